Background: an optimization exercise with open tools, aiming at small area and a short achievable clock period. Do not read the settings as production practice. At most, simulation tests tie the RTL to the original design; equivalence was not proved. Runs are listed by start time; runs that overlapped did not see each other's results, and the first one shown may already differ from the original design. Not every run is shown, and edits may drop behaviour that the tests do not exercise. For runs 1 to 9, 11, 13, 21, 23, 24, 27 to 29, 36 and 39, only the layout was checked, not whether the RTL still works. The clock cells of runs 19 to 40 come from the design's own scripts or RTL, not from TritonCTS. No driver is modelled on the clock port, so clock power and skew are understated where the tree is cut down; a real chip needs a root buffer or a tree.

===== design/flow/config.mk =====
export PLATFORM = sky130hd
export DESIGN_NAME = mult_top
export DESIGN_NICKNAME = mult_top
export VERILOG_FILES = /design/flow/design.v
export SDC_FILE = /design/flow/constraint.sdc
export NUM_CORES = 4
export LEC_CHECK = 0
export CAP_MARGIN = 20
export CORE_MARGIN = 2
export CORE_UTILIZATION = 40
export SLEW_MARGIN = 20

===== design/flow/constraint.sdc =====
create_clock -name core_clock -period 28.0 [get_ports {clk}]
set_input_delay 5.6000 -clock core_clock [delete_from_list [all_inputs] [get_ports {clk}]]
set_output_delay 5.6000 -clock core_clock [all_outputs]
set_load 0.01 [all_outputs]

===== design/flow/design.v =====
module mult_top (
    input             clk,
    input      [31:0] mplier,
    input      [31:0] mcand,
    output     [63:0] product
);
    reg  [31:0] mplier_q;
    reg  [31:0] mcand_q;
    reg  [63:0] product_q;
    wire [63:0] product_d;
    signed_array_mplier #(.N(32)) u_mult (
        .mplier (mplier_q),
        .mcand  (mcand_q),
        .product(product_d)
    );
    always @(posedge clk) begin
        mplier_q  <= mplier;
        mcand_q   <= mcand;
        product_q <= product_d;
    end
    assign product = product_q;
endmodule

module full_adder (
    input  a, b, c,
    output sum, cout
);
    assign sum = a ^ b ^ c;
    assign cout = (a & b) | (b & c) | (c & a);
endmodule
module signed_array_mplier #(
    parameter N = 32
) (
    input  [N-1:0]   mplier,
    input  [N-1:0]   mcand,
    output [2*N-1:0] product
);
    wire [N-1:0] pp [0:N-1];
    genvar i, j;
    generate
        for (i=0; i<N; i=i+1) begin : pp_gen
            for (j=0; j<N; j=j+1) begin : and_gen
                if(j == N-1 ^ i == N-1)                          
                    assign pp[i][j] = !(mcand[i] & mplier[j]);
                else
                    assign pp[i][j] = mcand[i] & mplier[j];
            end
        end
    endgenerate
    wire [N-1:0] sum [0:N-1];
    wire [N-1:0] carry [0:N-1];
    generate
        for (i = 0; i < N; i = i + 1) begin : rows_gen
            for (j = 0; j < N; j = j + 1) begin : cols_gen
                if (i == 0) begin                                
                    full_adder fa (
                        .a(pp[i][j]),
                        .b(1'b0),                                
                        .c(1'b0),                              
                        .sum(sum[i][j]),
                        .cout(carry[i][j])
                    );
                end
                else if (i > 0 && j == N-1) begin                
                    full_adder fa (
                        .a(pp[i][j]),
                        .b(carry[i-1][j]),
                        .c(1'b0),
                        .sum(sum[i][j]),
                        .cout(carry[i][j])
                    );
                end
                else begin                                       
                    full_adder fa (
                        .a(pp[i][j]),
                        .b(sum[i-1][j+1]),
                        .c(carry[i-1][j]),
                        .sum(sum[i][j]),
                        .cout(carry[i][j])
                    );
                end
            end
        end
    endgenerate
    wire [N-1:0] cin;
    assign cin[0] = 1'b1;
    assign product[0] = sum[0][0];
    generate
        for (j = 0; j < N ; j = j + 1) begin : Connect_lower_bits_of_product
            assign product[j] = sum[j][0];
        end
        for (i = 0; i < N-1; i = i + 1) begin : Connect_upper_bits_of_product
             full_adder fa (
                        .a(sum[N-1][i+1]),
                        .b(carry[N-1][i]),
                        .c(cin[i]),
            			.sum(product[N+i]),              
            			.cout(cin[i+1])
                     );
        end
    endgenerate
    assign product[2*N-1] = cin[N-1] + 1;
endmodule

===== design/flow/run.sh =====
#!/bin/bash
# synth_recipe.tcl (not shown) runs the flow's synth.tcl, then flattens the netlist and writes it again
# the make line also repeats each setting of config.mk as NAME=value (left out here)
make -C /OpenROAD-flow-scripts/flow DESIGN_CONFIG=/design/flow/config.mk WORK_HOME=/design/flow/orfs CLKGATE_MAP_FILE= SYNTH_SCRIPT=/design/flow/synth_recipe.tcl finish

==> impl_metrics.json, run 1 <==
{
  "slew_headroom_pct": 32.4,
  "drc": 0,
  "cpLargestDelayFamily": "adder cells",
  "period_share_pct": 97.7,
  "firstDrtPassIters": 4,
  "endpoint_kind": "flop",
  "n_fill_cell": 7039,
  "drv_cap": 0,
  "worstMarginPinSlew_ns": 1.01,
  "io_pins": 129,
  "hp-class": "reg2reg",
  "core_region_area_um2": 74700,
  "syn_area_per_cell_um2": 11.7,
  "insertion_delay_ns": 0.49,
  "htreeDepth": 4,
  "vias": 16800,
  "dpl.hpwl_um": 43200,
  "seq_area_frac_synth_pct": 8.45,
  "antenna_found_initial": 0,
  "antenna_cells": 0,
  "grt_pass1_vias": 19500,
  "pre_cts_ws_ns": -0.393,
  "cts-root-buf": "clkbuf_16",
  "worst-path-buf-inv": 5,
  "drt_iter0_drc": 327,
  "dieArea_um2": 78000,
  "synth_cells": 2595,
  "vias_per_cell": 4.70,
  "start_util_pct": 40.6,
  "slowest_stage": "fa_2",
  "drive_gt1_share_pct": 4.65,
  "yosysWarnings": 2,
  "crit_arrival_ns": 27.74,
  "cp.required_ns": 28.39,
  "cp-start-kind": "flop",
  "fmax_mhz": 36.6,
  "synthToLayoutAreaGrowth_pct": 8.61,
  "period_minus_slack_ns": 27.35,
  "worst_slack_ns": 0.646,
  "die_h_um": 279,
  "portBuffers": 128,
  "cts.sinks": 128,
  "final_cell_mix": "927 x and2_1, 919 x fa_1, 259 x inv_1",
  "status": "finished clean",
  "layout_commonest_cell": "and2_1",
  "instances_no_fill": 3571,
  "worstSetupPathType": "reg2reg",
  "globalRouteOverflowTotal": 0,
  "drt_wl_total_um": 48100,
  "ant_nets": 0,
  "finalWeightedCongestion": 0.743,
  "post_cts_buffers": 0,
  "slew_violations": 0,
  "netlist_area_um2": 30300,
  "die_x_um": 279,
  "fin_skew_ns": 0.0170,
  "post_dp_cell_area_um2": 32200,
  "final_cell_area_um2": 32900,
  "clockBufferDepth": 2,
  "setup_viol": 0,
  "cts_buffers": 17,
  "num_rows": 100,
  "cp_common_cell": "fa_1",
  "grt_max_degree": 33,
  "worstPathMaxFanout": 14,
  "cts_hold_buf": 0,
  "clk_pin_slew_ns": 0.07,
  "finalNetCount": 3646,
  "netlist-cell-type-count": 10,
  "wl_per_cell_um": 13.5,
  "hold_viol": 0,
  "tns_ns": 0,
  "cts_tree": "yes",
  "dp_cells": 3539,
  "grt.total_usage_pct": 13.6,
  "slowest_delay_ns": 0.58,
  "ys_ff_latch": 128,
  "grt_pass1_wl_um": 89200
}
==> worst min-delay path: cells and delay by family (launching register included) <==
kind / cells / cell delay (ns)
buf+inv: 1 / 0.17
flops: 1 / 0.35
simple gates: 1 / 0.14
==> worst paths after layout <==
path              depth (start not counted)  slack (ns)       endpoint          from
setup / recovery                         68        0.65  product_q[62]  mplier_q[29]
hold reg to reg                           2        0.74   product_q[0]    mcand_q[0]
setup reg to reg                         68        0.65  product_q[62]  mplier_q[29]
hold / removal                            2        0.74   product_q[0]    mcand_q[0]
==> state kept, by name, indices dropped and copies added, names as in the netlist <==
register	flops
mcand_q	32
mplier_q	32
product_q	64
==> cells in the mapped netlist <==
library cell	n	share of area [%]
buf_4	1	0.025
and2_2	8	0.20
nand2_1	89	1.1
and2_1	927	19
fa_1	960	63
dfxtp_1	128	8.5
clkbuf_2	116	1.9
ha_1	32	1.3
inv_1	259	3.2
buf_2	75	1.2
==> timing repair <==
| action | CTS | global route |
|---|---|---|
| hold endpoints to repair | 0 | 0 |
| resized for setup | 18 | 26 |
| pin swaps | 46 | 29 |
| endpoints found under the setup margin | 3 | 3 |
==> through the flow <==
step / hold slack, ns / util, %
after global routing: 0.781 / 44.1
after detailed placement: 0.774 / 43.1
after CTS: 0.743 / 44.0
final: 0.741 / 44.1
after floorplan: 0.607 / -
after global placement: 0.758 / 43.1
==> logic make-up (layout without fill, tap and decap cells) <==
| logic type | count (synthesis) | after routing | synth area share (%) |
|---|---|---|---|
| adders and majority gates | 992 | 992 | 64.7 |
| DFF | 128 | 128 | 8.45 |
| buffers and inverters | 451 | 458 | 6.39 |
| and+or+nand+nor | 1024 | 1024 | 20.4 |
==> per-layer routing <==
layer | vias to the layer above | wire, µm | global-route usage [%]
met5 | - | 0 | 0
met4 | 0 | 454 | 2.44
met3 | 31 | 1060 | 2.38
met2 | 118 | 26300 | 24.7
met1 | 9251 | 20300 | 17.0
li1 | 7399 | - | -
==> area by class of cell <==
class,count,area [µm²],share of cell area [%]
sequential,128,2560,7.79
tap,969,1210,3.68
clock buffer,19,443,1.35
multi-input combinational,2016,25900,78.7
timing repair buffer,167,1620,4.93
inverter,259,972,2.95
clock inverter,13,188,0.570
Power of run 1 is left out: the tool's default activity adds up to more than one toggle a clock period on the data nets, which glitch-free logic cannot reach.
==> run 2: too many edits to list; what changed since run 1 <==
design/flow/design.v: 103 -> 3910 lines; modules unchanged: 2
  signed_array_mplier: edited, 73 -> 3880 lines, shown in part
==> module signed_array_mplier as of run 2, first 61 of 3880 lines <==
module signed_array_mplier #(
    parameter N = 32
) (
    input  [N-1:0]   mplier,
    input  [N-1:0]   mcand,
    output [2*N-1:0] product
);
    wire one0;
    wire two0;
    wire pp0_0;
    wire pp0_1;
    wire pp0_2;
    wire pp0_3;
    wire pp0_4;
    wire pp0_5;
    wire pp0_6;
    wire pp0_7;
    wire pp0_8;
    wire pp0_9;
    wire pp0_10;
    wire pp0_11;
    wire pp0_12;
    wire pp0_13;
    wire pp0_14;
    wire pp0_15;
    wire pp0_16;
    wire pp0_17;
    wire pp0_18;
    wire pp0_19;
    wire pp0_20;
    wire pp0_21;
    wire pp0_22;
    wire pp0_23;
    wire pp0_24;
    wire pp0_25;
    wire pp0_26;
    wire pp0_27;
    wire pp0_28;
    wire pp0_29;
    wire pp0_30;
    wire pp0_31;
    wire pp0_32;
    wire ns0;
    wire one1;
    wire two1;
    wire pp1_0;
    wire pp1_1;
    wire pp1_2;
    wire pp1_3;
    wire pp1_4;
    wire pp1_5;
    wire pp1_6;
    wire pp1_7;
    wire pp1_8;
    wire pp1_9;
    wire pp1_10;
    wire pp1_11;
    wire pp1_12;
    wire pp1_13;
    wire pp1_14;
    wire pp1_15;
--- a/design/flow/config.mk
+++ b/design/flow/config.mk
@@ -5,6 +5,7 @@
 export SDC_FILE = /design/flow/constraint.sdc
 export NUM_CORES = 4
 export LEC_CHECK = 0
+export ABC_AREA = 1
 export CAP_MARGIN = 20
 export CORE_MARGIN = 2
 export CORE_UTILIZATION = 40
==> impl_metrics.json, run 2 <==
{
  "multi_input_area_um2": 20700,
  "synth-xor-area-share_pct": 17.5,
  "grt_pass1_vias": 23400,
  "ys_ff_latch": 128,
  "layout_commonest_cell": "inv_1",
  "htreeDepth": 4,
  "top_register": "product_q",
  "io_pins": 129,
  "cts_buffers": 17,
  "route.met3.wl_um": 10100,
  "portBuffers": 128,
  "ant_nets": 0,
  "grt_pass1_wl_um": 139000,
  "cts_tree": "yes",
  "pre_cts_ws_ns": 20.28,
  "synthTopCellsByCount": "608 x inv_1, 526 x xor2_1, 495 x o22ai_1, 427 x fa_1, 325 x nand2_1",
  "start_util_pct": 40.5,
  "fin_skew_ns": 0.0204,
  "synthArstFlopShare_pct": 0,
  "grt_max_degree": 39,
  "slew_violations": 0,
  "insertion_delay_ns": 0.51,
  "reg2regPathDepth": 26,
  "vias_per_cell": 5.61,
  "firstDrtPassIters": 7,
  "crit_arrival_ns": 8.13,
  "clk_pin_slew_ns": 0.08,
  "antenna_cells": 0,
  "tns_ns": 0,
  "hp-class": "reg2reg",
  "cp.required_ns": 28.39,
  "seq_area_frac_synth_pct": 9.60,
  "dpl.hpwl_um": 60800,
  "synth_cells": 3198,
  "grt.total_usage_pct": 26.3,
  "vias": 22800,
  "post_cts_buffers": 0,
  "wl_met2_um": 40700,
  "core_region_area_um2": 65900,
  "hold_viol": 0,
  "wl_per_cell_um": 22.2,
  "period_share_pct": 27.7,
  "post-synth-top-count-cell": "inv_1",
  "synth_top_area_share_pct": 32.0,
  "finalWeightedCongestion": 0.926,
  "seqCellArea_um2": 2560,
  "num_rows": 94,
  "worst_slack_ns": 20.26,
  "slew_headroom_pct": 35.3,
  "clockBufferDepth": 2,
  "cts.sinks": 128,
  "drt_wl_total_um": 90100,
  "rsz0062_at_grt": "false",
  "globalRouteOverflowTotal": 0,
  "synth_area_leaders": "fa_1 32%, xor2_1 17%, o22ai_1 12%, dfxtp_1 9.6%, inv_1 8.5%",
  "setup_viol": 0,
  "yosysTopAreaCell": "fa_1",
  "synth_top_family_by_area": "adder cells",
  "yosysWarnings": 1,
  "synth_edf_count": 0,
  "netlist-cell-type-count": 39,
  "met1_length_um": 35500,
  "syn_area_per_cell_um2": 8.35,
  "die_h_um": 262,
  "endpoint_kind": "flop",
  "dieArea_um2": 68800,
  "top_layer_used": "met5",
  "synth-adder-area-share_pct": 37.7,
  "cp-start-kind": "flop",
  "cts_hold_buf": 0,
  "drv_cap": 0,
  "final_cell_mix": "600 x inv_1, 526 x xor2_1, 495 x o22ai_1",
  "synth_compound_area_share_pct": 14.3,
  "n_fill_cell": 6529,
  "drive_gt1_share_pct": 6.05,
  "drt_iter0_drc": 2382,
  "synthToLayoutAreaGrowth_pct": 9.48,
  "worstMarginPinSlew_ns": 0.970,
  "largest_reg_flops": 64,
  "finalNetCount": 3792,
  "synth_mux_area_share_pct": 0,
  "yosys.area_share.simple_pct": 7.79,
  "fmax_mhz": 129,
  "drc": 0,
  "netlist_area_um2": 26700,
  "worstSetupPathType": "reg2reg",
  "die_x_um": 262,
  "status": "finished clean",
  "worstPathMaxFanout": 31,
  "cts-root-buf": "clkbuf_16",
  "period_minus_slack_ns": 7.74,
  "post_cts_resized": 0,
  "antenna_found_initial": 1,
  "reg.largest.list": "product_q x64, mcand_q x32, mplier_q x32",
  "hold_depth": 3,
  "synth_ff_type": "dfxtp_1"
}
==> run 2: cells by family (layout without fill, tap and decap cells) <==
group / count (synthesis) / after routing
compound gates: 608 / 608
xor+xnor: 532 / 532
fa+ha+maj: 548 / 548
buf+inv: 880 / 874
flops: 128 / 128
simple gates: 502 / 502
==> run 2: layout make-up <==
class / count / area share (%)
clock buffer: 17 / 1.46
clock inverter: 15 / 0.368
inverter: 619 / 7.95
multi-input combinational: 2190 / 70.9
sequential: 128 / 8.77
tap: 864 / 3.70
timing repair buffer: 223 / 6.82
==> run 2: stage by stage <==
stage	cells	hold WS, ns	utilization [%]	area (µm²)
after CTS	4056	0.632	44.4	29200
after global placement	4024	0.610	43.6	28700
after floorplan	3198	0.544	-	26700
after global routing	4056	0.676	44.4	29200
after detailed placement	4024	0.622	43.6	28700
final	4056	0.619	44.4	29200
==> run 2: metal layers <==
layer	vias up	GRT usage, %
li1	10100	-
met2	1382	41.1
met5	-	0
met1	11100	33.9
met4	2	11.9
met3	257	7.44
==> run 2: worst max-delay path: stages (launching register included) <==
cell,delay (ns)
dfxtp_1,0.96
inv_1,0.17
o21ai_2,0.72
buf_4,0.36
o22ai_1,0.11
xor2_1,0.19
fa_1,0.43
inv_1,0.11
fa_1,0.45
fa_1,0.43
fa_1,0.38
inv_1,0.08
fa_1,0.42
fa_1,0.49
inv_1,0.04
ha_1,0.27
ha_1,0.32
nand2_1,0.08
nand2_1,0.04
inv_1,0.06
nor2_1,0.04
nor2_1,0.08
nand2_1,0.06
a21oi_1,0.14
nand2_2,0.42
fa_1,0.58
xor2_1,0.14
==> run 2: worst paths after layout <==
check | from | endpoint | slack, ns
max | mplier_q[11] | product_q[33] | 20.26
max reg2reg | mplier_q[11] | product_q[33] | 20.26
min reg2reg | mcand_q[0] | product_q[0] | 0.62
min | mcand_q[0] | product_q[0] | 0.62
Power of run 2 is left out for the same reason.
==> run 3, diff against run 2 <==
--- a/design/flow/design.v
+++ b/design/flow/design.v
@@ -28,6 +28,13 @@
     assign sum = a ^ b ^ c;
     assign cout = (a & b) | (b & c) | (c & a);
 endmodule
+module half_adder (
+    input  a, b,
+    output sum, cout
+);
+    assign sum  = a ^ b;
+    assign cout = a & b;
+endmodule
 module signed_array_mplier #(
     parameter N = 32
 ) (
@@ -2734,76 +2741,62 @@
     assign pp15_31 = ((one15 & mcand[31]) | (two15 & mcand[30])) ^ neg15;
     assign pp15_32 = ((one15 & mcand[31]) | (two15 & mcand[31])) ^ neg15;
     assign ns15 = ~pp15_32;
-    assign s1 = neg1 ^ pp0_2;
-    assign c2 = neg1 & pp0_2;
-    assign s3 = pp0_3 ^ pp1_1;
-    assign c4 = pp0_3 & pp1_1;
+    half_adder ha1 (.a(neg1), .b(pp0_2), .sum(s1), .cout(c2));
+    half_adder ha2 (.a(pp0_3), .b(pp1_1), .sum(s3), .cout(c4));
     full_adder fa1 (.a(neg2), .b(pp0_4), .c(pp1_2), .sum(s5), .cout(c6));
-    assign s7 = pp2_0 ^ c4;
-    assign c8 = pp2_0 & c4;
+    half_adder ha3 (.a(pp2_0), .b(c4), .sum(s7), .cout(c8));
     full_adder fa2 (.a(pp0_5), .b(pp1_3), .c(pp2_1), .sum(s9), .cout(c10));
-    assign s11 = c6 ^ c8;
-    assign c12 = c6 & c8;
+    half_adder ha4 (.a(c6), .b(c8), .sum(s11), .cout(c12));
     full_adder fa3 (.a(neg3), .b(pp0_6), .c(pp1_4), .sum(s13), .cout(c14));
     full_adder fa4 (.a(pp2_2), .b(pp3_0), .c(c10), .sum(s15), .cout(c16));
-    assign s17 = s13 ^ c12;
-    assign c18 = s13 & c12;
+    half_adder ha5 (.a(s13), .b(c12), .sum(s17), .cout(c18));
     full_adder fa5 (.a(pp0_7), .b(pp1_5), .c(pp2_3), .sum(s19), .cout(c20));
     full_adder fa6 (.a(pp3_1), .b(c14), .c(s19), .sum(s21), .cout(c22));
-    assign s23 = c16 ^ c18;
-    assign c24 = c16 & c18;
+    half_adder ha6 (.a(c16), .b(c18), .sum(s23), .cout(c24));
     full_adder fa7 (.a(neg4), .b(pp0_8), .c(pp1_6), .sum(s25), .cout(c26));
     full_adder fa8 (.a(pp2_4), .b(pp3_2), .c(pp4_0), .sum(s27), .cout(c28));
     full_adder fa9 (.a(c20), .b(s25), .c(s27), .sum(s29), .cout(c30));
-    assign s31 = c22 ^ s29;
-    assign c32 = c22 & s29;
+    half_adder ha7 (.a(c22), .b(s29), .sum(s31), .cout(c32));
     full_adder fa10 (.a(pp0_9), .b(pp1_7), .c(pp2_5), .sum(s33), .cout(c34));
     full_adder fa11 (.a(pp3_3), .b(pp4_1), .c(c26), .sum(s35), .cout(c36));
     full_adder fa12 (.a(c28), .b(s33), .c(s35), .sum(s37), .cout(c38));
-    assign s39 = c30 ^ c32;
-    assign c40 = c30 & c32;
+    half_adder ha8 (.a(c30), .b(c32), .sum(s39), .cout(c40));
     full_adder fa13 (.a(neg5), .b(pp0_10), .c(pp1_8), .sum(s41), .cout(c42));
     full_adder fa14 (.a(pp2_6), .b(pp3_4), .c(pp4_2), .sum(s43), .cout(c44));
     full_adder fa15 (.a(pp5_0), .b(c34), .c(s41), .sum(s45), .cout(c46));
     full_adder fa16 (.a(s43), .b(c36), .c(s45), .sum(s47), .cout(c48));
-    assign s49 = c38 ^ c40;
-    assign c50 = c38 & c40;
+    half_adder ha9 (.a(c38), .b(c40), .sum(s49), .cout(c50));
     full_adder fa17 (.a(pp0_11), .b(pp1_9), .c(pp2_7), .sum(s51), .cout(c52));
     full_adder fa18 (.a(pp3_5), .b(pp4_3), .c(pp5_1), .sum(s53), .cout(c54));
     full_adder fa19 (.a(c42), .b(c44), .c(s51), .sum(s55), .cout(c56));
     full_adder fa20 (.a(s53), .b(c46), .c(s55), .sum(s57), .cout(c58));
-    assign s59 = c48 ^ s57;
-    assign c60 = c48 & s57;
+    half_adder ha10 (.a(c48), .b(s57), .sum(s59), .cout(c60));
     full_adder fa21 (.a(neg6), .b(pp0_12), .c(pp1_10), .sum(s61), .cout(c62));
     full_adder fa22 (.a(pp2_8), .b(pp3_6), .c(pp4_4), .sum(s63), .cout(c64));
     full_adder fa23 (.a(pp5_2), .b(pp6_0), .c(c52), .sum(s65), .cout(c66));
     full_adder fa24 (.a(c54), .b(s61), .c(s63), .sum(s67), .cout(c68));
     full_adder fa25 (.a(s65), .b(c56), .c(s67), .sum(s69), .cout(c70));
-    assign s71 = c58 ^ s69;
-    assign c72 = c58 & s69;
+    half_adder ha11 (.a(c58), .b(s69), .sum(s71), .cout(c72));
     full_adder fa26 (.a(pp0_13), .b(pp1_11), .c(pp2_9), .sum(s73), .cout(c74));
     full_adder fa27 (.a(pp3_7), .b(pp4_5), .c(pp5_3), .sum(s75), .cout(c76));
     full_adder fa28 (.a(pp6_1), .b(c62), .c(c64), .sum(s77), .cout(c78));
     full_adder fa29 (.a(s73), .b(s75), .c(c66), .sum(s79), .cout(c80));
     full_adder fa30 (.a(s77), .b(c68), .c(s79), .sum(s81), .cout(c82));
-    assign s83 = c70 ^ c72;
-    assign c84 = c70 & c72;
+    half_adder ha12 (.a(c70), .b(c72), .sum(s83), .cout(c84));
     full_adder fa31 (.a(neg7), .b(pp0_14), .c(pp1_12), .sum(s85), .cout(c86));
     full_adder fa32 (.a(pp2_10), .b(pp3_8), .c(pp4_6), .sum(s87), .cout(c88));
     full_adder fa33 (.a(pp5_4), .b(pp6_2), .c(pp7_0), .sum(s89), .cout(c90));
     full_adder fa34 (.a(c74), .b(c76), .c(s85), .sum(s91), .cout(c92));
     full_adder fa35 (.a(s87), .b(s89), .c(c78), .sum(s93), .cout(c94));
     full_adder fa36 (.a(s91), .b(c80), .c(s93), .sum(s95), .cout(c96));
-    assign s97 = c82 ^ s95;
-    assign c98 = c82 & s95;
+    half_adder ha13 (.a(c82), .b(s95), .sum(s97), .cout(c98));
     full_adder fa37 (.a(pp0_15), .b(pp1_13), .c(pp2_11), .sum(s99), .cout(c100));
     full_adder fa38 (.a(pp3_9), .b(pp4_7), .c(pp5_5), .sum(s101), .cout(c102));
     full_adder fa39 (.a(pp6_3), .b(pp7_1), .c(c86), .sum(s103), .cout(c104));
     full_adder fa40 (.a(c88), .b(c90), .c(s99), .sum(s105), .cout(c106));
     full_adder fa41 (.a(s101), .b(s103), .c(c92), .sum(s107), .cout(c108));
     full_adder fa42 (.a(s105), .b(c94), .c(s107), .sum(s109), .cout(c110));
-    assign s111 = c96 ^ s109;
-    assign c112 = c96 & s109;
+    half_adder ha14 (.a(c96), .b(s109), .sum(s111), .cout(c112));
     full_adder fa43 (.a(neg8), .b(pp0_16), .c(pp1_14), .sum(s113), .cout(c114));
     full_adder fa44 (.a(pp2_12), .b(pp3_10), .c(pp4_8), .sum(s115), .cout(c116));
     full_adder fa45 (.a(pp5_6), .b(pp6_4), .c(pp7_2), .sum(s117), .cout(c118));
@@ -2811,8 +2804,7 @@
     full_adder fa47 (.a(s113), .b(s115), .c(s117), .sum(s121), .cout(c122));
     full_adder fa48 (.a(c104), .b(s119), .c(c106), .sum(s123), .cout(c124));
     full_adder fa49 (.a(s121), .b(c108), .c(s123), .sum(s125), .cout(c126));
-    assign s127 = c110 ^ s125;
-    assign c128 = c110 & s125;
+    half_adder ha15 (.a(c110), .b(s125), .sum(s127), .cout(c128));
     full_adder fa50 (.a(pp0_17), .b(pp1_15), .c(pp2_13), .sum(s129), .cout(c130));
     full_adder fa51 (.a(pp3_11), .b(pp4_9), .c(pp5_7), .sum(s131), .cout(c132));
     full_adder fa52 (.a(pp6_5), .b(pp7_3), .c(pp8_1), .sum(s133), .cout(c134));
@@ -2820,8 +2812,7 @@
     full_adder fa54 (.a(s129), .b(s131), .c(s133), .sum(s137), .cout(c138));
     full_adder fa55 (.a(c120), .b(s135), .c(c122), .sum(s139), .cout(c140));
     full_adder fa56 (.a(s137), .b(c124), .c(s139), .sum(s141), .cout(c142));
-    assign s143 = c126 ^ s141;
-    assign c144 = c126 & s141;
+    half_adder ha16 (.a(c126), .b(s141), .sum(s143), .cout(c144));
     full_adder fa57 (.a(neg9), .b(pp0_18), .c(pp1_16), .sum(s145), .cout(c146));
     full_adder fa58 (.a(pp2_14), .b(pp3_12), .c(pp4_10), .sum(s147), .cout(c148));
     full_adder fa59 (.a(pp5_8), .b(pp6_6), .c(pp7_4), .sum(s149), .cout(c150));
@@ -2830,8 +2821,7 @@
     full_adder fa62 (.a(s147), .b(s149), .c(c136), .sum(s155), .cout(c156));
     full_adder fa63 (.a(s151), .b(c138), .c(s153), .sum(s157), .cout(c158));
     full_adder fa64 (.a(c140), .b(s155), .c(s157), .sum(s159), .cout(c160));
-    assign s161 = c142 ^ s159;
-    assign c162 = c142 & s159;
+    half_adder ha17 (.a(c142), .b(s159), .sum(s161), .cout(c162));
     full_adder fa65 (.a(pp0_19), .b(pp1_17), .c(pp2_15), .sum(s163), .cout(c164));
     full_adder fa66 (.a(pp3_13), .b(pp4_11), .c(pp5_9), .sum(s165), .cout(c166));
     full_adder fa67 (.a(pp6_7), .b(pp7_5), .c(pp8_3), .sum(s167), .cout(c168));
@@ -2840,8 +2830,7 @@
     full_adder fa70 (.a(s167), .b(c152), .c(s169), .sum(s173), .cout(c174));
     full_adder fa71 (.a(c154), .b(s171), .c(c156), .sum(s175), .cout(c176));
     full_adder fa72 (.a(c158), .b(s173), .c(s175), .sum(s177), .cout(c178));
-    assign s179 = c160 ^ c162;
-    assign c180 = c160 & c162;
+    half_adder ha18 (.a(c160), .b(c162), .sum(s179), .cout(c180));
     full_adder fa73 (.a(neg10), .b(pp0_20), .c(pp1_18), .sum(s181), .cout(c182));
     full_adder fa74 (.a(pp2_16), .b(pp3_14), .c(pp4_12), .sum(s183), .cout(c184));
     full_adder fa75 (.a(pp5_10), .b(pp6_8), .c(pp7_6), .sum(s185), .cout(c186));
@@ -2851,8 +2840,7 @@
     full_adder fa79 (.a(s187), .b(c170), .c(s189), .sum(s193), .cout(c194));
     full_adder fa80 (.a(c172), .b(s191), .c(c174), .sum(s195), .cout(c196));
     full_adder fa81 (.a(s193), .b(c176), .c(s195), .sum(s197), .cout(c198));
-    assign s199 = c178 ^ s197;
-    assign c200 = c178 & s197;
+    half_adder ha19 (.a(c178), .b(s197), .sum(s199), .cout(c200));
     full_adder fa82 (.a(pp0_21), .b(pp1_19), .c(pp2_17), .sum(s201), .cout(c202));
     full_adder fa83 (.a(pp3_15), .b(pp4_13), .c(pp5_11), .sum(s203), .cout(c204));
     full_adder fa84 (.a(pp6_9), .b(pp7_7), .c(pp8_5), .sum(s205), .cout(c206));
@@ -2862,8 +2850,7 @@
     full_adder fa88 (.a(c190), .b(s207), .c(s209), .sum(s213), .cout(c214));
     full_adder fa89 (.a(c192), .b(s211), .c(c194), .sum(s215), .cout(c216));
     full_adder fa90 (.a(s213), .b(c196), .c(s215), .sum(s217), .cout(c218));
-    assign s219 = c198 ^ s217;
-    assign c220 = c198 & s217;
+    half_adder ha20 (.a(c198), .b(s217), .sum(s219), .cout(c220));
     full_adder fa91 (.a(neg11), .b(pp0_22), .c(pp1_20), .sum(s221), .cout(c222));
     full_adder fa92 (.a(pp2_18), .b(pp3_16), .c(pp4_14), .sum(s223), .cout(c224));
     full_adder fa93 (.a(pp5_12), .b(pp6_10), .c(pp7_8), .sum(s225), .cout(c226));
@@ -2874,8 +2861,7 @@
     full_adder fa98 (.a(c210), .b(s229), .c(c212), .sum(s235), .cout(c236));
     full_adder fa99 (.a(s231), .b(c214), .c(s233), .sum(s237), .cout(c238));
     full_adder fa100 (.a(s235), .b(c216), .c(s237), .sum(s239), .cout(c240));
-    assign s241 = c218 ^ s239;
-    assign c242 = c218 & s239;
+    half_adder ha21 (.a(c218), .b(s239), .sum(s241), .cout(c242));
     full_adder fa101 (.a(pp0_23), .b(pp1_21), .c(pp2_19), .sum(s243), .cout(c244));
     full_adder fa102 (.a(pp3_17), .b(pp4_15), .c(pp5_13), .sum(s245), .cout(c246));
     full_adder fa103 (.a(pp6_11), .b(pp7_9), .c(pp8_7), .sum(s247), .cout(c248));
@@ -2886,8 +2872,7 @@
     full_adder fa108 (.a(s251), .b(c232), .c(s253), .sum(s257), .cout(c258));
     full_adder fa109 (.a(c234), .b(c236), .c(s255), .sum(s259), .cout(c260));
     full_adder fa110 (.a(s257), .b(c238), .c(s259), .sum(s261), .cout(c262));
-    assign s263 = c240 ^ s261;
-    assign c264 = c240 & s261;
+    half_adder ha22 (.a(c240), .b(s261), .sum(s263), .cout(c264));
     full_adder fa111 (.a(neg12), .b(pp0_24), .c(pp1_22), .sum(s265), .cout(c266));
     full_adder fa112 (.a(pp2_20), .b(pp3_18), .c(pp4_16), .sum(s267), .cout(c268));
     full_adder fa113 (.a(pp5_14), .b(pp6_12), .c(pp7_10), .sum(s269), .cout(c270));
@@ -2899,8 +2884,7 @@
     full_adder fa119 (.a(s275), .b(c254), .c(s277), .sum(s281), .cout(c282));
     full_adder fa120 (.a(c256), .b(c258), .c(s279), .sum(s283), .cout(c284));
     full_adder fa121 (.a(s281), .b(c260), .c(s283), .sum(s285), .cout(c286));
-    assign s287 = c262 ^ s285;
-    assign c288 = c262 & s285;
+    half_adder ha23 (.a(c262), .b(s285), .sum(s287), .cout(c288));
     full_adder fa122 (.a(pp0_25), .b(pp1_23), .c(pp2_21), .sum(s289), .cout(c290));
     full_adder fa123 (.a(pp3_19), .b(pp4_17), .c(pp5_15), .sum(s291), .cout(c292));
     full_adder fa124 (.a(pp6_13), .b(pp7_11), .c(pp8_9), .sum(s293), .cout(c294));
@@ -2912,8 +2896,7 @@
     full_adder fa130 (.a(c278), .b(s299), .c(s301), .sum(s305), .cout(c306));
     full_adder fa131 (.a(c280), .b(c282), .c(s303), .sum(s307), .cout(c308));
     full_adder fa132 (.a(s305), .b(c284), .c(s307), .sum(s309), .cout(c310));
-    assign s311 = c286 ^ s309;
-    assign c312 = c286 & s309;
+    half_adder ha24 (.a(c286), .b(s309), .sum(s311), .cout(c312));
     full_adder fa133 (.a(neg13), .b(pp0_26), .c(pp1_24), .sum(s313), .cout(c314));
     full_adder fa134 (.a(pp2_22), .b(pp3_20), .c(pp4_18), .sum(s315), .cout(c316));
     full_adder fa135 (.a(pp5_16), .b(pp6_14), .c(pp7_12), .sum(s317), .cout(c318));
@@ -2926,8 +2909,7 @@
     full_adder fa142 (.a(c302), .b(s325), .c(s327), .sum(s331), .cout(c332));
     full_adder fa143 (.a(c304), .b(c306), .c(s329), .sum(s333), .cout(c334));
     full_adder fa144 (.a(s331), .b(c308), .c(s333), .sum(s335), .cout(c336));
-    assign s337 = c310 ^ s335;
-    assign c338 = c310 & s335;
+    half_adder ha25 (.a(c310), .b(s335), .sum(s337), .cout(c338));
     full_adder fa145 (.a(pp0_27), .b(pp1_25), .c(pp2_23), .sum(s339), .cout(c340));
     full_adder fa146 (.a(pp3_21), .b(pp4_19), .c(pp5_17), .sum(s341), .cout(c342));
     full_adder fa147 (.a(pp6_15), .b(pp7_13), .c(pp8_11), .sum(s343), .cout(c344));
@@ -2940,8 +2922,7 @@
     full_adder fa154 (.a(c328), .b(s351), .c(c330), .sum(s357), .cout(c358));
     full_adder fa155 (.a(s353), .b(c332), .c(s355), .sum(s359), .cout(c360));
     full_adder fa156 (.a(c334), .b(s357), .c(s359), .sum(s361), .cout(c362));
-    assign s363 = c336 ^ s361;
-    assign c364 = c336 & s361;
+    half_adder ha26 (.a(c336), .b(s361), .sum(s363), .cout(c364));
     full_adder fa157 (.a(neg14), .b(pp0_28), .c(pp1_26), .sum(s365), .cout(c366));
     full_adder fa158 (.a(pp2_24), .b(pp3_22), .c(pp4_20), .sum(s367), .cout(c368));
     full_adder fa159 (.a(pp5_18), .b(pp6_16), .c(pp7_14), .sum(s369), .cout(c370));
@@ -2955,8 +2936,7 @@
     full_adder fa167 (.a(s379), .b(c354), .c(c356), .sum(s385), .cout(c386));
     full_adder fa168 (.a(s381), .b(s383), .c(c358), .sum(s387), .cout(c388));
     full_adder fa169 (.a(c360), .b(s385), .c(s387), .sum(s389), .cout(c390));
-    assign s391 = c362 ^ c364;
-    assign c392 = c362 & c364;
+    half_adder ha27 (.a(c362), .b(c364), .sum(s391), .cout(c392));
     full_adder fa170 (.a(pp0_29), .b(pp1_27), .c(pp2_25), .sum(s393), .cout(c394));
     full_adder fa171 (.a(pp3_23), .b(pp4_21), .c(pp5_19), .sum(s395), .cout(c396));
     full_adder fa172 (.a(pp6_17), .b(pp7_15), .c(pp8_13), .sum(s397), .cout(c398));
@@ -2970,8 +2950,7 @@
     full_adder fa180 (.a(s407), .b(c382), .c(c384), .sum(s413), .cout(c414));
     full_adder fa181 (.a(s409), .b(s411), .c(c386), .sum(s415), .cout(c416));
     full_adder fa182 (.a(s413), .b(c388), .c(s415), .sum(s417), .cout(c418));
-    assign s419 = c390 ^ s417;
-    assign c420 = c390 & s417;
+    half_adder ha28 (.a(c390), .b(s417), .sum(s419), .cout(c420));
     full_adder fa183 (.a(neg15), .b(pp0_30), .c(pp1_28), .sum(s421), .cout(c422));
     full_adder fa184 (.a(pp2_26), .b(pp3_24), .c(pp4_22), .sum(s423), .cout(c424));
     full_adder fa185 (.a(pp5_20), .b(pp6_18), .c(pp7_16), .sum(s425), .cout(c426));
@@ -2986,8 +2965,7 @@
     full_adder fa194 (.a(s437), .b(c410), .c(c412), .sum(s443), .cout(c444));
     full_adder fa195 (.a(s439), .b(s441), .c(c414), .sum(s445), .cout(c446));
     full_adder fa196 (.a(s443), .b(c416), .c(s445), .sum(s447), .cout(c448));
-    assign s449 = c418 ^ s447;
-    assign c450 = c418 & s447;
+    half_adder ha29 (.a(c418), .b(s447), .sum(s449), .cout(c450));
     full_adder fa197 (.a(pp0_31), .b(pp1_29), .c(pp2_27), .sum(s451), .cout(c452));
     full_adder fa198 (.a(pp3_25), .b(pp4_23), .c(pp5_21), .sum(s453), .cout(c454));
     full_adder fa199 (.a(pp6_19), .b(pp7_17), .c(pp8_15), .sum(s455), .cout(c456));
@@ -3002,8 +2980,7 @@
     full_adder fa208 (.a(c440), .b(s467), .c(c442), .sum(s473), .cout(c474));
     full_adder fa209 (.a(s469), .b(s471), .c(c444), .sum(s475), .cout(c476));
     full_adder fa210 (.a(s473), .b(c446), .c(s475), .sum(s477), .cout(c478));
-    assign s479 = c448 ^ s477;
-    assign c480 = c448 & s477;
+    half_adder ha30 (.a(c448), .b(s477), .sum(s479), .cout(c480));
     full_adder fa211 (.a(pp0_32), .b(pp1_30), .c(pp2_28), .sum(s481), .cout(c482));
     full_adder fa212 (.a(pp3_26), .b(pp4_24), .c(pp5_22), .sum(s483), .cout(c484));
     full_adder fa213 (.a(pp6_20), .b(pp7_18), .c(pp8_16), .sum(s485), .cout(c486));
@@ -3018,8 +2995,7 @@
     full_adder fa222 (.a(c470), .b(s497), .c(c472), .sum(s503), .cout(c504));
     full_adder fa223 (.a(s499), .b(s501), .c(c474), .sum(s505), .cout(c506));
     full_adder fa224 (.a(s503), .b(c476), .c(s505), .sum(s507), .cout(c508));
-    assign s509 = c478 ^ s507;
-    assign c510 = c478 & s507;
+    half_adder ha31 (.a(c478), .b(s507), .sum(s509), .cout(c510));
     full_adder fa225 (.a(pp0_32), .b(pp1_31), .c(pp2_29), .sum(s511), .cout(c512));
     full_adder fa226 (.a(pp3_27), .b(pp4_25), .c(pp5_23), .sum(s513), .cout(c514));
     full_adder fa227 (.a(pp6_21), .b(pp7_19), .c(pp8_17), .sum(s515), .cout(c516));
@@ -3034,8 +3010,7 @@
     full_adder fa236 (.a(c500), .b(s527), .c(s529), .sum(s533), .cout(c534));
     full_adder fa237 (.a(c502), .b(s531), .c(c504), .sum(s535), .cout(c536));
     full_adder fa238 (.a(s533), .b(c506), .c(s535), .sum(s537), .cout(c538));
-    assign s539 = c508 ^ s537;
-    assign c540 = c508 & s537;
+    half_adder ha32 (.a(c508), .b(s537), .sum(s539), .cout(c540));
     full_adder fa239 (.a(ns0), .b(ns1), .c(pp2_30), .sum(s541), .cout(c542));
     full_adder fa240 (.a(pp3_28), .b(pp4_26), .c(pp5_24), .sum(s543), .cout(c544));
     full_adder fa241 (.a(pp6_22), .b(pp7_20), .c(pp8_18), .sum(s545), .cout(c546));
@@ -3050,8 +3025,7 @@
     full_adder fa250 (.a(c530), .b(s557), .c(s559), .sum(s563), .cout(c564));
     full_adder fa251 (.a(c532), .b(s561), .c(c534), .sum(s565), .cout(c566));
     full_adder fa252 (.a(s563), .b(c536), .c(s565), .sum(s567), .cout(c568));
-    assign s569 = c538 ^ s567;
-    assign c570 = c538 & s567;
+    half_adder ha33 (.a(c538), .b(s567), .sum(s569), .cout(c570));
     assign s571 = ~(pp2_31 ^ pp3_29);
     assign c572 = pp2_31 | pp3_29;
     full_adder fa253 (.a(pp4_27), .b(pp5_25), .c(pp6_23), .sum(s573), .cout(c574));
@@ -3093,8 +3067,7 @@
     full_adder fa287 (.a(s637), .b(c614), .c(s639), .sum(s643), .cout(c644));
     full_adder fa288 (.a(c616), .b(s641), .c(c618), .sum(s645), .cout(c646));
     full_adder fa289 (.a(s643), .b(c620), .c(s645), .sum(s647), .cout(c648));
-    assign s649 = c622 ^ s647;
-    assign c650 = c622 & s647;
+    half_adder ha34 (.a(c622), .b(s647), .sum(s649), .cout(c650));
     full_adder fa290 (.a(ns3), .b(pp4_30), .c(pp5_28), .sum(s651), .cout(c652));
     full_adder fa291 (.a(pp6_26), .b(pp7_24), .c(pp8_22), .sum(s653), .cout(c654));
     full_adder fa292 (.a(pp9_20), .b(pp10_18), .c(pp11_16), .sum(s655), .cout(c656));
@@ -3119,8 +3092,7 @@
     full_adder fa309 (.a(c662), .b(c664), .c(s687), .sum(s691), .cout(c692));
     full_adder fa310 (.a(c666), .b(c668), .c(s689), .sum(s693), .cout(c694));
     full_adder fa311 (.a(s691), .b(c670), .c(s693), .sum(s695), .cout(c696));
-    assign s697 = c672 ^ s695;
-    assign c698 = c672 & s695;
+    half_adder ha35 (.a(c672), .b(s695), .sum(s697), .cout(c698));
     full_adder fa312 (.a(ns4), .b(pp5_30), .c(pp6_28), .sum(s699), .cout(c700));
     full_adder fa313 (.a(pp7_26), .b(pp8_24), .c(pp9_22), .sum(s701), .cout(c702));
     full_adder fa314 (.a(pp10_20), .b(pp11_18), .c(pp12_16), .sum(s703), .cout(c704));
@@ -3143,8 +3115,7 @@
     full_adder fa329 (.a(s729), .b(c710), .c(s731), .sum(s735), .cout(c736));
     full_adder fa330 (.a(c712), .b(c714), .c(s733), .sum(s737), .cout(c738));
     full_adder fa331 (.a(s735), .b(c716), .c(s737), .sum(s739), .cout(c740));
-    assign s741 = c718 ^ s739;
-    assign c742 = c718 & s739;
+    half_adder ha36 (.a(c718), .b(s739), .sum(s741), .cout(c742));
     full_adder fa332 (.a(ns5), .b(pp6_30), .c(pp7_28), .sum(s743), .cout(c744));
     full_adder fa333 (.a(pp8_26), .b(pp9_24), .c(pp10_22), .sum(s745), .cout(c746));
     full_adder fa334 (.a(pp11_20), .b(pp12_18), .c(pp13_16), .sum(s747), .cout(c748));
@@ -3165,8 +3136,7 @@
     full_adder fa347 (.a(s769), .b(c752), .c(s771), .sum(s775), .cout(c776));
     full_adder fa348 (.a(c754), .b(s773), .c(c756), .sum(s777), .cout(c778));
     full_adder fa349 (.a(s775), .b(c758), .c(s777), .sum(s779), .cout(c780));
-    assign s781 = c760 ^ s779;
-    assign c782 = c760 & s779;
+    half_adder ha37 (.a(c760), .b(s779), .sum(s781), .cout(c782));
     full_adder fa350 (.a(ns6), .b(pp7_30), .c(pp8_28), .sum(s783), .cout(c784));
     full_adder fa351 (.a(pp9_26), .b(pp10_24), .c(pp11_22), .sum(s785), .cout(c786));
     full_adder fa352 (.a(pp12_20), .b(pp13_18), .c(pp14_16), .sum(s787), .cout(c788));
@@ -3185,8 +3155,7 @@
     full_adder fa363 (.a(s805), .b(c790), .c(s807), .sum(s811), .cout(c812));
     full_adder fa364 (.a(c792), .b(s809), .c(c794), .sum(s813), .cout(c814));
     full_adder fa365 (.a(s811), .b(c796), .c(s813), .sum(s815), .cout(c816));
-    assign s817 = c798 ^ s815;
-    assign c818 = c798 & s815;
+    half_adder ha38 (.a(c798), .b(s815), .sum(s817), .cout(c818));
     full_adder fa366 (.a(ns7), .b(pp8_30), .c(pp9_28), .sum(s819), .cout(c820));
     full_adder fa367 (.a(pp10_26), .b(pp11_24), .c(pp12_22), .sum(s821), .cout(c822));
     full_adder fa368 (.a(pp13_20), .b(pp14_18), .c(pp15_16), .sum(s823), .cout(c824));
@@ -3203,8 +3172,7 @@
     full_adder fa377 (.a(c824), .b(s837), .c(s839), .sum(s843), .cout(c844));
     full_adder fa378 (.a(c826), .b(s841), .c(c828), .sum(s845), .cout(c846));
     full_adder fa379 (.a(s843), .b(c830), .c(s845), .sum(s847), .cout(c848));
-    assign s849 = c832 ^ s847;
-    assign c850 = c832 & s847;
+    half_adder ha39 (.a(c832), .b(s847), .sum(s849), .cout(c850));
     full_adder fa380 (.a(ns8), .b(pp9_30), .c(pp10_28), .sum(s851), .cout(c852));
     full_adder fa381 (.a(pp11_26), .b(pp12_24), .c(pp13_22), .sum(s853), .cout(c854));
     full_adder fa382 (.a(pp14_20), .b(pp15_18), .c(c836), .sum(s855), .cout(c856));
@@ -3219,8 +3187,7 @@
     full_adder fa389 (.a(c852), .b(c854), .c(s867), .sum(s871), .cout(c872));
     full_adder fa390 (.a(c856), .b(s869), .c(c858), .sum(s873), .cout(c874));
     full_adder fa391 (.a(s871), .b(c860), .c(s873), .sum(s875), .cout(c876));
-    assign s877 = c862 ^ s875;
-    assign c878 = c862 & s875;
+    half_adder ha40 (.a(c862), .b(s875), .sum(s877), .cout(c878));
     full_adder fa392 (.a(ns9), .b(pp10_30), .c(pp11_28), .sum(s879), .cout(c880));
     full_adder fa393 (.a(pp12_26), .b(pp13_24), .c(pp14_22), .sum(s881), .cout(c882));
     full_adder fa394 (.a(pp15_20), .b(c866), .c(c868), .sum(s883), .cout(c884));
@@ -3233,8 +3200,7 @@
     full_adder fa399 (.a(pp15_21), .b(s891), .c(c880), .sum(s895), .cout(c896));
     full_adder fa400 (.a(c882), .b(s893), .c(c884), .sum(s897), .cout(c898));
     full_adder fa401 (.a(s895), .b(c886), .c(s897), .sum(s899), .cout(c900));
-    assign s901 = c888 ^ s899;
-    assign c902 = c888 & s899;
+    half_adder ha41 (.a(c888), .b(s899), .sum(s901), .cout(c902));
     full_adder fa402 (.a(ns10), .b(pp11_30), .c(pp12_28), .sum(s903), .cout(c904));
     full_adder fa403 (.a(pp13_26), .b(pp14_24), .c(pp15_22), .sum(s905), .cout(c906));
     full_adder fa404 (.a(c892), .b(c894), .c(s903), .sum(s907), .cout(c908));
@@ -3245,8 +3211,7 @@
     full_adder fa407 (.a(pp13_27), .b(pp14_25), .c(pp15_23), .sum(s915), .cout(c916));
     full_adder fa408 (.a(s913), .b(c904), .c(c906), .sum(s917), .cout(c918));
     full_adder fa409 (.a(s915), .b(s917), .c(c908), .sum(s919), .cout(c920));
-    assign s921 = c910 ^ s919;
-    assign c922 = c910 & s919;
+    half_adder ha42 (.a(c910), .b(s919), .sum(s921), .cout(c922));
     full_adder fa410 (.a(ns11), .b(pp12_30), .c(pp13_28), .sum(s923), .cout(c924));
     full_adder fa411 (.a(pp14_26), .b(pp15_24), .c(c914), .sum(s925), .cout(c926));
     full_adder fa412 (.a(c916), .b(s923), .c(s925), .sum(s927), .cout(c928));
@@ -3255,22 +3220,19 @@
     assign c932 = pp12_31 | pp13_29;
     full_adder fa414 (.a(pp14_27), .b(pp15_25), .c(s931), .sum(s933), .cout(c934));
     full_adder fa415 (.a(c924), .b(c926), .c(s933), .sum(s935), .cout(c936));
-    assign s937 = c928 ^ s935;
-    assign c938 = c928 & s935;
+    half_adder ha43 (.a(c928), .b(s935), .sum(s937), .cout(c938));
     full_adder fa416 (.a(ns12), .b(pp13_30), .c(pp14_28), .sum(s939), .cout(c940));
     full_adder fa417 (.a(pp15_26), .b(c932), .c(s939), .sum(s941), .cout(c942));
     full_adder fa418 (.a(c934), .b(s941), .c(c936), .sum(s943), .cout(c944));
     assign s945 = ~(pp13_31 ^ pp14_29);
     assign c946 = pp13_31 | pp14_29;
     full_adder fa419 (.a(pp15_27), .b(s945), .c(c940), .sum(s947), .cout(c948));
-    assign s949 = s947 ^ c942;
-    assign c950 = s947 & c942;
+    half_adder ha44 (.a(s947), .b(c942), .sum(s949), .cout(c950));
     full_adder fa420 (.a(ns13), .b(pp14_30), .c(pp15_28), .sum(s951), .cout(c952));
     full_adder fa421 (.a(c946), .b(s951), .c(c948), .sum(s953), .cout(c954));
     assign s955 = ~(pp14_31 ^ pp15_29);
     assign c956 = pp14_31 | pp15_29;
-    assign s957 = s955 ^ c952;
-    assign c958 = s955 & c952;
+    half_adder ha45 (.a(s955), .b(c952), .sum(s957), .cout(c958));
     full_adder fa422 (.a(ns14), .b(pp15_30), .c(c956), .sum(s959), .cout(c960));
     assign s961 = ~(pp15_31 ^ c960);
     assign c962 = pp15_31 | c960;
--- a/design/flow/config.mk
+++ b/design/flow/config.mk
@@ -10,3 +10,5 @@
 export CORE_MARGIN = 2
 export CORE_UTILIZATION = 40
 export SLEW_MARGIN = 20
+export SYNTH_HIERARCHICAL = 1
+export SYNTH_MINIMUM_KEEP_SIZE = 0
==> impl_metrics.json, run 3 <==
{
  "htreeDepth": 4,
  "cp_common_cell": "fa_1",
  "start_util_pct": 40.4,
  "rsz0062_at_grt": "false",
  "final_cell_mix": "527 x xor2_1, 495 x o22ai_1, 427 x fa_1",
  "post_cts_resized": 0,
  "endpoint_kind": "flop",
  "post-synth-top-count-cell": "xor2_1",
  "instances_no_fill": 3590,
  "path_cells": "buf_4 -> inv_1 -> o21ai_2 -> buf_4 -> o22ai_1 -> xor2_1 -> fa_1 -> fa_1 -> fa_1 -> fa_1 -> fa_1 -> fa_1 -> ha_1 -> ha_1 -> nand2_1 -> nor2_1 -> nand2_1 -> nor2_1 -> nand2_1 -> nand2_2 -> fa_1",
  "crit_arrival_ns": 7.77,
  "tns_ns": 0,
  "top_register": "product_q",
  "synth_cells": 2833,
  "io_pins": 129,
  "busiest_layer": "met2",
  "antenna_cells": 0,
  "core_region_area_um2": 63000,
  "clk_pin_slew_ns": 0.08,
  "seq_area_frac_synth_pct": 10.1,
  "use_met2_pct": 42.5,
  "cp-start-kind": "flop",
  "slowest_stage": "buf_4",
  "cts_tree": "yes",
  "firstDrtPassIters": 5,
  "finalWeightedCongestion": 0.899,
  "finalNetCount": 3344,
  "grt_max_degree": 47,
  "layout_commonest_cell": "xor2_1",
  "globalRouteOverflowTotal": 0,
  "num_rows": 92,
  "syn_area_per_cell_um2": 8.98,
  "cp.required_ns": 28.36,
  "vias_per_cell": 5.94,
  "slowest_delay_ns": 0.58,
  "grt_util_met3_pct": 4.47,
  "worstSetupPathType": "reg2reg",
  "worstPathMaxFanout": 36,
  "n_fill_cell": 6032,
  "yosysWarnings": 7,
  "drive_gt1_share_pct": 6.38,
  "synth_area_leaders": "fa_1 34%, xor2_1 18%, o22ai_1 12%, dfxtp_1 10%, ha_1 6.0%",
  "yosysTopAreaCell": "fa_1",
  "drv_cap": 0,
  "antenna_found_initial": 0,
  "hp-class": "reg2reg",
  "synth_top_area_share_pct": 33.6,
  "grt_pass1_wl_um": 130000,
  "hold_viol": 0,
  "grt.total_usage_pct": 25.5,
  "worstMarginPinSlew_ns": 0.861,
  "slew_headroom_pct": 42.5,
  "vias": 21300,
  "reg.largest.list": "product_q x64, mcand_q x32, mplier_q x32",
  "status": "finished clean",
  "slew_violations": 0,
  "synth_edf_count": 0,
  "dieArea_um2": 65600,
  "grt_pass1_vias": 22500,
  "synth_mux_area_share_pct": 0,
  "synthArstFlopShare_pct": 0,
  "cts.sinks": 128,
  "fmax_mhz": 135,
  "ys_ff_latch": 128,
  "synth-xor-area-share_pct": 18.3,
  "use_met1_pct": 30.4,
  "dp_cells": 3558,
  "cts_buffers": 17,
  "drc": 0,
  "post_cts_buffers": 0,
  "drt_iter0_drc": 2247,
  "fin_skew_ns": 0.0205,
  "cts-root-buf": "clkbuf_16",
  "largest_reg_flops": 64,
  "synthToLayoutAreaGrowth_pct": 7.94,
  "wl_per_cell_um": 23.2,
  "netlist-cell-type-count": 36,
  "die_h_um": 256,
  "netlist_area_um2": 25400,
  "drt_wl_total_um": 83100,
  "ant_nets": 0,
  "synth_top_family_by_area": "adder cells",
  "synthTopCellsByCount": "527 x xor2_1, 495 x o22ai_1, 427 x fa_1, 312 x nand2_1, 202 x inv_1",
  "synth_ff_type": "dfxtp_1",
  "multi_input_area_um2": 20600,
  "setup_viol": 0,
  "clockBufferDepth": 2,
  "insertion_delay_ns": 0.50,
  "dpl.hpwl_um": 57600,
  "cts_hold_buf": 0,
  "synth_compound_area_share_pct": 14.9,
  "yosys.area_share.simple_pct": 7.64,
  "period_share_pct": 26.5,
  "period_minus_slack_ns": 7.41,
  "die_x_um": 256,
  "seqCellArea_um2": 2580,
  "portBuffers": 128,
  "synth-adder-area-share_pct": 39.5
}
run 3: cell count changes after synthesis, sizes merged, moves of 4 or more:
cell,previous run,this run
nand2,342,322
nor2,98,90
a21oi,68,75
buf,165,231
o21ai,21,16
inv,618,208
nor3,5,13
a211oi,11,15
nand3,53,49
run 3: routing by layer:
metal / share of wire [%] / up-vias
met1: 37 / 10600
met5: 0 / -
met4: 6.3 / 0
met2: 48 / 1289
li1: - / 9159
met3: 8.1 / 299
run 3: final timing paths:
path / start / to / slack, ns / cells past startpoint
setup reg to reg: mplier_q[23] / product_q[32] / 20.59 / 21
hold reg to reg: mplier_q[0] / product_q[0] / 0.73 / 3
hold / removal: mplier_q[0] / product_q[0] / 0.73 / 3
setup / recovery: mplier_q[23] / product_q[32] / 20.59 / 21
run 3: area by class of cell:
cell class                 count  share of cell area [%]
clock buffer                  17                    1.55
clock inverter                15                   0.715
inverter                     208                    2.84
multi-input combinational   2170                    74.8
sequential                   128                    9.40
tap                          846                    3.85
timing repair buffer         206                    6.80
run 3: critical path, delay by kind of cell (launching register included):
| family | cells | cell delay [ns] |
|---|---|---|
| flops | 1 | 0.32 |
| fa+ha+maj | 9 | 3.90 |
| compound gates | 2 | 0.51 |
| xor+xnor | 1 | 0.19 |
| simple gates | 6 | 1.07 |
| buf+inv | 3 | 1.21 |
run 3: through the flow:
stage          setup slack [ns]  hold slack, ns  instance area [µm²]  utilization [%]
2_1_floorplan             22.07           0.661                25400                -
3_3_place_gp              20.81           0.727                26800             42.6
3_5_place_dp              20.71           0.729                26800             42.6
4_1_cts                   20.68           0.740                27500             43.6
5_1_grt                   20.26           0.747                27500             43.6
6_report                  20.59           0.735                27500             43.6
run 3: kinds of logic (layout without fill, tap and decap cells):
kind of cell / Yosys count / count (layout)
AOI/OAI and AO/OA: 613 / 613
xor gates and xnor gates: 532 / 532
adders and majority gates: 548 / 548
buffers and inverters: 535 / 446
DFF: 128 / 128
and+or+nand+nor: 477 / 477
run 3: per-module statistics from Yosys (local to each module, per instance), excerpt:
module	flops+latches	copies in the design
full_adder	0	422
half_adder	0	45
mult_top	128	1
Power of run 3 is left out for the same reason.
==> run 4, diff against run 3 <==
==> design/flow/flow/run.sh (new file) <==
#!/bin/bash
# Own layout flow: the standard flow (standard.sh), with the standard
# synthesis unchanged, then the layout steps with
#  - plain buffers (buf_2) on the ports instead of the resizer's default pick,
#  - repair_timing aiming at a slack margin below the fixed clock period, so
#    that it sizes and buffers the multiplier's critical paths.
# Each step's full output is in this folder (make_*.log) and in orfs/logs/.
set -euo pipefail
MARGIN=${MARGIN:-21}
bash standard.sh synth > make_synth.log 2>&1
bash standard.sh \
  SETUP_SLACK_MARGIN=$MARGIN \
  "BUFFER_PORTS_ARGS=-buffer_cell sky130_fd_sc_hd__buf_2" \
  finish > make_finish.log 2>&1
==> design/flow/standard.sh (new file) <==
#!/bin/bash
# synth_recipe.tcl (not shown) runs the flow's synth.tcl, then flattens the netlist and writes it again
# the make line also repeats each setting of config.mk as NAME=value (left out here)
make -C /OpenROAD-flow-scripts/flow DESIGN_CONFIG=/design/flow/config.mk WORK_HOME=/design/flow/orfs CLKGATE_MAP_FILE= SYNTH_SCRIPT=/design/flow/synth_recipe.tcl "${@:-finish}"
removed: design/flow/run.sh
==> impl_metrics.json, run 4 <==
{
  "path_cells": "clkbuf_8 -> inv_1 -> o21ai_2 -> buf_6 -> o22ai_1 -> xor2_1 -> fa_1 -> fa_1 -> fa_1 -> fa_1 -> fa_1 -> fa_1 -> fa_1 -> ha_1 -> a21oi_1 -> nand2_2 -> nand2_2 -> nand2_2 -> nand2_2 -> nand2_4 -> a21oi_1 -> nand2_1 -> nand2_1 -> nand2_1",
  "top_register": "product_q",
  "layout_commonest_cell": "xor2_1",
  "worstSetupPathType": "reg2reg",
  "drive_gt1_share_pct": 11.4,
  "wl_per_cell_um": 23.7,
  "cp.required_ns": 28.39,
  "synth_area_leaders": "fa_1 34%, xor2_1 18%, o22ai_1 12%, dfxtp_1 10%, ha_1 6.0%",
  "drt_iter0_drc": 1906,
  "clockBufferDepth": 2,
  "slowest_delay_ns": 0.51,
  "cp-start-kind": "flop",
  "die_h_um": 256,
  "grt_max_degree": 47,
  "final_cell_mix": "527 x xor2_1, 495 x o22ai_1, 427 x fa_1",
  "period_share_pct": 24.0,
  "vias": 21700,
  "insertion_delay_ns": 0.50,
  "dp_cells": 3558,
  "ys_ff_latch": 128,
  "setup_viol": 0,
  "syn_area_per_cell_um2": 8.98,
  "yosysTopAreaCell": "fa_1",
  "slowest_stage": "fa_1",
  "finalNetCount": 3353,
  "cts_tree": "yes",
  "grt_pass1_wl_um": 132000,
  "worstMarginPinSlew_ns": 0.888,
  "status": "finished clean",
  "reg.largest.list": "product_q x64, mcand_q x32, mplier_q x32",
  "cts-root-buf": "clkbuf_16",
  "cts_buffers": 17,
  "synthTopCellsByCount": "527 x xor2_1, 495 x o22ai_1, 427 x fa_1, 312 x nand2_1, 202 x inv_1",
  "fmax_mhz": 149,
  "die_x_um": 256,
  "portBuffers": 128,
  "ant_nets": 0,
  "synth_top_area_share_pct": 33.6,
  "antenna_found_initial": 0,
  "drv_cap": 0,
  "instances_no_fill": 3599,
  "synth_cells": 2833,
  "htreeDepth": 4,
  "tns_ns": 0,
  "firstDrtPassIters": 6,
  "timing.hold.ws_ns": 0.730,
  "worst-path-buf-inv": 3,
  "num_rows": 92,
  "hold_viol": 0,
  "synthToLayoutAreaGrowth_pct": 6.69,
  "cp_common_cell": "fa_1",
  "dieArea_um2": 65600,
  "drt_wl_total_um": 85200,
  "synthArstFlopShare_pct": 0,
  "worstPathMaxFanout": 36,
  "yosysWarnings": 7,
  "finalWeightedCongestion": 0.881,
  "crit_arrival_ns": 7.10,
  "cpLargestDelayFamily": "adder cells",
  "post-synth-top-count-cell": "xor2_1",
  "fin_skew_ns": 0.0236,
  "core_region_area_um2": 63000,
  "hp-class": "reg2reg",
  "netlist-cell-type-count": 36,
  "grt_pass1_vias": 23000,
  "dpl.hpwl_um": 57000,
  "synth_edf_count": 0,
  "netlist_area_um2": 25400,
  "synth_ff_type": "dfxtp_1",
  "vias_per_cell": 6.04,
  "start_util_pct": 40.4,
  "slew_headroom_pct": 40.7,
  "cts_hold_buf": 0,
  "io_pins": 129,
  "fin_util_pct": 43.1,
  "rsz0062_at_grt": "false",
  "clk_pin_slew_ns": 0.06,
  "endpoint_kind": "flop",
  "period_minus_slack_ns": 6.71,
  "cts.sinks": 128,
  "slew_violations": 0,
  "drc": 0,
  "largest_reg_flops": 64,
  "globalRouteOverflowTotal": 0,
  "grt.total_usage_pct": 25.9,
  "antenna_cells": 0,
  "seq_area_frac_synth_pct": 10.1
}
==> run 4: cell counts after synthesis <==
Identical to the previous run, type by type.
==> run 4: cell families (layout without fill, tap and decap cells) <==
family / count (synthesis) / after routing / synth area share [%]
compound gates: 613 / 613 / 14.9
xor+xnor: 532 / 532 / 18.3
fa+ha+maj: 548 / 548 / 39.5
buf+inv: 535 / 455 / 9.53
flops: 128 / 128 / 10.1
simple gates: 477 / 477 / 7.64
==> run 4: layer usage <==
metal	wire [µm]	vias up	track usage, %	part of all wire, %
li1	-	9174	-	-
met1	32000	10800	31.6	38
met2	40500	1394	42.7	48
met3	7930	343	5.28	9.3
met4	4790	0	14.7	5.6
met5	0	-	0	0
==> run 4: worst register-to-register path, delay by kind of cell (launching register included) <==
| family | cells | cell delay, ns |
|---|---|---|
| adder cells (fa/ha/maj) | 8 | 3.44 |
| buffers and inverters | 3 | 0.97 |
| AO/OA/AOI/OAI | 4 | 0.87 |
| AND/OR/NAND/NOR | 8 | 0.82 |
| flip-flops | 1 | 0.32 |
| XOR/XNOR | 1 | 0.19 |
==> run 4: layout make-up <==
type | count | area [µm²]
fillers | 6076 | 35800
multi-input cells | 2170 | 20600
flip-flops and latches | 128 | 2590
repair buffers | 215 | 1500
well taps | 846 | 1060
inverters | 208 | 781
clock buffers | 22 | 464
clock inverters | 10 | 150
==> run 4: final timing paths <==
path	start	slack, ns	cells past startpoint	to
worst max register to register	mplier_q[27]	21.29	24	product_q[58]
worst min-delay path	mplier_q[0]	0.73	3	product_q[0]
worst min register to register	mplier_q[0]	0.73	3	product_q[0]
worst max-delay path	mplier_q[27]	21.29	24	product_q[58]
==> run 4: repair_timing <==
action	4_1_cts	5_1_grt
setup endpoints to repair	32	32
setup buffers	0	9
pin swaps	0	1
resized for setup	10	65
==> run 4: modules after synthesis (local to each module, per instance), a selection <==
| module | area [µm²] | times used | cells inside | flip-flops and latches |
|---|---|---|---|---|
| half_adder | 12.5 | 45 | 1 | 0 |
| mult_top | 2560 | 1 | 128 | 128 |
| full_adder | 20.0 | 422 | 1 | 0 |
==> run 4: through the flow <==
| stage | setup WS, ns | area (µm²) |
|---|---|---|
| after floorplan | 22.07 | 25400 |
| after global placement | 20.70 | 26200 |
| after detailed placement | 20.59 | 26200 |
| after CTS | 20.98 | 26900 |
| after global routing | 21.01 | 27100 |
| final | 21.29 | 27100 |
Power of run 4 is left out for the same reason.
==> run 5: too many edits to list; what changed since run 4 <==
design/flow/design.v: 3872 -> 3616 lines; modules unchanged: 3
  signed_array_mplier: edited, 3835 -> 3579 lines, shown in part
==> module signed_array_mplier, changes in run 5, first 57 of 2504 lines <==
@@ -1543,22 +1543,22 @@
     wire c960;
     wire s961;
     wire c962;
-    wire g963;
-    wire p964;
-    wire g965;
-    wire p966;
-    wire g967;
-    wire p968;
-    wire g969;
-    wire p970;
-    wire g971;
-    wire p972;
-    wire g973;
-    wire p974;
-    wire g975;
-    wire p976;
-    wire g977;
-    wire p978;
+    wire s963;
+    wire c964;
+    wire s965;
+    wire c966;
+    wire s967;
+    wire c968;
+    wire s969;
+    wire c970;
+    wire s971;
+    wire c972;
+    wire s973;
+    wire c974;
+    wire s975;
+    wire c976;
+    wire s977;
+    wire c978;
     wire g979;
     wire p980;
     wire g981;
@@ -1621,50 +1621,50 @@
     wire p1038;
     wire g1039;
     wire p1040;
-    wire g1041;
-    wire p1042;
-    wire g1043;
-    wire p1044;
-    wire g1045;
-    wire p1046;
-    wire g1047;
-    wire p1048;
-    wire g1049;
-    wire p1050;
-    wire g1051;
-    wire p1052;
-    wire g1053;
-    wire p1054;
--- a/design/flow/flow/run.sh
+++ b/design/flow/flow/run.sh
@@ -6,7 +6,7 @@
 #    that it sizes and buffers the multiplier's critical paths.
 # Each step's full output is in this folder (make_*.log) and in orfs/logs/.
 set -euo pipefail
-MARGIN=${MARGIN:-21}
+MARGIN=${MARGIN:-21.45}
 bash standard.sh synth > make_synth.log 2>&1
 bash standard.sh \
   SETUP_SLACK_MARGIN=$MARGIN \
==> impl_metrics.json, run 5 <==
{
  "status": "finished clean",
  "synth_ff_type": "dfxtp_1",
  "endpoint_kind": "output pin",
  "period_minus_slack_ns": 6.58,
  "period_share_pct": 23.5,
  "synth_top_area_share_pct": 36.8,
  "netlist-cell-type-count": 36,
  "fmax_mhz": 152,
  "drv_cap": 0,
  "worst-path-buf-inv": 1,
  "core_region_area_um2": 61400,
  "rsz0062_at_grt": "true",
  "slew_violations": 0,
  "vias_per_cell": 6.27,
  "n_fill_cell": 5534,
  "synthArstFlopShare_pct": 0,
  "cpLargestDelayFamily": "flip-flops",
  "reg2regPathDepth": 25,
  "die_h_um": 252,
  "worstSetupPathType": "reg2out",
  "synth_area_leaders": "fa_1 37%, xor2_1 17%, o22ai_1 12%, dfxtp_1 10%, nand2_1 4.0%",
  "seqCellArea_um2": 2650,
  "firstDrtPassIters": 6,
  "grt.total_usage_pct": 28.7,
  "finalNetCount": 3317,
  "drt_iter0_drc": 2754,
  "slowest_stage": "dfxtp_4",
  "worstMarginPinSlew_ns": 0.772,
  "drive_gt1_share_pct": 21.3,
  "finalWeightedCongestion": 0.925,
  "tns_ns": 0,
  "drc": 0,
  "reg.largest.list": "product_q x64, mcand_q x32, mplier_q x32",
  "die_x_um": 252,
  "dieArea_um2": 63700,
  "cp-start-kind": "flop",
  "ys_ff_latch": 128,
  "instances_no_fill": 3532,
  "hold_depth": 3,
  "path_cells": "buf_6",
  "start_util_pct": 40.2,
  "vias": 22200,
  "globalRouteOverflowTotal": 0,
  "setup_viol": 0,
  "dp_cells": 3366,
  "worstPathMaxFanout": 1,
  "cts.sinks": 128,
  "htreeDepth": 4,
  "post-synth-top-count-cell": "xor2_1",
  "reg2reg_from": "mplier_q[13]",
  "hp-class": "reg2reg",
  "fin_skew_ns": 0.0329,
  "seq_area_frac_synth_pct": 10.4,
  "synthTopCellsByCount": "489 x xor2_1, 466 x o22ai_1, 454 x fa_1, 262 x nand2_1, 176 x inv_1",
  "min_to": "product_q[1]",
  "r2r_end": "product_q[41]",
  "r2r_slack_ns": 21.56,
  "drt_wl_total_um": 95700,
  "largest_reg_flops": 64,
  "syn_area_per_cell_um2": 9.12,
  "multi_input_area_um2": 20700,
  "final_cell_mix": "484 x xor2_1, 454 x o22ai_1, 412 x fa_1",
  "yosysWarnings": 7,
  "layout_commonest_cell": "xor2_1",
  "slew_headroom_pct": 48.4,
  "slowest_delay_ns": 0.37,
  "io_pins": 129,
  "cts_tree": "yes",
  "hold_viol": 0,
  "cts_buffers": 17,
  "clockBufferDepth": 2,
  "synth_cells": 2706,
  "grt_pass1_vias": 22700,
  "synthToLayoutAreaGrowth_pct": 17.1,
  "antenna_found_initial": 3,
  "top_register": "product_q",
  "insertion_delay_ns": 0.51,
  "synth_edf_count": 0,
  "cp.required_ns": 22.40,
  "dpl.hpwl_um": 58100,
  "num_rows": 91,
  "portBuffers": 128,
  "grt_pass1_wl_um": 137000,
  "clk_pin_slew_ns": 0.07,
  "cts-root-buf": "clkbuf_16",
  "wl_per_cell_um": 27.1,
  "crit_arrival_ns": 0.98,
  "ant_nets": 0,
  "yosysTopAreaCell": "fa_1",
  "netlist_area_um2": 24700,
  "worstHoldStart": "mcand_q[1]",
  "grt_max_degree": 64
}
-- run 5: cell types whose count changed in the layout (fill, tap and decap cells not counted), moves of 38 or more --
cell,delta
o22ai_1,-41
xor2_1,-43
ha_1,-67
fa_2,+42
buf_4,+76
dfxtp_1,-38
inv_1,-39
nand2_1,-66
-- run 5: cell families (layout without fill, tap and decap cells) --
logic type                 after synthesis  in the layout  share of synthesized area [%]
AOI/OAI and AO/OA                      615            619                           15.1
xor gates and xnor gates               493            493                           17.5
adders and majority gates              526            526                           40.5
buffers and inverters                  504            531                           9.23
DFF                                    128            128                           10.4
other                                    0              3                              0
and+or+nand+nor                        440            442                           7.24
-- run 5: how the worst max path moves through the flow --
| stage | depth (start not counted) | slack [ns] | end | start |
|---|---|---|---|---|
| after floorplan | 25 | 21.90 | product_q[41] | mplier_q[3] |
| after global placement | 23 | 20.22 | product_q[41] | mplier_q[9] |
| after detailed placement | 22 | 20.22 | product_q[41] | mplier_q[9] |
| after CTS | 1 | 21.36 | product[63] | product_q[63] |
| after global routing | 1 | 21.38 | product[63] | product_q[63] |
| final | 1 | 21.42 | product[63] | product_q[63] |
-- run 5: timing repair --
action	in CTS	in global routing
hold buffers	0	0
resized for setup	142	199
setup endpoints to repair	107	92
cloned	14	13
pin swaps	11	60
buffers inserted	44	60
-- run 5: area by class of cell --
type                    count  share of cell area (%)
inverters                 179                    2.60
flip-flops and latches    128                    9.18
repair buffers            318                    10.9
multi-input cells        2080                    71.7
diodes                      3                  0.0260
repair inverters            2                  0.0520
clock buffers              18                    1.52
clock inverters            14                   0.554
well taps                 790                    3.42
-- run 5: metal layers --
layer	GRT usage, %	vias to the layer above	routed length (µm)
li1	-	8979	-
met1	34.3	10900	34100
met2	45.2	1788	43000
met3	9.32	453	12200
met4	17.2	2	6330
met5	0	-	77
-- run 5: modules after synthesis (local to each module, per instance), a selection --
module	cell area, µm²	flops+latches	cells inside	copies in the design
full_adder	20.0	0	1	452
mult_top	2560	128	128	1
half_adder	12.5	0	1	23
-- run 5: metrics by stage --
stage	util [%]	area [µm²]	setup WS, ns	hold WS [ns]
floorplan	-	24700	21.90	0.669
global placement	41.3	25300	20.22	0.709
detailed placement	41.3	25300	20.22	0.698
CTS	44.4	27200	21.36	0.717
global route	47.1	28900	21.38	0.799
finish	47.1	28900	21.42	0.711
Power of run 5 is left out for the same reason.
==> run 6, diff against run 5 <==
--- a/design/flow/design.v
+++ b/design/flow/design.v
@@ -1864,167 +1864,61 @@
     wire P1244;
     wire G1245;
     wire P1246;
-    wire G1247;
-    wire P1248;
-    wire G1249;
-    wire P1250;
-    wire G1251;
-    wire P1252;
-    wire G1253;
-    wire P1254;
-    wire G1255;
-    wire P1256;
-    wire G1257;
-    wire P1258;
-    wire G1259;
-    wire P1260;
-    wire G1261;
-    wire P1262;
-    wire G1263;
-    wire P1264;
-    wire G1265;
-    wire P1266;
-    wire G1267;
-    wire P1268;
-    wire G1269;
-    wire P1270;
-    wire G1271;
-    wire P1272;
-    wire G1273;
-    wire P1274;
-    wire G1275;
-    wire P1276;
-    wire G1277;
-    wire P1278;
-    wire G1279;
-    wire P1280;
-    wire G1281;
-    wire P1282;
-    wire G1283;
-    wire P1284;
-    wire G1285;
-    wire P1286;
-    wire G1287;
-    wire P1288;
-    wire G1289;
-    wire P1290;
-    wire G1291;
-    wire P1292;
-    wire G1293;
-    wire P1294;
-    wire G1295;
-    wire P1296;
-    wire G1297;
-    wire P1298;
-    wire G1299;
-    wire P1300;
-    wire G1301;
-    wire P1302;
-    wire G1303;
-    wire P1304;
-    wire G1305;
-    wire P1306;
-    wire G1307;
-    wire P1308;
-    wire G1309;
-    wire P1310;
-    wire G1311;
-    wire P1312;
-    wire G1313;
-    wire P1314;
-    wire G1315;
-    wire P1316;
-    wire G1317;
-    wire P1318;
-    wire G1319;
-    wire P1320;
-    wire G1321;
-    wire P1322;
-    wire G1323;
-    wire P1324;
-    wire G1325;
-    wire P1326;
-    wire G1327;
-    wire P1328;
-    wire G1329;
-    wire P1330;
-    wire G1331;
-    wire P1332;
-    wire G1333;
-    wire P1334;
-    wire G1335;
-    wire P1336;
-    wire G1337;
-    wire P1338;
-    wire G1339;
-    wire P1340;
-    wire G1341;
-    wire P1342;
-    wire G1343;
-    wire P1344;
-    wire G1345;
-    wire P1346;
-    wire G1347;
-    wire P1348;
-    wire G1349;
-    wire P1350;
-    wire G1351;
-    wire P1352;
-    wire o1353;
-    wire o1354;
-    wire o1355;
-    wire o1356;
-    wire o1357;
-    wire o1358;
-    wire o1359;
-    wire o1360;
-    wire o1361;
-    wire o1362;
-    wire o1363;
-    wire o1364;
-    wire o1365;
-    wire o1366;
-    wire o1367;
-    wire o1368;
-    wire o1369;
-    wire o1370;
-    wire o1371;
-    wire o1372;
-    wire o1373;
-    wire o1374;
-    wire o1375;
-    wire o1376;
-    wire o1377;
-    wire o1378;
-    wire o1379;
-    wire o1380;
-    wire o1381;
-    wire o1382;
-    wire o1383;
-    wire o1384;
-    wire o1385;
-    wire o1386;
-    wire o1387;
-    wire o1388;
-    wire o1389;
-    wire o1390;
-    wire o1391;
-    wire o1392;
-    wire o1393;
-    wire o1394;
-    wire o1395;
-    wire o1396;
-    wire o1397;
-    wire o1398;
-    wire o1399;
-    wire o1400;
-    wire o1401;
-    wire o1402;
-    wire o1403;
-    wire o1404;
-    wire o1405;
-    wire o1406;
-    wire o1407;
+    wire o1247;
+    wire o1248;
+    wire o1249;
+    wire o1250;
+    wire o1251;
+    wire o1252;
+    wire o1253;
+    wire o1254;
+    wire o1255;
+    wire o1256;
+    wire o1257;
+    wire o1258;
+    wire o1259;
+    wire o1260;
+    wire o1261;
+    wire o1262;
+    wire o1263;
+    wire o1264;
+    wire o1265;
+    wire o1266;
+    wire o1267;
+    wire o1268;
+    wire o1269;
+    wire o1270;
+    wire o1271;
+    wire o1272;
+    wire o1273;
+    wire o1274;
+    wire o1275;
+    wire o1276;
+    wire o1277;
+    wire o1278;
+    wire o1279;
+    wire o1280;
+    wire o1281;
+    wire o1282;
+    wire o1283;
+    wire o1284;
+    wire o1285;
+    wire o1286;
+    wire o1287;
+    wire o1288;
+    wire o1289;
+    wire o1290;
+    wire o1291;
+    wire o1292;
+    wire o1293;
+    wire o1294;
+    wire o1295;
+    wire o1296;
+    wire o1297;
+    wire o1298;
+    wire o1299;
+    wire o1300;
+    wire o1301;
     assign one0 = mplier[0];
     assign two0 = mplier[1] & ~mplier[0];
     wire neg0 = mplier[1];
@@ -3238,317 +3132,211 @@
     assign P1094 = s977 & p1038;
     assign G1095 = 1'b0 | (1'b1 & g1039);
     assign P1096 = 1'b1 & p1040;
-    assign G1097 = g981 | (p982 & G1041);
-    assign P1098 = p982 & P1042;
-    assign G1099 = G1043 | (P1044 & G1041);
-    assign P1100 = P1044 & P1042;
-    assign G1101 = g983 | (p984 & G1045);
-    assign P1102 = p984 & P1046;
-    assign G1103 = G1047 | (P1048 & G1045);
-    assign P1104 = P1048 & P1046;
-    assign G1105 = g985 | (p986 & G1049);
-    assign P1106 = p986 & P1050;
-    assign G1107 = G1051 | (P1052 & G1049);
-    assign P1108 = P1052 & P1050;
-    assign G1109 = 1'b0 | (s257 & G1053);
-    assign P1110 = s257 & P1054;
-    assign G1111 = G1055 | (P1056 & G1053);
-    assign P1112 = P1056 & P1054;
-    assign G1113 = 1'b0 | (s353 & G1057);
-    assign P1114 = s353 & P1058;
-    assign G1115 = G1059 | (P1060 & G1057);
-    assign P1116 = P1060 & P1058;
-    assign G1117 = g997 | (p998 & G1061);
-    assign P1118 = p998 & P1062;
-    assign G1119 = G1063 | (P1064 & G1061);
-    assign P1120 = P1064 & P1062;
-    assign G1121 = g1005 | (p1006 & G1065);
-    assign P1122 = p1006 & P1066;
-    assign G1123 = G1067 | (P1068 & G1065);
-    assign P1124 = P1068 & P1066;
-    assign G1125 = g1013 | (p1014 & G1069);
-    assign P1126 = p1014 & P1070;
-    assign G1127 = G1071 | (P1072 & G1069);
-    assign P1128 = P1072 & P1070;
-    assign G1129 = g1019 | (p1020 & G1073);
-    assign P1130 = p1020 & P1074;
-    assign G1131 = G1075 | (P1076 & G1073);
-    assign P1132 = P1076 & P1074;
-    assign G1133 = g1023 | (p1024 & G1077);
-    assign P1134 = p1024 & P1078;
-    assign G1135 = G1079 | (P1080 & G1077);
-    assign P1136 = P1080 & P1078;
-    assign G1137 = g1027 | (p1028 & G1081);
-    assign P1138 = p1028 & P1082;
-    assign G1139 = G1083 | (P1084 & G1081);
-    assign P1140 = P1084 & P1082;
-    assign G1141 = g1031 | (p1032 & G1085);
-    assign P1142 = p1032 & P1086;
-    assign G1143 = G1087 | (P1088 & G1085);
-    assign P1144 = P1088 & P1086;
-    assign G1145 = g1035 | (p1036 & G1089);
-    assign P1146 = p1036 & P1090;
-    assign G1147 = G1091 | (P1092 & G1089);
-    assign P1148 = P1092 & P1090;
-    assign G1149 = g1039 | (p1040 & G1093);
-    assign P1150 = p1040 & P1094;
-    assign G1151 = G1095 | (P1096 & G1093);
-    assign P1152 = P1096 & P1094;
-    assign G1153 = 1'b0 | (s87 & G1099);
-    assign P1154 = s87 & P1100;
-    assign G1155 = G1045 | (P1046 & G1099);
-    assign P1156 = P1046 & P1100;
-    assign G1157 = G1101 | (P1102 & G1099);
-    assign P1158 = P1102 & P1100;
-    assign G1159 = G1103 | (P1104 & G1099);
-    assign P1160 = P1104 & P1100;
-    assign G1161 = 1'b0 | (s215 & G1107);
-    assign P1162 = s215 & P1108;
-    assign G1163 = G1053 | (P1054 & G1107);
-    assign P1164 = P1054 & P1108;
-    assign G1165 = G1109 | (P1110 & G1107);
-    assign P1166 = P1110 & P1108;
-    assign G1167 = G1111 | (P1112 & G1107);
-    assign P1168 = P1112 & P1108;
-    assign G1169 = 1'b0 | (s407 & G1115);
-    assign P1170 = s407 & P1116;
-    assign G1171 = G1061 | (P1062 & G1115);
-    assign P1172 = P1062 & P1116;
-    assign G1173 = G1117 | (P1118 & G1115);
-    assign P1174 = P1118 & P1116;
-    assign G1175 = G1119 | (P1120 & G1115);
-    assign P1176 = P1120 & P1116;
-    assign G1177 = g1009 | (p1010 & G1123);
-    assign P1178 = p1010 & P1124;
-    assign G1179 = G1069 | (P1070 & G1123);
-    assign P1180 = P1070 & P1124;
-    assign G1181 = G1125 | (P1126 & G1123);
-    assign P1182 = P1126 & P1124;
-    assign G1183 = G1127 | (P1128 & G1123);
-    assign P1184 = P1128 & P1124;
-    assign G1185 = g1021 | (p1022 & G1131);
-    assign P1186 = p1022 & P1132;
-    assign G1187 = G1077 | (P1078 & G1131);
-    assign P1188 = P1078 & P1132;
-    assign G1189 = G1133 | (P1134 & G1131);
-    assign P1190 = P1134 & P1132;
-    assign G1191 = G1135 | (P1136 & G1131);
-    assign P1192 = P1136 & P1132;
-    assign G1193 = g1029 | (p1030 & G1139);
-    assign P1194 = p1030 & P1140;
-    assign G1195 = G1085 | (P1086 & G1139);
-    assign P1196 = P1086 & P1140;
-    assign G1197 = G1141 | (P1142 & G1139);
-    assign P1198 = P1142 & P1140;
-    assign G1199 = G1143 | (P1144 & G1139);
-    assign P1200 = P1144 & P1140;
-    assign G1201 = g1037 | (p1038 & G1147);
-    assign P1202 = p1038 & P1148;
-    assign G1203 = G1093 | (P1094 & G1147);
-    assign P1204 = P1094 & P1148;
-    assign G1205 = G1149 | (P1150 & G1147);
-    assign P1206 = P1150 & P1148;
-    assign G1207 = G1151 | (P1152 & G1147);
-    assign P1208 = P1152 & P1148;
-    assign G1209 = 1'b0 | (s143 & G1159);
-    assign P1210 = s143 & P1160;
-    assign G1211 = G1049 | (P1050 & G1159);
-    assign P1212 = P1050 & P1160;
-    assign G1213 = G1105 | (P1106 & G1159);
-    assign P1214 = P1106 & P1160;
-    assign G1215 = G1107 | (P1108 & G1159);
-    assign P1216 = P1108 & P1160;
-    assign G1217 = G1161 | (P1162 & G1159);
-    assign P1218 = P1162 & P1160;
-    assign G1219 = G1163 | (P1164 & G1159);
-    assign P1220 = P1164 & P1160;
-    assign G1221 = G1165 | (P1166 & G1159);
-    assign P1222 = P1166 & P1160;
-    assign G1223 = G1167 | (P1168 & G1159);
-    assign P1224 = P1168 & P1160;
-    assign G1225 = g1001 | (p1002 & G1175);
-    assign P1226 = p1002 & P1176;
-    assign G1227 = G1065 | (P1066 & G1175);
-    assign P1228 = P1066 & P1176;
-    assign G1229 = G1121 | (P1122 & G1175);
-    assign P1230 = P1122 & P1176;
-    assign G1231 = G1123 | (P1124 & G1175);
-    assign P1232 = P1124 & P1176;
-    assign G1233 = G1177 | (P1178 & G1175);
-    assign P1234 = P1178 & P1176;
-    assign G1235 = G1179 | (P1180 & G1175);
-    assign P1236 = P1180 & P1176;
-    assign G1237 = G1181 | (P1182 & G1175);
-    assign P1238 = P1182 & P1176;
-    assign G1239 = G1183 | (P1184 & G1175);
-    assign P1240 = P1184 & P1176;
-    assign G1241 = g1025 | (p1026 & G1191);
-    assign P1242 = p1026 & P1192;
-    assign G1243 = G1081 | (P1082 & G1191);
-    assign P1244 = P1082 & P1192;
-    assign G1245 = G1137 | (P1138 & G1191);
-    assign P1246 = P1138 & P1192;
-    assign G1247 = G1139 | (P1140 & G1191);
-    assign P1248 = P1140 & P1192;
-    assign G1249 = G1193 | (P1194 & G1191);
-    assign P1250 = P1194 & P1192;
-    assign G1251 = G1195 | (P1196 & G1191);
-    assign P1252 = P1196 & P1192;
-    assign G1253 = G1197 | (P1198 & G1191);
-    assign P1254 = P1198 & P1192;
-    assign G1255 = G1199 | (P1200 & G1191);
-    assign P1256 = P1200 & P1192;
-    assign G1257 = 1'b0 | (s303 & G1223);
-    assign P1258 = s303 & P1224;
-    assign G1259 = G1057 | (P1058 & G1223);
-    assign P1260 = P1058 & P1224;
-    assign G1261 = G1113 | (P1114 & G1223);
-    assign P1262 = P1114 & P1224;
-    assign G1263 = G1115 | (P1116 & G1223);
-    assign P1264 = P1116 & P1224;
-    assign G1265 = G1169 | (P1170 & G1223);
-    assign P1266 = P1170 & P1224;
-    assign G1267 = G1171 | (P1172 & G1223);
-    assign P1268 = P1172 & P1224;
-    assign G1269 = G1173 | (P1174 & G1223);
-    assign P1270 = P1174 & P1224;
-    assign G1271 = G1175 | (P1176 & G1223);
-    assign P1272 = P1176 & P1224;
-    assign G1273 = G1225 | (P1226 & G1223);
-    assign P1274 = P1226 & P1224;
-    assign G1275 = G1227 | (P1228 & G1223);
-    assign P1276 = P1228 & P1224;
-    assign G1277 = G1229 | (P1230 & G1223);
-    assign P1278 = P1230 & P1224;
-    assign G1279 = G1231 | (P1232 & G1223);
-    assign P1280 = P1232 & P1224;
-    assign G1281 = G1233 | (P1234 & G1223);
-    assign P1282 = P1234 & P1224;
-    assign G1283 = G1235 | (P1236 & G1223);
-    assign P1284 = P1236 & P1224;
-    assign G1285 = G1237 | (P1238 & G1223);
-    assign P1286 = P1238 & P1224;
-    assign G1287 = G1239 | (P1240 & G1223);
-    assign P1288 = P1240 & P1224;
-    assign G1289 = g1033 | (p1034 & G1255);
-    assign P1290 = p1034 & P1256;
-    assign G1291 = G1089 | (P1090 & G1255);
-    assign P1292 = P1090 & P1256;
-    assign G1293 = G1145 | (P1146 & G1255);
-    assign P1294 = P1146 & P1256;
-    assign G1295 = G1147 | (P1148 & G1255);
-    assign P1296 = P1148 & P1256;
-    assign G1297 = G1201 | (P1202 & G1255);
-    assign P1298 = P1202 & P1256;
-    assign G1299 = G1203 | (P1204 & G1255);
-    assign P1300 = P1204 & P1256;
-    assign G1301 = G1205 | (P1206 & G1255);
-    assign P1302 = P1206 & P1256;
-    assign G1303 = G1207 | (P1208 & G1255);
-    assign P1304 = P1208 & P1256;
-    assign G1305 = g1017 | (p1018 & G1287);
-    assign P1306 = p1018 & P1288;
-    assign G1307 = G1073 | (P1074 & G1287);
-    assign P1308 = P1074 & P1288;
-    assign G1309 = G1129 | (P1130 & G1287);
-    assign P1310 = P1130 & P1288;
-    assign G1311 = G1131 | (P1132 & G1287);
-    assign P1312 = P1132 & P1288;
-    assign G1313 = G1185 | (P1186 & G1287);
-    assign P1314 = P1186 & P1288;
-    assign G1315 = G1187 | (P1188 & G1287);
-    assign P1316 = P1188 & P1288;
-    assign G1317 = G1189 | (P1190 & G1287);
-    assign P1318 = P1190 & P1288;
-    assign G1319 = G1191 | (P1192 & G1287);
-    assign P1320 = P1192 & P1288;
-    assign G1321 = G1241 | (P1242 & G1287);
-    assign P1322 = P1242 & P1288;
-    assign G1323 = G1243 | (P1244 & G1287);
-    assign P1324 = P1244 & P1288;
-    assign G1325 = G1245 | (P1246 & G1287);
-    assign P1326 = P1246 & P1288;
-    assign G1327 = G1247 | (P1248 & G1287);
-    assign P1328 = P1248 & P1288;
-    assign G1329 = G1249 | (P1250 & G1287);
-    assign P1330 = P1250 & P1288;
-    assign G1331 = G1251 | (P1252 & G1287);
-    assign P1332 = P1252 & P1288;
-    assign G1333 = G1253 | (P1254 & G1287);
-    assign P1334 = P1254 & P1288;
-    assign G1335 = G1255 | (P1256 & G1287);
-    assign P1336 = P1256 & P1288;
-    assign G1337 = G1289 | (P1290 & G1287);
-    assign P1338 = P1290 & P1288;
-    assign G1339 = G1291 | (P1292 & G1287);
-    assign P1340 = P1292 & P1288;
-    assign G1341 = G1293 | (P1294 & G1287);
-    assign P1342 = P1294 & P1288;
-    assign G1343 = G1295 | (P1296 & G1287);
-    assign P1344 = P1296 & P1288;
-    assign G1345 = G1297 | (P1298 & G1287);
-    assign P1346 = P1298 & P1288;
-    assign G1347 = G1299 | (P1300 & G1287);
-    assign P1348 = P1300 & P1288;
-    assign G1349 = G1301 | (P1302 & G1287);
-    assign P1350 = P1302 & P1288;
-    assign G1351 = G1303 | (P1304 & G1287);
-    assign P1352 = P1304 & P1288;
-    assign o1353 = s55 ^ g979;
-    assign o1354 = p982 ^ G1041;
-    assign o1355 = s75 ^ G1097;
-    assign o1356 = s87 ^ G1099;
-    assign o1357 = s99 ^ G1153;
-    assign o1358 = p984 ^ G1155;
-    assign o1359 = s127 ^ G1157;
-    assign o1360 = s143 ^ G1159;
-    assign o1361 = s159 ^ G1209;
-    assign o1362 = p986 ^ G1211;
-    assign o1363 = s195 ^ G1213;
-    assign o1364 = s215 ^ G1215;
-    assign o1365 = p988 ^ G1217;
-    assign o1366 = s257 ^ G1219;
-    assign o1367 = p990 ^ G1221;
-    assign o1368 = s303 ^ G1223;
-    assign o1369 = p992 ^ G1257;
-    assign o1370 = s353 ^ G1259;
-    assign o1371 = p994 ^ G1261;
-    assign o1372 = s407 ^ G1263;
-    assign o1373 = p996 ^ G1265;
-    assign o1374 = p998 ^ G1267;
-    assign o1375 = p1000 ^ G1269;
-    assign o1376 = p1002 ^ G1271;
-    assign o1377 = p1004 ^ G1273;
-    assign o1378 = p1006 ^ G1275;
-    assign o1379 = p1008 ^ G1277;
-    assign o1380 = p1010 ^ G1279;
-    assign o1381 = p1012 ^ G1281;
-    assign o1382 = p1014 ^ G1283;
-    assign o1383 = p1016 ^ G1285;
-    assign o1384 = p1018 ^ G1287;
-    assign o1385 = s757 ^ G1305;
-    assign o1386 = p1020 ^ G1307;
-    assign o1387 = s797 ^ G1309;
-    assign o1388 = p1022 ^ G1311;
-    assign o1389 = s833 ^ G1313;
-    assign o1390 = p1024 ^ G1315;
-    assign o1391 = s865 ^ G1317;
-    assign o1392 = p1026 ^ G1319;
-    assign o1393 = s893 ^ G1321;
-    assign o1394 = p1028 ^ G1323;
-    assign o1395 = s917 ^ G1325;
-    assign o1396 = p1030 ^ G1327;
-    assign o1397 = s937 ^ G1329;
-    assign o1398 = p1032 ^ G1331;
-    assign o1399 = s953 ^ G1333;
-    assign o1400 = p1034 ^ G1335;
-    assign o1401 = s965 ^ G1337;
-    assign o1402 = p1036 ^ G1339;
-    assign o1403 = s973 ^ G1341;
-    assign o1404 = p1038 ^ G1343;
-    assign o1405 = s977 ^ G1345;
-    assign o1406 = p1040 ^ G1347;
-    assign o1407 = 1'b1 ^ G1349;
+    assign G1097 = G1043 | (P1044 & G1041);
+    assign P1098 = P1044 & P1042;
+    assign G1099 = G1047 | (P1048 & G1045);
+    assign P1100 = P1048 & P1046;
+    assign G1101 = G1051 | (P1052 & G1049);
+    assign P1102 = P1052 & P1050;
+    assign G1103 = G1055 | (P1056 & G1053);
+    assign P1104 = P1056 & P1054;
+    assign G1105 = G1059 | (P1060 & G1057);
+    assign P1106 = P1060 & P1058;
+    assign G1107 = G1063 | (P1064 & G1061);
+    assign P1108 = P1064 & P1062;
+    assign G1109 = G1067 | (P1068 & G1065);
+    assign P1110 = P1068 & P1066;
+    assign G1111 = G1071 | (P1072 & G1069);
+    assign P1112 = P1072 & P1070;
+    assign G1113 = G1075 | (P1076 & G1073);
+    assign P1114 = P1076 & P1074;
+    assign G1115 = G1079 | (P1080 & G1077);
+    assign P1116 = P1080 & P1078;
+    assign G1117 = G1083 | (P1084 & G1081);
+    assign P1118 = P1084 & P1082;
+    assign G1119 = G1087 | (P1088 & G1085);
+    assign P1120 = P1088 & P1086;
+    assign G1121 = G1091 | (P1092 & G1089);
+    assign P1122 = P1092 & P1090;
+    assign G1123 = G1095 | (P1096 & G1093);
+    assign P1124 = P1096 & P1094;
+    assign G1125 = G1099 | (P1100 & G1097);
+    assign P1126 = P1100 & P1098;
+    assign G1127 = G1103 | (P1104 & G1101);
+    assign P1128 = P1104 & P1102;
+    assign G1129 = G1107 | (P1108 & G1105);
+    assign P1130 = P1108 & P1106;
+    assign G1131 = G1111 | (P1112 & G1109);
+    assign P1132 = P1112 & P1110;
+    assign G1133 = G1115 | (P1116 & G1113);
+    assign P1134 = P1116 & P1114;
+    assign G1135 = G1119 | (P1120 & G1117);
+    assign P1136 = P1120 & P1118;
+    assign G1137 = G1123 | (P1124 & G1121);
+    assign P1138 = P1124 & P1122;
+    assign G1139 = G1127 | (P1128 & G1125);
+    assign P1140 = P1128 & P1126;
+    assign G1141 = G1131 | (P1132 & G1129);
+    assign P1142 = P1132 & P1130;
+    assign G1143 = G1135 | (P1136 & G1133);
+    assign P1144 = P1136 & P1134;
+    assign G1145 = G1141 | (P1142 & G1139);
+    assign P1146 = P1142 & P1140;
+    assign G1147 = G1143 | (P1144 & G1145);
+    assign P1148 = P1144 & P1146;
+    assign G1149 = G1129 | (P1130 & G1139);
+    assign P1150 = P1130 & P1140;
+    assign G1151 = G1133 | (P1134 & G1145);
+    assign P1152 = P1134 & P1146;
+    assign G1153 = G1137 | (P1138 & G1147);
+    assign P1154 = P1138 & P1148;
+    assign G1155 = G1101 | (P1102 & G1125);
+    assign P1156 = P1102 & P1126;
+    assign G1157 = G1105 | (P1106 & G1139);
+    assign P1158 = P1106 & P1140;
+    assign G1159 = G1109 | (P1110 & G1149);
+    assign P1160 = P1110 & P1150;
+    assign G1161 = G1113 | (P1114 & G1145);
+    assign P1162 = P1114 & P1146;
+    assign G1163 = G1117 | (P1118 & G1151);
+    assign P1164 = P1118 & P1152;
+    assign G1165 = G1121 | (P1122 & G1147);
+    assign P1166 = P1122 & P1148;
+    assign G1167 = G1045 | (P1046 & G1097);
+    assign P1168 = P1046 & P1098;
+    assign G1169 = G1049 | (P1050 & G1125);
+    assign P1170 = P1050 & P1126;
+    assign G1171 = G1053 | (P1054 & G1155);
+    assign P1172 = P1054 & P1156;
+    assign G1173 = G1057 | (P1058 & G1139);
+    assign P1174 = P1058 & P1140;
+    assign G1175 = G1061 | (P1062 & G1157);
+    assign P1176 = P1062 & P1158;
+    assign G1177 = G1065 | (P1066 & G1149);
+    assign P1178 = P1066 & P1150;
+    assign G1179 = G1069 | (P1070 & G1159);
+    assign P1180 = P1070 & P1160;
+    assign G1181 = G1073 | (P1074 & G1145);
+    assign P1182 = P1074 & P1146;
+    assign G1183 = G1077 | (P1078 & G1161);
+    assign P1184 = P1078 & P1162;
+    assign G1185 = G1081 | (P1082 & G1151);
+    assign P1186 = P1082 & P1152;
+    assign G1187 = G1085 | (P1086 & G1163);
+    assign P1188 = P1086 & P1164;
+    assign G1189 = G1089 | (P1090 & G1147);
+    assign P1190 = P1090 & P1148;
+    assign G1191 = G1093 | (P1094 & G1165);
+    assign P1192 = P1094 & P1166;
+    assign G1193 = g981 | (p982 & G1041);
+    assign P1194 = p982 & P1042;
+    assign G1195 = 1'b0 | (s87 & G1097);
+    assign P1196 = s87 & P1098;
+    assign G1197 = g983 | (p984 & G1167);
+    assign P1198 = p984 & P1168;
+    assign G1199 = 1'b0 | (s143 & G1125);
+    assign P1200 = s143 & P1126;
+    assign G1201 = g985 | (p986 & G1169);
+    assign P1202 = p986 & P1170;
+    assign G1203 = 1'b0 | (s215 & G1155);
+    assign P1204 = s215 & P1156;
+    assign G1205 = 1'b0 | (s257 & G1171);
+    assign P1206 = s257 & P1172;
+    assign G1207 = 1'b0 | (s303 & G1139);
+    assign P1208 = s303 & P1140;
+    assign G1209 = 1'b0 | (s353 & G1173);
+    assign P1210 = s353 & P1174;
+    assign G1211 = 1'b0 | (s407 & G1157);
+    assign P1212 = s407 & P1158;
+    assign G1213 = g997 | (p998 & G1175);
+    assign P1214 = p998 & P1176;
+    assign G1215 = g1001 | (p1002 & G1149);
+    assign P1216 = p1002 & P1150;
+    assign G1217 = g1005 | (p1006 & G1177);
+    assign P1218 = p1006 & P1178;
+    assign G1219 = g1009 | (p1010 & G1159);
+    assign P1220 = p1010 & P1160;
+    assign G1221 = g1013 | (p1014 & G1179);
+    assign P1222 = p1014 & P1180;
+    assign G1223 = g1017 | (p1018 & G1145);
+    assign P1224 = p1018 & P1146;
+    assign G1225 = g1019 | (p1020 & G1181);
+    assign P1226 = p1020 & P1182;
+    assign G1227 = g1021 | (p1022 & G1161);
+    assign P1228 = p1022 & P1162;
+    assign G1229 = g1023 | (p1024 & G1183);
+    assign P1230 = p1024 & P1184;
+    assign G1231 = g1025 | (p1026 & G1151);
+    assign P1232 = p1026 & P1152;
+    assign G1233 = g1027 | (p1028 & G1185);
+    assign P1234 = p1028 & P1186;
+    assign G1235 = g1029 | (p1030 & G1163);
+    assign P1236 = p1030 & P1164;
+    assign G1237 = g1031 | (p1032 & G1187);
+    assign P1238 = p1032 & P1188;
+    assign G1239 = g1033 | (p1034 & G1147);
+    assign P1240 = p1034 & P1148;
+    assign G1241 = g1035 | (p1036 & G1189);
+    assign P1242 = p1036 & P1190;
+    assign G1243 = g1037 | (p1038 & G1165);
+    assign P1244 = p1038 & P1166;
+    assign G1245 = g1039 | (p1040 & G1191);
+    assign P1246 = p1040 & P1192;
+    assign o1247 = s55 ^ g979;
+    assign o1248 = p982 ^ G1041;
+    assign o1249 = s75 ^ G1193;
+    assign o1250 = s87 ^ G1097;
+    assign o1251 = s99 ^ G1195;
+    assign o1252 = p984 ^ G1167;
+    assign o1253 = s127 ^ G1197;
+    assign o1254 = s143 ^ G1125;
+    assign o1255 = s159 ^ G1199;
+    assign o1256 = p986 ^ G1169;
+    assign o1257 = s195 ^ G1201;
+    assign o1258 = s215 ^ G1155;
+    assign o1259 = p988 ^ G1203;
+    assign o1260 = s257 ^ G1171;
+    assign o1261 = p990 ^ G1205;
+    assign o1262 = s303 ^ G1139;
+    assign o1263 = p992 ^ G1207;
+    assign o1264 = s353 ^ G1173;
+    assign o1265 = p994 ^ G1209;
+    assign o1266 = s407 ^ G1157;
+    assign o1267 = p996 ^ G1211;
+    assign o1268 = p998 ^ G1175;
+    assign o1269 = p1000 ^ G1213;
+    assign o1270 = p1002 ^ G1149;
+    assign o1271 = p1004 ^ G1215;
+    assign o1272 = p1006 ^ G1177;
+    assign o1273 = p1008 ^ G1217;
+    assign o1274 = p1010 ^ G1159;
+    assign o1275 = p1012 ^ G1219;
+    assign o1276 = p1014 ^ G1179;
+    assign o1277 = p1016 ^ G1221;
+    assign o1278 = p1018 ^ G1145;
+    assign o1279 = s757 ^ G1223;
+    assign o1280 = p1020 ^ G1181;
+    assign o1281 = s797 ^ G1225;
+    assign o1282 = p1022 ^ G1161;
+    assign o1283 = s833 ^ G1227;
+    assign o1284 = p1024 ^ G1183;
+    assign o1285 = s865 ^ G1229;
+    assign o1286 = p1026 ^ G1151;
+    assign o1287 = s893 ^ G1231;
+    assign o1288 = p1028 ^ G1185;
+    assign o1289 = s917 ^ G1233;
+    assign o1290 = p1030 ^ G1163;
+    assign o1291 = s937 ^ G1235;
+    assign o1292 = p1032 ^ G1187;
+    assign o1293 = s953 ^ G1237;
+    assign o1294 = p1034 ^ G1147;
+    assign o1295 = s965 ^ G1239;
+    assign o1296 = p1036 ^ G1189;
+    assign o1297 = s973 ^ G1241;
+    assign o1298 = p1038 ^ G1165;
+    assign o1299 = s977 ^ G1243;
+    assign o1300 = p1040 ^ G1191;
+    assign o1301 = 1'b1 ^ G1245;
     assign product[0] = s1;
     assign product[1] = s3;
     assign product[2] = s7;
@@ -3558,59 +3346,59 @@
     assign product[6] = s31;
     assign product[7] = s39;
     assign product[8] = p980;
-    assign product[9] = o1353;
-    assign product[10] = o1354;
-    assign product[11] = o1355;
-    assign product[12] = o1356;
-    assign product[13] = o1357;
-    assign product[14] = o1358;
-    assign product[15] = o1359;
-    assign product[16] = o1360;
-    assign product[17] = o1361;
-    assign product[18] = o1362;
-    assign product[19] = o1363;
-    assign product[20] = o1364;
-    assign product[21] = o1365;
-    assign product[22] = o1366;
-    assign product[23] = o1367;
-    assign product[24] = o1368;
-    assign product[25] = o1369;
-    assign product[26] = o1370;
-    assign product[27] = o1371;
-    assign product[28] = o1372;
-    assign product[29] = o1373;
-    assign product[30] = o1374;
-    assign product[31] = o1375;
-    assign product[32] = o1376;
-    assign product[33] = o1377;
-    assign product[34] = o1378;
-    assign product[35] = o1379;
-    assign product[36] = o1380;
-    assign product[37] = o1381;
-    assign product[38] = o1382;
-    assign product[39] = o1383;
-    assign product[40] = o1384;
-    assign product[41] = o1385;
-    assign product[42] = o1386;
-    assign product[43] = o1387;
-    assign product[44] = o1388;
-    assign product[45] = o1389;
-    assign product[46] = o1390;
-    assign product[47] = o1391;
-    assign product[48] = o1392;
-    assign product[49] = o1393;
-    assign product[50] = o1394;
-    assign product[51] = o1395;
-    assign product[52] = o1396;
-    assign product[53] = o1397;
-    assign product[54] = o1398;
-    assign product[55] = o1399;
-    assign product[56] = o1400;
-    assign product[57] = o1401;
-    assign product[58] = o1402;
-    assign product[59] = o1403;
-    assign product[60] = o1404;
-    assign product[61] = o1405;
-    assign product[62] = o1406;
-    assign product[63] = o1407;
+    assign product[9] = o1247;
+    assign product[10] = o1248;
+    assign product[11] = o1249;
+    assign product[12] = o1250;
+    assign product[13] = o1251;
+    assign product[14] = o1252;
+    assign product[15] = o1253;
+    assign product[16] = o1254;
+    assign product[17] = o1255;
+    assign product[18] = o1256;
+    assign product[19] = o1257;
+    assign product[20] = o1258;
+    assign product[21] = o1259;
+    assign product[22] = o1260;
+    assign product[23] = o1261;
+    assign product[24] = o1262;
+    assign product[25] = o1263;
+    assign product[26] = o1264;
+    assign product[27] = o1265;
+    assign product[28] = o1266;
+    assign product[29] = o1267;
+    assign product[30] = o1268;
+    assign product[31] = o1269;
+    assign product[32] = o1270;
+    assign product[33] = o1271;
+    assign product[34] = o1272;
+    assign product[35] = o1273;
+    assign product[36] = o1274;
+    assign product[37] = o1275;
+    assign product[38] = o1276;
+    assign product[39] = o1277;
+    assign product[40] = o1278;
+    assign product[41] = o1279;
+    assign product[42] = o1280;
+    assign product[43] = o1281;
+    assign product[44] = o1282;
+    assign product[45] = o1283;
+    assign product[46] = o1284;
+    assign product[47] = o1285;
+    assign product[48] = o1286;
+    assign product[49] = o1287;
+    assign product[50] = o1288;
+    assign product[51] = o1289;
+    assign product[52] = o1290;
+    assign product[53] = o1291;
+    assign product[54] = o1292;
+    assign product[55] = o1293;
+    assign product[56] = o1294;
+    assign product[57] = o1295;
+    assign product[58] = o1296;
+    assign product[59] = o1297;
+    assign product[60] = o1298;
+    assign product[61] = o1299;
+    assign product[62] = o1300;
+    assign product[63] = o1301;
 endmodule
==> impl_metrics.json, run 6 <==
{
  "dpl.hpwl_um": 52700,
  "fmax_mhz": 153,
  "start_util_pct": 40.2,
  "syn_area_per_cell_um2": 9.97,
  "die_h_um": 250,
  "grt_pass1_vias": 22300,
  "cts_tree": "yes",
  "worst-path-buf-inv": 5,
  "wl_per_cell_um": 28.0,
  "worstPathMaxFanout": 6,
  "synth_top_area_share_pct": 39.2,
  "period_share_pct": 23.4,
  "yosysTopAreaCell": "fa_1",
  "top_register": "product_q",
  "io_pins": 129,
  "endpoint_kind": "flop",
  "clockBufferDepth": 2,
  "dieArea_um2": 62300,
  "synth_cells": 2420,
  "drt_iter0_drc": 3112,
  "synthArstFlopShare_pct": 0,
  "clk_pin_slew_ns": 0.07,
  "finalNetCount": 3121,
  "portBuffers": 128,
  "fin_skew_ns": 0.0143,
  "worstSetupPathType": "reg2reg",
  "setup_viol": 0,
  "grt_max_degree": 33,
  "cp.required_ns": 28.36,
  "layout_commonest_cell": "xor2_1",
  "antenna_found_initial": 2,
  "period_minus_slack_ns": 6.55,
  "slew_headroom_pct": 55.5,
  "netlist_area_um2": 24100,
  "slowest_delay_ns": 0.58,
  "seq_area_frac_synth_pct": 10.6,
  "synth_ff_type": "dfxtp_1",
  "reg.largest.list": "product_q x64, mcand_q x32, mplier_q x32",
  "post-synth-top-count-cell": "xor2_1",
  "final_cell_mix": "522 x xor2_1, 461 x o22ai_1, 334 x fa_1",
  "cts_hold_buf": 0,
  "drc": 0,
  "synthTopCellsByCount": "531 x xor2_1, 495 x o22ai_1, 472 x fa_1, 128 x dfxtp_1, 126 x buf_2",
  "globalRouteOverflowTotal": 0,
  "hold_depth": 2,
  "ant_nets": 0,
  "cpLargestDelayFamily": "adder cells",
  "cts-root-buf": "clkbuf_16",
  "tns_ns": 0,
  "synth_edf_count": 0,
  "cp-start-kind": "flop",
  "die_x_um": 250,
  "slowest_stage": "fa_1",
  "drive_gt1_share_pct": 32.2,
  "synthToLayoutAreaGrowth_pct": 24.5,
  "netlist-cell-type-count": 36,
  "crit_cells": 30,
  "core_region_area_um2": 60000,
  "largest_reg_flops": 64,
  "firstDrtPassIters": 9,
  "rsz0062_at_grt": "true",
  "worstMarginPinSlew_ns": 0.667,
  "synth_area_leaders": "fa_1 39%, xor2_1 19%, o22ai_1 13%, dfxtp_1 11%, ha_1 3.9%",
  "reg2regPathDepth": 30,
  "hold_viol": 0,
  "finalWeightedCongestion": 0.942,
  "slew_violations": 0,
  "hp-class": "reg2reg",
  "drv_cap": 0,
  "cts_buffers": 17,
  "drt_wl_total_um": 92600,
  "insertion_delay_ns": 0.49,
  "crit_arrival_ns": 6.91,
  "yosysWarnings": 7,
  "vias": 21400,
  "grt.total_usage_pct": 28.9,
  "grt_pass1_wl_um": 135000,
  "cts.sinks": 128,
  "ys_ff_latch": 128,
  "vias_per_cell": 6.46,
  "num_rows": 90,
  "htreeDepth": 4,
  "status": "finished clean"
}
## run 6: cell count changes after synthesis, moves of 15 or more
cell | before | now
o21ai_0 | 35 | 6
buf_2 | 103 | 126
xor2_1 | 489 | 531
inv_1 | 176 | 119
o22ai_1 | 466 | 495
a21oi_1 | 70 | 19
nand3_1 | 33 | 13
inv_2 | 1 | 16
nand2_1 | 262 | 105
clkbuf_1 | 134 | 109
nor2_1 | 118 | 47
fa_1 | 454 | 472
## run 6: area by class of cell
class                   instances  area (µm²)
well taps                     782         978
flip-flops and latches        128        2650
repair buffers                380        4200
fillers                      5256       30000
clock buffers                  17         425
clock inverters                14         158
diodes                          1        2.50
inverters                     136         552
multi-input cells            1845       21100
repair inverters                1        7.51
## run 6: per-stage QoR
stage	setup WS (ns)	cells	hold slack, ns	instance area, µm²	utilization, %
after floorplan	21.72	2420	0.540	24100	-
after global placement	20.20	3080	0.826	24800	41.4
after detailed placement	20.13	3080	0.856	24800	41.4
after CTS	21.41	3252	0.914	28700	47.8
after global routing	21.32	3304	0.938	30000	50.0
final	21.45	3304	0.896	30000	50.0
## run 6: worst paths after layout
| kind | from | to | slack (ns) |
|---|---|---|---|
| worst max register to register | mplier_q[11] | product_q[55] | 21.45 |
| worst min-delay path | mcand_q[31] | product_q[63] | 0.90 |
| worst max-delay path | mplier_q[11] | product_q[55] | 21.45 |
| worst min register to register | mcand_q[31] | product_q[63] | 0.90 |
## run 6: tightest hold or removal path, stage by stage, from the launching register on
cell     delay (ns)
dfxtp_2        0.37
o21ai_0        0.29
fa_1           0.19
## run 6: kinds of logic (layout without fill, tap and decap cells)
kind of cell | after synthesis | after routing | synth area share (%)
AO/OA/AOI/OAI | 560 | 565 | 14.5
other | 0 | 1 | 0
AND/OR/NAND/NOR | 192 | 196 | 3.59
buffers and inverters | 456 | 548 | 8.76
flip-flops | 128 | 128 | 10.6
XOR/XNOR | 537 | 537 | 19.5
adder cells (fa/ha/maj) | 547 | 547 | 43.1
## run 6: modules after synthesis, one instance, submodules excluded, excerpt
module	flip-flops and latches	times used	cells
full_adder	0	452	1
mult_top	128	1	128
half_adder	0	23	1
## run 6: layer usage
metal  routed length (µm)  global-route usage [%]
met4                 7520                    20.3
met3                12700                    9.12
met1                31400                    34.5
met2                41000                    44.4
met5                   11                       0
## run 6: what timing repair did
item	CTS	global route
resized for setup	346	206
buffers inserted	106	47
setup endpoints to repair	115	72
pin swaps	102	112
cloned	35	4
Power of run 6 is left out for the same reason.
--- run 7: outline of the changes from run 6 ---
design/flow/design.v: 3404 -> 3592 lines; modules unchanged: 3
  signed_array_mplier: edited, 3367 -> 3555 lines, shown in part
==> module signed_array_mplier, changes in run 7, first 42 of 2055 lines <==
@@ -1609,18 +1609,18 @@
     wire p1026;
     wire g1027;
     wire p1028;
-    wire g1029;
-    wire p1030;
-    wire g1031;
-    wire p1032;
-    wire g1033;
-    wire p1034;
-    wire g1035;
-    wire p1036;
-    wire g1037;
-    wire p1038;
-    wire g1039;
-    wire p1040;
+    wire G1029;
+    wire P1030;
+    wire G1031;
+    wire P1032;
+    wire G1033;
+    wire P1034;
+    wire G1035;
+    wire P1036;
+    wire G1037;
+    wire P1038;
+    wire G1039;
+    wire P1040;
     wire G1041;
     wire P1042;
     wire G1043;
@@ -1827,64 +1827,158 @@
     wire P1244;
     wire G1245;
     wire P1246;
-    wire o1247;
-    wire o1248;
-    wire o1249;
-    wire o1250;
-    wire o1251;
-    wire o1252;
-    wire o1253;
==> design/flow/flow/run.sh (replaced) <==
#!/bin/bash
# Own layout flow: the standard flow (standard.sh) with the standard
# synthesis unchanged, then the layout steps with
#  - the buffers ABC inserted removed at floorplan (the resizer rebuffers),
#  - plain buffers (buf_2) on the ports,
#  - repair_timing aiming at a slack margin below the fixed clock period, so
#    that it sizes and buffers the multiplier's critical paths.
# The output of each make run is in make_*.log here; each step's log is in
# orfs/logs/.
set -euo pipefail
bash standard.sh synth > make_synth.log 2>&1
bash standard.sh \
  SETUP_SLACK_MARGIN=21.2 \
  REMOVE_ABC_BUFFERS=1 \
  "BUFFER_PORTS_ARGS=-buffer_cell sky130_fd_sc_hd__buf_2" \
  finish > make_finish.log 2>&1
==> impl_metrics.json, run 7 <==
{
  "die_h_um": 252,
  "cts-root-buf": "clkbuf_16",
  "grt_max_degree": 64,
  "hp-class": "reg2reg",
  "worstSetupPathType": "reg2reg",
  "vias_per_cell": 6.30,
  "cts_hold_buf": 0,
  "syn_area_per_cell_um2": 9.19,
  "endpoint_kind": "flop",
  "cp-start-kind": "flop",
  "synthArstFlopShare_pct": 0,
  "yosysTopAreaCell": "fa_1",
  "grt_pass1_vias": 22800,
  "cts_buffers": 17,
  "slew_violations": 0,
  "reg.largest.list": "product_q x64, mcand_q x32, mplier_q x32",
  "synth_cells": 2671,
  "netlist-cell-type-count": 32,
  "finalWeightedCongestion": 0.922,
  "rsz0062_at_grt": "true",
  "start_util_pct": 40.6,
  "setup_viol": 0,
  "insertion_delay_ns": 0.50,
  "ant_nets": 0,
  "firstDrtPassIters": 6,
  "drt_iter0_drc": 2828,
  "io_pins": 129,
  "ys_ff_latch": 128,
  "synth_top_area_share_pct": 37.5,
  "period_share_pct": 23.9,
  "globalRouteOverflowTotal": 0,
  "cp.required_ns": 28.39,
  "die_x_um": 252,
  "dpl.hpwl_um": 56100,
  "worstPathMaxFanout": 10,
  "drt_wl_total_um": 90600,
  "yosysWarnings": 7,
  "clk_pin_slew_ns": 0.07,
  "tns_ns": 0,
  "drc": 0,
  "finalNetCount": 3222,
  "synthTopCellsByCount": "494 x xor2_1, 466 x o22ai_1, 460 x fa_1, 222 x nand2_1, 159 x inv_1",
  "top_register": "product_q",
  "grt_pass1_wl_um": 136000,
  "cts_tree": "yes",
  "seq_area_frac_synth_pct": 10.4,
  "synth_area_leaders": "fa_1 38%, xor2_1 18%, o22ai_1 12%, dfxtp_1 10%, nand2_1 3.4%",
  "worstMarginPinSlew_ns": 0.953,
  "clockBufferDepth": 2,
  "period_minus_slack_ns": 6.68,
  "largest_reg_flops": 64,
  "fin_skew_ns": 0.0215,
  "layout_commonest_cell": "xor2_1",
  "synthToLayoutAreaGrowth_pct": 12.6,
  "htreeDepth": 4,
  "post-synth-top-count-cell": "xor2_1",
  "num_rows": 90,
  "status": "finished clean",
  "grt.total_usage_pct": 28.4,
  "slew_headroom_pct": 36.4,
  "fmax_mhz": 150,
  "dieArea_um2": 63400,
  "portBuffers": 128,
  "crit_arrival_ns": 7.07,
  "netlist_area_um2": 24500,
  "drive_gt1_share_pct": 17.3,
  "core_region_area_um2": 60500,
  "vias": 21600,
  "antenna_found_initial": 1,
  "synth_edf_count": 0,
  "synth_ff_type": "dfxtp_1",
  "hold_viol": 0,
  "drv_cap": 0,
  "cts.sinks": 128,
  "wl_per_cell_um": 26.4,
  "final_cell_mix": "492 x xor2_1, 461 x o22ai_1, 422 x fa_1"
}
-- run 7: changes by cell type after synthesis, sizes merged, moves of 15 or more --
cell	before	now
a21oi	21	77
nand3	14	42
ha	75	60
xor2	531	494
buf	211	193
nor2	54	125
clkbuf	109	133
nand2	120	232
o22ai	495	466
inv	135	163
o21ai	22	53
-- run 7: worst max-delay path, stage by stage, from the launching register on --
cell        delay (ns)
dfxtp_4           0.38
buf_12            0.17
nand2_1           0.11
inv_1             0.08
nor2_4            0.17
clkinvlp_4        0.20
buf_6             0.18
o22ai_1           0.18
xor2_1            0.27
fa_2              0.51
fa_2              0.44
fa_1              0.41
fa_1              0.41
fa_1              0.47
fa_1              0.38
ha_1              0.22
fa_2              0.36
ha_4              0.29
nand2_1           0.12
nor2_4            0.15
nand2_2           0.10
a21oi_4           0.15
nor2_4            0.06
buf_12            0.12
nand2_8           0.06
inv_1             0.05
fa_1              0.37
xnor2_1           0.14
-- run 7: cells by family after synthesis --
logic type	Yosys count	synth area share (%)
AOI/OAI and AO/OA	628	15.5
xor gates and xnor gates	496	17.7
adders and majority gates	520	40.6
buffers and inverters	491	9.08
DFF	128	10.4
and+or+nand+nor	408	6.71
-- run 7: metal layers --
| layer | wire (µm) | share of wire, % | global-route usage, % | vias to the layer above |
|---|---|---|---|---|
| met2 | 41800 | 46 | 45.4 | 1690 |
| met4 | 5430 | 6.0 | 16.5 | 0 |
| li1 | - | - | - | 8775 |
| met5 | 0 | 0 | 0 | - |
| met1 | 32800 | 36 | 34.4 | 10700 |
| met3 | 10600 | 12 | 7.85 | 425 |
-- run 7: repair_timing --
action / 4_1_cts / 5_1_grt
endpoints found under the hold margin: 0 / 0
setup buffers: 30 / 22
endpoints found under the setup margin: 42 / 28
resized for setup: 115 / 103
cloned: 15 / 3
pin swaps: 11 / 38
-- run 7: per-stage QoR --
step	util [%]	cells	hold slack, ns	worst slack [ns]	cell area, µm²
2_1_floorplan	-	2345	0.659	19.90	22900
3_3_place_gp	41.8	3330	0.688	20.24	25300
3_5_place_dp	41.8	3330	0.704	20.10	25300
4_1_cts	44.6	3407	0.719	21.20	27000
5_1_grt	45.7	3432	0.760	21.14	27600
6_report	45.7	3433	0.725	21.32	27600
-- run 7: path summary, 6_finish.rpt --
path / cells past startpoint / from / endpoint / slack, ns
setup reg to reg: 27 / mplier_q[3] / product_q[41] / 21.32
hold / removal: 3 / mcand_q[1] / product_q[1] / 0.72
hold reg to reg: 3 / mcand_q[1] / product_q[1] / 0.72
setup / recovery: 27 / mplier_q[3] / product_q[41] / 21.32
-- run 7: final cells by class --
class / count / area, µm²
antenna: 1 / 2.50
clock buffer: 17 / 425
clock inverter: 15 / 151
fill: 5629 / 32800
inverter: 165 / 646
multi-input combinational: 2054 / 20400
sequential: 128 / 2600
tap: 782 / 978
timing repair buffer: 269 / 2450
timing repair inverter: 2 / 15.0
-- run 7: modules after synthesis (local to each module, per instance), a selection --
module	flops+latches	area [µm²]	times used
full_adder	0	20.0	458
half_adder	0	12.5	17
mult_top	128	2560	1
Power of run 7 is left out for the same reason.
==> run 8, diff against run 7 <==
--- a/design/flow/design.v
+++ b/design/flow/design.v
@@ -1852,167 +1852,61 @@
     wire P1232;
     wire G1233;
     wire P1234;
-    wire G1235;
-    wire P1236;
-    wire G1237;
-    wire P1238;
-    wire G1239;
-    wire P1240;
-    wire G1241;
-    wire P1242;
-    wire G1243;
-    wire P1244;
-    wire G1245;
-    wire P1246;
-    wire G1247;
-    wire P1248;
-    wire G1249;
-    wire P1250;
-    wire G1251;
-    wire P1252;
-    wire G1253;
-    wire P1254;
-    wire G1255;
-    wire P1256;
-    wire G1257;
-    wire P1258;
-    wire G1259;
-    wire P1260;
-    wire G1261;
-    wire P1262;
-    wire G1263;
-    wire P1264;
-    wire G1265;
-    wire P1266;
-    wire G1267;
-    wire P1268;
-    wire G1269;
-    wire P1270;
-    wire G1271;
-    wire P1272;
-    wire G1273;
-    wire P1274;
-    wire G1275;
-    wire P1276;
-    wire G1277;
-    wire P1278;
-    wire G1279;
-    wire P1280;
-    wire G1281;
-    wire P1282;
-    wire G1283;
-    wire P1284;
-    wire G1285;
-    wire P1286;
-    wire G1287;
-    wire P1288;
-    wire G1289;
-    wire P1290;
-    wire G1291;
-    wire P1292;
-    wire G1293;
-    wire P1294;
-    wire G1295;
-    wire P1296;
-    wire G1297;
-    wire P1298;
-    wire G1299;
-    wire P1300;
-    wire G1301;
-    wire P1302;
-    wire G1303;
-    wire P1304;
-    wire G1305;
-    wire P1306;
-    wire G1307;
-    wire P1308;
-    wire G1309;
-    wire P1310;
-    wire G1311;
-    wire P1312;
-    wire G1313;
-    wire P1314;
-    wire G1315;
-    wire P1316;
-    wire G1317;
-    wire P1318;
-    wire G1319;
-    wire P1320;
-    wire G1321;
-    wire P1322;
-    wire G1323;
-    wire P1324;
-    wire G1325;
-    wire P1326;
-    wire G1327;
-    wire P1328;
-    wire G1329;
-    wire P1330;
-    wire G1331;
-    wire P1332;
-    wire G1333;
-    wire P1334;
-    wire G1335;
-    wire P1336;
-    wire G1337;
-    wire P1338;
-    wire G1339;
-    wire P1340;
-    wire o1341;
-    wire o1342;
-    wire o1343;
-    wire o1344;
-    wire o1345;
-    wire o1346;
-    wire o1347;
-    wire o1348;
-    wire o1349;
-    wire o1350;
-    wire o1351;
-    wire o1352;
-    wire o1353;
-    wire o1354;
-    wire o1355;
-    wire o1356;
-    wire o1357;
-    wire o1358;
-    wire o1359;
-    wire o1360;
-    wire o1361;
-    wire o1362;
-    wire o1363;
-    wire o1364;
-    wire o1365;
-    wire o1366;
-    wire o1367;
-    wire o1368;
-    wire o1369;
-    wire o1370;
-    wire o1371;
-    wire o1372;
-    wire o1373;
-    wire o1374;
-    wire o1375;
-    wire o1376;
-    wire o1377;
-    wire o1378;
-    wire o1379;
-    wire o1380;
-    wire o1381;
-    wire o1382;
-    wire o1383;
-    wire o1384;
-    wire o1385;
-    wire o1386;
-    wire o1387;
-    wire o1388;
-    wire o1389;
-    wire o1390;
-    wire o1391;
-    wire o1392;
-    wire o1393;
-    wire o1394;
-    wire o1395;
+    wire o1235;
+    wire o1236;
+    wire o1237;
+    wire o1238;
+    wire o1239;
+    wire o1240;
+    wire o1241;
+    wire o1242;
+    wire o1243;
+    wire o1244;
+    wire o1245;
+    wire o1246;
+    wire o1247;
+    wire o1248;
+    wire o1249;
+    wire o1250;
+    wire o1251;
+    wire o1252;
+    wire o1253;
+    wire o1254;
+    wire o1255;
+    wire o1256;
+    wire o1257;
+    wire o1258;
+    wire o1259;
+    wire o1260;
+    wire o1261;
+    wire o1262;
+    wire o1263;
+    wire o1264;
+    wire o1265;
+    wire o1266;
+    wire o1267;
+    wire o1268;
+    wire o1269;
+    wire o1270;
+    wire o1271;
+    wire o1272;
+    wire o1273;
+    wire o1274;
+    wire o1275;
+    wire o1276;
+    wire o1277;
+    wire o1278;
+    wire o1279;
+    wire o1280;
+    wire o1281;
+    wire o1282;
+    wire o1283;
+    wire o1284;
+    wire o1285;
+    wire o1286;
+    wire o1287;
+    wire o1288;
+    wire o1289;
     wire neg0 = mplier[1];
     assign one0 = mplier[0];
     assign two0 = mplier[1] & ~mplier[0];
@@ -3214,317 +3108,211 @@
     assign P1082 = s977 & p1026;
     assign G1083 = 1'b0 | (1'b1 & g1027);
     assign P1084 = 1'b1 & p1028;
-    assign G1085 = g981 | (p982 & G1029);
-    assign P1086 = p982 & P1030;
-    assign G1087 = G1031 | (P1032 & G1029);
-    assign P1088 = P1032 & P1030;
-    assign G1089 = 1'b0 | (s113 & G1033);
-    assign P1090 = s113 & P1034;
-    assign G1091 = G1035 | (P1036 & G1033);
-    assign P1092 = P1036 & P1034;
-    assign G1093 = 1'b0 | (s177 & G1037);
-    assign P1094 = s177 & P1038;
-    assign G1095 = G1039 | (P1040 & G1037);
-    assign P1096 = P1040 & P1038;
-    assign G1097 = g987 | (p988 & G1041);
-    assign P1098 = p988 & P1042;
-    assign G1099 = G1043 | (P1044 & G1041);
-    assign P1100 = P1044 & P1042;
-    assign G1101 = 1'b0 | (s353 & G1045);
-    assign P1102 = s353 & P1046;
-    assign G1103 = G1047 | (P1048 & G1045);
-    assign P1104 = P1048 & P1046;
-    assign G1105 = g993 | (p994 & G1049);
-    assign P1106 = p994 & P1050;
-    assign G1107 = G1051 | (P1052 & G1049);
-    assign P1108 = P1052 & P1050;
-    assign G1109 = g997 | (p998 & G1053);
-    assign P1110 = p998 & P1054;
-    assign G1111 = G1055 | (P1056 & G1053);
-    assign P1112 = P1056 & P1054;
-    assign G1113 = g1003 | (p1004 & G1057);
-    assign P1114 = p1004 & P1058;
-    assign G1115 = G1059 | (P1060 & G1057);
-    assign P1116 = P1060 & P1058;
-    assign G1117 = g1007 | (p1008 & G1061);
-    assign P1118 = p1008 & P1062;
-    assign G1119 = G1063 | (P1064 & G1061);
-    assign P1120 = P1064 & P1062;
-    assign G1121 = g1011 | (p1012 & G1065);
-    assign P1122 = p1012 & P1066;
-    assign G1123 = G1067 | (P1068 & G1065);
-    assign P1124 = P1068 & P1066;
-    assign G1125 = g1015 | (p1016 & G1069);
-    assign P1126 = p1016 & P1070;
-    assign G1127 = G1071 | (P1072 & G1069);
-    assign P1128 = P1072 & P1070;
-    assign G1129 = g1019 | (p1020 & G1073);
-    assign P1130 = p1020 & P1074;
-    assign G1131 = G1075 | (P1076 & G1073);
-    assign P1132 = P1076 & P1074;
-    assign G1133 = g1023 | (p1024 & G1077);
-    assign P1134 = p1024 & P1078;
-    assign G1135 = G1079 | (P1080 & G1077);
-    assign P1136 = P1080 & P1078;
-    assign G1137 = g1027 | (p1028 & G1081);
-    assign P1138 = p1028 & P1082;
-    assign G1139 = G1083 | (P1084 & G1081);
-    assign P1140 = P1084 & P1082;
-    assign G1141 = 1'b0 | (s87 & G1087);
-    assign P1142 = s87 & P1088;
-    assign G1143 = G1033 | (P1034 & G1087);
-    assign P1144 = P1034 & P1088;
-    assign G1145 = G1089 | (P1090 & G1087);
-    assign P1146 = P1090 & P1088;
-    assign G1147 = G1091 | (P1092 & G1087);
-    assign P1148 = P1092 & P1088;
-    assign G1149 = 1'b0 | (s215 & G1095);
-    assign P1150 = s215 & P1096;
-    assign G1151 = G1041 | (P1042 & G1095);
-    assign P1152 = P1042 & P1096;
-    assign G1153 = G1097 | (P1098 & G1095);
-    assign P1154 = P1098 & P1096;
-    assign G1155 = G1099 | (P1100 & G1095);
-    assign P1156 = P1100 & P1096;
-    assign G1157 = g991 | (p992 & G1103);
-    assign P1158 = p992 & P1104;
-    assign G1159 = G1049 | (P1050 & G1103);
-    assign P1160 = P1050 & P1104;
-    assign G1161 = G1105 | (P1106 & G1103);
-    assign P1162 = P1106 & P1104;
-    assign G1163 = G1107 | (P1108 & G1103);
-    assign P1164 = P1108 & P1104;
-    assign G1165 = g1001 | (p1002 & G1111);
-    assign P1166 = p1002 & P1112;
-    assign G1167 = G1057 | (P1058 & G1111);
-    assign P1168 = P1058 & P1112;
-    assign G1169 = G1113 | (P1114 & G1111);
-    assign P1170 = P1114 & P1112;
-    assign G1171 = G1115 | (P1116 & G1111);
-    assign P1172 = P1116 & P1112;
-    assign G1173 = g1009 | (p1010 & G1119);
-    assign P1174 = p1010 & P1120;
-    assign G1175 = G1065 | (P1066 & G1119);
-    assign P1176 = P1066 & P1120;
-    assign G1177 = G1121 | (P1122 & G1119);
-    assign P1178 = P1122 & P1120;
-    assign G1179 = G1123 | (P1124 & G1119);
-    assign P1180 = P1124 & P1120;
-    assign G1181 = g1017 | (p1018 & G1127);
-    assign P1182 = p1018 & P1128;
-    assign G1183 = G1073 | (P1074 & G1127);
-    assign P1184 = P1074 & P1128;
-    assign G1185 = G1129 | (P1130 & G1127);
-    assign P1186 = P1130 & P1128;
-    assign G1187 = G1131 | (P1132 & G1127);
-    assign P1188 = P1132 & P1128;
-    assign G1189 = g1025 | (p1026 & G1135);
-    assign P1190 = p1026 & P1136;
-    assign G1191 = G1081 | (P1082 & G1135);
-    assign P1192 = P1082 & P1136;
-    assign G1193 = G1137 | (P1138 & G1135);
-    assign P1194 = P1138 & P1136;
-    assign G1195 = G1139 | (P1140 & G1135);
-    assign P1196 = P1140 & P1136;
-    assign G1197 = 1'b0 | (s143 & G1147);
-    assign P1198 = s143 & P1148;
-    assign G1199 = G1037 | (P1038 & G1147);
-    assign P1200 = P1038 & P1148;
-    assign G1201 = G1093 | (P1094 & G1147);
-    assign P1202 = P1094 & P1148;
-    assign G1203 = G1095 | (P1096 & G1147);
-    assign P1204 = P1096 & P1148;
-    assign G1205 = G1149 | (P1150 & G1147);
-    assign P1206 = P1150 & P1148;
-    assign G1207 = G1151 | (P1152 & G1147);
-    assign P1208 = P1152 & P1148;
-    assign G1209 = G1153 | (P1154 & G1147);
-    assign P1210 = P1154 & P1148;
-    assign G1211 = G1155 | (P1156 & G1147);
-    assign P1212 = P1156 & P1148;
-    assign G1213 = g995 | (p996 & G1163);
-    assign P1214 = p996 & P1164;
-    assign G1215 = G1053 | (P1054 & G1163);
-    assign P1216 = P1054 & P1164;
-    assign G1217 = G1109 | (P1110 & G1163);
-    assign P1218 = P1110 & P1164;
-    assign G1219 = G1111 | (P1112 & G1163);
-    assign P1220 = P1112 & P1164;
-    assign G1221 = G1165 | (P1166 & G1163);
-    assign P1222 = P1166 & P1164;
-    assign G1223 = G1167 | (P1168 & G1163);
-    assign P1224 = P1168 & P1164;
-    assign G1225 = G1169 | (P1170 & G1163);
-    assign P1226 = P1170 & P1164;
-    assign G1227 = G1171 | (P1172 & G1163);
-    assign P1228 = P1172 & P1164;
-    assign G1229 = g1013 | (p1014 & G1179);
-    assign P1230 = p1014 & P1180;
-    assign G1231 = G1069 | (P1070 & G1179);
-    assign P1232 = P1070 & P1180;
-    assign G1233 = G1125 | (P1126 & G1179);
-    assign P1234 = P1126 & P1180;
-    assign G1235 = G1127 | (P1128 & G1179);
-    assign P1236 = P1128 & P1180;
-    assign G1237 = G1181 | (P1182 & G1179);
-    assign P1238 = P1182 & P1180;
-    assign G1239 = G1183 | (P1184 & G1179);
-    assign P1240 = P1184 & P1180;
-    assign G1241 = G1185 | (P1186 & G1179);
-    assign P1242 = P1186 & P1180;
-    assign G1243 = G1187 | (P1188 & G1179);
-    assign P1244 = P1188 & P1180;
-    assign G1245 = 1'b0 | (s303 & G1211);
-    assign P1246 = s303 & P1212;
-    assign G1247 = G1045 | (P1046 & G1211);
-    assign P1248 = P1046 & P1212;
-    assign G1249 = G1101 | (P1102 & G1211);
-    assign P1250 = P1102 & P1212;
-    assign G1251 = G1103 | (P1104 & G1211);
-    assign P1252 = P1104 & P1212;
-    assign G1253 = G1157 | (P1158 & G1211);
-    assign P1254 = P1158 & P1212;
-    assign G1255 = G1159 | (P1160 & G1211);
-    assign P1256 = P1160 & P1212;
-    assign G1257 = G1161 | (P1162 & G1211);
-    assign P1258 = P1162 & P1212;
-    assign G1259 = G1163 | (P1164 & G1211);
-    assign P1260 = P1164 & P1212;
-    assign G1261 = G1213 | (P1214 & G1211);
-    assign P1262 = P1214 & P1212;
-    assign G1263 = G1215 | (P1216 & G1211);
-    assign P1264 = P1216 & P1212;
-    assign G1265 = G1217 | (P1218 & G1211);
-    assign P1266 = P1218 & P1212;
-    assign G1267 = G1219 | (P1220 & G1211);
-    assign P1268 = P1220 & P1212;
-    assign G1269 = G1221 | (P1222 & G1211);
-    assign P1270 = P1222 & P1212;
-    assign G1271 = G1223 | (P1224 & G1211);
-    assign P1272 = P1224 & P1212;
-    assign G1273 = G1225 | (P1226 & G1211);
-    assign P1274 = P1226 & P1212;
-    assign G1275 = G1227 | (P1228 & G1211);
-    assign P1276 = P1228 & P1212;
-    assign G1277 = g1021 | (p1022 & G1243);
-    assign P1278 = p1022 & P1244;
-    assign G1279 = G1077 | (P1078 & G1243);
-    assign P1280 = P1078 & P1244;
-    assign G1281 = G1133 | (P1134 & G1243);
-    assign P1282 = P1134 & P1244;
-    assign G1283 = G1135 | (P1136 & G1243);
-    assign P1284 = P1136 & P1244;
-    assign G1285 = G1189 | (P1190 & G1243);
-    assign P1286 = P1190 & P1244;
-    assign G1287 = G1191 | (P1192 & G1243);
-    assign P1288 = P1192 & P1244;
-    assign G1289 = G1193 | (P1194 & G1243);
-    assign P1290 = P1194 & P1244;
-    assign G1291 = G1195 | (P1196 & G1243);
-    assign P1292 = P1196 & P1244;
-    assign G1293 = g1005 | (p1006 & G1275);
-    assign P1294 = p1006 & P1276;
-    assign G1295 = G1061 | (P1062 & G1275);
-    assign P1296 = P1062 & P1276;
-    assign G1297 = G1117 | (P1118 & G1275);
-    assign P1298 = P1118 & P1276;
-    assign G1299 = G1119 | (P1120 & G1275);
-    assign P1300 = P1120 & P1276;
-    assign G1301 = G1173 | (P1174 & G1275);
-    assign P1302 = P1174 & P1276;
-    assign G1303 = G1175 | (P1176 & G1275);
-    assign P1304 = P1176 & P1276;
-    assign G1305 = G1177 | (P1178 & G1275);
-    assign P1306 = P1178 & P1276;
-    assign G1307 = G1179 | (P1180 & G1275);
-    assign P1308 = P1180 & P1276;
-    assign G1309 = G1229 | (P1230 & G1275);
-    assign P1310 = P1230 & P1276;
-    assign G1311 = G1231 | (P1232 & G1275);
-    assign P1312 = P1232 & P1276;
-    assign G1313 = G1233 | (P1234 & G1275);
-    assign P1314 = P1234 & P1276;
-    assign G1315 = G1235 | (P1236 & G1275);
-    assign P1316 = P1236 & P1276;
-    assign G1317 = G1237 | (P1238 & G1275);
-    assign P1318 = P1238 & P1276;
-    assign G1319 = G1239 | (P1240 & G1275);
-    assign P1320 = P1240 & P1276;
-    assign G1321 = G1241 | (P1242 & G1275);
-    assign P1322 = P1242 & P1276;
-    assign G1323 = G1243 | (P1244 & G1275);
-    assign P1324 = P1244 & P1276;
-    assign G1325 = G1277 | (P1278 & G1275);
-    assign P1326 = P1278 & P1276;
-    assign G1327 = G1279 | (P1280 & G1275);
-    assign P1328 = P1280 & P1276;
-    assign G1329 = G1281 | (P1282 & G1275);
-    assign P1330 = P1282 & P1276;
-    assign G1331 = G1283 | (P1284 & G1275);
-    assign P1332 = P1284 & P1276;
-    assign G1333 = G1285 | (P1286 & G1275);
-    assign P1334 = P1286 & P1276;
-    assign G1335 = G1287 | (P1288 & G1275);
-    assign P1336 = P1288 & P1276;
-    assign G1337 = G1289 | (P1290 & G1275);
-    assign P1338 = P1290 & P1276;
-    assign G1339 = G1291 | (P1292 & G1275);
-    assign P1340 = P1292 & P1276;
-    assign o1341 = s55 ^ g979;
-    assign o1342 = p982 ^ G1029;
-    assign o1343 = s75 ^ G1085;
-    assign o1344 = s87 ^ G1087;
-    assign o1345 = s99 ^ G1141;
-    assign o1346 = s113 ^ G1143;
-    assign o1347 = p984 ^ G1145;
-    assign o1348 = s143 ^ G1147;
-    assign o1349 = s159 ^ G1197;
-    assign o1350 = s177 ^ G1199;
-    assign o1351 = p986 ^ G1201;
-    assign o1352 = s215 ^ G1203;
-    assign o1353 = s235 ^ G1205;
-    assign o1354 = p988 ^ G1207;
-    assign o1355 = s279 ^ G1209;
-    assign o1356 = s303 ^ G1211;
-    assign o1357 = p990 ^ G1245;
-    assign o1358 = s353 ^ G1247;
-    assign o1359 = s379 ^ G1249;
-    assign o1360 = p992 ^ G1251;
-    assign o1361 = s435 ^ G1253;
-    assign o1362 = p994 ^ G1255;
-    assign o1363 = s495 ^ G1257;
-    assign o1364 = p996 ^ G1259;
-    assign o1365 = s555 ^ G1261;
-    assign o1366 = p998 ^ G1263;
-    assign o1367 = p1000 ^ G1265;
-    assign o1368 = p1002 ^ G1267;
-    assign o1369 = s665 ^ G1269;
-    assign o1370 = p1004 ^ G1271;
-    assign o1371 = s713 ^ G1273;
-    assign o1372 = p1006 ^ G1275;
-    assign o1373 = s757 ^ G1293;
-    assign o1374 = p1008 ^ G1295;
-    assign o1375 = s797 ^ G1297;
-    assign o1376 = p1010 ^ G1299;
-    assign o1377 = s833 ^ G1301;
-    assign o1378 = p1012 ^ G1303;
-    assign o1379 = s865 ^ G1305;
-    assign o1380 = p1014 ^ G1307;
-    assign o1381 = s893 ^ G1309;
-    assign o1382 = p1016 ^ G1311;
-    assign o1383 = s917 ^ G1313;
-    assign o1384 = p1018 ^ G1315;
-    assign o1385 = s937 ^ G1317;
-    assign o1386 = p1020 ^ G1319;
-    assign o1387 = s953 ^ G1321;
-    assign o1388 = p1022 ^ G1323;
-    assign o1389 = s965 ^ G1325;
-    assign o1390 = p1024 ^ G1327;
-    assign o1391 = s973 ^ G1329;
-    assign o1392 = p1026 ^ G1331;
-    assign o1393 = s977 ^ G1333;
-    assign o1394 = p1028 ^ G1335;
-    assign o1395 = 1'b1 ^ G1337;
+    assign G1085 = G1031 | (P1032 & G1029);
+    assign P1086 = P1032 & P1030;
+    assign G1087 = G1035 | (P1036 & G1033);
+    assign P1088 = P1036 & P1034;
+    assign G1089 = G1039 | (P1040 & G1037);
+    assign P1090 = P1040 & P1038;
+    assign G1091 = G1043 | (P1044 & G1041);
+    assign P1092 = P1044 & P1042;
+    assign G1093 = G1047 | (P1048 & G1045);
+    assign P1094 = P1048 & P1046;
+    assign G1095 = G1051 | (P1052 & G1049);
+    assign P1096 = P1052 & P1050;
+    assign G1097 = G1055 | (P1056 & G1053);
+    assign P1098 = P1056 & P1054;
+    assign G1099 = G1059 | (P1060 & G1057);
+    assign P1100 = P1060 & P1058;
+    assign G1101 = G1063 | (P1064 & G1061);
+    assign P1102 = P1064 & P1062;
+    assign G1103 = G1067 | (P1068 & G1065);
+    assign P1104 = P1068 & P1066;
+    assign G1105 = G1071 | (P1072 & G1069);
+    assign P1106 = P1072 & P1070;
+    assign G1107 = G1075 | (P1076 & G1073);
+    assign P1108 = P1076 & P1074;
+    assign G1109 = G1079 | (P1080 & G1077);
+    assign P1110 = P1080 & P1078;
+    assign G1111 = G1083 | (P1084 & G1081);
+    assign P1112 = P1084 & P1082;
+    assign G1113 = G1087 | (P1088 & G1085);
+    assign P1114 = P1088 & P1086;
+    assign G1115 = G1091 | (P1092 & G1089);
+    assign P1116 = P1092 & P1090;
+    assign G1117 = G1095 | (P1096 & G1093);
+    assign P1118 = P1096 & P1094;
+    assign G1119 = G1099 | (P1100 & G1097);
+    assign P1120 = P1100 & P1098;
+    assign G1121 = G1103 | (P1104 & G1101);
+    assign P1122 = P1104 & P1102;
+    assign G1123 = G1107 | (P1108 & G1105);
+    assign P1124 = P1108 & P1106;
+    assign G1125 = G1111 | (P1112 & G1109);
+    assign P1126 = P1112 & P1110;
+    assign G1127 = G1115 | (P1116 & G1113);
+    assign P1128 = P1116 & P1114;
+    assign G1129 = G1119 | (P1120 & G1117);
+    assign P1130 = P1120 & P1118;
+    assign G1131 = G1123 | (P1124 & G1121);
+    assign P1132 = P1124 & P1122;
+    assign G1133 = G1129 | (P1130 & G1127);
+    assign P1134 = P1130 & P1128;
+    assign G1135 = G1131 | (P1132 & G1133);
+    assign P1136 = P1132 & P1134;
+    assign G1137 = G1117 | (P1118 & G1127);
+    assign P1138 = P1118 & P1128;
+    assign G1139 = G1121 | (P1122 & G1133);
+    assign P1140 = P1122 & P1134;
+    assign G1141 = G1125 | (P1126 & G1135);
+    assign P1142 = P1126 & P1136;
+    assign G1143 = G1089 | (P1090 & G1113);
+    assign P1144 = P1090 & P1114;
+    assign G1145 = G1093 | (P1094 & G1127);
+    assign P1146 = P1094 & P1128;
+    assign G1147 = G1097 | (P1098 & G1137);
+    assign P1148 = P1098 & P1138;
+    assign G1149 = G1101 | (P1102 & G1133);
+    assign P1150 = P1102 & P1134;
+    assign G1151 = G1105 | (P1106 & G1139);
+    assign P1152 = P1106 & P1140;
+    assign G1153 = G1109 | (P1110 & G1135);
+    assign P1154 = P1110 & P1136;
+    assign G1155 = G1033 | (P1034 & G1085);
+    assign P1156 = P1034 & P1086;
+    assign G1157 = G1037 | (P1038 & G1113);
+    assign P1158 = P1038 & P1114;
+    assign G1159 = G1041 | (P1042 & G1143);
+    assign P1160 = P1042 & P1144;
+    assign G1161 = G1045 | (P1046 & G1127);
+    assign P1162 = P1046 & P1128;
+    assign G1163 = G1049 | (P1050 & G1145);
+    assign P1164 = P1050 & P1146;
+    assign G1165 = G1053 | (P1054 & G1137);
+    assign P1166 = P1054 & P1138;
+    assign G1167 = G1057 | (P1058 & G1147);
+    assign P1168 = P1058 & P1148;
+    assign G1169 = G1061 | (P1062 & G1133);
+    assign P1170 = P1062 & P1134;
+    assign G1171 = G1065 | (P1066 & G1149);
+    assign P1172 = P1066 & P1150;
+    assign G1173 = G1069 | (P1070 & G1139);
+    assign P1174 = P1070 & P1140;
+    assign G1175 = G1073 | (P1074 & G1151);
+    assign P1176 = P1074 & P1152;
+    assign G1177 = G1077 | (P1078 & G1135);
+    assign P1178 = P1078 & P1136;
+    assign G1179 = G1081 | (P1082 & G1153);
+    assign P1180 = P1082 & P1154;
+    assign G1181 = g981 | (p982 & G1029);
+    assign P1182 = p982 & P1030;
+    assign G1183 = 1'b0 | (s87 & G1085);
+    assign P1184 = s87 & P1086;
+    assign G1185 = 1'b0 | (s113 & G1155);
+    assign P1186 = s113 & P1156;
+    assign G1187 = 1'b0 | (s143 & G1113);
+    assign P1188 = s143 & P1114;
+    assign G1189 = 1'b0 | (s177 & G1157);
+    assign P1190 = s177 & P1158;
+    assign G1191 = 1'b0 | (s215 & G1143);
+    assign P1192 = s215 & P1144;
+    assign G1193 = g987 | (p988 & G1159);
+    assign P1194 = p988 & P1160;
+    assign G1195 = 1'b0 | (s303 & G1127);
+    assign P1196 = s303 & P1128;
+    assign G1197 = 1'b0 | (s353 & G1161);
+    assign P1198 = s353 & P1162;
+    assign G1199 = g991 | (p992 & G1145);
+    assign P1200 = p992 & P1146;
+    assign G1201 = g993 | (p994 & G1163);
+    assign P1202 = p994 & P1164;
+    assign G1203 = g995 | (p996 & G1137);
+    assign P1204 = p996 & P1138;
+    assign G1205 = g997 | (p998 & G1165);
+    assign P1206 = p998 & P1166;
+    assign G1207 = g1001 | (p1002 & G1147);
+    assign P1208 = p1002 & P1148;
+    assign G1209 = g1003 | (p1004 & G1167);
+    assign P1210 = p1004 & P1168;
+    assign G1211 = g1005 | (p1006 & G1133);
+    assign P1212 = p1006 & P1134;
+    assign G1213 = g1007 | (p1008 & G1169);
+    assign P1214 = p1008 & P1170;
+    assign G1215 = g1009 | (p1010 & G1149);
+    assign P1216 = p1010 & P1150;
+    assign G1217 = g1011 | (p1012 & G1171);
+    assign P1218 = p1012 & P1172;
+    assign G1219 = g1013 | (p1014 & G1139);
+    assign P1220 = p1014 & P1140;
+    assign G1221 = g1015 | (p1016 & G1173);
+    assign P1222 = p1016 & P1174;
+    assign G1223 = g1017 | (p1018 & G1151);
+    assign P1224 = p1018 & P1152;
+    assign G1225 = g1019 | (p1020 & G1175);
+    assign P1226 = p1020 & P1176;
+    assign G1227 = g1021 | (p1022 & G1135);
+    assign P1228 = p1022 & P1136;
+    assign G1229 = g1023 | (p1024 & G1177);
+    assign P1230 = p1024 & P1178;
+    assign G1231 = g1025 | (p1026 & G1153);
+    assign P1232 = p1026 & P1154;
+    assign G1233 = g1027 | (p1028 & G1179);
+    assign P1234 = p1028 & P1180;
+    assign o1235 = s55 ^ g979;
+    assign o1236 = p982 ^ G1029;
+    assign o1237 = s75 ^ G1181;
+    assign o1238 = s87 ^ G1085;
+    assign o1239 = s99 ^ G1183;
+    assign o1240 = s113 ^ G1155;
+    assign o1241 = p984 ^ G1185;
+    assign o1242 = s143 ^ G1113;
+    assign o1243 = s159 ^ G1187;
+    assign o1244 = s177 ^ G1157;
+    assign o1245 = p986 ^ G1189;
+    assign o1246 = s215 ^ G1143;
+    assign o1247 = s235 ^ G1191;
+    assign o1248 = p988 ^ G1159;
+    assign o1249 = s279 ^ G1193;
+    assign o1250 = s303 ^ G1127;
+    assign o1251 = p990 ^ G1195;
+    assign o1252 = s353 ^ G1161;
+    assign o1253 = s379 ^ G1197;
+    assign o1254 = p992 ^ G1145;
+    assign o1255 = s435 ^ G1199;
+    assign o1256 = p994 ^ G1163;
+    assign o1257 = s495 ^ G1201;
+    assign o1258 = p996 ^ G1137;
+    assign o1259 = s555 ^ G1203;
+    assign o1260 = p998 ^ G1165;
+    assign o1261 = p1000 ^ G1205;
+    assign o1262 = p1002 ^ G1147;
+    assign o1263 = s665 ^ G1207;
+    assign o1264 = p1004 ^ G1167;
+    assign o1265 = s713 ^ G1209;
+    assign o1266 = p1006 ^ G1133;
+    assign o1267 = s757 ^ G1211;
+    assign o1268 = p1008 ^ G1169;
+    assign o1269 = s797 ^ G1213;
+    assign o1270 = p1010 ^ G1149;
+    assign o1271 = s833 ^ G1215;
+    assign o1272 = p1012 ^ G1171;
+    assign o1273 = s865 ^ G1217;
+    assign o1274 = p1014 ^ G1139;
+    assign o1275 = s893 ^ G1219;
+    assign o1276 = p1016 ^ G1173;
+    assign o1277 = s917 ^ G1221;
+    assign o1278 = p1018 ^ G1151;
+    assign o1279 = s937 ^ G1223;
+    assign o1280 = p1020 ^ G1175;
+    assign o1281 = s953 ^ G1225;
+    assign o1282 = p1022 ^ G1135;
+    assign o1283 = s965 ^ G1227;
+    assign o1284 = p1024 ^ G1177;
+    assign o1285 = s973 ^ G1229;
+    assign o1286 = p1026 ^ G1153;
+    assign o1287 = s977 ^ G1231;
+    assign o1288 = p1028 ^ G1179;
+    assign o1289 = 1'b1 ^ G1233;
     assign product[0] = s1;
     assign product[1] = s3;
     assign product[2] = s7;
@@ -3534,59 +3322,59 @@
     assign product[6] = s31;
     assign product[7] = s39;
     assign product[8] = p980;
-    assign product[9] = o1341;
-    assign product[10] = o1342;
-    assign product[11] = o1343;
-    assign product[12] = o1344;
-    assign product[13] = o1345;
-    assign product[14] = o1346;
-    assign product[15] = o1347;
-    assign product[16] = o1348;
-    assign product[17] = o1349;
-    assign product[18] = o1350;
-    assign product[19] = o1351;
-    assign product[20] = o1352;
-    assign product[21] = o1353;
-    assign product[22] = o1354;
-    assign product[23] = o1355;
-    assign product[24] = o1356;
-    assign product[25] = o1357;
-    assign product[26] = o1358;
-    assign product[27] = o1359;
-    assign product[28] = o1360;
-    assign product[29] = o1361;
-    assign product[30] = o1362;
-    assign product[31] = o1363;
-    assign product[32] = o1364;
-    assign product[33] = o1365;
-    assign product[34] = o1366;
-    assign product[35] = o1367;
-    assign product[36] = o1368;
-    assign product[37] = o1369;
-    assign product[38] = o1370;
-    assign product[39] = o1371;
-    assign product[40] = o1372;
-    assign product[41] = o1373;
-    assign product[42] = o1374;
-    assign product[43] = o1375;
-    assign product[44] = o1376;
-    assign product[45] = o1377;
-    assign product[46] = o1378;
-    assign product[47] = o1379;
-    assign product[48] = o1380;
-    assign product[49] = o1381;
-    assign product[50] = o1382;
-    assign product[51] = o1383;
-    assign product[52] = o1384;
-    assign product[53] = o1385;
-    assign product[54] = o1386;
-    assign product[55] = o1387;
-    assign product[56] = o1388;
-    assign product[57] = o1389;
-    assign product[58] = o1390;
-    assign product[59] = o1391;
-    assign product[60] = o1392;
-    assign product[61] = o1393;
-    assign product[62] = o1394;
-    assign product[63] = o1395;
+    assign product[9] = o1235;
+    assign product[10] = o1236;
+    assign product[11] = o1237;
+    assign product[12] = o1238;
+    assign product[13] = o1239;
+    assign product[14] = o1240;
+    assign product[15] = o1241;
+    assign product[16] = o1242;
+    assign product[17] = o1243;
+    assign product[18] = o1244;
+    assign product[19] = o1245;
+    assign product[20] = o1246;
+    assign product[21] = o1247;
+    assign product[22] = o1248;
+    assign product[23] = o1249;
+    assign product[24] = o1250;
+    assign product[25] = o1251;
+    assign product[26] = o1252;
+    assign product[27] = o1253;
+    assign product[28] = o1254;
+    assign product[29] = o1255;
+    assign product[30] = o1256;
+    assign product[31] = o1257;
+    assign product[32] = o1258;
+    assign product[33] = o1259;
+    assign product[34] = o1260;
+    assign product[35] = o1261;
+    assign product[36] = o1262;
+    assign product[37] = o1263;
+    assign product[38] = o1264;
+    assign product[39] = o1265;
+    assign product[40] = o1266;
+    assign product[41] = o1267;
+    assign product[42] = o1268;
+    assign product[43] = o1269;
+    assign product[44] = o1270;
+    assign product[45] = o1271;
+    assign product[46] = o1272;
+    assign product[47] = o1273;
+    assign product[48] = o1274;
+    assign product[49] = o1275;
+    assign product[50] = o1276;
+    assign product[51] = o1277;
+    assign product[52] = o1278;
+    assign product[53] = o1279;
+    assign product[54] = o1280;
+    assign product[55] = o1281;
+    assign product[56] = o1282;
+    assign product[57] = o1283;
+    assign product[58] = o1284;
+    assign product[59] = o1285;
+    assign product[60] = o1286;
+    assign product[61] = o1287;
+    assign product[62] = o1288;
+    assign product[63] = o1289;
 endmodule
==> impl_metrics.json, run 8 <==
{
  "status": "finished clean",
  "endpoint_kind": "flop",
  "firstDrtPassIters": 22,
  "insertion_delay_ns": 0.51,
  "synth_area_leaders": "fa_1 40%, xor2_1 20%, o22ai_1 13%, dfxtp_1 11%, ha_1 3.3%",
  "crit_arrival_ns": 7.26,
  "grt.total_usage_pct": 32.2,
  "yosysTopAreaCell": "fa_1",
  "cp-start-kind": "flop",
  "netlist_area_um2": 24000,
  "ant_nets": 0,
  "dp_cells": 3051,
  "drive_gt1_share_pct": 27.7,
  "cts_tree": "yes",
  "num_rows": 89,
  "cts.sinks": 128,
  "seq_area_frac_synth_pct": 10.7,
  "clk_pin_slew_ns": 0.08,
  "synth_cells": 2395,
  "cts_buffers": 17,
  "finalNetCount": 3087,
  "wl_per_cell_um": 31.6,
  "syn_area_per_cell_um2": 10.0,
  "layout_commonest_cell": "xor2_1",
  "drt_wl_total_um": 103000,
  "n_fill_cell": 5060,
  "top_register": "product_q",
  "slew_violations": 0,
  "portBuffers": 128,
  "drc": 0,
  "hold_viol": 0,
  "final_cell_mix": "525 x xor2_1, 478 x o22ai_1, 384 x fa_1",
  "synth_top_area_share_pct": 39.9,
  "synth_mux_area_share_pct": 0,
  "reg2reg_from": "mplier_q[4]",
  "period_minus_slack_ns": 6.86,
  "reg2regPathDepth": 29,
  "cpLargestDelayFamily": "adder cells",
  "core_region_area_um2": 59100,
  "worstMarginPinSlew_ns": 0.675,
  "io_pins": 129,
  "slowest_delay_ns": 0.53,
  "hp-class": "reg2reg",
  "worst-path-buf-inv": 3,
  "die_h_um": 249,
  "period_share_pct": 24.5,
  "endpoint": "product_q[62]",
  "fin_util_pct": 49.9,
  "worstSetupPathType": "reg2reg",
  "finalWeightedCongestion": 0.956,
  "die_x_um": 249,
  "r2r_end": "product_q[62]",
  "netlist-cell-type-count": 29,
  "synth_top_family_by_area": "adder cells",
  "yosys.area_share.simple_pct": 3.50,
  "synth_edf_count": 0,
  "cts-root-buf": "clkbuf_16",
  "synth-adder-area-share_pct": 43.2,
  "yosysWarnings": 7,
  "startpoint": "mplier_q[4]",
  "drv_cap": 0,
  "antenna_found_initial": 4,
  "cp.required_ns": 28.40,
  "reg.largest.list": "product_q x64, mcand_q x32, mplier_q x32",
  "slew_headroom_pct": 55.0,
  "r2r_slack_ns": 21.14,
  "vias": 22200,
  "grt_pass1_vias": 22700,
  "post-synth-top-count-cell": "xor2_1",
  "instances_no_fill": 3271,
  "worstPathMaxFanout": 8,
  "synth-xor-area-share_pct": 19.6,
  "dieArea_um2": 61900,
  "synthToLayoutAreaGrowth_pct": 23.1,
  "drt_iter0_drc": 4057,
  "clockBufferDepth": 2,
  "fmax_mhz": 146,
  "slowest_stage": "fa_1",
  "grt_pass1_wl_um": 147000,
  "synthArstFlopShare_pct": 0,
  "fin_skew_ns": 0.0199,
  "synthTopCellsByCount": "535 x xor2_1, 495 x o22ai_1, 478 x fa_1, 128 x dfxtp_1, 126 x buf_2",
  "crit_cells": 29,
  "ys_ff_latch": 128,
  "synth_compound_area_share_pct": 14.5,
  "htreeDepth": 4,
  "vias_per_cell": 6.78,
  "globalRouteOverflowTotal": 0,
  "tns_ns": 0,
  "setup_viol": 0,
  "grt_max_degree": 46,
  "rsz0062_at_grt": "true",
  "start_util_pct": 40.6,
  "dpl.hpwl_um": 54200,
  "largest_reg_flops": 64,
  "synth_ff_type": "dfxtp_1"
}
[run 8: cell count changes in the layout (fill, tap and decap cells not counted), moves of 31 or more]
cell / previous run / this run
fa_1: 422 / 384
a21oi_1: 75 / 19
inv_1: 151 / 97
buf_12: 28 / 66
nand3_1: 41 / 10
o21ai_0: 37 / 5
nand2_1: 212 / 63
nor2_1: 97 / 29
xor2_1: 492 / 525
buf_4: 85 / 135
fa_2: 38 / 94
[run 8: final cells by class]
| type | instances | area [µm²] | area share [%] |
|---|---|---|---|
| Clock buffer | 21 | 450 | 1.53 |
| Inverter | 119 | 517 | 1.75 |
| Sequential cell | 128 | 2620 | 8.89 |
| Clock inverter | 11 | 83.8 | 0.284 |
| Multi-Input combinational cell | 1832 | 20500 | 69.6 |
| Antenna cell | 4 | 10.0 | 0.0339 |
| Tap cell | 773 | 967 | 3.28 |
| Timing Repair Buffer | 383 | 4330 | 14.7 |
[run 8: repair_timing]
action                                  4_1_cts  5_1_grt
gates cloned                                 35        6
hold buffers                                  0        0
pin swaps                                    46      130
endpoints found under the setup margin       47       35
setup buffers                                71       72
resized for setup                           241      195
[run 8: worst min path at each step]
stage / from / slack [ns] / end / cells past startpoint
6_report: mplier_q[0] / 0.76 / product_q[0] / 3
5_1_grt: mplier_q[0] / 0.83 / product_q[0] / 3
4_1_cts: mplier_q[0] / 0.75 / product_q[0] / 3
3_5_place_dp: mplier_q[0] / 0.78 / product_q[0] / 3
3_3_place_gp: mplier_q[0] / 0.78 / product_q[0] / 3
2_1_floorplan: mcand_q[0] / 0.65 / product_q[0] / 3
[run 8: kinds of logic (layout without fill, tap and decap cells)]
family                     Yosys count  count (layout)
xor gates and xnor gates           537             537
AOI/OAI and AO/OA                  559             563
DFF                                128             128
buffers and inverters              439             534
other                                0               4
and+or+nand+nor                    191             191
adders and majority gates          541             541
[run 8: per-layer routing]
metal	GRT usage (%)	share of wire, %	up-vias
met4	23.6	10	12
met2	45.9	41	2400
met3	16.8	17	942
met1	36.3	32	10600
met5	4.17	0.26	-
li1	-	-	8187
[run 8: tightest hold or removal path: cells and delay by family, from the launching register on]
family,cells,cell delay (ns)
and+or+nand+nor,1,0.08
DFF,1,0.39
xor gates and xnor gates,1,0.15
adders and majority gates,1,0.13
[run 8: stage by stage]
step	area (µm²)	hold slack (ns)	worst slack (ns)
2_1_floorplan	22400	0.654	19.78
3_3_place_gp	24700	0.782	19.94
3_5_place_dp	24700	0.782	19.92
4_1_cts	27900	0.748	21.19
5_1_grt	29500	0.830	21.00
6_report	29500	0.758	21.14
[run 8: Yosys stat by module (local to each module, per instance), a selection]
module	flip-flops and latches	times used	cell area [µm²]	cells inside
full_adder	0	458	20.0	1
half_adder	0	17	12.5	1
mult_top	128	1	2560	128
Power of run 8 is left out for the same reason.
==> run 9: too many edits to list; what changed since run 8 <==
design/flow/design.v: 3380 -> 4648 lines; modules unchanged: 3
  signed_array_mplier: edited, 3343 -> 4611 lines, shown in part
==> module signed_array_mplier, changes in run 9, first 52 of 5709 lines <==
@@ -5,8 +5,42 @@
     input  [N-1:0]   mcand,
     output [2*N-1:0] product
 );
-    wire one0;
-    wire two0;
+    wire one_n0;
+    wire two_n0;
+    wire neg0;
+    wire tn0_0;
+    wire tn0_1;
+    wire tn0_2;
+    wire tn0_3;
+    wire tn0_4;
+    wire tn0_5;
+    wire tn0_6;
+    wire tn0_7;
+    wire tn0_8;
+    wire tn0_9;
+    wire tn0_10;
+    wire tn0_11;
+    wire tn0_12;
+    wire tn0_13;
+    wire tn0_14;
+    wire tn0_15;
+    wire tn0_16;
+    wire tn0_17;
+    wire tn0_18;
+    wire tn0_19;
+    wire tn0_20;
+    wire tn0_21;
+    wire tn0_22;
+    wire tn0_23;
+    wire tn0_24;
+    wire tn0_25;
+    wire tn0_26;
+    wire tn0_27;
+    wire tn0_28;
+    wire tn0_29;
+    wire tn0_30;
+    wire tn0_31;
+    wire tn0_32;
     wire pp0_0;
     wire pp0_1;
     wire pp0_2;
@@ -41,8 +75,42 @@
     wire pp0_31;
     wire pp0_32;
     wire ns0;
-    wire one1;
-    wire two1;
+    wire one_n1;
--- a/design/flow/flow/run.sh
+++ b/design/flow/flow/run.sh
@@ -10,7 +10,7 @@
 set -euo pipefail
 bash standard.sh synth > make_synth.log 2>&1
 bash standard.sh \
-  SETUP_SLACK_MARGIN=21.2 \
+  SETUP_SLACK_MARGIN=21.0 \
   REMOVE_ABC_BUFFERS=1 \
   "BUFFER_PORTS_ARGS=-buffer_cell sky130_fd_sc_hd__buf_2" \
   finish > make_finish.log 2>&1
==> impl_metrics.json, run 9 <==
{
  "io_pins": 129,
  "reg2reg_from": "mplier_q[3]",
  "start_util_pct": 40.4,
  "slowest_delay_ns": 0.61,
  "fin_skew_ns": 0.0206,
  "grt_max_degree": 37,
  "cp.required_ns": 28.37,
  "endpoint_kind": "flop",
  "ys_ff_latch": 128,
  "antenna_found_initial": 0,
  "endpoint": "product_q[62]",
  "drc": 0,
  "syn_area_per_cell_um2": 10.1,
  "dieArea_um2": 62800,
  "worstPathMaxFanout": 34,
  "crit_cells": 27,
  "yosys.area_share.simple_pct": 3.88,
  "drt_iter0_drc": 2123,
  "grt_pass1_wl_um": 120000,
  "slew_headroom_pct": 36.5,
  "hp-class": "reg2reg",
  "cts_buffers": 17,
  "wl_per_cell_um": 24.6,
  "synth_area_leaders": "fa_1 38%, xnor2_1 16%, o22ai_1 12%, dfxtp_1 11%, ha_1 6.4%",
  "fmax_mhz": 148,
  "netlist-cell-type-count": 35,
  "firstDrtPassIters": 7,
  "setup_viol": 0,
  "synth_ff_type": "dfxtp_1",
  "synth_cells": 2400,
  "rsz0062_at_grt": "false",
  "hold_viol": 0,
  "post-synth-top-count-cell": "o22ai_1",
  "r2r_slack_ns": 21.24,
  "seq_area_frac_synth_pct": 10.5,
  "synth-adder-area-share_pct": 44.1,
  "worstMarginPinSlew_ns": 0.950,
  "final_cell_mix": "479 x o22ai_1, 458 x fa_1, 451 x xnor2_1",
  "cts.sinks": 128,
  "reg.largest.list": "product_q x64, mcand_q x32, mplier_q x32",
  "top_register": "product_q",
  "ant_nets": 0,
  "synth_top_area_share_pct": 37.7,
  "layout_commonest_cell": "o22ai_1",
  "cpLargestDelayFamily": "adder cells",
  "antenna_cells": 0,
  "clk_pin_slew_ns": 0.07,
  "drive_gt1_share_pct": 12.5,
  "synthTopCellsByCount": "479 x o22ai_1, 458 x fa_1, 451 x xnor2_1, 128 x dfxtp_1, 125 x ha_1",
  "synthToLayoutAreaGrowth_pct": 6.36,
  "synth_edf_count": 0,
  "period_share_pct": 24.1,
  "grt.total_usage_pct": 25.1,
  "num_rows": 90,
  "n_fill_cell": 5747,
  "worstSetupPathType": "reg2reg",
  "period_minus_slack_ns": 6.76,
  "largest_reg_flops": 64,
  "crit_arrival_ns": 7.14,
  "status": "finished clean",
  "dpl.hpwl_um": 59000,
  "die_h_um": 251,
  "synth_compound_area_share_pct": 14.2,
  "portBuffers": 128,
  "vias_per_cell": 6.02,
  "finalWeightedCongestion": 0.924,
  "yosysTopAreaCell": "fa_1",
  "startpoint": "mplier_q[3]",
  "cts_hold_buf": 0,
  "synth_top_family_by_area": "adder cells",
  "worst-path-buf-inv": 1,
  "grt_pass1_vias": 20400,
  "reg2regPathDepth": 27,
  "slowest_stage": "fa_1",
  "synth-xor-area-share_pct": 20.0,
  "yosysWarnings": 7,
  "cts-root-buf": "clkbuf_16",
  "cp-start-kind": "flop",
  "htreeDepth": 4,
  "tns_ns": 0,
  "cp_common_cell": "fa_1",
  "synthArstFlopShare_pct": 0,
  "drv_cap": 0,
  "die_x_um": 251,
  "core_region_area_um2": 60200,
  "vias": 18900,
  "netlist_area_um2": 24300,
  "insertion_delay_ns": 0.51,
  "globalRouteOverflowTotal": 0,
  "finalNetCount": 3002,
  "cts_tree": "yes",
  "clockBufferDepth": 2,
  "r2r_end": "product_q[62]",
  "drt_wl_total_um": 77500,
  "synth_mux_area_share_pct": 0,
  "slew_violations": 0
}
## run 9: cell count changes in the layout (fill, tap and decap cells not counted), moves of 20 or more
| cell | change |
|---|---|
| buf_12 | -65 |
| buf_4 | -64 |
| bufbuf_16 | -25 |
| fa_1 | +74 |
| fa_2 | -94 |
| ha_1 | +73 |
| nand2_1 | +20 |
| nand2_4 | -20 |
| nor2_1 | +37 |
| xnor2_1 | +449 |
| xor2_1 | -419 |
## run 9: how the worst min path moves through the flow
stage	slack [ns]	depth (start not counted)	to	start
after floorplan	0.63	2	product_q[1]	mcand_q[0]
after global placement	0.74	2	product_q[1]	mcand_q[0]
after detailed placement	0.74	2	product_q[1]	mcand_q[0]
after CTS	0.75	2	product_q[1]	mcand_q[0]
after global routing	0.76	2	product_q[1]	mcand_q[0]
final	0.76	2	product_q[1]	mcand_q[0]
## run 9: per-layer routing
| layer | routed length, µm | GRT usage (%) | part of all wire [%] | vias up |
|---|---|---|---|---|
| li1 | - | - | - | 8079 |
| met1 | 29800 | 30.9 | 38 | 9537 |
| met2 | 37200 | 41.7 | 48 | 1105 |
| met3 | 6540 | 5.57 | 8.4 | 222 |
| met4 | 3970 | 12.5 | 5.1 | 0 |
| met5 | 0 | 0 | 0 | - |
## run 9: Yosys stat by module, one instance, submodules excluded, excerpt
| module | flops+latches | cells | cell area (µm²) |
|---|---|---|---|
| half_adder | 0 | 1 | 12.5 |
| mult_top | 128 | 128 | 2560 |
| full_adder | 0 | 1 | 20.0 |
## run 9: worst reg2reg max path: stages (launching register included)
cell and delay [ns]:
dfxtp_1 0.38, ha_1 0.26, nor2_4 0.10, buf_4 0.48
xnor2_1 0.25, o22ai_1 0.15, fa_1 0.61, fa_1 0.44
fa_1 0.46, fa_1 0.39, fa_1 0.51, fa_1 0.45
ha_1 0.35, nand2_1 0.10, nor2_1 0.13, and2_1 0.19
and3_1 0.19, nand2_2 0.08, nand2_4 0.13, nand2_4 0.07
nand2_4 0.16, nand2_4 0.08, nand2_4 0.08, nand2_2 0.05
nand2_2 0.08, nand2_2 0.05, nand2_2 0.06, fa_1 0.38
## run 9: kinds of logic after synthesis
family                     after synthesis
buffers and inverters                  374
DFF                                    128
and+or+nand+nor                        207
adders and majority gates              583
xor gates and xnor gates               557
AOI/OAI and AO/OA                      551
## run 9: what timing repair did
item / 4_1_cts / 5_1_grt
cloned: 1 / 1
pin swaps: 0 / 0
hold endpoints to repair: 0 / 0
resized for setup: 5 / 12
buffers inserted: 3 / 0
endpoints found under the setup margin: 45 / 19
## run 9: per-stage QoR
stage / util (%) / cells / setup WS (ns) / hold WS [ns] / area [µm²]
4_1_cts: 42.9 / 3148 / 21.07 / 0.751 / 25800
3_3_place_gp: 41.8 / 3112 / 19.93 / 0.744 / 25200
5_1_grt: 43.0 / 3149 / 21.01 / 0.760 / 25900
2_1_floorplan: - / 2132 / 19.69 / 0.630 / 23000
6_report: 43.0 / 3149 / 21.24 / 0.757 / 25900
3_5_place_dp: 41.8 / 3112 / 19.73 / 0.736 / 25200
## run 9: cell type report
type / instances / area, µm² / share of cell area (%)
Clock buffer: 17 / 425 / 1.64
Clock inverter: 15 / 141 / 0.546
Inverter: 106 / 405 / 1.57
Multi-Input combinational cell: 1898 / 20100 / 77.8
Sequential cell: 128 / 2570 / 9.92
Tap cell: 782 / 978 / 3.78
Timing Repair Buffer: 202 / 1230 / 4.76
Timing Repair inverter: 1 / 5.00 / 0.0193
Power of run 9 is left out for the same reason.
## Run 10: large edit since run 9, in outline
design/flow/design.v: 4648 -> 4936 lines; modules unchanged: 3
  signed_array_mplier: edited, 4611 -> 4899 lines, shown in part
==> module signed_array_mplier, changes in run 10, first 54 of 1031 lines <==
@@ -2445,69 +2445,213 @@
     wire P1318;
     wire G1319;
     wire P1320;
-    wire o1321;
-    wire o1322;
-    wire o1323;
-    wire o1324;
-    wire o1325;
-    wire o1326;
-    wire o1327;
-    wire o1328;
-    wire o1329;
-    wire o1330;
-    wire o1331;
-    wire o1332;
-    wire o1333;
-    wire o1334;
-    wire o1335;
-    wire o1336;
-    wire o1337;
-    wire o1338;
-    wire o1339;
-    wire o1340;
-    wire o1341;
-    wire o1342;
-    wire o1343;
-    wire o1344;
-    wire o1345;
-    wire o1346;
-    wire o1347;
-    wire o1348;
-    wire o1349;
-    wire o1350;
-    wire o1351;
-    wire o1352;
-    wire o1353;
-    wire o1354;
-    wire o1355;
-    wire o1356;
-    wire o1357;
-    wire o1358;
-    wire o1359;
-    wire o1360;
-    wire o1361;
-    wire o1362;
-    wire o1363;
-    wire o1364;
-    wire o1365;
-    wire o1366;
-    wire o1367;
-    wire o1368;
-    wire o1369;
-    wire o1370;
--- a/design/flow/flow/run.sh
+++ b/design/flow/flow/run.sh
@@ -10,7 +10,7 @@
 set -euo pipefail
 bash standard.sh synth > make_synth.log 2>&1
 bash standard.sh \
-  SETUP_SLACK_MARGIN=21.0 \
+  SETUP_SLACK_MARGIN=21.3 \
   REMOVE_ABC_BUFFERS=1 \
   "BUFFER_PORTS_ARGS=-buffer_cell sky130_fd_sc_hd__buf_2" \
   finish > make_finish.log 2>&1
==> impl_metrics.json, run 10 <==
{
  "status": "finished clean",
  "worstSetupPathType": "reg2out",
  "reg2reg_from": "mplier_q[1]",
  "cts.sinks": 128,
  "grt_pass1_vias": 22400,
  "cts_buffers": 17,
  "drive_gt1_share_pct": 11.4,
  "antenna_cells": 0,
  "die_h_um": 257,
  "r2r_end": "product_q[32]",
  "period_share_pct": 23.5,
  "clk_pin_slew_ns": 0.07,
  "num_rows": 92,
  "synth_area_leaders": "fa_1 34%, xnor2_1 16%, o22ai_1 12%, dfxtp_1 10%, ha_1 6.2%",
  "grt_max_degree": 36,
  "vias_per_cell": 5.86,
  "hp-class": "reg2reg",
  "start_util_pct": 40.5,
  "fmax_mhz": 152,
  "vias": 21100,
  "hold_viol": 0,
  "layout_commonest_cell": "o22ai_1",
  "worstPathMaxFanout": 1,
  "slew_violations": 0,
  "top_register": "product_q",
  "slowest_stage": "dfxtp_1",
  "cp.required_ns": 22.40,
  "tns_ns": 0,
  "synth_mux_area_share_pct": 0,
  "cts-root-buf": "clkbuf_16",
  "clockBufferDepth": 2,
  "path_cells": "buf_2",
  "ant_nets": 0,
  "synth_top_area_share_pct": 33.9,
  "synth_edf_count": 0,
  "insertion_delay_ns": 0.50,
  "synthArstFlopShare_pct": 0,
  "cpLargestDelayFamily": "flip-flops",
  "synth_ff_type": "dfxtp_1",
  "yosys.area_share.simple_pct": 8.33,
  "cts_tree": "yes",
  "startpoint": "product_q[47]",
  "crit_cells": 1,
  "firstDrtPassIters": 7,
  "drc": 0,
  "grt_pass1_wl_um": 128000,
  "drv_cap": 0,
  "r2r_slack_ns": 21.58,
  "antenna_found_initial": 1,
  "drt_wl_total_um": 82100,
  "synth-xor-area-share_pct": 18.7,
  "globalRouteOverflowTotal": 0,
  "reg2regPathDepth": 20,
  "slew_headroom_pct": 42.0,
  "die_x_um": 257,
  "dieArea_um2": 65900,
  "drt_iter0_drc": 2152,
  "synth_compound_area_share_pct": 14.4,
  "io_pins": 129,
  "slowest_delay_ns": 0.34,
  "fin_skew_ns": 0.0167,
  "crit_arrival_ns": 0.97,
  "final_cell_mix": "479 x o22ai_1, 455 x xnor2_1, 432 x fa_1",
  "yosysWarnings": 7,
  "htreeDepth": 4,
  "seq_area_frac_synth_pct": 10.0,
  "syn_area_per_cell_um2": 9.18,
  "synth_top_family_by_area": "adder cells",
  "ys_ff_latch": 128,
  "synthToLayoutAreaGrowth_pct": 6.25,
  "synthTopCellsByCount": "479 x o22ai_1, 455 x xnor2_1, 432 x fa_1, 280 x nand2_1, 193 x inv_1",
  "post-synth-top-count-cell": "o22ai_1",
  "setup_viol": 0,
  "cp-start-kind": "flop",
  "yosysTopAreaCell": "fa_1",
  "worstMarginPinSlew_ns": 0.870,
  "largest_reg_flops": 64,
  "endpoint_kind": "output pin",
  "wl_per_cell_um": 22.8,
  "core_region_area_um2": 63100,
  "finalNetCount": 3357,
  "netlist_area_um2": 25500,
  "portBuffers": 128,
  "grt.total_usage_pct": 25.2,
  "synth_cells": 2781,
  "reg.largest.list": "product_q x64, mcand_q x32, mplier_q x32",
  "rsz0062_at_grt": "false",
  "netlist-cell-type-count": 42,
  "synth-adder-area-share_pct": 40.0,
  "period_minus_slack_ns": 6.57,
  "worst-path-buf-inv": 1,
  "finalWeightedCongestion": 0.911,
  "endpoint": "product[47]",
  "dpl.hpwl_um": 61800
}
run 10: cell types whose count changed after synthesis, moves of 16 or more:
cell     delta
a21oi_1    +32
xor2_1     -16
nand2_1   +196
nor2_1     +31
nand3_1    +33
fa_1       -26
inv_1      +93
run 10: kinds of logic (layout without fill, tap and decap cells):
| kind of cell | count (synthesis) | count (layout) |
|---|---|---|
| and+or+nand+nor | 491 | 491 |
| AOI/OAI and AO/OA | 585 | 585 |
| adders and majority gates | 558 | 558 |
| DFF | 128 | 128 |
| xor gates and xnor gates | 545 | 545 |
| buffers and inverters | 474 | 440 |
run 10: final cells by class:
class	count	area (µm²)
fillers	6252	36000
multi-input cells	2179	20900
flip-flops and latches	128	2560
repair buffers	207	1250
well taps	846	1060
inverters	200	767
clock buffers	17	425
clock inverters	15	168
repair inverters	1	5.00
run 10: per-stage QoR:
stage | cells | util, % | hold slack (ns) | area (µm²) | setup WS [ns]
6_report | 3593 | 43.0 | 0.738 | 27100 | 21.43
5_1_grt | 3593 | 43.0 | 0.770 | 27100 | 21.28
4_1_cts | 3587 | 42.9 | 0.738 | 27100 | 21.37
3_5_place_dp | 3555 | 41.9 | 0.721 | 26500 | 20.94
3_3_place_gp | 3555 | 41.9 | 0.697 | 26500 | 21.04
2_1_floorplan | 2507 | - | 0.630 | 24100 | 20.44
run 10: how the worst min path moves through the flow:
stage / depth (start not counted) / from / to / slack, ns
after floorplan: 2 / mcand_q[0] / product_q[1] / 0.63
after global placement: 2 / mcand_q[0] / product_q[1] / 0.70
after detailed placement: 2 / mcand_q[0] / product_q[1] / 0.72
after CTS: 2 / mcand_q[0] / product_q[1] / 0.74
after global routing: 2 / mcand_q[0] / product_q[1] / 0.77
final: 2 / mcand_q[0] / product_q[1] / 0.74
run 10: layer usage:
metal,global-route usage (%),share of wire (%),up-vias
met5,0,0,-
li1,-,-,9174
met3,5.77,8.9,281
met4,13.6,5.5,0
met2,42.6,49,1184
met1,29.7,37,10400
run 10: per-module statistics from Yosys, one instance, submodules excluded, excerpt:
module,area (µm²),flip-flops and latches
half_adder,12.5,0
full_adder,20.0,0
mult_top,2560,128
run 10: worst register-to-register path, stage by stage (launching register included):
cell,delay (ns)
dfxtp_2,0.34
buf_4,0.51
nand2_1,0.11
buf_4,0.27
o22ai_1,0.37
fa_1,0.47
fa_1,0.52
fa_1,0.44
fa_1,0.40
fa_1,0.56
fa_1,0.44
ha_1,0.35
nand2_1,0.18
nor2_1,0.07
nor2_1,0.11
nand2_1,0.07
a21oi_1,0.22
nand2_4,0.27
inv_1,0.18
fa_1,0.41
inv_1,0.06
run 10: repair_timing:
item / CTS / global route
resized for setup: 2 / 10
hold buffers: 0 / 0
setup endpoints to repair: 32 / 32
cloned: 0 / 1
buffers inserted: 0 / 5
Power of run 10 is left out for the same reason.
--- run 11: outline of the changes from run 10 ---
design/flow/design.v: 4936 -> 4792 lines; modules unchanged: 3
  signed_array_mplier: edited, 4899 -> 4755 lines, shown in part
==> module signed_array_mplier, changes in run 11, first 74 of 2291 lines <==
@@ -2517,177 +2517,105 @@
     wire P1390;
     wire G1391;
     wire P1392;
-    wire G1393;
-    wire P1394;
-    wire G1395;
-    wire P1396;
-    wire G1397;
-    wire P1398;
-    wire G1399;
-    wire P1400;
-    wire G1401;
-    wire P1402;
-    wire G1403;
-    wire P1404;
-    wire G1405;
-    wire P1406;
-    wire G1407;
-    wire P1408;
-    wire G1409;
-    wire P1410;
-    wire G1411;
-    wire P1412;
-    wire G1413;
-    wire P1414;
-    wire G1415;
-    wire P1416;
-    wire G1417;
-    wire P1418;
-    wire G1419;
-    wire P1420;
-    wire G1421;
-    wire P1422;
-    wire G1423;
-    wire P1424;
-    wire G1425;
-    wire P1426;
-    wire G1427;
-    wire P1428;
-    wire G1429;
-    wire P1430;
-    wire G1431;
-    wire P1432;
-    wire G1433;
-    wire P1434;
-    wire G1435;
-    wire P1436;
-    wire G1437;
-    wire P1438;
-    wire G1439;
-    wire P1440;
-    wire G1441;
-    wire P1442;
-    wire G1443;
-    wire P1444;
-    wire G1445;
-    wire P1446;
-    wire G1447;
-    wire P1448;
-    wire G1449;
-    wire P1450;
-    wire G1451;
-    wire P1452;
-    wire G1453;
-    wire P1454;
-    wire G1455;
-    wire P1456;
-    wire G1457;
-    wire P1458;
-    wire G1459;
-    wire P1460;
-    wire G1461;
-    wire P1462;
==> impl_metrics.json, run 11 <==
{
  "insertion_delay_ns": 0.50,
  "crit_arrival_ns": 0.99,
  "worst-path-buf-inv": 1,
  "worstMarginPinSlew_ns": 0.958,
  "netlist_area_um2": 24800,
  "cts_buffers": 17,
  "antenna_cells": 0,
  "reg.largest.list": "product_q x64, mcand_q x32, mplier_q x32",
  "worstSetupPathType": "reg2out",
  "dpl.hpwl_um": 58800,
  "synth_cells": 2572,
  "cts_tree": "yes",
  "wl_per_cell_um": 24.3,
  "synthTopCellsByCount": "522 x xnor2_1, 493 x o22ai_1, 440 x fa_1, 178 x nand2_1, 151 x inv_1",
  "top_register": "product_q",
  "endpoint_kind": "output pin",
  "vias": 19800,
  "io_pins": 129,
  "reg2reg_from": "mplier_q[7]",
  "grt_pass1_wl_um": 125000,
  "synth_ff_type": "dfxtp_1",
  "slowest_stage": "dfxtp_1",
  "n_fill_cell": 5894,
  "hold_viol": 0,
  "start_util_pct": 40.3,
  "grt_max_degree": 37,
  "synthArstFlopShare_pct": 0,
  "hp-class": "reg2reg",
  "path_cells": "buf_2",
  "yosysTopAreaCell": "fa_1",
  "slew_violations": 0,
  "layout_commonest_cell": "xnor2_1",
  "cts-root-buf": "clkbuf_16",
  "synth_top_area_share_pct": 35.5,
  "ys_ff_latch": 128,
  "netlist-cell-type-count": 38,
  "grt_pass1_vias": 21500,
  "endpoint": "product[2]",
  "portBuffers": 128,
  "final_cell_area_um2": 26500,
  "drt_wl_total_um": 80700,
  "period_share_pct": 23.5,
  "worstPathMaxFanout": 1,
  "fin_skew_ns": 0.0201,
  "cpLargestDelayFamily": "flip-flops",
  "clockBufferDepth": 2,
  "antenna_found_initial": 2,
  "r2r_slack_ns": 21.55,
  "cp-start-kind": "flop",
  "reg2regPathDepth": 28,
  "synthToLayoutAreaGrowth_pct": 6.89,
  "cts.sinks": 128,
  "globalRouteOverflowTotal": 0,
  "seq_area_frac_synth_pct": 10.3,
  "finalNetCount": 3144,
  "post-synth-top-count-cell": "xnor2_1",
  "vias_per_cell": 5.97,
  "num_rows": 91,
  "dieArea_um2": 64000,
  "finalWeightedCongestion": 0.909,
  "r2r_end": "product_q[47]",
  "drive_gt1_share_pct": 12.4,
  "clk_pin_slew_ns": 0.06,
  "htreeDepth": 4,
  "ant_nets": 0,
  "final_cell_mix": "522 x xnor2_1, 489 x o22ai_1, 440 x fa_1",
  "grt.total_usage_pct": 25.9,
  "hold_depth": 2,
  "firstDrtPassIters": 5,
  "tns_ns": 0,
  "largest_reg_flops": 64,
  "slowest_delay_ns": 0.36,
  "startpoint": "product_q[2]",
  "syn_area_per_cell_um2": 9.64,
  "timing.hold.ws_ns": 0.905,
  "drv_cap": 0,
  "cp.required_ns": 22.40,
  "crit_cells": 1,
  "drt_iter0_drc": 1832,
  "die_h_um": 253,
  "period_minus_slack_ns": 6.59,
  "fmax_mhz": 152,
  "slew_headroom_pct": 36.1,
  "setup_viol": 0,
  "die_x_um": 253,
  "synth_area_leaders": "fa_1 36%, xnor2_1 18%, o22ai_1 12%, dfxtp_1 10%, ha_1 6.3%",
  "cts_hold_buf": 0,
  "status": "finished clean",
  "core_region_area_um2": 61500,
  "post_dp_cell_area_um2": 25400,
  "drc": 0,
  "rsz0062_at_grt": "false",
  "synth_edf_count": 0,
  "yosysWarnings": 7
}
## run 11: per-layer routing
layer | global-route usage (%) | share of wire, % | routed length (µm) | vias to the layer above
met1 | 31.1 | 38 | 30700 | 9943
met4 | 12.5 | 4.8 | 3870 | 2
met3 | 7.08 | 9.7 | 7830 | 236
li1 | - | - | - | 8535
met5 | 0 | 0.016 | 13 | -
met2 | 42.8 | 47 | 38300 | 1091
## run 11: cell type report
type                            count  area (µm²)  area share, %
Timing Repair inverter              5        37.5          0.142
Timing Repair Buffer              208        1420           5.36
Clock inverter                     12         135          0.510
Sequential cell                   128        2590           9.79
Inverter                          152         593           2.24
Clock buffer                       20         437           1.65
Multi-Input combinational cell   2002       20300           76.6
Tap cell                          790         988           3.73
## run 11: kinds of logic (layout without fill, tap and decap cells)
kind of cell / count (synthesis) / count (layout) / share of synthesized area, %
AOI/OAI and AO/OA: 585 / 585 / 14.9
adders and majority gates: 565 / 565 / 41.8
xor gates and xnor gates: 555 / 555 / 19.6
buffers and inverters: 442 / 397 / 8.39
and+or+nand+nor: 297 / 297 / 4.99
DFF: 128 / 128 / 10.3
## run 11: how the worst min path moves through the flow
stage,slack (ns),end,from
3_3_place_gp,0.91,product_q[63],mplier_q[30]
2_1_floorplan,0.83,product_q[63],mplier_q[30]
5_1_grt,0.93,product_q[0],mplier_q[1]
6_report,0.91,product_q[0],mplier_q[1]
3_5_place_dp,0.91,product_q[63],mplier_q[30]
4_1_cts,0.93,product_q[63],mplier_q[30]
## run 11: worst min-delay path, cell delays in order, from the launching register on
cell	delay (ns)
dfxtp_2	0.34
buf_12	0.26
ha_1	0.25
## run 11: through the flow
step / setup slack [ns] / std cells / util, %
6_report: 21.41 / 3317 / 43.1
5_1_grt: 21.28 / 3317 / 43.1
4_1_cts: 21.30 / 3312 / 42.7
3_5_place_dp: 19.53 / 3264 / 41.4
3_3_place_gp: 19.63 / 3264 / 41.4
2_1_floorplan: 20.44 / 2282 / -
## run 11: timing repair
action / 4_1_cts / 5_1_grt
buffers inserted: 11 / 4
pin swaps: 0 / 1
cloned: 5 / 1
gates resized for setup: 39 / 50
endpoints found under the setup margin: 51 / 22
## run 11: modules after synthesis, one instance, submodules excluded, a selection
module / cells inside / cell area [µm²] / flip-flops and latches
mult_top: 128 / 2560 / 128
full_adder: 1 / 20.0 / 0
half_adder: 1 / 12.5 / 0
Power of run 11 is left out for the same reason.
==> run 12, diff against run 11 <==
--- a/design/flow/design.v
+++ b/design/flow/design.v
@@ -35,6 +35,12 @@
     assign sum  = a ^ b;
     assign cout = a & b;
 endmodule
+module inverter (
+    input  a,
+    output y
+);
+    assign y = ~a;
+endmodule
 module signed_array_mplier #(
     parameter N = 32
 ) (
--- a/design/flow/config.mk
+++ b/design/flow/config.mk
@@ -8,7 +8,7 @@
 export ABC_AREA = 1
 export CAP_MARGIN = 20
 export CORE_MARGIN = 2
-export CORE_UTILIZATION = 40
+export CORE_UTILIZATION = 60
 export SLEW_MARGIN = 20
 export SYNTH_HIERARCHICAL = 1
 export SYNTH_MINIMUM_KEEP_SIZE = 0
==> impl_metrics.json, run 12 <==
{
  "endpoint_kind": "output pin",
  "insertion_delay_ns": 0.51,
  "drt_wl_total_um": 77000,
  "drive_gt1_share_pct": 12.1,
  "finalNetCount": 3142,
  "fmax_mhz": 151,
  "largest_reg_flops": 64,
  "top_register": "product_q",
  "yosysWarnings": 7,
  "wl_per_cell_um": 25.2,
  "synth_cells": 2572,
  "setup_viol": 0,
  "cts_tree": "yes",
  "die_h_um": 207,
  "synthArstFlopShare_pct": 0,
  "layout_commonest_cell": "xnor2_1",
  "netlist_area_um2": 24800,
  "syn_area_per_cell_um2": 9.64,
  "slowest_delay_ns": 0.37,
  "worstSetupPathType": "reg2out",
  "fin_skew_ns": 0.0205,
  "hp-class": "reg2reg",
  "tns_ns": 0,
  "vias": 19700,
  "worstPathMaxFanout": 1,
  "period_minus_slack_ns": 6.63,
  "synthTopCellsByCount": "522 x xnor2_1, 493 x o22ai_1, 440 x fa_1, 178 x nand2_1, 151 x inv_1",
  "yosysTopAreaCell": "fa_1",
  "dpl.hpwl_um": 57700,
  "post-synth-top-count-cell": "xnor2_1",
  "htreeDepth": 4,
  "cp.required_ns": 22.40,
  "synthToLayoutAreaGrowth_pct": 5.58,
  "seq_area_frac_synth_pct": 10.3,
  "n_fill_cell": 3425,
  "synth_area_leaders": "fa_1 36%, xnor2_1 18%, o22ai_1 12%, dfxtp_1 10%, ha_1 6.3%",
  "io_pins": 129,
  "slew_violations": 0,
  "worst-path-buf-inv": 1,
  "grt_pass1_wl_um": 120000,
  "vias_per_cell": 6.45,
  "finalWeightedCongestion": 0.924,
  "firstDrtPassIters": 6,
  "ys_ff_latch": 128,
  "crit_arrival_ns": 1.03,
  "hold_viol": 0,
  "synth_ff_type": "dfxtp_1",
  "drv_cap": 0,
  "num_rows": 74,
  "netlist-cell-type-count": 38,
  "worstMarginPinSlew_ns": 0.901,
  "drc": 0,
  "synth_edf_count": 0,
  "cts-root-buf": "clkbuf_16",
  "clockBufferDepth": 2,
  "ant_nets": 0,
  "grt.total_usage_pct": 36.6,
  "status": "finished clean",
  "final_cell_mix": "521 x xnor2_1, 492 x o22ai_1, 440 x fa_1",
  "cts.sinks": 128,
  "antenna_found_initial": 1,
  "cp-start-kind": "flop",
  "clk_pin_slew_ns": 0.09,
  "dieArea_um2": 43000,
  "path_cells": "buf_2",
  "cpLargestDelayFamily": "flip-flops",
  "reg.largest.list": "product_q x64, mcand_q x32, mplier_q x32",
  "core_region_area_um2": 40800,
  "slew_headroom_pct": 40.0,
  "die_x_um": 207,
  "slowest_stage": "dfxtp_1",
  "cts_hold_buf": 0,
  "globalRouteOverflowTotal": 0,
  "start_util_pct": 60.7,
  "period_share_pct": 23.7,
  "synth_top_area_share_pct": 35.5,
  "portBuffers": 128,
  "grt_max_degree": 37,
  "drt_iter0_drc": 1854,
  "cts_buffers": 17,
  "rsz0062_at_grt": "true",
  "grt_pass1_vias": 20900
}
-- run 12: cell count changes in the layout (fill, tap and decap cells not counted), sizes merged --
| cell | previous run | this run |
|---|---|---|
| diode | 0 | 1 |
| buf | 202 | 205 |
| clkinvlp | 14 | 11 |
| clkbuf | 26 | 19 |
| clkinv | 5 | 7 |
| inv | 148 | 153 |
| bufinv | 2 | 0 |
-- run 12: per-layer routing --
layer | track usage, % | vias to the layer above | part of all wire [%]
met1 | 46.5 | 9768 | 39
met3 | 9.64 | 255 | 9.8
met4 | 18.6 | 2 | 5.2
li1 | - | 8555 | -
met5 | 0 | - | 0.014
met2 | 57.9 | 1152 | 46
-- run 12: modules after synthesis (local to each module, per instance), excerpt --
module | cells inside | flops+latches
mult_top | 128 | 128
half_adder | 1 | 0
full_adder | 1 | 0
-- run 12: cell type report --
type                    count  area (µm²)  share of cell area, %
multi-input cells        2002       20300                   77.3
well taps                 532         666                   2.54
repair inverters            4        30.0                  0.115
repair buffers            207        1440                   5.49
clock buffers              17         425                   1.62
diodes                      1        2.50                0.00956
flip-flops and latches    128        2600                   9.92
inverters                 152         593                   2.26
clock inverters            15         185                  0.707
-- run 12: tightest hold or removal path, delay by kind of cell (launching register included) --
| family | cells | cell delay, ns |
|---|---|---|
| flip-flops | 1 | 0.34 |
| buffers and inverters | 1 | 0.25 |
| adder cells (fa/ha/maj) | 1 | 0.19 |
-- run 12: worst paths after layout --
path                      from            end  slack, ns  cells after the start
setup reg to reg  mplier_q[13]  product_q[47]      21.49                     25
hold reg to reg    mplier_q[1]   product_q[0]       0.81                      2
hold / removal     mplier_q[1]   product_q[0]       0.81                      2
setup / recovery  product_q[7]     product[7]      21.37                      1
-- run 12: stage by stage --
stage / hold WS [ns] / cell area (µm²) / std cells / worst slack, ns / utilization, %
global route: 0.846 / 26200 / 3057 / 21.30 / 64.1
finish: 0.813 / 26200 / 3058 / 21.37 / 64.1
CTS: 0.890 / 26000 / 3054 / 21.30 / 63.7
global placement: 0.911 / 25100 / 3008 / 19.84 / 61.5
floorplan: 0.827 / 23300 / 2282 / 20.44 / -
detailed placement: 0.926 / 25100 / 3008 / 19.66 / 61.5
-- run 12: kinds of logic after synthesis --
group	Yosys count	share of synthesized area, %
flip-flops	128	10.3
buffers and inverters	442	8.39
AND/OR/NAND/NOR	297	4.99
adder cells (fa/ha/maj)	565	41.8
XOR/XNOR	555	19.6
AO/OA/AOI/OAI	585	14.9
-- run 12: repair_timing --
item                       in CTS  in global routing
resized for setup              37                 37
setup buffers                  10                  2
setup endpoints to repair      47                 11
cloned                          4                  1
Power of run 12 is left out for the same reason.
--- run 13: outline of the changes from run 12 ---
design/flow/design.v: 4798 -> 4894 lines; modules unchanged: 4
  signed_array_mplier: edited, 4755 -> 4851 lines, shown in part
==> module signed_array_mplier, changes in run 13, first 59 of 1382 lines <==
@@ -5,9 +5,42 @@
     input  [N-1:0]   mcand,
     output [2*N-1:0] product
 );
+    wire xn0;
+    wire xn1;
+    wire xn2;
+    wire xn3;
+    wire xn4;
+    wire xn5;
+    wire xn6;
+    wire xn7;
+    wire xn8;
+    wire xn9;
+    wire xn10;
+    wire xn11;
+    wire xn12;
+    wire xn13;
+    wire xn14;
+    wire xn15;
+    wire xn16;
+    wire xn17;
+    wire xn18;
+    wire xn19;
+    wire xn20;
+    wire xn21;
+    wire xn22;
+    wire xn23;
+    wire xn24;
+    wire xn25;
+    wire xn26;
+    wire xn27;
+    wire xn28;
+    wire xn29;
+    wire xn30;
+    wire xn31;
     wire one_n0;
     wire two_n0;
     wire neg0;
+    wire b2n0;
     wire tn0_0;
     wire tn0_1;
     wire tn0_2;
@@ -78,6 +111,7 @@
     wire one_n1;
     wire two_n1;
     wire neg1;
+    wire b2n1;
     wire tn1_0;
     wire tn1_1;
     wire tn1_2;
@@ -148,6 +182,7 @@
     wire one_n2;
     wire two_n2;
     wire neg2;
+    wire b2n2;
     wire tn2_0;
     wire tn2_1;
     wire tn2_2;
--- a/design/flow/config.mk
+++ b/design/flow/config.mk
@@ -8,7 +8,7 @@
 export ABC_AREA = 1
 export CAP_MARGIN = 20
 export CORE_MARGIN = 2
-export CORE_UTILIZATION = 60
+export CORE_UTILIZATION = 40
 export SLEW_MARGIN = 20
 export SYNTH_HIERARCHICAL = 1
 export SYNTH_MINIMUM_KEEP_SIZE = 0
==> impl_metrics.json, run 13 <==
{
  "final_cell_mix": "944 x o22ai_1, 440 x fa_1, 166 x nor2_1, 166 x nand2_1, 164 x inv_1",
  "synth_area_leaders": "fa_1 36%, o22ai_1 24%, dfxtp_1 11%, ha_1 6.5%, clkbuf_1 5.2%",
  "synthArstFlopShare_pct": 0,
  "layout_commonest_cell": "o22ai_1",
  "synthTopCellsByCount": "947 x o22ai_1, 440 x fa_1, 335 x clkbuf_1, 207 x inv_1",
  "status": "finished clean",
  "die_x_um": 250,
  "vias": 24800,
  "antenna_found_initial": 0,
  "synth_ff_type": "dfxtp_1",
  "use_met1_pct": 38.1,
  "cpLargestDelayFamily": "flip-flops",
  "yosysTopAreaCell": "fa_1",
  "grt_util_met3_pct": 11.6,
  "slowest_delay_ns": 0.36,
  "synth_top_area_share_pct": 36.4,
  "drv_cap": 0,
  "synthToLayoutAreaGrowth_pct": 9.63,
  "dpl.hpwl_um": 70700,
  "min_to": "product_q[0]",
  "clockBufferDepth": 2,
  "seq_area_frac_synth_pct": 10.6,
  "tns_ns": 0,
  "synth_cells": 2810,
  "fin_util_pct": 44.2,
  "ant_nets": 0,
  "synth_edf_count": 0,
  "drt_wl_total_um": 102000,
  "dieArea_um2": 62400,
  "cts_buffers": 17,
  "dp_cells": 3376,
  "endpoint_kind": "output pin",
  "die_h_um": 250,
  "rsz0062_at_grt": "false",
  "reg2regPathDepth": 20,
  "num_rows": 90,
  "fin_skew_ns": 0.0267,
  "top_register": "product_q",
  "io_pins": 129,
  "cp.required_ns": 22.40,
  "wl_per_cell_um": 29.2,
  "vias_per_cell": 7.07,
  "yosysWarnings": 7,
  "reg.largest.list": "product_q x64, mcand_q x32, mplier_q x32",
  "drt_iter0_drc": 3649,
  "slew_violations": 0,
  "period_share_pct": 23.6,
  "cp-start-kind": "flop",
  "grt_max_degree": 39,
  "antenna_cells": 0,
  "period_minus_slack_ns": 6.61,
  "drc": 0,
  "finalWeightedCongestion": 0.986,
  "use_met2_pct": 50.0,
  "ys_ff_latch": 128,
  "grt_pass1_vias": 25200,
  "firstDrtPassIters": 10,
  "netlist-cell-type-count": 38,
  "syn_area_per_cell_um2": 8.61,
  "hold_depth": 2,
  "r2r_end": "product_q[47]",
  "grt_pass1_wl_um": 153000,
  "largest_reg_flops": 64,
  "drive_gt1_share_pct": 15.5,
  "cts.sinks": 128,
  "setup_viol": 0,
  "globalRouteOverflowTotal": 0,
  "slew_headroom_pct": 25.8,
  "slowest_stage": "dfxtp_1",
  "worst-path-buf-inv": 1,
  "clk_pin_slew_ns": 0.08,
  "finalNetCount": 3339,
  "reg2reg_from": "mplier_q[13]",
  "n_fill_cell": 5769,
  "fmax_mhz": 151,
  "worstSetupPathType": "reg2out",
  "insertion_delay_ns": 0.51,
  "portBuffers": 128,
  "worstHoldStart": "mplier_q[1]",
  "multi_input_area_um2": 19100,
  "instances_no_fill": 3504,
  "worstPathMaxFanout": 1,
  "hp-class": "reg2reg",
  "busiest_layer": "met2",
  "hold_viol": 0,
  "r2r_slack_ns": 21.44,
  "worstMarginPinSlew_ns": 1.11,
  "cts-root-buf": "clkbuf_16",
  "seqCellArea_um2": 2590,
  "netlist_area_um2": 24200,
  "htreeDepth": 4,
  "path_cells": "buf_2",
  "grt.total_usage_pct": 32.2,
  "start_util_pct": 40.3,
  "crit_arrival_ns": 1.01,
  "post-synth-top-count-cell": "o22ai_1",
  "cts_tree": "yes",
  "core_region_area_um2": 60000
}
==> run 13: cell count changes after synthesis, sizes merged, moves of 7 or more <==
cell and delta:
o22a -8, o32ai +29, clkbuf +243, xor2 -9, xnor2 -503, nor2 +110
nand2 -11, o22ai +454, inv +56, buf -115, o21bai -7
==> run 13: area by class of cell <==
type / instances / area share (%)
clock inverters: 14 / 0.741
well taps: 782 / 3.69
multi-input cells: 2057 / 72.1
inverters: 207 / 3.49
clock buffers: 18 / 1.62
repair buffers: 289 / 8.34
flip-flops and latches: 128 / 9.77
repair inverters: 9 / 0.227
==> run 13: metrics by stage <==
stage                     hold WS [ns]  cell area (µm²)  worst slack [ns]
final                            0.856            26500             21.39
after global routing             0.842            26500             21.28
after CTS                        0.901            25500             21.30
after detailed placement         0.830            24500             20.14
after global placement           0.819            24500             20.38
after floorplan                  0.650            22400             20.95
==> run 13: kinds of logic after synthesis <==
kind of cell	synth area share, %
compound gates	27.5
xor+xnor	1.56
fa+ha+maj	42.9
buf+inv	10.8
flops	10.6
simple gates	6.67
==> run 13: per-layer routing <==
metal | wire (µm) | part of all wire [%] | vias to the layer above
met3 | 13700 | 13 | 564
met2 | 44800 | 44 | 2254
met1 | 36100 | 35 | 12000
met5 | 0 | 0 | -
li1 | - | - | 9953
met4 | 7910 | 7.7 | 0
==> run 13: how the worst max path moves through the flow <==
| stage | start | endpoint | slack, ns | cells past startpoint |
|---|---|---|---|---|
| 3_3_place_gp | mplier_q[1] | product_q[47] | 20.38 | 22 |
| 4_1_cts | mplier_q[3] | product_q[48] | 21.30 | 22 |
| 2_1_floorplan | mplier_q[1] | product_q[48] | 20.95 | 22 |
| 5_1_grt | mplier_q[3] | product_q[47] | 21.28 | 26 |
| 3_5_place_dp | mplier_q[1] | product_q[48] | 20.14 | 22 |
| 6_report | product_q[52] | product[52] | 21.39 | 1 |
==> run 13: Yosys stat by module (local to each module, per instance), a selection <==
module      area, µm²  times used
full_adder       20.0         427
half_adder       12.5          40
mult_top         2560           1
inverter         3.75          48
==> run 13: repair_timing <==
item,in CTS,in global routing
hold buffers,0,0
pin swaps,0,2
buffers inserted,20,62
gates resized for setup,42,72
endpoints found under the hold margin,0,0
gates cloned,7,5
setup endpoints to repair,39,21
Power of run 13 is left out for the same reason.
==> run 14, diff against run 13 <==
==> design/flow/design.v: back to that of run 12 <==
--- a/design/flow/flow/run.sh
+++ b/design/flow/flow/run.sh
@@ -12,5 +12,5 @@
 bash standard.sh \
   SETUP_SLACK_MARGIN=21.3 \
   REMOVE_ABC_BUFFERS=1 \
-  "BUFFER_PORTS_ARGS=-buffer_cell sky130_fd_sc_hd__buf_2" \
+  "BUFFER_PORTS_ARGS=-buffer_cell sky130_fd_sc_hd__buf_2" TNS_END_PERCENT=0 \
   finish > make_finish.log 2>&1
==> impl_metrics.json, run 14 <==
{
  "endpoint": "product[2]",
  "firstDrtPassIters": 5,
  "period_minus_slack_ns": 6.59,
  "status": "finished clean",
  "top_register": "product_q",
  "grt_pass1_vias": 21500,
  "clockBufferDepth": 2,
  "endpoint_kind": "output pin",
  "r2r_end": "product_q[47]",
  "drv_cap": 0,
  "period_share_pct": 23.5,
  "cpLargestDelayFamily": "flip-flops",
  "synth_cells": 2572,
  "cp.required_ns": 22.40,
  "crit_arrival_ns": 0.99,
  "insertion_delay_ns": 0.50,
  "worstPathMaxFanout": 1,
  "die_x_um": 253,
  "portBuffers": 128,
  "synthArstFlopShare_pct": 0,
  "clk_pin_slew_ns": 0.06,
  "num_rows": 91,
  "cts-root-buf": "clkbuf_16",
  "worstMarginPinSlew_ns": 0.958,
  "yosysTopAreaCell": "fa_1",
  "final_cell_mix": "522 x xnor2_1, 489 x o22ai_1, 440 x fa_1",
  "slew_violations": 0,
  "synth_area_leaders": "fa_1 36%, xnor2_1 18%, o22ai_1 12%, dfxtp_1 10%, ha_1 6.3%",
  "htreeDepth": 4,
  "antenna_found_initial": 2,
  "slowest_stage": "dfxtp_1",
  "path_cells": "buf_2",
  "seq_area_frac_synth_pct": 10.3,
  "core_region_area_um2": 61500,
  "io_pins": 129,
  "hp-class": "reg2reg",
  "antenna_cells": 0,
  "rsz0062_at_grt": "false",
  "setup_viol": 0,
  "reg2reg_from": "mplier_q[7]",
  "cts_buffers": 17,
  "vias_per_cell": 5.97,
  "vias": 19800,
  "grt_pass1_wl_um": 125000,
  "synthTopCellsByCount": "522 x xnor2_1, 493 x o22ai_1, 440 x fa_1, 178 x nand2_1, 151 x inv_1",
  "finalWeightedCongestion": 0.909,
  "dieArea_um2": 64000,
  "ant_nets": 0,
  "drt_wl_total_um": 80700,
  "slowest_delay_ns": 0.36,
  "cp-start-kind": "flop",
  "fin_skew_ns": 0.0201,
  "cts_tree": "yes",
  "syn_area_per_cell_um2": 9.64,
  "hold_viol": 0,
  "drc": 0,
  "netlist-cell-type-count": 38,
  "reg.largest.list": "product_q x64, mcand_q x32, mplier_q x32",
  "slew_headroom_pct": 36.1,
  "globalRouteOverflowTotal": 0,
  "cts.sinks": 128,
  "finalNetCount": 3144,
  "start_util_pct": 40.3,
  "worstSetupPathType": "reg2out",
  "dpl.hpwl_um": 58800,
  "synthToLayoutAreaGrowth_pct": 6.89,
  "netlist_area_um2": 24800,
  "synth_top_area_share_pct": 35.5,
  "r2r_slack_ns": 21.55,
  "cts_hold_buf": 0,
  "synth_edf_count": 0,
  "largest_reg_flops": 64,
  "synth_ff_type": "dfxtp_1",
  "post-synth-top-count-cell": "xnor2_1",
  "startpoint": "product_q[2]",
  "grt.total_usage_pct": 25.9,
  "worst-path-buf-inv": 1,
  "reg2regPathDepth": 28,
  "crit_cells": 1,
  "worstHoldStart": "mplier_q[1]",
  "tns_ns": 0,
  "fmax_mhz": 152,
  "layout_commonest_cell": "xnor2_1",
  "wl_per_cell_um": 24.3,
  "drt_iter0_drc": 1832,
  "grt_max_degree": 37,
  "drive_gt1_share_pct": 12.4,
  "ys_ff_latch": 128,
  "die_h_um": 253,
  "yosysWarnings": 7
}
## run 14: changes by cell type in the layout (fill, tap and decap cells not counted), moves of 5 or more
| cell | previous run | this run |
|---|---|---|
| xnor2_1 | 17 | 522 |
| o22ai_1 | 944 | 489 |
| nor2_1 | 166 | 56 |
| buf_4 | 128 | 55 |
| clkinvlp_4 | 45 | 14 |
| o32ai_1 | 28 | 0 |
| inv_1 | 164 | 144 |
| buf_12 | 19 | 5 |
| dfxtp_2 | 10 | 23 |
| dfxtp_1 | 114 | 104 |
| xor2_1 | 24 | 33 |
| o22a_1 | 8 | 16 |
| o21bai_1 | 4 | 11 |
| nand2_1 | 166 | 171 |
## run 14: logic make-up (layout without fill, tap and decap cells)
logic type / count (synthesis) / in the layout / synth area share (%)
AO/OA/AOI/OAI: 585 / 585 / 14.9
adder cells (fa/ha/maj): 565 / 565 / 41.8
XOR/XNOR: 555 / 555 / 19.6
buffers and inverters: 442 / 397 / 8.39
AND/OR/NAND/NOR: 297 / 297 / 4.99
flip-flops: 128 / 128 / 10.3
## run 14: how the worst min path moves through the flow
stage / slack, ns / cells past startpoint / end
after floorplan: 0.83 / 7 / product_q[63]
after global placement: 0.91 / 7 / product_q[63]
after detailed placement: 0.91 / 7 / product_q[63]
after CTS: 0.93 / 7 / product_q[63]
after global routing: 0.93 / 2 / product_q[0]
final: 0.91 / 2 / product_q[0]
## run 14: final cells by class
class / instances / area, µm²
clock buffers: 20 / 437
inverters: 152 / 593
repair inverters: 5 / 37.5
repair buffers: 208 / 1420
fillers: 5894 / 35000
multi-input cells: 2002 / 20300
well taps: 790 / 988
flip-flops and latches: 128 / 2590
clock inverters: 12 / 135
## run 14: Yosys stat by module, one instance, submodules excluded, excerpt
module / flip-flops and latches / cells inside / cell area (µm²)
full_adder: 0 / 1 / 20.0
half_adder: 0 / 1 / 12.5
mult_top: 128 / 128 / 2560
## run 14: stage by stage
stage / setup WS, ns / utilization [%] / hold slack, ns / instance area, µm² / cells
4_1_cts: 21.30 / 42.7 / 0.934 / 26300 / 3312
6_report: 21.41 / 43.1 / 0.905 / 26500 / 3317
2_1_floorplan: 20.44 / - / 0.827 / 23300 / 2282
5_1_grt: 21.28 / 43.1 / 0.926 / 26500 / 3317
3_5_place_dp: 19.53 / 41.4 / 0.912 / 25400 / 3264
3_3_place_gp: 19.63 / 41.4 / 0.914 / 25400 / 3264
## run 14: what timing repair did
action,4_1_cts,5_1_grt
endpoints found under the setup margin,51,22
gates cloned,5,1
resized for setup,39,50
pin swaps,0,1
setup buffers,11,4
## run 14: routing by layer
| layer | global-route usage, % | up-vias | part of all wire, % |
|---|---|---|---|
| met2 | 42.8 | 1091 | 47 |
| met4 | 12.5 | 2 | 4.8 |
| li1 | - | 8535 | - |
| met3 | 7.08 | 236 | 9.7 |
| met1 | 31.1 | 9943 | 38 |
| met5 | 0 | - | 0.016 |
Power of run 14 is left out for the same reason.
==> run 15, diff against run 14 <==
--- a/design/flow/flow/run.sh
+++ b/design/flow/flow/run.sh
@@ -11,6 +11,6 @@
 bash standard.sh synth > make_synth.log 2>&1
 bash standard.sh \
   SETUP_SLACK_MARGIN=21.3 \
-  REMOVE_ABC_BUFFERS=1 \
-  "BUFFER_PORTS_ARGS=-buffer_cell sky130_fd_sc_hd__buf_2" TNS_END_PERCENT=0 \
+  REMOVE_ABC_BUFFERS=0 \
+  "BUFFER_PORTS_ARGS=-buffer_cell sky130_fd_sc_hd__buf_2"  \
   finish > make_finish.log 2>&1
==> impl_metrics.json, run 15 <==
{
  "synthArstFlopShare_pct": 0,
  "num_rows": 91,
  "reg.largest.list": "product_q x64, mcand_q x32, mplier_q x32",
  "crit_arrival_ns": 0.95,
  "yosysTopAreaCell": "fa_1",
  "largest_reg_flops": 64,
  "cts_hold_buf": 0,
  "drive_gt1_share_pct": 12.1,
  "ant_nets": 0,
  "reg2reg_from": "mplier_q[15]",
  "drc": 0,
  "worstHoldStart": "mplier_q[30]",
  "vias_per_cell": 5.96,
  "slowest_stage": "dfxtp_1",
  "cp.required_ns": 22.40,
  "fin_skew_ns": 0.0103,
  "drv_cap": 0,
  "finalNetCount": 3144,
  "netlist-cell-type-count": 38,
  "synthTopCellsByCount": "522 x xnor2_1, 493 x o22ai_1, 440 x fa_1, 178 x nand2_1, 151 x inv_1",
  "io_pins": 129,
  "endpoint_kind": "output pin",
  "period_share_pct": 23.4,
  "synthToLayoutAreaGrowth_pct": 7.02,
  "layout_commonest_cell": "xnor2_1",
  "grt.total_usage_pct": 25.4,
  "vias": 19800,
  "post-synth-top-count-cell": "xnor2_1",
  "top_register": "product_q",
  "cp-start-kind": "flop",
  "firstDrtPassIters": 6,
  "worstPathMaxFanout": 1,
  "netlist_area_um2": 24800,
  "hold_viol": 0,
  "synth_top_area_share_pct": 35.5,
  "grt_pass1_wl_um": 123000,
  "syn_area_per_cell_um2": 9.64,
  "htreeDepth": 4,
  "wl_per_cell_um": 23.9,
  "rsz0062_at_grt": "false",
  "tns_ns": 0,
  "yosysWarnings": 7,
  "synth_edf_count": 0,
  "die_x_um": 253,
  "setup_viol": 0,
  "status": "finished clean",
  "fmax_mhz": 153,
  "core_region_area_um2": 61500,
  "worst-path-buf-inv": 1,
  "drt_iter0_drc": 1577,
  "die_h_um": 253,
  "antenna_cells": 0,
  "portBuffers": 128,
  "cts-root-buf": "clkbuf_16",
  "dieArea_um2": 64000,
  "cts_buffers": 17,
  "ys_ff_latch": 128,
  "seq_area_frac_synth_pct": 10.3,
  "finalWeightedCongestion": 0.933,
  "period_minus_slack_ns": 6.55,
  "start_util_pct": 40.3,
  "antenna_found_initial": 0,
  "grt_max_degree": 36,
  "worstSetupPathType": "reg2out",
  "dpl.hpwl_um": 60100,
  "worstMarginPinSlew_ns": 0.641,
  "cts_tree": "yes",
  "hp-class": "reg2reg",
  "slew_violations": 0,
  "synth_area_leaders": "fa_1 36%, xnor2_1 18%, o22ai_1 12%, dfxtp_1 10%, ha_1 6.3%",
  "final_cell_mix": "521 x xnor2_1, 492 x o22ai_1, 440 x fa_1",
  "insertion_delay_ns": 0.49,
  "clockBufferDepth": 2,
  "slowest_delay_ns": 0.33,
  "path_cells": "buf_2",
  "startpoint": "product_q[52]",
  "slew_headroom_pct": 57.0,
  "drt_wl_total_um": 79100,
  "synth_cells": 2572,
  "grt_pass1_vias": 21600,
  "cpLargestDelayFamily": "flip-flops",
  "clk_pin_slew_ns": 0.06,
  "cts.sinks": 128,
  "globalRouteOverflowTotal": 0,
  "synth_ff_type": "dfxtp_1"
}
[run 15: routing by layer]
| metal | vias up | routed length, µm | GRT usage, % |
|---|---|---|---|
| li1 | 8558 | - | - |
| met2 | 961 | 39300 | 43.6 |
| met3 | 233 | 5830 | 4.76 |
| met1 | 10000 | 30500 | 31.0 |
| met4 | 0 | 3510 | 11.2 |
| met5 | - | 0 | 0 |
[run 15: final cells by class]
type	instances	area, µm²
Clock inverter	14	156
Clock buffer	18	429
Timing Repair Buffer	209	1470
Inverter	152	598
Sequential cell	128	2580
Tap cell	790	988
Multi-Input combinational cell	2002	20300
Timing Repair inverter	4	25.0
Fill cell	5976	34900
[run 15: timing repair]
action,CTS,global route
buffers inserted,5,3
gates cloned,3,3
endpoints found under the setup margin,50,7
hold endpoints to repair,0,0
pin swaps,0,1
gates resized for setup,45,39
[run 15: per-stage QoR]
step	instances	setup WS [ns]	cell area, µm²	util, %	hold slack, ns
after floorplan	2572	22.07	24800	-	0.572
after global placement	3271	19.56	25500	41.4	0.897
after detailed placement	3271	19.49	25500	41.4	0.911
after CTS	3311	21.31	26300	42.8	0.930
after global routing	3317	21.30	26500	43.2	0.985
final	3317	21.45	26500	43.2	0.922
[run 15: cell families (layout without fill, tap and decap cells)]
| logic type | count (synthesis) | count (layout) | share of synthesized area, % |
|---|---|---|---|
| buf+inv | 442 | 397 | 8.39 |
| fa+ha+maj | 565 | 565 | 41.8 |
| xor+xnor | 555 | 555 | 19.6 |
| flops | 128 | 128 | 10.3 |
| simple gates | 297 | 297 | 4.99 |
| compound gates | 585 | 585 | 14.9 |
[run 15: final timing paths]
kind	to	cells past startpoint	slack (ns)
max reg2reg	product_q[47]	24	21.59
max	product[52]	1	21.45
min reg2reg	product_q[63]	7	0.92
min	product_q[63]	7	0.92
[run 15: Yosys stat by module, one instance, submodules excluded, excerpt]
| module | cell area (µm²) | cells inside | copies in the design | flip-flops and latches |
|---|---|---|---|---|
| mult_top | 2560 | 128 | 1 | 128 |
| full_adder | 20.0 | 1 | 427 | 0 |
| half_adder | 12.5 | 1 | 40 | 0 |
Power of run 15 is left out for the same reason.
==> run 16, diff against run 15 <==
--- a/design/flow/flow/run.sh
+++ b/design/flow/flow/run.sh
@@ -12,5 +12,5 @@
 bash standard.sh \
   SETUP_SLACK_MARGIN=21.3 \
   REMOVE_ABC_BUFFERS=0 \
-  "BUFFER_PORTS_ARGS=-buffer_cell sky130_fd_sc_hd__buf_2"  \
+  "BUFFER_PORTS_ARGS=-buffer_cell sky130_fd_sc_hd__buf_2" CTS_CLUSTER_SIZE=32 CTS_CLUSTER_DIAMETER=200 \
   finish > make_finish.log 2>&1
==> impl_metrics.json, run 16 <==
{
  "status": "finished clean",
  "largest_reg_flops": 64,
  "netlist-cell-type-count": 38,
  "dpl.hpwl_um": 60100,
  "synthToLayoutAreaGrowth_pct": 7.02,
  "ant_nets": 0,
  "reg2reg_from": "mplier_q[15]",
  "met1_length_um": 30500,
  "synth-adder-area-share_pct": 41.8,
  "drv_cap": 0,
  "finalNetCount": 3144,
  "synth_mux_area_share_pct": 0,
  "drt_iter0_drc": 1577,
  "portBuffers": 128,
  "cts.sinks": 128,
  "cts_hold_buf": 0,
  "cp-start-kind": "flop",
  "setup_viol": 0,
  "period_share_pct": 23.4,
  "num_rows": 91,
  "netlist_area_um2": 24800,
  "multi_input_area_um2": 20300,
  "clk_pin_slew_ns": 0.06,
  "hold_depth": 7,
  "synth_ff_type": "dfxtp_1",
  "reg2regPathDepth": 24,
  "reg.largest.list": "product_q x64, mcand_q x32, mplier_q x32",
  "synth_area_leaders": "fa_1 36%, xnor2_1 18%, o22ai_1 12%, dfxtp_1 10%, ha_1 6.3%",
  "startpoint": "product_q[52]",
  "synth_compound_area_share_pct": 14.9,
  "dp_cells": 3271,
  "slew_headroom_pct": 57.0,
  "dieArea_um2": 64000,
  "globalRouteOverflowTotal": 0,
  "endpoint_kind": "output pin",
  "final_cell_area_um2": 26500,
  "vias": 19800,
  "worstHoldStart": "mplier_q[30]",
  "rsz0062_at_grt": "false",
  "seqCellArea_um2": 2580,
  "seq_area_frac_synth_pct": 10.3,
  "cts_buffers": 17,
  "min_to": "product_q[63]",
  "period_minus_slack_ns": 6.55,
  "ys_ff_latch": 128,
  "final_cell_mix": "521 x xnor2_1, 492 x o22ai_1, 440 x fa_1",
  "firstDrtPassIters": 6,
  "worst-path-buf-inv": 1,
  "die_x_um": 253,
  "wl_met2_um": 39300,
  "hp-class": "reg2reg",
  "grt.total_usage_pct": 25.4,
  "syn_area_per_cell_um2": 9.64,
  "synthArstFlopShare_pct": 0,
  "synth_cells": 2572,
  "io_pins": 129,
  "start_util_pct": 40.3,
  "htreeDepth": 4,
  "synth-xor-area-share_pct": 19.6,
  "fin_skew_ns": 0.0103,
  "worstPathMaxFanout": 1,
  "yosysWarnings": 7,
  "finalWeightedCongestion": 0.933,
  "r2r_end": "product_q[47]",
  "post-synth-top-count-cell": "xnor2_1",
  "clockBufferDepth": 2,
  "route.met3.wl_um": 5830,
  "layout_commonest_cell": "xnor2_1",
  "synth_top_family_by_area": "adder cells",
  "slowest_stage": "dfxtp_1",
  "n_fill_cell": 5976,
  "synth_top_area_share_pct": 35.5,
  "fmax_mhz": 153,
  "die_h_um": 253,
  "tns_ns": 0,
  "yosys.area_share.simple_pct": 4.99,
  "drive_gt1_share_pct": 12.1,
  "r2r_slack_ns": 21.59,
  "antenna_cells": 0,
  "grt_pass1_vias": 21600,
  "crit_arrival_ns": 0.95,
  "hold_viol": 0,
  "wl_per_cell_um": 23.9,
  "worstMarginPinSlew_ns": 0.641,
  "core_region_area_um2": 61500,
  "drc": 0,
  "cpLargestDelayFamily": "flip-flops",
  "synth_edf_count": 0,
  "slowest_delay_ns": 0.33,
  "vias_per_cell": 5.96,
  "post_dp_cell_area_um2": 25500,
  "cts_tree": "yes",
  "top_register": "product_q",
  "instances_no_fill": 3317,
  "grt_max_degree": 36,
  "slew_violations": 0,
  "cts-root-buf": "clkbuf_16",
  "grt_pass1_wl_um": 123000,
  "drt_wl_total_um": 79100,
  "path_cells": "buf_2",
  "yosysTopAreaCell": "fa_1",
  "synthTopCellsByCount": "522 x xnor2_1, 493 x o22ai_1, 440 x fa_1, 178 x nand2_1, 151 x inv_1",
  "insertion_delay_ns": 0.49,
  "worstSetupPathType": "reg2out",
  "cp.required_ns": 22.40,
  "top_layer_used": "met4",
  "antenna_found_initial": 0
}
-- run 16: modules after synthesis (local to each module, per instance), excerpt --
module | cells inside | area, µm²
full_adder | 1 | 20.0
half_adder | 1 | 12.5
mult_top | 128 | 2560
-- run 16: worst max-delay path by stage --
stage / to / slack [ns] / cells after the start
floorplan: product[0] / 22.07 / 0
global placement: product_q[47] / 19.56 / 20
detailed placement: product_q[48] / 19.49 / 20
CTS: product_q[47] / 21.31 / 22
global route: product_q[47] / 21.30 / 29
finish: product[52] / 21.45 / 1
-- run 16: final cells by class --
type                            instances  share of cell area, %
Multi-Input combinational cell       2002                   76.5
Sequential cell                       128                   9.74
Timing Repair Buffer                  209                   5.53
Tap cell                              790                   3.72
Inverter                              152                   2.25
Clock buffer                           18                   1.62
Clock inverter                         14                  0.589
Timing Repair inverter                  4                 0.0943
-- run 16: worst min-delay path: cells and delay by family, from the launching register on --
family | cells | cell delay [ns]
AOI/OAI and AO/OA | 2 | 0.08
xor gates and xnor gates | 1 | 0.14
adders and majority gates | 1 | 0.14
DFF | 1 | 0.34
and+or+nand+nor | 3 | 0.17
-- run 16: kinds of logic after synthesis --
group / count (synthesis)
compound gates: 585
fa+ha+maj: 565
xor+xnor: 555
simple gates: 297
flops: 128
buf+inv: 442
-- run 16: metrics by stage --
step	hold slack, ns	utilization [%]	worst slack, ns
3_3_place_gp	0.897	41.4	19.56
6_report	0.922	43.2	21.45
3_5_place_dp	0.911	41.4	19.49
5_1_grt	0.985	43.2	21.30
4_1_cts	0.930	42.8	21.31
2_1_floorplan	0.572	-	22.07
-- run 16: per-layer routing --
metal / vias up / track usage (%)
li1: 8558 / -
met1: 10000 / 31.0
met2: 961 / 43.6
met3: 233 / 4.76
met4: 0 / 11.2
met5: - / 0
-- run 16: repair_timing --
action,CTS,global route
resized for setup,45,39
hold endpoints to repair,0,0
endpoints found under the setup margin,50,7
pin swaps,0,1
cloned,3,3
buffers inserted,5,3
Power of run 16 is left out for the same reason.
==> run 17, diff against run 16 <==
--- a/design/flow/flow/run.sh
+++ b/design/flow/flow/run.sh
@@ -12,5 +12,5 @@
 bash standard.sh \
   SETUP_SLACK_MARGIN=21.3 \
   REMOVE_ABC_BUFFERS=0 \
-  "BUFFER_PORTS_ARGS=-buffer_cell sky130_fd_sc_hd__buf_2" CTS_CLUSTER_SIZE=32 CTS_CLUSTER_DIAMETER=200 \
+  "BUFFER_PORTS_ARGS=-buffer_cell sky130_fd_sc_hd__buf_2" CTS_BUF_LIST=sky130_fd_sc_hd__clkbuf_8 \
   finish > make_finish.log 2>&1
==> impl_metrics.json, run 17 <==
{
  "status": "finished clean",
  "drt_wl_total_um": 78900,
  "synthArstFlopShare_pct": 0,
  "synth_ff_type": "dfxtp_1",
  "synthToLayoutAreaGrowth_pct": 6.32,
  "worst-path-buf-inv": 1,
  "min_to": "product_q[63]",
  "n_fill_cell": 5995,
  "drv_cap": 0,
  "yosys.area_share.simple_pct": 4.99,
  "ant_nets": 0,
  "worstSetupPathType": "reg2out",
  "tns_ns": 0,
  "fmax_mhz": 151,
  "grt_pass1_wl_um": 123000,
  "syn_area_per_cell_um2": 9.64,
  "timing.hold.ws_ns": 0.928,
  "seq_area_frac_synth_pct": 10.3,
  "rsz0062_at_grt": "false",
  "grt_pass1_vias": 21600,
  "worstPathMaxFanout": 1,
  "firstDrtPassIters": 5,
  "yosysTopAreaCell": "fa_1",
  "hp-class": "reg2reg",
  "grt.total_usage_pct": 25.4,
  "period_share_pct": 23.7,
  "reg2reg_from": "mplier_q[23]",
  "globalRouteOverflowTotal": 0,
  "worstHoldStart": "mplier_q[30]",
  "largest_reg_flops": 64,
  "slowest_stage": "dfxtp_1",
  "netlist-cell-type-count": 38,
  "wl_per_cell_um": 23.8,
  "grt_max_degree": 36,
  "cts_hold_buf": 0,
  "yosysWarnings": 7,
  "insertion_delay_ns": 0.56,
  "netlist_area_um2": 24800,
  "cts_buffers": 17,
  "drive_gt1_share_pct": 12.0,
  "synth-adder-area-share_pct": 41.8,
  "worstMarginPinSlew_ns": 0.625,
  "synth_top_family_by_area": "adder cells",
  "synth_area_leaders": "fa_1 36%, xnor2_1 18%, o22ai_1 12%, dfxtp_1 10%, ha_1 6.3%",
  "reg2regPathDepth": 22,
  "portBuffers": 128,
  "crit_arrival_ns": 1.03,
  "die_h_um": 253,
  "synth_compound_area_share_pct": 14.9,
  "slew_violations": 0,
  "antenna_found_initial": 1,
  "synthTopCellsByCount": "522 x xnor2_1, 493 x o22ai_1, 440 x fa_1, 178 x nand2_1, 151 x inv_1",
  "cp.required_ns": 22.40,
  "cpLargestDelayFamily": "flip-flops",
  "vias": 19700,
  "ys_ff_latch": 128,
  "num_rows": 91,
  "io_pins": 129,
  "slew_headroom_pct": 58.1,
  "clockBufferDepth": 2,
  "r2r_slack_ns": 21.57,
  "hold_depth": 7,
  "setup_viol": 0,
  "fin_util_pct": 42.9,
  "finalNetCount": 3144,
  "start_util_pct": 40.3,
  "synth-xor-area-share_pct": 19.6,
  "top_register": "product_q",
  "cp-start-kind": "flop",
  "slowest_delay_ns": 0.34,
  "dpl.hpwl_um": 60100,
  "layout_commonest_cell": "xnor2_1",
  "cts_tree": "yes",
  "die_x_um": 253,
  "startpoint": "product_q[52]",
  "vias_per_cell": 5.95,
  "reg.largest.list": "product_q x64, mcand_q x32, mplier_q x32",
  "period_minus_slack_ns": 6.63,
  "path_cells": "buf_2",
  "synth_mux_area_share_pct": 0,
  "fin_skew_ns": 0.0141,
  "drc": 0,
  "synth_top_area_share_pct": 35.5,
  "synth_cells": 2572,
  "cts.sinks": 128,
  "core_region_area_um2": 61500,
  "r2r_end": "product_q[47]",
  "clk_pin_slew_ns": 0.08,
  "synth_edf_count": 0,
  "hold_viol": 0,
  "cts-root-buf": "clkbuf_8",
  "endpoint_kind": "output pin",
  "drt_iter0_drc": 1690,
  "final_cell_mix": "521 x xnor2_1, 492 x o22ai_1, 440 x fa_1",
  "htreeDepth": 4,
  "dieArea_um2": 64000,
  "post-synth-top-count-cell": "xnor2_1",
  "finalWeightedCongestion": 0.933
}
## run 17: cell counts after synthesis
No cell type changed its count.
## run 17: how the worst max path moves through the flow
stage	end	slack (ns)	cells after the start
floorplan	product[0]	22.07	0
global placement	product_q[47]	19.56	20
detailed placement	product_q[48]	19.49	20
CTS	product[52]	21.30	1
global route	product[43]	21.30	1
finish	product[52]	21.37	1
## run 17: routing by layer
metal | global-route usage (%) | vias to the layer above | part of all wire (%)
li1 | - | 8558 | -
met1 | 30.9 | 10100 | 39
met2 | 43.6 | 908 | 50
met3 | 5.00 | 215 | 7.3
met4 | 10.9 | 0 | 4.3
met5 | 0 | - | 0
## run 17: cell type report
type | count | area (µm²) | share of cell area [%]
multi-input cells | 2002 | 20300 | 76.9
repair inverters | 4 | 25.0 | 0.0949
flip-flops and latches | 128 | 2580 | 9.80
clock buffers | 17 | 234 | 0.887
inverters | 152 | 601 | 2.28
clock inverters | 15 | 160 | 0.607
well taps | 790 | 988 | 3.75
diodes | 2 | 5.00 | 0.0190
repair buffers | 209 | 1490 | 5.65
## run 17: per-stage QoR
step | instances | area (µm²) | setup WS [ns]
2_1_floorplan | 2572 | 24800 | 22.07
3_3_place_gp | 3271 | 25500 | 19.56
3_5_place_dp | 3271 | 25500 | 19.49
4_1_cts | 3311 | 26100 | 21.30
5_1_grt | 3319 | 26400 | 21.30
6_report | 3319 | 26400 | 21.37
## run 17: per-module statistics from Yosys, one instance, submodules excluded, excerpt
module / cell area (µm²) / flops+latches / cells
mult_top: 2560 / 128 / 128
full_adder: 20.0 / 0 / 1
half_adder: 12.5 / 0 / 1
## run 17: cell families after synthesis
group,after synthesis
XOR/XNOR,555
adder cells (fa/ha/maj),565
buffers and inverters,442
AO/OA/AOI/OAI,585
flip-flops,128
AND/OR/NAND/NOR,297
## run 17: timing repair
action,in CTS,in global routing
pin swaps,0,1
endpoints found under the setup margin,50,9
buffers inserted,5,3
resized for setup,46,43
cloned,3,3
Power of run 17 is left out for the same reason.
==> run 18, diff against run 17 <==
--- a/design/flow/flow/run.sh
+++ b/design/flow/flow/run.sh
@@ -12,5 +12,5 @@
 bash standard.sh \
   SETUP_SLACK_MARGIN=21.3 \
   REMOVE_ABC_BUFFERS=0 \
-  "BUFFER_PORTS_ARGS=-buffer_cell sky130_fd_sc_hd__buf_2" CTS_BUF_LIST=sky130_fd_sc_hd__clkbuf_8 \
+  "BUFFER_PORTS_ARGS=-buffer_cell sky130_fd_sc_hd__buf_2" SLEW_MARGIN=50 CAP_MARGIN=50 \
   finish > make_finish.log 2>&1
==> impl_metrics.json, run 18 <==
{
  "hp-class": "reg2reg",
  "n_fill_cell": 5960,
  "drv_cap": 0,
  "netlist_area_um2": 24800,
  "synthTopCellsByCount": "522 x xnor2_1, 493 x o22ai_1, 440 x fa_1, 178 x nand2_1, 151 x inv_1",
  "cts.sinks": 128,
  "synth_edf_count": 0,
  "slowest_stage": "dfxtp_1",
  "fin_skew_ns": 0.00836,
  "antenna_cells": 0,
  "worstMarginPinSlew_ns": 0.621,
  "status": "finished clean",
  "top_register": "product_q",
  "num_rows": 91,
  "met1_length_um": 30600,
  "synth_area_leaders": "fa_1 36%, xnor2_1 18%, o22ai_1 12%, dfxtp_1 10%, ha_1 6.3%",
  "period_share_pct": 23.4,
  "cpLargestDelayFamily": "flip-flops",
  "worstPathMaxFanout": 1,
  "seqCellArea_um2": 2590,
  "layout_commonest_cell": "xnor2_1",
  "crit_arrival_ns": 0.95,
  "die_x_um": 253,
  "synth_cells": 2572,
  "grt_pass1_vias": 21600,
  "synth_top_family_by_area": "adder cells",
  "multi_input_area_um2": 20300,
  "finalWeightedCongestion": 0.933,
  "core_region_area_um2": 61500,
  "post-synth-top-count-cell": "xnor2_1",
  "drt_wl_total_um": 79200,
  "fmax_mhz": 153,
  "slew_violations": 0,
  "dpl.hpwl_um": 60100,
  "synthArstFlopShare_pct": 0,
  "hold_viol": 0,
  "timing.hold.ws_ns": 0.917,
  "rsz0062_at_grt": "false",
  "endpoint_kind": "output pin",
  "insertion_delay_ns": 0.50,
  "top_layer_used": "met4",
  "globalRouteOverflowTotal": 0,
  "synth-adder-area-share_pct": 41.8,
  "drive_gt1_share_pct": 12.0,
  "grt.total_usage_pct": 25.3,
  "vias": 19600,
  "fin_util_pct": 43.2,
  "reg.largest.list": "product_q x64, mcand_q x32, mplier_q x32",
  "synth_ff_type": "dfxtp_1",
  "slew_headroom_pct": 58.5,
  "syn_area_per_cell_um2": 9.64,
  "synthToLayoutAreaGrowth_pct": 6.98,
  "ant_nets": 0,
  "die_h_um": 253,
  "cp.required_ns": 22.40,
  "firstDrtPassIters": 8,
  "largest_reg_flops": 64,
  "portBuffers": 128,
  "antenna_found_initial": 0,
  "grt_max_degree": 36,
  "wl_met2_um": 39100,
  "final_cell_mix": "521 x xnor2_1, 489 x o22ai_1, 440 x fa_1",
  "route.met3.wl_um": 6130,
  "dieArea_um2": 64000,
  "start_util_pct": 40.3,
  "drt_iter0_drc": 1801,
  "io_pins": 129,
  "path_cells": "buf_2",
  "slowest_delay_ns": 0.33,
  "synth-xor-area-share_pct": 19.6,
  "worstSetupPathType": "reg2out",
  "clockBufferDepth": 2,
  "cts_buffers": 17,
  "worst-path-buf-inv": 1,
  "ys_ff_latch": 128,
  "cp-start-kind": "flop",
  "period_minus_slack_ns": 6.55,
  "cts_tree": "yes",
  "clk_pin_slew_ns": 0.07,
  "tns_ns": 0,
  "yosysTopAreaCell": "fa_1",
  "htreeDepth": 4,
  "yosysWarnings": 7,
  "netlist-cell-type-count": 38,
  "grt_pass1_wl_um": 123000,
  "synth_top_area_share_pct": 35.5,
  "cts-root-buf": "clkbuf_16",
  "wl_per_cell_um": 23.9,
  "drc": 0,
  "vias_per_cell": 5.92,
  "synth_mux_area_share_pct": 0,
  "setup_viol": 0,
  "yosys.area_share.simple_pct": 4.99,
  "finalNetCount": 3139,
  "seq_area_frac_synth_pct": 10.3,
  "synth_compound_area_share_pct": 14.9
}
## run 18: cell types whose count changed in the layout (fill, tap and decap cells not counted), moves of 3 or more
cell | before | now
clkbuf_8 | 21 | 3
clkbuf_16 | 2 | 19
clkinvlp_4 | 11 | 5
buf_12 | 10 | 7
buf_8 | 3 | 6
o22ai_1 | 492 | 489
o22ai_2 | 1 | 4
## run 18: cell families (layout without fill, tap and decap cells)
kind of cell    Yosys count  in the layout
compound gates          585            585
xor+xnor                555            555
fa+ha+maj               565            565
buf+inv                 442            391
flops                   128            128
simple gates            297            298
## run 18: worst register-to-register path: stages (launching register included)
cell     delay, ns
dfxtp_2       0.40
buf_12        0.25
ha_1          0.33
inv_1         0.10
buf_8         0.27
nand2_2       0.21
buf_6         0.24
o22ai_1       0.22
fa_1          0.48
fa_1          0.52
fa_1          0.45
fa_1          0.51
fa_1          0.45
ha_1          0.36
nand2_1       0.11
nor3_1        0.24
nand2_2       0.10
nand2_4       0.17
nand2_2       0.14
nand2_8       0.17
inv_1         0.10
fa_1          0.37
xnor2_1       0.13
## run 18: per-module statistics from Yosys (local to each module, per instance), a selection
module      times used  cells inside  area, µm²  flip-flops and latches
mult_top             1           128       2560                     128
full_adder         427             1       20.0                       0
half_adder          40             1       12.5                       0
## run 18: worst paths after layout
check,slack [ns],depth (start not counted),from,to
setup / recovery,21.45,1,product_q[43],product[43]
hold / removal,0.92,7,mplier_q[30],product_q[63]
setup reg to reg,21.56,22,mplier_q[23],product_q[48]
hold reg to reg,0.92,7,mplier_q[30],product_q[63]
## run 18: layout make-up
type,instances,share of cell area [%]
multi-input cells,2003,76.5
flip-flops and latches,128,9.75
repair buffers,207,5.49
well taps,790,3.73
inverters,152,2.28
clock buffers,18,1.62
clock inverters,14,0.589
## run 18: routing by layer
metal	GRT usage, %	vias to the layer above
met5	0	-
met4	11.5	0
met3	5.63	220
met2	43.3	941
met1	30.3	9886
li1	-	8565
## run 18: stage by stage
stage | std cells | instance area, µm² | setup WS (ns)
detailed placement | 3271 | 25500 | 20.50
CTS | 3304 | 26200 | 21.30
global placement | 3271 | 25500 | 19.56
global route | 3312 | 26500 | 21.29
floorplan | 2572 | 24800 | 22.07
finish | 3312 | 26500 | 21.45
## run 18: what timing repair did
action	4_1_cts	5_1_grt
endpoints found under the hold margin	0	0
hold buffers	0	0
buffers inserted	1	5
pin swaps	0	3
gates cloned	0	3
endpoints found under the setup margin	33	16
resized for setup	35	58
Power of run 18 is left out for the same reason.
==> run 19, diff against run 18 <==
==> design/flow/flow/run.sh (replaced) <==
#!/bin/bash
# Own layout flow: the standard flow (standard.sh) with the standard
# synthesis unchanged, then the layout steps with
#  - plain buffers (buf_2) on the ports,
#  - a two-level balanced clock tree (flow/cts_own.tcl) in place of ORFS's CTS,
#  - repair_timing aiming at a slack margin below the fixed clock period, so
#    that it sizes and buffers the multiplier's critical paths.
# The output of each make run is in make_*.log here; each step's log is in
# orfs/logs/.
set -euo pipefail
export OWN_FLOW_DIR=$(pwd)/flow
bash standard.sh synth > make_synth.log 2>&1
bash standard.sh \
  SETUP_SLACK_MARGIN=21.6 \
  "BUFFER_PORTS_ARGS=-buffer_cell sky130_fd_sc_hd__buf_2" \
  PRE_CTS_TCL=$OWN_FLOW_DIR/cts_own.tcl \
  finish > make_finish.log 2>&1
==> design/flow/flow/cts_own.tcl (new file) <==
set own_l1 sky130_fd_sc_hd__clkbuf_8
set own_l2 sky130_fd_sc_hd__clkbuf_16
set db [ord::get_db]
set block [ord::get_db_block]
set clk_net [$block findNet clk]
set sinks {}
foreach it [$clk_net getITerms] {
  set inst [$it getInst]
  set bb [$inst getBBox]
  set x [expr {([$bb xMin] + [$bb xMax]) / 2}]
  set y [expr {([$bb yMin] + [$bb yMax]) / 2}]
  lappend sinks [list $it $x $y]
}
puts "own cts: [llength $sinks] clock sinks"

# split items (lists whose elements 1, 2 are x, y) into two halves of equal
# size along the longer side of their bounding box
proc own_halves {items} {
  set xs {}; set ys {}
  foreach s $items { lappend xs [lindex $s 1]; lappend ys [lindex $s 2] }
  set xs [lsort -integer $xs]; set ys [lsort -integer $ys]
  set idx [expr {([lindex $xs end] - [lindex $xs 0]) >= ([lindex $ys end] - [lindex $ys 0]) ? 1 : 2}]
  set sorted [lsort -integer -index $idx $items]
  set h [expr {[llength $sorted] / 2}]
  return [list [lrange $sorted 0 [expr {$h - 1}]] [lrange $sorted $h end]]
}
proc own_centroid {items} {
  set sx 0; set sy 0
  foreach s $items { incr sx [lindex $s 1]; incr sy [lindex $s 2] }
  return [list [expr {$sx / [llength $items]}] [expr {$sy / [llength $items]}]]
}
proc own_buffer {name master in_net cx cy} {
  set block [ord::get_db_block]
  set inst [odb::dbInst_create $block $master $name]
  set net [odb::dbNet_create $block "${name}_net"]
  $net setSigType CLOCK
  [$inst findITerm A] connect $in_net
  [$inst findITerm X] connect $net
  set m [$inst getMaster]
  $inst setLocation [expr {$cx - [$m getWidth] / 2}] [expr {$cy - [$m getHeight] / 2}]
  $inst setPlacementStatus PLACED
  return $net
}

set m1 [$db findMaster $own_l1]
set m2 [$db findMaster $own_l2]
set quarters {}
foreach h [own_halves $sinks] { foreach q [own_halves $h] { lappend quarters $q } }
set qi 0
foreach q $quarters {
  set eighths [own_halves $q]
  set leaves {}
  foreach e $eighths { lappend leaves [concat [own_centroid $e]] }
  # first-level buffer midway between its two second-level buffers
  set c1 [own_centroid [list [concat x [lindex $leaves 0]] [concat x [lindex $leaves 1]]]]
  set n1 [own_buffer "clkbuf_own_l1_$qi" $m1 $clk_net [lindex $c1 0] [lindex $c1 1]]
  set ei 0
  foreach e $eighths {
    set c2 [own_centroid $e]
    set n2 [own_buffer "clkbuf_own_l2_${qi}_$ei" $m2 $n1 [lindex $c2 0] [lindex $c2 1]]
    foreach s $e {
      set it [lindex $s 0]
      $it disconnect
      $it connect $n2
    }
    puts "own cts: clkbuf_own_l2_${qi}_$ei drives [llength $e] registers"
    incr ei
  }
  incr qi
}
set_propagated_clock [all_clocks]
rename clock_tree_synthesis own_unused_clock_tree_synthesis
proc clock_tree_synthesis {args} {
  puts "own cts: ORFS clock_tree_synthesis skipped, two-level tree built by flow/cts_own.tcl"
}
==> impl_metrics.json, run 19 <==
{
  "status": "finished clean",
  "worst-path-buf-inv": 1,
  "post_dp_cell_area_um2": 25500,
  "antenna_found_initial": 1,
  "netlist-cell-type-count": 38,
  "dpl.hpwl_um": 60100,
  "n_fill_cell": 5920,
  "cp.required_ns": 22.40,
  "grt_pass1_vias": 21500,
  "synthToLayoutAreaGrowth_pct": 9.46,
  "drt_wl_total_um": 82200,
  "synth_ff_type": "dfxtp_1",
  "yosysWarnings": 7,
  "clk_pin_slew_ns": 0.09,
  "yosysTopAreaCell": "fa_1",
  "cp-start-kind": "flop",
  "endpoint_kind": "output pin",
  "die_h_um": 253,
  "io_pins": 129,
  "synthArstFlopShare_pct": 0,
  "antenna_cells": 0,
  "reg.largest.list": "product_q x64, mcand_q x32, mplier_q x32",
  "drc": 0,
  "dieArea_um2": 64000,
  "num_rows": 91,
  "drt_iter0_drc": 1763,
  "globalRouteOverflowTotal": 0,
  "synth_compound_area_share_pct": 14.9,
  "hp-class": "reg2reg",
  "rsz0062_at_grt": "true",
  "grt.total_usage_pct": 24.9,
  "slew_violations": 0,
  "crit_arrival_ns": 0.77,
  "met1_length_um": 31600,
  "slew_headroom_pct": 56.8,
  "synth_mux_area_share_pct": 0,
  "synth_cells": 2572,
  "worstSetupPathType": "reg2out",
  "syn_area_per_cell_um2": 9.64,
  "setup_viol": 0,
  "hold_viol": 0,
  "route.met3.wl_um": 6330,
  "core_region_area_um2": 61500,
  "path_cells": "buf_6",
  "netlist_area_um2": 24800,
  "synth-xor-area-share_pct": 19.6,
  "finalNetCount": 3180,
  "final_cell_area_um2": 27200,
  "ant_nets": 0,
  "vias": 20000,
  "vias_per_cell": 5.99,
  "synth_top_family_by_area": "adder cells",
  "yosys.area_share.simple_pct": 4.99,
  "ys_ff_latch": 128,
  "slowest_delay_ns": 0.33,
  "insertion_delay_ns": 0.33,
  "fmax_mhz": 157,
  "drv_cap": 0,
  "synth-adder-area-share_pct": 41.8,
  "synth_top_area_share_pct": 35.5,
  "final_cell_mix": "521 x xnor2_1, 477 x o22ai_1, 429 x fa_1",
  "grt_pass1_wl_um": 124000,
  "die_x_um": 253,
  "post-synth-top-count-cell": "xnor2_1",
  "finalWeightedCongestion": 0.933,
  "synthTopCellsByCount": "522 x xnor2_1, 493 x o22ai_1, 440 x fa_1, 178 x nand2_1, 151 x inv_1",
  "largest_reg_flops": 64,
  "period_share_pct": 22.7,
  "synth_area_leaders": "fa_1 36%, xnor2_1 18%, o22ai_1 12%, dfxtp_1 10%, ha_1 6.3%",
  "synth_edf_count": 0,
  "layout_commonest_cell": "xnor2_1",
  "top_layer_used": "met5",
  "top_register": "product_q",
  "start_util_pct": 40.3,
  "tns_ns": 0,
  "worstMarginPinSlew_ns": 0.645,
  "period_minus_slack_ns": 6.37,
  "cpLargestDelayFamily": "flip-flops",
  "wl_met2_um": 40800,
  "grt_max_degree": 36,
  "wl_per_cell_um": 24.6,
  "slowest_stage": "dfxtp_2",
  "worstPathMaxFanout": 1,
  "fin_skew_ns": 0.0476,
  "portBuffers": 128,
  "seq_area_frac_synth_pct": 10.3,
  "drive_gt1_share_pct": 14.8,
  "firstDrtPassIters": 5
}
run 19: final timing paths:
check / from / to / slack (ns) / depth (start not counted)
max: product_q[19] / product[19] / 21.63 / 1
min: mplier_q[30] / product_q[63] / 0.93 / 7
max reg2reg: mplier_q[2] / product_q[48] / 21.74 / 20
min reg2reg: mplier_q[30] / product_q[63] / 0.93 / 7
run 19: metal layers:
layer  global-route usage [%]  vias up
met5                        0        -
met4                     9.99        2
met3                     3.48      205
met2                     43.3      998
met1                     31.1    10200
li1                         -     8630
run 19: Yosys stat by module (local to each module, per instance), excerpt:
module,flip-flops and latches,times used
full_adder,0,427
half_adder,0,40
mult_top,128,1
run 19: stage by stage:
stage | setup slack [ns] | util, % | hold WS, ns | instances
global placement | 19.56 | 41.4 | 0.897 | 3271
global route | 21.57 | 44.2 | 0.966 | 3338
detailed placement | 19.49 | 41.4 | 0.911 | 3271
finish | 21.63 | 44.2 | 0.929 | 3338
CTS | 21.60 | 42.6 | 0.928 | 3297
floorplan | 22.07 | - | 0.572 | 2572
run 19: final cells by class:
type | instances | area, µm² | share of cell area [%]
Multi-Input combinational cell | 2003 | 20600 | 75.9
Sequential cell | 128 | 2600 | 9.57
Timing Repair Buffer | 248 | 2060 | 7.57
Tap cell | 790 | 988 | 3.64
Inverter | 152 | 611 | 2.25
Buffer | 12 | 255 | 0.940
Timing Repair inverter | 5 | 36.3 | 0.134
run 19: repair_timing:
item,4_1_cts,5_1_grt
buffers inserted,8,31
resized for setup,80,111
pin swaps,0,10
hold buffers,0,0
cloned,6,10
setup endpoints to repair,56,24
run 19: cells by family (layout without fill, tap and decap cells):
group	count (synthesis)	after routing
DFF	128	128
and+or+nand+nor	297	298
AOI/OAI and AO/OA	585	585
buffers and inverters	442	417
adders and majority gates	565	565
xor gates and xnor gates	555	555
Power of run 19 is left out for the same reason.
==> run 20, diff against run 19 <==
--- a/design/flow/flow/run.sh
+++ b/design/flow/flow/run.sh
@@ -11,7 +11,7 @@
 export OWN_FLOW_DIR=$(pwd)/flow
 bash standard.sh synth > make_synth.log 2>&1
 bash standard.sh \
-  SETUP_SLACK_MARGIN=21.6 \
+  SETUP_SLACK_MARGIN=21.75 \
   "BUFFER_PORTS_ARGS=-buffer_cell sky130_fd_sc_hd__buf_2" \
   PRE_CTS_TCL=$OWN_FLOW_DIR/cts_own.tcl \
   finish > make_finish.log 2>&1
==> impl_metrics.json, run 20 <==
{
  "status": "finished clean",
  "slowest_stage": "dfxtp_2",
  "largest_reg_flops": 64,
  "worst-path-buf-inv": 1,
  "cp.required_ns": 22.40,
  "core_region_area_um2": 61500,
  "slowest_delay_ns": 0.33,
  "synth-adder-area-share_pct": 41.8,
  "period_share_pct": 22.7,
  "synthToLayoutAreaGrowth_pct": 11.7,
  "top_register": "product_q",
  "worstMarginPinSlew_ns": 0.632,
  "setup_viol": 0,
  "dieArea_um2": 64000,
  "slew_headroom_pct": 57.6,
  "synth_compound_area_share_pct": 14.9,
  "drv_cap": 0,
  "synth_top_family_by_area": "adder cells",
  "synth_top_area_share_pct": 35.5,
  "antenna_cells": 0,
  "yosysWarnings": 7,
  "portBuffers": 128,
  "globalRouteOverflowTotal": 0,
  "finalNetCount": 3186,
  "cpLargestDelayFamily": "flip-flops",
  "firstDrtPassIters": 5,
  "hp-class": "reg2reg",
  "wl_per_cell_um": 24.8,
  "die_x_um": 253,
  "grt_pass1_wl_um": 126000,
  "num_rows": 91,
  "synth_ff_type": "dfxtp_1",
  "netlist_area_um2": 24800,
  "layout_commonest_cell": "xnor2_1",
  "final_cell_mix": "520 x xnor2_1, 466 x o22ai_1, 432 x fa_1",
  "netlist-cell-type-count": 38,
  "period_minus_slack_ns": 6.37,
  "antenna_found_initial": 1,
  "fmax_mhz": 157,
  "drc": 0,
  "synthArstFlopShare_pct": 0,
  "synth_mux_area_share_pct": 0,
  "grt_pass1_vias": 21700,
  "dpl.hpwl_um": 60100,
  "rsz0062_at_grt": "true",
  "synth_area_leaders": "fa_1 36%, xnor2_1 18%, o22ai_1 12%, dfxtp_1 10%, ha_1 6.3%",
  "vias_per_cell": 6.01,
  "ys_ff_latch": 128,
  "drt_wl_total_um": 83000,
  "synth-xor-area-share_pct": 19.6,
  "path_cells": "buf_6",
  "syn_area_per_cell_um2": 9.64,
  "drive_gt1_share_pct": 16.8,
  "cp-start-kind": "flop",
  "ant_nets": 0,
  "synth_edf_count": 0,
  "slew_violations": 0,
  "post-synth-top-count-cell": "xnor2_1",
  "cts_hold_buf": 0,
  "worstSetupPathType": "reg2out",
  "tns_ns": 0,
  "worstPathMaxFanout": 1,
  "grt.total_usage_pct": 25.4,
  "synth_cells": 2572,
  "synthTopCellsByCount": "522 x xnor2_1, 493 x o22ai_1, 440 x fa_1, 178 x nand2_1, 151 x inv_1",
  "reg.largest.list": "product_q x64, mcand_q x32, mplier_q x32",
  "finalWeightedCongestion": 0.933,
  "clk_pin_slew_ns": 0.10,
  "fin_skew_ns": 0.0516,
  "grt_max_degree": 36,
  "crit_arrival_ns": 0.77,
  "fin_util_pct": 45.1,
  "drt_iter0_drc": 1775,
  "hold_viol": 0,
  "yosys.area_share.simple_pct": 4.99,
  "io_pins": 129,
  "endpoint_kind": "output pin",
  "die_h_um": 253,
  "vias": 20100,
  "seq_area_frac_synth_pct": 10.3,
  "start_util_pct": 40.3,
  "yosysTopAreaCell": "fa_1",
  "insertion_delay_ns": 0.33
}
run 20: final cells by class:
cell class                 count  area, µm²
fill                        5877      33800
multi-input combinational   2005      20800
inverter                     152        613
sequential                   128       2630
timing repair buffer         252       2410
tap                          790        988
timing repair inverter         5       35.0
buffer                        12        255
run 20: logic make-up after synthesis:
family	count (synthesis)
AO/OA/AOI/OAI	585
XOR/XNOR	555
adder cells (fa/ha/maj)	565
buffers and inverters	442
flip-flops	128
AND/OR/NAND/NOR	297
run 20: path summary, 6_finish.rpt:
kind / startpoint / endpoint / slack, ns / cells past startpoint
setup / recovery: product_q[19] / product[19] / 21.63 / 1
hold / removal: mplier_q[1] / product_q[0] / 0.89 / 2
setup reg to reg: mplier_q[9] / product_q[47] / 21.87 / 22
hold reg to reg: mplier_q[1] / product_q[0] / 0.89 / 2
run 20: Yosys stat by module (local to each module, per instance), excerpt:
| module | cell area [µm²] | cells | copies in the design |
|---|---|---|---|
| mult_top | 2560 | 128 | 1 |
| full_adder | 20.0 | 1 | 427 |
| half_adder | 12.5 | 1 | 40 |
run 20: per-layer routing:
metal	routed length [µm]	global-route usage (%)
met5	13	0
met4	3820	10.0
met3	6560	3.61
met2	40900	44.2
met1	31700	31.6
run 20: repair_timing:
| item | 4_1_cts | 5_1_grt |
|---|---|---|
| setup endpoints to repair | 120 | 82 |
| cloned | 11 | 8 |
| resized for setup | 145 | 139 |
| buffers inserted | 14 | 28 |
| pin swaps | 1 | 8 |
run 20: per-stage QoR:
stage	hold WS, ns	std cells	cell area, µm²	setup slack (ns)
floorplan	0.572	2572	24800	22.07
global placement	0.897	3271	25500	19.56
detailed placement	0.911	3271	25500	19.49
CTS	0.928	3308	26700	21.61
global route	0.926	3344	27700	21.60
finish	0.887	3344	27700	21.63
Power of run 20 is left out for the same reason.
==> run 21, diff against run 20 <==
--- a/design/flow/design.v
+++ b/design/flow/design.v
@@ -4232,130 +4232,68 @@
     full_adder fa426 (.a(pp15_29), .b(s837), .c(c836), .sum(s952), .cout(c953));
     full_adder fa427 (.a(ns14), .b(pp15_30), .c(pp14_31), .sum(s954), .cout(c955));
     assign s956 = ~pp15_31;
-    assign g957 = neg0 & pp0_0;
-    assign p958 = neg0 ^ pp0_0;
-    assign g959 = pp1_0 & s838;
-    assign p960 = pp1_0 ^ s838;
-    assign g961 = c839 & s840;
-    assign p962 = c839 ^ s840;
-    assign g963 = c841 & s842;
-    assign p964 = c841 ^ s842;
-    assign g965 = c843 & s844;
-    assign p966 = c843 ^ s844;
-    assign g967 = c845 & s846;
-    assign p968 = c845 ^ s846;
-    assign g969 = c847 & s848;
-    assign p970 = c847 ^ s848;
-    assign g971 = c849 & s850;
-    assign p972 = c849 ^ s850;
-    assign g973 = c851 & s852;
-    assign p974 = c851 ^ s852;
-    assign g975 = c853 & s854;
-    assign p976 = c853 ^ s854;
-    assign g977 = c855 & s856;
-    assign p978 = c855 ^ s856;
-    assign g979 = c857 & s858;
-    assign p980 = c857 ^ s858;
-    assign g981 = c859 & s860;
-    assign p982 = c859 ^ s860;
-    assign g983 = c861 & s862;
-    assign p984 = c861 ^ s862;
-    assign g985 = c863 & s864;
-    assign p986 = c863 ^ s864;
-    assign g987 = c865 & s866;
-    assign p988 = c865 ^ s866;
-    assign g989 = c867 & s868;
-    assign p990 = c867 ^ s868;
-    assign g991 = c869 & s870;
-    assign p992 = c869 ^ s870;
-    assign g993 = c871 & s872;
-    assign p994 = c871 ^ s872;
-    assign g995 = c873 & s874;
-    assign p996 = c873 ^ s874;
-    assign g997 = c875 & s876;
-    assign p998 = c875 ^ s876;
-    assign g999 = c877 & s878;
-    assign p1000 = c877 ^ s878;
-    assign g1001 = c879 & s880;
-    assign p1002 = c879 ^ s880;
-    assign g1003 = c881 & s882;
-    assign p1004 = c881 ^ s882;
-    assign g1005 = c883 & s884;
-    assign p1006 = c883 ^ s884;
-    assign g1007 = c885 & s886;
-    assign p1008 = c885 ^ s886;
-    assign g1009 = c887 & s888;
-    assign p1010 = c887 ^ s888;
-    assign g1011 = c889 & s890;
-    assign p1012 = c889 ^ s890;
-    assign g1013 = c891 & s892;
-    assign p1014 = c891 ^ s892;
-    assign g1015 = c893 & s894;
-    assign p1016 = c893 ^ s894;
-    assign g1017 = c895 & s896;
-    assign p1018 = c895 ^ s896;
-    assign g1019 = c897 & s898;
-    assign p1020 = c897 ^ s898;
-    assign g1021 = c899 & s900;
-    assign p1022 = c899 ^ s900;
-    assign g1023 = c901 & s902;
-    assign p1024 = c901 ^ s902;
-    assign g1025 = c903 & s904;
-    assign p1026 = c903 ^ s904;
-    assign g1027 = c905 & s906;
-    assign p1028 = c905 ^ s906;
-    assign g1029 = c907 & s908;
-    assign p1030 = c907 ^ s908;
-    assign g1031 = c909 & s910;
-    assign p1032 = c909 ^ s910;
-    assign g1033 = c911 & s912;
-    assign p1034 = c911 ^ s912;
-    assign g1035 = c913 & s914;
-    assign p1036 = c913 ^ s914;
-    assign g1037 = s916 & c915;
-    assign p1038 = s916 ^ c915;
-    assign g1039 = s918 & c917;
-    assign p1040 = s918 ^ c917;
-    assign g1041 = c919 & s920;
-    assign p1042 = c919 ^ s920;
-    assign g1043 = c921 & s922;
-    assign p1044 = c921 ^ s922;
-    assign g1045 = c923 & s924;
-    assign p1046 = c923 ^ s924;
-    assign g1047 = c925 & s926;
-    assign p1048 = c925 ^ s926;
-    assign g1049 = c927 & s928;
-    assign p1050 = c927 ^ s928;
-    assign g1051 = c929 & s930;
-    assign p1052 = c929 ^ s930;
-    assign g1053 = c931 & s932;
-    assign p1054 = c931 ^ s932;
-    assign g1055 = s934 & c933;
-    assign p1056 = s934 ^ c933;
-    assign g1057 = c935 & s936;
-    assign p1058 = c935 ^ s936;
-    assign g1059 = c937 & s938;
-    assign p1060 = c937 ^ s938;
-    assign g1061 = c939 & s940;
-    assign p1062 = c939 ^ s940;
-    assign g1063 = c941 & s942;
-    assign p1064 = c941 ^ s942;
-    assign g1065 = s944 & c943;
-    assign p1066 = s944 ^ c943;
-    assign g1067 = c945 & s946;
-    assign p1068 = c945 ^ s946;
-    assign g1069 = s948 & c947;
-    assign p1070 = s948 ^ c947;
-    assign g1071 = s950 & c949;
-    assign p1072 = s950 ^ c949;
-    assign g1073 = c951 & s952;
-    assign p1074 = c951 ^ s952;
-    assign g1075 = s954 & c953;
-    assign p1076 = s954 ^ c953;
-    assign g1077 = s956 & c955;
-    assign p1078 = s956 ^ c955;
-    assign g1079 = ns15 & pp15_31;
-    assign p1080 = ns15 ^ pp15_31;
+    half_adder pg0 (.a(neg0), .b(pp0_0), .sum(p958), .cout(g957));
+    half_adder pg2 (.a(pp1_0), .b(s838), .sum(p960), .cout(g959));
+    half_adder pg3 (.a(c839), .b(s840), .sum(p962), .cout(g961));
+    half_adder pg4 (.a(c841), .b(s842), .sum(p964), .cout(g963));
+    half_adder pg5 (.a(c843), .b(s844), .sum(p966), .cout(g965));
+    half_adder pg6 (.a(c845), .b(s846), .sum(p968), .cout(g967));
+    half_adder pg7 (.a(c847), .b(s848), .sum(p970), .cout(g969));
+    half_adder pg8 (.a(c849), .b(s850), .sum(p972), .cout(g971));
+    half_adder pg9 (.a(c851), .b(s852), .sum(p974), .cout(g973));
+    half_adder pg10 (.a(c853), .b(s854), .sum(p976), .cout(g975));
+    half_adder pg11 (.a(c855), .b(s856), .sum(p978), .cout(g977));
+    half_adder pg12 (.a(c857), .b(s858), .sum(p980), .cout(g979));
+    half_adder pg13 (.a(c859), .b(s860), .sum(p982), .cout(g981));
+    half_adder pg14 (.a(c861), .b(s862), .sum(p984), .cout(g983));
+    half_adder pg15 (.a(c863), .b(s864), .sum(p986), .cout(g985));
+    half_adder pg16 (.a(c865), .b(s866), .sum(p988), .cout(g987));
+    half_adder pg17 (.a(c867), .b(s868), .sum(p990), .cout(g989));
+    half_adder pg18 (.a(c869), .b(s870), .sum(p992), .cout(g991));
+    half_adder pg19 (.a(c871), .b(s872), .sum(p994), .cout(g993));
+    half_adder pg20 (.a(c873), .b(s874), .sum(p996), .cout(g995));
+    half_adder pg21 (.a(c875), .b(s876), .sum(p998), .cout(g997));
+    half_adder pg22 (.a(c877), .b(s878), .sum(p1000), .cout(g999));
+    half_adder pg23 (.a(c879), .b(s880), .sum(p1002), .cout(g1001));
+    half_adder pg24 (.a(c881), .b(s882), .sum(p1004), .cout(g1003));
+    half_adder pg25 (.a(c883), .b(s884), .sum(p1006), .cout(g1005));
+    half_adder pg26 (.a(c885), .b(s886), .sum(p1008), .cout(g1007));
+    half_adder pg27 (.a(c887), .b(s888), .sum(p1010), .cout(g1009));
+    half_adder pg28 (.a(c889), .b(s890), .sum(p1012), .cout(g1011));
+    half_adder pg29 (.a(c891), .b(s892), .sum(p1014), .cout(g1013));
+    half_adder pg30 (.a(c893), .b(s894), .sum(p1016), .cout(g1015));
+    half_adder pg31 (.a(c895), .b(s896), .sum(p1018), .cout(g1017));
+    half_adder pg32 (.a(c897), .b(s898), .sum(p1020), .cout(g1019));
+    half_adder pg33 (.a(c899), .b(s900), .sum(p1022), .cout(g1021));
+    half_adder pg34 (.a(c901), .b(s902), .sum(p1024), .cout(g1023));
+    half_adder pg35 (.a(c903), .b(s904), .sum(p1026), .cout(g1025));
+    half_adder pg36 (.a(c905), .b(s906), .sum(p1028), .cout(g1027));
+    half_adder pg37 (.a(c907), .b(s908), .sum(p1030), .cout(g1029));
+    half_adder pg38 (.a(c909), .b(s910), .sum(p1032), .cout(g1031));
+    half_adder pg39 (.a(c911), .b(s912), .sum(p1034), .cout(g1033));
+    half_adder pg40 (.a(c913), .b(s914), .sum(p1036), .cout(g1035));
+    half_adder pg41 (.a(s916), .b(c915), .sum(p1038), .cout(g1037));
+    half_adder pg42 (.a(s918), .b(c917), .sum(p1040), .cout(g1039));
+    half_adder pg43 (.a(c919), .b(s920), .sum(p1042), .cout(g1041));
+    half_adder pg44 (.a(c921), .b(s922), .sum(p1044), .cout(g1043));
+    half_adder pg45 (.a(c923), .b(s924), .sum(p1046), .cout(g1045));
+    half_adder pg46 (.a(c925), .b(s926), .sum(p1048), .cout(g1047));
+    half_adder pg47 (.a(c927), .b(s928), .sum(p1050), .cout(g1049));
+    half_adder pg48 (.a(c929), .b(s930), .sum(p1052), .cout(g1051));
+    half_adder pg49 (.a(c931), .b(s932), .sum(p1054), .cout(g1053));
+    half_adder pg50 (.a(s934), .b(c933), .sum(p1056), .cout(g1055));
+    half_adder pg51 (.a(c935), .b(s936), .sum(p1058), .cout(g1057));
+    half_adder pg52 (.a(c937), .b(s938), .sum(p1060), .cout(g1059));
+    half_adder pg53 (.a(c939), .b(s940), .sum(p1062), .cout(g1061));
+    half_adder pg54 (.a(c941), .b(s942), .sum(p1064), .cout(g1063));
+    half_adder pg55 (.a(s944), .b(c943), .sum(p1066), .cout(g1065));
+    half_adder pg56 (.a(c945), .b(s946), .sum(p1068), .cout(g1067));
+    half_adder pg57 (.a(s948), .b(c947), .sum(p1070), .cout(g1069));
+    half_adder pg58 (.a(s950), .b(c949), .sum(p1072), .cout(g1071));
+    half_adder pg59 (.a(c951), .b(s952), .sum(p1074), .cout(g1073));
+    half_adder pg60 (.a(s954), .b(c953), .sum(p1076), .cout(g1075));
+    half_adder pg61 (.a(s956), .b(c955), .sum(p1078), .cout(g1077));
+    half_adder pg62 (.a(ns15), .b(pp15_31), .sum(p1080), .cout(g1079));
     assign G1081 = 1'b0 | (pp0_1 & g957);
     assign P1082 = pp0_1 & p958;
     assign G1083 = g961 | (p962 & g959);
--- a/design/flow/flow/run.sh
+++ b/design/flow/flow/run.sh
@@ -11,7 +11,7 @@
 export OWN_FLOW_DIR=$(pwd)/flow
 bash standard.sh synth > make_synth.log 2>&1
 bash standard.sh \
-  SETUP_SLACK_MARGIN=21.75 \
+  SETUP_SLACK_MARGIN=21.3 \
   "BUFFER_PORTS_ARGS=-buffer_cell sky130_fd_sc_hd__buf_2" \
   PRE_CTS_TCL=$OWN_FLOW_DIR/cts_own.tcl \
   finish > make_finish.log 2>&1
==> impl_metrics.json, run 21 <==
{
  "antenna_cells": 0,
  "synth_top_area_share_pct": 34.4,
  "vias": 19900,
  "cp.required_ns": 28.25,
  "top_register": "product_q",
  "slowest_stage": "fa_1",
  "netlist-cell-type-count": 39,
  "largest_reg_flops": 64,
  "reg.largest.list": "product_q x64, mcand_q x32, mplier_q x32",
  "hold_depth": 6,
  "seq_area_frac_synth_pct": 10.3,
  "ant_nets": 0,
  "final_cell_mix": "531 x xnor2_1, 492 x o22ai_1, 427 x fa_1",
  "grt_max_degree": 37,
  "synth_edf_count": 0,
  "min_to": "product_q[63]",
  "grt_pass1_vias": 21500,
  "synth_ff_type": "dfxtp_1",
  "worstSetupPathType": "reg2reg",
  "ys_ff_latch": 128,
  "grt_util_met3_pct": 3.46,
  "core_region_area_um2": 61600,
  "portBuffers": 128,
  "drt_iter0_drc": 1840,
  "antenna_found_initial": 1,
  "fin_skew_ns": 0.0534,
  "tns_ns": 0,
  "worstHoldStart": "mplier_q[30]",
  "reg2regPathDepth": 22,
  "reg2reg_from": "mplier_q[5]",
  "grt_pass1_wl_um": 122000,
  "num_rows": 91,
  "path_cells": "clkbuf_8 -> ha_1 -> nor2_4 -> clkinvlp_4 -> buf_4 -> o22ai_1 -> ha_1 -> fa_1 -> fa_1 -> fa_1 -> fa_1 -> fa_1 -> ha_1 -> nand2_1 -> nor2_1 -> a21oi_4 -> nand2_4 -> nand2_4 -> nand2_4 -> ha_1 -> nor2_1 -> xnor2_1",
  "finalNetCount": 3158,
  "cts_hold_buf": 0,
  "io_pins": 129,
  "die_h_um": 253,
  "cp_common_cell": "fa_1",
  "worstPathMaxFanout": 35,
  "slew_headroom_pct": 52.1,
  "slew_violations": 0,
  "crit_arrival_ns": 6.73,
  "use_met1_pct": 30.1,
  "yosysTopAreaCell": "fa_1",
  "dieArea_um2": 64100,
  "worstMarginPinSlew_ns": 0.714,
  "cpLargestDelayFamily": "adder cells",
  "firstDrtPassIters": 7,
  "layout_commonest_cell": "xnor2_1",
  "hp-class": "reg2reg",
  "rsz0062_at_grt": "false",
  "busiest_layer": "met2",
  "synthArstFlopShare_pct": 0,
  "synthToLayoutAreaGrowth_pct": 5.32,
  "globalRouteOverflowTotal": 0,
  "dpl.hpwl_um": 59500,
  "synth_cells": 2586,
  "r2r_slack_ns": 21.51,
  "clk_pin_slew_ns": 0.08,
  "insertion_delay_ns": 0.33,
  "timing.hold.ws_ns": 0.925,
  "fmax_mhz": 154,
  "vias_per_cell": 5.92,
  "synth_area_leaders": "fa_1 34%, xnor2_1 19%, o22ai_1 12%, dfxtp_1 10%, ha_1 7.0%",
  "drv_cap": 0,
  "start_util_pct": 40.3,
  "period_minus_slack_ns": 6.49,
  "r2r_end": "product_q[48]",
  "period_share_pct": 23.2,
  "drt_wl_total_um": 78500,
  "syn_area_per_cell_um2": 9.61,
  "setup_viol": 0,
  "die_x_um": 253,
  "post-synth-top-count-cell": "xnor2_1",
  "status": "finished clean",
  "synthTopCellsByCount": "531 x xnor2_1, 494 x o22ai_1, 427 x fa_1, 173 x nand2_1, 145 x inv_1",
  "netlist_area_um2": 24800,
  "drive_gt1_share_pct": 11.9,
  "endpoint_kind": "flop",
  "worst-path-buf-inv": 3,
  "grt.total_usage_pct": 24.5,
  "slowest_delay_ns": 0.56,
  "wl_per_cell_um": 23.3,
  "drc": 0,
  "yosysWarnings": 7,
  "finalWeightedCongestion": 0.941,
  "cp-start-kind": "flop",
  "use_met2_pct": 42.9,
  "hold_viol": 0
}
## run 21: changes by cell type after synthesis, moves of 9 or more
| cell | previous run | this run |
|---|---|---|
| xnor2_1 | 522 | 531 |
| xor2_1 | 33 | 21 |
| nor2_1 | 58 | 76 |
| ha_1 | 125 | 139 |
| fa_1 | 440 | 427 |
| buf_2 | 115 | 127 |
## run 21: layout make-up
cell class                 instances  area [µm²]
buffer                            12         255
fill                            5989       35400
inverter                         147         586
multi-input combinational       2021       20300
sequential                       128        2580
tap                              837        1050
timing repair buffer             210        1360
timing repair inverter             7        45.0
## run 21: worst min-delay path: cells and delay by family, from the launching register on
family,cells,cell delay (ns)
xor gates and xnor gates,1,0.14
adders and majority gates,1,0.15
AOI/OAI and AO/OA,3,0.20
DFF,1,0.35
and+or+nand+nor,1,0.05
## run 21: repair_timing
| action | CTS | global route |
|---|---|---|
| endpoints found under the setup margin | 45 | 34 |
| buffers inserted | 5 | 5 |
| gates cloned | 4 | 3 |
| resized for setup | 17 | 32 |
| pin swaps | 0 | 0 |
## run 21: kinds of logic (layout without fill, tap and decap cells)
kind of cell	Yosys count	after routing	synth area share, %
DFF	128	128	10.3
adders and majority gates	566	566	41.4
AOI/OAI and AO/OA	589	589	15.0
buffers and inverters	437	376	8.30
xor gates and xnor gates	552	552	19.5
and+or+nand+nor	314	314	5.51
## run 21: stage by stage
step           worst slack (ns)  std cells  instance area [µm²]  utilization (%)
2_1_floorplan             22.07       2586                24800                -
3_3_place_gp              20.04       3331                25600             41.5
3_5_place_dp              20.16       3333                25600             41.6
4_1_cts                   21.32       3354                26000             42.2
5_1_grt                   21.31       3362                26200             42.5
6_report                  21.51       3362                26200             42.5
## run 21: layer usage
layer / up-vias / share of wire (%) / routed length [µm]
met5: - / 0.017 / 13
met4: 2 / 5.0 / 3920
met3: 261 / 8.3 / 6510
met2: 1106 / 49 / 38500
met1: 9946 / 38 / 29500
li1: 8573 / - / -
## run 21: how the worst max path moves through the flow
stage / startpoint / to / slack [ns] / cells after the start
finish: mplier_q[5] / product_q[48] / 21.51 / 22
detailed placement: mplier_q[1] / product_q[48] / 20.16 / 23
global route: mplier_q[15] / product_q[48] / 21.31 / 24
floorplan: product_q[0] / product[0] / 22.07 / 0
global placement: mplier_q[9] / product_q[48] / 20.04 / 23
CTS: mplier_q[11] / product_q[48] / 21.32 / 24
## run 21: modules after synthesis, one instance, submodules excluded, a selection
module / copies in the design / flip-flops and latches / cell area (µm²) / cells inside
mult_top: 1 / 128 / 2560 / 128
full_adder: 427 / 0 / 20.0 / 1
half_adder: 102 / 0 / 12.5 / 1
Power of run 21 is left out for the same reason.
==> run 22, diff against run 21 <==
==> design/flow/design.v: back to that of run 12 <==
==> impl_metrics.json, run 22 <==
{
  "dpl.hpwl_um": 60100,
  "period_minus_slack_ns": 6.44,
  "antenna_found_initial": 1,
  "worstMarginPinSlew_ns": 0.662,
  "post-synth-top-count-cell": "xnor2_1",
  "cp_common_cell": "fa_1",
  "synth_ff_type": "dfxtp_1",
  "path_cells": "clkbuf_8 -> ha_1 -> nor2_1 -> inv_2 -> buf_6 -> o22ai_1 -> fa_1 -> fa_1 -> fa_1 -> fa_1 -> fa_1 -> fa_1 -> ha_1 -> nand2_1 -> inv_1 -> nand2_1 -> nand2_1 -> nand2_1 -> nand2_2 -> a21oi_2 -> nand2_8 -> inv_1 -> fa_1 -> inv_1",
  "seq_area_frac_synth_pct": 10.3,
  "hp-class": "reg2reg",
  "netlist-cell-type-count": 38,
  "clk_pin_slew_ns": 0.07,
  "dp_cells": 3271,
  "pre_cts_ws_ns": 19.49,
  "endpoint": "product_q[47]",
  "insertion_delay_ns": 0.33,
  "drc": 0,
  "tns_ns": 0,
  "seqCellArea_um2": 2580,
  "synthTopCellsByCount": "522 x xnor2_1, 493 x o22ai_1, 440 x fa_1, 178 x nand2_1, 151 x inv_1",
  "finalWeightedCongestion": 0.933,
  "slowest_delay_ns": 0.58,
  "synth_cells": 2572,
  "synth_edf_count": 0,
  "drv_cap": 0,
  "drt_iter0_drc": 1636,
  "endpoint_kind": "flop",
  "grt.total_usage_pct": 24.7,
  "die_h_um": 253,
  "rsz0062_at_grt": "false",
  "grt_pass1_wl_um": 123000,
  "fmax_mhz": 155,
  "fin_skew_ns": 0.0532,
  "synthToLayoutAreaGrowth_pct": 5.79,
  "use_met2_pct": 43.3,
  "ys_ff_latch": 128,
  "worstPathMaxFanout": 35,
  "io_pins": 129,
  "r2r_end": "product_q[47]",
  "period_share_pct": 23.0,
  "slew_violations": 0,
  "ant_nets": 0,
  "busiest_layer": "met2",
  "slowest_stage": "fa_1",
  "vias_per_cell": 5.94,
  "n_fill_cell": 6005,
  "grt_util_met3_pct": 3.33,
  "synthArstFlopShare_pct": 0,
  "slew_headroom_pct": 55.6,
  "syn_area_per_cell_um2": 9.64,
  "cp-start-kind": "flop",
  "core_region_area_um2": 61500,
  "final_cell_mix": "521 x xnor2_1, 492 x o22ai_1, 440 x fa_1",
  "globalRouteOverflowTotal": 0,
  "reg.largest.list": "product_q x64, mcand_q x32, mplier_q x32",
  "cts_hold_buf": 0,
  "die_x_um": 253,
  "largest_reg_flops": 64,
  "reg2reg_from": "mplier_q[15]",
  "dieArea_um2": 64000,
  "startpoint": "mplier_q[15]",
  "netlist_area_um2": 24800,
  "start_util_pct": 40.3,
  "use_met1_pct": 31.0,
  "status": "finished clean",
  "num_rows": 91,
  "drive_gt1_share_pct": 11.5,
  "worst_slack_ns": 21.56,
  "finalNetCount": 3140,
  "vias": 19600,
  "grt_pass1_vias": 21400,
  "crit_arrival_ns": 6.67,
  "fin_util_pct": 42.7,
  "synth_area_leaders": "fa_1 36%, xnor2_1 18%, o22ai_1 12%, dfxtp_1 10%, ha_1 6.3%",
  "yosysWarnings": 7,
  "r2r_slack_ns": 21.56,
  "yosysTopAreaCell": "fa_1",
  "grt_max_degree": 36,
  "cp.required_ns": 28.23,
  "portBuffers": 128,
  "multi_input_area_um2": 20300,
  "reg2regPathDepth": 24,
  "wl_per_cell_um": 23.9,
  "layout_commonest_cell": "xnor2_1",
  "worstSetupPathType": "reg2reg",
  "hold_viol": 0,
  "setup_viol": 0,
  "synth_top_area_share_pct": 35.5,
  "firstDrtPassIters": 7,
  "drt_wl_total_um": 78700,
  "top_register": "product_q",
  "instances_no_fill": 3299
}
-- run 22: cell types whose count changed after synthesis, moves of 6 or more --
cell     change
nor2_1      -18
xnor2_1      -9
inv_1        +6
nand2_4      -8
buf_4        +7
ha_1        -14
buf_2       -12
buf_1        +6
xor2_1      +12
fa_1        +13
-- run 22: worst min path at each step --
stage / slack (ns) / start / cells past startpoint / to
after floorplan: 0.57 / mplier_q[1] / 2 / product_q[0]
after global placement: 0.90 / mplier_q[30] / 7 / product_q[63]
after detailed placement: 0.91 / mplier_q[30] / 7 / product_q[63]
after CTS: 0.93 / mplier_q[30] / 7 / product_q[63]
after global routing: 0.99 / mplier_q[30] / 7 / product_q[63]
final: 0.92 / mplier_q[30] / 7 / product_q[63]
-- run 22: timing repair --
action | 4_1_cts | 5_1_grt
resized for setup | 46 | 44
cloned | 3 | 3
pin swaps | 0 | 1
setup endpoints to repair | 51 | 7
setup buffers | 5 | 4
-- run 22: logic make-up (layout without fill, tap and decap cells) --
group                    Yosys count  count (layout)  share of synthesized area (%)
AO/OA/AOI/OAI                    585             585                           14.9
adder cells (fa/ha/maj)          565             565                           41.8
XOR/XNOR                         555             555                           19.6
buffers and inverters            442             378                           8.39
AND/OR/NAND/NOR                  297             297                           4.99
flip-flops                       128             128                           10.3
other                              0               1                              0
-- run 22: metal layers --
metal	vias to the layer above	share of wire, %
li1	8543	-
met1	9915	39
met2	888	49
met3	240	7.1
met4	2	4.6
met5	-	0.017
-- run 22: stage by stage --
stage	cell area [µm²]	hold WS [ns]
after global placement	25500	0.897
final	26200	0.920
after CTS	26000	0.928
after global routing	26200	0.989
after detailed placement	25500	0.911
after floorplan	24800	0.572
-- run 22: cell type report --
type | instances | share of cell area [%]
sequential | 128 | 9.85
timing repair buffer | 210 | 5.67
tap | 790 | 3.77
inverter | 152 | 2.29
multi-input combinational | 2002 | 77.3
buffer | 12 | 0.973
timing repair inverter | 4 | 0.0954
antenna | 1 | 0.00954
-- run 22: Yosys stat by module, one instance, submodules excluded, a selection --
module / flip-flops and latches / cells inside / copies in the design
full_adder: 0 / 1 / 427
mult_top: 128 / 128 / 1
half_adder: 0 / 1 / 40
-- run 22: critical path: cells and delay by family (launching register included) --
| family | cells | cell delay (ns) |
|---|---|---|
| buffers and inverters | 6 | 1.03 |
| DFF | 1 | 0.32 |
| adders and majority gates | 9 | 3.91 |
| and+or+nand+nor | 7 | 0.68 |
| AOI/OAI and AO/OA | 2 | 0.39 |
Power of run 22 is left out for the same reason.
==> run 23, diff against run 22 <==
==> design/flow/design.v: back to that of run 21 <==
--- a/design/flow/flow/run.sh
+++ b/design/flow/flow/run.sh
@@ -11,7 +11,7 @@
 export OWN_FLOW_DIR=$(pwd)/flow
 bash standard.sh synth > make_synth.log 2>&1
 bash standard.sh \
-  SETUP_SLACK_MARGIN=21.3 \
+  SETUP_SLACK_MARGIN=21.45 \
   "BUFFER_PORTS_ARGS=-buffer_cell sky130_fd_sc_hd__buf_2" \
   PRE_CTS_TCL=$OWN_FLOW_DIR/cts_own.tcl \
   finish > make_finish.log 2>&1
==> impl_metrics.json, run 23 <==
{
  "ys_ff_latch": 128,
  "synth-xor-area-share_pct": 19.5,
  "final_cell_mix": "531 x xnor2_1, 489 x o22ai_1, 427 x fa_1",
  "synth_top_area_share_pct": 34.4,
  "synthToLayoutAreaGrowth_pct": 5.82,
  "synth_mux_area_share_pct": 0,
  "drt_iter0_drc": 1813,
  "netlist-cell-type-count": 39,
  "antenna_cells": 0,
  "dieArea_um2": 64100,
  "start_util_pct": 40.3,
  "synth_compound_area_share_pct": 15.0,
  "antenna_found_initial": 2,
  "largest_reg_flops": 64,
  "die_h_um": 253,
  "slew_headroom_pct": 54.6,
  "synth_cells": 2586,
  "portBuffers": 128,
  "grt_pass1_vias": 21600,
  "slowest_stage": "dfxtp_1",
  "globalRouteOverflowTotal": 0,
  "hold_viol": 0,
  "use_met2_pct": 43.0,
  "io_pins": 129,
  "firstDrtPassIters": 7,
  "ant_nets": 0,
  "status": "finished clean",
  "reg.largest.list": "product_q x64, mcand_q x32, mplier_q x32",
  "top_register": "product_q",
  "drc": 0,
  "yosys.area_share.simple_pct": 5.51,
  "synthArstFlopShare_pct": 0,
  "worstPathMaxFanout": 1,
  "slowest_delay_ns": 0.36,
  "finalNetCount": 3164,
  "core_region_area_um2": 61600,
  "netlist_area_um2": 24800,
  "cp.required_ns": 22.40,
  "wl_per_cell_um": 23.3,
  "seq_area_frac_synth_pct": 10.3,
  "slew_violations": 0,
  "grt_max_degree": 37,
  "insertion_delay_ns": 0.33,
  "synth_edf_count": 0,
  "endpoint_kind": "output pin",
  "path_cells": "buf_2",
  "drt_wl_total_um": 78300,
  "finalWeightedCongestion": 0.941,
  "rsz0062_at_grt": "false",
  "synthTopCellsByCount": "531 x xnor2_1, 494 x o22ai_1, 427 x fa_1, 173 x nand2_1, 145 x inv_1",
  "syn_area_per_cell_um2": 9.61,
  "vias_per_cell": 5.89,
  "grt_util_met3_pct": 3.71,
  "worstSetupPathType": "reg2out",
  "synth_area_leaders": "fa_1 34%, xnor2_1 19%, o22ai_1 12%, dfxtp_1 10%, ha_1 7.0%",
  "setup_viol": 0,
  "busiest_layer": "met2",
  "period_minus_slack_ns": 6.39,
  "dpl.hpwl_um": 59500,
  "grt.total_usage_pct": 24.5,
  "vias": 19800,
  "cpLargestDelayFamily": "flip-flops",
  "fin_skew_ns": 0.0570,
  "worst-path-buf-inv": 1,
  "yosysTopAreaCell": "fa_1",
  "tns_ns": 0,
  "instances_no_fill": 3368,
  "worstMarginPinSlew_ns": 0.677,
  "cts_hold_buf": 0,
  "period_share_pct": 22.8,
  "clk_pin_slew_ns": 0.07,
  "fmax_mhz": 156,
  "die_x_um": 253,
  "layout_commonest_cell": "xnor2_1",
  "use_met1_pct": 30.0,
  "drive_gt1_share_pct": 12.3,
  "dp_cells": 3333,
  "drv_cap": 0,
  "post-synth-top-count-cell": "xnor2_1",
  "synth-adder-area-share_pct": 41.4,
  "hp-class": "reg2reg",
  "cp-start-kind": "flop",
  "yosysWarnings": 7,
  "num_rows": 91,
  "synth_ff_type": "dfxtp_1",
  "grt_pass1_wl_um": 122000,
  "crit_arrival_ns": 0.79,
  "synth_top_family_by_area": "adder cells"
}
[run 23: area by class of cell]
class | instances | area [µm²]
tap | 837 | 1050
multi-input combinational | 2021 | 20300
fill | 5977 | 35300
timing repair buffer | 216 | 1440
timing repair inverter | 7 | 47.5
sequential | 128 | 2580
inverter | 147 | 588
buffer | 12 | 255
[run 23: worst paths after layout]
check,slack [ns],from,cells past startpoint,end
worst max-delay path,21.61,product_q[46],1,product[46]
worst min-delay path,0.92,mplier_q[30],6,product_q[63]
worst max register to register,21.63,mplier_q[9],24,product_q[48]
worst min register to register,0.92,mplier_q[30],6,product_q[63]
[run 23: logic make-up (layout without fill, tap and decap cells)]
logic type	Yosys count	count (layout)
compound gates	589	589
fa+ha+maj	566	566
xor+xnor	552	552
buf+inv	437	382
simple gates	314	314
flops	128	128
[run 23: per-module statistics from Yosys (local to each module, per instance), excerpt]
| module | times used | flops+latches |
|---|---|---|
| mult_top | 1 | 128 |
| full_adder | 427 | 0 |
| half_adder | 102 | 0 |
[run 23: per-layer routing]
metal	up-vias	share of wire, %
met5	-	0.034
met4	4	5.1
met2	1035	49
li1	8584	-
met1	9931	38
met3	267	7.8
[run 23: timing repair]
action                     CTS  global route
setup endpoints to repair   47            30
gates resized for setup     29            41
buffers inserted             5            11
cloned                       5             2
[run 23: per-stage QoR]
| stage | cell area [µm²] | util (%) | worst slack (ns) | hold slack [ns] |
|---|---|---|---|---|
| after floorplan | 24800 | - | 22.07 | 0.572 |
| after global placement | 25600 | 41.5 | 20.04 | 0.917 |
| after detailed placement | 25600 | 41.6 | 20.16 | 0.928 |
| after CTS | 26000 | 42.3 | 21.46 | 0.921 |
| after global routing | 26300 | 42.7 | 21.44 | 0.949 |
| final | 26300 | 42.7 | 21.61 | 0.923 |
Power of run 23 is left out for the same reason.
==> run 24, diff against run 23 <==
==> design/flow/design.v: back to that of run 13 <==
==> impl_metrics.json, run 24 <==
{
  "rsz0062_at_grt": "false",
  "slew_violations": 0,
  "ys_ff_latch": 128,
  "die_h_um": 250,
  "wl_per_cell_um": 27.1,
  "firstDrtPassIters": 9,
  "synth_edf_count": 0,
  "antenna_found_initial": 1,
  "status": "finished clean",
  "synth_cells": 2810,
  "vias": 24100,
  "clk_pin_slew_ns": 0.08,
  "synth_area_leaders": "fa_1 36%, o22ai_1 24%, dfxtp_1 11%, ha_1 6.5%, clkbuf_1 5.2%",
  "drive_gt1_share_pct": 14.8,
  "slew_headroom_pct": 32.8,
  "drc": 0,
  "post-synth-top-count-cell": "o22ai_1",
  "ant_nets": 0,
  "layout_commonest_cell": "o22ai_1",
  "final_cell_mix": "941 x o22ai_1, 438 x fa_1, 167 x inv_1",
  "synth_ff_type": "dfxtp_1",
  "num_rows": 90,
  "dieArea_um2": 62400,
  "use_met1_pct": 36.9,
  "grt_max_degree": 39,
  "syn_area_per_cell_um2": 8.61,
  "die_x_um": 250,
  "fin_skew_ns": 0.0558,
  "synthToLayoutAreaGrowth_pct": 7.36,
  "start_util_pct": 40.3,
  "busiest_layer": "met2",
  "cp-start-kind": "flop",
  "finalNetCount": 3329,
  "yosysTopAreaCell": "fa_1",
  "grt_pass1_wl_um": 145000,
  "endpoint_kind": "flop",
  "hp-class": "reg2reg",
  "largest_reg_flops": 64,
  "grt_pass1_vias": 24500,
  "top_register": "product_q",
  "seq_area_frac_synth_pct": 10.6,
  "yosysWarnings": 7,
  "portBuffers": 128,
  "io_pins": 129,
  "synthTopCellsByCount": "947 x o22ai_1, 440 x fa_1, 335 x clkbuf_1, 207 x inv_1",
  "drt_iter0_drc": 3050,
  "drt_wl_total_um": 94300,
  "crit_arrival_ns": 6.60,
  "reg.largest.list": "product_q x64, mcand_q x32, mplier_q x32",
  "drv_cap": 0,
  "globalRouteOverflowTotal": 0,
  "worstSetupPathType": "reg2reg",
  "period_share_pct": 22.8,
  "core_region_area_um2": 60000,
  "cts_hold_buf": 0,
  "synth_top_area_share_pct": 36.4,
  "setup_viol": 0,
  "period_minus_slack_ns": 6.39,
  "netlist-cell-type-count": 38,
  "synthArstFlopShare_pct": 0,
  "grt.total_usage_pct": 29.4,
  "hold_viol": 0,
  "insertion_delay_ns": 0.33,
  "finalWeightedCongestion": 1.02,
  "cp.required_ns": 28.21,
  "worstMarginPinSlew_ns": 1.01,
  "worstPathMaxFanout": 32,
  "tns_ns": 0,
  "fmax_mhz": 156,
  "netlist_area_um2": 24200,
  "vias_per_cell": 6.91,
  "grt_util_met3_pct": 6.78,
  "use_met2_pct": 47.6,
  "dpl.hpwl_um": 69000
}
run 24: repair_timing:
| action | in CTS | in global routing |
|---|---|---|
| cloned | 5 | 4 |
| endpoints found under the hold margin | 0 | 0 |
| pin swaps | 0 | 3 |
| endpoints found under the setup margin | 33 | 23 |
| resized for setup | 35 | 75 |
| setup buffers | 4 | 72 |
run 24: kinds of logic (layout without fill, tap and decap cells):
family,after synthesis,count (layout),share of synthesized area [%]
xor+xnor,43,43,1.56
buf+inv,625,511,10.8
other cells,0,1,0
flops,128,128,10.6
fa+ha+maj,565,565,42.9
compound gates,1052,1052,27.5
simple gates,397,398,6.67
run 24: final timing paths:
| kind | from | end | slack, ns | cells past startpoint |
|---|---|---|---|---|
| hold reg to reg | mplier_q[1] | product_q[0] | 0.85 | 2 |
| hold / removal | mplier_q[1] | product_q[0] | 0.85 | 2 |
| setup reg to reg | mplier_q[1] | product_q[48] | 21.61 | 23 |
| setup / recovery | mplier_q[1] | product_q[48] | 21.61 | 23 |
run 24: critical path, stage by stage, from the launching register on:
cell,delay [ns]
dfxtp_2,0.40
buf_12,0.19
ha_1,0.27
inv_1,0.10
buf_12,0.20
nand2_2,0.14
buf_8,0.20
o22ai_2,0.15
fa_1,0.50
fa_1,0.53
fa_1,0.44
fa_1,0.40
fa_1,0.52
fa_1,0.43
ha_1,0.35
nand2_1,0.11
nor3_2,0.22
nand2_2,0.10
nand2_4,0.15
nand2_2,0.11
nand2_8,0.15
inv_1,0.07
fa_1,0.37
xnor2_1,0.14
run 24: metal layers:
layer | vias to the layer above | wire length (µm) | part of all wire (%)
met5 | - | 13 | 0.014
met4 | 2 | 5640 | 6.0
met3 | 439 | 10500 | 11
met2 | 1897 | 43100 | 46
met1 | 11800 | 35100 | 37
li1 | 9921 | - | -
run 24: cell type report:
class                      instances  area, µm²
antenna                            1       2.50
buffer                            12        255
fill                            6010      34100
inverter                         207        911
multi-input combinational       2058      19200
sequential                       128       2580
tap                              782        978
timing repair buffer             286       2050
timing repair inverter             6       37.5
run 24: Yosys stat by module, one instance, submodules excluded, a selection:
module	cells inside	flip-flops and latches	area, µm²	copies in the design
full_adder	1	0	20.0	427
half_adder	1	0	12.5	40
inverter	1	0	3.75	48
mult_top	128	128	2560	1
run 24: stage by stage:
| stage | utilization (%) | instances | worst slack [ns] | hold WS (ns) | instance area [µm²] |
|---|---|---|---|---|---|
| floorplan | - | 2810 | 22.07 | 0.594 | 24200 |
| global placement | 40.9 | 3382 | 20.90 | 0.771 | 24600 |
| detailed placement | 40.9 | 3382 | 20.81 | 0.805 | 24600 |
| CTS | 41.7 | 3403 | 21.45 | 0.862 | 25000 |
| global route | 43.3 | 3480 | 21.42 | 0.854 | 26000 |
| finish | 43.3 | 3480 | 21.61 | 0.846 | 26000 |
Power of run 24 is left out for the same reason.
==> run 25, diff against run 24 <==
==> design/flow/design.v: back to that of run 12 <==
==> impl_metrics.json, run 25 <==
{
  "seqCellArea_um2": 2590,
  "start_util_pct": 40.3,
  "dieArea_um2": 64000,
  "synth_cells": 2572,
  "ys_ff_latch": 128,
  "cp.required_ns": 22.40,
  "portBuffers": 128,
  "synthTopCellsByCount": "522 x xnor2_1, 493 x o22ai_1, 440 x fa_1, 178 x nand2_1, 151 x inv_1",
  "netlist_area_um2": 24800,
  "cpLargestDelayFamily": "flip-flops",
  "core_region_area_um2": 61500,
  "path_cells": "buf_2",
  "grt_pass1_wl_um": 124000,
  "cts_hold_buf": 0,
  "die_h_um": 253,
  "vias": 19700,
  "top_register": "product_q",
  "fmax_mhz": 157,
  "period_share_pct": 22.8,
  "wl_per_cell_um": 24.1,
  "die_x_um": 253,
  "grt_max_degree": 36,
  "multi_input_area_um2": 20400,
  "timing.hold.ws_ns": 0.919,
  "drive_gt1_share_pct": 12.4,
  "drt_iter0_drc": 1752,
  "synthToLayoutAreaGrowth_pct": 6.94,
  "layout_commonest_cell": "xnor2_1",
  "firstDrtPassIters": 5,
  "slowest_delay_ns": 0.33,
  "slowest_stage": "dfxtp_1",
  "globalRouteOverflowTotal": 0,
  "rsz0062_at_grt": "false",
  "drc": 0,
  "endpoint_kind": "output pin",
  "hp-class": "reg2reg",
  "grt_pass1_vias": 21500,
  "reg.largest.list": "product_q x64, mcand_q x32, mplier_q x32",
  "synth_ff_type": "dfxtp_1",
  "syn_area_per_cell_um2": 9.64,
  "worstSetupPathType": "reg2out",
  "worstMarginPinSlew_ns": 0.624,
  "insertion_delay_ns": 0.33,
  "yosysWarnings": 7,
  "vias_per_cell": 5.95,
  "n_fill_cell": 5977,
  "drt_wl_total_um": 79700,
  "io_pins": 129,
  "drv_cap": 0,
  "num_rows": 91,
  "netlist-cell-type-count": 38,
  "fin_skew_ns": 0.0493,
  "slew_violations": 0,
  "ant_nets": 0,
  "antenna_found_initial": 1,
  "antenna_cells": 0,
  "synth_edf_count": 0,
  "grt.total_usage_pct": 24.9,
  "yosysTopAreaCell": "fa_1",
  "synth_top_area_share_pct": 35.5,
  "worst-path-buf-inv": 1,
  "largest_reg_flops": 64,
  "post-synth-top-count-cell": "xnor2_1",
  "finalNetCount": 3152,
  "dpl.hpwl_um": 60100,
  "worstPathMaxFanout": 1,
  "synth_area_leaders": "fa_1 36%, xnor2_1 18%, o22ai_1 12%, dfxtp_1 10%, ha_1 6.3%",
  "setup_viol": 0,
  "cp-start-kind": "flop",
  "slew_headroom_pct": 58.2,
  "period_minus_slack_ns": 6.37,
  "hold_viol": 0,
  "status": "finished clean",
  "clk_pin_slew_ns": 0.09,
  "synthArstFlopShare_pct": 0,
  "tns_ns": 0,
  "final_cell_mix": "520 x xnor2_1, 489 x o22ai_1, 440 x fa_1",
  "finalWeightedCongestion": 0.933,
  "crit_arrival_ns": 0.77,
  "seq_area_frac_synth_pct": 10.3
}
-- run 25: layout make-up --
| cell class | instances | area share [%] |
|---|---|---|
| buffer | 12 | 0.962 |
| inverter | 152 | 2.29 |
| multi-input combinational | 2002 | 76.8 |
| sequential | 128 | 9.75 |
| tap | 790 | 3.73 |
| timing repair buffer | 222 | 6.32 |
| timing repair inverter | 4 | 0.104 |
-- run 25: timing repair --
action | 4_1_cts | 5_1_grt
gates cloned | 5 | 3
endpoints found under the setup margin | 52 | 13
gates resized for setup | 57 | 72
buffers inserted | 8 | 11
hold endpoints to repair | 0 | 0
pin swaps | 0 | 2
-- run 25: logic make-up after synthesis --
family | after synthesis | share of synthesized area (%)
buf+inv | 442 | 8.39
compound gates | 585 | 14.9
simple gates | 297 | 4.99
flops | 128 | 10.3
xor+xnor | 555 | 19.6
fa+ha+maj | 565 | 41.8
-- run 25: modules after synthesis, one instance, submodules excluded, excerpt --
module,cells inside,copies in the design,flip-flops and latches,cell area (µm²)
mult_top,128,1,128,2560
half_adder,1,40,0,12.5
full_adder,1,427,0,20.0
-- run 25: routing by layer --
metal | vias up | global-route usage (%) | part of all wire, %
met5 | - | 0 | 0.016
met4 | 2 | 9.64 | 4.3
met3 | 208 | 3.48 | 7.1
met2 | 910 | 43.5 | 50
met1 | 9982 | 31.1 | 39
li1 | 8579 | - | -
-- run 25: path summary, 6_finish.rpt --
check	startpoint	end	slack, ns	cells past startpoint
worst max-delay path	product_q[30]	product[30]	21.63	1
worst min-delay path	mplier_q[30]	product_q[63]	0.92	7
worst max register to register	mplier_q[21]	product_q[48]	21.72	21
worst min register to register	mplier_q[30]	product_q[63]	0.92	7
-- run 25: stage by stage --
stage | worst slack [ns] | utilization, % | cells | cell area [µm²]
6_report | 21.63 | 43.1 | 3310 | 26500
5_1_grt | 21.45 | 43.1 | 3310 | 26500
4_1_cts | 21.48 | 42.4 | 3296 | 26100
3_5_place_dp | 19.49 | 41.4 | 3271 | 25500
3_3_place_gp | 19.56 | 41.4 | 3271 | 25500
2_1_floorplan | 22.07 | - | 2572 | 24800
Power of run 25 is left out for the same reason.
==> run 26, diff against run 25 <==
--- a/design/flow/flow/run.sh
+++ b/design/flow/flow/run.sh
@@ -11,7 +11,7 @@
 export OWN_FLOW_DIR=$(pwd)/flow
 bash standard.sh synth > make_synth.log 2>&1
 bash standard.sh \
-  SETUP_SLACK_MARGIN=21.45 \
+  SETUP_SLACK_MARGIN=21.5 \
   "BUFFER_PORTS_ARGS=-buffer_cell sky130_fd_sc_hd__buf_2" \
   PRE_CTS_TCL=$OWN_FLOW_DIR/cts_own.tcl \
   finish > make_finish.log 2>&1
==> impl_metrics.json, run 26 <==
{
  "post-synth-top-count-cell": "xnor2_1",
  "slew_headroom_pct": 57.3,
  "fin_skew_ns": 0.0482,
  "yosysWarnings": 7,
  "portBuffers": 128,
  "vias": 19800,
  "firstDrtPassIters": 7,
  "netlist-cell-type-count": 38,
  "drive_gt1_share_pct": 12.7,
  "globalRouteOverflowTotal": 0,
  "fmax_mhz": 157,
  "grt_pass1_wl_um": 124000,
  "drv_cap": 0,
  "finalWeightedCongestion": 0.933,
  "worstMarginPinSlew_ns": 0.637,
  "drc": 0,
  "slowest_delay_ns": 0.33,
  "insertion_delay_ns": 0.33,
  "instances_no_fill": 3314,
  "seq_area_frac_synth_pct": 10.3,
  "yosysTopAreaCell": "fa_1",
  "endpoint_kind": "output pin",
  "worstSetupPathType": "reg2out",
  "num_rows": 91,
  "drt_iter0_drc": 1811,
  "synth_edf_count": 0,
  "rsz0062_at_grt": "false",
  "netlist_area_um2": 24800,
  "vias_per_cell": 5.98,
  "clk_pin_slew_ns": 0.09,
  "status": "finished clean",
  "hold_viol": 0,
  "synth_ff_type": "dfxtp_1",
  "path_cells": "buf_2",
  "dieArea_um2": 64000,
  "worstPathMaxFanout": 1,
  "hp-class": "reg2reg",
  "synth_area_leaders": "fa_1 36%, xnor2_1 18%, o22ai_1 12%, dfxtp_1 10%, ha_1 6.3%",
  "antenna_cells": 0,
  "slowest_stage": "dfxtp_1",
  "reg.largest.list": "product_q x64, mcand_q x32, mplier_q x32",
  "syn_area_per_cell_um2": 9.64,
  "dp_cells": 3271,
  "ant_nets": 0,
  "io_pins": 129,
  "antenna_found_initial": 1,
  "grt_max_degree": 36,
  "die_h_um": 253,
  "ys_ff_latch": 128,
  "die_x_um": 253,
  "crit_arrival_ns": 0.77,
  "core_region_area_um2": 61500,
  "start_util_pct": 40.3,
  "period_share_pct": 22.8,
  "final_cell_mix": "520 x xnor2_1, 489 x o22ai_1, 440 x fa_1",
  "wl_per_cell_um": 24.1,
  "synth_cells": 2572,
  "grt_pass1_vias": 21500,
  "period_minus_slack_ns": 6.37,
  "worst-path-buf-inv": 1,
  "largest_reg_flops": 64,
  "drt_wl_total_um": 79900,
  "top_register": "product_q",
  "cp.required_ns": 22.40,
  "cpLargestDelayFamily": "flip-flops",
  "grt.total_usage_pct": 24.9,
  "setup_viol": 0,
  "cp-start-kind": "flop",
  "slew_violations": 0,
  "tns_ns": 0,
  "cts_hold_buf": 0,
  "synth_top_area_share_pct": 35.5,
  "dpl.hpwl_um": 60100,
  "synthArstFlopShare_pct": 0,
  "synthToLayoutAreaGrowth_pct": 7.29,
  "layout_commonest_cell": "xnor2_1",
  "synthTopCellsByCount": "522 x xnor2_1, 493 x o22ai_1, 440 x fa_1, 178 x nand2_1, 151 x inv_1",
  "finalNetCount": 3156
}
[run 26: cell counts after synthesis]
No cell type changed its count.
[run 26: path summary, 6_finish.rpt]
| path | startpoint | to | slack, ns | depth (start not counted) |
|---|---|---|---|---|
| worst max-delay path | product_q[30] | product[30] | 21.63 | 1 |
| worst min-delay path | mplier_q[30] | product_q[63] | 0.92 | 7 |
| worst max register to register | mplier_q[25] | product_q[48] | 21.74 | 21 |
| worst min register to register | mplier_q[30] | product_q[63] | 0.92 | 7 |
[run 26: layout make-up]
type / count / area (µm²)
Tap cell: 790 / 988
Sequential cell: 128 / 2590
Inverter: 152 / 608
Fill cell: 5969 / 34900
Timing Repair Buffer: 226 / 1740
Buffer: 12 / 255
Multi-Input combinational cell: 2002 / 20400
Timing Repair inverter: 4 / 27.5
[run 26: cells by family after synthesis]
| family | Yosys count | synth area share, % |
|---|---|---|
| adder cells (fa/ha/maj) | 565 | 41.8 |
| XOR/XNOR | 555 | 19.6 |
| AND/OR/NAND/NOR | 297 | 4.99 |
| AO/OA/AOI/OAI | 585 | 14.9 |
| buffers and inverters | 442 | 8.39 |
| flip-flops | 128 | 10.3 |
[run 26: stage by stage]
step	cell area [µm²]	hold WS, ns	util, %	setup WS (ns)
detailed placement	25500	0.911	41.4	19.49
global route	26600	0.989	43.3	21.47
finish	26600	0.919	43.3	21.63
floorplan	24800	0.572	-	22.07
CTS	26100	0.928	42.5	21.50
global placement	25500	0.897	41.4	19.56
[run 26: Yosys stat by module (local to each module, per instance), excerpt]
module      area [µm²]  copies in the design  cells inside
full_adder        20.0                   427             1
mult_top          2560                     1           128
half_adder        12.5                    40             1
[run 26: per-layer routing]
| layer | vias up | wire length [µm] | global-route usage (%) |
|---|---|---|---|
| met1 | 10100 | 30900 | 31.1 |
| met5 | - | 13 | 0 |
| met2 | 959 | 39300 | 43.5 |
| met3 | 235 | 5920 | 3.39 |
| li1 | 8568 | - | - |
| met4 | 2 | 3690 | 9.54 |
[run 26: what timing repair did]
action	4_1_cts	5_1_grt
pin swaps	0	3
resized for setup	60	77
cloned	5	4
endpoints found under the setup margin	52	18
buffers inserted	8	14
Power of run 26 is left out for the same reason.
==> run 27, diff against run 26 <==
--- a/design/flow/design.v
+++ b/design/flow/design.v
@@ -2695,7 +2695,7 @@
     assign ns0 = ~pp0_32;
     assign one_n1 = ~(mplier[2] ^ mplier[1]);
     assign two_n1 = ~((mplier[3] ^ mplier[2]) & one_n1);
-    assign neg1 = mplier[3] & ~(mplier[2] & mplier[1]);
+    assign neg1 = mplier[3] & ~(one_n1 & two_n1);
     assign tn1_0 = ~mplier[3];
     assign tn1_1 = ~(mcand[0] ^ mplier[3]);
     assign tn1_2 = ~(mcand[1] ^ mplier[3]);
@@ -2765,7 +2765,7 @@
     assign ns1 = ~pp1_32;
     assign one_n2 = ~(mplier[4] ^ mplier[3]);
     assign two_n2 = ~((mplier[5] ^ mplier[4]) & one_n2);
-    assign neg2 = mplier[5] & ~(mplier[4] & mplier[3]);
+    assign neg2 = mplier[5] & ~(one_n2 & two_n2);
     assign tn2_0 = ~mplier[5];
     assign tn2_1 = ~(mcand[0] ^ mplier[5]);
     assign tn2_2 = ~(mcand[1] ^ mplier[5]);
@@ -2835,7 +2835,7 @@
     assign ns2 = ~pp2_32;
     assign one_n3 = ~(mplier[6] ^ mplier[5]);
     assign two_n3 = ~((mplier[7] ^ mplier[6]) & one_n3);
-    assign neg3 = mplier[7] & ~(mplier[6] & mplier[5]);
+    assign neg3 = mplier[7] & ~(one_n3 & two_n3);
     assign tn3_0 = ~mplier[7];
     assign tn3_1 = ~(mcand[0] ^ mplier[7]);
     assign tn3_2 = ~(mcand[1] ^ mplier[7]);
@@ -2905,7 +2905,7 @@
     assign ns3 = ~pp3_32;
     assign one_n4 = ~(mplier[8] ^ mplier[7]);
     assign two_n4 = ~((mplier[9] ^ mplier[8]) & one_n4);
-    assign neg4 = mplier[9] & ~(mplier[8] & mplier[7]);
+    assign neg4 = mplier[9] & ~(one_n4 & two_n4);
     assign tn4_0 = ~mplier[9];
     assign tn4_1 = ~(mcand[0] ^ mplier[9]);
     assign tn4_2 = ~(mcand[1] ^ mplier[9]);
@@ -2975,7 +2975,7 @@
     assign ns4 = ~pp4_32;
     assign one_n5 = ~(mplier[10] ^ mplier[9]);
     assign two_n5 = ~((mplier[11] ^ mplier[10]) & one_n5);
-    assign neg5 = mplier[11] & ~(mplier[10] & mplier[9]);
+    assign neg5 = mplier[11] & ~(one_n5 & two_n5);
     assign tn5_0 = ~mplier[11];
     assign tn5_1 = ~(mcand[0] ^ mplier[11]);
     assign tn5_2 = ~(mcand[1] ^ mplier[11]);
@@ -3045,7 +3045,7 @@
     assign ns5 = ~pp5_32;
     assign one_n6 = ~(mplier[12] ^ mplier[11]);
     assign two_n6 = ~((mplier[13] ^ mplier[12]) & one_n6);
-    assign neg6 = mplier[13] & ~(mplier[12] & mplier[11]);
+    assign neg6 = mplier[13] & ~(one_n6 & two_n6);
     assign tn6_0 = ~mplier[13];
     assign tn6_1 = ~(mcand[0] ^ mplier[13]);
     assign tn6_2 = ~(mcand[1] ^ mplier[13]);
@@ -3115,7 +3115,7 @@
     assign ns6 = ~pp6_32;
     assign one_n7 = ~(mplier[14] ^ mplier[13]);
     assign two_n7 = ~((mplier[15] ^ mplier[14]) & one_n7);
-    assign neg7 = mplier[15] & ~(mplier[14] & mplier[13]);
+    assign neg7 = mplier[15] & ~(one_n7 & two_n7);
     assign tn7_0 = ~mplier[15];
     assign tn7_1 = ~(mcand[0] ^ mplier[15]);
     assign tn7_2 = ~(mcand[1] ^ mplier[15]);
@@ -3185,7 +3185,7 @@
     assign ns7 = ~pp7_32;
     assign one_n8 = ~(mplier[16] ^ mplier[15]);
     assign two_n8 = ~((mplier[17] ^ mplier[16]) & one_n8);
-    assign neg8 = mplier[17] & ~(mplier[16] & mplier[15]);
+    assign neg8 = mplier[17] & ~(one_n8 & two_n8);
     assign tn8_0 = ~mplier[17];
     assign tn8_1 = ~(mcand[0] ^ mplier[17]);
     assign tn8_2 = ~(mcand[1] ^ mplier[17]);
@@ -3255,7 +3255,7 @@
     assign ns8 = ~pp8_32;
     assign one_n9 = ~(mplier[18] ^ mplier[17]);
     assign two_n9 = ~((mplier[19] ^ mplier[18]) & one_n9);
-    assign neg9 = mplier[19] & ~(mplier[18] & mplier[17]);
+    assign neg9 = mplier[19] & ~(one_n9 & two_n9);
     assign tn9_0 = ~mplier[19];
     assign tn9_1 = ~(mcand[0] ^ mplier[19]);
     assign tn9_2 = ~(mcand[1] ^ mplier[19]);
@@ -3325,7 +3325,7 @@
     assign ns9 = ~pp9_32;
     assign one_n10 = ~(mplier[20] ^ mplier[19]);
     assign two_n10 = ~((mplier[21] ^ mplier[20]) & one_n10);
-    assign neg10 = mplier[21] & ~(mplier[20] & mplier[19]);
+    assign neg10 = mplier[21] & ~(one_n10 & two_n10);
     assign tn10_0 = ~mplier[21];
     assign tn10_1 = ~(mcand[0] ^ mplier[21]);
     assign tn10_2 = ~(mcand[1] ^ mplier[21]);
@@ -3395,7 +3395,7 @@
     assign ns10 = ~pp10_32;
     assign one_n11 = ~(mplier[22] ^ mplier[21]);
     assign two_n11 = ~((mplier[23] ^ mplier[22]) & one_n11);
-    assign neg11 = mplier[23] & ~(mplier[22] & mplier[21]);
+    assign neg11 = mplier[23] & ~(one_n11 & two_n11);
     assign tn11_0 = ~mplier[23];
     assign tn11_1 = ~(mcand[0] ^ mplier[23]);
     assign tn11_2 = ~(mcand[1] ^ mplier[23]);
@@ -3465,7 +3465,7 @@
     assign ns11 = ~pp11_32;
     assign one_n12 = ~(mplier[24] ^ mplier[23]);
     assign two_n12 = ~((mplier[25] ^ mplier[24]) & one_n12);
-    assign neg12 = mplier[25] & ~(mplier[24] & mplier[23]);
+    assign neg12 = mplier[25] & ~(one_n12 & two_n12);
     assign tn12_0 = ~mplier[25];
     assign tn12_1 = ~(mcand[0] ^ mplier[25]);
     assign tn12_2 = ~(mcand[1] ^ mplier[25]);
@@ -3535,7 +3535,7 @@
     assign ns12 = ~pp12_32;
     assign one_n13 = ~(mplier[26] ^ mplier[25]);
     assign two_n13 = ~((mplier[27] ^ mplier[26]) & one_n13);
-    assign neg13 = mplier[27] & ~(mplier[26] & mplier[25]);
+    assign neg13 = mplier[27] & ~(one_n13 & two_n13);
     assign tn13_0 = ~mplier[27];
     assign tn13_1 = ~(mcand[0] ^ mplier[27]);
     assign tn13_2 = ~(mcand[1] ^ mplier[27]);
@@ -3605,7 +3605,7 @@
     assign ns13 = ~pp13_32;
     assign one_n14 = ~(mplier[28] ^ mplier[27]);
     assign two_n14 = ~((mplier[29] ^ mplier[28]) & one_n14);
-    assign neg14 = mplier[29] & ~(mplier[28] & mplier[27]);
+    assign neg14 = mplier[29] & ~(one_n14 & two_n14);
     assign tn14_0 = ~mplier[29];
     assign tn14_1 = ~(mcand[0] ^ mplier[29]);
     assign tn14_2 = ~(mcand[1] ^ mplier[29]);
@@ -3675,7 +3675,7 @@
     assign ns14 = ~pp14_32;
     assign one_n15 = ~(mplier[30] ^ mplier[29]);
     assign two_n15 = ~((mplier[31] ^ mplier[30]) & one_n15);
-    assign neg15 = mplier[31] & ~(mplier[30] & mplier[29]);
+    assign neg15 = mplier[31] & ~(one_n15 & two_n15);
     assign tn15_0 = ~mplier[31];
     assign tn15_1 = ~(mcand[0] ^ mplier[31]);
     assign tn15_2 = ~(mcand[1] ^ mplier[31]);
@@ -4232,130 +4232,68 @@
     full_adder fa426 (.a(pp15_29), .b(s837), .c(c836), .sum(s952), .cout(c953));
     full_adder fa427 (.a(ns14), .b(pp15_30), .c(pp14_31), .sum(s954), .cout(c955));
     assign s956 = ~pp15_31;
-    assign g957 = neg0 & pp0_0;
-    assign p958 = neg0 ^ pp0_0;
-    assign g959 = pp1_0 & s838;
-    assign p960 = pp1_0 ^ s838;
-    assign g961 = c839 & s840;
-    assign p962 = c839 ^ s840;
-    assign g963 = c841 & s842;
-    assign p964 = c841 ^ s842;
-    assign g965 = c843 & s844;
-    assign p966 = c843 ^ s844;
-    assign g967 = c845 & s846;
-    assign p968 = c845 ^ s846;
-    assign g969 = c847 & s848;
-    assign p970 = c847 ^ s848;
-    assign g971 = c849 & s850;
-    assign p972 = c849 ^ s850;
-    assign g973 = c851 & s852;
-    assign p974 = c851 ^ s852;
-    assign g975 = c853 & s854;
-    assign p976 = c853 ^ s854;
-    assign g977 = c855 & s856;
-    assign p978 = c855 ^ s856;
-    assign g979 = c857 & s858;
-    assign p980 = c857 ^ s858;
-    assign g981 = c859 & s860;
-    assign p982 = c859 ^ s860;
-    assign g983 = c861 & s862;
-    assign p984 = c861 ^ s862;
-    assign g985 = c863 & s864;
-    assign p986 = c863 ^ s864;
-    assign g987 = c865 & s866;
-    assign p988 = c865 ^ s866;
-    assign g989 = c867 & s868;
-    assign p990 = c867 ^ s868;
-    assign g991 = c869 & s870;
-    assign p992 = c869 ^ s870;
-    assign g993 = c871 & s872;
-    assign p994 = c871 ^ s872;
-    assign g995 = c873 & s874;
-    assign p996 = c873 ^ s874;
-    assign g997 = c875 & s876;
-    assign p998 = c875 ^ s876;
-    assign g999 = c877 & s878;
-    assign p1000 = c877 ^ s878;
-    assign g1001 = c879 & s880;
-    assign p1002 = c879 ^ s880;
-    assign g1003 = c881 & s882;
-    assign p1004 = c881 ^ s882;
-    assign g1005 = c883 & s884;
-    assign p1006 = c883 ^ s884;
-    assign g1007 = c885 & s886;
-    assign p1008 = c885 ^ s886;
-    assign g1009 = c887 & s888;
-    assign p1010 = c887 ^ s888;
-    assign g1011 = c889 & s890;
-    assign p1012 = c889 ^ s890;
-    assign g1013 = c891 & s892;
-    assign p1014 = c891 ^ s892;
-    assign g1015 = c893 & s894;
-    assign p1016 = c893 ^ s894;
-    assign g1017 = c895 & s896;
-    assign p1018 = c895 ^ s896;
-    assign g1019 = c897 & s898;
-    assign p1020 = c897 ^ s898;
-    assign g1021 = c899 & s900;
-    assign p1022 = c899 ^ s900;
-    assign g1023 = c901 & s902;
-    assign p1024 = c901 ^ s902;
-    assign g1025 = c903 & s904;
-    assign p1026 = c903 ^ s904;
-    assign g1027 = c905 & s906;
-    assign p1028 = c905 ^ s906;
-    assign g1029 = c907 & s908;
-    assign p1030 = c907 ^ s908;
-    assign g1031 = c909 & s910;
-    assign p1032 = c909 ^ s910;
-    assign g1033 = c911 & s912;
-    assign p1034 = c911 ^ s912;
-    assign g1035 = c913 & s914;
-    assign p1036 = c913 ^ s914;
-    assign g1037 = s916 & c915;
-    assign p1038 = s916 ^ c915;
-    assign g1039 = s918 & c917;
-    assign p1040 = s918 ^ c917;
-    assign g1041 = c919 & s920;
-    assign p1042 = c919 ^ s920;
-    assign g1043 = c921 & s922;
-    assign p1044 = c921 ^ s922;
-    assign g1045 = c923 & s924;
-    assign p1046 = c923 ^ s924;
-    assign g1047 = c925 & s926;
-    assign p1048 = c925 ^ s926;
-    assign g1049 = c927 & s928;
-    assign p1050 = c927 ^ s928;
-    assign g1051 = c929 & s930;
-    assign p1052 = c929 ^ s930;
-    assign g1053 = c931 & s932;
-    assign p1054 = c931 ^ s932;
-    assign g1055 = s934 & c933;
-    assign p1056 = s934 ^ c933;
-    assign g1057 = c935 & s936;
-    assign p1058 = c935 ^ s936;
-    assign g1059 = c937 & s938;
-    assign p1060 = c937 ^ s938;
-    assign g1061 = c939 & s940;
-    assign p1062 = c939 ^ s940;
-    assign g1063 = c941 & s942;
-    assign p1064 = c941 ^ s942;
-    assign g1065 = s944 & c943;
-    assign p1066 = s944 ^ c943;
-    assign g1067 = c945 & s946;
-    assign p1068 = c945 ^ s946;
-    assign g1069 = s948 & c947;
-    assign p1070 = s948 ^ c947;
-    assign g1071 = s950 & c949;
-    assign p1072 = s950 ^ c949;
-    assign g1073 = c951 & s952;
-    assign p1074 = c951 ^ s952;
-    assign g1075 = s954 & c953;
-    assign p1076 = s954 ^ c953;
-    assign g1077 = s956 & c955;
-    assign p1078 = s956 ^ c955;
-    assign g1079 = ns15 & pp15_31;
-    assign p1080 = ns15 ^ pp15_31;
+    half_adder pg0 (.a(neg0), .b(pp0_0), .sum(p958), .cout(g957));
+    half_adder pg2 (.a(pp1_0), .b(s838), .sum(p960), .cout(g959));
+    half_adder pg3 (.a(c839), .b(s840), .sum(p962), .cout(g961));
+    half_adder pg4 (.a(c841), .b(s842), .sum(p964), .cout(g963));
+    half_adder pg5 (.a(c843), .b(s844), .sum(p966), .cout(g965));
+    half_adder pg6 (.a(c845), .b(s846), .sum(p968), .cout(g967));
+    half_adder pg7 (.a(c847), .b(s848), .sum(p970), .cout(g969));
+    half_adder pg8 (.a(c849), .b(s850), .sum(p972), .cout(g971));
+    half_adder pg9 (.a(c851), .b(s852), .sum(p974), .cout(g973));
+    half_adder pg10 (.a(c853), .b(s854), .sum(p976), .cout(g975));
+    half_adder pg11 (.a(c855), .b(s856), .sum(p978), .cout(g977));
+    half_adder pg12 (.a(c857), .b(s858), .sum(p980), .cout(g979));
+    half_adder pg13 (.a(c859), .b(s860), .sum(p982), .cout(g981));
+    half_adder pg14 (.a(c861), .b(s862), .sum(p984), .cout(g983));
+    half_adder pg15 (.a(c863), .b(s864), .sum(p986), .cout(g985));
+    half_adder pg16 (.a(c865), .b(s866), .sum(p988), .cout(g987));
+    half_adder pg17 (.a(c867), .b(s868), .sum(p990), .cout(g989));
+    half_adder pg18 (.a(c869), .b(s870), .sum(p992), .cout(g991));
+    half_adder pg19 (.a(c871), .b(s872), .sum(p994), .cout(g993));
+    half_adder pg20 (.a(c873), .b(s874), .sum(p996), .cout(g995));
+    half_adder pg21 (.a(c875), .b(s876), .sum(p998), .cout(g997));
+    half_adder pg22 (.a(c877), .b(s878), .sum(p1000), .cout(g999));
+    half_adder pg23 (.a(c879), .b(s880), .sum(p1002), .cout(g1001));
+    half_adder pg24 (.a(c881), .b(s882), .sum(p1004), .cout(g1003));
+    half_adder pg25 (.a(c883), .b(s884), .sum(p1006), .cout(g1005));
+    half_adder pg26 (.a(c885), .b(s886), .sum(p1008), .cout(g1007));
+    half_adder pg27 (.a(c887), .b(s888), .sum(p1010), .cout(g1009));
+    half_adder pg28 (.a(c889), .b(s890), .sum(p1012), .cout(g1011));
+    half_adder pg29 (.a(c891), .b(s892), .sum(p1014), .cout(g1013));
+    half_adder pg30 (.a(c893), .b(s894), .sum(p1016), .cout(g1015));
+    half_adder pg31 (.a(c895), .b(s896), .sum(p1018), .cout(g1017));
+    half_adder pg32 (.a(c897), .b(s898), .sum(p1020), .cout(g1019));
+    half_adder pg33 (.a(c899), .b(s900), .sum(p1022), .cout(g1021));
+    half_adder pg34 (.a(c901), .b(s902), .sum(p1024), .cout(g1023));
+    half_adder pg35 (.a(c903), .b(s904), .sum(p1026), .cout(g1025));
+    half_adder pg36 (.a(c905), .b(s906), .sum(p1028), .cout(g1027));
+    half_adder pg37 (.a(c907), .b(s908), .sum(p1030), .cout(g1029));
+    half_adder pg38 (.a(c909), .b(s910), .sum(p1032), .cout(g1031));
+    half_adder pg39 (.a(c911), .b(s912), .sum(p1034), .cout(g1033));
+    half_adder pg40 (.a(c913), .b(s914), .sum(p1036), .cout(g1035));
+    half_adder pg41 (.a(s916), .b(c915), .sum(p1038), .cout(g1037));
+    half_adder pg42 (.a(s918), .b(c917), .sum(p1040), .cout(g1039));
+    half_adder pg43 (.a(c919), .b(s920), .sum(p1042), .cout(g1041));
+    half_adder pg44 (.a(c921), .b(s922), .sum(p1044), .cout(g1043));
+    half_adder pg45 (.a(c923), .b(s924), .sum(p1046), .cout(g1045));
+    half_adder pg46 (.a(c925), .b(s926), .sum(p1048), .cout(g1047));
+    half_adder pg47 (.a(c927), .b(s928), .sum(p1050), .cout(g1049));
+    half_adder pg48 (.a(c929), .b(s930), .sum(p1052), .cout(g1051));
+    half_adder pg49 (.a(c931), .b(s932), .sum(p1054), .cout(g1053));
+    half_adder pg50 (.a(s934), .b(c933), .sum(p1056), .cout(g1055));
+    half_adder pg51 (.a(c935), .b(s936), .sum(p1058), .cout(g1057));
+    half_adder pg52 (.a(c937), .b(s938), .sum(p1060), .cout(g1059));
+    half_adder pg53 (.a(c939), .b(s940), .sum(p1062), .cout(g1061));
+    half_adder pg54 (.a(c941), .b(s942), .sum(p1064), .cout(g1063));
+    half_adder pg55 (.a(s944), .b(c943), .sum(p1066), .cout(g1065));
+    half_adder pg56 (.a(c945), .b(s946), .sum(p1068), .cout(g1067));
+    half_adder pg57 (.a(s948), .b(c947), .sum(p1070), .cout(g1069));
+    half_adder pg58 (.a(s950), .b(c949), .sum(p1072), .cout(g1071));
+    half_adder pg59 (.a(c951), .b(s952), .sum(p1074), .cout(g1073));
+    half_adder pg60 (.a(s954), .b(c953), .sum(p1076), .cout(g1075));
+    half_adder pg61 (.a(s956), .b(c955), .sum(p1078), .cout(g1077));
+    half_adder pg62 (.a(ns15), .b(pp15_31), .sum(p1080), .cout(g1079));
     assign G1081 = 1'b0 | (pp0_1 & g957);
     assign P1082 = pp0_1 & p958;
     assign G1083 = g961 | (p962 & g959);
--- a/design/flow/flow/run.sh
+++ b/design/flow/flow/run.sh
@@ -11,7 +11,7 @@
 export OWN_FLOW_DIR=$(pwd)/flow
 bash standard.sh synth > make_synth.log 2>&1
 bash standard.sh \
-  SETUP_SLACK_MARGIN=21.5 \
+  SETUP_SLACK_MARGIN=21.45 \
   "BUFFER_PORTS_ARGS=-buffer_cell sky130_fd_sc_hd__buf_2" \
   PRE_CTS_TCL=$OWN_FLOW_DIR/cts_own.tcl \
   finish > make_finish.log 2>&1
==> impl_metrics.json, run 27 <==
{
  "worstSetupPathType": "reg2out",
  "antenna_cells": 0,
  "netlist-cell-type-count": 40,
  "cp-start-kind": "flop",
  "die_h_um": 254,
  "synth_top_area_share_pct": 34.1,
  "synthArstFlopShare_pct": 0,
  "endpoint_kind": "output pin",
  "period_minus_slack_ns": 6.40,
  "start_util_pct": 40.5,
  "tns_ns": 0,
  "die_x_um": 254,
  "dieArea_um2": 64600,
  "worst-path-buf-inv": 1,
  "ys_ff_latch": 128,
  "finalWeightedCongestion": 0.925,
  "ant_nets": 0,
  "synthToLayoutAreaGrowth_pct": 5.46,
  "vias_per_cell": 5.85,
  "clk_pin_slew_ns": 0.09,
  "final_cell_area_um2": 26400,
  "num_rows": 91,
  "drive_gt1_share_pct": 11.8,
  "netlist_area_um2": 25000,
  "wl_per_cell_um": 23.4,
  "core_region_area_um2": 61800,
  "synth_ff_type": "dfxtp_1",
  "status": "finished clean",
  "finalNetCount": 3199,
  "cpLargestDelayFamily": "flip-flops",
  "instances_no_fill": 3418,
  "grt_pass1_wl_um": 125000,
  "hp-class": "reg2reg",
  "worstMarginPinSlew_ns": 0.732,
  "crit_arrival_ns": 0.80,
  "worst_slack_ns": 21.60,
  "slowest_stage": "dfxtp_1",
  "dp_cells": 3388,
  "grt_pass1_vias": 21600,
  "rsz0062_at_grt": "false",
  "largest_reg_flops": 64,
  "portBuffers": 128,
  "firstDrtPassIters": 5,
  "path_cells": "buf_2",
  "post-synth-top-count-cell": "xnor2_1",
  "slowest_delay_ns": 0.35,
  "insertion_delay_ns": 0.33,
  "synth_cells": 2652,
  "drt_iter0_drc": 1681,
  "slew_violations": 0,
  "syn_area_per_cell_um2": 9.44,
  "final_cell_mix": "517 x xnor2_1, 499 x o22ai_1, 427 x fa_1",
  "period_share_pct": 22.9,
  "synth_area_leaders": "fa_1 34%, xnor2_1 18%, o22ai_1 13%, dfxtp_1 10%, ha_1 6.2%",
  "hold_viol": 0,
  "globalRouteOverflowTotal": 0,
  "fmax_mhz": 156,
  "synth_edf_count": 0,
  "drt_wl_total_um": 80000,
  "fin_skew_ns": 0.0448,
  "vias": 20000,
  "grt_max_degree": 38,
  "pre_cts_ws_ns": 20.35,
  "grt.total_usage_pct": 24.8,
  "multi_input_area_um2": 20300,
  "drc": 0,
  "post_dp_cell_area_um2": 25700,
  "synthTopCellsByCount": "517 x xnor2_1, 505 x o22ai_1, 427 x fa_1, 202 x nand2_1, 183 x buf_2",
  "drv_cap": 0,
  "top_register": "product_q",
  "setup_viol": 0,
  "yosysTopAreaCell": "fa_1",
  "r2r_slack_ns": 21.66,
  "cp.required_ns": 22.40,
  "seq_area_frac_synth_pct": 10.2,
  "slew_headroom_pct": 51.2,
  "antenna_found_initial": 2,
  "yosysWarnings": 7,
  "layout_commonest_cell": "xnor2_1",
  "reg.largest.list": "product_q x64, mcand_q x32, mplier_q x32",
  "seqCellArea_um2": 2590,
  "dpl.hpwl_um": 59600,
  "io_pins": 129,
  "n_fill_cell": 5988,
  "worstPathMaxFanout": 1
}
-- run 27: metrics by stage --
step                hold slack, ns  utilization, %
global route                 0.831            42.7
floorplan                    0.540               -
global placement             0.946            41.5
detailed placement           0.943            41.5
CTS                          0.881            42.2
finish                       0.795            42.7
-- run 27: logic make-up (layout without fill, tap and decap cells) --
kind of cell	after synthesis	count (layout)	synth area share (%)
AOI/OAI and AO/OA	586	586	14.7
and+or+nand+nor	367	368	6.43
adders and majority gates	551	551	40.3
DFF	128	128	10.2
buffers and inverters	468	396	9.02
xor gates and xnor gates	552	552	19.3
-- run 27: cell type report --
type | count | area share, %
multi-input cells | 2057 | 76.9
flip-flops and latches | 128 | 9.83
repair buffers | 217 | 5.90
well taps | 837 | 3.97
inverters | 166 | 2.37
plain buffers | 12 | 0.967
repair inverters | 1 | 0.0284
-- run 27: per-module statistics from Yosys, one instance, submodules excluded, a selection --
| module | times used | area [µm²] | cells | flip-flops and latches |
|---|---|---|---|---|
| full_adder | 427 | 20.0 | 1 | 0 |
| half_adder | 102 | 12.5 | 1 | 0 |
| mult_top | 1 | 2560 | 128 | 128 |
-- run 27: routing by layer --
metal	up-vias	wire length (µm)	global-route usage [%]
met1	10100	31200	31.3
met2	999	38600	42.5
li1	8717	-	-
met3	216	6630	4.31
met4	2	3480	9.04
met5	-	10	0
-- run 27: tightest hold or removal path: stages, from the launching register on --
cell     delay (ns)
dfxtp_2        0.35
buf_12         0.25
ha_1           0.17
-- run 27: timing repair --
item / CTS / global route
endpoints found under the setup margin: 47 / 31
cloned: 1 / 3
pin swaps: 0 / 3
setup buffers: 3 / 11
gates resized for setup: 27 / 45
hold buffers: 0 / 0
-- run 27: final timing paths --
| path | startpoint | to | cells past startpoint |
|---|---|---|---|
| worst max-delay path | product_q[48] | product[48] | 1 |
| worst min-delay path | mplier_q[1] | product_q[0] | 2 |
| worst max register to register | mplier_q[19] | product_q[48] | 26 |
| worst min register to register | mplier_q[1] | product_q[0] | 2 |
Power of run 27 is left out for the same reason.
## Run 28: large edit since run 27, in outline
design/flow/design.v: 4736 -> 4842 lines; modules unchanged: 4
  signed_array_mplier: edited, 4693 -> 4799 lines, shown in part
==> module signed_array_mplier, changes in run 28, first 75 of 2514 lines <==
@@ -5,9 +5,42 @@
     input  [N-1:0]   mcand,
     output [2*N-1:0] product
 );
+    wire xn0;
+    wire xn1;
+    wire xn2;
+    wire xn3;
+    wire xn4;
+    wire xn5;
+    wire xn6;
+    wire xn7;
+    wire xn8;
+    wire xn9;
+    wire xn10;
+    wire xn11;
+    wire xn12;
+    wire xn13;
+    wire xn14;
+    wire xn15;
+    wire xn16;
+    wire xn17;
+    wire xn18;
+    wire xn19;
+    wire xn20;
+    wire xn21;
+    wire xn22;
+    wire xn23;
+    wire xn24;
+    wire xn25;
+    wire xn26;
+    wire xn27;
+    wire xn28;
+    wire xn29;
+    wire xn30;
+    wire xn31;
     wire one_n0;
     wire two_n0;
     wire neg0;
+    wire b2n0;
     wire tn0_0;
     wire tn0_1;
     wire tn0_2;
@@ -78,6 +111,7 @@
     wire one_n1;
     wire two_n1;
     wire neg1;
+    wire b2n1;
     wire tn1_0;
     wire tn1_1;
     wire tn1_2;
@@ -148,6 +182,7 @@
     wire one_n2;
     wire two_n2;
     wire neg2;
+    wire b2n2;
     wire tn2_0;
     wire tn2_1;
     wire tn2_2;
@@ -218,6 +253,7 @@
     wire one_n3;
     wire two_n3;
     wire neg3;
+    wire b2n3;
     wire tn3_0;
     wire tn3_1;
     wire tn3_2;
@@ -288,6 +324,7 @@
     wire one_n4;
     wire two_n4;
     wire neg4;
+    wire b2n4;
     wire tn4_0;
     wire tn4_1;
     wire tn4_2;
==> impl_metrics.json, run 28 <==
{
  "status": "finished clean",
  "cts_hold_buf": 0,
  "hold_viol": 0,
  "final_cell_mix": "914 x o22ai_1, 437 x fa_1, 161 x nor2_1",
  "drt_iter0_drc": 3306,
  "slew_violations": 0,
  "wl_per_cell_um": 28.4,
  "post-synth-top-count-cell": "o22ai_1",
  "reg2reg_from": "mcand_q[27]",
  "start_util_pct": 40.7,
  "drc": 0,
  "firstDrtPassIters": 8,
  "layout_commonest_cell": "o22ai_1",
  "endpoint_kind": "flop",
  "io_pins": 129,
  "portBuffers": 128,
  "clk_pin_slew_ns": 0.08,
  "cp-start-kind": "flop",
  "antenna_cells": 0,
  "hp-class": "reg2reg",
  "min_to": "product_q[0]",
  "vias_per_cell": 7.02,
  "dpl.hpwl_um": 69100,
  "setup_viol": 0,
  "synth_ff_type": "dfxtp_1",
  "yosysWarnings": 7,
  "fin_util_pct": 45.5,
  "top_register": "product_q",
  "grt.total_usage_pct": 30.0,
  "r2r_end": "product_q[56]",
  "hold_depth": 3,
  "fin_skew_ns": 0.0725,
  "core_region_area_um2": 59200,
  "reg2regPathDepth": 21,
  "num_rows": 89,
  "synth_top_area_share_pct": 36.9,
  "synth_edf_count": 0,
  "slew_headroom_pct": 45.2,
  "grt_max_degree": 39,
  "syn_area_per_cell_um2": 8.80,
  "reg.largest.list": "product_q x64, mcand_q x32, mplier_q x32",
  "die_x_um": 249,
  "ant_nets": 0,
  "worstPathMaxFanout": 17,
  "yosysTopAreaCell": "fa_1",
  "finalWeightedCongestion": 0.998,
  "worst_slack_ns": 21.59,
  "worstSetupPathType": "reg2reg",
  "die_h_um": 249,
  "synthTopCellsByCount": "946 x o22ai_1, 444 x fa_1, 284 x clkbuf_1, 189 x inv_1, 164 x nor2_1",
  "synth_area_leaders": "fa_1 37%, o22ai_1 25%, dfxtp_1 11%, ha_1 6.5%, clkbuf_1 4.4%",
  "synth_cells": 2738,
  "worstHoldStart": "mplier_q[1]",
  "antenna_found_initial": 1,
  "seq_area_frac_synth_pct": 10.6,
  "largest_reg_flops": 64,
  "globalRouteOverflowTotal": 0,
  "synthToLayoutAreaGrowth_pct": 11.9,
  "drive_gt1_share_pct": 19.1,
  "worstMarginPinSlew_ns": 0.819,
  "netlist-cell-type-count": 39,
  "r2r_slack_ns": 21.59,
  "period_share_pct": 22.9,
  "fmax_mhz": 156,
  "finalNetCount": 3313,
  "cp.required_ns": 28.20,
  "drv_cap": 0,
  "drt_wl_total_um": 97900,
  "grt_pass1_vias": 24800,
  "tns_ns": 0,
  "netlist_area_um2": 24100,
  "pre_cts_ws_ns": 20.04,
  "vias": 24200,
  "synthArstFlopShare_pct": 0,
  "dieArea_um2": 62200,
  "rsz0062_at_grt": "false",
  "ys_ff_latch": 128,
  "crit_arrival_ns": 6.61,
  "grt_pass1_wl_um": 147000,
  "period_minus_slack_ns": 6.41,
  "insertion_delay_ns": 0.35
}
## run 28: kinds of logic after synthesis
family,Yosys count,share of synthesized area (%)
simple gates,346,5.97
xor+xnor,48,1.74
fa+ha+maj,569,43.4
flops,128,10.6
buf+inv,606,10.8
compound gates,1041,27.5
## run 28: worst max-delay path: stages (launching register included)
cell and delay, ns:
dfxtp_1 0.30, buf_4 0.21, inv_1 0.53, nor2_1 0.13, o32ai_1 0.69, fa_1 0.40
fa_1 0.49, fa_1 0.48, fa_1 0.41, fa_1 0.52, fa_1 0.42, ha_1 0.34
nand2_2 0.10, inv_1 0.05, a21oi_2 0.19, nand2_4 0.13, nand2_8 0.11, nand2_8 0.09
nand2_4 0.11, nand2_8 0.07, fa_2 0.34, xor2_1 0.16
## run 28: per-stage QoR
stage | instance area (µm²) | hold slack (ns) | cells
final | 27000 | 0.884 | 3450
after CTS | 25800 | 0.782 | 3394
after global placement | 24500 | 0.897 | 3312
after detailed placement | 24500 | 0.896 | 3312
after global routing | 27000 | 0.885 | 3450
after floorplan | 24100 | 0.594 | 2738
## run 28: routing by layer
layer | vias to the layer above | part of all wire (%) | global-route usage, %
li1 | 9783 | - | -
met1 | 11800 | 36 | 37.8
met2 | 2106 | 45 | 48.3
met3 | 500 | 13 | 7.49
met4 | 4 | 6.6 | 13.9
met5 | - | 0.047 | 1.00
## run 28: layout make-up
type | count | area [µm²]
inverter | 189 | 842
multi-input combinational | 2005 | 19400
buffer | 12 | 255
fill | 5708 | 32300
timing repair inverter | 6 | 42.5
timing repair buffer | 337 | 2810
sequential | 128 | 2610
tap | 773 | 967
## run 28: what timing repair did
item	4_1_cts	5_1_grt
setup endpoints to repair	40	13
cloned	7	10
buffers inserted	63	45
pin swaps	2	21
resized for setup	113	124
## run 28: worst max-delay path by stage
stage / startpoint / endpoint / slack (ns) / cells after the start
floorplan: mplier_q[1] / product_q[56] / 21.99 / 28
global placement: mplier_q[1] / product_q[56] / 20.14 / 29
detailed placement: mplier_q[1] / product_q[56] / 20.04 / 29
CTS: mplier_q[5] / product_q[56] / 21.45 / 27
global route: mplier_q[1] / product_q[56] / 21.40 / 28
finish: mcand_q[27] / product_q[56] / 21.59 / 21
## run 28: per-module statistics from Yosys (local to each module, per instance), a selection
| module | copies in the design | area (µm²) |
|---|---|---|
| mult_top | 1 | 2560 |
| full_adder | 427 | 20.0 |
| half_adder | 40 | 12.5 |
| inverter | 48 | 3.75 |
Power of run 28 is left out for the same reason.
--- run 29: outline of the changes from run 28 ---
design/flow/design.v: 4842 -> 5038 lines; modules unchanged: 4
  signed_array_mplier: edited, 4799 -> 4995 lines, shown in part
==> module signed_array_mplier, changes in run 29, first 74 of 1111 lines <==
@@ -2539,69 +2539,167 @@
     wire P1364;
     wire G1365;
     wire P1366;
-    wire o1367;
-    wire o1368;
-    wire o1369;
-    wire o1370;
-    wire o1371;
-    wire o1372;
-    wire o1373;
-    wire o1374;
-    wire o1375;
-    wire o1376;
-    wire o1377;
-    wire o1378;
-    wire o1379;
-    wire o1380;
-    wire o1381;
-    wire o1382;
-    wire o1383;
-    wire o1384;
-    wire o1385;
-    wire o1386;
-    wire o1387;
-    wire o1388;
-    wire o1389;
-    wire o1390;
-    wire o1391;
-    wire o1392;
-    wire o1393;
-    wire o1394;
-    wire o1395;
-    wire o1396;
-    wire o1397;
-    wire o1398;
-    wire o1399;
-    wire o1400;
-    wire o1401;
-    wire o1402;
-    wire o1403;
-    wire o1404;
-    wire o1405;
-    wire o1406;
-    wire o1407;
-    wire o1408;
-    wire o1409;
-    wire o1410;
-    wire o1411;
-    wire o1412;
-    wire o1413;
-    wire o1414;
-    wire o1415;
-    wire o1416;
-    wire o1417;
-    wire o1418;
-    wire o1419;
-    wire o1420;
-    wire o1421;
-    wire o1422;
-    wire o1423;
-    wire o1424;
-    wire o1425;
-    wire o1426;
-    wire o1427;
-    wire o1428;
-    wire o1429;
+    wire G1367;
+    wire P1368;
+    wire G1369;
+    wire P1370;
+    wire G1371;
+    wire P1372;
+    wire G1373;
==> impl_metrics.json, run 29 <==
{
  "status": "finished clean",
  "synthToLayoutAreaGrowth_pct": 6.02,
  "top_register": "product_q",
  "synthTopCellsByCount": "948 x o22ai_1, 432 x fa_1, 335 x clkbuf_1, 265 x nand2_1, 239 x inv_1",
  "die_x_um": 253,
  "grt_pass1_vias": 26100,
  "synth_cells": 2990,
  "crit_arrival_ns": 0.80,
  "n_fill_cell": 6104,
  "antenna_cells": 0,
  "drive_gt1_share_pct": 13.2,
  "dpl.hpwl_um": 74500,
  "synth_edf_count": 0,
  "finalNetCount": 3475,
  "post-synth-top-count-cell": "o22ai_1",
  "tns_ns": 0,
  "synthArstFlopShare_pct": 0,
  "hp-class": "reg2reg",
  "start_util_pct": 40.3,
  "netlist_area_um2": 24800,
  "worstSetupPathType": "reg2out",
  "clk_pin_slew_ns": 0.08,
  "dieArea_um2": 64100,
  "drc": 0,
  "portBuffers": 128,
  "slowest_delay_ns": 0.35,
  "slew_violations": 0,
  "synth_ff_type": "dfxtp_1",
  "synth_area_leaders": "fa_1 35%, o22ai_1 24%, dfxtp_1 10%, ha_1 6.3%, clkbuf_1 5.1%",
  "drt_wl_total_um": 102000,
  "antenna_found_initial": 1,
  "grt_max_degree": 38,
  "cp.required_ns": 22.40,
  "drt_iter0_drc": 3114,
  "drv_cap": 0,
  "insertion_delay_ns": 0.34,
  "worst-path-buf-inv": 1,
  "setup_viol": 0,
  "syn_area_per_cell_um2": 8.31,
  "worstMarginPinSlew_ns": 1.06,
  "die_h_um": 253,
  "rsz0062_at_grt": "true",
  "grt_pass1_wl_um": 155000,
  "netlist-cell-type-count": 38,
  "io_pins": 129,
  "reg.largest.list": "product_q x64, mcand_q x32, mplier_q x32",
  "yosysWarnings": 7,
  "period_share_pct": 22.9,
  "num_rows": 91,
  "cp-start-kind": "flop",
  "fmax_mhz": 156,
  "cpLargestDelayFamily": "flip-flops",
  "yosysTopAreaCell": "fa_1",
  "period_minus_slack_ns": 6.40,
  "vias": 25300,
  "globalRouteOverflowTotal": 0,
  "post_dp_cell_area_um2": 25400,
  "vias_per_cell": 6.85,
  "finalWeightedCongestion": 0.999,
  "ant_nets": 0,
  "grt.total_usage_pct": 31.5,
  "largest_reg_flops": 64,
  "core_region_area_um2": 61600,
  "hold_viol": 0,
  "fin_skew_ns": 0.0628,
  "final_cell_area_um2": 26300,
  "synth_top_area_share_pct": 34.8,
  "final_cell_mix": "945 x o22ai_1, 432 x fa_1, 263 x nand2_1",
  "layout_commonest_cell": "o22ai_1",
  "seq_area_frac_synth_pct": 10.3,
  "ys_ff_latch": 128,
  "slowest_stage": "dfxtp_1",
  "worstPathMaxFanout": 1,
  "slew_headroom_pct": 29.1,
  "endpoint_kind": "output pin",
  "wl_per_cell_um": 27.7,
  "path_cells": "buf_2",
  "firstDrtPassIters": 12
}
## run 29: layout make-up
class	instances	area (µm²)	area share (%)
Inverter	243	998	3.79
Tap cell	837	1050	3.98
Timing Repair inverter	3	17.5	0.0665
Buffer	12	255	0.969
Multi-Input combinational cell	2198	19600	74.5
Timing Repair Buffer	266	1830	6.96
Sequential cell	128	2570	9.78
## run 29: worst paths after layout
path	cells past startpoint	from	endpoint	slack, ns
max reg2reg	19	mcand_q[11]	product_q[33]	21.61
max	1	product_q[63]	product[63]	21.60
min reg2reg	5	mplier_q[30]	product_q[62]	1.0
min	5	mplier_q[30]	product_q[62]	1.0
## run 29: cell families after synthesis
logic type               after synthesis  share of synthesized area [%]
AND/OR/NAND/NOR                      538                           8.99
buffers and inverters                665                           11.2
XOR/XNOR                              33                           1.16
flip-flops                           128                           10.3
adder cells (fa/ha/maj)              558                           41.2
AO/OA/AOI/OAI                       1068                           27.2
## run 29: layer usage
metal  GRT usage [%]  vias to the layer above  wire length (µm)  part of all wire, %
met5               0                        -                46                0.045
met4            16.0                        2              7040                  6.9
met3            9.99                      578             13000                   13
met2            51.0                     2024             46000                   45
met1            37.6                    12300             36200                   35
li1                -                    10400                 -                    -
## run 29: through the flow
| stage | setup slack, ns | utilization, % | hold slack, ns | std cells |
|---|---|---|---|---|
| floorplan | 22.07 | - | 0.594 | 2990 |
| global placement | 20.49 | 41.2 | 1.01 | 3629 |
| detailed placement | 20.33 | 41.2 | 1.02 | 3629 |
| CTS | 21.48 | 41.9 | 1.04 | 3653 |
| global route | 21.44 | 42.7 | 1.10 | 3687 |
| finish | 21.60 | 42.7 | 0.996 | 3687 |
## run 29: per-module statistics from Yosys, one instance, submodules excluded, excerpt
module / cell area, µm² / flops+latches / copies in the design / cells
mult_top: 2560 / 128 / 1 / 128
full_adder: 20.0 / 0 / 427 / 1
inverter: 3.75 / 0 / 48 / 1
half_adder: 12.5 / 0 / 40 / 1
## run 29: repair_timing
action | CTS | global route
cloned | 2 | 2
endpoints found under the setup margin | 32 | 32
hold buffers | 0 | 0
resized for setup | 33 | 56
pin swaps | 1 | 0
buffers inserted | 10 | 32
Power of run 29 is left out for the same reason.
==> run 30: too many edits to list; what changed since run 29 <==
design/flow/design.v: 5038 -> 4832 lines; modules unchanged: 4
  signed_array_mplier: edited, 4995 -> 4789 lines, shown in part
==> module signed_array_mplier, changes in run 30, first 74 of 1320 lines <==
@@ -2565,141 +2565,69 @@
     wire P1390;
     wire G1391;
     wire P1392;
-    wire G1393;
-    wire P1394;
-    wire G1395;
-    wire P1396;
-    wire G1397;
-    wire P1398;
-    wire G1399;
-    wire P1400;
-    wire G1401;
-    wire P1402;
-    wire G1403;
-    wire P1404;
-    wire G1405;
-    wire P1406;
-    wire G1407;
-    wire P1408;
-    wire G1409;
-    wire P1410;
-    wire G1411;
-    wire P1412;
-    wire G1413;
-    wire P1414;
-    wire G1415;
-    wire P1416;
-    wire G1417;
-    wire P1418;
-    wire G1419;
-    wire P1420;
-    wire G1421;
-    wire P1422;
-    wire G1423;
-    wire P1424;
-    wire G1425;
-    wire P1426;
-    wire G1427;
-    wire P1428;
-    wire G1429;
-    wire P1430;
-    wire G1431;
-    wire P1432;
-    wire G1433;
-    wire P1434;
-    wire G1435;
-    wire P1436;
-    wire G1437;
-    wire P1438;
-    wire G1439;
-    wire P1440;
-    wire G1441;
-    wire P1442;
-    wire G1443;
-    wire P1444;
-    wire G1445;
-    wire P1446;
-    wire G1447;
-    wire P1448;
-    wire G1449;
-    wire P1450;
-    wire G1451;
-    wire P1452;
-    wire G1453;
-    wire P1454;
-    wire G1455;
-    wire P1456;
-    wire G1457;
-    wire P1458;
-    wire G1459;
-    wire P1460;
-    wire G1461;
-    wire P1462;
==> impl_metrics.json, run 30 <==
{
  "ant_nets": 0,
  "worstSetupPathType": "reg2reg",
  "firstDrtPassIters": 8,
  "worstHoldStart": "mplier_q[1]",
  "grt_pass1_vias": 24700,
  "synth_ff_type": "dfxtp_1",
  "hp-class": "reg2reg",
  "fin_skew_ns": 0.0750,
  "cts_hold_buf": 0,
  "die_x_um": 250,
  "drv_cap": 0,
  "synth_area_leaders": "fa_1 35%, o22ai_1 24%, dfxtp_1 11%, ha_1 7.2%, clkbuf_1 5.1%",
  "period_share_pct": 22.9,
  "drc": 0,
  "worstPathMaxFanout": 17,
  "path_cells": "inv_1 -> o22ai_1 -> o22ai_1 -> fa_1 -> fa_1 -> fa_1 -> fa_1 -> fa_1 -> fa_1 -> ha_1 -> nand2_1 -> inv_2 -> nand2_1 -> nand2_1 -> nand2_1 -> nand2_4 -> a21oi_4 -> buf_4 -> nand2_4 -> buf_4 -> nand2_1 -> nand2_1 -> nand2_1 -> nand2_1",
  "netlist-cell-type-count": 42,
  "vias": 24200,
  "portBuffers": 128,
  "fin_util_pct": 42.6,
  "period_minus_slack_ns": 6.43,
  "clk_pin_slew_ns": 0.08,
  "min_to": "product_q[0]",
  "reg.largest.list": "product_q x64, mcand_q x32, mplier_q x32",
  "setup_viol": 0,
  "die_h_um": 250,
  "dp_cells": 3385,
  "grt_pass1_wl_um": 144000,
  "num_rows": 90,
  "yosysWarnings": 7,
  "synth_edf_count": 0,
  "antenna_found_initial": 0,
  "drive_gt1_share_pct": 13.5,
  "hold_depth": 2,
  "start_util_pct": 40.3,
  "cp.required_ns": 28.21,
  "synth_top_area_share_pct": 35.4,
  "r2r_end": "product_q[52]",
  "fmax_mhz": 156,
  "drt_iter0_drc": 3302,
  "dpl.hpwl_um": 68900,
  "worstMarginPinSlew_ns": 1.16,
  "dieArea_um2": 62400,
  "finalNetCount": 3306,
  "core_region_area_um2": 60000,
  "yosysTopAreaCell": "fa_1",
  "insertion_delay_ns": 0.35,
  "tns_ns": 0,
  "slew_headroom_pct": 22.2,
  "netlist_area_um2": 24200,
  "endpoint_kind": "flop",
  "synthTopCellsByCount": "945 x o22ai_1, 427 x fa_1, 327 x clkbuf_1, 196 x inv_1, 172 x nand2_1",
  "slowest_stage": "dfxtp_2",
  "top_register": "product_q",
  "post-synth-top-count-cell": "o22ai_1",
  "startpoint": "mcand_q[25]",
  "grt.total_usage_pct": 29.2,
  "seq_area_frac_synth_pct": 10.6,
  "crit_arrival_ns": 6.64,
  "layout_commonest_cell": "o22ai_1",
  "synth_cells": 2815,
  "largest_reg_flops": 64,
  "timing.hold.ws_ns": 0.790,
  "reg2regPathDepth": 24,
  "reg2reg_from": "mcand_q[25]",
  "hold_viol": 0,
  "finalWeightedCongestion": 1.02,
  "rsz0062_at_grt": "true",
  "r2r_slack_ns": 21.57,
  "cp_common_cell": "nand2_1",
  "slowest_delay_ns": 0.67,
  "antenna_cells": 0,
  "slew_violations": 0,
  "grt_max_degree": 39,
  "drt_wl_total_um": 94100,
  "synthToLayoutAreaGrowth_pct": 5.65,
  "syn_area_per_cell_um2": 8.59,
  "status": "finished clean",
  "final_cell_mix": "937 x o22ai_1, 427 x fa_1, 171 x nand2_1",
  "cp-start-kind": "flop",
  "io_pins": 129,
  "vias_per_cell": 6.99,
  "wl_per_cell_um": 27.2,
  "ys_ff_latch": 128,
  "globalRouteOverflowTotal": 0,
  "synthArstFlopShare_pct": 0,
  "instances_no_fill": 3455
}
-- run 30: cell families (layout without fill, tap and decap cells) --
family / Yosys count / after routing / synth area share [%]
adders and majority gates: 566 / 566 / 42.6
xor gates and xnor gates: 40 / 40 / 1.45
buffers and inverters: 617 / 474 / 10.7
AOI/OAI and AO/OA: 1059 / 1059 / 27.7
DFF: 128 / 128 / 10.6
and+or+nand+nor: 405 / 406 / 6.96
-- run 30: worst max path at each step --
| stage | slack [ns] | end | depth (start not counted) |
|---|---|---|---|
| 3_3_place_gp | 21.05 | product_q[48] | 21 |
| 4_1_cts | 21.48 | product_q[48] | 25 |
| 6_report | 21.57 | product_q[52] | 24 |
| 2_1_floorplan | 22.07 | product[0] | 0 |
| 3_5_place_dp | 20.93 | product_q[48] | 21 |
| 5_1_grt | 21.38 | product_q[48] | 22 |
-- run 30: per-stage QoR --
stage                     setup slack, ns  instance area, µm²
after CTS                           21.48               24900
after floorplan                     22.07               24200
after global placement              21.05               24500
after detailed placement            20.93               24500
after global routing                21.38               25500
final                               21.57               25500
-- run 30: layout make-up --
type | instances | area (µm²)
repair buffers | 255 | 1720
inverters | 200 | 841
well taps | 782 | 978
plain buffers | 12 | 255
multi-input cells | 2071 | 19100
fillers | 6015 | 34500
flip-flops and latches | 128 | 2580
repair inverters | 7 | 37.5
-- run 30: per-layer routing --
metal	vias up	track usage [%]	share of wire, %	routed length, µm
met1	11800	35.8	36	34300
met3	495	7.34	12	10800
met5	-	0	0	0
met2	1921	47.4	45	42600
li1	9897	-	-	-
met4	0	15.7	6.8	6420
-- run 30: Yosys stat by module (local to each module, per instance), a selection --
module | cells | flip-flops and latches
inverter | 1 | 0
half_adder | 1 | 0
full_adder | 1 | 0
mult_top | 128 | 128
-- run 30: critical path, delay by kind of cell, from the launching register on --
family                   cells  cell delay (ns)
buffers and inverters        4             0.83
adder cells (fa/ha/maj)      7             3.17
AND/OR/NAND/NOR             10             0.82
AO/OA/AOI/OAI                3             0.79
flip-flops                   1             0.67
-- run 30: what timing repair did --
| item | CTS | global route |
|---|---|---|
| resized for setup | 21 | 58 |
| pin swaps | 0 | 2 |
| buffers inserted | 1 | 47 |
| setup endpoints to repair | 33 | 33 |
| cloned | 7 | 2 |
Power of run 30 is left out for the same reason.
==> run 31, diff against run 30 <==
--- a/design/flow/flow/run.sh
+++ b/design/flow/flow/run.sh
@@ -11,7 +11,7 @@
 export OWN_FLOW_DIR=$(pwd)/flow
 bash standard.sh synth > make_synth.log 2>&1
 bash standard.sh \
-  SETUP_SLACK_MARGIN=21.45 \
+  SETUP_SLACK_MARGIN=21.35 \
   "BUFFER_PORTS_ARGS=-buffer_cell sky130_fd_sc_hd__buf_2" \
   PRE_CTS_TCL=$OWN_FLOW_DIR/cts_own.tcl \
   finish > make_finish.log 2>&1
==> impl_metrics.json, run 31 <==
{
  "status": "finished clean",
  "drv_cap": 0,
  "finalNetCount": 3276,
  "dpl.hpwl_um": 68900,
  "pre_cts_ws_ns": 20.93,
  "dieArea_um2": 62400,
  "start_util_pct": 40.3,
  "worstPathMaxFanout": 17,
  "layout_commonest_cell": "o22ai_1",
  "netlist-cell-type-count": 42,
  "cp.required_ns": 28.21,
  "synthTopCellsByCount": "945 x o22ai_1, 427 x fa_1, 327 x clkbuf_1, 196 x inv_1, 172 x nand2_1",
  "period_share_pct": 23.1,
  "synth_edf_count": 0,
  "grt_pass1_vias": 24700,
  "tns_ns": 0,
  "core_region_area_um2": 60000,
  "die_h_um": 250,
  "synthArstFlopShare_pct": 0,
  "portBuffers": 128,
  "drt_wl_total_um": 93300,
  "yosysTopAreaCell": "fa_1",
  "cp-start-kind": "flop",
  "slowest_stage": "inv_1",
  "largest_reg_flops": 64,
  "wl_per_cell_um": 27.2,
  "cpLargestDelayFamily": "adder cells",
  "slew_violations": 0,
  "crit_arrival_ns": 6.69,
  "hp-class": "reg2reg",
  "startpoint": "mcand_q[28]",
  "worst_slack_ns": 21.52,
  "antenna_found_initial": 0,
  "fmax_mhz": 154,
  "setup_viol": 0,
  "ant_nets": 0,
  "hold_viol": 0,
  "synthToLayoutAreaGrowth_pct": 4.09,
  "slew_headroom_pct": 28.0,
  "drc": 0,
  "clk_pin_slew_ns": 0.08,
  "path_cells": "buf_4 -> inv_1 -> nor2_1 -> o32ai_1 -> fa_1 -> fa_1 -> fa_1 -> fa_1 -> fa_1 -> fa_1 -> ha_1 -> nand2_1 -> inv_1 -> nand2_1 -> nand2_1 -> a21oi_2 -> nand2_4 -> nand2_2 -> nand2_4 -> buf_4 -> nand2_1 -> nand2_1 -> nand2_1 -> nand2_1",
  "top_register": "product_q",
  "finalWeightedCongestion": 1.02,
  "ys_ff_latch": 128,
  "insertion_delay_ns": 0.35,
  "final_cell_mix": "939 x o22ai_1, 427 x fa_1, 181 x inv_1",
  "worstMarginPinSlew_ns": 1.08,
  "synth_ff_type": "dfxtp_1",
  "drive_gt1_share_pct": 12.0,
  "num_rows": 90,
  "drt_iter0_drc": 3082,
  "reg2reg_from": "mcand_q[28]",
  "synth_top_area_share_pct": 35.4,
  "slowest_delay_ns": 0.56,
  "grt.total_usage_pct": 29.1,
  "io_pins": 129,
  "grt_max_degree": 39,
  "yosysWarnings": 7,
  "post-synth-top-count-cell": "o22ai_1",
  "antenna_cells": 0,
  "firstDrtPassIters": 8,
  "die_x_um": 250,
  "period_minus_slack_ns": 6.48,
  "fin_skew_ns": 0.0734,
  "worstHoldStart": "mplier_q[1]",
  "grt_pass1_wl_um": 143000,
  "syn_area_per_cell_um2": 8.59,
  "synth_area_leaders": "fa_1 35%, o22ai_1 24%, dfxtp_1 11%, ha_1 7.2%, clkbuf_1 5.1%",
  "cp_common_cell": "nand2_1",
  "netlist_area_um2": 24200,
  "vias": 23800,
  "final_cell_area_um2": 25200,
  "vias_per_cell": 6.96,
  "seq_area_frac_synth_pct": 10.6,
  "endpoint_kind": "flop",
  "reg.largest.list": "product_q x64, mcand_q x32, mplier_q x32",
  "globalRouteOverflowTotal": 0,
  "rsz0062_at_grt": "false",
  "worst-path-buf-inv": 4,
  "synth_cells": 2815,
  "post_dp_cell_area_um2": 24500,
  "worstSetupPathType": "reg2reg"
}
==> run 31: cell types whose count changed in the layout (fill, tap and decap cells not counted), moves of 2 or more <==
cell        previous run  this run
o22ai_2                8         6
buf_6                  6         3
clkinvlp_4            25        11
buf_4                113        91
inv_1                169       181
o22ai_1              937       939
nand2_2               11        13
buf_12                 5         3
nand2_4                9         7
==> run 31: cells by family after synthesis <==
family | after synthesis | synth area share (%)
flops | 128 | 10.6
xor+xnor | 40 | 1.45
compound gates | 1059 | 27.7
fa+ha+maj | 566 | 42.6
simple gates | 405 | 6.96
buf+inv | 617 | 10.7
==> run 31: modules after synthesis (local to each module, per instance), a selection <==
module      times used  cell area [µm²]  flip-flops and latches
half_adder         102             12.5                       0
inverter            48             3.75                       0
full_adder         427             20.0                       0
mult_top             1             2560                     128
==> run 31: per-layer routing <==
| metal | vias up | global-route usage [%] | part of all wire [%] |
|---|---|---|---|
| met5 | - | 0 | 0 |
| met4 | 0 | 15.9 | 6.8 |
| met3 | 489 | 7.19 | 12 |
| met2 | 1889 | 47.2 | 45 |
| met1 | 11600 | 35.5 | 36 |
| li1 | 9829 | - | - |
==> run 31: worst register-to-register path, stage by stage, from the launching register on <==
cell and delay (ns):
dfxtp_1 0.31, buf_4 0.21, inv_1 0.56, nor2_1 0.17, o32ai_1 0.56, fa_1 0.55, fa_1 0.52, fa_1 0.45
fa_1 0.41, fa_1 0.51, fa_1 0.43, ha_1 0.34, nand2_1 0.14, inv_1 0.05, nand2_1 0.07, nand2_1 0.06
a21oi_2 0.15, nand2_4 0.15, nand2_2 0.13, nand2_4 0.15, buf_4 0.22, nand2_1 0.08, nand2_1 0.06, nand2_1 0.05
nand2_1 0.05
==> run 31: stage by stage <==
stage	std cells	hold WS (ns)	utilization [%]
floorplan	2815	0.594	-
global placement	3385	0.901	40.9
detailed placement	3385	0.890	40.9
CTS	3400	0.844	41.4
global route	3425	0.811	41.9
finish	3425	0.784	41.9
==> run 31: cell type report <==
| type | count | area (µm²) |
|---|---|---|
| fill | 6035 | 34900 |
| multi-input combinational | 2070 | 19100 |
| sequential | 128 | 2580 |
| timing repair buffer | 227 | 1460 |
| tap | 782 | 978 |
| inverter | 200 | 792 |
| buffer | 12 | 255 |
| timing repair inverter | 6 | 30.0 |
==> run 31: final timing paths <==
path / endpoint / slack (ns) / cells past startpoint
max: product_q[52] / 21.52 / 24
min: product_q[0] / 0.78 / 2
max reg2reg: product_q[52] / 21.52 / 24
min reg2reg: product_q[0] / 0.78 / 2
==> run 31: repair_timing <==
item                       4_1_cts  5_1_grt
gates resized for setup         13       37
hold buffers                     0        0
pin swaps                        0        1
gates cloned                     2        4
buffers inserted                 1       20
setup endpoints to repair       31       33
Power of run 31 is left out for the same reason.
==> run 32, diff against run 31 <==
--- a/design/flow/flow/run.sh
+++ b/design/flow/flow/run.sh
@@ -11,7 +11,7 @@
 export OWN_FLOW_DIR=$(pwd)/flow
 bash standard.sh synth > make_synth.log 2>&1
 bash standard.sh \
-  SETUP_SLACK_MARGIN=21.35 \
+  SETUP_SLACK_MARGIN=21.55 \
   "BUFFER_PORTS_ARGS=-buffer_cell sky130_fd_sc_hd__buf_2" \
   PRE_CTS_TCL=$OWN_FLOW_DIR/cts_own.tcl \
   finish > make_finish.log 2>&1
==> impl_metrics.json, run 32 <==
{
  "period_share_pct": 22.9,
  "drt_iter0_drc": 3210,
  "tns_ns": 0,
  "portBuffers": 128,
  "seqCellArea_um2": 2580,
  "yosysTopAreaCell": "fa_1",
  "drt_wl_total_um": 93700,
  "grt.total_usage_pct": 29.2,
  "worstMarginPinSlew_ns": 1.02,
  "die_x_um": 250,
  "io_pins": 129,
  "ant_nets": 0,
  "status": "finished clean",
  "synthTopCellsByCount": "945 x o22ai_1, 427 x fa_1, 327 x clkbuf_1, 196 x inv_1, 172 x nand2_1",
  "synthToLayoutAreaGrowth_pct": 5.48,
  "dpl.hpwl_um": 68900,
  "post-synth-top-count-cell": "o22ai_1",
  "yosysWarnings": 7,
  "synth_cells": 2815,
  "antenna_found_initial": 0,
  "endpoint_kind": "output pin",
  "synth_edf_count": 0,
  "cp-start-kind": "flop",
  "drive_gt1_share_pct": 13.3,
  "cp.required_ns": 22.40,
  "synth_area_leaders": "fa_1 35%, o22ai_1 24%, dfxtp_1 11%, ha_1 7.2%, clkbuf_1 5.1%",
  "antenna_cells": 0,
  "hold_depth": 2,
  "globalRouteOverflowTotal": 0,
  "synth_ff_type": "dfxtp_1",
  "cts_hold_buf": 0,
  "grt_pass1_vias": 24800,
  "hp-class": "reg2reg",
  "largest_reg_flops": 64,
  "crit_arrival_ns": 0.80,
  "worstSetupPathType": "reg2out",
  "synthArstFlopShare_pct": 0,
  "grt_max_degree": 39,
  "startpoint": "product_q[29]",
  "rsz0062_at_grt": "true",
  "r2r_slack_ns": 21.70,
  "synth_top_area_share_pct": 35.4,
  "grt_pass1_wl_um": 144000,
  "n_fill_cell": 6014,
  "slew_violations": 0,
  "reg2regPathDepth": 24,
  "fin_skew_ns": 0.0757,
  "dieArea_um2": 62400,
  "cpLargestDelayFamily": "flip-flops",
  "worstHoldStart": "mplier_q[1]",
  "firstDrtPassIters": 6,
  "hold_viol": 0,
  "finalNetCount": 3296,
  "final_cell_mix": "938 x o22ai_1, 427 x fa_1, 171 x nand2_1",
  "die_h_um": 250,
  "ys_ff_latch": 128,
  "setup_viol": 0,
  "slew_headroom_pct": 32.1,
  "reg2reg_from": "mcand_q[12]",
  "vias_per_cell": 7.01,
  "netlist-cell-type-count": 42,
  "finalWeightedCongestion": 1.02,
  "top_register": "product_q",
  "core_region_area_um2": 60000,
  "wl_per_cell_um": 27.2,
  "slowest_stage": "dfxtp_1",
  "r2r_end": "product_q[61]",
  "path_cells": "buf_2",
  "drv_cap": 0,
  "reg.largest.list": "product_q x64, mcand_q x32, mplier_q x32",
  "period_minus_slack_ns": 6.40,
  "clk_pin_slew_ns": 0.10,
  "slowest_delay_ns": 0.33,
  "vias": 24200,
  "multi_input_area_um2": 19100,
  "netlist_area_um2": 24200,
  "seq_area_frac_synth_pct": 10.6,
  "syn_area_per_cell_um2": 8.59,
  "num_rows": 90,
  "insertion_delay_ns": 0.35,
  "drc": 0,
  "layout_commonest_cell": "o22ai_1",
  "min_to": "product_q[0]",
  "worstPathMaxFanout": 1,
  "fmax_mhz": 156,
  "start_util_pct": 40.3,
  "worst-path-buf-inv": 1
}
run 32: cell counts after synthesis:
No cell type changed its count.
run 32: per-module statistics from Yosys (local to each module, per instance), excerpt:
| module | times used | flops+latches | cell area, µm² |
|---|---|---|---|
| inverter | 48 | 0 | 3.75 |
| half_adder | 102 | 0 | 12.5 |
| full_adder | 427 | 0 | 20.0 |
| mult_top | 1 | 128 | 2560 |
run 32: cell type report:
class	count	area share, %
plain buffers	12	1.00
inverters	200	3.28
multi-input cells	2070	75.0
flip-flops and latches	128	10.1
well taps	782	3.84
repair buffers	244	6.54
repair inverters	9	0.206
run 32: stage by stage:
step / setup WS, ns / hold slack [ns] / instance area, µm² / util [%] / cells
finish: 21.60 / 0.789 / 25500 / 42.5 / 3445
global route: 21.51 / 0.796 / 25500 / 42.5 / 3445
CTS: 21.55 / 0.823 / 25000 / 41.6 / 3406
detailed placement: 20.93 / 0.890 / 24500 / 40.9 / 3385
global placement: 21.05 / 0.901 / 24500 / 40.9 / 3385
floorplan: 22.07 / 0.594 / 24200 / - / 2815
run 32: cells by family (layout without fill, tap and decap cells):
kind of cell | count (synthesis) | in the layout | share of synthesized area (%)
AO/OA/AOI/OAI | 1059 | 1059 | 27.7
buffers and inverters | 617 | 465 | 10.7
adder cells (fa/ha/maj) | 566 | 566 | 42.6
AND/OR/NAND/NOR | 405 | 405 | 6.96
flip-flops | 128 | 128 | 10.6
XOR/XNOR | 40 | 40 | 1.45
run 32: layer usage:
metal / GRT usage [%] / part of all wire [%]
met5: 0 / 0
met4: 16.0 / 6.6
met3: 7.15 / 12
met2: 47.4 / 45
met1: 35.8 / 36
run 32: worst max-delay path by stage:
stage / endpoint / slack [ns] / depth (start not counted)
after floorplan: product[0] / 22.07 / 0
after global placement: product_q[48] / 21.05 / 21
after detailed placement: product_q[48] / 20.93 / 21
after CTS: product[32] / 21.55 / 1
after global routing: product_q[61] / 21.51 / 27
final: product[29] / 21.60 / 1
run 32: what timing repair did:
action / in CTS / in global routing
pin swaps: 1 / 1
gates cloned: 7 / 3
buffers inserted: 2 / 35
gates resized for setup: 32 / 51
setup endpoints to repair: 33 / 31
Power of run 32 is left out for the same reason.
==> run 33, diff against run 32 <==
--- a/design/flow/flow/run.sh
+++ b/design/flow/flow/run.sh
@@ -1,7 +1,8 @@
 #!/bin/bash
 # Own layout flow: the standard flow (standard.sh) with the standard
 # synthesis unchanged, then the layout steps with
-#  - plain buffers (buf_2) on the ports,
+#  - plain buffers on the ports: buf_2 on the outputs, buf_1 on the inputs
+#    (flow/inbuf.tcl),
 #  - a two-level balanced clock tree (flow/cts_own.tcl) in place of ORFS's CTS,
 #  - repair_timing aiming at a slack margin below the fixed clock period, so
 #    that it sizes and buffers the multiplier's critical paths.
@@ -14,4 +15,5 @@
   SETUP_SLACK_MARGIN=21.55 \
   "BUFFER_PORTS_ARGS=-buffer_cell sky130_fd_sc_hd__buf_2" \
   PRE_CTS_TCL=$OWN_FLOW_DIR/cts_own.tcl \
+  PRE_RESIZE_TCL=$OWN_FLOW_DIR/inbuf.tcl \
   finish > make_finish.log 2>&1
==> design/flow/flow/inbuf.tcl (new file) <==
# Own flow (sourced as PRE_RESIZE_TCL): the input ports keep their buffer, but
# the smallest one (buf_1): the paths from the inputs have a lot of slack.
set own_n 0
foreach inst [[ord::get_db_block] getInsts] {
  if {[string match "input*" [$inst getName]] && [[$inst getMaster] getName] eq "sky130_fd_sc_hd__buf_2"} {
    replace_cell [$inst getName] sky130_fd_sc_hd__buf_1
    incr own_n
  }
}
puts "own flow: $own_n input port buffers set to buf_1"
==> impl_metrics.json, run 33 <==
{
  "grt_max_degree": 39,
  "worstPathMaxFanout": 1,
  "crit_arrival_ns": 0.82,
  "vias_per_cell": 6.97,
  "wl_per_cell_um": 27.3,
  "drt_wl_total_um": 94200,
  "die_x_um": 250,
  "post_dp_cell_area_um2": 24500,
  "slowest_stage": "dfxtp_1",
  "cp-start-kind": "flop",
  "cpLargestDelayFamily": "flip-flops",
  "endpoint_kind": "output pin",
  "path_cells": "buf_2",
  "core_region_area_um2": 60000,
  "slew_headroom_pct": 31.0,
  "fmax_mhz": 156,
  "die_h_um": 250,
  "drive_gt1_share_pct": 11.3,
  "fin_skew_ns": 0.0755,
  "dieArea_um2": 62400,
  "synthArstFlopShare_pct": 0,
  "yosysTopAreaCell": "fa_1",
  "top_register": "product_q",
  "reg.largest.list": "product_q x64, mcand_q x32, mplier_q x32",
  "globalRouteOverflowTotal": 0,
  "worstHoldStart": "mplier_q[1]",
  "netlist-cell-type-count": 42,
  "dpl.hpwl_um": 68900,
  "grt_pass1_wl_um": 145000,
  "largest_reg_flops": 64,
  "final_cell_area_um2": 25500,
  "start_util_pct": 40.3,
  "grt_pass1_vias": 24600,
  "ys_ff_latch": 128,
  "insertion_delay_ns": 0.35,
  "status": "finished clean",
  "num_rows": 90,
  "startpoint": "product_q[29]",
  "vias": 24100,
  "finalWeightedCongestion": 1.02,
  "synthTopCellsByCount": "945 x o22ai_1, 427 x fa_1, 327 x clkbuf_1, 196 x inv_1, 172 x nand2_1",
  "portBuffers": 128,
  "synth_area_leaders": "fa_1 35%, o22ai_1 24%, dfxtp_1 11%, ha_1 7.2%, clkbuf_1 5.1%",
  "post-synth-top-count-cell": "o22ai_1",
  "rsz0062_at_grt": "false",
  "drt_iter0_drc": 3122,
  "clk_pin_slew_ns": 0.11,
  "antenna_cells": 0,
  "layout_commonest_cell": "o22ai_1",
  "hold_viol": 0,
  "ant_nets": 0,
  "final_cell_mix": "938 x o22ai_1, 427 x fa_1, 171 x nand2_1",
  "fin_util_pct": 42.5,
  "io_pins": 129,
  "synthToLayoutAreaGrowth_pct": 5.63,
  "synth_edf_count": 0,
  "syn_area_per_cell_um2": 8.59,
  "synth_cells": 2815,
  "finalNetCount": 3303,
  "seq_area_frac_synth_pct": 10.6,
  "slowest_delay_ns": 0.34,
  "synth_ff_type": "dfxtp_1",
  "yosysWarnings": 7,
  "synth_top_area_share_pct": 35.4,
  "drc": 0,
  "worstSetupPathType": "reg2out",
  "setup_viol": 0,
  "period_minus_slack_ns": 6.42,
  "reg2reg_from": "mcand_q[25]",
  "cp.required_ns": 22.40,
  "netlist_area_um2": 24200,
  "period_share_pct": 22.9,
  "cts_hold_buf": 0,
  "tns_ns": 0,
  "firstDrtPassIters": 9,
  "worst-path-buf-inv": 1,
  "grt.total_usage_pct": 29.4,
  "hp-class": "reg2reg",
  "drv_cap": 0,
  "slew_violations": 0,
  "worstMarginPinSlew_ns": 1.03,
  "antenna_found_initial": 0
}
[run 33: cell count changes in the layout (fill, tap and decap cells not counted), sizes merged]
| cell | delta |
|---|---|
| buf | +3 |
| clkinv | -1 |
| clkinvlp | +4 |
| clkbuf | +2 |
| inv | -1 |
[run 33: tightest hold or removal path, cell delays in order, from the launching register on]
cell       delay (ns)
dfxtp_2          0.40
clkbuf_16        0.20
ha_1             0.15
[run 33: final cells by class]
| class | instances | area, µm² |
|---|---|---|
| buffer | 12 | 255 |
| fill | 5933 | 34500 |
| inverter | 200 | 847 |
| multi-input combinational | 2070 | 19100 |
| sequential | 128 | 2580 |
| tap | 782 | 978 |
| timing repair buffer | 249 | 1680 |
| timing repair inverter | 11 | 65.1 |
[run 33: what timing repair did]
action / CTS / global route
endpoints found under the hold margin: 0 / 0
cloned: 7 / 6
gates resized for setup: 42 / 50
pin swaps: 0 / 1
setup endpoints to repair: 33 / 19
setup buffers: 3 / 39
[run 33: final timing paths]
path	end	slack [ns]	cells past startpoint
setup / recovery	product[29]	21.58	1
hold / removal	product_q[0]	0.79	2
setup reg to reg	product_q[61]	21.72	23
hold reg to reg	product_q[0]	0.79	2
[run 33: routing by layer]
| layer | part of all wire (%) | GRT usage, % | vias up | wire, µm |
|---|---|---|---|---|
| met5 | 0.070 | 0 | - | 66 |
| met4 | 6.8 | 14.9 | 2 | 6430 |
| met3 | 12 | 7.44 | 492 | 11200 |
| met2 | 45 | 47.9 | 1964 | 42300 |
| met1 | 36 | 36.1 | 11700 | 34200 |
| li1 | - | - | 9892 | - |
[run 33: per-stage QoR]
step	instances	hold slack, ns	setup slack (ns)
floorplan	2815	0.594	22.07
global route	3452	0.804	21.53
CTS	3407	0.788	21.56
detailed placement	3385	0.890	20.93
finish	3452	0.794	21.58
global placement	3385	0.901	21.05
[run 33: logic make-up after synthesis]
kind of cell | synth area share, %
AOI/OAI and AO/OA | 27.7
buffers and inverters | 10.7
adders and majority gates | 42.6
and+or+nand+nor | 6.96
DFF | 10.6
xor gates and xnor gates | 1.45
[run 33: Yosys stat by module (local to each module, per instance), excerpt]
module,flip-flops and latches,copies in the design,cells,area (µm²)
inverter,0,48,1,3.75
mult_top,128,1,128,2560
half_adder,0,102,1,12.5
full_adder,0,427,1,20.0
Power of run 33 is left out for the same reason.
==> run 34, diff against run 33 <==
==> design/flow/flow/run.sh (replaced) <==
#!/bin/bash
# Own layout flow: the standard flow (standard.sh) with the standard
# synthesis unchanged, then the layout steps with
#  - plain buffers (buf_2) on the ports,
#  - a two-level balanced clock tree (flow/cts_own.tcl) in place of ORFS's CTS,
#  - repair_timing aiming at a slack margin below the fixed clock period, so
#    that it sizes and buffers the multiplier's critical paths.
# The output of each make run is in make_*.log here; each step's log is in
# orfs/logs/.
set -euo pipefail
export OWN_FLOW_DIR=$(pwd)/flow
bash standard.sh synth > make_synth.log 2>&1
bash standard.sh \
  SETUP_SLACK_MARGIN=21.6 \
  "BUFFER_PORTS_ARGS=-buffer_cell sky130_fd_sc_hd__buf_2" \
  PRE_CTS_TCL=$OWN_FLOW_DIR/cts_own.tcl \
  finish > make_finish.log 2>&1
removed: design/flow/flow/inbuf.tcl
==> impl_metrics.json, run 34 <==
{
  "synth_edf_count": 0,
  "reg.largest.list": "product_q x64, mcand_q x32, mplier_q x32",
  "cp.required_ns": 22.40,
  "synthToLayoutAreaGrowth_pct": 6.78,
  "period_minus_slack_ns": 6.40,
  "synth_cells": 2815,
  "drt_wl_total_um": 94200,
  "netlist-cell-type-count": 42,
  "yosysWarnings": 7,
  "grt_pass1_vias": 24800,
  "worstMarginPinSlew_ns": 1.01,
  "post-synth-top-count-cell": "o22ai_1",
  "worst-path-buf-inv": 1,
  "netlist_area_um2": 24200,
  "period_share_pct": 22.9,
  "fin_skew_ns": 0.0778,
  "slew_headroom_pct": 32.3,
  "seq_area_frac_synth_pct": 10.6,
  "drive_gt1_share_pct": 14.8,
  "cp-start-kind": "flop",
  "rsz0062_at_grt": "true",
  "setup_viol": 0,
  "grt_max_degree": 39,
  "die_x_um": 250,
  "yosysTopAreaCell": "fa_1",
  "synthArstFlopShare_pct": 0,
  "slowest_stage": "dfxtp_2",
  "start_util_pct": 40.3,
  "path_cells": "buf_6",
  "worstSetupPathType": "reg2out",
  "synth_ff_type": "dfxtp_1",
  "core_region_area_um2": 60000,
  "top_register": "product_q",
  "die_h_um": 250,
  "ys_ff_latch": 128,
  "drt_iter0_drc": 3356,
  "status": "finished clean",
  "finalNetCount": 3313,
  "use_met1_pct": 35.8,
  "slowest_delay_ns": 0.33,
  "vias_per_cell": 6.98,
  "synth_area_leaders": "fa_1 35%, o22ai_1 24%, dfxtp_1 11%, ha_1 7.2%, clkbuf_1 5.1%",
  "firstDrtPassIters": 8,
  "slew_violations": 0,
  "drv_cap": 0,
  "globalRouteOverflowTotal": 0,
  "final_cell_mix": "936 x o22ai_1, 427 x fa_1, 171 x nand2_1",
  "tns_ns": 0,
  "hp-class": "reg2reg",
  "grt.total_usage_pct": 29.2,
  "finalWeightedCongestion": 1.02,
  "grt_util_met3_pct": 7.15,
  "largest_reg_flops": 64,
  "synth_top_area_share_pct": 35.4,
  "hold_viol": 0,
  "antenna_cells": 0,
  "layout_commonest_cell": "o22ai_1",
  "vias": 24200,
  "fmax_mhz": 156,
  "crit_arrival_ns": 0.80,
  "synthTopCellsByCount": "945 x o22ai_1, 427 x fa_1, 327 x clkbuf_1, 196 x inv_1, 172 x nand2_1",
  "dpl.hpwl_um": 68900,
  "insertion_delay_ns": 0.35,
  "cpLargestDelayFamily": "flip-flops",
  "endpoint_kind": "output pin",
  "busiest_layer": "met2",
  "num_rows": 90,
  "grt_pass1_wl_um": 144000,
  "worstPathMaxFanout": 1,
  "dieArea_um2": 62400,
  "portBuffers": 128,
  "io_pins": 129,
  "ant_nets": 0,
  "clk_pin_slew_ns": 0.11,
  "antenna_found_initial": 0,
  "wl_per_cell_um": 27.2,
  "syn_area_per_cell_um2": 8.59,
  "drc": 0,
  "use_met2_pct": 47.4
}
==> run 34: changes by cell type in the layout (fill, tap and decap cells not counted), sizes merged <==
| cell | delta |
|---|---|
| clkinv | +1 |
| buf | +12 |
| clkbuf | -1 |
| inv | -2 |
==> run 34: tightest hold or removal path: cells and delay by family, from the launching register on <==
kind	cells	cell delay [ns]
buffers and inverters	1	0.20
DFF	1	0.40
adders and majority gates	1	0.15
==> run 34: cell families after synthesis <==
group | count (synthesis) | share of synthesized area (%)
buffers and inverters | 617 | 10.7
and+or+nand+nor | 405 | 6.96
adders and majority gates | 566 | 42.6
xor gates and xnor gates | 40 | 1.45
DFF | 128 | 10.6
AOI/OAI and AO/OA | 1059 | 27.7
==> run 34: metal layers <==
layer | vias to the layer above | wire, µm
met3 | 493 | 11000
met4 | 0 | 6230
met1 | 11800 | 34200
met5 | - | 0
met2 | 1969 | 42800
li1 | 9912 | -
==> run 34: worst paths after layout <==
path | startpoint | end | slack (ns) | cells past startpoint
max | product_q[29] | product[29] | 21.60 | 1
min | mplier_q[1] | product_q[0] | 0.78 | 2
max reg2reg | mcand_q[18] | product_q[61] | 21.78 | 24
min reg2reg | mplier_q[1] | product_q[0] | 0.78 | 2
==> run 34: cell type report <==
cell class,instances,area (µm²)
timing repair inverter,10,60.1
buffer,12,255
timing repair buffer,260,1910
inverter,200,848
fill,6003,34200
multi-input combinational,2070,19200
tap,782,978
sequential,128,2600
==> run 34: timing repair <==
action                                  4_1_cts  5_1_grt
pin swaps                                     1        2
gates cloned                                  7        5
resized for setup                            41       89
setup buffers                                 2       50
endpoints found under the setup margin       46       56
hold buffers                                  0        0
==> run 34: modules after synthesis, one instance, submodules excluded, excerpt <==
| module | cells inside | times used |
|---|---|---|
| full_adder | 1 | 427 |
| inverter | 1 | 48 |
| mult_top | 128 | 1 |
| half_adder | 1 | 102 |
==> run 34: metrics by stage <==
stage                     hold WS (ns)  cell area, µm²  cells  setup slack (ns)  utilization [%]
after floorplan                  0.594           24200   2815             22.07                -
after global placement           0.901           24500   3385             21.05             40.9
after detailed placement         0.890           24500   3385             20.93             40.9
after CTS                        0.823           25000   3406             21.59             41.6
after global routing             0.796           25800   3462             21.55             43.0
final                            0.777           25800   3462             21.60             43.0
Power of run 34 is left out for the same reason.
==> run 35, diff against run 34 <==
--- a/design/flow/flow/run.sh
+++ b/design/flow/flow/run.sh
@@ -11,7 +11,7 @@
 export OWN_FLOW_DIR=$(pwd)/flow
 bash standard.sh synth > make_synth.log 2>&1
 bash standard.sh \
-  SETUP_SLACK_MARGIN=21.6 \
+  SETUP_SLACK_MARGIN=21.5 \
   "BUFFER_PORTS_ARGS=-buffer_cell sky130_fd_sc_hd__buf_2" \
   PRE_CTS_TCL=$OWN_FLOW_DIR/cts_own.tcl \
   finish > make_finish.log 2>&1
==> impl_metrics.json, run 35 <==
{
  "status": "finished clean",
  "drt_iter0_drc": 3315,
  "worst-path-buf-inv": 1,
  "netlist_area_um2": 24200,
  "min_to": "product_q[0]",
  "fmax_mhz": 156,
  "drv_cap": 0,
  "worstPathMaxFanout": 1,
  "largest_reg_flops": 64,
  "post-synth-top-count-cell": "o22ai_1",
  "synth_top_area_share_pct": 35.4,
  "drt_wl_total_um": 94700,
  "reg2reg_from": "mcand_q[21]",
  "hp-class": "reg2reg",
  "r2r_end": "product_q[52]",
  "period_share_pct": 22.9,
  "vias": 24200,
  "setup_viol": 0,
  "portBuffers": 128,
  "endpoint_kind": "output pin",
  "synthArstFlopShare_pct": 0,
  "tns_ns": 0,
  "rsz0062_at_grt": "false",
  "dpl.hpwl_um": 68900,
  "clk_pin_slew_ns": 0.08,
  "cts_hold_buf": 0,
  "path_cells": "buf_2",
  "reg2regPathDepth": 23,
  "firstDrtPassIters": 9,
  "antenna_cells": 0,
  "slew_violations": 0,
  "drive_gt1_share_pct": 14.0,
  "slowest_stage": "dfxtp_1",
  "synth_cells": 2815,
  "hold_depth": 2,
  "num_rows": 90,
  "cp-start-kind": "flop",
  "syn_area_per_cell_um2": 8.59,
  "synthToLayoutAreaGrowth_pct": 6.06,
  "yosysWarnings": 7,
  "worstMarginPinSlew_ns": 1.01,
  "start_util_pct": 40.3,
  "globalRouteOverflowTotal": 0,
  "finalNetCount": 3311,
  "netlist-cell-type-count": 42,
  "worstSetupPathType": "reg2out",
  "grt.total_usage_pct": 29.2,
  "crit_arrival_ns": 0.81,
  "die_x_um": 250,
  "reg.largest.list": "product_q x64, mcand_q x32, mplier_q x32",
  "wl_per_cell_um": 27.4,
  "r2r_slack_ns": 21.64,
  "synth_area_leaders": "fa_1 35%, o22ai_1 24%, dfxtp_1 11%, ha_1 7.2%, clkbuf_1 5.1%",
  "dieArea_um2": 62400,
  "antenna_found_initial": 0,
  "grt_pass1_wl_um": 144000,
  "ys_ff_latch": 128,
  "layout_commonest_cell": "o22ai_1",
  "yosysTopAreaCell": "fa_1",
  "grt_pass1_vias": 24800,
  "worstHoldStart": "mplier_q[1]",
  "insertion_delay_ns": 0.36,
  "fin_skew_ns": 0.0798,
  "io_pins": 129,
  "die_h_um": 250,
  "n_fill_cell": 6012,
  "cpLargestDelayFamily": "flip-flops",
  "hold_viol": 0,
  "final_cell_mix": "937 x o22ai_1, 427 x fa_1, 171 x nand2_1",
  "vias_per_cell": 6.99,
  "synthTopCellsByCount": "945 x o22ai_1, 427 x fa_1, 327 x clkbuf_1, 196 x inv_1, 172 x nand2_1",
  "slew_headroom_pct": 32.4,
  "seq_area_frac_synth_pct": 10.6,
  "core_region_area_um2": 60000,
  "finalWeightedCongestion": 1.02,
  "cp.required_ns": 22.40,
  "top_register": "product_q",
  "synth_edf_count": 0,
  "synth_ff_type": "dfxtp_1",
  "period_minus_slack_ns": 6.41,
  "drc": 0,
  "ant_nets": 0,
  "slowest_delay_ns": 0.34,
  "grt_max_degree": 39
}
run 35: final cells by class:
| class | instances | area [µm²] | share of cell area, % |
|---|---|---|---|
| multi-input cells | 2071 | 19200 | 74.7 |
| flip-flops and latches | 128 | 2580 | 10.1 |
| repair buffers | 258 | 1780 | 6.92 |
| well taps | 782 | 978 | 3.82 |
| inverters | 200 | 845 | 3.29 |
| plain buffers | 12 | 255 | 0.996 |
| repair inverters | 9 | 50.0 | 0.195 |
run 35: per-layer routing:
metal	vias up	part of all wire (%)	global-route usage [%]
met2	1985	45	47.4
met4	0	6.5	15.9
met3	480	12	7.20
li1	9907	-	-
met5	-	0	0
met1	11800	36	35.8
run 35: per-stage QoR:
| step | cell area, µm² | instances | hold slack (ns) | setup slack [ns] | utilization (%) |
|---|---|---|---|---|---|
| 2_1_floorplan | 24200 | 2815 | 0.594 | 22.07 | - |
| 3_3_place_gp | 24500 | 3385 | 0.901 | 21.05 | 40.9 |
| 3_5_place_dp | 24500 | 3385 | 0.890 | 20.93 | 40.9 |
| 4_1_cts | 24900 | 3405 | 0.817 | 21.50 | 41.5 |
| 5_1_grt | 25600 | 3460 | 0.796 | 21.46 | 42.7 |
| 6_report | 25600 | 3460 | 0.783 | 21.59 | 42.7 |
run 35: worst max-delay path by stage:
stage | from | end | cells past startpoint
2_1_floorplan | product_q[0] | product[0] | 0
3_3_place_gp | mplier_q[0] | product_q[48] | 21
3_5_place_dp | mplier_q[0] | product_q[48] | 21
4_1_cts | mplier_q[0] | product_q[48] | 21
5_1_grt | mplier_q[1] | product_q[48] | 26
6_report | product_q[32] | product[32] | 1
run 35: cell families after synthesis:
| group | Yosys count | synth area share, % |
|---|---|---|
| compound gates | 1059 | 27.7 |
| xor+xnor | 40 | 1.45 |
| flops | 128 | 10.6 |
| simple gates | 405 | 6.96 |
| buf+inv | 617 | 10.7 |
| fa+ha+maj | 566 | 42.6 |
run 35: worst reg2reg max path, stage by stage, from the launching register on:
cell	delay, ns
dfxtp_1	0.31
buf_4	0.31
clkinvlp_4	0.55
o22ai_1	0.37
o22ai_1	0.18
fa_1	0.49
fa_1	0.55
fa_1	0.47
fa_1	0.44
fa_1	0.52
fa_1	0.42
ha_1	0.33
nand2_1	0.08
nand2_1	0.09
a21oi_2	0.18
nand2_4	0.13
a21oi_4	0.18
buf_4	0.14
nand2_4	0.11
buf_4	0.19
nand2_1	0.08
nand2_1	0.06
nand2_1	0.05
nand2_1	0.05
run 35: per-module statistics from Yosys, one instance, submodules excluded, a selection:
module	area (µm²)	copies in the design
full_adder	20.0	427
half_adder	12.5	102
inverter	3.75	48
mult_top	2560	1
run 35: what timing repair did:
item	CTS	global route
resized for setup	31	59
pin swaps	0	4
buffers inserted	1	49
cloned	7	5
setup endpoints to repair	33	30
Power of run 35 is left out for the same reason.
==> run 36: too many edits to list; what changed since run 35 <==
design/flow/design.v: 4832 -> 4888 lines; modules unchanged: 4
  signed_array_mplier: edited, 4789 -> 4845 lines, shown in part
==> module signed_array_mplier, changes in run 36, first 51 of 992 lines <==
@@ -2565,34 +2565,34 @@
     wire P1390;
     wire G1391;
     wire P1392;
-    wire o1393;
-    wire o1394;
-    wire o1395;
-    wire o1396;
-    wire o1397;
-    wire o1398;
-    wire o1399;
-    wire o1400;
-    wire o1401;
-    wire o1402;
-    wire o1403;
-    wire o1404;
-    wire o1405;
-    wire o1406;
-    wire o1407;
-    wire o1408;
-    wire o1409;
-    wire o1410;
-    wire o1411;
-    wire o1412;
-    wire o1413;
-    wire o1414;
-    wire o1415;
-    wire o1416;
-    wire o1417;
-    wire o1418;
-    wire o1419;
-    wire o1420;
+    wire G1393;
+    wire P1394;
+    wire G1395;
+    wire P1396;
+    wire G1397;
+    wire P1398;
+    wire G1399;
+    wire P1400;
+    wire G1401;
+    wire P1402;
+    wire G1403;
+    wire P1404;
+    wire G1405;
+    wire P1406;
+    wire G1407;
+    wire P1408;
+    wire G1409;
+    wire P1410;
+    wire G1411;
--- a/design/flow/flow/run.sh
+++ b/design/flow/flow/run.sh
@@ -11,7 +11,7 @@
 export OWN_FLOW_DIR=$(pwd)/flow
 bash standard.sh synth > make_synth.log 2>&1
 bash standard.sh \
-  SETUP_SLACK_MARGIN=21.5 \
+  SETUP_SLACK_MARGIN=21.55 \
   "BUFFER_PORTS_ARGS=-buffer_cell sky130_fd_sc_hd__buf_2" \
   PRE_CTS_TCL=$OWN_FLOW_DIR/cts_own.tcl \
   finish > make_finish.log 2>&1
==> impl_metrics.json, run 36 <==
{
  "status": "finished clean",
  "slew_violations": 0,
  "r2r_end": "product_q[40]",
  "fmax_mhz": 156,
  "worstMarginPinSlew_ns": 1.09,
  "layout_commonest_cell": "o22ai_1",
  "r2r_slack_ns": 21.65,
  "grt_pass1_vias": 25200,
  "grt_max_degree": 39,
  "drt_iter0_drc": 3241,
  "ys_ff_latch": 128,
  "grt_pass1_wl_um": 148000,
  "top_register": "product_q",
  "setup_viol": 0,
  "synthToLayoutAreaGrowth_pct": 5.99,
  "wl_per_cell_um": 27.4,
  "drive_gt1_share_pct": 13.9,
  "tns_ns": 0,
  "endpoint_kind": "output pin",
  "antenna_found_initial": 0,
  "core_region_area_um2": 60500,
  "worstHoldStart": "mplier_q[1]",
  "yosysTopAreaCell": "fa_1",
  "hp-class": "reg2reg",
  "grt.total_usage_pct": 29.8,
  "reg2regPathDepth": 20,
  "cpLargestDelayFamily": "flip-flops",
  "yosysWarnings": 7,
  "rsz0062_at_grt": "true",
  "drc": 0,
  "synth_area_leaders": "fa_1 35%, o22ai_1 24%, dfxtp_1 10%, ha_1 6.9%, clkbuf_1 5.0%",
  "synth_edf_count": 0,
  "io_pins": 129,
  "fin_skew_ns": 0.0761,
  "num_rows": 90,
  "drt_wl_total_um": 96600,
  "cp-start-kind": "flop",
  "min_to": "product_q[0]",
  "finalWeightedCongestion": 1.00,
  "ant_nets": 0,
  "slowest_delay_ns": 0.36,
  "period_share_pct": 22.9,
  "crit_cells": 1,
  "reg2reg_from": "mcand_q[23]",
  "largest_reg_flops": 64,
  "die_h_um": 251,
  "syn_area_per_cell_um2": 8.47,
  "synthTopCellsByCount": "945 x o22ai_1, 427 x fa_1, 326 x clkbuf_1, 213 x nand2_1, 209 x inv_1",
  "die_x_um": 251,
  "insertion_delay_ns": 0.35,
  "vias": 24600,
  "portBuffers": 128,
  "drv_cap": 0,
  "crit_arrival_ns": 0.81,
  "dieArea_um2": 63200,
  "slowest_stage": "dfxtp_2",
  "firstDrtPassIters": 9,
  "hold_depth": 2,
  "worstSetupPathType": "reg2out",
  "dpl.hpwl_um": 71500,
  "cp.required_ns": 22.40,
  "reg.largest.list": "product_q x64, mcand_q x32, mplier_q x32",
  "seq_area_frac_synth_pct": 10.5,
  "period_minus_slack_ns": 6.41,
  "path_cells": "buf_6",
  "vias_per_cell": 6.95,
  "synth_cells": 2892,
  "post-synth-top-count-cell": "o22ai_1",
  "hold_viol": 0,
  "synth_ff_type": "dfxtp_1",
  "netlist_area_um2": 24500,
  "worst-path-buf-inv": 1,
  "start_util_pct": 40.5,
  "netlist-cell-type-count": 40,
  "final_cell_mix": "942 x o22ai_1, 427 x fa_1, 211 x nand2_1",
  "slew_headroom_pct": 27.4,
  "clk_pin_slew_ns": 0.10,
  "n_fill_cell": 5954,
  "globalRouteOverflowTotal": 0,
  "synthArstFlopShare_pct": 0,
  "seqCellArea_um2": 2580,
  "finalNetCount": 3379,
  "synth_top_area_share_pct": 34.9,
  "multi_input_area_um2": 19400,
  "worstPathMaxFanout": 1
}
run 36: cell count changes after synthesis, sizes merged, moves of 3 or more:
cell,before,now
nand2,191,237
inv,199,216
nand3,30,42
a21oi,46,55
nor2,171,177
ha,139,135
or2,4,1
xnor2,25,22
run 36: per-layer routing:
metal	part of all wire, %	global-route usage, %
met5	0	0.618
met4	6.7	14.9
met1	37	37.0
met2	45	47.6
met3	12	8.15
run 36: cell families (layout without fill, tap and decap cells):
group / count (synthesis) / count (layout) / share of synthesized area, %
flip-flops: 128 / 128 / 10.5
XOR/XNOR: 36 / 36 / 1.29
AO/OA/AOI/OAI: 1063 / 1063 / 27.5
other: 0 / 1 / 0
AND/OR/NAND/NOR: 468 / 468 / 8.04
adder cells (fa/ha/maj): 562 / 562 / 41.8
buffers and inverters: 635 / 493 / 10.9
run 36: repair_timing:
item,CTS,global route
resized for setup,38,62
pin swaps,0,4
gates cloned,8,6
hold buffers,0,0
setup buffers,11,26
setup endpoints to repair,45,32
run 36: modules after synthesis (local to each module, per instance), a selection:
module / copies in the design / cells / area, µm² / flip-flops and latches
mult_top: 1 / 128 / 2560 / 128
full_adder: 427 / 1 / 20.0 / 0
inverter: 48 / 1 / 3.75 / 0
half_adder: 102 / 1 / 12.5 / 0
run 36: how the worst max path moves through the flow:
stage	start	endpoint	slack (ns)
CTS	mcand_q[31]	product_q[40]	21.52
floorplan	product_q[0]	product[0]	22.07
finish	product_q[32]	product[32]	21.59
detailed placement	mplier_q[1]	product_q[40]	20.78
global placement	mplier_q[1]	product_q[40]	20.82
global route	mplier_q[7]	product_q[40]	21.53
run 36: final cells by class:
class | instances | area share [%]
multi-input combinational | 2129 | 74.7
timing repair buffer | 251 | 6.81
inverter | 217 | 3.45
tap | 782 | 3.77
buffer | 12 | 0.984
timing repair inverter | 13 | 0.299
sequential | 128 | 9.94
antenna | 1 | 0.00964
run 36: metrics by stage:
step	cell area (µm²)	instances	setup slack (ns)	util [%]	hold WS, ns
floorplan	24500	2892	22.07	-	0.594
global placement	24900	3468	20.82	41.1	0.883
detailed placement	24900	3468	20.78	41.1	0.920
CTS	25400	3499	21.52	42.0	0.943
global route	25900	3532	21.53	42.9	0.865
finish	25900	3533	21.59	42.9	0.890
Power of run 36 is left out for the same reason.
==> run 37, diff against run 36 <==
==> design/flow/design.v: back to that of run 30 <==
--- a/design/flow/config.mk
+++ b/design/flow/config.mk
@@ -8,7 +8,7 @@
 export ABC_AREA = 1
 export CAP_MARGIN = 20
 export CORE_MARGIN = 2
-export CORE_UTILIZATION = 40
+export CORE_UTILIZATION = 50
 export SLEW_MARGIN = 20
 export SYNTH_HIERARCHICAL = 1
 export SYNTH_MINIMUM_KEEP_SIZE = 0
==> impl_metrics.json, run 37 <==
{
  "synthTopCellsByCount": "945 x o22ai_1, 427 x fa_1, 327 x clkbuf_1, 196 x inv_1, 172 x nand2_1",
  "grt.total_usage_pct": 37.1,
  "post-synth-top-count-cell": "o22ai_1",
  "rsz0062_at_grt": "false",
  "num_rows": 80,
  "synth-adder-area-share_pct": 42.6,
  "seqCellArea_um2": 2570,
  "worst_slack_ns": 21.62,
  "slew_violations": 0,
  "antenna_found_initial": 1,
  "worstMarginPinSlew_ns": 1.09,
  "synth_top_area_share_pct": 35.4,
  "start_util_pct": 50.6,
  "grt_pass1_vias": 24600,
  "tns_ns": 0,
  "cp-start-kind": "flop",
  "hp-class": "reg2reg",
  "crit_arrival_ns": 0.78,
  "crit_cells": 1,
  "endpoint_kind": "output pin",
  "synthToLayoutAreaGrowth_pct": 4.77,
  "period_share_pct": 22.8,
  "cp.required_ns": 22.40,
  "slowest_delay_ns": 0.33,
  "ant_nets": 0,
  "netlist_area_um2": 24200,
  "portBuffers": 128,
  "path_cells": "buf_2",
  "cts_hold_buf": 0,
  "clk_pin_slew_ns": 0.11,
  "vias": 24100,
  "finalNetCount": 3297,
  "fin_skew_ns": 0.0575,
  "netlist-cell-type-count": 42,
  "vias_per_cell": 7.34,
  "synth_top_family_by_area": "adder cells",
  "worstPathMaxFanout": 1,
  "slowest_stage": "dfxtp_1",
  "synthArstFlopShare_pct": 0,
  "worstSetupPathType": "reg2out",
  "slew_headroom_pct": 27.0,
  "die_h_um": 224,
  "layout_commonest_cell": "o22ai_1",
  "grt_pass1_wl_um": 144000,
  "drive_gt1_share_pct": 13.1,
  "io_pins": 129,
  "insertion_delay_ns": 0.34,
  "largest_reg_flops": 64,
  "synth_compound_area_share_pct": 27.7,
  "synth-xor-area-share_pct": 1.45,
  "multi_input_area_um2": 19100,
  "drv_cap": 0,
  "instances_no_fill": 3280,
  "pre_cts_ws_ns": 21.14,
  "hold_depth": 2,
  "syn_area_per_cell_um2": 8.59,
  "drc": 0,
  "synth_mux_area_share_pct": 0,
  "synth_edf_count": 0,
  "final_cell_mix": "939 x o22ai_1, 422 x fa_1, 174 x inv_1",
  "fmax_mhz": 157,
  "worst-path-buf-inv": 1,
  "n_fill_cell": 4519,
  "yosys.area_share.simple_pct": 6.96,
  "dpl.hpwl_um": 68600,
  "status": "finished clean",
  "hold_viol": 0,
  "die_x_um": 224,
  "cpLargestDelayFamily": "flip-flops",
  "wl_per_cell_um": 28.7,
  "reg2regPathDepth": 24,
  "dieArea_um2": 50100,
  "reg.largest.list": "product_q x64, mcand_q x32, mplier_q x32",
  "drt_iter0_drc": 3304,
  "drt_wl_total_um": 94000,
  "synth_cells": 2815,
  "core_region_area_um2": 47700,
  "top_register": "product_q",
  "seq_area_frac_synth_pct": 10.6,
  "firstDrtPassIters": 7,
  "finalWeightedCongestion": 1.01,
  "yosysTopAreaCell": "fa_1",
  "grt_max_degree": 39,
  "yosysWarnings": 7,
  "synth_area_leaders": "fa_1 35%, o22ai_1 24%, dfxtp_1 11%, ha_1 7.2%, clkbuf_1 5.1%",
  "dp_cells": 3224,
  "period_minus_slack_ns": 6.38,
  "globalRouteOverflowTotal": 0,
  "setup_viol": 0,
  "ys_ff_latch": 128,
  "synth_ff_type": "dfxtp_1"
}
-- run 37: final timing paths --
path,to,startpoint,slack [ns]
setup reg to reg,product_q[57],mcand_q[13],21.76
hold reg to reg,product_q[0],mplier_q[1],0.89
setup / recovery,product[26],product_q[26],21.62
hold / removal,product_q[0],mplier_q[1],0.89
-- run 37: modules after synthesis (local to each module, per instance), a selection --
| module | cells inside | flip-flops and latches |
|---|---|---|
| inverter | 1 | 0 |
| mult_top | 128 | 128 |
| half_adder | 1 | 0 |
| full_adder | 1 | 0 |
-- run 37: area by class of cell --
cell class | count | area share (%)
antenna | 1 | 0.00988
buffer | 12 | 1.01
inverter | 200 | 3.23
multi-input combinational | 2070 | 75.5
sequential | 128 | 10.2
tap | 615 | 3.04
timing repair buffer | 249 | 6.91
timing repair inverter | 5 | 0.128
-- run 37: kinds of logic after synthesis --
family,Yosys count
adders and majority gates,566
xor gates and xnor gates,40
and+or+nand+nor,405
DFF,128
buffers and inverters,617
AOI/OAI and AO/OA,1059
-- run 37: through the flow --
stage	utilization [%]	cell area, µm²	hold slack, ns
floorplan	-	24200	0.594
global placement	51.0	24400	0.905
detailed placement	51.0	24400	0.919
CTS	51.9	24800	0.918
global route	53.0	25300	0.888
finish	53.0	25300	0.887
-- run 37: metal layers --
metal / global-route usage [%] / share of wire [%]
met1: 46.2 / 36
met5: 0 / 0
met2: 59.2 / 45
met3: 11.6 / 13
met4: 16.9 / 6.7
-- run 37: what timing repair did --
item / CTS / global route
setup buffers: 6 / 29
gates cloned: 5 / 2
setup endpoints to repair: 24 / 36
pin swaps: 1 / 4
gates resized for setup: 21 / 70
Power of run 37 is left out for the same reason.
==> run 38, diff against run 37 <==
--- a/design/flow/flow/run.sh
+++ b/design/flow/flow/run.sh
@@ -14,4 +14,5 @@
   SETUP_SLACK_MARGIN=21.55 \
   "BUFFER_PORTS_ARGS=-buffer_cell sky130_fd_sc_hd__buf_2" \
   PRE_CTS_TCL=$OWN_FLOW_DIR/cts_own.tcl \
+  SKIP_GATE_CLONING=1 \
   finish > make_finish.log 2>&1
--- a/design/flow/config.mk
+++ b/design/flow/config.mk
@@ -8,7 +8,7 @@
 export ABC_AREA = 1
 export CAP_MARGIN = 20
 export CORE_MARGIN = 2
-export CORE_UTILIZATION = 50
+export CORE_UTILIZATION = 40
 export SLEW_MARGIN = 20
 export SYNTH_HIERARCHICAL = 1
 export SYNTH_MINIMUM_KEEP_SIZE = 0
==> impl_metrics.json, run 38 <==
{
  "synth_ff_type": "dfxtp_1",
  "num_rows": 90,
  "start_util_pct": 40.3,
  "drive_gt1_share_pct": 13.4,
  "antenna_cells": 0,
  "path_cells": "buf_2",
  "cp-start-kind": "flop",
  "rsz0062_at_grt": "true",
  "slew_headroom_pct": 30.7,
  "insertion_delay_ns": 0.35,
  "final_cell_mix": "938 x o22ai_1, 427 x fa_1, 171 x nand2_1",
  "reg2regPathDepth": 24,
  "r2r_end": "product_q[61]",
  "r2r_slack_ns": 21.76,
  "endpoint_kind": "output pin",
  "synthTopCellsByCount": "945 x o22ai_1, 427 x fa_1, 327 x clkbuf_1, 196 x inv_1, 172 x nand2_1",
  "netlist_area_um2": 24200,
  "worst-path-buf-inv": 1,
  "crit_arrival_ns": 0.80,
  "drv_cap": 0,
  "syn_area_per_cell_um2": 8.59,
  "slew_violations": 0,
  "min_to": "product_q[0]",
  "worstPathMaxFanout": 1,
  "vias": 24100,
  "post-synth-top-count-cell": "o22ai_1",
  "yosysTopAreaCell": "fa_1",
  "synth_area_leaders": "fa_1 35%, o22ai_1 24%, dfxtp_1 11%, ha_1 7.2%, clkbuf_1 5.1%",
  "dieArea_um2": 62400,
  "startpoint": "product_q[29]",
  "grt_pass1_wl_um": 144000,
  "synth_edf_count": 0,
  "dpl.hpwl_um": 68900,
  "vias_per_cell": 6.98,
  "grt_max_degree": 38,
  "clk_pin_slew_ns": 0.10,
  "yosysWarnings": 7,
  "ys_ff_latch": 128,
  "hold_viol": 0,
  "drt_iter0_drc": 3066,
  "worstMarginPinSlew_ns": 1.04,
  "seq_area_frac_synth_pct": 10.6,
  "synth_cells": 2815,
  "hp-class": "reg2reg",
  "core_region_area_um2": 60000,
  "io_pins": 129,
  "largest_reg_flops": 64,
  "drc": 0,
  "netlist-cell-type-count": 42,
  "cts_hold_buf": 0,
  "die_x_um": 250,
  "ant_nets": 0,
  "worstSetupPathType": "reg2out",
  "die_h_um": 250,
  "finalNetCount": 3303,
  "status": "finished clean",
  "finalWeightedCongestion": 1.02,
  "tns_ns": 0,
  "firstDrtPassIters": 9,
  "drt_wl_total_um": 93900,
  "layout_commonest_cell": "o22ai_1",
  "period_share_pct": 22.9,
  "setup_viol": 0,
  "slowest_delay_ns": 0.33,
  "cp.required_ns": 22.40,
  "grt_pass1_vias": 24700,
  "top_register": "product_q",
  "cpLargestDelayFamily": "flip-flops",
  "hold_depth": 3,
  "antenna_found_initial": 0,
  "wl_per_cell_um": 27.2,
  "reg2reg_from": "mcand_q[20]",
  "worstHoldStart": "mplier_q[1]",
  "synthToLayoutAreaGrowth_pct": 5.73,
  "grt.total_usage_pct": 29.2,
  "globalRouteOverflowTotal": 0,
  "fin_skew_ns": 0.0741,
  "portBuffers": 128,
  "period_minus_slack_ns": 6.40,
  "synthArstFlopShare_pct": 0,
  "reg.largest.list": "product_q x64, mcand_q x32, mplier_q x32",
  "slowest_stage": "dfxtp_1",
  "fmax_mhz": 156,
  "synth_top_area_share_pct": 35.4
}
[run 38: cell type report]
class                   count  area, µm²
flip-flops and latches    128       2580
plain buffers              12        255
well taps                 782        978
multi-input cells        2070      19100
fillers                  6000      34500
repair buffers            260       1790
inverters                 200        841
[run 38: kinds of logic after synthesis]
group / share of synthesized area, %
adders and majority gates: 42.6
DFF: 10.6
xor gates and xnor gates: 1.45
buffers and inverters: 10.7
and+or+nand+nor: 6.96
AOI/OAI and AO/OA: 27.7
[run 38: how the worst max path moves through the flow]
stage	depth (start not counted)	to	slack (ns)
final	1	product[29]	21.60
after global routing	27	product_q[61]	21.53
after CTS	1	product[32]	21.55
after detailed placement	21	product_q[48]	20.93
after global placement	21	product_q[48]	21.05
after floorplan	0	product[0]	22.07
[run 38: repair_timing]
action	CTS	global route
endpoints found under the setup margin	33	35
gates resized for setup	28	47
pin swaps	1	0
setup buffers	9	45
[run 38: layer usage]
| metal | up-vias | share of wire (%) | wire (µm) | track usage (%) |
|---|---|---|---|---|
| met2 | 1965 | 45 | 42600 | 47.6 |
| met4 | 0 | 6.6 | 6220 | 15.9 |
| met5 | - | 0 | 0 | 0 |
| li1 | 9881 | - | - | - |
| met3 | 483 | 12 | 11000 | 7.06 |
| met1 | 11800 | 36 | 34200 | 35.7 |
[run 38: stage by stage]
step                cells  util (%)  setup WS [ns]  area [µm²]  hold slack (ns)
CTS                  3406      41.6          21.55       25000            0.815
finish               3452      42.6          21.60       25600            0.953
floorplan            2815         -          22.07       24200            0.594
global route         3452      42.6          21.53       25600            0.976
detailed placement   3385      40.9          20.93       24500            0.890
global placement     3385      40.9          21.05       24500            0.901
[run 38: worst register-to-register path, delay by kind of cell, from the launching register on]
kind                     cells  cell delay (ns)
flip-flops                   1             0.31
buffers and inverters        4             1.13
AO/OA/AOI/OAI                3             0.70
AND/OR/NAND/NOR             10             0.83
adder cells (fa/ha/maj)      7             3.14
[run 38: Yosys stat by module (local to each module, per instance), a selection]
module / flops+latches / cell area (µm²) / copies in the design / cells inside
mult_top: 128 / 2560 / 1 / 128
full_adder: 0 / 20.0 / 427 / 1
inverter: 0 / 3.75 / 48 / 1
half_adder: 0 / 12.5 / 102 / 1
Power of run 38 is left out for the same reason.
==> run 39, diff against run 38 <==
--- a/design/flow/design.v
+++ b/design/flow/design.v
@@ -48,6 +48,21 @@
     input  [N-1:0]   mcand,
     output [2*N-1:0] product
 );
+    generate
+        if (N == 32) begin : g32
+            booth_mult32 u_mult (.mplier(mplier), .mcand(mcand), .product(product));
+        end else begin : gn
+            assign product = $signed(mplier) * $signed(mcand);
+        end
+    endgenerate
+endmodule
+module booth_mult32 #(
+    parameter N = 32
+) (
+    input  [N-1:0]   mplier,
+    input  [N-1:0]   mcand,
+    output [2*N-1:0] product
+);
     wire xn0;
     wire xn1;
     wire xn2;
--- a/design/flow/flow/run.sh
+++ b/design/flow/flow/run.sh
@@ -14,5 +14,4 @@
   SETUP_SLACK_MARGIN=21.55 \
   "BUFFER_PORTS_ARGS=-buffer_cell sky130_fd_sc_hd__buf_2" \
   PRE_CTS_TCL=$OWN_FLOW_DIR/cts_own.tcl \
-  SKIP_GATE_CLONING=1 \
   finish > make_finish.log 2>&1
==> impl_metrics.json, run 39 <==
{
  "status": "finished clean",
  "portBuffers": 128,
  "fmax_mhz": 156,
  "syn_area_per_cell_um2": 8.59,
  "grt_pass1_wl_um": 144000,
  "hold_depth": 2,
  "die_h_um": 250,
  "ys_ff_latch": 128,
  "endpoint_kind": "output pin",
  "cts_hold_buf": 0,
  "reg2regPathDepth": 24,
  "min_to": "product_q[0]",
  "insertion_delay_ns": 0.35,
  "ant_nets": 0,
  "antenna_found_initial": 0,
  "globalRouteOverflowTotal": 0,
  "firstDrtPassIters": 6,
  "cp.required_ns": 22.40,
  "reg.largest.list": "product_q x64, mcand_q x32, mplier_q x32",
  "grt_max_degree": 39,
  "drt_iter0_drc": 3210,
  "worst-path-buf-inv": 1,
  "netlist-cell-type-count": 42,
  "core_region_area_um2": 60000,
  "drive_gt1_share_pct": 13.3,
  "slowest_delay_ns": 0.33,
  "drt_wl_total_um": 93700,
  "wl_per_cell_um": 27.2,
  "timing.hold.ws_ns": 0.789,
  "top_register": "product_q",
  "final_cell_area_um2": 25500,
  "yosysTopAreaCell": "fa_1",
  "vias_per_cell": 7.01,
  "dpl.hpwl_um": 68900,
  "startpoint": "product_q[29]",
  "dieArea_um2": 62400,
  "die_x_um": 250,
  "setup_viol": 0,
  "path_cells": "buf_2",
  "synth_top_area_share_pct": 35.4,
  "grt_pass1_vias": 24800,
  "period_share_pct": 22.9,
  "finalNetCount": 3296,
  "n_fill_cell": 6014,
  "crit_arrival_ns": 0.80,
  "drc": 0,
  "synthTopCellsByCount": "945 x o22ai_1, 427 x fa_1, 327 x clkbuf_1, 196 x inv_1, 172 x nand2_1",
  "clk_pin_slew_ns": 0.10,
  "largest_reg_flops": 64,
  "io_pins": 129,
  "drv_cap": 0,
  "tns_ns": 0,
  "final_cell_mix": "938 x o22ai_1, 427 x fa_1, 171 x nand2_1",
  "post_dp_cell_area_um2": 24500,
  "cp-start-kind": "flop",
  "reg2reg_from": "mcand_q[12]",
  "worstPathMaxFanout": 1,
  "synth_edf_count": 0,
  "antenna_cells": 0,
  "finalWeightedCongestion": 1.02,
  "netlist_area_um2": 24200,
  "hold_viol": 0,
  "slowest_stage": "dfxtp_1",
  "grt.total_usage_pct": 29.2,
  "start_util_pct": 40.3,
  "hp-class": "reg2reg",
  "layout_commonest_cell": "o22ai_1",
  "synth_cells": 2815,
  "synth_ff_type": "dfxtp_1",
  "rsz0062_at_grt": "true",
  "cpLargestDelayFamily": "flip-flops",
  "fin_skew_ns": 0.0757,
  "synthToLayoutAreaGrowth_pct": 5.48,
  "post-synth-top-count-cell": "o22ai_1",
  "r2r_end": "product_q[61]",
  "worstSetupPathType": "reg2out",
  "num_rows": 90,
  "worstHoldStart": "mplier_q[1]",
  "seq_area_frac_synth_pct": 10.6,
  "synthArstFlopShare_pct": 0,
  "period_minus_slack_ns": 6.40,
  "r2r_slack_ns": 21.70,
  "slew_violations": 0,
  "worstMarginPinSlew_ns": 1.02,
  "yosysWarnings": 7,
  "slew_headroom_pct": 32.1,
  "synth_area_leaders": "fa_1 35%, o22ai_1 24%, dfxtp_1 11%, ha_1 7.2%, clkbuf_1 5.1%",
  "vias": 24200
}
## run 39: how the worst max path moves through the flow
stage | to | slack, ns | cells after the start
6_report | product[29] | 21.60 | 1
2_1_floorplan | product[0] | 22.07 | 0
3_5_place_dp | product_q[48] | 20.93 | 21
5_1_grt | product_q[61] | 21.51 | 27
3_3_place_gp | product_q[48] | 21.05 | 21
4_1_cts | product[32] | 21.55 | 1
## run 39: routing by layer
| metal | track usage [%] | wire length, µm |
|---|---|---|
| met1 | 35.8 | 33800 |
| met5 | 0 | 0 |
| met2 | 47.4 | 42500 |
| met4 | 16.0 | 6190 |
| met3 | 7.15 | 11200 |
## run 39: through the flow
| stage | cells | utilization [%] | worst slack, ns |
|---|---|---|---|
| after floorplan | 2815 | - | 22.07 |
| after global placement | 3385 | 40.9 | 21.05 |
| after detailed placement | 3385 | 40.9 | 20.93 |
| after CTS | 3406 | 41.6 | 21.55 |
| after global routing | 3445 | 42.5 | 21.51 |
| final | 3445 | 42.5 | 21.60 |
## run 39: cell type report
type	count	area [µm²]	area share, %
timing repair buffer	244	1670	6.54
sequential	128	2580	10.1
timing repair inverter	9	52.6	0.206
inverter	200	837	3.28
multi-input combinational	2070	19100	75.0
buffer	12	255	1.00
tap	782	978	3.84
## run 39: modules after synthesis (local to each module, per instance), excerpt
| module | cell area [µm²] | copies in the design |
|---|---|---|
| booth_mult32 | 11600 | 1 |
| full_adder | 20.0 | 427 |
| half_adder | 12.5 | 102 |
| inverter | 3.75 | 48 |
| mult_top | 2560 | 1 |
## run 39: logic make-up after synthesis
family,synth area share (%)
buffers and inverters,10.7
adder cells (fa/ha/maj),42.6
flip-flops,10.6
AND/OR/NAND/NOR,6.96
AO/OA/AOI/OAI,27.7
XOR/XNOR,1.45
## run 39: repair_timing
| action | 4_1_cts | 5_1_grt |
|---|---|---|
| endpoints found under the hold margin | 0 | 0 |
| pin swaps | 1 | 1 |
| cloned | 7 | 3 |
| setup endpoints to repair | 33 | 31 |
| resized for setup | 32 | 51 |
| setup buffers | 2 | 35 |
Power of run 39 is left out for the same reason.
==> run 40, diff against run 39 <==
--- a/design/flow/design.v
+++ b/design/flow/design.v
@@ -52,7 +52,9 @@
         if (N == 32) begin : g32
             booth_mult32 u_mult (.mplier(mplier), .mcand(mcand), .product(product));
         end else begin : gn
-            assign product = $signed(mplier) * $signed(mcand);
+            wire [2*N-1:0] a_ext = {{N{mplier[N-1]}}, mplier};
+            wire [2*N-1:0] b_ext = {{N{mcand[N-1]}}, mcand};
+            assign product = a_ext * b_ext;
         end
     endgenerate
 endmodule
==> impl_metrics.json, run 40 <==
{
  "synth_compound_area_share_pct": 27.7,
  "core_region_area_um2": 60000,
  "num_rows": 90,
  "die_h_um": 250,
  "antenna_found_initial": 0,
  "fin_skew_ns": 0.0757,
  "yosysTopAreaCell": "fa_1",
  "io_pins": 129,
  "worstSetupPathType": "reg2out",
  "dpl.hpwl_um": 68900,
  "cp.required_ns": 22.40,
  "worst-path-buf-inv": 1,
  "setup_viol": 0,
  "portBuffers": 128,
  "drive_gt1_share_pct": 13.3,
  "synth_cells": 2815,
  "synth_area_leaders": "fa_1 35%, o22ai_1 24%, dfxtp_1 11%, ha_1 7.2%, clkbuf_1 5.1%",
  "seqCellArea_um2": 2580,
  "netlist-cell-type-count": 42,
  "synth_ff_type": "dfxtp_1",
  "drt_iter0_drc": 3210,
  "slew_violations": 0,
  "syn_area_per_cell_um2": 8.59,
  "multi_input_area_um2": 19100,
  "clk_pin_slew_ns": 0.10,
  "fmax_mhz": 156,
  "cts_hold_buf": 0,
  "synth-xor-area-share_pct": 1.45,
  "r2r_slack_ns": 21.70,
  "netlist_area_um2": 24200,
  "synth_mux_area_share_pct": 0,
  "n_fill_cell": 6014,
  "ys_ff_latch": 128,
  "pre_cts_ws_ns": 20.93,
  "rsz0062_at_grt": "true",
  "finalWeightedCongestion": 1.02,
  "hp-class": "reg2reg",
  "reg2regPathDepth": 24,
  "synth_top_area_share_pct": 35.4,
  "crit_arrival_ns": 0.80,
  "drt_wl_total_um": 93700,
  "start_util_pct": 40.3,
  "synthTopCellsByCount": "945 x o22ai_1, 427 x fa_1, 327 x clkbuf_1, 196 x inv_1, 172 x nand2_1",
  "period_minus_slack_ns": 6.40,
  "worstHoldStart": "mplier_q[1]",
  "finalNetCount": 3296,
  "wl_per_cell_um": 27.2,
  "dieArea_um2": 62400,
  "fin_util_pct": 42.5,
  "synth-adder-area-share_pct": 42.6,
  "slowest_delay_ns": 0.33,
  "hold_depth": 2,
  "status": "finished clean",
  "reg2reg_from": "mcand_q[12]",
  "die_x_um": 250,
  "largest_reg_flops": 64,
  "path_cells": "buf_2",
  "worst_slack_ns": 21.60,
  "hold_viol": 0,
  "worstMarginPinSlew_ns": 1.02,
  "drv_cap": 0,
  "grt_pass1_vias": 24800,
  "grt.total_usage_pct": 29.2,
  "vias": 24200,
  "synth_edf_count": 0,
  "ant_nets": 0,
  "period_share_pct": 22.9,
  "cp-start-kind": "flop",
  "layout_commonest_cell": "o22ai_1",
  "drc": 0,
  "synthArstFlopShare_pct": 0,
  "top_register": "product_q",
  "r2r_end": "product_q[61]",
  "globalRouteOverflowTotal": 0,
  "slew_headroom_pct": 32.1,
  "yosys.area_share.simple_pct": 6.96,
  "synthToLayoutAreaGrowth_pct": 5.48,
  "slowest_stage": "dfxtp_1",
  "vias_per_cell": 7.01,
  "seq_area_frac_synth_pct": 10.6,
  "insertion_delay_ns": 0.35,
  "yosysWarnings": 7,
  "endpoint_kind": "output pin",
  "antenna_cells": 0,
  "grt_pass1_wl_um": 144000,
  "final_cell_mix": "938 x o22ai_1, 427 x fa_1, 171 x nand2_1",
  "worstPathMaxFanout": 1,
  "post-synth-top-count-cell": "o22ai_1",
  "firstDrtPassIters": 6,
  "grt_max_degree": 39,
  "tns_ns": 0,
  "reg.largest.list": "product_q x64, mcand_q x32, mplier_q x32",
  "min_to": "product_q[0]",
  "cpLargestDelayFamily": "flip-flops",
  "synth_top_family_by_area": "adder cells"
}
-- run 40: per-stage QoR --
step	std cells	hold slack, ns	instance area [µm²]
after global placement	3385	0.901	24500
after CTS	3406	0.823	25000
after detailed placement	3385	0.890	24500
after global routing	3445	0.796	25500
final	3445	0.789	25500
after floorplan	2815	0.594	24200
-- run 40: worst max-delay path by stage --
stage / slack, ns / start / end / depth (start not counted)
after floorplan: 22.07 / product_q[0] / product[0] / 0
after global placement: 21.05 / mplier_q[0] / product_q[48] / 21
after detailed placement: 20.93 / mplier_q[0] / product_q[48] / 21
after CTS: 21.55 / product_q[32] / product[32] / 1
after global routing: 21.51 / mplier_q[1] / product_q[61] / 27
final: 21.60 / product_q[29] / product[29] / 1
-- run 40: area by class of cell --
cell class	instances	share of cell area [%]
buffer	12	1.00
tap	782	3.84
multi-input combinational	2070	75.0
timing repair inverter	9	0.206
timing repair buffer	244	6.54
inverter	200	3.28
sequential	128	10.1
-- run 40: kinds of logic after synthesis --
kind of cell / after synthesis
adders and majority gates: 566
buffers and inverters: 617
DFF: 128
and+or+nand+nor: 405
xor gates and xnor gates: 40
AOI/OAI and AO/OA: 1059
-- run 40: timing repair --
item	4_1_cts	5_1_grt
buffers inserted	2	35
gates cloned	7	3
pin swaps	1	1
endpoints found under the setup margin	33	31
endpoints found under the hold margin	0	0
resized for setup	32	51
-- run 40: per-layer routing --
metal	track usage, %	up-vias	part of all wire, %	wire, µm
met4	16.0	0	6.6	6190
met5	0	-	0	0
met3	7.15	482	12	11200
met1	35.8	11800	36	33800
li1	-	9872	-	-
met2	47.4	2047	45	42500
-- run 40: Yosys stat by module, one instance, submodules excluded, excerpt --
module        cells  cell area [µm²]  flops+latches  times used
full_adder        1             20.0              0         427
mult_top        128             2560            128           1
booth_mult32   2110            11600              0           1
inverter          1             3.75              0          48
half_adder        1             12.5              0         102
Power of run 40 is left out for the same reason.

==> static timing again, ports no longer ideal <==
The results above use ideal ports. As a check the final layouts listed here were re-extracted and re-timed, cells and wires unchanged.
Step 1: set_driving_cell puts a clkbuf_16 on clk and a buf_2 on each other input, an assumption about the parent block.
Step 2 adds t to the input delays and takes it off the output delays; t is the mean of the earliest and latest rising clock arrival at the registers after step 1. Input paths then give back, and output paths get back, about the clock's delay inside the block.
Three values: ideal ports, drivers, drivers and shift; two values: the first two.
| run | shift t [ns] | setup WS [ns] | worst setup path after step 2 | cell pins on the clock port's net |
|---|---|---|---|---|
| run 1 | 0.536 | 0.646 / 0.646 / 0.646 | register to register | 1 |
| run 2 | 0.561 | 20.257 / 20.257 / 20.257 | register to register | 1 |
| run 3 | 0.556 | 20.589 / 20.589 / 20.589 | register to register | 1 |
| run 4 | 0.544 | 21.289 / 21.289 / 21.289 | register to register | 1 |
| run 5 | 0.549 | 21.415 / 21.355 / 21.558 | register to register | 1 |
| run 6 | 0.542 | 21.449 / 21.409 / 21.449 | register to register | 1 |
| run 7 | 0.548 | 21.318 / 21.318 / 21.318 | register to register | 1 |
| run 8 | 0.559 | 21.140 / 21.091 / 21.140 | register to register | 1 |
| run 9 | 0.551 | 21.238 / 21.238 / 21.238 | register to register | 1 |
| run 10 | 0.560 | 21.425 / 21.361 / 21.576 | register to register | 1 |
| run 11 | 0.553 | 21.408 / 21.347 / 21.552 | register to register | 1 |
| run 12 | 0.560 | 21.373 / 21.314 / 21.492 | register to register | 1 |
| run 13 | 0.556 | 21.386 / 21.324 / 21.442 | register to register | 1 |
| run 14 | 0.553 | 21.408 / 21.347 / 21.552 | register to register | 1 |
| run 15 | 0.543 | 21.451 / 21.392 / 21.592 | register to register | 1 |
| run 16 | 0.543 | 21.451 / 21.392 / 21.592 | register to register | 1 |
| run 17 | 0.609 | 21.371 / 21.316 / 21.569 | register to register | 1 |
| run 18 | 0.552 | 21.446 / 21.384 / 21.562 | register to register | 1 |
| run 19 | 0.428 | 21.635 / 21.512 / 21.743 | register to register | 4 |
| run 20 | 0.429 | 21.633 / 21.511 / 21.870 | register to register | 4 |
| run 21 | 0.426 | 21.514 / 21.483 / 21.514 | register to register | 4 |
| run 22 | 0.427 | 21.559 / 21.504 / 21.559 | register to register | 4 |
| run 23 | 0.427 | 21.605 / 21.481 / 21.635 | register to register | 4 |
| run 24 | 0.444 | 21.609 / 21.475 / 21.609 | register to register | 4 |
| run 25 | 0.429 | 21.628 / 21.504 / 21.723 | register to register | 4 |
| run 26 | 0.429 | 21.629 / 21.506 / 21.743 | register to register | 4 |
| run 27 | 0.426 | 21.600 / 21.481 / 21.657 | register to register | 4 |
| run 28 | 0.453 | 21.590 / 21.470 / 21.590 | register to register | 4 |
| run 29 | 0.435 | 21.595 / 21.467 / 21.606 | register to register | 4 |
| run 30 | 0.444 | 21.574 / 21.462 / 21.574 | register to register | 4 |
| run 31 | 0.444 | 21.523 / 21.463 / 21.523 | register to register | 4 |
| run 32 | 0.440 | 21.595 / 21.470 / 21.704 | register to register | 4 |
| run 33 | 0.440 | 21.584 / 21.457 / 21.722 | register to register | 4 |
| run 34 | 0.442 | 21.601 / 21.475 / 21.776 | register to register | 4 |
| run 35 | 0.442 | 21.589 / 21.464 / 21.642 | register to register | 4 |
| run 36 | 0.440 | 21.594 / 21.471 / 21.646 | register to register | 4 |
| run 37 | 0.429 | 21.617 / 21.497 / 21.755 | register to register | 4 |
| run 38 | 0.441 | 21.598 / 21.471 / 21.763 | register to register | 4 |
| run 39 | 0.440 | 21.595 / 21.470 / 21.704 | register to register | 4 |
| run 40 | 0.440 | 21.595 / 21.470 / 21.704 | register to register | 4 |
After both steps every run listed still meets setup and hold.
